Context: an optimization exercise on an open-source flow, tuned for small area, a short achievable clock period and few clock cycles. The choices shown serve that exercise and are no tape-out recipe. RTL that was checked went through simulation tests only; none was proved equivalent to the original. Runs are listed by start time; runs that overlapped did not see each other's results, and the first one shown may already differ from the original design. Not every run is shown, and edits may drop behaviour that the tests do not exercise. Only the layout flow was run in runs 2, 3, 5, 7, 8, 10 to 12, 14, 17, 19 to 22, 34 and 35; the RTL was not checked for function there. No activity file was given, so power comes from the tool's default toggle rates.

## design.v

```verilog
module full_adder(
    input wire a,
    input wire b,
    input wire cin,
    output wire sum,
    output wire cout
);
    wire sum1, carry1, carry2;
    xor xor1(sum1, a, b);
    and and1(carry1, a, b);
    xor xor2(sum, sum1, cin);
    and and2(carry2, sum1, cin);
    or or1(cout, carry1, carry2);
endmodule
module adder_8bit(
    input wire [7:0] a,
    input wire [7:0] b,
    output wire [7:0] sum,
    output wire overflow
);
    wire [8:0] carry;   
    assign carry[0] = 1'b0;   
    genvar i;
    generate
        for (i = 0; i < 8; i = i + 1) begin : adder_gen
            full_adder fa(
                .a(a[i]),
                .b(b[i]),
                .cin(carry[i]),
                .sum(sum[i]),
                .cout(carry[i+1])
            );
        end
    endgenerate
    assign overflow = (a[7] == b[7]) && (sum[7] != a[7]);
endmodule
module subtractor_8bit(
    input wire [7:0] a,
    input wire [7:0] b,
    output wire [7:0] difference,
    output wire overflow
);
    wire [7:0] b_comp;
    wire [7:0] sum;
    wire [8:0] carry;
    assign b_comp = ~b;
    assign carry[0] = 1'b1;   
    genvar i;
    generate
        for (i = 0; i < 8; i = i + 1) begin : subtractor_gen
            full_adder fa(
                .a(a[i]),
                .b(b_comp[i]),
                .cin(carry[i]),
                .sum(difference[i]),
                .cout(carry[i+1])
            );
        end
    endgenerate
    assign overflow = (a[7] != b[7]) && (difference[7] != a[7]);
endmodule
module mux_4to1_16bit(
    input wire [15:0] a,
    input wire [15:0] b,
    input wire [15:0] c,
    input wire [15:0] d,
    input wire [3:0] sel,   
    output wire [15:0] out
);
    wire [15:0] out_a, out_b, out_c, out_d;
    genvar i;
    generate
        for (i = 0; i < 16; i = i + 1) begin : mux_16bit_gen
            and and_a(out_a[i], a[i], sel[0]);
            and and_b(out_b[i], b[i], sel[1]);
            and and_c(out_c[i], c[i], sel[2]);
            and and_d(out_d[i], d[i], sel[3]);
            or or_out(out[i], out_a[i], out_b[i], out_c[i], out_d[i]);
        end
    endgenerate
endmodule
module mux_4to1_1bit(
    input wire a,
    input wire b,
    input wire c,
    input wire d,
    input wire [3:0] sel,   
    output wire out
);
    wire out_a, out_b, out_c, out_d;
    and and_a(out_a, a, sel[0]);
    and and_b(out_b, b, sel[1]);
    and and_c(out_c, c, sel[2]);
    and and_d(out_d, d, sel[3]);
    or or_out(out, out_a, out_b, out_c, out_d);
endmodule
module mux_2to1_8bit(
    input wire [7:0] a,
    input wire [7:0] b,
    input wire sel,   
    output wire [7:0] out
);
    wire [7:0] out_a, out_b;
    wire not_sel;
    not not_gate(not_sel, sel);
    genvar i;
    generate
        for (i = 0; i < 8; i = i + 1) begin : mux_8bit_gen
            and and_a(out_a[i], a[i], not_sel);
            and and_b(out_b[i], b[i], sel);
            or or_out(out[i], out_a[i], out_b[i]);
        end
    endgenerate
endmodule
module booth_radix4_multiplier(
    input wire clk,
    input wire reset,
    input wire start,
    input wire [7:0] multiplicand,
    input wire [7:0] multiplier,
    output reg [15:0] product,
    output reg ready,
    output reg overflow
);
    localparam IDLE = 2'b00;
    localparam COMPUTE = 2'b01;
    localparam DONE = 2'b10;
    reg [1:0] state;
    reg [3:0] counter;           
    reg [9:0] acc;               
    reg [7:0] Q;                 
    reg Q_neg1;                  
    reg [8:0] M;                 
    wire [2:0] booth_sel;
    wire [9:0] booth_value;
    wire [9:0] acc_sum;
    assign booth_sel = {Q[1:0], Q_neg1};
    booth_value_generator booth_gen(
        .sel(booth_sel),
        .M(M),
        .booth_value(booth_value)
    );
    assign acc_sum = acc + booth_value;
    always @(posedge clk or posedge reset) begin
        if (reset) begin
            state <= IDLE;
            counter <= 4'b0000;
            acc <= 10'b0;
            Q <= 8'b0;
            Q_neg1 <= 1'b0;
            M <= 9'b0;
            product <= 16'b0;
            ready <= 1'b0;
            overflow <= 1'b0;
        end
        else begin
            case (state)
                IDLE: begin
                    if (start) begin
                        acc <= 10'b0;
                        Q <= multiplier;
                        Q_neg1 <= 1'b0;
                        M <= {multiplicand[7], multiplicand};  
                        counter <= 4'd4;    
                        state <= COMPUTE;
                        ready <= 1'b0;
                    end
                end
                COMPUTE: begin
                    acc <= {{2{acc_sum[9]}}, acc_sum[9:2]};
                    Q <= {acc_sum[1:0], Q[7:2]};
                    Q_neg1 <= Q[1];
                    counter <= counter - 1;
                    if (counter == 4'd1) begin
                        state <= DONE;
                    end
                end
                DONE: begin
                    product <= {acc[7:0], Q};
                    overflow <= (acc[9:8] != {2{acc[7]}});
                    ready <= 1'b1;
                    state <= IDLE;
                end
                default: state <= IDLE;
            endcase
        end
    end
endmodule
module booth_value_generator(
    input wire [2:0] sel,         
    input wire [8:0] M,           
    output reg [9:0] booth_value  
);
    always @(*) begin
        case (sel)
            3'b000, 3'b111: booth_value = 10'b0;               
            3'b001, 3'b010: booth_value = {M[8], M};            
            3'b011:         booth_value = {M, 1'b0};            
            3'b100:         booth_value = ~{M, 1'b0} + 1'b1;    
            3'b101, 3'b110: booth_value = ~{M[8], M} + 1'b1;    
            default:        booth_value = 10'b0;
        endcase
    end
endmodule
module nonrestoring_divider(
    input wire clk,
    input wire reset,
    input wire start,
    input wire [7:0] dividend,     
    input wire [7:0] divisor,      
    output reg [7:0] quotient,     
    output reg [7:0] remainder,    
    output reg ready,              
    output reg overflow            
);
    localparam IDLE = 2'b00;
    localparam COMPUTE = 2'b01;
    localparam FINAL_RESTORE = 2'b10;
    localparam DONE = 2'b11;
    reg [1:0] state;
    reg [3:0] counter;           
    reg [8:0] partial_remainder;  
    reg [7:0] A;                 
    reg [7:0] Q;                 
    reg [7:0] M;                 
    wire [8:0] extended_divisor;
    assign extended_divisor = {1'b0, M};
    wire [8:0] shifted_remainder;
    wire [8:0] add_operand;
    wire [8:0] add_result, sub_result;
    assign shifted_remainder = {partial_remainder[7:0], Q[7]};
    assign add_operand = (state == FINAL_RESTORE) ? partial_remainder : shifted_remainder;
    assign add_result = add_operand + extended_divisor;
    assign sub_result = add_operand - extended_divisor;
    always @(posedge clk or posedge reset) begin
        if (reset) begin
            state <= IDLE;
            counter <= 4'b0;
            partial_remainder <= 9'b0;
            A <= 8'b0;
            Q <= 8'b0;
            M <= 8'b0;
            quotient <= 8'b0;
            remainder <= 8'b0;
            ready <= 1'b0;
            overflow <= 1'b0;
        end
        else begin
            case (state)
                IDLE: begin
                    if (start) begin
                        if (divisor == 8'b0) begin
                            quotient <= 8'hFF;
                            remainder <= dividend;
                            overflow <= 1'b1;
                            ready <= 1'b1;
                            state <= IDLE;
                        end
                        else begin
                            partial_remainder <= 9'b0;
                            A <= 8'b0;
                            Q <= dividend;
                            M <= divisor;
                            counter <= 4'd8;   
                            overflow <= 1'b0;
                            ready <= 1'b0;
                            state <= COMPUTE;
                        end
                    end
                end
                COMPUTE: begin
                    if (partial_remainder[8] == 1'b0) begin
                        partial_remainder <= sub_result;
                        Q <= {Q[6:0], ~sub_result[8]};
                    end
                    else begin
                        partial_remainder <= add_result;
                        Q <= {Q[6:0], ~add_result[8]};
                    end
                    counter <= counter - 1;
                    if (counter == 4'd1) begin
                        state <= FINAL_RESTORE;
                    end
                end
                FINAL_RESTORE: begin
                    if (partial_remainder[8] == 1'b1) begin
                        partial_remainder <= add_result;
                    end
                    state <= DONE;
                end
                DONE: begin
                    quotient <= Q;
                    remainder <= partial_remainder[7:0];
                    ready <= 1'b1;
                    state <= IDLE;
                end
                default: state <= IDLE;
            endcase
        end
    end
endmodule
module control_unit(
    input wire clk,
    input wire reset,
    input wire [1:0] operation,     
    input wire start,               
    input wire mul_ready,           
    input wire div_ready,           
    output reg select_add,          
    output reg select_sub,          
    output reg select_mul,          
    output reg select_div,          
    output reg start_mul,           
    output reg start_div,           
    output reg ready                
);
    localparam IDLE = 2'b00;
    localparam COMPUTING = 2'b01;
    localparam DONE = 2'b10;
    localparam ADD = 2'b00;
    localparam SUB = 2'b01;
    localparam MUL = 2'b10;
    localparam DIV = 2'b11;
    reg [1:0] current_state, next_state;
    reg [1:0] current_op;
    always @(posedge clk or posedge reset) begin
        if (reset) begin
            current_state <= IDLE;
            current_op <= ADD;
        end
        else begin
            current_state <= next_state;
            if (current_state == IDLE && start)
                current_op <= operation;
        end
    end
    always @(*) begin
        case (current_state)
            IDLE: begin
                if (start) begin
                    if (operation == ADD || operation == SUB)
                        next_state = IDLE;     
                    else
                        next_state = COMPUTING;   
                end
                else
                    next_state = IDLE;
            end
            COMPUTING: begin
                if ((current_op == MUL && mul_ready) || 
                    (current_op == DIV && div_ready))
                    next_state = IDLE;
                else
                    next_state = COMPUTING;
            end
            DONE: begin
                next_state = IDLE;
            end
            default: next_state = IDLE;
        endcase
    end
    always @(*) begin
        select_add = 1'b0;
        select_sub = 1'b0;
        select_mul = 1'b0;
        select_div = 1'b0;
        start_mul = 1'b0;
        start_div = 1'b0;
        ready = 1'b0;
        case (current_state)
            IDLE: begin
                case (operation)
                    ADD: select_add = 1'b1;
                    SUB: select_sub = 1'b1;
                    MUL: select_mul = 1'b1;
                    DIV: select_div = 1'b1;
                endcase
                if (operation == ADD || operation == SUB)
                    ready = start;
                start_mul = (operation == MUL) && start;
                start_div = (operation == DIV) && start;
            end
            COMPUTING: begin
                case (current_op)
                    MUL: begin
                        select_mul = 1'b1;
                        ready = mul_ready;
                    end
                    DIV: begin
                        select_div = 1'b1;
                        ready = div_ready;
                    end
                endcase
            end
            DONE: begin
                case (current_op)
                    ADD: select_add = 1'b1;
                    SUB: select_sub = 1'b1;
                    MUL: select_mul = 1'b1;
                    DIV: select_div = 1'b1;
                endcase
                ready = 1'b1;
            end
        endcase
    end
endmodule
module alu_top(
    input wire clk,               
    input wire reset,              
    input wire [7:0] operand_a,    
    input wire [7:0] operand_b,    
    input wire [1:0] operation,    
    input wire start,              
    output wire [15:0] result,     
    output wire ready,             
    output wire overflow,         
    output wire zero              
);
    wire [15:0] add_result;
    wire [15:0] sub_result;
    wire [15:0] mul_result;
    wire [15:0] div_result;
    wire add_overflow, sub_overflow, mul_overflow, div_overflow;
    wire add_zero, sub_zero, mul_zero, div_zero;
    wire mul_ready, div_ready;
    wire select_add, select_sub, select_mul, select_div;
    wire start_mul, start_div;
    control_unit ctrl_unit (
        .clk(clk),
        .reset(reset),
        .operation(operation),
        .start(start),
        .mul_ready(mul_ready),
        .div_ready(div_ready),
        .select_add(select_add),
        .select_sub(select_sub),
        .select_mul(select_mul),
        .select_div(select_div),
        .start_mul(start_mul),
        .start_div(start_div),
        .ready(ready)
    );
    adder_8bit adder (
        .a(operand_a),
        .b(operand_b),
        .sum(add_result[7:0]),
        .overflow(add_overflow)
    );
    assign add_result[15:8] = {8{add_result[7]}};  
    assign add_zero = (add_result[7:0] == 8'd0);
    subtractor_8bit subtractor (
        .a(operand_a),
        .b(operand_b),
        .difference(sub_result[7:0]),
        .overflow(sub_overflow)
    );
    assign sub_result[15:8] = {8{sub_result[7]}}; 
    assign sub_zero = (sub_result[7:0] == 8'd0);
    booth_radix4_multiplier multiplier (
        .clk(clk),
        .reset(reset),
        .start(start_mul),
        .multiplicand(operand_a),
        .multiplier(operand_b),
        .product(mul_result),
        .ready(mul_ready),
        .overflow(mul_overflow)
    );
    assign mul_zero = (mul_result == 16'd0);
    nonrestoring_divider divider (
        .clk(clk),
        .reset(reset),
        .start(start_div),
        .dividend(operand_a),
        .divisor(operand_b),
        .quotient(div_result[7:0]),
        .remainder(div_result[15:8]),
        .ready(div_ready),
        .overflow(div_overflow)
    );
    assign div_zero = (div_result[7:0] == 8'd0);
    mux_4to1_16bit result_mux (
        .a(add_result),
        .b(sub_result),
        .c(mul_result),
        .d(div_result),
        .sel({select_div, select_mul, select_sub, select_add}),
        .out(result)
    );
    mux_4to1_1bit overflow_mux (
        .a(add_overflow),
        .b(sub_overflow),
        .c(mul_overflow),
        .d(div_overflow),
        .sel({select_div, select_mul, select_sub, select_add}),
        .out(overflow)
    );
    mux_4to1_1bit zero_mux (
        .a(add_zero),
        .b(sub_zero),
        .c(mul_zero),
        .d(div_zero),
        .sel({select_div, select_mul, select_sub, select_add}),
        .out(zero)
    );
endmodule
```

## run.sh

```bash
#!/bin/bash
# synth_recipe.tcl (not shown) runs the flow's synth.tcl, then flattens the netlist and writes it again
# the make line also repeats each setting of config.mk as NAME=value (left out here)
make -C /OpenROAD-flow-scripts/flow DESIGN_CONFIG=/design/flow/config.mk WORK_HOME=/design/flow/orfs CLKGATE_MAP_FILE= SYNTH_SCRIPT=/design/flow/synth_recipe.tcl finish
```

## config.mk

```make
export PLATFORM = sky130hd
export DESIGN_NAME = alu_top
export DESIGN_NICKNAME = alu_top
export VERILOG_FILES = /design/flow/design.v
export SDC_FILE = /design/flow/constraint.sdc
export NUM_CORES = 4
export LEC_CHECK = 0
export CAP_MARGIN = 20
export CORE_MARGIN = 2
export CORE_UTILIZATION = 40
export SETUP_SLACK_MARGIN = 0.2
export SLEW_MARGIN = 20
```

## constraint.sdc

```tcl
create_clock -name core_clock -period 7.0 [get_ports {clk}]
set_input_delay 1.4000 -clock core_clock [delete_from_list [all_inputs] [get_ports {clk}]]
set_output_delay 1.4000 -clock core_clock [all_outputs]
set_load 0.01 [all_outputs]
```

==> flow_metrics.env, run 1 <==
export IMPL_status="timing/DRC/antenna clean"
export IMPL_fin_cells=1024
export IMPL_crit_slowest_cell="clkdlybuf4s50_1"
export IMPL_postCtsHoldBufs=0
export IMPL_antenna_found_initial=0
export IMPL_synth_cell_types=63
export IMPL_maxSlewViolCount=0
export IMPL_ys_seq_area_frac=0.3630
export IMPL_clock_path_buffers=2
export IMPL_antenna_cells=0
export IMPL_core_area_sq_um=17060
export IMPL_hp_class="reg2reg"
export IMPL_die_h_um=135.3
export IMPL_gr_total_overflow=0
export IMPL_cts_tree="done"
export IMPL_final_cell_mix="dfrtp_1, nand2_1, nor2_1"
export IMPL_wirelength_um=19150
export IMPL_netlist_area_sq_um=6894
export IMPL_clock_tree_root_cell="clkbuf_16"
export IMPL_endpoint_kind="output pin"
export IMPL_max_slew_margin_rel=0.3739
export IMPL_yosysTopAreaCell="dfrtp_1"
export IMPL_setup_violations=0
export IMPL_final_net_count=871
export IMPL_rr_worst_depth=15
export IMPL_period_needed_ns=6.708
export IMPL_place_congestion=0.8903
export IMPL_first_iter_violations=457
export IMPL_worstHoldEndpoint="multiplier.counter[3]$_DFFE_PP0P_"
export IMPL_cp_data_arrival_time_ns=5.31
export IMPL_die_area_sq_um=18300
export IMPL_dp_cells=1008
export IMPL_routedWlPerCell_um=18.70
export IMPL_gr_usage_all_layers=0.2194
export IMPL_clk_pin_slew_ns=0.07
export IMPL_io_pins=40
export IMPL_drive_gt1_frac=0.1001
export IMPL_worstHoldStart="multiplier.counter[3]$_DFFE_PP0P_"
export IMPL_holdPathStages=1
export IMPL_finalCritPeriodShare=0.9583
export IMPL_cts_sinks=100
export IMPL_final_util=0.4580
export IMPL_worstPathCellList="clkdlybuf4s50_1 -> inv_2 -> fa_1 -> fa_1 -> fa_2 -> fa_1 -> inv_1 -> fa_1 -> fa_1 -> mux2i_2 -> xnor2_2 -> nor3_2 -> a221o_1 -> clkdlybuf4s50_1"
export IMPL_async_flop_share=1.000
export IMPL_htreeDepth=3
export IMPL_die_w_um=135.3
export IMPL_io_buffers=39
export IMPL_rows=48
export IMPL_r2r_slack_ns=3.01
export IMPL_crit_buf_inv=4
export IMPL_drtPass1Iterations=7
export IMPL_drc_errors=0
export IMPL_multiInputGateArea_sq_um=4026
export IMPL_grt_pass1_vias=5503
export IMPL_layout_commonest_cell="dfrtp_1"
export IMPL_yosysTopAreaCellShare=0.3630
export IMPL_worst_pin_slew_ns=0.9369
export IMPL_ant_nets=0
export IMPL_numCtsBuffers=9
export IMPL_slowest_delay_ns=0.52
export IMPL_r2r_start="divider.state[0]$_DFFE_PP0P_"
export IMPL_cp_top_family="adder cells"
export IMPL_vias=5738
export IMPL_avgSynthCellArea_sq_um=8.919
export IMPL_synth_seq_cells=100
export IMPL_avgViaCountPerCell=5.604
export IMPL_grt_max_degree=53
export IMPL_cp_max_fo=4
export IMPL_maxCapViolCount=0
export IMPL_rsz0062_at_grt="true"
export IMPL_finalSetupTns_ns=0
export IMPL_yosysWarningCount=4
export IMPL_final_hold_viol_count=0
export IMPL_synth_cells=773
export IMPL_synth_edff_count=0
export IMPL_critPathRequiredTime_ns=5.60
export IMPL_fin_hold_ws_ns=0.5014
export IMPL_dp_hpwl_um=14600
export IMPL_n_fill_cell=1657
export IMPL_syn_num_nets=848
export IMPL_grt_pass1_wl_um=30930
export IMPL_ys_top_cells_by_area="dfrtp_1, ha_1, nand2_1"
export IMPL_crit_top_cell="fa_1"
export IMPL_max_freq_mhz=149.1
export IMPL_start_kind="primary input"
export IMPL_r2r_end="divider.Q[0]$_DFFE_PP0P_"
export IMPL_cp_depth=14
export IMPL_skew_ns=0.01136
export IMPL_synthToLayoutAreaGrowth_pct=13.32
export IMPL_worstSkewPairLatency_ns=0.36
export IMPL_regArea_sq_um=2502
export IMPL_critPathKind="in2out"
export IMPL_synth_top_flop_cell="dfrtp_1"
export IMPL_start_util=0.4042
synthesized netlist by cell type, types with 19 or more instances:
cell type	number
a21oi_1	35
clkbuf_1	32
dfrtp_1	100
ha_1	39
inv_1	62
mux2_2	27
mux2i_1	20
nand2_1	92
nand3_1	20
nor2_1	65
o21ai_0	51
xnor2_1	19
worst max path at each step:
stage | from | to
global route | operand_a[0] | result[12]
CTS | operand_b[0] | result[8]
global placement | operand_a[0] | zero
floorplan | operand_a[0] | zero
detailed placement | operand_a[0] | zero
finish | operand_b[1] | result[11]
repair_timing:
| action | CTS | global route |
|---|---|---|
| pin swaps | 7 | 7 |
| buffers inserted | 1 | 0 |
| gates cloned | 1 | 0 |
| endpoints found under the setup margin | 12 | 12 |
| resized for setup | 15 | 8 |
routing by layer:
layer,vias up,wire length (um),part of all wire,global-route usage
met1,2793,9322,0.49,0.3245
met4,0,380,0.020,0.07060
met3,24,957,0.050,0.03853
met5,-,0,0,0
li1,2755,-,-,-
met2,166,8487,0.44,0.3260
area by class of cell:
cell class / instances / share of cell area
multi-input combinational: 569 / 0.5154
tap: 225 / 0.03603
timing repair buffer: 54 / 0.06422
sequential: 100 / 0.3203
clock buffer: 10 / 0.03059
inverter: 62 / 0.03011
clock inverter: 4 / 0.003363
cells by family after synthesis:
family | Yosys count | synth area share
simple gates | 245 | 0.1639
xor+xnor | 31 | 0.03938
mux | 47 | 0.07314
compound gates | 191 | 0.1857
fa+ha+maj | 54 | 0.1143
flops | 100 | 0.3630
buf+inv | 105 | 0.06062
sequential cells by signal, summed over array words and instances (netlist names), 4 cells and up:
name,flops
multiplier.counter,4
multiplier.acc,8
multiplier.M,8
divider.counter,4
divider.Q,8
divider.remainder,8
divider.M,8
multiplier.product,16
divider.partial_remainder,9
divider.quotient,8
multiplier.Q,8
stage by stage:
step / worst slack [ns] / cell area (sq um)
floorplan: 1.057 / 6894
global placement: -0.1845 / 7488
global route: 0.1501 / 7812
CTS: 0.08510 / 7800
detailed placement: -0.3410 / 7488
finish: 0.2919 / 7812
Testbench counts, summed over its fixed seeds: cycles 16,960.
Power of run 1 is not shown: the default activity estimate is doubtful for this run.
==> run 2, diff against run 1 <==
==> design.v (replaced) <==
module alu_top(
    input wire clk,
    input wire reset,
    input wire [7:0] operand_a,
    input wire [7:0] operand_b,
    input wire [1:0] operation,
    input wire start,
    output reg [15:0] result,
    output wire ready,
    output reg overflow,
    output reg zero
);
    wire [7:0] a = operand_a;
    wire [7:0] b = operand_b;
    reg busy;           
    reg is_div;         
    reg [1:0] cnt;      
    reg flag;           
    reg [7:0] M;        
    reg [16:0] W;       
    wire [7:0] bx = b ^ {8{operation[0]}};
    wire [8:0] sum = {1'b0, a} + {1'b0, bx} + {8'b0, operation[0]};
    wire [7:0] s = sum[7:0];
    wire as_ov = (a[7] == bx[7]) && (s[7] != a[7]);
    wire lt = ~sum[8];                           
    wire lt2 = {1'b0, a} < {b, 1'b0};           
    wire div_fast = lt2;
    wire signed [13:0] p_lo = $signed(b) * $signed(a[5:0]);
    wire q7 = ({7'b0, a[7]} >= b);
    wire r1 = q7 ? 1'b0 : a[7];                
    wire r1b = (b == 8'd0) ? a[7] : r1;
    wire [1:0] x2 = {r1b, a[6]};
    wire q6 = ({6'b0, x2} >= b);
    wire [1:0] r2 = q6 ? (x2 - b[1:0]) : x2;
    wire [7:0] R = W[15:8];
    wire [7:0] QL = W[7:0];
    wire [8:0] X1 = {R, QL[7]};
    wire [9:0] D1 = {1'b0, X1} - {2'b0, M};
    wire qa = ~D1[9];
    wire [7:0] Ra = qa ? D1[7:0] : X1[7:0];
    wire [8:0] X2 = {Ra, QL[6]};
    wire [9:0] D2 = {1'b0, X2} - {2'b0, M};
    wire qb = ~D2[9];
    wire [7:0] Rb = qb ? D2[7:0] : X2[7:0];
    wire [15:0] div_next = {Rb, QL[5:0], qa, qb};
    wire [2:0] a_hi = W[16:14];
    wire signed [13:0] P = W[13:0];
    reg signed [9:0] bd;
    always @(*) begin
        case (a_hi)
            3'b001, 3'b010: bd = {{2{M[7]}}, M};
            3'b011:         bd = {M[7], M, 1'b0};
            3'b100:         bd = -{M[7], M, 1'b0};
            3'b101, 3'b110: bd = -{{2{M[7]}}, M};
            default:        bd = 10'd0;
        endcase
    end
    wire [9:0] mul_hi = {{2{P[13]}}, P[13:6]} + bd;    
    wire [15:0] mul_res = {mul_hi, P[5:0]};
    wire fast = ~operation[1] | (operation[0] & div_fast);
    wire last = busy & (~is_div | cnt[1]);
    assign ready = (start & fast) | last;
    always @(posedge clk or posedge reset) begin
        if (reset) busy <= 1'b0;
        else busy <= busy ? ~last : (start & ~fast);
    end
    always @(posedge clk) begin
        if (!busy) begin
            M <= b;
            is_div <= operation[0];
            cnt <= 2'd0;
            flag <= operation[0] ? (b == 8'd0) : ((a == 8'd0) | (b == 8'd0));
            W <= operation[0] ? {1'b0, 6'b0, r2, a[5:0], q7, q6} : {a[7:5], p_lo};
        end else begin
            cnt <= cnt + 2'd1;
            W <= {1'b0, div_next};
        end
    end
    always @(*) begin
        if (busy) begin
            if (is_div) begin
                result = div_next;
                overflow = flag;
                zero = 1'b0;
            end else begin
                result = mul_res;
                overflow = 1'b0;
                zero = flag;
            end
        end else if (operation[1]) begin
            result = lt ? {a, 8'h00} : {s, 8'h01};
            overflow = 1'b0;
            zero = lt;
        end else begin
            result = {{8{s[7]}}, s};
            overflow = as_ov;
            zero = (s == 8'd0);
        end
    end
endmodule
==> flow_metrics.env, run 2 <==
export IMPL_clock_tree_root_cell="clkbuf_16"
export IMPL_wirelength_um=17170
export IMPL_place_congestion=0.9606
export IMPL_final_cell_mix="ha_1, inv_1, nand2_1"
export IMPL_final_hold_viol_count=0
export IMPL_maxSlewViolCount=0
export IMPL_cts_resized=0
export IMPL_n_fill_cell=1411
export IMPL_final_net_count=868
export IMPL_gr_usage_all_layers=0.2376
export IMPL_core_area_sq_um=13990
export IMPL_io_pins=40
export IMPL_numCtsBuffers=5
export IMPL_rr_worst_depth=15
export IMPL_routedWlPerCell_um=18.68
export IMPL_ir_worst_vdd_mv=0.1817
export IMPL_yosysMostFrequentCell="ha_1"
export IMPL_ys_top_cells_by_area="ha_1, fa_1, dfxtp_1"
export IMPL_yosys_area_share_simple=0.1830
export IMPL_skew_ns=0.007429
export IMPL_r2r_start="M[6]$_DFFE_PN_"
export IMPL_cts_setup_buffers=0
export IMPL_regMostFlops="W"
export IMPL_finalCritPeriodShare=0.9313
export IMPL_antenna_found_initial=0
export IMPL_maxCapViolCount=0
export IMPL_hp_class="reg2reg"
export IMPL_die_area_sq_um=15350
export IMPL_clk_pin_slew_ns=0.05
export IMPL_cts_sinks=30
export IMPL_gr_usage_met1=0.3178
export IMPL_clock_path_buffers=2
export IMPL_largestRegisters="W x17, M x8, cnt x2"
export IMPL_synth_mux_area_frac=0.07093
export IMPL_synth_compound_area_frac=0.1952
export IMPL_worstHoldStart="cnt[0]$_SDFF_PN0_"
export IMPL_rows=43
export IMPL_holdPathStages=1
export IMPL_gr_usage_met3=0.01923
export IMPL_multiInputGateArea_sq_um=4677
export IMPL_grt_max_degree=38
export IMPL_async_flop_share=0.03333
export IMPL_final_util=0.4674
export IMPL_synthAdderAreaFrac=0.2881
export IMPL_r2r_slack_ns=2.61
export IMPL_endpoint_kind="output pin"
export IMPL_synth_commonest_cells="ha_1, inv_1, nand2_1"
export IMPL_htreeDepth=2
export IMPL_finalSetupTns_ns=0
export IMPL_drc_errors=0
export IMPL_rsz0062_at_grt="false"
export IMPL_yosysWarningCount=1
export IMPL_power_density_nw_per_um2=391.6
export IMPL_die_h_um=123.9
export IMPL_max_freq_mhz=153.4
export IMPL_first_iter_violations=286
export IMPL_period_needed_ns=6.519
export IMPL_dp_hpwl_um=13810
export IMPL_start_kind="register"
export IMPL_vias=5250
export IMPL_synth_top_family_by_area="adder cells"
export IMPL_postCtsHoldBufs=0
export IMPL_critPathRequiredTime_ns=5.60
export IMPL_synthToLayoutAreaGrowth_pct=13.71
export IMPL_synth_cells=702
export IMPL_avgViaCountPerCell=5.713
export IMPL_start_util=0.4111
export IMPL_antenna_cells=0
export IMPL_worstHoldEndpoint="cnt[0]$_SDFF_PN0_"
export IMPL_synth_cell_types=66
export IMPL_cp_max_fo=9
export IMPL_drtPass1Iterations=6
export IMPL_critPathKind="reg2out"
export IMPL_layout_commonest_cell="ha_1"
export IMPL_syn_num_nets=832
export IMPL_grt_pass1_wl_um=27910
export IMPL_synth_top_flop_cell="dfxtp_1"
export IMPL_status="timing/DRC/antenna clean"
export IMPL_synth_edff_count=10
export IMPL_worstSkewPairLatency_ns=0.28
export IMPL_io_buffers=39
export IMPL_die_w_um=123.9
export IMPL_drive_gt1_frac=0.07307
export IMPL_ant_nets=0
export IMPL_r2r_end="W[14]$_DFF_P_"
export IMPL_cp_data_arrival_time_ns=5.12
export IMPL_setup_violations=0
export IMPL_top_usage_layer="met2"
export IMPL_largest_reg_flops=17
export IMPL_gr_total_overflow=0
export IMPL_regArea_sq_um=706.9
export IMPL_yosysTopAreaCell="ha_1"
export IMPL_met2_usage=0.4045
export IMPL_yosysTopAreaCellShare=0.1523
export IMPL_worst_pin_slew_ns=0.8681
export IMPL_synth_seq_cells=30
export IMPL_synth_xor_area_frac=0.07615
export IMPL_grt_pass1_vias=5343
export IMPL_p_leak_nw=3.004
export IMPL_avgSynthCellArea_sq_um=8.192
export IMPL_cts_tree="done"
export IMPL_netlist_area_sq_um=5751
export IMPL_max_slew_margin_rel=0.4177
export IMPL_ys_seq_area_frac=0.1227
## run 2: cell count changes in the layout (fill, tap and decap cells not counted), moves of 14 or more
cell     change
dfrtp_1     -99
nand2_1     -36
ha_1        +31
fa_1        +28
and2_1      +26
nor2_1      -19
dfxtp_1     +18
a31oi_1     -15
mux2_2      -15
nand3_1     -15
a221o_1     -14
## run 2: metal layers
metal / share of wire / up-vias
li1: - / 2524
met1: 0.45 / 2515
met2: 0.48 / 173
met3: 0.040 / 38
met4: 0.031 / 0
met5: 0 / -
## run 2: logic make-up after synthesis
kind of cell / after synthesis
muxes: 38
buffers and inverters: 96
AOI/OAI and AO/OA: 173
DFF: 30
xor gates and xnor gates: 50
adders and majority gates: 109
and+or+nand+nor: 206
## run 2: worst max-delay path by stage
stage	start	depth (start not counted)	endpoint	slack (ns)
finish	M[6]$_DFFE_PN_	16	result[10]	0.48
global route	M[3]$_DFFE_PN_	17	result[10]	0.24
CTS	M[6]$_DFFE_PN_	16	result[10]	0.53
detailed placement	operation[0]	11	zero	0.61
global placement	operation[0]	11	zero	0.67
floorplan	operation[0]	12	result[8]	1.38
## run 2: worst max-delay path, cell delays in order (launching register included)
cell,delay (ns)
edfxtp_1,0.47
inv_1,0.10
ha_1,0.36
a211o_1,0.35
o311a_1,0.37
nor3_1,0.18
buf_4,0.17
mux2i_1,0.35
ha_1,0.30
nor2b_1,0.14
o211ai_1,0.26
a32oi_1,0.16
and2_1,0.25
nor2_8,0.21
mux2_4,0.33
a311o_1,0.37
clkdlybuf4s50_1,0.48
## run 2: metrics by stage
stage	instances	hold slack (ns)	setup slack, ns	area (sq um)	power [W]
floorplan	702	0.3973	1.381	5751	0.001798
global placement	911	0.4060	0.6656	6392	0.002295
detailed placement	911	0.4187	0.6096	6392	0.002317
CTS	919	0.4312	0.5302	6538	0.002544
global route	919	0.4617	0.2380	6539	0.002785
finish	919	0.4278	0.4807	6539	0.002561
## run 2: cell type report
type | count | area share
Tap cell | 180 | 0.03444
Clock inverter | 3 | 0.003062
Clock buffer | 5 | 0.01914
Sequential cell | 30 | 0.1081
Timing Repair Buffer | 58 | 0.08152
Multi-Input combinational cell | 576 | 0.7153
Inverter | 67 | 0.03846
## run 2: power breakdown
| group | switching [W] | internal (W) | total (W) |
|---|---|---|---|
| sequential | 0.0000860 | 0.000233 | 0.000319 |
| clock | 0.0000816 | 0.000132 | 0.000213 |
| combinational | 0.00111 | 0.000920 | 0.00203 |
| total | 0.00128 | 0.00128 | 0.00256 |
==> run 3, diff against run 2 <==
==> design.v (replaced) <==
module alu_top(
    input wire clk,
    input wire reset,
    input wire [7:0] operand_a,
    input wire [7:0] operand_b,
    input wire [1:0] operation,
    input wire start,
    output reg [15:0] result,
    output wire ready,
    output reg overflow,
    output reg zero
);
    wire [7:0] a = operand_a;
    wire [7:0] b = operand_b;
    wire is_mul_in = operation[1] & ~operation[0];
    function [9:0] brow(input [7:0] m, input one, input two, input neg, input ext);
        reg [9:0] m1, m2;
        begin
            m1 = {{2{ext & m[7]}}, m};
            m2 = {ext & m[7], m, 1'b0};
            brow = (({10{one}} & m1) | ({10{two}} & m2)) ^ {10{neg}};
        end
    endfunction
    function [2:0] benc(input [2:0] x);
        benc = {x[1] ^ x[0], (x[2] & ~x[1] & ~x[0]) | (~x[2] & x[1] & x[0]), x[2]};
    endfunction
    reg busy;           
    reg is_div;         
    reg [1:0] cnt;      
    reg flag;           
    reg [7:0] M;        
    reg [16:0] W;       
    wire [2:0] e0 = benc({a[1:0], 1'b0});
    wire u1_one = is_mul_in ? e0[2] : 1'b1;
    wire u1_two = is_mul_in & e0[1];
    wire u1_neg = is_mul_in ? e0[0] : operation[0];
    wire [9:0] A1 = is_mul_in ? 10'd0 : {2'b00, a};
    wire [9:0] B1 = brow(b, u1_one, u1_two, u1_neg, is_mul_in);
    wire [10:0] S1 = {1'b0, A1} + {1'b0, B1} + {10'd0, u1_neg};
    wire [7:0] s = S1[7:0];
    wire as_ov = (a[7] == (b[7] ^ operation[0])) && (s[7] != a[7]);
    wire lt = S1[9];                                 
    wire [2:0] e1 = benc(a[3:1]);
    wire u2_one = is_mul_in & e1[2];
    wire u2_two = is_mul_in ? e1[1] : 1'b1;
    wire u2_neg = is_mul_in ? e1[0] : 1'b1;
    wire [9:0] A2 = is_mul_in ? {{2{S1[9]}}, S1[9:2]} : {2'b00, a};
    wire [9:0] B2 = brow(b, u2_one, u2_two, u2_neg, is_mul_in);
    wire [10:0] S2 = {1'b0, A2} + {1'b0, B2} + {10'd0, u2_neg};
    wire lt2 = S2[9];                                
    wire [11:0] p01 = {S2[9:0], S1[1:0]};            
    wire bz = (b == 8'd0);
    wire q7 = ({7'b0, a[7]} >= b);
    wire r1 = (q7 & ~bz) ? 1'b0 : a[7];
    wire [1:0] x2 = {r1, a[6]};
    wire q6 = ({6'b0, x2} >= b);
    wire [1:0] r2 = q6 ? (x2 - b[1:0]) : x2;
    wire [7:0] R = W[15:8];
    wire [7:0] QL = W[7:0];
    wire [11:0] P = W[11:0];
    wire [4:0] ah = W[16:12];                        
    wire [2:0] e2 = benc(ah[2:0]);
    wire [2:0] e3 = benc(ah[4:2]);
    wire d1_one = is_div | e2[2];
    wire d1_two = ~is_div & e2[1];
    wire d1_neg = is_div | e2[0];
    wire [9:0] DA1 = is_div ? {1'b0, R, QL[7]} : {{2{P[11]}}, P[11:4]};
    wire [9:0] DB1 = brow(M, d1_one, d1_two, d1_neg, ~is_div);
    wire [10:0] T1 = {1'b0, DA1} + {1'b0, DB1} + {10'd0, d1_neg};
    wire qa = ~T1[9];
    wire [7:0] Ra = qa ? T1[7:0] : {R[6:0], QL[7]};
    wire d2_one = is_div | e3[2];
    wire d2_two = ~is_div & e3[1];
    wire d2_neg = is_div | e3[0];
    wire [9:0] DA2 = is_div ? {1'b0, Ra, QL[6]} : {{2{T1[9]}}, T1[9:2]};
    wire [9:0] DB2 = brow(M, d2_one, d2_two, d2_neg, ~is_div);
    wire [10:0] T2 = {1'b0, DA2} + {1'b0, DB2} + {10'd0, d2_neg};
    wire qb = ~T2[9];
    wire [7:0] Rb = qb ? T2[7:0] : {Ra[6:0], QL[6]};
    wire [15:0] div_res = {Rb, QL[5:0], qa, qb};
    wire [15:0] mul_res = {T2[9:0], T1[1:0], P[3:0]};
    wire fast = ~operation[1] | (operation[0] & lt2);
    wire last = busy & (~is_div | cnt[1]);
    assign ready = (start & fast) | last;
    always @(posedge clk or posedge reset) begin
        if (reset) busy <= 1'b0;
        else busy <= busy ? ~last : (start & ~fast);
    end
    always @(posedge clk) begin
        if (!busy) begin
            M <= b;
            is_div <= operation[0];
            cnt <= 2'd0;
            flag <= bz | (~operation[0] & (a == 8'd0));
            W <= operation[0] ? {1'b0, 6'b0, r2, a[5:0], q7, q6} : {a[7:3], p01};
        end else begin
            cnt <= cnt + 2'd1;
            W <= {1'b0, div_res};
        end
    end
    always @(*) begin
        if (busy) begin
            if (is_div) begin
                result = div_res;
                overflow = flag;
                zero = 1'b0;
            end else begin
                result = mul_res;
                overflow = 1'b0;
                zero = flag;
            end
        end else if (operation[1]) begin
            result = lt ? {a, 8'h00} : {s, 8'h01};
            overflow = 1'b0;
            zero = lt;
        end else begin
            result = {{8{s[7]}}, s};
            overflow = as_ov;
            zero = (s == 8'd0);
        end
    end
endmodule
==> flow_metrics.env, run 3 <==
export IMPL_status="timing/DRC/antenna clean"
export IMPL_die_area_sq_um=13340
export IMPL_layout_commonest_cell="buf_4"
export IMPL_avgSynthCellArea_sq_um=6.938
export IMPL_synth_seq_cells=30
export IMPL_final_cell_mix="buf_4, nand2_1, o21ai_0"
export IMPL_largestRegisters="W x17, M x8, cnt x2"
export IMPL_maxCapViolCount=0
export IMPL_layout_setup_ws_ns=0.1282
export IMPL_rows=40
export IMPL_final_net_count=956
export IMPL_setup_violations=0
export IMPL_gr_total_overflow=0
export IMPL_cts_tree="done"
export IMPL_synthToLayoutAreaGrowth_pct=48.82
export IMPL_postCtsHoldBufs=0
export IMPL_cts_sinks=30
export IMPL_routedWlPerCell_um=19.08
export IMPL_netlist_area_sq_um=4975
export IMPL_drive_gt1_frac=0.3300
export IMPL_antenna_cells=0
export IMPL_wirelength_um=20320
export IMPL_grt_pass1_vias=6067
export IMPL_yosysWarningCount=1
export IMPL_maxSlewViolCount=0
export IMPL_largest_reg_flops=17
export IMPL_yosysTopAreaCell="ha_1"
export IMPL_core_area_sq_um=12060
export IMPL_n_fill_cell=1050
export IMPL_clk_pin_slew_ns=0.05
export IMPL_ant_nets=0
export IMPL_regMostFlops="W"
export IMPL_drc_errors=0
export IMPL_critPathKind="reg2out"
export IMPL_syn_num_nets=777
export IMPL_worstSkewPairLatency_ns=0.27
export IMPL_rsz0062_at_grt="true"
export IMPL_place_congestion=0.9626
export IMPL_cp_max_fo=6
export IMPL_max_freq_mhz=145.5
export IMPL_ys_top_cells_by_area="ha_1, o21ai_0, dfxtp_1"
export IMPL_synth_edff_count=10
export IMPL_synth_cell_types=63
export IMPL_skew_ns=0.008086
export IMPL_dp_slack_ns=-0.6391
export IMPL_yosysTopAreaCellShare=0.08551
export IMPL_grt_max_degree=44
export IMPL_grt_pass1_wl_um=31070
export IMPL_yosysMostFrequentCell="nand2_1"
export IMPL_clock_tree_root_cell="clkbuf_16"
export IMPL_ys_seq_area_frac=0.1419
export IMPL_period_needed_ns=6.872
export IMPL_max_slew_margin_rel=0.3656
export IMPL_antenna_found_initial=0
export IMPL_finalCritPeriodShare=0.9817
export IMPL_first_iter_violations=661
export IMPL_synth_commonest_cells="nand2_1, o21ai_0, a21oi_1"
export IMPL_io_buffers=39
export IMPL_synth_top_flop_cell="dfxtp_1"
export IMPL_worst_pin_slew_ns=0.9449
export IMPL_vias=6394
export IMPL_dp_hpwl_um=15060
export IMPL_cp_data_arrival_time_ns=5.47
export IMPL_endpoint_kind="output pin"
export IMPL_io_pins=40
export IMPL_synth_cells=717
export IMPL_start_util=0.4124
export IMPL_hp_class="reg2reg"
export IMPL_clock_path_buffers=2
export IMPL_critPathRequiredTime_ns=5.60
export IMPL_gr_usage_all_layers=0.2955
export IMPL_htreeDepth=2
export IMPL_drtPass1Iterations=7
export IMPL_die_w_um=115.5
export IMPL_numCtsBuffers=5
export IMPL_r2r_slack_ns=1.69
export IMPL_async_flop_share=0.03333
export IMPL_final_hold_viol_count=0
export IMPL_avgViaCountPerCell=6.004
export IMPL_start_kind="register"
export IMPL_die_h_um=115.5
==> run 3: changes by cell type after synthesis, moves of 18 or more <==
cell      before  now
o21ai_0       39   82
inv_1         66   29
ha_1          70   34
fa_1          39    5
a21oi_1       43   74
nand2_1       56   83
clkbuf_1      24   46
and2_1        28    8
nand3_1        5   23
==> run 3: final timing paths <==
| check | from | to | cells past startpoint |
|---|---|---|---|
| worst max-delay path | W[13]$_DFF_P_ | result[11] | 25 |
| worst min-delay path | cnt[0]$_SDFF_PN0_ | cnt[0]$_SDFF_PN0_ | 1 |
| worst max register to register | W[13]$_DFF_P_ | W[13]$_DFF_P_ | 27 |
| worst min register to register | cnt[0]$_SDFF_PN0_ | cnt[0]$_SDFF_PN0_ | 1 |
| max in group asynchronous | reset | busy$_DFF_PP0_ | 2 |
| min in group asynchronous | reset | busy$_DFF_PP0_ | 2 |
==> run 3: per-layer routing <==
layer  GRT usage  wire, um
met1      0.3929      8518
met2      0.4979      9546
met3     0.04184      1555
met4     0.08835       701
met5           0         0
==> run 3: critical path: stages (launching register included) <==
cell	delay (ns)
dfxtp_4	0.39
and2_4	0.19
buf_4	0.14
a222oi_1	0.34
o22ai_1	0.13
ha_1	0.31
a21oi_1	0.18
nor2_1	0.08
a211oi_2	0.19
o31a_1	0.31
xnor2_4	0.22
buf_6	0.15
mux2_4	0.32
nand2_1	0.07
o21ai_1	0.06
ha_1	0.32
a21o_1	0.21
a21oi_2	0.12
nor2b_1	0.06
a311oi_2	0.29
buf_6	0.18
buf_4	0.12
buf_4	0.10
o21ai_0	0.14
o21ai_0	0.37
buf_2	0.20
==> run 3: final cells by class <==
cell class / instances / area [sq um] / share of cell area
tap: 168 / 210.2 / 0.02839
inverter: 31 / 116.4 / 0.01572
clock inverter: 2 / 8.758 / 0.001183
multi-input combinational: 602 / 4382 / 0.5919
clock buffer: 6 / 128.9 / 0.01741
timing repair buffer: 226 / 1844 / 0.2491
sequential: 30 / 713.2 / 0.09633
==> run 3: metrics by stage <==
step / utilization / std cells / area, sq um / hold slack, ns / TNS (ns)
3_5_place_dp: 0.5401 / 1021 / 6515 / 0.4275 / -1.042
6_report: 0.6138 / 1065 / 7403 / 0.4313 / 0
3_3_place_gp: 0.5401 / 1021 / 6515 / 0.4220 / -0.7529
4_1_cts: 0.5837 / 1050 / 7041 / 0.4341 / 0
2_1_floorplan: - / 717 / 4992 / 0.4127 / 0
5_1_grt: 0.6138 / 1065 / 7403 / 0.4433 / -0.02946
==> run 3: logic make-up (layout without fill, tap and decap cells) <==
| group | count (synthesis) | after routing | synth area share |
|---|---|---|---|
| AND/OR/NAND/NOR | 212 | 213 | 0.1944 |
| adder cells (fa/ha/maj) | 39 | 39 | 0.1056 |
| AO/OA/AOI/OAI | 276 | 276 | 0.3451 |
| multiplexers | 32 | 32 | 0.06791 |
| XOR/XNOR | 41 | 42 | 0.07822 |
| flip-flops | 30 | 30 | 0.1418 |
| buffers and inverters | 87 | 265 | 0.06690 |
==> run 3: timing repair <==
action                     CTS  global route
pin swaps                   22            73
setup endpoints to repair   10            10
gates resized for setup     79            85
setup buffers               20            13
cloned                       1             1
Power of run 3 is not shown: the default activity estimate is doubtful for this run.
==> run 4, diff against run 3 <==
--- a/design.v
+++ b/design.v
@@ -42,12 +42,9 @@
     wire lt = S1[9];                                 
     wire [2:0] e1 = benc(a[3:1]);
-    wire u2_one = is_mul_in & e1[2];
-    wire u2_two = is_mul_in ? e1[1] : 1'b1;
-    wire u2_neg = is_mul_in ? e1[0] : 1'b1;
-    wire [9:0] A2 = is_mul_in ? {{2{S1[9]}}, S1[9:2]} : {2'b00, a};
-    wire [9:0] B2 = brow(b, u2_one, u2_two, u2_neg, is_mul_in);
-    wire [10:0] S2 = {1'b0, A2} + {1'b0, B2} + {10'd0, u2_neg};
-    wire lt2 = S2[9];                                
+    wire [9:0] A2 = {{2{S1[9]}}, S1[9:2]};
+    wire [9:0] B2 = brow(b, e1[2], e1[1], e1[0], 1'b1);
+    wire [10:0] S2 = {1'b0, A2} + {1'b0, B2} + {10'd0, e1[0]};
     wire [11:0] p01 = {S2[9:0], S1[1:0]};            
+    wire lt2 = {1'b0, a} < {b, 1'b0};                
     wire bz = (b == 8'd0);
     wire q7 = ({7'b0, a[7]} >= b);
--- a/config.mk
+++ b/config.mk
@@ -6,4 +6,5 @@
 export NUM_CORES = 4
 export LEC_CHECK = 0
+export ABC_AREA = 1
 export CAP_MARGIN = 20
 export CORE_MARGIN = 2
==> flow_metrics.env, run 4 <==
export IMPL_antenna_found_initial=0
export IMPL_synthToLayoutAreaGrowth_pct=17.71
export IMPL_cts_tree="done"
export IMPL_status="timing/DRC/antenna clean"
export IMPL_gr_usage_all_layers=0.2625
export IMPL_max_freq_mhz=151.4
export IMPL_rows=39
export IMPL_place_congestion=0.9131
export IMPL_gr_total_overflow=0
export IMPL_synth_seq_cells=30
export IMPL_die_w_um=112.0
export IMPL_netlist_area_sq_um=4662
export IMPL_cp_max_fo=10
export IMPL_finalCritPeriodShare=0.9434
export IMPL_clock_path_buffers=2
export IMPL_setup_violations=0
export IMPL_maxCapViolCount=0
export IMPL_ys_seq_area_frac=0.1514
export IMPL_ant_nets=0
export IMPL_avgViaCountPerCell=5.638
export IMPL_endpoint_kind="output pin"
export IMPL_fin_cells=899
export IMPL_cts_sinks=30
export IMPL_drive_gt1_frac=0.1124
export IMPL_start_util=0.4083
export IMPL_final_cell_mix="nand2_1, inv_1, nand3_1"
export IMPL_max_slew_margin_rel=0.6345
export IMPL_synth_top_flop_cell="dfxtp_1"
export IMPL_postCtsHoldBufs=0
export IMPL_skew_ns=0.004429
export IMPL_synth_edff_count=10
export IMPL_n_fill_cell=1177
export IMPL_period_needed_ns=6.604
export IMPL_clock_tree_root_cell="clkbuf_16"
export IMPL_numCtsBuffers=5
export IMPL_avgSynthCellArea_sq_um=6.557
export IMPL_synth_commonest_cells="nand2_1, inv_1, nand3_1"
export IMPL_final_cell_area_sq_um=5488
export IMPL_die_area_sq_um=12530
export IMPL_io_buffers=39
export IMPL_synth_cells=711
export IMPL_core_area_sq_um=11420
export IMPL_clk_pin_slew_ns=0.05
export IMPL_yosysTopAreaCell="nand2_1"
export IMPL_slowest_delay_ns=0.57
export IMPL_fin_hold_ws_ns=0.4330
export IMPL_drc_errors=0
export IMPL_cp_data_arrival_time_ns=5.20
export IMPL_largestRegisters="W x17, M x8, cnt x2"
export IMPL_layout_commonest_cell="nand2_1"
export IMPL_wirelength_um=16400
export IMPL_async_flop_share=0.03333
export IMPL_drtPass1Iterations=5
export IMPL_regMostFlops="W"
export IMPL_final_net_count=821
export IMPL_vias=5069
export IMPL_ys_top_cells_by_area="nand2_1, ha_1, dfxtp_1"
export IMPL_first_iter_violations=451
export IMPL_die_h_um=112.0
export IMPL_antenna_cells=0
export IMPL_rsz0062_at_grt="true"
export IMPL_worst_pin_slew_ns=0.5474
export IMPL_start_kind="primary input"
export IMPL_grt_pass1_vias=4861
export IMPL_hp_class="reg2reg"
export IMPL_grt_max_degree=32
export IMPL_worstSkewPairLatency_ns=0.28
export IMPL_syn_num_nets=777
export IMPL_htreeDepth=2
export IMPL_final_hold_viol_count=0
export IMPL_yosysTopAreaCellShare=0.1159
export IMPL_worstPathCellList="clkdlybuf4s50_1 -> inv_4 -> nor2_8 -> nand2_2 -> clkinvlp_4 -> nand2_2 -> o22ai_1 -> xnor2_1 -> fa_1 -> xnor2_1 -> buf_4 -> inv_1 -> nor4_1 -> nand4_1 -> o21ai_1 -> nand2_1 -> o21ai_0 -> clkdlybuf4s50_1"
export IMPL_maxSlewViolCount=0
export IMPL_critPathKind="in2out"
export IMPL_largest_reg_flops=17
export IMPL_routedWlPerCell_um=18.24
export IMPL_io_pins=40
export IMPL_dp_cells=888
export IMPL_finalSetupTns_ns=0
export IMPL_placed_cell_area_sq_um=5226
export IMPL_critPathRequiredTime_ns=5.60
export IMPL_crit_slowest_cell="clkdlybuf4s50_1"
export IMPL_yosysWarningCount=1
export IMPL_dp_hpwl_um=13350
export IMPL_grt_pass1_wl_um=26080
export IMPL_yosysMostFrequentCell="nand2_1"
export IMPL_synth_cell_types=52
-- run 4: cell count changes in the layout (fill, tap and decap cells not counted), sizes merged, moves of 12 or more --
cell	before	now
a21o	20	1
a21oi	74	43
buf	194	14
clkdlybuf4s50	20	38
inv	30	101
mux2	14	0
mux2i	18	3
nand2	83	150
nand3	23	80
nor2b	12	0
nor3	14	2
o21ai	84	68
o22ai	20	32
xor2	15	39
-- run 4: logic make-up after synthesis --
family / after synthesis / share of synthesized area
xor gates and xnor gates: 56 / 0.1068
buffers and inverters: 118 / 0.1020
AOI/OAI and AO/OA: 172 / 0.2228
adders and majority gates: 45 / 0.1288
and+or+nand+nor: 287 / 0.2818
DFF: 30 / 0.1514
muxes: 3 / 0.006441
-- run 4: timing repair --
item | in CTS | in global routing
gates resized for setup | 2 | 29
endpoints found under the setup margin | 8 | 11
pin swaps | 0 | 3
setup buffers | 0 | 3
-- run 4: worst max-delay path: cells and delay by family --
kind,cells,cell delay (ns)
buffers and inverters,6,1.59
and+or+nand+nor,6,0.88
AOI/OAI and AO/OA,3,0.46
adders and majority gates,1,0.45
xor gates and xnor gates,2,0.40
-- run 4: worst paths after layout --
| path | cells past startpoint | startpoint | endpoint | slack [ns] |
|---|---|---|---|---|
| max in group asynchronous | 2 | reset | busy$_DFF_PP0_ | 5.65 |
| setup reg to reg | 27 | W[12]$_DFF_P_ | W[15]$_DFF_P_ | 2.51 |
| hold / removal | 1 | cnt[0]$_SDFF_PN0_ | cnt[0]$_SDFF_PN0_ | 0.43 |
| hold reg to reg | 1 | cnt[0]$_SDFF_PN0_ | cnt[0]$_SDFF_PN0_ | 0.43 |
| setup / recovery | 18 | operation[1] | zero | 0.40 |
| min in group asynchronous | 2 | reset | busy$_DFF_PP0_ | 1.26 |
-- run 4: final cells by class --
type / count / area [sq um] / share of cell area
multi-input cells: 563 / 3567 / 0.6500
flip-flops and latches: 30 / 708.2 / 0.1290
repair buffers: 53 / 498.0 / 0.09074
inverters: 102 / 394.1 / 0.07182
well taps: 143 / 178.9 / 0.03260
clock buffers: 5 / 125.1 / 0.02280
clock inverters: 3 / 16.27 / 0.002964
-- run 4: routing by layer --
metal	vias to the layer above	GRT usage	part of all wire
met5	-	0	0
met4	0	0.09024	0.034
met3	37	0.04518	0.056
met2	184	0.4610	0.50
met1	2346	0.3250	0.41
li1	2502	-	-
-- run 4: per-stage QoR --
step                setup WS (ns)  utilization
CTS                        0.2134       0.4701
global route               0.1246       0.4806
floorplan                   1.390            -
detailed placement         0.3361       0.4577
finish                     0.3964       0.4806
global placement           0.4267       0.4577
Testbench counts for the RTL of run 4, summed over its fixed seeds: cycles 4,589.
Power of run 4 is left out: the tool's default activity adds up to more than one toggle a clock period on the data nets, which glitch-free logic cannot reach.
==> run 5, diff against run 4 <==
==> design.v (replaced) <==
module alu_top(
    input wire clk,
    input wire reset,
    input wire [7:0] operand_a,
    input wire [7:0] operand_b,
    input wire [1:0] operation,
    input wire start,
    output reg [15:0] result,
    output wire ready,
    output reg overflow,
    output reg zero
);
    wire [7:0] a = operand_a;
    wire [7:0] b = operand_b;
    function [9:0] brow(input [7:0] m, input one, input two, input neg, input ext);
        reg [9:0] m1, m2;
        begin
            m1 = {{2{ext & m[7]}}, m};
            m2 = {ext & m[7], m, 1'b0};
            brow = (({10{one}} & m1) | ({10{two}} & m2)) ^ {10{neg}};
        end
    endfunction
    function [2:0] benc(input [2:0] x);
        benc = {x[1] ^ x[0], (x[2] & ~x[1] & ~x[0]) | (~x[2] & x[1] & x[0]), x[2]};
    endfunction
    reg busy;           
    reg is_div;         
    reg [2:0] cnt;      
    reg flag;           
    reg [7:0] M;        
    reg [18:0] W;       
    wire is_mul_in = operation[1] & ~operation[0];
    wire [2:0] e0 = benc({a[1:0], 1'b0});
    wire u1_one = is_mul_in ? e0[2] : 1'b1;
    wire u1_two = is_mul_in & e0[1];
    wire u1_neg = is_mul_in ? e0[0] : operation[0];
    wire [9:0] A1 = is_mul_in ? 10'd0 : {2'b00, a};
    wire [9:0] B1 = brow(b, u1_one, u1_two, u1_neg, is_mul_in);
    wire [10:0] S1 = {1'b0, A1} + {1'b0, B1} + {10'd0, u1_neg};
    wire [7:0] s = S1[7:0];
    wire as_ov = (a[7] == (b[7] ^ operation[0])) && (s[7] != a[7]);
    wire lt = S1[9];                                 
    wire lt2 = {1'b0, a} < {b, 1'b0};                
    wire bz = (b == 8'd0);
    wire q7 = ({7'b0, a[7]} >= b);
    wire r7 = q7 ? (a[7] - b[0]) : a[7];
    wire [1:0] x6 = {r7, a[6]};
    wire q6 = ({6'b0, x6} >= b);
    wire [1:0] r6 = q6 ? (x6 - b[1:0]) : x6;
    wire [2:0] x5 = {r6, a[5]};
    wire q5 = ({5'b0, x5} >= b);
    wire [2:0] r5 = q5 ? (x5 - b[2:0]) : x5;
    wire [9:0] acc = W[18:9];
    wire [7:0] Q = W[8:1];
    wire qm1 = W[0];
    wire [7:0] R = W[16:9];
    wire [7:0] QL = W[8:1];
    wire [2:0] e = benc({Q[1:0], qm1});
    wire d_one = is_div | e[2];
    wire d_two = ~is_div & e[1];
    wire d_neg = is_div | e[0];
    wire [9:0] DA = is_div ? {1'b0, R, QL[7]} : acc;
    wire [9:0] DB = brow(M, d_one, d_two, d_neg, ~is_div);
    wire [10:0] T = {1'b0, DA} + {1'b0, DB} + {10'd0, d_neg};
    wire qbit = ~T[9];
    wire [7:0] Rn = qbit ? T[7:0] : {R[6:0], QL[7]};
    wire [18:0] W_mul = {{2{T[9]}}, T[9:2], T[1:0], Q[7:2], Q[1]};
    wire [18:0] W_div = {2'b00, Rn, QL[6:0], qbit, 1'b0};
    wire fast = ~operation[1] | (operation[0] & lt2);
    wire last = busy & (cnt == 3'd0);
    assign ready = (start & fast) | last;
    always @(posedge clk or posedge reset) begin
        if (reset) busy <= 1'b0;
        else busy <= busy ? ~last : (start & ~fast);
    end
    always @(posedge clk) begin
        if (!busy) begin
            M <= b;
            is_div <= operation[0];
            cnt <= operation[0] ? 3'd4 : 3'd2;
            flag <= bz | (~operation[0] & (a == 8'd0));
            if (operation[0]) W <= {2'b00, 5'b0, r5, a[4:0], q7, q6, q5, 1'b0};
            else              W <= {{2{S1[9]}}, S1[9:2], S1[1:0], a[7:2], a[1]};
        end else begin
            cnt <= cnt - 3'd1;
            W <= is_div ? W_div : W_mul;
        end
    end
    always @(*) begin
        if (busy) begin
            if (is_div) begin
                result = {Rn, QL[6:0], qbit};
                overflow = flag;
                zero = 1'b0;
            end else begin
                result = {T[9:0], Q[7:2]};
                overflow = 1'b0;
                zero = flag;
            end
        end else if (operation[1]) begin
            result = lt ? {a, 8'h00} : {s, 8'h01};
            overflow = 1'b0;
            zero = lt;
        end else begin
            result = {{8{s[7]}}, s};
            overflow = as_ov;
            zero = (s == 8'd0);
        end
    end
endmodule
==> flow_metrics.env, run 5 <==
export IMPL_start_util=0.4093
export IMPL_rr_worst_depth=18
export IMPL_holdPathStages=1
export IMPL_vias=3950
export IMPL_die_area_sq_um=10200
export IMPL_drc_errors=0
export IMPL_ant_nets=0
export IMPL_grt_pass1_vias=3770
export IMPL_ys_top_cells_by_area="nand2_1, dfxtp_1, ha_1"
export IMPL_start_kind="primary input"
export IMPL_status="timing/DRC/antenna clean"
export IMPL_routedWlPerCell_um=16.28
export IMPL_antenna_cells=0
export IMPL_layout_commonest_cell="nand2_1"
export IMPL_maxSlewViolCount=0
export IMPL_place_congestion=1.015
export IMPL_rows=35
export IMPL_drtPass1Iterations=5
export IMPL_setup_violations=0
export IMPL_cts_sinks=32
export IMPL_finalSetupTns_ns=0
export IMPL_p_leak_nw=2.159
export IMPL_largestRegisters="W x18, M x8, cnt x3"
export IMPL_grt_max_degree=28
export IMPL_drive_gt1_frac=0.08333
export IMPL_endpoint_kind="output pin"
export IMPL_numCtsBuffers=5
export IMPL_r2r_end="W[1]$_DFF_P_"
export IMPL_rsz0062_at_grt="false"
export IMPL_placed_cell_area_sq_um=4244
export IMPL_power_density_nw_per_um2=494.2
export IMPL_clock_path_buffers=2
export IMPL_dp_hpwl_um=9634
export IMPL_yosysTopAreaCell="nand2_1"
export IMPL_gr_total_overflow=0
export IMPL_postCtsHoldBufs=0
export IMPL_yosysMostFrequentCell="nand2_1"
export IMPL_cts_resized=0
export IMPL_io_pins=40
export IMPL_critPathKind="in2out"
export IMPL_synth_edff_count=10
export IMPL_totalPowerFinal_w=0.002159
export IMPL_yosysWarningCount=1
export IMPL_critPathRequiredTime_ns=5.60
export IMPL_final_hold_viol_count=0
export IMPL_avgSynthCellArea_sq_um=6.568
export IMPL_max_freq_mhz=154.3
export IMPL_syn_num_nets=627
export IMPL_antenna_found_initial=0
export IMPL_fin_hold_ws_ns=0.4099
export IMPL_regMostFlops="W"
export IMPL_worst_pin_slew_ns=0.7501
export IMPL_final_cell_area_sq_um=4369
export IMPL_clk_pin_slew_ns=0.07
export IMPL_finalCritPeriodShare=0.9261
export IMPL_r2r_slack_ns=3.20
export IMPL_avgViaCountPerCell=5.463
export IMPL_first_iter_violations=228
export IMPL_synth_commonest_cells="nand2_1, inv_1, nand3_1"
export IMPL_gr_usage_all_layers=0.2409
export IMPL_synthToLayoutAreaGrowth_pct=16.09
export IMPL_htreeDepth=2
export IMPL_period_needed_ns=6.482
export IMPL_worstSkewPairLatency_ns=0.29
export IMPL_die_h_um=101
export IMPL_synth_seq_cells=32
export IMPL_max_slew_margin_rel=0.5000
export IMPL_ir_worst_vdd_mv=0.1571
export IMPL_synth_top_flop_cell="dfxtp_1"
export IMPL_final_net_count=665
export IMPL_hp_class="reg2reg"
export IMPL_worstHoldStart="cnt[0]$_SDFF_PN0_"
export IMPL_io_buffers=39
export IMPL_yosysTopAreaCellShare=0.1426
export IMPL_worstHoldEndpoint="cnt[0]$_SDFF_PN0_"
export IMPL_cts_setup_buffers=0
export IMPL_cts_tree="done"
export IMPL_async_flop_share=0.03125
export IMPL_core_area_sq_um=9196
export IMPL_cp_data_arrival_time_ns=5.08
export IMPL_ys_seq_area_frac=0.1981
export IMPL_clock_tree_root_cell="clkbuf_8"
export IMPL_synth_cells=573
export IMPL_largest_reg_flops=18
export IMPL_r2r_start="is_div$_DFFE_PN_"
export IMPL_grt_pass1_wl_um=19020
export IMPL_final_cell_mix="nand2_1, inv_1, nand3_1"
export IMPL_cp_max_fo=11
export IMPL_skew_ns=0.008306
export IMPL_die_w_um=101
export IMPL_netlist_area_sq_um=3764
export IMPL_synth_cell_types=44
export IMPL_wirelength_um=11770
export IMPL_maxCapViolCount=0
run 5: changes by cell type in the layout (fill, tap and decap cells not counted), moves of 6 or more:
cell and change:
xor2_1 -25, a21oi_1 -22, o21ai_0 -15, o22ai_1 -14, o21ai_1 -12, nand4_1 +11
buf_4 -10, ha_1 -10, inv_2 -10, o21ai_2 -9, inv_1 -8, clkbuf_8 +6
xnor2_1 -6
run 5: final cells by class:
class,count,area [sq um]
Tap cell,111,138.9
Fill cell,935,4827
Clock buffer,6,82.58
Clock inverter,2,33.78
Inverter,85,322.8
Multi-Input combinational cell,444,2623
Sequential cell,32,745.7
Timing Repair Buffer,43,422.9
run 5: worst max-delay path, cell delays in order:
cell and delay (ns):
clkdlybuf4s50_1 0.50, inv_2 0.11, nor2_8 0.16, nand2_2 0.11, clkinvlp_4 0.15, nand2_2 0.11, o22ai_1 0.18, xnor2_1 0.09
ha_1 0.38, nand2_1 0.10, nand2_1 0.05, inv_1 0.08, o21a_1 0.15, nand2_2 0.08, nand2_2 0.08, nand2_2 0.05
nand2_2 0.20, nand3_2 0.22, nand3_1 0.15, nand2_1 0.06, nand2_1 0.11, clkdlybuf4s50_1 0.55
run 5: logic make-up after synthesis:
group / after synthesis / share of synthesized area
AOI/OAI and AO/OA: 92 / 0.1516
buffers and inverters: 97 / 0.1057
DFF: 32 / 0.1981
and+or+nand+nor: 295 / 0.3710
adders and majority gates: 33 / 0.1177
xor gates and xnor gates: 24 / 0.05585
run 5: metrics by stage:
step | std cells | util | setup WS, ns
6_report | 723 | 0.4751 | 0.5175
5_1_grt | 723 | 0.4751 | 0.2134
4_1_cts | 723 | 0.4742 | 0.4119
3_5_place_dp | 715 | 0.4615 | 0.4347
3_3_place_gp | 715 | 0.4615 | 0.5370
2_1_floorplan | 573 | - | 1.839
run 5: how the worst max path moves through the flow:
stage,startpoint,endpoint
floorplan,operation[0],overflow
global placement,operation[0],result[9]
detailed placement,operation[0],result[8]
CTS,operation[0],result[8]
global route,operation[1],result[8]
finish,operation[1],result[8]
run 5: where the power goes:
part	total (W)	switching (W)	internal, W
clock	0.000188	0.0000735	0.000115
sequential	0.000344	0.0000669	0.000277
combinational	0.00163	0.000997	0.000630
total	0.00216	0.00114	0.00102
run 5: metal layers:
layer  up-vias  part of all wire  track usage
li1       1994                 -            -
met1      1818              0.44       0.2921
met2       100              0.48       0.4190
met3        38             0.027      0.02080
met4         0             0.054       0.1331
met5         -                 0            0
==> run 6, diff against run 5 <==
==> design.v: back to that of run 4 <==
--- a/config.mk
+++ b/config.mk
@@ -10,4 +10,4 @@
 export CORE_MARGIN = 2
 export CORE_UTILIZATION = 40
-export SETUP_SLACK_MARGIN = 0.2
+export SETUP_SLACK_MARGIN = 1.0
 export SLEW_MARGIN = 20
==> flow_metrics.env, run 6 <==
export IMPL_setup_violations=0
export IMPL_synth_mux_area_frac=0.006441
export IMPL_vias=5508
export IMPL_placed_cell_area_sq_um=5226
export IMPL_maxCapViolCount=0
export IMPL_worstSkewPairLatency_ns=0.28
export IMPL_start_util=0.4083
export IMPL_yosysWarningCount=1
export IMPL_netlist_area_sq_um=4662
export IMPL_largestRegisters="W x17, M x8, cnt x2"
export IMPL_wirelength_um=18240
export IMPL_dp_cells=888
export IMPL_skew_ns=0.005773
export IMPL_avgViaCountPerCell=5.792
export IMPL_yosysTopAreaCell="nand2_1"
export IMPL_final_net_count=873
export IMPL_core_area_sq_um=11420
export IMPL_io_pins=40
export IMPL_cts_sinks=30
export IMPL_final_hold_viol_count=0
export IMPL_finalCritPeriodShare=0.8488
export IMPL_grt_pass1_wl_um=27270
export IMPL_start_kind="register"
export IMPL_grt_pass1_vias=5118
export IMPL_synth_top_flop_cell="dfxtp_1"
export IMPL_synthAdderAreaFrac=0.1288
export IMPL_synth_xor_area_frac=0.1068
export IMPL_dp_slack_ns=0.3361
export IMPL_grt_max_degree=32
export IMPL_synth_edff_count=10
export IMPL_dp_hpwl_um=13350
export IMPL_synth_top_family_by_area="simple AND/OR/NAND/NOR gates"
export IMPL_die_w_um=112.0
export IMPL_critPathRequiredTime_ns=5.60
export IMPL_layout_commonest_cell="nand2_1"
export IMPL_drc_errors=0
export IMPL_avgSynthCellArea_sq_um=6.557
export IMPL_status="timing/DRC/antenna clean"
export IMPL_hp_class="reg2reg"
export IMPL_critPathKind="reg2out"
export IMPL_finalSetupTns_ns=0
export IMPL_maxSlewViolCount=0
export IMPL_die_area_sq_um=12530
export IMPL_slowest_delay_ns=0.39
export IMPL_rows=39
export IMPL_routedWlPerCell_um=19.18
export IMPL_drtPass1Iterations=7
export IMPL_crit_slowest_cell="dfxtp_4"
export IMPL_first_iter_violations=454
export IMPL_synth_cells=711
export IMPL_ys_seq_area_frac=0.1514
export IMPL_layout_setup_ws_ns=1.058
export IMPL_die_h_um=112.0
export IMPL_clk_pin_slew_ns=0.06
export IMPL_drive_gt1_frac=0.2797
export IMPL_yosysMostFrequentCell="nand2_1"
export IMPL_yosys_area_share_simple=0.2818
export IMPL_synth_commonest_cells="nand2_1, inv_1, nand3_1"
export IMPL_ys_top_cells_by_area="nand2_1, ha_1, dfxtp_1"
export IMPL_max_slew_margin_rel=0.6004
export IMPL_htreeDepth=2
export IMPL_worst_pin_slew_ns=0.5932
export IMPL_synth_compound_area_frac=0.2228
export IMPL_cp_max_fo=6
export IMPL_ant_nets=0
export IMPL_clock_path_buffers=2
export IMPL_n_fill_cell=1088
export IMPL_period_needed_ns=5.942
export IMPL_endpoint_kind="output pin"
export IMPL_clock_tree_root_cell="clkbuf_16"
export IMPL_largest_reg_flops=17
export IMPL_gr_usage_all_layers=0.2730
export IMPL_numCtsBuffers=5
export IMPL_antenna_cells=0
export IMPL_rsz0062_at_grt="true"
export IMPL_crit_top_cell="nand2_2"
export IMPL_synth_seq_cells=30
export IMPL_gr_total_overflow=0
export IMPL_async_flop_share=0.03333
export IMPL_cts_tree="done"
export IMPL_place_congestion=0.9131
export IMPL_fin_cells=951
export IMPL_final_cell_mix="nand2_1, inv_1, buf_4"
export IMPL_multiInputGateArea_sq_um=4060
export IMPL_regArea_sq_um=713.2
export IMPL_syn_num_nets=777
export IMPL_antenna_found_initial=0
export IMPL_yosysTopAreaCellShare=0.1159
export IMPL_io_buffers=39
export IMPL_final_cell_area_sq_um=6381
export IMPL_max_freq_mhz=168.3
export IMPL_cp_data_arrival_time_ns=4.54
export IMPL_synthToLayoutAreaGrowth_pct=36.88
export IMPL_regMostFlops="W"
export IMPL_synth_cell_types=52
==> run 6: kinds of logic after synthesis <==
group | count (synthesis)
DFF | 30
xor gates and xnor gates | 56
adders and majority gates | 45
muxes | 3
and+or+nand+nor | 287
buffers and inverters | 118
AOI/OAI and AO/OA | 172
==> run 6: final timing paths <==
path                                    from                end  slack (ns)  cells past startpoint
max                            W[13]$_DFF_P_         result[10]        1.06                     31
max in group asynchronous              reset     busy$_DFF_PP0_        5.65                      2
min reg2reg                cnt[0]$_SDFF_PN0_  cnt[0]$_SDFF_PN0_        0.43                      1
max reg2reg                    W[13]$_DFF_P_      W[15]$_DFF_P_        2.59                     31
min in group asynchronous              reset     busy$_DFF_PP0_        1.26                      2
min                        cnt[0]$_SDFF_PN0_  cnt[0]$_SDFF_PN0_        0.43                      1
==> run 6: final cells by class <==
class                   count  share of cell area
clock inverters             3            0.002549
multi-input cells         567              0.6363
repair buffers            100              0.1349
clock buffers               5             0.01961
well taps                 143             0.02804
flip-flops and latches     30              0.1118
repair inverters            1            0.001373
inverters                 102             0.06549
==> run 6: routing by layer <==
| metal | GRT usage | part of all wire | routed length (um) |
|---|---|---|---|
| met1 | 0.3371 | 0.41 | 7502 |
| met2 | 0.4881 | 0.50 | 9161 |
| met3 | 0.03321 | 0.045 | 828 |
| met4 | 0.09919 | 0.041 | 751 |
| met5 | 0 | 0 | 0 |
==> run 6: timing repair <==
action	in CTS	in global routing
buffers inserted	27	23
endpoints found under the setup margin	16	15
endpoints found under the hold margin	0	0
gates resized for setup	67	131
gates cloned	0	5
hold buffers	0	0
pin swaps	24	49
==> run 6: critical path: cells and delay by family (launching register included) <==
kind	cells	cell delay, ns
and+or+nand+nor	15	1.58
DFF	1	0.39
xor gates and xnor gates	1	0.25
AOI/OAI and AO/OA	5	0.53
buffers and inverters	8	0.85
adders and majority gates	2	0.65
==> run 6: stage by stage <==
step           hold slack, ns    util
2_1_floorplan          0.4134       -
3_3_place_gp           0.4214  0.4577
3_5_place_dp           0.4257  0.4577
4_1_cts                0.4329  0.5011
5_1_grt                0.4575  0.5588
6_report               0.4328  0.5588
Testbench counts for the RTL of run 6, summed over its fixed seeds: cycles 4,589.
Power of run 6 is not shown: default switching activity piles up to over one toggle a cycle in this logic, so the estimate is an artifact.
==> run 7, diff against run 6 <==
==> design.v (replaced) <==
module alu_top(
    input wire clk,
    input wire reset,
    input wire [7:0] operand_a,
    input wire [7:0] operand_b,
    input wire [1:0] operation,
    input wire start,
    output reg [15:0] result,
    output wire ready,
    output reg overflow,
    output reg zero
);
    wire [7:0] a = operand_a;
    wire [7:0] b = operand_b;
    function [9:0] brow(input [7:0] m, input one, input two, input neg, input ext);
        reg [9:0] m1, m2;
        begin
            m1 = {{2{ext & m[7]}}, m};
            m2 = {ext & m[7], m, 1'b0};
            brow = (({10{one}} & m1) | ({10{two}} & m2)) ^ {10{neg}};
        end
    endfunction
    function [2:0] benc(input [2:0] x);
        benc = {x[1] ^ x[0], (x[2] & ~x[1] & ~x[0]) | (~x[2] & x[1] & x[0]), x[2]};
    endfunction
    reg busy;           
    reg is_div;         
    reg [1:0] cnt;      
    reg flag;           
    reg [7:0] M;        
    reg [16:0] W;       
    wire [7:0] R = W[15:8];
    wire [7:0] QL = W[7:0];
    wire [11:0] P = W[11:0];
    wire [4:0] ah = W[16:12];
    wire is_mul_in = operation[1] & ~operation[0];
    wire [2:0] e0 = benc({a[1:0], 1'b0});
    wire u1_one = is_mul_in ? e0[2] : 1'b1;
    wire u1_two = is_mul_in & e0[1];
    wire u1_neg = is_mul_in ? e0[0] : operation[0];
    wire [9:0] A1 = is_mul_in ? 10'd0 : {2'b00, a};
    wire [9:0] B1 = brow(b, u1_one, u1_two, u1_neg, is_mul_in);
    wire [10:0] S1 = {1'b0, A1} + {1'b0, B1} + {10'd0, u1_neg};
    wire [7:0] s = S1[7:0];
    wire as_ov = (a[7] == (b[7] ^ operation[0])) && (s[7] != a[7]);
    wire lt = S1[9];                                 
    wire lt2 = {1'b0, a} < {b, 1'b0};                
    wire bz = (b == 8'd0);
    wire q7 = ({7'b0, a[7]} >= b);
    wire r7 = q7 ? (a[7] - b[0]) : a[7];
    wire [1:0] x6 = {r7, a[6]};
    wire q6 = ({6'b0, x6} >= b);
    wire [1:0] r6 = q6 ? (x6 - b[1:0]) : x6;
    wire [2:0] x5 = {r6, a[5]};
    wire q5 = ({5'b0, x5} >= b);
    wire [2:0] r5 = q5 ? (x5 - b[2:0]) : x5;
    wire [2:0] e2 = benc(ah[2:0]);
    wire [2:0] e3 = benc(ah[4:2]);
    wire [9:0] row2 = brow(M, e2[2], e2[1], e2[0], 1'b1);
    wire [9:0] row3 = brow(M, e3[2], e3[1], e3[0], 1'b1);
    wire [11:0] cx = {{4{P[11]}}, P[11:4]};
    wire [11:0] cy = {{2{row2[9]}}, row2};
    wire [11:0] cz = {row3, e3[0], e3[0]};
    wire [11:0] cs = cx ^ cy ^ cz;
    wire [11:0] cc = {(cx[10:0] & cy[10:0]) | (cx[10:0] & cz[10:0]) | (cy[10:0] & cz[10:0]), e3[0]};
    wire [11:0] DA = is_div ? {3'b000, R, QL[7]} : cs;
    wire [11:0] DB = is_div ? {4'b1111, ~M} : cc;
    wire d_ci = is_div | e2[0];
    wire [12:0] T = {1'b0, DA} + {1'b0, DB} + {12'd0, d_ci};
    wire qa = ~T[11];
    wire [7:0] Ra = qa ? T[7:0] : {R[6:0], QL[7]};
    wire [2:0] e1 = benc(a[3:1]);
    wire u2_one = busy | e1[2];
    wire u2_two = ~busy & e1[1];
    wire u2_neg = busy | e1[0];
    wire [9:0] A2 = busy ? {1'b0, Ra, QL[6]} : {{2{S1[9]}}, S1[9:2]};
    wire [9:0] B2 = brow(busy ? M : b, u2_one, u2_two, u2_neg, ~busy);
    wire [10:0] S2 = {1'b0, A2} + {1'b0, B2} + {10'd0, u2_neg};
    wire qb = ~S2[9];
    wire [7:0] Rb = qb ? S2[7:0] : {Ra[6:0], QL[6]};
    wire [11:0] p01 = {S2[9:0], S1[1:0]};            
    wire fast = ~operation[1] | (operation[0] & lt2);
    wire last = busy & (~is_div | cnt[1]);
    assign ready = (start & fast) | last;
    always @(posedge clk or posedge reset) begin
        if (reset) busy <= 1'b0;
        else busy <= busy ? ~last : (start & ~fast);
    end
    always @(posedge clk) begin
        if (!busy) begin
            M <= b;
            is_div <= operation[0];
            cnt <= 2'd0;
            flag <= bz | (~operation[0] & (a == 8'd0));
            W <= operation[0] ? {1'b0, 5'b0, r5, a[4:0], q7, q6, q5} : {a[7:3], p01};
        end else begin
            cnt <= cnt + 2'd1;
            W <= {1'b0, Rb, QL[5:0], qa, qb};
        end
    end
    always @(*) begin
        if (busy) begin
            if (is_div) begin
                result = {Ra, QL[6:0], qa};
                overflow = flag;
                zero = 1'b0;
            end else begin
                result = {T[11:0], P[3:0]};
                overflow = 1'b0;
                zero = flag;
            end
        end else if (operation[1]) begin
            result = lt ? {a, 8'h00} : {s, 8'h01};
            overflow = 1'b0;
            zero = lt;
        end else begin
            result = {{8{s[7]}}, s};
            overflow = as_ov;
            zero = (s == 8'd0);
        end
    end
endmodule
==> flow_metrics.env, run 7 <==
export IMPL_synth_seq_cells=30
export IMPL_htreeDepth=2
export IMPL_placed_cell_area_sq_um=5426
export IMPL_critPathKind="in2out"
export IMPL_grt_pass1_vias=5028
export IMPL_maxCapViolCount=0
export IMPL_layout_commonest_cell="nand2_1"
export IMPL_gr_total_overflow=0
export IMPL_dp_slack_ns=0.4005
export IMPL_die_h_um=114.3
export IMPL_synthToLayoutAreaGrowth_pct=21.58
export IMPL_drtPass1Iterations=5
export IMPL_io_buffers=39
export IMPL_period_needed_ns=5.835
export IMPL_skew_ns=0.004376
export IMPL_antenna_found_initial=0
export IMPL_rsz0062_at_grt="false"
export IMPL_syn_num_nets=824
export IMPL_clock_tree_root_cell="clkbuf_16"
export IMPL_numCtsBuffers=5
export IMPL_io_pins=40
export IMPL_drc_errors=0
export IMPL_finalCritPeriodShare=0.8336
export IMPL_grt_pass1_wl_um=26820
export IMPL_slowest_delay_ns=0.31
export IMPL_rows=40
export IMPL_gr_usage_all_layers=0.2639
export IMPL_synth_cell_types=55
export IMPL_clock_path_buffers=2
export IMPL_cts_tree="done"
export IMPL_yosysTopAreaCell="nand2_1"
export IMPL_first_iter_violations=513
export IMPL_core_area_sq_um=11960
export IMPL_synth_commonest_cells="nand2_1, inv_1, o21ai_0"
export IMPL_crit_slowest_cell="dlygate4sd2_1"
export IMPL_avgViaCountPerCell=5.659
export IMPL_drive_gt1_frac=0.1360
export IMPL_vias=5410
export IMPL_status="timing/DRC/antenna clean"
export IMPL_async_flop_share=0.03333
export IMPL_endpoint_kind="output pin"
export IMPL_yosysMostFrequentCell="nand2_1"
export IMPL_regMostFlops="W"
export IMPL_clk_pin_slew_ns=0.06
export IMPL_largestRegisters="W x17, M x8, cnt x2"
export IMPL_worst_pin_slew_ns=0.6190
export IMPL_finalSetupTns_ns=0
export IMPL_grt_max_degree=48
export IMPL_critPathRequiredTime_ns=5.60
export IMPL_routedWlPerCell_um=17.96
export IMPL_antenna_cells=0
export IMPL_maxSlewViolCount=0
export IMPL_yosysTopAreaCellShare=0.1457
export IMPL_setup_violations=0
export IMPL_start_util=0.4071
export IMPL_synth_top_flop_cell="dfxtp_1"
export IMPL_final_hold_viol_count=0
export IMPL_dp_hpwl_um=13750
export IMPL_max_freq_mhz=171.4
export IMPL_final_cell_mix="nand2_1, inv_1, o21ai_0"
export IMPL_die_w_um=114.3
export IMPL_worstSkewPairLatency_ns=0.28
export IMPL_cp_max_fo=7
export IMPL_r2r_end="W[9]$_DFF_P_"
export IMPL_yosysWarningCount=1
export IMPL_cts_sinks=30
export IMPL_r2r_start="W[14]$_DFF_P_"
export IMPL_final_cell_area_sq_um=5921
export IMPL_ys_top_cells_by_area="nand2_1, dfxtp_1, ha_1"
export IMPL_synth_cells=749
export IMPL_hp_class="reg2reg"
export IMPL_ant_nets=0
export IMPL_cp_top_family="simple AND/OR/NAND/NOR gates"
export IMPL_wirelength_um=17170
export IMPL_final_net_count=883
export IMPL_cp_data_arrival_time_ns=4.43
export IMPL_final_util=0.4950
export IMPL_worstHoldEndpoint="cnt[0]$_SDFF_PN0_"
export IMPL_crit_buf_inv=6
export IMPL_r2r_slack_ns=1.35
export IMPL_crit_top_cell="nand2_1"
export IMPL_worstPathCellList="dlygate4sd2_1 -> inv_2 -> nand3_2 -> inv_4 -> nand2_4 -> o22ai_4 -> xnor2_1 -> ha_1 -> nand2_1 -> nand2_1 -> a31oi_2 -> nand2_1 -> nand2_1 -> nand2_2 -> nand2_4 -> nand2_4 -> nor2_4 -> buf_4 -> inv_2 -> nor2_1 -> o21ai_1 -> nand3_1 -> dlygate4sd2_1"
export IMPL_synth_edff_count=2
export IMPL_rr_worst_depth=33
export IMPL_place_congestion=0.9709
export IMPL_largest_reg_flops=17
export IMPL_ys_seq_area_frac=0.1285
export IMPL_layout_setup_ws_ns=1.165
export IMPL_holdPathStages=1
export IMPL_worstHoldStart="cnt[0]$_SDFF_PN0_"
export IMPL_max_slew_margin_rel=0.5858
export IMPL_start_kind="primary input"
export IMPL_die_area_sq_um=13070
export IMPL_netlist_area_sq_um=4870
export IMPL_avgSynthCellArea_sq_um=6.502
==> run 7: cell families after synthesis <==
logic type,count (synthesis),share of synthesized area
AO/OA/AOI/OAI,168,0.2174
buffers and inverters,120,0.09609
XOR/XNOR,53,0.09532
adder cells (fa/ha/maj),54,0.1650
AND/OR/NAND/NOR,324,0.2978
flip-flops,30,0.1285
==> run 7: cell type report <==
| class | instances | area, sq um |
|---|---|---|
| Multi-Input combinational cell | 599 | 3929 |
| Sequential cell | 30 | 625.6 |
| Fill cell | 1205 | 6041 |
| Timing Repair Buffer | 72 | 646.9 |
| Clock buffer | 6 | 138.9 |
| Tap cell | 147 | 183.9 |
| Inverter | 100 | 385.4 |
| Clock inverter | 2 | 11.26 |
==> run 7: per-stage QoR <==
step | std cells | hold WS (ns)
floorplan | 749 | 0.4127
global placement | 925 | 0.4202
detailed placement | 925 | 0.4286
CTS | 944 | 0.4365
global route | 956 | 0.4460
finish | 956 | 0.4352
==> run 7: worst max path at each step <==
stage	cells past startpoint	slack, ns	from	to
after detailed placement	24	0.40	operand_a[0]	result[8]
after CTS	22	0.81	operation[0]	result[10]
after floorplan	23	1.68	operation[0]	result[8]
after global routing	20	1.00	W[14]$_DFF_P_	result[12]
after global placement	21	0.50	operand_a[0]	result[11]
final	23	1.17	operand_a[0]	result[12]
==> run 7: metal layers <==
metal,wire length [um],vias to the layer above,GRT usage
met2,7510,248,0.4079
met3,1468,29,0.03070
met4,442,0,0.08293
met5,0,-,0
li1,-,2628,-
met1,7751,2505,0.3831
==> run 7: timing repair <==
item	CTS	global route
endpoints found under the setup margin	23	26
pin swaps	6	11
hold endpoints to repair	0	0
gates resized for setup	36	40
setup buffers	11	12
hold buffers	0	0
Power of run 7 is left out for the same reason.
==> run 8, diff against run 7 <==
--- a/design.v
+++ b/design.v
@@ -39,5 +39,5 @@
     wire u1_two = is_mul_in & e0[1];
     wire u1_neg = is_mul_in ? e0[0] : operation[0];
-    wire [9:0] A1 = is_mul_in ? 10'd0 : {2'b00, a};
+    wire [9:0] A1 = is_mul_in ? {3'b000, a[7], 1'b0, a[5], 1'b0, a[3], 2'b00} : {2'b00, a};
     wire [9:0] B1 = brow(b, u1_one, u1_two, u1_neg, is_mul_in);
     wire [10:0] S1 = {1'b0, A1} + {1'b0, B1} + {10'd0, u1_neg};
@@ -61,10 +61,10 @@
     wire [11:0] cx = {{4{P[11]}}, P[11:4]};
     wire [11:0] cy = {{2{row2[9]}}, row2};
-    wire [11:0] cz = {row3, e3[0], e3[0]};
+    wire [11:0] cz = {row3, 2'b00};
     wire [11:0] cs = cx ^ cy ^ cz;
-    wire [11:0] cc = {(cx[10:0] & cy[10:0]) | (cx[10:0] & cz[10:0]) | (cy[10:0] & cz[10:0]), e3[0]};
+    wire [11:0] cc = {(cx[10:0] & cy[10:0]) | (cx[10:0] & cz[10:0]) | (cy[10:0] & cz[10:0]), 1'b0};
     wire [11:0] DA = is_div ? {3'b000, R, QL[7]} : cs;
     wire [11:0] DB = is_div ? {4'b1111, ~M} : cc;
-    wire d_ci = is_div | e2[0];
+    wire d_ci = is_div;
     wire [12:0] T = {1'b0, DA} + {1'b0, DB} + {12'd0, d_ci};
     wire qa = ~T[11];
@@ -74,7 +74,8 @@
     wire u2_two = ~busy & e1[1];
     wire u2_neg = busy | e1[0];
+    wire u2_ci = busy;
     wire [9:0] A2 = busy ? {1'b0, Ra, QL[6]} : {{2{S1[9]}}, S1[9:2]};
     wire [9:0] B2 = brow(busy ? M : b, u2_one, u2_two, u2_neg, ~busy);
-    wire [10:0] S2 = {1'b0, A2} + {1'b0, B2} + {10'd0, u2_neg};
+    wire [10:0] S2 = {1'b0, A2} + {1'b0, B2} + {10'd0, u2_ci};
     wire qb = ~S2[9];
     wire [7:0] Rb = qb ? S2[7:0] : {Ra[6:0], QL[6]};
==> flow/run.sh (new file) <==
#!/bin/bash
# Standard layout, with the port buffers made of sky130_fd_sc_hd__buf_2 cells
# (buffer_ports otherwise picks the slow clkdlybuf4s50_1). Every port is still buffered.
set -euo pipefail
export BUFFER_PORTS_ARGS="-buffer_cell sky130_fd_sc_hd__buf_2"
bash standard.sh > standard.log 2>&1
==> standard.sh (new file) <==
#!/bin/bash
# synth_recipe.tcl (not shown) runs the flow's synth.tcl, then flattens the netlist and writes it again
# the make line also repeats each setting of config.mk as NAME=value (left out here)
make -C /OpenROAD-flow-scripts/flow DESIGN_CONFIG=/design/flow/config.mk WORK_HOME=/design/flow/orfs CLKGATE_MAP_FILE= SYNTH_SCRIPT=/design/flow/synth_recipe.tcl "${@:-finish}"
--- a/config.mk
+++ b/config.mk
@@ -10,4 +10,4 @@
 export CORE_MARGIN = 2
 export CORE_UTILIZATION = 40
-export SETUP_SLACK_MARGIN = 1.0
+export SETUP_SLACK_MARGIN = 0.2
 export SLEW_MARGIN = 20
removed: run.sh
==> flow_metrics.env, run 8 <==
export IMPL_status="timing/DRC/antenna clean"
export IMPL_maxSlewViolCount=0
export IMPL_placed_cell_area_sq_um=5220
export IMPL_period_needed_ns=6.253
export IMPL_start_kind="register"
export IMPL_finalSetupTns_ns=0
export IMPL_ys_seq_area_frac=0.1278
export IMPL_n_fill_cell=1268
export IMPL_largest_reg_flops=17
export IMPL_ys_top_cells_by_area="nand2_1, dfxtp_1, ha_1"
export IMPL_final_net_count=842
export IMPL_async_flop_share=0.03333
export IMPL_synthAdderAreaFrac=0.1676
export IMPL_synth_cell_types=53
export IMPL_dp_cells=905
export IMPL_rows=40
export IMPL_numCtsBuffers=5
export IMPL_drc_errors=0
export IMPL_crit_top_cell="nand2_1"
export IMPL_drtPass1Iterations=5
export IMPL_first_iter_violations=462
export IMPL_synth_commonest_cells="nand2_1, inv_1, o21ai_0"
export IMPL_finalCritPeriodShare=0.8932
export IMPL_synth_compound_area_frac=0.2216
export IMPL_wirelength_um=17970
export IMPL_grt_max_degree=49
export IMPL_synth_edff_count=2
export IMPL_avgViaCountPerCell=5.720
export IMPL_skew_ns=0.005508
export IMPL_clock_path_buffers=2
export IMPL_drive_gt1_frac=0.1123
export IMPL_start_util=0.4093
export IMPL_cts_sinks=30
export IMPL_syn_num_nets=809
export IMPL_crit_slowest_cell="dfxtp_1"
export IMPL_synth_top_family_by_area="simple AND/OR/NAND/NOR gates"
export IMPL_die_w_um=114.6
export IMPL_die_area_sq_um=13140
export IMPL_final_util=0.4507
export IMPL_cp_data_arrival_time_ns=6.41
export IMPL_clk_pin_slew_ns=0.06
export IMPL_dp_hpwl_um=14880
export IMPL_setup_violations=0
export IMPL_vias=5222
export IMPL_io_pins=40
export IMPL_clock_tree_root_cell="clkbuf_16"
export IMPL_ant_nets=0
export IMPL_critPathKind="reg2reg"
export IMPL_synth_mux_area_frac=0
export IMPL_cts_tree="done"
export IMPL_antenna_cells=0
export IMPL_yosysMostFrequentCell="nand2_1"
export IMPL_netlist_area_sq_um=4896
export IMPL_cts_setup_buffers=0
export IMPL_layout_commonest_cell="nand2_1"
export IMPL_grt_pass1_vias=5140
export IMPL_worst_pin_slew_ns=0.8117
export IMPL_gr_usage_all_layers=0.2822
export IMPL_yosysWarningCount=1
export IMPL_avgSynthCellArea_sq_um=6.688
export IMPL_critPathRequiredTime_ns=7.16
export IMPL_maxCapViolCount=0
export IMPL_antenna_found_initial=0
export IMPL_gr_total_overflow=0
export IMPL_htreeDepth=2
export IMPL_synthToLayoutAreaGrowth_pct=10.12
export IMPL_yosysTopAreaCell="nand2_1"
export IMPL_place_congestion=0.9589
export IMPL_max_freq_mhz=159.9
export IMPL_slowest_delay_ns=0.51
export IMPL_fin_cells=913
export IMPL_synth_xor_area_frac=0.1022
export IMPL_rsz0062_at_grt="false"
export IMPL_max_slew_margin_rel=0.4531
export IMPL_die_h_um=114.6
export IMPL_yosys_area_share_simple=0.2867
export IMPL_synth_cells=732
export IMPL_synth_seq_cells=30
export IMPL_regArea_sq_um=625.6
export IMPL_core_area_sq_um=11960
export IMPL_worstSkewPairLatency_ns=0.28
export IMPL_synth_top_flop_cell="dfxtp_1"
export IMPL_final_hold_viol_count=0
export IMPL_multiInputGateArea_sq_um=3814
export IMPL_final_cell_mix="nand2_1, inv_1, o21ai_0"
export IMPL_hp_class="reg2reg"
export IMPL_endpoint_kind="register"
export IMPL_grt_pass1_wl_um=28210
export IMPL_io_buffers=39
export IMPL_routedWlPerCell_um=19.68
export IMPL_cp_max_fo=13
export IMPL_yosysTopAreaCellShare=0.1303
export IMPL_final_cell_area_sq_um=5391
export IMPL_regMostFlops="W"
export IMPL_largestRegisters="W x17, M x8, cnt x2"
-- run 8: layout make-up --
class / instances / share of cell area
well taps: 147 / 0.03411
flip-flops and latches: 30 / 0.1160
repair buffers: 44 / 0.04317
multi-input cells: 586 / 0.7074
inverters: 98 / 0.06823
clock buffers: 8 / 0.03110
-- run 8: critical path, delay by kind of cell (launching register included) --
family / cells / cell delay [ns]
simple gates: 13 / 1.77
flops: 1 / 0.51
fa+ha+maj: 3 / 1.09
xor+xnor: 1 / 0.24
compound gates: 9 / 1.93
buf+inv: 3 / 0.59
-- run 8: cells by family (layout without fill, tap and decap cells) --
family	Yosys count	after routing
buffers and inverters	116	150
DFF	30	30
AOI/OAI and AO/OA	176	176
adders and majority gates	56	56
xor gates and xnor gates	55	55
and+or+nand+nor	299	299
-- run 8: repair_timing --
item,CTS,global route
resized for setup,0,2
endpoints found under the setup margin,0,9
hold buffers,0,0
-- run 8: per-stage QoR --
stage,hold slack [ns],setup WS [ns]
after detailed placement,0.4271,0.5419
after CTS,0.4387,0.6087
final,0.4348,0.7473
after global routing,0.4599,0.2074
after global placement,0.4215,0.4695
after floorplan,0.4127,1.751
-- run 8: path summary, 6_finish.rpt --
path	start	endpoint	slack, ns	depth (start not counted)
worst max register to register	W[16]$_SDFF_PP0_	W[15]$_DFF_P_	0.75	29
worst min register to register	cnt[0]$_SDFF_PN0_	cnt[0]$_SDFF_PN0_	0.43	1
worst min-delay path	cnt[0]$_SDFF_PN0_	cnt[0]$_SDFF_PN0_	0.43	1
max in group asynchronous	reset	busy$_DFF_PP0_	5.97	2
worst max-delay path	W[16]$_SDFF_PP0_	W[15]$_DFF_P_	0.75	29
min in group asynchronous	reset	busy$_DFF_PP0_	0.94	2
-- run 8: metal layers --
metal | global-route usage | vias to the layer above | routed length [um]
met4 | 0.1073 | 0 | 612
met1 | 0.3563 | 2430 | 7456
met3 | 0.04553 | 40 | 1397
met2 | 0.4813 | 210 | 8499
met5 | 0 | - | 0
li1 | - | 2542 | -
Power of run 8 is left out for the same reason.
==> run 9, diff against run 8 <==
==> design.v: back to that of run 4 <==
==> flow_metrics.env, run 9 <==
export IMPL_status="timing/DRC/antenna clean"
export IMPL_synth_edff_count=10
export IMPL_cp_max_fo=10
export IMPL_worst_pin_slew_ns=0.6760
export IMPL_rows=39
export IMPL_grt_pass1_vias=4768
export IMPL_crit_buf_inv=4
export IMPL_synth_seq_cells=30
export IMPL_endpoint_kind="output pin"
export IMPL_worstSkewPairLatency_ns=0.28
export IMPL_clock_path_buffers=2
export IMPL_ant_nets=0
export IMPL_start_kind="register"
export IMPL_ys_top_cells_by_area="nand2_1, ha_1, dfxtp_1"
export IMPL_final_hold_viol_count=0
export IMPL_netlist_area_sq_um=4662
export IMPL_io_buffers=39
export IMPL_dp_hpwl_um=12650
export IMPL_critPathRequiredTime_ns=5.60
export IMPL_clk_pin_slew_ns=0.05
export IMPL_yosysTopAreaCellShare=0.1159
export IMPL_maxSlewViolCount=0
export IMPL_n_fill_cell=1249
export IMPL_routedWlPerCell_um=17.57
export IMPL_hp_class="reg2reg"
export IMPL_synth_commonest_cells="nand2_1, inv_1, nand3_1"
export IMPL_numCtsBuffers=5
export IMPL_die_h_um=112.0
export IMPL_io_pins=40
export IMPL_finalSetupTns_ns=0
export IMPL_cp_data_arrival_time_ns=4.91
export IMPL_fin_hold_ws_ns=0.4439
export IMPL_avgViaCountPerCell=5.568
export IMPL_synthToLayoutAreaGrowth_pct=10.55
export IMPL_clock_tree_root_cell="clkbuf_16"
export IMPL_antenna_cells=0
export IMPL_finalCritPeriodShare=0.9014
export IMPL_critPathKind="reg2out"
export IMPL_yosysTopAreaCell="nand2_1"
export IMPL_yosysMostFrequentCell="nand2_1"
export IMPL_layout_commonest_cell="nand2_1"
export IMPL_final_cell_mix="nand2_1, inv_1, nand3_1"
export IMPL_ys_seq_area_frac=0.1514
export IMPL_setup_violations=0
export IMPL_max_freq_mhz=158.5
export IMPL_first_iter_violations=539
export IMPL_drc_errors=0
export IMPL_grt_pass1_wl_um=24780
export IMPL_antenna_found_initial=0
export IMPL_postCtsHoldBufs=0
export IMPL_crit_top_cell="nand2_1"
export IMPL_cts_tree="done"
export IMPL_async_flop_share=0.03333
export IMPL_core_area_sq_um=11420
export IMPL_max_slew_margin_rel=0.5477
export IMPL_start_util=0.4083
export IMPL_cts_sinks=30
export IMPL_rsz0062_at_grt="false"
export IMPL_regMostFlops="W"
export IMPL_drive_gt1_frac=0.1364
export IMPL_period_needed_ns=6.310
export IMPL_slowest_delay_ns=0.45
export IMPL_syn_num_nets=777
export IMPL_yosysWarningCount=1
export IMPL_drtPass1Iterations=5
export IMPL_cp_top_family="compound AO/OA/AOI/OAI gates"
export IMPL_vias=4961
export IMPL_maxCapViolCount=0
export IMPL_final_net_count=813
export IMPL_synth_cells=711
export IMPL_die_area_sq_um=12530
export IMPL_grt_max_degree=32
export IMPL_wirelength_um=15650
export IMPL_skew_ns=0.004553
export IMPL_synth_cell_types=52
export IMPL_largest_reg_flops=17
export IMPL_gr_total_overflow=0
export IMPL_htreeDepth=2
export IMPL_die_w_um=112.0
export IMPL_crit_slowest_cell="dfxtp_1"
export IMPL_place_congestion=0.9921
export IMPL_gr_usage_all_layers=0.2464
export IMPL_synth_top_flop_cell="dfxtp_1"
export IMPL_avgSynthCellArea_sq_um=6.557
export IMPL_largestRegisters="W x17, M x8, cnt x2"
==> run 9: worst paths after layout <==
kind / slack [ns] / from / depth (start not counted) / to
worst min register to register: 0.44 / cnt[0]$_SDFF_PN0_ / 1 / cnt[0]$_SDFF_PN0_
worst min-delay path: 0.44 / cnt[0]$_SDFF_PN0_ / 1 / cnt[0]$_SDFF_PN0_
worst max register to register: 2.31 / W[13]$_DFF_P_ / 26 / W[11]$_DFF_P_
worst max-delay path: 0.69 / W[13]$_DFF_P_ / 27 / result[10]
min in group asynchronous: 0.95 / reset / 2 / busy$_DFF_PP0_
max in group asynchronous: 5.96 / reset / 2 / busy$_DFF_PP0_
==> run 9: through the flow <==
step	worst slack (ns)	instance area [sq um]	instances	util
2_1_floorplan	1.390	4662	711	-
3_3_place_gp	0.9227	4971	880	0.4354
3_5_place_dp	0.7560	4971	880	0.4354
4_1_cts	0.4700	5117	888	0.4482
5_1_grt	0.2130	5154	891	0.4513
6_report	0.6900	5154	891	0.4513
==> run 9: routing by layer <==
layer  up-vias  GRT usage  wire (um)
met5         -          0          0
met4         0    0.09431        505
met3        34    0.02667        899
met2       198     0.4137       7352
met1      2237     0.3263       6893
li1       2492          -          -
==> run 9: cell families after synthesis <==
group	Yosys count	synth area share
xor gates and xnor gates	56	0.1068
DFF	30	0.1514
adders and majority gates	45	0.1288
buffers and inverters	118	0.1020
muxes	3	0.006441
and+or+nand+nor	287	0.2818
AOI/OAI and AO/OA	172	0.2228
==> run 9: area by class of cell <==
type                            count  area, sq um  area share
Multi-Input combinational cell    563         3493      0.6778
Sequential cell                    30        706.9      0.1372
Inverter                          102        387.9     0.07526
Timing Repair Buffer               45        240.2     0.04661
Tap cell                          143        178.9     0.03472
Clock buffer                        8        146.4     0.02840
==> run 9: what timing repair did <==
item / 4_1_cts / 5_1_grt
endpoints found under the setup margin: 0 / 9
gates resized for setup: 0 / 7
buffers inserted: 0 / 3
endpoints found under the hold margin: 0 / 0
Testbench counts for the RTL of run 9, summed over its fixed seeds: cycles 4,589.
Power of run 9 is left out for the same reason.
==> run 10, diff against run 9 <==
==> design.v (replaced) <==
module alu_top(
    input wire clk,
    input wire reset,
    input wire [7:0] operand_a,
    input wire [7:0] operand_b,
    input wire [1:0] operation,
    input wire start,
    output reg [15:0] result,
    output wire ready,
    output reg overflow,
    output reg zero
);
    wire [7:0] a = operand_a;
    wire [7:0] b = operand_b;
    function [9:0] brow(input [7:0] m, input one, input two, input neg, input ext);
        reg [9:0] m1, m2;
        begin
            m1 = {{2{ext & m[7]}}, m};
            m2 = {ext & m[7], m, 1'b0};
            brow = (({10{one}} & m1) | ({10{two}} & m2)) ^ {10{neg}};
        end
    endfunction
    function [2:0] benc(input [2:0] x);
        benc = {x[1] ^ x[0], (x[2] & ~x[1] & ~x[0]) | (~x[2] & x[1] & x[0]), x[2]};
    endfunction
    reg busy;           
    reg is_div;         
    reg [1:0] cnt;      
    reg flag;           
    reg [7:0] M;        
    reg [17:0] W;       
    wire [7:0] R = W[15:8];
    wire [7:0] QL = W[7:0];
    wire [11:0] P = W[11:0];
    wire [2:0] e2 = W[14:12];
    wire [2:0] e3 = W[17:15];
    wire is_mul_in = operation[1] & ~operation[0];
    wire [2:0] e0 = benc({a[1:0], 1'b0});
    wire u1_one = is_mul_in ? e0[2] : 1'b1;
    wire u1_two = is_mul_in & e0[1];
    wire u1_neg = is_mul_in ? e0[0] : operation[0];
    wire [9:0] A1 = is_mul_in ? {3'b000, a[7], 1'b0, a[5], 1'b0, a[3], 2'b00} : {2'b00, a};
    wire [9:0] B1 = brow(b, u1_one, u1_two, u1_neg, is_mul_in);
    wire [10:0] S1 = {1'b0, A1} + {1'b0, B1} + {10'd0, u1_neg};
    wire [7:0] s = S1[7:0];
    wire as_ov = (a[7] == (b[7] ^ operation[0])) && (s[7] != a[7]);
    wire lt = S1[9];                                 
    wire lt2 = {1'b0, a} < {b, 1'b0};                
    wire [7:0] zx = a ^ b;
    wire s_zero = operation[0] ? (zx == 8'd0) : (zx == {a[6:0] | b[6:0], 1'b0});
    wire bz = (b == 8'd0);
    wire q7 = ({7'b0, a[7]} >= b);
    wire r7 = q7 ? (a[7] - b[0]) : a[7];
    wire [1:0] x6 = {r7, a[6]};
    wire q6 = ({6'b0, x6} >= b);
    wire [1:0] r6 = q6 ? (x6 - b[1:0]) : x6;
    wire [2:0] x5 = {r6, a[5]};
    wire q5 = ({5'b0, x5} >= b);
    wire [2:0] r5 = q5 ? (x5 - b[2:0]) : x5;
    wire [9:0] row2 = brow(M, e2[2], e2[1], e2[0], 1'b1);
    wire [9:0] row3 = brow(M, e3[2], e3[1], e3[0], 1'b1);
    wire [11:0] cx = {{4{P[11]}}, P[11:4]};
    wire [11:0] cy = {{2{row2[9]}}, row2};
    wire [11:0] cz = {row3, 2'b00};
    wire [11:0] cs = cx ^ cy ^ cz;
    wire [11:0] cc = {(cx[10:0] & cy[10:0]) | (cx[10:0] & cz[10:0]) | (cy[10:0] & cz[10:0]), 1'b0};
    wire [11:0] DA = is_div ? {3'b000, R, QL[7]} : cs;
    wire [11:0] DB = is_div ? {4'b1111, ~M} : cc;
    wire d_ci = is_div;
    wire [12:0] T = {1'b0, DA} + {1'b0, DB} + {12'd0, d_ci};
    wire qa = ~T[11];
    wire [7:0] Ra = qa ? T[7:0] : {R[6:0], QL[7]};
    wire [2:0] e1 = benc(a[3:1]);
    wire u2_one = busy | e1[2];
    wire u2_two = ~busy & e1[1];
    wire u2_neg = busy | e1[0];
    wire u2_ci = busy;
    wire [9:0] A2 = busy ? {1'b0, Ra, QL[6]} : {{2{S1[9]}}, S1[9:2]};
    wire [9:0] B2 = brow(busy ? M : b, u2_one, u2_two, u2_neg, ~busy);
    wire [10:0] S2 = {1'b0, A2} + {1'b0, B2} + {10'd0, u2_ci};
    wire qb = ~S2[9];
    wire [7:0] Rb = qb ? S2[7:0] : {Ra[6:0], QL[6]};
    wire [11:0] p01 = {S2[9:0], S1[1:0]};            
    wire fast = ~operation[1] | (operation[0] & lt2);
    wire last = busy & (~is_div | cnt[1]);
    assign ready = (start & fast) | last;
    always @(posedge clk or posedge reset) begin
        if (reset) busy <= 1'b0;
        else busy <= busy ? ~last : (start & ~fast);
    end
    always @(posedge clk) begin
        if (!busy) begin
            M <= b;
            is_div <= operation[0];
            cnt <= 2'd0;
            flag <= bz | (~operation[0] & (a == 8'd0));
            W <= operation[0] ? {2'b0, 5'b0, r5, a[4:0], q7, q6, q5} : {benc(a[7:5]), benc(a[5:3]), p01};
        end else begin
            cnt <= cnt + 2'd1;
            W <= {2'b0, Rb, QL[5:0], qa, qb};
        end
    end
    always @(*) begin
        if (busy) begin
            if (is_div) begin
                result = {Ra, QL[6:0], qa};
                overflow = flag;
                zero = 1'b0;
            end else begin
                result = {T[11:0], P[3:0]};
                overflow = 1'b0;
                zero = flag;
            end
        end else if (operation[1]) begin
            result = lt ? {a, 8'h00} : {s, 8'h01};
            overflow = 1'b0;
            zero = lt;
        end else begin
            result = {{8{s[7]}}, s};
            overflow = as_ov;
            zero = s_zero;
        end
    end
endmodule
==> flow_metrics.env, run 10 <==
export IMPL_status="timing/DRC/antenna clean"
export IMPL_cts_sinks=31
export IMPL_cp_data_arrival_time_ns=4.57
export IMPL_synth_commonest_cells="nand2_1, inv_1, o21ai_0"
export IMPL_worstSkewPairLatency_ns=0.28
export IMPL_critPathKind="reg2out"
export IMPL_start_util=0.4090
export IMPL_dp_hpwl_um=13900
export IMPL_gr_usage_all_layers=0.2409
export IMPL_avgViaCountPerCell=5.600
export IMPL_syn_num_nets=883
export IMPL_core_area_sq_um=12570
export IMPL_postCtsHoldBufs=0
export IMPL_vias=5589
export IMPL_endpoint_kind="output pin"
export IMPL_grt_pass1_wl_um=26450
export IMPL_worst_pin_slew_ns=0.9484
export IMPL_grt_pass1_vias=5011
export IMPL_critPathRequiredTime_ns=5.60
export IMPL_synth_cells=799
export IMPL_final_hold_viol_count=0
export IMPL_yosysMostFrequentCell="nand2_1"
export IMPL_avgSynthCellArea_sq_um=6.433
export IMPL_htreeDepth=2
export IMPL_io_buffers=39
export IMPL_layout_commonest_cell="nand2_1"
export IMPL_dp_cells=990
export IMPL_maxSlewViolCount=0
export IMPL_final_cell_area_sq_um=5610
export IMPL_final_cell_mix="nand2_1, inv_1, o21ai_0"
export IMPL_wirelength_um=17130
export IMPL_worstPathCellList="inv_1 -> o21ai_0 -> ha_1 -> a21oi_1 -> o21ai_0 -> nand2_1 -> nand3_1 -> nand2_2 -> nand2_1 -> o21ai_0 -> nor2_1 -> o21ai_1 -> buf_2"
export IMPL_io_pins=40
export IMPL_max_freq_mhz=167.4
export IMPL_netlist_area_sq_um=5140
export IMPL_first_iter_violations=603
export IMPL_final_net_count=909
export IMPL_cts_tree="done"
export IMPL_layout_setup_ws_ns=1.027
export IMPL_hp_class="reg2reg"
export IMPL_die_area_sq_um=13770
export IMPL_crit_slowest_cell="edfxtp_1"
export IMPL_maxCapViolCount=0
export IMPL_gr_total_overflow=0
export IMPL_die_w_um=117.4
export IMPL_finalCritPeriodShare=0.8532
export IMPL_clk_pin_slew_ns=0.06
export IMPL_largestRegisters="W x18, M x8, cnt x2"
export IMPL_fin_cells=998
export IMPL_synth_top_flop_cell="dfxtp_1"
export IMPL_cts_setup_buffers=0
export IMPL_ys_seq_area_frac=0.1256
export IMPL_cp_max_fo=30
export IMPL_finalSetupTns_ns=0
export IMPL_drive_gt1_frac=0.08959
export IMPL_max_slew_margin_rel=0.3514
export IMPL_yosysTopAreaCell="nand2_1"
export IMPL_skew_ns=0.005806
export IMPL_die_h_um=117.4
export IMPL_rsz0062_at_grt="false"
export IMPL_rows=41
export IMPL_clock_tree_root_cell="clkbuf_16"
export IMPL_synth_cell_types=52
export IMPL_slowest_delay_ns=0.85
export IMPL_synthToLayoutAreaGrowth_pct=9.153
export IMPL_yosysTopAreaCellShare=0.1358
export IMPL_antenna_found_initial=0
export IMPL_largest_reg_flops=18
export IMPL_start_kind="register"
export IMPL_dp_slack_ns=1.123
export IMPL_ys_top_cells_by_area="nand2_1, ha_1, dfxtp_1"
export IMPL_placed_cell_area_sq_um=5451
export IMPL_drc_errors=0
export IMPL_cts_resized=0
export IMPL_drtPass1Iterations=5
export IMPL_regMostFlops="W"
export IMPL_async_flop_share=0.03226
export IMPL_antenna_cells=0
export IMPL_yosysWarningCount=1
export IMPL_place_congestion=0.9677
export IMPL_setup_violations=0
export IMPL_period_needed_ns=5.973
export IMPL_clock_path_buffers=2
export IMPL_grt_max_degree=46
export IMPL_ant_nets=0
export IMPL_crit_top_cell="o21ai_0"
export IMPL_synth_edff_count=2
export IMPL_numCtsBuffers=5
export IMPL_synth_seq_cells=31
export IMPL_routedWlPerCell_um=17.16
[run 10: worst max-delay path, delay by kind of cell, from the launching register on]
kind                     cells  cell delay [ns]
AO/OA/AOI/OAI                5             1.47
flip-flops                   1             0.85
AND/OR/NAND/NOR              5             0.84
buffers and inverters        2             0.78
adder cells (fa/ha/maj)      1             0.34
[run 10: stage by stage]
stage          utilization  hold WS [ns]
4_1_cts             0.4464        0.4371
2_1_floorplan            -        0.4127
3_5_place_dp        0.4337        0.4290
6_report            0.4464        0.4356
3_3_place_gp        0.4337        0.4222
5_1_grt             0.4464        0.4608
[run 10: final timing paths]
kind,slack [ns],startpoint,cells past startpoint,endpoint
max in group asynchronous,5.97,reset,2,busy$_DFF_PP0_
setup / recovery,1.03,is_div$_DFFE_PN_,13,result[15]
hold reg to reg,0.44,cnt[0]$_SDFF_PN0_,1,cnt[0]$_SDFF_PN0_
hold / removal,0.44,cnt[0]$_SDFF_PN0_,1,cnt[0]$_SDFF_PN0_
setup reg to reg,1.26,is_div$_DFFE_PN_,25,W[9]$_DFF_P_
min in group asynchronous,0.95,reset,2,busy$_DFF_PP0_
[run 10: routing by layer]
metal / GRT usage / routed length, um / vias to the layer above
met5: 0 / 0 / -
met4: 0.07003 / 462 / 0
met3: 0.01654 / 1119 / 33
met2: 0.3958 / 7834 / 252
met1: 0.3395 / 7710 / 2573
li1: - / - / 2731
[run 10: cell families after synthesis]
kind of cell | synth area share
and+or+nand+nor | 0.3028
AOI/OAI and AO/OA | 0.1916
buffers and inverters | 0.09932
adders and majority gates | 0.1767
xor gates and xnor gates | 0.1039
DFF | 0.1256
[run 10: cell type report]
class / count / area, sq um
Fill cell: 1364 / 6958
Sequential cell: 31 / 645.6
Inverter: 107 / 404.1
Clock inverter: 1 / 6.256
Timing Repair Buffer: 40 / 202.7
Tap cell: 172 / 215.2
Multi-Input combinational cell: 640 / 3984
Clock buffer: 7 / 152.6
Power of run 10 is left out for the same reason.
==> run 11, diff against run 10 <==
==> design.v (replaced) <==
module alu_top(
    input wire clk,
    input wire reset,
    input wire [7:0] operand_a,
    input wire [7:0] operand_b,
    input wire [1:0] operation,
    input wire start,
    output reg [15:0] result,
    output wire ready,
    output reg overflow,
    output reg zero
);
    wire [7:0] a = operand_a;
    wire [7:0] b = operand_b;
    wire is_mul_in = operation[1] & ~operation[0];
    function [9:0] brow(input [7:0] m, input one, input two, input neg, input ext);
        reg [9:0] m1, m2;
        begin
            m1 = {{2{ext & m[7]}}, m};
            m2 = {ext & m[7], m, 1'b0};
            brow = (({10{one}} & m1) | ({10{two}} & m2)) ^ {10{neg}};
        end
    endfunction
    function [2:0] benc(input [2:0] x);
        benc = {x[1] ^ x[0], (x[2] & ~x[1] & ~x[0]) | (~x[2] & x[1] & x[0]), x[2]};
    endfunction
    reg busy;           
    reg is_div;         
    reg [1:0] cnt;      
    reg flag;           
    reg [7:0] M;        
    reg [16:0] W;       
    wire [2:0] e0 = benc({a[1:0], 1'b0});
    wire u1_one = is_mul_in ? e0[2] : 1'b1;
    wire u1_two = is_mul_in & e0[1];
    wire u1_neg = is_mul_in ? e0[0] : operation[0];
    wire [9:0] A1 = is_mul_in ? 10'd0 : {2'b00, a};
    wire [9:0] B1 = brow(b, u1_one, u1_two, u1_neg, is_mul_in);
    wire [10:0] S1 = {1'b0, A1} + {1'b0, B1} + {10'd0, u1_neg};
    wire [7:0] s = S1[7:0];
    wire as_ov = (a[7] == (b[7] ^ operation[0])) && (s[7] != a[7]);
    wire lt = S1[9];                                 
    wire lt2 = {1'b0, a} < {b, 1'b0};                
    wire [7:0] zx = a ^ b;
    wire s_zero = operation[0] ? (zx == 8'd0) : (zx == {a[6:0] | b[6:0], 1'b0});
    wire bz = (b == 8'd0);
    wire q7 = ({7'b0, a[7]} >= b);
    wire r7 = q7 ? (a[7] - b[0]) : a[7];
    wire [1:0] x6 = {r7, a[6]};
    wire q6 = ({6'b0, x6} >= b);
    wire [1:0] r6 = q6 ? (x6 - b[1:0]) : x6;
    wire [2:0] x5 = {r6, a[5]};
    wire q5 = ({5'b0, x5} >= b);
    wire [2:0] r5 = q5 ? (x5 - b[2:0]) : x5;
    wire [2:0] e1 = benc(a[3:1]);
    wire u2_one = is_mul_in ? e1[2] : 1'b1;
    wire u2_two = is_mul_in & e1[1];
    wire u2_neg = is_mul_in ? e1[0] : 1'b1;
    wire [9:0] A2 = is_mul_in ? {{2{S1[9]}}, S1[9:2]} : {6'b0, r5, a[4]};
    wire [9:0] B2 = brow(b, u2_one, u2_two, u2_neg, is_mul_in);
    wire [10:0] S2 = {1'b0, A2} + {1'b0, B2} + {10'd0, u2_neg};
    wire [11:0] p01 = {S2[9:0], S1[1:0]};            
    wire q4 = ~S2[9];
    wire [7:0] r4 = q4 ? S2[7:0] : {4'b0, r5, a[4]};
    wire [7:0] R = W[15:8];
    wire [7:0] QL = W[7:0];
    wire [11:0] P = W[11:0];
    wire [4:0] ah = W[16:12];                        
    wire [2:0] e2 = benc(ah[2:0]);
    wire [2:0] e3 = benc(ah[4:2]);
    wire d1_one = is_div | e2[2];
    wire d1_two = ~is_div & e2[1];
    wire d1_neg = is_div | e2[0];
    wire [9:0] DA1 = is_div ? {1'b0, R, QL[7]} : {{2{P[11]}}, P[11:4]};
    wire [9:0] DB1 = brow(M, d1_one, d1_two, d1_neg, ~is_div);
    wire [10:0] T1 = {1'b0, DA1} + {1'b0, DB1} + {10'd0, d1_neg};
    wire qa = ~T1[9];
    wire [7:0] Ra = qa ? T1[7:0] : {R[6:0], QL[7]};
    wire d2_one = is_div | e3[2];
    wire d2_two = ~is_div & e3[1];
    wire d2_neg = is_div | e3[0];
    wire [9:0] DA2 = is_div ? {1'b0, Ra, QL[6]} : {{2{T1[9]}}, T1[9:2]};
    wire [9:0] DB2 = brow(M, d2_one, d2_two, d2_neg, ~is_div);
    wire [10:0] T2 = {1'b0, DA2} + {1'b0, DB2} + {10'd0, d2_neg};
    wire qb = ~T2[9];
    wire [7:0] Rb = qb ? T2[7:0] : {Ra[6:0], QL[6]};
    wire [15:0] div_res = {Rb, QL[5:0], qa, qb};
    wire [15:0] mul_res = {T2[9:0], T1[1:0], P[3:0]};
    wire fast = ~operation[1] | (operation[0] & lt2);
    wire last = busy & (~is_div | cnt[0]);
    assign ready = (start & fast) | last;
    always @(posedge clk or posedge reset) begin
        if (reset) busy <= 1'b0;
        else busy <= busy ? ~last : (start & ~fast);
    end
    always @(posedge clk) begin
        if (!busy) begin
            M <= b;
            is_div <= operation[0];
            cnt <= 2'd0;
            flag <= bz | (~operation[0] & (a == 8'd0));
            W <= operation[0] ? {1'b0, r4, a[3:0], q7, q6, q5, q4} : {a[7:3], p01};
        end else begin
            cnt <= cnt + 2'd1;
            W <= {1'b0, div_res};
        end
    end
    always @(*) begin
        if (busy) begin
            if (is_div) begin
                result = div_res;
                overflow = flag;
                zero = 1'b0;
            end else begin
                result = mul_res;
                overflow = 1'b0;
                zero = flag;
            end
        end else if (operation[1]) begin
            result = lt ? {a, 8'h00} : {s, 8'h01};
            overflow = 1'b0;
            zero = lt;
        end else begin
            result = {{8{s[7]}}, s};
            overflow = as_ov;
            zero = s_zero;
        end
    end
endmodule
==> flow_metrics.env, run 11 <==
export IMPL_die_area_sq_um=13790
export IMPL_max_freq_mhz=155.2
export IMPL_cts_tree="done"
export IMPL_ys_top_cells_by_area="nand2_1, ha_1, inv_1"
export IMPL_r2r_start="is_div$_DFFE_PN_"
export IMPL_wirelength_um=18180
export IMPL_fin_hold_ws_ns=0.4295
export IMPL_maxSlewViolCount=0
export IMPL_r2r_slack_ns=2.37
export IMPL_synth_commonest_cells="nand2_1, inv_1, nand3_1"
export IMPL_finalCritPeriodShare=0.9203
export IMPL_period_needed_ns=6.442
export IMPL_yosysWarningCount=1
export IMPL_antenna_cells=0
export IMPL_fin_cells=1048
export IMPL_endpoint_kind="output pin"
export IMPL_n_fill_cell=1376
export IMPL_crit_top_cell="nand2_1"
export IMPL_dp_cells=1032
export IMPL_layout_commonest_cell="nand2_1"
export IMPL_yosysMostFrequentCell="nand2_1"
export IMPL_status="timing/DRC/antenna clean"
export IMPL_async_flop_share=0.03448
export IMPL_grt_max_degree=34
export IMPL_cts_sinks=29
export IMPL_ant_nets=0
export IMPL_rr_worst_depth=31
export IMPL_slowest_delay_ns=0.42
export IMPL_synth_cells=827
export IMPL_drc_errors=0
export IMPL_io_buffers=39
export IMPL_cp_max_fo=9
export IMPL_setup_violations=0
export IMPL_place_congestion=0.9442
export IMPL_io_pins=40
export IMPL_antenna_found_initial=0
export IMPL_vias=5697
export IMPL_worstSkewPairLatency_ns=0.28
export IMPL_synth_xor_area_frac=0.1072
export IMPL_crit_slowest_cell="edfxtp_1"
export IMPL_htreeDepth=2
export IMPL_final_hold_viol_count=0
export IMPL_r2r_end="W[11]$_DFF_P_"
export IMPL_maxCapViolCount=0
export IMPL_yosys_area_share_simple=0.3101
export IMPL_synthAdderAreaFrac=0.1449
export IMPL_synth_edff_count=10
export IMPL_synth_compound_area_frac=0.2028
export IMPL_die_h_um=117.4
export IMPL_dp_hpwl_um=14580
export IMPL_ys_seq_area_frac=0.1333
export IMPL_synthToLayoutAreaGrowth_pct=13.50
export IMPL_synth_top_family_by_area="simple AND/OR/NAND/NOR gates"
export IMPL_die_w_um=117.4
export IMPL_yosysTopAreaCellShare=0.1620
export IMPL_synth_cell_types=50
export IMPL_critPathRequiredTime_ns=5.60
export IMPL_drive_gt1_frac=0.1256
export IMPL_largestRegisters="W x17, M x8"
export IMPL_max_slew_margin_rel=0.4263
export IMPL_netlist_area_sq_um=5145
export IMPL_critPathKind="reg2out"
export IMPL_multiInputGateArea_sq_um=3999
export IMPL_rsz0062_at_grt="false"
export IMPL_final_net_count=952
export IMPL_largest_reg_flops=17
export IMPL_yosysTopAreaCell="nand2_1"
export IMPL_synth_mux_area_frac=0
export IMPL_regMostFlops="W"
export IMPL_routedWlPerCell_um=17.34
export IMPL_gr_usage_all_layers=0.2597
export IMPL_avgSynthCellArea_sq_um=6.221
export IMPL_grt_pass1_wl_um=28580
export IMPL_final_cell_mix="nand2_1, inv_1, nand3_1"
export IMPL_crit_start="is_div$_DFFE_PN_"
export IMPL_skew_ns=0.004658
export IMPL_synth_seq_cells=29
export IMPL_drtPass1Iterations=5
export IMPL_avgViaCountPerCell=5.436
export IMPL_first_iter_violations=543
export IMPL_core_area_sq_um=12570
export IMPL_regArea_sq_um=689.4
export IMPL_gr_total_overflow=0
export IMPL_rows=41
export IMPL_synth_top_flop_cell="dfxtp_1"
export IMPL_hp_class="reg2reg"
export IMPL_clk_pin_slew_ns=0.05
export IMPL_syn_num_nets=904
export IMPL_start_kind="register"
export IMPL_finalSetupTns_ns=0
export IMPL_crit_path_end="result[0]"
export IMPL_clock_path_buffers=2
export IMPL_worst_pin_slew_ns=0.8574
export IMPL_cp_data_arrival_time_ns=5.04
export IMPL_numCtsBuffers=5
export IMPL_grt_pass1_vias=5334
export IMPL_clock_tree_root_cell="clkbuf_16"
export IMPL_start_util=0.4094
## run 11: layer usage
layer / global-route usage / part of all wire / vias up
met2: 0.4221 / 0.45 / 247
met3: 0.02091 / 0.066 / 49
met5: 0 / 0 / -
met1: 0.3566 / 0.45 / 2525
met4: 0.1032 / 0.038 / 0
li1: - / - / 2876
## run 11: timing repair
| action | in CTS | in global routing |
|---|---|---|
| gates resized for setup | 0 | 28 |
| buffers inserted | 0 | 7 |
| hold buffers | 0 | 0 |
| setup endpoints to repair | 0 | 13 |
## run 11: cells by family (layout without fill, tap and decap cells)
family,after synthesis,count (layout)
AND/OR/NAND/NOR,371,372
buffers and inverters,132,180
XOR/XNOR,63,63
adder cells (fa/ha/maj),56,56
AO/OA/AOI/OAI,176,176
flip-flops,29,29
## run 11: worst min-delay path by stage
stage | cells past startpoint | slack (ns) | endpoint | start
2_1_floorplan | 1 | 0.39 | cnt[0]$_SDFF_PN0_ | cnt[0]$_SDFF_PN0_
3_3_place_gp | 1 | 0.41 | cnt[0]$_SDFF_PN0_ | cnt[0]$_SDFF_PN0_
3_5_place_dp | 1 | 0.41 | cnt[0]$_SDFF_PN0_ | cnt[0]$_SDFF_PN0_
4_1_cts | 1 | 0.43 | cnt[0]$_SDFF_PN0_ | cnt[0]$_SDFF_PN0_
5_1_grt | 1 | 0.47 | cnt[0]$_SDFF_PN0_ | cnt[0]$_SDFF_PN0_
6_report | 1 | 0.43 | cnt[0]$_SDFF_PN0_ | cnt[0]$_SDFF_PN0_
## run 11: layout make-up
type / count / area share
Clock inverter: 1 / 0.0008571
Inverter: 113 / 0.07349
Tap cell: 172 / 0.03685
Sequential cell: 29 / 0.1181
Multi-Input combinational cell: 667 / 0.6848
Clock buffer: 7 / 0.02614
Timing Repair Buffer: 59 / 0.05978
## run 11: critical path: cells and delay by family (launching register included)
kind / cells / cell delay (ns)
and+or+nand+nor: 14 / 1.37
AOI/OAI and AO/OA: 5 / 1.13
buffers and inverters: 7 / 1.02
adders and majority gates: 2 / 0.63
DFF: 1 / 0.42
xor gates and xnor gates: 1 / 0.18
## run 11: per-stage QoR
| step | setup WS (ns) | cell area [sq um] | utilization |
|---|---|---|---|
| 2_1_floorplan | 0.9618 | 5145 | - |
| 3_3_place_gp | 0.1204 | 5559 | 0.4423 |
| 3_5_place_dp | 0.2111 | 5559 | 0.4423 |
| 4_1_cts | 0.3340 | 5717 | 0.4549 |
| 5_1_grt | 0.1607 | 5839 | 0.4646 |
| 6_report | 0.5576 | 5839 | 0.4646 |
Power of run 11 is left out for the same reason.
==> run 12, diff against run 11 <==
--- a/design.v
+++ b/design.v
@@ -45,12 +45,79 @@
     wire s_zero = operation[0] ? (zx == 8'd0) : (zx == {a[6:0] | b[6:0], 1'b0});
     wire bz = (b == 8'd0);
-    wire q7 = ({7'b0, a[7]} >= b);
-    wire r7 = q7 ? (a[7] - b[0]) : a[7];
-    wire [1:0] x6 = {r7, a[6]};
-    wire q6 = ({6'b0, x6} >= b);
-    wire [1:0] r6 = q6 ? (x6 - b[1:0]) : x6;
-    wire [2:0] x5 = {r6, a[5]};
-    wire q5 = ({5'b0, x5} >= b);
-    wire [2:0] r5 = q5 ? (x5 - b[2:0]) : x5;
+    reg [5:0] t;
+    always @(*) begin
+        case ({a[7:5], b[2:0]})
+            6'b000000: t = 6'b111000;
+            6'b000001: t = 6'b000000;
+            6'b000010: t = 6'b000000;
+            6'b000011: t = 6'b000000;
+            6'b000100: t = 6'b000000;
+            6'b000101: t = 6'b000000;
+            6'b000110: t = 6'b000000;
+            6'b000111: t = 6'b000000;
+            6'b001000: t = 6'b111001;
+            6'b001001: t = 6'b001000;
+            6'b001010: t = 6'b000001;
+            6'b001011: t = 6'b000001;
+            6'b001100: t = 6'b000001;
+            6'b001101: t = 6'b000001;
+            6'b001110: t = 6'b000001;
+            6'b001111: t = 6'b000001;
+            6'b010000: t = 6'b111010;
+            6'b010001: t = 6'b010000;
+            6'b010010: t = 6'b001000;
+            6'b010011: t = 6'b000010;
+            6'b010100: t = 6'b000010;
+            6'b010101: t = 6'b000010;
+            6'b010110: t = 6'b000010;
+            6'b010111: t = 6'b000010;
+            6'b011000: t = 6'b111011;
+            6'b011001: t = 6'b011000;
+            6'b011010: t = 6'b001001;
+            6'b011011: t = 6'b001000;
+            6'b011100: t = 6'b000011;
+            6'b011101: t = 6'b000011;
+            6'b011110: t = 6'b000011;
+            6'b011111: t = 6'b000011;
+            6'b100000: t = 6'b111100;
+            6'b100001: t = 6'b100000;
+            6'b100010: t = 6'b010000;
+            6'b100011: t = 6'b001001;
+            6'b100100: t = 6'b001000;
+            6'b100101: t = 6'b000100;
+            6'b100110: t = 6'b000100;
+            6'b100111: t = 6'b000100;
+            6'b101000: t = 6'b111101;
+            6'b101001: t = 6'b101000;
+            6'b101010: t = 6'b010001;
+            6'b101011: t = 6'b001010;
+            6'b101100: t = 6'b001001;
+            6'b101101: t = 6'b001000;
+            6'b101110: t = 6'b000101;
+            6'b101111: t = 6'b000101;
+            6'b110000: t = 6'b111110;
+            6'b110001: t = 6'b110000;
+            6'b110010: t = 6'b011000;
+            6'b110011: t = 6'b010000;
+            6'b110100: t = 6'b001010;
+            6'b110101: t = 6'b001001;
+            6'b110110: t = 6'b001000;
+            6'b110111: t = 6'b000110;
+            6'b111000: t = 6'b111111;
+            6'b111001: t = 6'b111000;
+            6'b111010: t = 6'b011001;
+            6'b111011: t = 6'b010001;
+            6'b111100: t = 6'b001011;
+            6'b111101: t = 6'b001010;
+            6'b111110: t = 6'b001001;
+            6'b111111: t = 6'b001000;
+            default: t = 6'b000000;
+        endcase
+    end
+    wire bh = |b[7:3];
+    wire q7 = ~bh & t[5];
+    wire q6 = ~bh & t[4];
+    wire q5 = ~bh & t[3];
+    wire [2:0] r5 = bh ? a[7:5] : t[2:0];
     wire [2:0] e1 = benc(a[3:1]);
     wire u2_one = is_mul_in ? e1[2] : 1'b1;
==> flow_metrics.env, run 12 <==
export IMPL_status="timing/DRC/antenna clean"
export IMPL_dp_hpwl_um=14920
export IMPL_grt_max_degree=36
export IMPL_die_h_um=120.2
export IMPL_gr_total_overflow=0
export IMPL_start_util=0.4093
export IMPL_cp_data_arrival_time_ns=4.96
export IMPL_async_flop_share=0.03448
export IMPL_place_congestion=0.9362
export IMPL_synth_top_flop_cell="dfxtp_1"
export IMPL_worstSkewPairLatency_ns=0.27
export IMPL_final_hold_viol_count=0
export IMPL_yosysTopAreaCellShare=0.1592
export IMPL_synth_cells=870
export IMPL_grt_pass1_vias=5582
export IMPL_cts_tree="done"
export IMPL_crit_top_cell="nand2_1"
export IMPL_r2r_slack_ns=2.33
export IMPL_htreeDepth=2
export IMPL_rr_worst_depth=27
export IMPL_rsz0062_at_grt="false"
export IMPL_regMostFlops="W"
export IMPL_die_w_um=120.2
export IMPL_setup_violations=0
export IMPL_clock_tree_root_cell="clkbuf_16"
export IMPL_io_buffers=39
export IMPL_io_pins=40
export IMPL_wirelength_um=18310
export IMPL_finalSetupTns_ns=0
export IMPL_largestRegisters="W x17, M x8"
export IMPL_start_kind="register"
export IMPL_drc_errors=0
export IMPL_avgViaCountPerCell=5.501
export IMPL_finalCritPeriodShare=0.9082
export IMPL_syn_num_nets=945
export IMPL_grt_pass1_wl_um=28920
export IMPL_first_iter_violations=395
export IMPL_netlist_area_sq_um=5399
export IMPL_synth_cell_types=53
export IMPL_slowest_delay_ns=0.51
export IMPL_max_freq_mhz=157.3
export IMPL_period_needed_ns=6.357
export IMPL_final_cell_mix="nand2_1, inv_1, nand3_1"
export IMPL_final_net_count=974
export IMPL_yosysWarningCount=1
export IMPL_yosysMostFrequentCell="nand2_1"
export IMPL_cts_sinks=29
export IMPL_antenna_found_initial=0
export IMPL_synth_commonest_cells="nand2_1, inv_1, nand3_1"
export IMPL_cp_max_fo=17
export IMPL_synthToLayoutAreaGrowth_pct=10.71
export IMPL_critPathRequiredTime_ns=5.60
export IMPL_layout_commonest_cell="nand2_1"
export IMPL_ant_nets=0
export IMPL_maxSlewViolCount=0
export IMPL_maxCapViolCount=0
export IMPL_drtPass1Iterations=5
export IMPL_hp_class="reg2reg"
export IMPL_crit_slowest_cell="edfxtp_1"
export IMPL_numCtsBuffers=5
export IMPL_die_area_sq_um=14440
export IMPL_routedWlPerCell_um=17.01
export IMPL_core_area_sq_um=13190
export IMPL_synth_edff_count=10
export IMPL_r2r_end="W[15]$_DFF_P_"
export IMPL_worst_pin_slew_ns=0.6737
export IMPL_avgSynthCellArea_sq_um=6.206
export IMPL_largest_reg_flops=17
export IMPL_ys_seq_area_frac=0.1270
export IMPL_clk_pin_slew_ns=0.05
export IMPL_gr_usage_all_layers=0.2537
export IMPL_crit_path_end="result[14]"
export IMPL_max_slew_margin_rel=0.5489
export IMPL_postCtsHoldBufs=0
export IMPL_antenna_cells=0
export IMPL_skew_ns=0.005185
export IMPL_r2r_start="is_div$_DFFE_PN_"
export IMPL_vias=5919
export IMPL_critPathKind="reg2out"
export IMPL_clock_path_buffers=2
export IMPL_crit_start="is_div$_DFFE_PN_"
export IMPL_drive_gt1_frac=0.1222
export IMPL_endpoint_kind="output pin"
export IMPL_yosysTopAreaCell="nand2_1"
export IMPL_ys_top_cells_by_area="nand2_1, ha_1, inv_1"
export IMPL_rows=42
export IMPL_synth_seq_cells=29
-- run 12: cell types whose count changed in the layout (fill, tap and decap cells not counted), sizes merged, moves of 6 or more --
cell,change
xnor2,-6
o211ai,+7
a21oi,+6
a22oi,+10
nand2,+11
buf,-10
-- run 12: layer usage --
layer | GRT usage | vias up | share of wire
met5 | 0 | - | 0
met4 | 0.1059 | 0 | 0.039
met3 | 0.01934 | 44 | 0.042
met2 | 0.4368 | 194 | 0.48
met1 | 0.3269 | 2688 | 0.44
li1 | - | 2993 | -
-- run 12: cells by family after synthesis --
| kind of cell | count (synthesis) | synth area share |
|---|---|---|
| AND/OR/NAND/NOR | 385 | 0.3159 |
| AO/OA/AOI/OAI | 199 | 0.2250 |
| buffers and inverters | 145 | 0.1059 |
| XOR/XNOR | 58 | 0.09548 |
| adder cells (fa/ha/maj) | 54 | 0.1307 |
| flip-flops | 29 | 0.1270 |
-- run 12: worst min path at each step --
stage                                 start                end  slack (ns)  cells after the start
after CTS                 cnt[0]$_SDFF_PN0_  cnt[0]$_SDFF_PN0_        0.42                      1
final                     cnt[0]$_SDFF_PN0_  cnt[0]$_SDFF_PN0_        0.41                      1
after floorplan           cnt[0]$_SDFF_PN0_  cnt[0]$_SDFF_PN0_        0.39                      1
after detailed placement  cnt[0]$_SDFF_PN0_  cnt[0]$_SDFF_PN0_        0.41                      1
after global routing      cnt[0]$_SDFF_PN0_  cnt[0]$_SDFF_PN0_        0.45                      1
after global placement    cnt[0]$_SDFF_PN0_  cnt[0]$_SDFF_PN0_        0.39                      1
-- run 12: cell type report --
cell class / count / area [sq um]
fillers: 1450 / 7213
multi-input cells: 696 / 4185
flip-flops and latches: 29 / 689.4
inverters: 119 / 449.2
repair buffers: 48 / 266.5
well taps: 176 / 220.2
clock buffers: 5 / 125.1
clock inverters: 3 / 41.29
-- run 12: what timing repair did --
item,in CTS,in global routing
setup endpoints to repair,0,9
resized for setup,0,23
setup buffers,0,2
-- run 12: through the flow --
| step | util | worst slack, ns | instance area (sq um) | instances | hold slack (ns) |
|---|---|---|---|---|---|
| 6_report | 0.4531 | 0.6429 | 5977 | 1076 | 0.4134 |
| 5_1_grt | 0.4531 | 0.2101 | 5977 | 1076 | 0.4531 |
| 4_1_cts | 0.4479 | 0.4332 | 5908 | 1074 | 0.4197 |
| 3_5_place_dp | 0.4353 | 0.5915 | 5742 | 1066 | 0.4121 |
| 3_3_place_gp | 0.4353 | 0.6136 | 5742 | 1066 | 0.3929 |
| 2_1_floorplan | - | 1.455 | 5399 | 870 | 0.3871 |
-- run 12: critical path, delay by kind of cell, from the launching register on --
family / cells / cell delay [ns]
AND/OR/NAND/NOR: 11 / 1.05
adder cells (fa/ha/maj): 2 / 0.89
buffers and inverters: 5 / 0.57
AO/OA/AOI/OAI: 10 / 1.33
flip-flops: 1 / 0.51
XOR/XNOR: 2 / 0.34
Power of run 12 is left out for the same reason.
==> run 13, diff against run 12 <==
==> design.v: back to that of run 4 <==
--- a/config.mk
+++ b/config.mk
@@ -10,4 +10,5 @@
 export CORE_MARGIN = 2
 export CORE_UTILIZATION = 40
+export CTS_BUF_LIST = sky130_fd_sc_hd__clkbuf_4
 export SETUP_SLACK_MARGIN = 0.2
 export SLEW_MARGIN = 20
==> flow_metrics.env, run 13 <==
export IMPL_rows=39
export IMPL_io_pins=40
export IMPL_largest_reg_flops=17
export IMPL_ant_nets=0
export IMPL_wirelength_um=15600
export IMPL_status="timing/DRC/antenna clean"
export IMPL_grt_pass1_vias=4781
export IMPL_final_hold_viol_count=0
export IMPL_syn_num_nets=777
export IMPL_synth_commonest_cells="nand2_1, inv_1, nand3_1"
export IMPL_io_buffers=39
export IMPL_finalCritPeriodShare=0.9119
export IMPL_synth_top_flop_cell="dfxtp_1"
export IMPL_drive_gt1_frac=0.1390
export IMPL_yosysWarningCount=1
export IMPL_synth_cells=711
export IMPL_async_flop_share=0.03333
export IMPL_netlist_area_sq_um=4662
export IMPL_max_freq_mhz=156.7
export IMPL_rr_worst_depth=26
export IMPL_routedWlPerCell_um=17.51
export IMPL_largestRegisters="W x17, M x8, cnt x2"
export IMPL_ys_top_cells_by_area="nand2_1, ha_1, dfxtp_1"
export IMPL_cts_tree="done"
export IMPL_grt_pass1_wl_um=24750
export IMPL_avgSynthCellArea_sq_um=6.557
export IMPL_htreeDepth=2
export IMPL_critPathKind="reg2out"
export IMPL_cp_max_fo=10
export IMPL_start_kind="register"
export IMPL_synthToLayoutAreaGrowth_pct=8.642
export IMPL_gr_usage_all_layers=0.2464
export IMPL_final_util=0.4436
export IMPL_placed_cell_area_sq_um=4971
export IMPL_fin_hold_ws_ns=0.4460
export IMPL_clock_path_buffers=2
export IMPL_die_area_sq_um=12530
export IMPL_numCtsBuffers=5
export IMPL_r2r_slack_ns=2.30
export IMPL_hp_class="reg2reg"
export IMPL_final_cell_area_sq_um=5065
export IMPL_cp_data_arrival_time_ns=4.98
export IMPL_cts_sinks=30
export IMPL_first_iter_violations=571
export IMPL_skew_ns=0.01137
export IMPL_ys_seq_area_frac=0.1514
export IMPL_endpoint_kind="output pin"
export IMPL_r2r_start="W[12]$_DFF_P_"
export IMPL_rsz0062_at_grt="false"
export IMPL_synth_seq_cells=30
export IMPL_setup_violations=0
export IMPL_grt_max_degree=32
export IMPL_maxCapViolCount=0
export IMPL_maxSlewViolCount=0
export IMPL_dp_hpwl_um=12650
export IMPL_crit_path_end="result[8]"
export IMPL_n_fill_cell=1261
export IMPL_clock_tree_root_cell="clkbuf_4"
export IMPL_worstSkewPairLatency_ns=0.33
export IMPL_start_util=0.4083
export IMPL_finalSetupTns_ns=0
export IMPL_vias=4977
export IMPL_die_h_um=112.0
export IMPL_synth_cell_types=52
export IMPL_drtPass1Iterations=5
export IMPL_final_net_count=813
export IMPL_yosysMostFrequentCell="nand2_1"
export IMPL_die_w_um=112.0
export IMPL_postCtsHoldBufs=0
export IMPL_gr_total_overflow=0
export IMPL_r2r_end="W[11]$_DFF_P_"
export IMPL_synth_edff_count=10
export IMPL_max_slew_margin_rel=0.5603
export IMPL_place_congestion=0.9921
export IMPL_layout_commonest_cell="nand2_1"
export IMPL_yosysTopAreaCell="nand2_1"
export IMPL_crit_start="W[12]$_DFF_P_"
export IMPL_worst_pin_slew_ns=0.6571
export IMPL_regMostFlops="W"
export IMPL_period_needed_ns=6.383
export IMPL_antenna_cells=0
export IMPL_drc_errors=0
export IMPL_clk_pin_slew_ns=0.10
export IMPL_avgViaCountPerCell=5.586
export IMPL_antenna_found_initial=0
export IMPL_critPathRequiredTime_ns=5.60
export IMPL_yosysTopAreaCellShare=0.1159
export IMPL_final_cell_mix="nand2_1, inv_1, nand3_1"
export IMPL_core_area_sq_um=11420
## run 13: cell count changes after synthesis, sizes merged, moves of 8 or more
cell,change
nand2,-94
inv,-15
a22oi,-9
o211ai,-8
ha,-10
## run 13: what timing repair did
item	4_1_cts	5_1_grt
endpoints found under the setup margin	0	9
buffers inserted	0	3
gates resized for setup	0	9
## run 13: cell families (layout without fill, tap and decap cells)
group                      after synthesis  in the layout  synth area share
xor gates and xnor gates                56             56            0.1068
adders and majority gates               45             45            0.1288
DFF                                     30             30            0.1514
muxes                                    3              3          0.006441
AOI/OAI and AO/OA                      172            172            0.2228
and+or+nand+nor                        287            287            0.2818
buffers and inverters                  118            155            0.1020
## run 13: final cells by class
class / instances / area [sq um] / share of cell area
clock inverters: 1 / 3.754 / 0.0007411
clock buffers: 7 / 52.55 / 0.01038
repair buffers: 45 / 240.2 / 0.04743
inverters: 102 / 387.9 / 0.07658
well taps: 143 / 178.9 / 0.03533
flip-flops and latches: 30 / 708.2 / 0.1398
multi-input cells: 563 / 3493 / 0.6897
## run 13: critical path, stage by stage (launching register included)
cell and delay [ns]:
dfxtp_1 0.45, inv_2 0.07, nand2_1 0.12, nand3_1 0.15
inv_2 0.16, o22ai_1 0.10, xor2_1 0.18, fa_1 0.45
o21ai_1 0.22, a21oi_1 0.11, o21ai_0 0.27, nand2_1 0.09
nand2_1 0.07, a21oi_1 0.07, xnor2_1 0.14, nand2_1 0.05
o21ai_0 0.08, ha_1 0.37, a21oi_1 0.27, o21ai_0 0.16
a21oi_1 0.14, nand2_1 0.13, inv_2 0.09, nand3_2 0.20
nand3_1 0.16, nand3_1 0.11, nand3_1 0.09, buf_2 0.13
## run 13: worst min path at each step
stage	from	end	slack, ns	cells after the start
finish	cnt[0]$_SDFF_PN0_	cnt[0]$_SDFF_PN0_	0.45	1
global route	cnt[0]$_SDFF_PN0_	cnt[0]$_SDFF_PN0_	0.47	1
CTS	cnt[0]$_SDFF_PN0_	cnt[0]$_SDFF_PN0_	0.45	1
detailed placement	cnt[0]$_SDFF_PN0_	cnt[0]$_SDFF_PN0_	0.43	1
global placement	cnt[0]$_SDFF_PN0_	cnt[0]$_SDFF_PN0_	0.42	1
floorplan	cnt[0]$_SDFF_PN0_	cnt[0]$_SDFF_PN0_	0.41	1
## run 13: through the flow
step,setup slack [ns],cells
final,0.6166,891
after detailed placement,0.7560,880
after global placement,0.9227,880
after global routing,0.1944,891
after floorplan,1.390,711
after CTS,0.3972,888
## run 13: routing by layer
metal,up-vias,wire [um],GRT usage
li1,2498,-,-
met1,2247,6930,0.3246
met2,192,7251,0.4121
met3,40,851,0.02994
met4,0,563,0.09675
met5,-,0,0
Testbench counts for the RTL of run 13, summed over its fixed seeds: cycles 4,589.
Power of run 13 is left out for the same reason.
==> run 14, diff against run 13 <==
--- a/design.v
+++ b/design.v
@@ -30,5 +30,5 @@
     reg flag;           
     reg [7:0] M;        
-    reg [16:0] W;       
+    reg [17:0] W;       
     wire [2:0] e0 = benc({a[1:0], 1'b0});
     wire u1_one = is_mul_in ? e0[2] : 1'b1;
@@ -47,4 +47,6 @@
     wire [11:0] p01 = {S2[9:0], S1[1:0]};            
     wire lt2 = {1'b0, a} < {b, 1'b0};                
+    wire [7:0] zx = a ^ b;
+    wire s_zero = operation[0] ? (zx == 8'd0) : (zx == {a[6:0] | b[6:0], 1'b0});
     wire bz = (b == 8'd0);
     wire q7 = ({7'b0, a[7]} >= b);
@@ -56,7 +58,6 @@
     wire [7:0] QL = W[7:0];
     wire [11:0] P = W[11:0];
-    wire [4:0] ah = W[16:12];                        
-    wire [2:0] e2 = benc(ah[2:0]);
-    wire [2:0] e3 = benc(ah[4:2]);
+    wire [2:0] e2 = W[14:12];                        
+    wire [2:0] e3 = W[17:15];                        
     wire d1_one = is_div | e2[2];
     wire d1_two = ~is_div & e2[1];
@@ -90,8 +91,8 @@
             cnt <= 2'd0;
             flag <= bz | (~operation[0] & (a == 8'd0));
-            W <= operation[0] ? {1'b0, 6'b0, r2, a[5:0], q7, q6} : {a[7:3], p01};
+            W <= operation[0] ? {2'b0, 6'b0, r2, a[5:0], q7, q6} : {benc(a[7:5]), benc(a[5:3]), p01};
         end else begin
             cnt <= cnt + 2'd1;
-            W <= {1'b0, div_res};
+            W <= {2'b0, div_res};
         end
     end
@@ -114,5 +115,5 @@
             result = {{8{s[7]}}, s};
             overflow = as_ov;
-            zero = (s == 8'd0);
+            zero = s_zero;
         end
     end
--- a/config.mk
+++ b/config.mk
@@ -10,5 +10,4 @@
 export CORE_MARGIN = 2
 export CORE_UTILIZATION = 40
-export CTS_BUF_LIST = sky130_fd_sc_hd__clkbuf_4
 export SETUP_SLACK_MARGIN = 0.2
 export SLEW_MARGIN = 20
==> flow_metrics.env, run 14 <==
export IMPL_htreeDepth=2
export IMPL_die_w_um=116.7
export IMPL_grt_max_degree=29
export IMPL_antenna_cells=0
export IMPL_gr_total_overflow=0
export IMPL_drtPass1Iterations=5
export IMPL_cp_max_fo=12
export IMPL_numCtsBuffers=5
export IMPL_avgSynthCellArea_sq_um=6.483
export IMPL_core_area_sq_um=12520
export IMPL_gr_usage_met1=0.3349
export IMPL_regMostFlops="W"
export IMPL_critPathRequiredTime_ns=5.60
export IMPL_met2_usage=0.4337
export IMPL_largest_reg_flops=18
export IMPL_ys_top_cells_by_area="nand2_1, ha_1, nand3_1"
export IMPL_finalSetupTns_ns=0
export IMPL_syn_num_nets=856
export IMPL_layout_setup_ws_ns=0.7469
export IMPL_cts_sinks=31
export IMPL_synth_cells=783
export IMPL_gr_usage_met3=0.02595
export IMPL_worstSkewPairLatency_ns=0.28
export IMPL_drive_gt1_frac=0.1311
export IMPL_start_kind="register"
export IMPL_io_pins=40
export IMPL_final_cell_mix="nand2_1, inv_1, nand3_1"
export IMPL_crit_buf_inv=4
export IMPL_layout_commonest_cell="nand2_1"
export IMPL_rows=41
export IMPL_dp_slack_ns=0.9681
export IMPL_maxSlewViolCount=0
export IMPL_cp_top_family="simple AND/OR/NAND/NOR gates"
export IMPL_first_iter_violations=466
export IMPL_synthToLayoutAreaGrowth_pct=9.662
export IMPL_final_hold_viol_count=0
export IMPL_gr_usage_all_layers=0.2546
export IMPL_finalCritPeriodShare=0.8933
export IMPL_synth_commonest_cells="nand2_1, inv_1, nand3_1"
export IMPL_avgViaCountPerCell=5.399
export IMPL_crit_top_cell="nand2_1"
export IMPL_io_buffers=39
export IMPL_final_net_count=888
export IMPL_max_freq_mhz=159.9
export IMPL_clk_pin_slew_ns=0.05
export IMPL_endpoint_kind="output pin"
export IMPL_antenna_found_initial=0
export IMPL_critPathKind="reg2out"
export IMPL_die_h_um=116.7
export IMPL_yosysTopAreaCellShare=0.1383
export IMPL_max_slew_margin_rel=0.5492
export IMPL_slowest_delay_ns=0.57
export IMPL_yosysWarningCount=1
export IMPL_rsz0062_at_grt="false"
export IMPL_yosysTopAreaCell="nand2_1"
export IMPL_period_needed_ns=6.253
export IMPL_die_area_sq_um=13610
export IMPL_skew_ns=0.005561
export IMPL_grt_pass1_vias=5081
export IMPL_crit_slowest_cell="o21ai_0"
export IMPL_status="timing/DRC/antenna clean"
export IMPL_maxCapViolCount=0
export IMPL_synth_top_flop_cell="dfxtp_1"
export IMPL_ys_seq_area_frac=0.1430
export IMPL_drc_errors=0
export IMPL_clock_path_buffers=2
export IMPL_dp_hpwl_um=13540
export IMPL_start_util=0.4055
export IMPL_setup_violations=0
export IMPL_vias=5334
export IMPL_top_usage_layer="met2"
export IMPL_synth_seq_cells=31
export IMPL_wirelength_um=16660
export IMPL_routedWlPerCell_um=16.86
export IMPL_yosysMostFrequentCell="nand2_1"
export IMPL_place_congestion=0.9381
export IMPL_async_flop_share=0.03226
export IMPL_synth_cell_types=52
export IMPL_worst_pin_slew_ns=0.6691
export IMPL_ant_nets=0
export IMPL_netlist_area_sq_um=5076
export IMPL_clock_tree_root_cell="clkbuf_16"
export IMPL_cts_tree="done"
export IMPL_largestRegisters="W x18, M x8, cnt x2"
export IMPL_hp_class="reg2reg"
export IMPL_cp_data_arrival_time_ns=4.85
export IMPL_synth_edff_count=10
export IMPL_grt_pass1_wl_um=26620
==> run 14: layout make-up <==
cell class	count	area, sq um
clock inverter	3	38.79
tap	172	215.2
inverter	101	386.6
fill	1397	6950
clock buffer	5	125.1
sequential	31	725.7
timing repair buffer	45	240.2
multi-input combinational	631	3835
==> run 14: worst reg2reg max path, delay by kind of cell (launching register included) <==
family | cells | cell delay, ns
AOI/OAI and AO/OA | 6 | 1.15
and+or+nand+nor | 13 | 1.41
buffers and inverters | 3 | 0.55
muxes | 1 | 0.12
DFF | 1 | 0.46
adders and majority gates | 2 | 0.75
==> run 14: kinds of logic (layout without fill, tap and decap cells) <==
| family | count (synthesis) | count (layout) | synth area share |
|---|---|---|---|
| buf+inv | 121 | 154 | 0.1020 |
| mux | 6 | 6 | 0.01183 |
| simple gates | 367 | 367 | 0.3352 |
| compound gates | 157 | 157 | 0.1878 |
| flops | 31 | 31 | 0.1430 |
| fa+ha+maj | 52 | 52 | 0.1356 |
| xor+xnor | 49 | 49 | 0.08454 |
==> run 14: layer usage <==
metal,routed length (um),part of all wire
met2,7921,0.48
met3,889,0.053
met5,0,0
met1,7285,0.44
met4,561,0.034
==> run 14: path summary, 6_finish.rpt <==
check                                  startpoint                 to  slack [ns]  cells after the start
worst max-delay path             is_div$_DFFE_PN_          result[9]        0.75                     26
worst min-delay path            cnt[0]$_SDFF_PN0_  cnt[0]$_SDFF_PN0_        0.43                      1
worst max register to register   is_div$_DFFE_PN_      W[10]$_DFF_P_        2.43                     25
worst min register to register  cnt[0]$_SDFF_PN0_  cnt[0]$_SDFF_PN0_        0.43                      1
max in group asynchronous                   reset     busy$_DFF_PP0_        5.96                      2
min in group asynchronous                   reset     busy$_DFF_PP0_        0.95                      2
==> run 14: repair_timing <==
item / CTS / global route
endpoints found under the hold margin: 0 / 0
hold buffers: 0 / 0
endpoints found under the setup margin: 0 / 8
buffers inserted: 0 / 1
resized for setup: 0 / 1
==> run 14: per-stage QoR <==
stage | instance area, sq um | std cells | util | hold WS [ns]
4_1_cts | 5557 | 987 | 0.4439 | 0.4357
5_1_grt | 5567 | 988 | 0.4447 | 0.4817
3_5_place_dp | 5393 | 979 | 0.4308 | 0.4291
2_1_floorplan | 5076 | 783 | - | 0.4127
6_report | 5567 | 988 | 0.4447 | 0.4338
3_3_place_gp | 5393 | 979 | 0.4308 | 0.4203
Power of run 14 is left out for the same reason.
==> run 15, diff against run 14 <==
--- a/design.v
+++ b/design.v
@@ -30,5 +30,5 @@
     reg flag;           
     reg [7:0] M;        
-    reg [17:0] W;       
+    reg [16:0] W;       
     wire [2:0] e0 = benc({a[1:0], 1'b0});
     wire u1_one = is_mul_in ? e0[2] : 1'b1;
@@ -47,6 +47,4 @@
     wire [11:0] p01 = {S2[9:0], S1[1:0]};            
     wire lt2 = {1'b0, a} < {b, 1'b0};                
-    wire [7:0] zx = a ^ b;
-    wire s_zero = operation[0] ? (zx == 8'd0) : (zx == {a[6:0] | b[6:0], 1'b0});
     wire bz = (b == 8'd0);
     wire q7 = ({7'b0, a[7]} >= b);
@@ -58,6 +56,7 @@
     wire [7:0] QL = W[7:0];
     wire [11:0] P = W[11:0];
-    wire [2:0] e2 = W[14:12];                        
-    wire [2:0] e3 = W[17:15];                        
+    wire [4:0] ah = W[16:12];                        
+    wire [2:0] e2 = benc(ah[2:0]);
+    wire [2:0] e3 = benc(ah[4:2]);
     wire d1_one = is_div | e2[2];
     wire d1_two = ~is_div & e2[1];
@@ -91,8 +90,8 @@
             cnt <= 2'd0;
             flag <= bz | (~operation[0] & (a == 8'd0));
-            W <= operation[0] ? {2'b0, 6'b0, r2, a[5:0], q7, q6} : {benc(a[7:5]), benc(a[5:3]), p01};
+            W <= operation[0] ? {1'b0, 6'b0, r2, a[5:0], q7, q6} : {a[7:3], p01};
         end else begin
             cnt <= cnt + 2'd1;
-            W <= {2'b0, div_res};
+            W <= {1'b0, div_res};
         end
     end
@@ -115,5 +114,5 @@
             result = {{8{s[7]}}, s};
             overflow = as_ov;
-            zero = s_zero;
+            zero = (s == 8'd0);
         end
     end
--- a/config.mk
+++ b/config.mk
@@ -10,4 +10,7 @@
 export CORE_MARGIN = 2
 export CORE_UTILIZATION = 40
+export CTS_BUF_LIST = sky130_fd_sc_hd__clkbuf_16
+export CTS_CLUSTER_DIAMETER = 500
+export CTS_CLUSTER_SIZE = 50
 export SETUP_SLACK_MARGIN = 0.2
 export SLEW_MARGIN = 20
==> flow_metrics.env, run 15 <==
export IMPL_max_slew_margin_rel=0.5611
export IMPL_clk_pin_slew_ns=0.05
export IMPL_grt_pass1_vias=4768
export IMPL_final_hold_viol_count=0
export IMPL_place_congestion=0.9921
export IMPL_yosysTopAreaCell="nand2_1"
export IMPL_grt_max_degree=32
export IMPL_finalCritPeriodShare=0.9051
export IMPL_cts_tree="done"
export IMPL_die_h_um=112.0
export IMPL_die_area_sq_um=12530
export IMPL_layout_setup_ws_ns=0.6643
export IMPL_maxCapViolCount=0
export IMPL_largestRegisters="W x17, M x8, cnt x2"
export IMPL_cp_data_arrival_time_ns=4.94
export IMPL_ant_nets=0
export IMPL_yosysWarningCount=1
export IMPL_synthToLayoutAreaGrowth_pct=10.33
export IMPL_hp_class="reg2reg"
export IMPL_first_iter_violations=546
export IMPL_top_usage_layer="met2"
export IMPL_syn_num_nets=777
export IMPL_gr_usage_met3=0.02667
export IMPL_max_freq_mhz=157.8
export IMPL_cts_sinks=30
export IMPL_gr_total_overflow=0
export IMPL_dp_hpwl_um=12650
export IMPL_clock_path_buffers=2
export IMPL_die_w_um=112.0
export IMPL_endpoint_kind="output pin"
export IMPL_yosysTopAreaCellShare=0.1159
export IMPL_layout_commonest_cell="nand2_1"
export IMPL_drive_gt1_frac=0.1350
export IMPL_synth_edff_count=10
export IMPL_synth_cell_types=52
export IMPL_drtPass1Iterations=6
export IMPL_final_net_count=813
export IMPL_core_area_sq_um=11420
export IMPL_period_needed_ns=6.336
export IMPL_critPathKind="reg2out"
export IMPL_drc_errors=0
export IMPL_grt_pass1_wl_um=24780
export IMPL_cp_max_fo=10
export IMPL_io_pins=40
export IMPL_synth_cells=711
export IMPL_numCtsBuffers=5
export IMPL_dp_slack_ns=0.7560
export IMPL_met2_usage=0.4137
export IMPL_worst_pin_slew_ns=0.6559
export IMPL_netlist_area_sq_um=4662
export IMPL_avgViaCountPerCell=5.587
export IMPL_gr_usage_all_layers=0.2464
export IMPL_skew_ns=0.003800
export IMPL_rsz0062_at_grt="false"
export IMPL_finalSetupTns_ns=0
export IMPL_maxSlewViolCount=0
export IMPL_largest_reg_flops=17
export IMPL_yosysMostFrequentCell="nand2_1"
export IMPL_ys_top_cells_by_area="nand2_1, ha_1, dfxtp_1"
export IMPL_ys_seq_area_frac=0.1514
export IMPL_clock_tree_root_cell="clkbuf_16"
export IMPL_async_flop_share=0.03333
export IMPL_gr_usage_met1=0.3263
export IMPL_antenna_cells=0
export IMPL_synth_top_flop_cell="dfxtp_1"
export IMPL_status="timing/DRC/antenna clean"
export IMPL_antenna_found_initial=0
export IMPL_worstSkewPairLatency_ns=0.28
export IMPL_start_util=0.4083
export IMPL_rows=39
export IMPL_critPathRequiredTime_ns=5.60
export IMPL_postCtsHoldBufs=0
export IMPL_htreeDepth=2
export IMPL_wirelength_um=15690
export IMPL_start_kind="register"
export IMPL_n_fill_cell=1250
export IMPL_setup_violations=0
export IMPL_vias=4978
export IMPL_routedWlPerCell_um=17.61
export IMPL_regMostFlops="W"
export IMPL_avgSynthCellArea_sq_um=6.557
export IMPL_synth_commonest_cells="nand2_1, inv_1, nand3_1"
export IMPL_synth_seq_cells=30
export IMPL_final_cell_mix="nand2_1, inv_1, nand3_1"
export IMPL_io_buffers=39
run 15: timing repair:
item / CTS / global route
buffers inserted: 0 / 3
resized for setup: 0 / 7
endpoints found under the setup margin: 0 / 9
run 15: area by class of cell:
cell class / instances / area [sq um] / share of cell area
Clock buffer: 5 / 125.1 / 0.02432
Multi-Input combinational cell: 563 / 3493 / 0.6792
Inverter: 102 / 387.9 / 0.07541
Timing Repair Buffer: 45 / 240.2 / 0.04670
Clock inverter: 3 / 11.26 / 0.002189
Tap cell: 143 / 178.9 / 0.03478
Sequential cell: 30 / 706.9 / 0.1374
run 15: cells by family (layout without fill, tap and decap cells):
kind of cell	Yosys count	in the layout	share of synthesized area
xor+xnor	56	56	0.1068
simple gates	287	287	0.2818
flops	30	30	0.1514
fa+ha+maj	45	45	0.1288
mux	3	3	0.006441
compound gates	172	172	0.2228
buf+inv	118	155	0.1020
run 15: final timing paths:
check | startpoint | to | slack [ns] | cells after the start
max in group asynchronous | reset | busy$_DFF_PP0_ | 5.96 | 2
worst max register to register | W[13]$_DFF_P_ | W[11]$_DFF_P_ | 2.30 | 26
worst min register to register | cnt[0]$_SDFF_PN0_ | cnt[0]$_SDFF_PN0_ | 0.44 | 1
worst min-delay path | cnt[0]$_SDFF_PN0_ | cnt[0]$_SDFF_PN0_ | 0.44 | 1
min in group asynchronous | reset | busy$_DFF_PP0_ | 0.95 | 2
worst max-delay path | W[13]$_DFF_P_ | result[8] | 0.66 | 27
run 15: routing by layer:
metal	vias up	wire, um
met5	-	0
met4	0	545
met2	190	7354
met3	36	892
li1	2492	-
met1	2260	6899
run 15: critical path, stage by stage (launching register included):
cell     delay, ns
dfxtp_1       0.45
inv_1         0.12
nand2_1       0.08
nand3_1       0.14
inv_2         0.16
o22ai_1       0.11
xor2_1        0.18
fa_1          0.44
o21ai_1       0.22
a21oi_1       0.11
o21ai_0       0.27
nand2_1       0.09
nand2_1       0.07
a21oi_1       0.07
xnor2_1       0.14
nand2_1       0.05
o21ai_0       0.08
ha_1          0.37
a21oi_1       0.26
o21ai_0       0.15
a21oi_1       0.14
nand2_1       0.14
inv_2         0.10
nand3_2       0.20
nand3_1       0.17
nand3_1       0.12
nand3_1       0.09
buf_2         0.13
run 15: metrics by stage:
step | cell area (sq um) | instances | util | hold WS, ns
detailed placement | 4971 | 880 | 0.4354 | 0.4274
finish | 5144 | 891 | 0.4505 | 0.4440
CTS | 5107 | 888 | 0.4473 | 0.4415
global placement | 4971 | 880 | 0.4354 | 0.4228
global route | 5144 | 891 | 0.4505 | 0.4647
floorplan | 4662 | 711 | - | 0.4134
Testbench counts for the RTL of run 15, summed over its fixed seeds: cycles 4,589.
Power of run 15 is left out for the same reason.
==> run 16, diff against run 15 <==
--- a/config.mk
+++ b/config.mk
@@ -10,5 +10,5 @@
 export CORE_MARGIN = 2
 export CORE_UTILIZATION = 40
-export CTS_BUF_LIST = sky130_fd_sc_hd__clkbuf_16
+export CTS_BUF_LIST = sky130_fd_sc_hd__clkbuf_8
 export CTS_CLUSTER_DIAMETER = 500
 export CTS_CLUSTER_SIZE = 50
==> flow_metrics.env, run 16 <==
export IMPL_ys_top_cells_by_area="nand2_1, ha_1, dfxtp_1"
export IMPL_synth_seq_cells=30
export IMPL_postCtsHoldBufs=0
export IMPL_synth_top_flop_cell="dfxtp_1"
export IMPL_core_area_sq_um=11420
export IMPL_max_slew_margin_rel=0.5394
export IMPL_rows=39
export IMPL_ys_seq_area_frac=0.1514
export IMPL_critPathKind="reg2out"
export IMPL_gr_total_overflow=0
export IMPL_first_iter_violations=579
export IMPL_final_hold_viol_count=0
export IMPL_final_cell_mix="nand2_1, inv_1, nand3_1"
export IMPL_maxSlewViolCount=0
export IMPL_ant_nets=0
export IMPL_n_fill_cell=1260
export IMPL_worst_pin_slew_ns=0.6884
export IMPL_io_buffers=39
export IMPL_vias=4958
export IMPL_htreeDepth=2
export IMPL_hp_class="reg2reg"
export IMPL_drive_gt1_frac=0.1364
export IMPL_yosysTopAreaCellShare=0.1159
export IMPL_largestRegisters="W x17, M x8, cnt x2"
export IMPL_synthToLayoutAreaGrowth_pct=9.340
export IMPL_die_h_um=112.0
export IMPL_synth_cell_types=52
export IMPL_setup_violations=0
export IMPL_avgSynthCellArea_sq_um=6.557
export IMPL_layout_commonest_cell="nand2_1"
export IMPL_worstSkewPairLatency_ns=0.28
export IMPL_cp_data_arrival_time_ns=4.93
export IMPL_netlist_area_sq_um=4662
export IMPL_multiInputGateArea_sq_um=3493
export IMPL_antenna_found_initial=0
export IMPL_largest_reg_flops=17
export IMPL_finalSetupTns_ns=0
export IMPL_wirelength_um=15530
export IMPL_grt_pass1_wl_um=24780
export IMPL_clk_pin_slew_ns=0.07
export IMPL_grt_pass1_vias=4767
export IMPL_gr_usage_all_layers=0.2464
export IMPL_max_freq_mhz=158.0
export IMPL_clock_path_buffers=2
export IMPL_routedWlPerCell_um=17.43
export IMPL_dp_hpwl_um=12650
export IMPL_fin_hold_ws_ns=0.4459
export IMPL_io_pins=40
export IMPL_numCtsBuffers=5
export IMPL_synth_commonest_cells="nand2_1, inv_1, nand3_1"
export IMPL_endpoint_kind="output pin"
export IMPL_start_kind="register"
export IMPL_status="timing/DRC/antenna clean"
export IMPL_cts_tree="done"
export IMPL_antenna_cells=0
export IMPL_cts_sinks=30
export IMPL_regArea_sq_um=706.9
export IMPL_yosysWarningCount=1
export IMPL_rsz0062_at_grt="false"
export IMPL_yosysTopAreaCell="nand2_1"
export IMPL_die_area_sq_um=12530
export IMPL_clock_tree_root_cell="clkbuf_8"
export IMPL_skew_ns=0.005023
export IMPL_drc_errors=0
export IMPL_period_needed_ns=6.330
export IMPL_die_w_um=112.0
export IMPL_drtPass1Iterations=5
export IMPL_synth_cells=711
export IMPL_place_congestion=0.9921
export IMPL_critPathRequiredTime_ns=5.60
export IMPL_cp_max_fo=10
export IMPL_maxCapViolCount=0
export IMPL_start_util=0.4083
export IMPL_synth_edff_count=10
export IMPL_grt_max_degree=32
export IMPL_regMostFlops="W"
export IMPL_yosysMostFrequentCell="nand2_1"
export IMPL_async_flop_share=0.03333
export IMPL_finalCritPeriodShare=0.9044
export IMPL_syn_num_nets=777
export IMPL_final_net_count=813
export IMPL_avgViaCountPerCell=5.565
==> run 16: cell families after synthesis <==
kind of cell,Yosys count,synth area share
and+or+nand+nor,287,0.2818
xor gates and xnor gates,56,0.1068
DFF,30,0.1514
muxes,3,0.006441
adders and majority gates,45,0.1288
AOI/OAI and AO/OA,172,0.2228
buffers and inverters,118,0.1020
==> run 16: path summary, 6_finish.rpt <==
path / from / end / slack (ns) / cells past startpoint
max in group asynchronous: reset / busy$_DFF_PP0_ / 5.97 / 2
min in group asynchronous: reset / busy$_DFF_PP0_ / 0.94 / 2
hold / removal: cnt[0]$_SDFF_PN0_ / cnt[0]$_SDFF_PN0_ / 0.45 / 1
hold reg to reg: cnt[0]$_SDFF_PN0_ / cnt[0]$_SDFF_PN0_ / 0.45 / 1
setup / recovery: W[13]$_DFF_P_ / result[8] / 0.67 / 27
setup reg to reg: W[13]$_DFF_P_ / W[11]$_DFF_P_ / 2.30 / 26
==> run 16: area by class of cell <==
cell class              instances  share of cell area
repair buffers                 45             0.04713
flip-flops and latches         30              0.1387
clock inverters                 2            0.001473
inverters                     102             0.07609
well taps                     143             0.03510
multi-input cells             563              0.6853
clock buffers                   6             0.01620
==> run 16: through the flow <==
stage / worst slack (ns) / instance area [sq um] / utilization / cells
after floorplan: 1.390 / 4662 / - / 711
after global placement: 0.9227 / 4971 / 0.4354 / 880
after detailed placement: 0.7560 / 4971 / 0.4354 / 880
after CTS: 0.4568 / 5061 / 0.4432 / 888
after global routing: 0.1977 / 5097 / 0.4464 / 891
final: 0.6695 / 5097 / 0.4464 / 891
==> run 16: repair_timing <==
action                     in CTS  in global routing
setup endpoints to repair       0                  9
buffers inserted                0                  3
gates resized for setup         0                  7
==> run 16: worst max-delay path: stages (launching register included) <==
cell	delay (ns)
dfxtp_1	0.45
inv_1	0.12
nand2_1	0.08
nand3_1	0.14
inv_2	0.16
o22ai_1	0.11
xor2_1	0.19
fa_1	0.45
o21ai_1	0.22
a21oi_1	0.11
o21ai_0	0.27
nand2_1	0.09
nand2_1	0.07
a21oi_1	0.07
xnor2_1	0.14
nand2_1	0.05
o21ai_0	0.08
ha_1	0.37
a21oi_1	0.27
o21ai_0	0.16
a21oi_1	0.14
nand2_1	0.14
inv_2	0.10
nand3_2	0.19
nand3_1	0.16
nand3_1	0.11
nand3_1	0.09
buf_2	0.13
==> run 16: layer usage <==
layer / track usage / wire length (um)
met1: 0.3263 / 6789
met2: 0.4137 / 7310
met3: 0.02667 / 887
met4: 0.09431 / 547
met5: 0 / 0
Power of run 16 is left out for the same reason.
==> run 17, diff against run 16 <==
--- a/design.v
+++ b/design.v
@@ -31,14 +31,34 @@
     reg [7:0] M;        
     reg [16:0] W;       
-    wire [2:0] e0 = benc({a[1:0], 1'b0});
-    wire u1_one = is_mul_in ? e0[2] : 1'b1;
-    wire u1_two = is_mul_in & e0[1];
-    wire u1_neg = is_mul_in ? e0[0] : operation[0];
-    wire [9:0] A1 = is_mul_in ? 10'd0 : {2'b00, a};
-    wire [9:0] B1 = brow(b, u1_one, u1_two, u1_neg, is_mul_in);
+    wire [7:0] R = W[15:8];
+    wire [7:0] QL = W[7:0];
+    wire [11:0] P = W[11:0];
+    wire [4:0] ah = W[16:12];                        
+    wire [2:0] e2 = benc(ah[2:0]);
+    wire d1_one = is_div | e2[2];
+    wire d1_two = ~is_div & e2[1];
+    wire d1_neg = is_div | e2[0];
+    wire [9:0] DA1 = is_div ? {1'b0, R, QL[7]} : {{2{P[11]}}, P[11:4]};
+    wire [9:0] DB1 = brow(M, d1_one, d1_two, d1_neg, ~is_div);
+    wire [10:0] T1 = {1'b0, DA1} + {1'b0, DB1} + {10'd0, d1_neg};
+    wire qa = ~T1[9];
+    wire [7:0] Ra = qa ? T1[7:0] : {R[6:0], QL[7]};
+    wire [2:0] e0 = benc(busy ? ah[4:2] : {a[1:0], 1'b0});
+    wire mulmode = busy ? ~is_div : is_mul_in;
+    wire u1_one = mulmode ? e0[2] : 1'b1;
+    wire u1_two = mulmode & e0[1];
+    wire u1_neg = mulmode ? e0[0] : (busy | operation[0]);
+    reg [9:0] A1;
+    always @(*) begin
+        if (busy) A1 = is_div ? {1'b0, Ra, QL[6]} : {{2{T1[9]}}, T1[9:2]};
+        else      A1 = is_mul_in ? 10'd0 : {2'b00, a};
+    end
+    wire [9:0] B1 = brow(busy ? M : b, u1_one, u1_two, u1_neg, mulmode);
     wire [10:0] S1 = {1'b0, A1} + {1'b0, B1} + {10'd0, u1_neg};
     wire [7:0] s = S1[7:0];
     wire as_ov = (a[7] == (b[7] ^ operation[0])) && (s[7] != a[7]);
     wire lt = S1[9];                                 
+    wire qb = ~S1[9];
+    wire [7:0] Rb = qb ? S1[7:0] : {Ra[6:0], QL[6]};
     wire [2:0] e1 = benc(a[3:1]);
     wire [9:0] A2 = {{2{S1[9]}}, S1[9:2]};
@@ -53,28 +73,6 @@
     wire q6 = ({6'b0, x2} >= b);
     wire [1:0] r2 = q6 ? (x2 - b[1:0]) : x2;
-    wire [7:0] R = W[15:8];
-    wire [7:0] QL = W[7:0];
-    wire [11:0] P = W[11:0];
-    wire [4:0] ah = W[16:12];                        
-    wire [2:0] e2 = benc(ah[2:0]);
-    wire [2:0] e3 = benc(ah[4:2]);
-    wire d1_one = is_div | e2[2];
-    wire d1_two = ~is_div & e2[1];
-    wire d1_neg = is_div | e2[0];
-    wire [9:0] DA1 = is_div ? {1'b0, R, QL[7]} : {{2{P[11]}}, P[11:4]};
-    wire [9:0] DB1 = brow(M, d1_one, d1_two, d1_neg, ~is_div);
-    wire [10:0] T1 = {1'b0, DA1} + {1'b0, DB1} + {10'd0, d1_neg};
-    wire qa = ~T1[9];
-    wire [7:0] Ra = qa ? T1[7:0] : {R[6:0], QL[7]};
-    wire d2_one = is_div | e3[2];
-    wire d2_two = ~is_div & e3[1];
-    wire d2_neg = is_div | e3[0];
-    wire [9:0] DA2 = is_div ? {1'b0, Ra, QL[6]} : {{2{T1[9]}}, T1[9:2]};
-    wire [9:0] DB2 = brow(M, d2_one, d2_two, d2_neg, ~is_div);
-    wire [10:0] T2 = {1'b0, DA2} + {1'b0, DB2} + {10'd0, d2_neg};
-    wire qb = ~T2[9];
-    wire [7:0] Rb = qb ? T2[7:0] : {Ra[6:0], QL[6]};
     wire [15:0] div_res = {Rb, QL[5:0], qa, qb};
-    wire [15:0] mul_res = {T2[9:0], T1[1:0], P[3:0]};
+    wire [15:0] mul_res = {S1[9:0], T1[1:0], P[3:0]};
     wire fast = ~operation[1] | (operation[0] & lt2);
     wire last = busy & (~is_div | cnt[1]);
--- a/config.mk
+++ b/config.mk
@@ -10,7 +10,5 @@
 export CORE_MARGIN = 2
 export CORE_UTILIZATION = 40
-export CTS_BUF_LIST = sky130_fd_sc_hd__clkbuf_8
-export CTS_CLUSTER_DIAMETER = 500
-export CTS_CLUSTER_SIZE = 50
+export CTS_BUF_LIST = sky130_fd_sc_hd__clkbuf_4
 export SETUP_SLACK_MARGIN = 0.2
 export SLEW_MARGIN = 20
==> flow_metrics.env, run 17 <==
export IMPL_avgViaCountPerCell=5.777
export IMPL_cp_data_arrival_time_ns=5.18
export IMPL_final_cell_mix="nand2_1, inv_1, nand3_1, o21ai_0, buf_2"
export IMPL_gr_total_overflow=0
export IMPL_drtPass1Iterations=5
export IMPL_n_fill_cell=1075
export IMPL_maxSlewViolCount=0
export IMPL_finalSetupTns_ns=0
export IMPL_cts_sinks=30
export IMPL_dp_hpwl_um=12900
export IMPL_die_area_sq_um=11660
export IMPL_ys_top_cells_by_area="nand2_1, dfxtp_1, ha_1"
export IMPL_gr_usage_all_layers=0.2737
export IMPL_final_hold_viol_count=0
export IMPL_layout_commonest_cell="nand2_1"
export IMPL_cp_max_fo=7
export IMPL_core_area_sq_um=10420
export IMPL_regArea_sq_um=629.4
export IMPL_antenna_cells=0
export IMPL_yosysMostFrequentCell="nand2_1"
export IMPL_dp_cells=860
export IMPL_final_net_count=807
export IMPL_synth_edff_count=2
export IMPL_cts_tree="done"
export IMPL_clock_path_buffers=2
export IMPL_htreeDepth=2
export IMPL_start_util=0.4154
export IMPL_grt_pass1_vias=4486
export IMPL_synth_top_flop_cell="dfxtp_1"
export IMPL_crit_buf_inv=4
export IMPL_finalCritPeriodShare=0.9402
export IMPL_ys_seq_area_frac=0.1446
export IMPL_multiInputGateArea_sq_um=3501
export IMPL_die_h_um=108
export IMPL_worst_pin_slew_ns=0.8978
export IMPL_async_flop_share=0.03333
export IMPL_critPathKind="reg2out"
export IMPL_first_iter_violations=535
export IMPL_synth_commonest_cells="nand2_1, inv_1, o21ai_0"
export IMPL_synthToLayoutAreaGrowth_pct=18.59
export IMPL_start_kind="register"
export IMPL_max_freq_mhz=151.9
export IMPL_setup_violations=0
export IMPL_yosysWarningCount=1
export IMPL_clk_pin_slew_ns=0.12
export IMPL_crit_slowest_cell="edfxtp_1"
export IMPL_grt_max_degree=29
export IMPL_largestRegisters="W x17, M x8, cnt x2"
export IMPL_yosysTopAreaCell="nand2_1"
export IMPL_drive_gt1_frac=0.2077
export IMPL_postCtsHoldBufs=0
export IMPL_netlist_area_sq_um=4327
export IMPL_io_buffers=39
export IMPL_wirelength_um=16610
export IMPL_synth_cell_types=52
export IMPL_drc_errors=0
export IMPL_routedWlPerCell_um=18.72
export IMPL_slowest_delay_ns=0.52
export IMPL_final_cell_area_sq_um=5131
export IMPL_largest_reg_flops=17
export IMPL_synth_seq_cells=30
export IMPL_crit_top_cell="nand2_1"
export IMPL_die_w_um=108
export IMPL_ant_nets=0
export IMPL_synth_cells=695
export IMPL_placed_cell_area_sq_um=4643
export IMPL_numCtsBuffers=5
export IMPL_rsz0062_at_grt="false"
export IMPL_fin_cells=887
export IMPL_skew_ns=0.007878
export IMPL_max_slew_margin_rel=0.3860
export IMPL_rows=37
export IMPL_clock_tree_root_cell="clkbuf_4"
export IMPL_avgSynthCellArea_sq_um=6.225
export IMPL_syn_num_nets=752
export IMPL_endpoint_kind="output pin"
export IMPL_cp_top_family="compound AO/OA/AOI/OAI gates"
export IMPL_grt_pass1_wl_um=24340
export IMPL_regMostFlops="W"
export IMPL_vias=5124
export IMPL_worstSkewPairLatency_ns=0.35
export IMPL_period_needed_ns=6.581
export IMPL_critPathRequiredTime_ns=5.60
export IMPL_yosysTopAreaCellShare=0.1544
export IMPL_hp_class="reg2reg"
export IMPL_io_pins=40
export IMPL_antenna_found_initial=0
export IMPL_status="timing/DRC/antenna clean"
export IMPL_maxCapViolCount=0
export IMPL_place_congestion=1.018
-- run 17: changes by cell type after synthesis, sizes merged, moves of 10 or more --
cell | before | now
xnor2 | 17 | 7
o22ai | 32 | 17
nand2 | 150 | 195
nand3 | 80 | 48
-- run 17: kinds of logic (layout without fill, tap and decap cells) --
kind of cell    after synthesis  count (layout)  share of synthesized area
simple gates                300             302                     0.3146
mux                           1               1                   0.002314
buf+inv                     120             174                     0.1154
flops                        30              30                     0.1446
compound gates              169             169                     0.2331
xor+xnor                     39              39                    0.07895
fa+ha+maj                    36              36                     0.1110
-- run 17: cell type report --
cell class                      instances  share of cell area
Clock buffer                            5            0.007315
Timing Repair Buffer                   64             0.07462
Sequential cell                        30              0.1227
Inverter                              102             0.07705
Clock inverter                          3            0.002926
Tap cell                              136             0.03316
Multi-Input combinational cell        547              0.6823
-- run 17: timing repair --
item | CTS | global route
buffers inserted | 1 | 16
setup endpoints to repair | 10 | 15
gates cloned | 0 | 2
pin swaps | 0 | 19
gates resized for setup | 3 | 67
-- run 17: per-layer routing --
metal | share of wire | track usage | vias to the layer above
li1 | - | - | 2439
met1 | 0.42 | 0.3834 | 2346
met2 | 0.44 | 0.4371 | 292
met3 | 0.10 | 0.03255 | 47
met4 | 0.034 | 0.08883 | 0
met5 | 0 | 0 | -
-- run 17: worst register-to-register path, delay by kind of cell, from the launching register on --
family / cells / cell delay, ns
AND/OR/NAND/NOR: 13 / 1.36
adder cells (fa/ha/maj): 3 / 1.09
XOR/XNOR: 2 / 0.28
AO/OA/AOI/OAI: 11 / 1.77
flip-flops: 1 / 0.52
buffers and inverters: 5 / 0.51
-- run 17: path summary, 6_finish.rpt --
check                                   from                 to  slack (ns)  cells after the start
setup / recovery            is_div$_DFFE_PN_         result[10]        0.42                     30
hold / removal             cnt[0]$_SDFF_PN0_  cnt[0]$_SDFF_PN0_        0.45                      1
setup reg to reg            is_div$_DFFE_PN_       W[9]$_DFF_P_        1.42                     34
hold reg to reg            cnt[0]$_SDFF_PN0_  cnt[0]$_SDFF_PN0_        0.45                      1
max in group asynchronous              reset     busy$_DFF_PP0_        6.06                      2
min in group asynchronous              reset     busy$_DFF_PP0_        0.85                      2
-- run 17: stage by stage --
step                      utilization  hold WS [ns]  setup slack [ns]
final                          0.4926        0.4531            0.4188
after global routing           0.4926        0.4884           0.09115
after CTS                      0.4525        0.4561            0.2614
after detailed placement       0.4458        0.4371            0.3148
after global placement         0.4458        0.4215            0.3907
after floorplan                     -        0.4127             1.099
Power of run 17 is left out for the same reason.
==> run 18, diff against run 17 <==
==> design.v: back to that of run 4 <==
--- a/config.mk
+++ b/config.mk
@@ -11,4 +11,4 @@
 export CORE_UTILIZATION = 40
 export CTS_BUF_LIST = sky130_fd_sc_hd__clkbuf_4
-export SETUP_SLACK_MARGIN = 0.2
+export SETUP_SLACK_MARGIN = 0.7
 export SLEW_MARGIN = 20
==> flow_metrics.env, run 18 <==
export IMPL_die_w_um=112.0
export IMPL_cts_sinks=30
export IMPL_vias=5170
export IMPL_rsz0062_at_grt="true"
export IMPL_io_buffers=39
export IMPL_die_h_um=112.0
export IMPL_grt_pass1_vias=4813
export IMPL_core_area_sq_um=11420
export IMPL_maxCapViolCount=0
export IMPL_synth_cells=711
export IMPL_place_congestion=0.9921
export IMPL_clock_tree_root_cell="clkbuf_4"
export IMPL_clk_pin_slew_ns=0.09
export IMPL_synth_top_flop_cell="dfxtp_1"
export IMPL_worst_pin_slew_ns=0.6693
export IMPL_postCtsHoldBufs=0
export IMPL_period_needed_ns=6.060
export IMPL_gr_usage_all_layers=0.2471
export IMPL_synth_seq_cells=30
export IMPL_max_freq_mhz=165.0
export IMPL_netlist_area_sq_um=4662
export IMPL_cts_tree="done"
export IMPL_critPathKind="in2out"
export IMPL_dp_slack_ns=0.7560
export IMPL_final_util=0.4699
export IMPL_async_flop_share=0.03333
export IMPL_dp_hpwl_um=12650
export IMPL_finalSetupTns_ns=0
export IMPL_drive_gt1_frac=0.1924
export IMPL_final_net_count=829
export IMPL_htreeDepth=2
export IMPL_finalCritPeriodShare=0.8658
export IMPL_route_met2_wl_um=7665
export IMPL_cp_data_arrival_time_ns=4.66
export IMPL_maxSlewViolCount=0
export IMPL_ys_top_cells_by_area="nand2_1, ha_1, dfxtp_1"
export IMPL_wl_met1_um=6851
export IMPL_die_area_sq_um=12530
export IMPL_yosysWarningCount=1
export IMPL_antenna_cells=0
export IMPL_worstHoldStart="cnt[0]$_SDFF_PN0_"
export IMPL_grt_max_degree=32
export IMPL_final_hold_viol_count=0
export IMPL_start_kind="primary input"
export IMPL_synthToLayoutAreaGrowth_pct=15.08
export IMPL_setup_violations=0
export IMPL_antenna_found_initial=0
export IMPL_numCtsBuffers=5
export IMPL_gr_total_overflow=0
export IMPL_drc_errors=0
export IMPL_final_cell_area_sq_um=5365
export IMPL_yosysTopAreaCellShare=0.1159
export IMPL_crit_start="operation[1]"
export IMPL_synth_cell_types=52
export IMPL_layout_commonest_cell="nand2_1"
export IMPL_rr_worst_depth=24
export IMPL_regMostFlops="W"
export IMPL_critPathRequiredTime_ns=5.60
export IMPL_crit_path_end="result[13]"
export IMPL_largestRegisters="W x17, M x8, cnt x2"
export IMPL_ys_seq_area_frac=0.1514
export IMPL_io_pins=40
export IMPL_r2r_end="W[10]$_DFF_P_"
export IMPL_rows=39
export IMPL_syn_num_nets=777
export IMPL_layout_setup_ws_ns=0.9396
export IMPL_wirelength_um=16000
export IMPL_ant_nets=0
export IMPL_endpoint_kind="output pin"
export IMPL_placed_cell_area_sq_um=4971
export IMPL_r2r_start="W[12]$_DFF_P_"
export IMPL_grt_pass1_wl_um=24810
export IMPL_hp_class="reg2reg"
export IMPL_clock_path_buffers=2
export IMPL_synth_commonest_cells="nand2_1, inv_1, nand3_1"
export IMPL_start_util=0.4083
export IMPL_wl_met3_um=878
export IMPL_r2r_slack_ns=2.64
export IMPL_first_iter_violations=510
export IMPL_routedWlPerCell_um=17.64
export IMPL_worstSkewPairLatency_ns=0.33
export IMPL_yosysTopAreaCell="nand2_1"
export IMPL_final_cell_mix="nand2_1, inv_1, nand3_1"
export IMPL_yosysMostFrequentCell="nand2_1"
export IMPL_avgSynthCellArea_sq_um=6.557
export IMPL_largest_reg_flops=17
export IMPL_status="timing/DRC/antenna clean"
export IMPL_avgViaCountPerCell=5.700
export IMPL_top_layer="met4"
export IMPL_skew_ns=0.01202
export IMPL_max_slew_margin_rel=0.5522
export IMPL_synth_edff_count=10
export IMPL_cp_max_fo=10
export IMPL_drtPass1Iterations=7
## run 18: changes by cell type in the layout (fill, tap and decap cells not counted), moves of 7 or more
cell | before | now
nand2_1 | 175 | 143
nand3_1 | 39 | 69
o21ai_1 | 31 | 18
o22ai_1 | 11 | 23
ha_1 | 27 | 38
xnor2_1 | 6 | 17
dfxtp_1 | 24 | 16
edfxtp_1 | 2 | 10
nand2_2 | 14 | 6
nand4_1 | 12 | 4
a22o_1 | 7 | 0
## run 18: area by class of cell
class / instances / area, sq um
Timing Repair Buffer: 61 / 362.8
Multi-Input combinational cell: 563 / 3645
Tap cell: 143 / 178.9
Sequential cell: 30 / 716.9
Fill cell: 1223 / 6053
Clock inverter: 1 / 3.754
Clock buffer: 7 / 52.55
Inverter: 102 / 405.4
## run 18: how the worst min path moves through the flow
stage	end	slack (ns)	cells after the start
2_1_floorplan	cnt[0]$_SDFF_PN0_	0.41	1
3_3_place_gp	cnt[0]$_SDFF_PN0_	0.42	1
3_5_place_dp	cnt[0]$_SDFF_PN0_	0.43	1
4_1_cts	cnt[0]$_SDFF_PN0_	0.45	1
5_1_grt	cnt[0]$_SDFF_PN0_	0.47	1
6_report	cnt[0]$_SDFF_PN0_	0.44	1
## run 18: worst max-delay path, cell delays in order
cell and delay [ns]:
clkbuf_4 0.23, inv_4 0.09, nor2_8 0.17, nand2_2 0.09, inv_1 0.20, nand2_1 0.21, o22ai_1 0.20, xnor2_1 0.15
ha_1 0.29, inv_1 0.11, o21bai_1 0.08, a31oi_1 0.22, nor2_1 0.08, nor2_1 0.13, nand3_2 0.14, nand2_1 0.26
nor2_1 0.07, o21ai_1 0.28, nand3_1 0.11, buf_2 0.15
## run 18: what timing repair did
action | 4_1_cts | 5_1_grt
gates resized for setup | 7 | 48
pin swaps | 2 | 15
gates cloned | 0 | 0
endpoints found under the setup margin | 9 | 10
buffers inserted | 4 | 15
## run 18: kinds of logic after synthesis
group           Yosys count  synth area share
flops                    30            0.1514
xor+xnor                 56            0.1068
mux                       3          0.006441
fa+ha+maj                45            0.1288
compound gates          172            0.2228
simple gates            287            0.2818
buf+inv                 118            0.1020
## run 18: metal layers
metal	vias to the layer above	global-route usage
li1	2530	-
met1	2397	0.3250
met2	202	0.4121
met3	41	0.02994
met4	0	0.1008
met5	-	0
## run 18: through the flow
| step | cells | hold WS (ns) |
|---|---|---|
| 2_1_floorplan | 711 | 0.4134 |
| 3_3_place_gp | 880 | 0.4228 |
| 3_5_place_dp | 880 | 0.4274 |
| 4_1_cts | 892 | 0.4480 |
| 5_1_grt | 907 | 0.4745 |
| 6_report | 907 | 0.4443 |
Testbench counts for the RTL of run 18, summed over its fixed seeds: cycles 4,589.
Power of run 18 is left out for the same reason.
==> run 19, diff against run 18 <==
--- a/design.v
+++ b/design.v
@@ -30,5 +30,5 @@
     reg flag;           
     reg [7:0] M;        
-    reg [16:0] W;       
+    reg [19:0] W;       
     wire [2:0] e0 = benc({a[1:0], 1'b0});
     wire u1_one = is_mul_in ? e0[2] : 1'b1;
@@ -56,12 +56,12 @@
     wire [7:0] QL = W[7:0];
     wire [11:0] P = W[11:0];
-    wire [4:0] ah = W[16:12];                        
-    wire [2:0] e2 = benc(ah[2:0]);
-    wire [2:0] e3 = benc(ah[4:2]);
-    wire d1_one = is_div | e2[2];
-    wire d1_two = ~is_div & e2[1];
-    wire d1_neg = is_div | e2[0];
+    wire [2:0] ah = W[14:12];                        
+    wire [2:0] e3 = benc(ah);
+    wire [3:0] dc = W[19:16];                        
+    wire d1_one = dc[3];
+    wire d1_two = dc[2];
+    wire d1_neg = dc[1];
     wire [9:0] DA1 = is_div ? {1'b0, R, QL[7]} : {{2{P[11]}}, P[11:4]};
-    wire [9:0] DB1 = brow(M, d1_one, d1_two, d1_neg, ~is_div);
+    wire [9:0] DB1 = brow(M, d1_one, d1_two, d1_neg, dc[0]);
     wire [10:0] T1 = {1'b0, DA1} + {1'b0, DB1} + {10'd0, d1_neg};
     wire qa = ~T1[9];
@@ -90,8 +90,8 @@
             cnt <= 2'd0;
             flag <= bz | (~operation[0] & (a == 8'd0));
-            W <= operation[0] ? {1'b0, 6'b0, r2, a[5:0], q7, q6} : {a[7:3], p01};
+            W <= operation[0] ? {4'b1010, 6'b0, r2, a[5:0], q7, q6} : {benc(a[5:3]), 1'b1, 1'b0, a[7:5], p01};
         end else begin
             cnt <= cnt + 2'd1;
-            W <= {1'b0, div_res};
+            W <= {4'b1010, div_res};
         end
     end
--- a/config.mk
+++ b/config.mk
@@ -10,5 +10,5 @@
 export CORE_MARGIN = 2
 export CORE_UTILIZATION = 40
-export CTS_BUF_LIST = sky130_fd_sc_hd__clkbuf_4
-export SETUP_SLACK_MARGIN = 0.7
+export CTS_BUF_LIST = sky130_fd_sc_hd__clkbuf_8
+export SETUP_SLACK_MARGIN = 0.2
 export SLEW_MARGIN = 20
==> flow_metrics.env, run 19 <==
export IMPL_clk_pin_slew_ns=0.07
export IMPL_cts_resized=0
export IMPL_drtPass1Iterations=5
export IMPL_cts_tree="done"
export IMPL_start_util=0.4058
export IMPL_antenna_cells=0
export IMPL_final_util=0.4422
export IMPL_grt_max_degree=37
export IMPL_worstSkewPairLatency_ns=0.30
export IMPL_vias=5193
export IMPL_die_h_um=113.9
export IMPL_drive_gt1_frac=0.1111
export IMPL_syn_num_nets=825
export IMPL_synth_edff_count=10
export IMPL_finalSetupTns_ns=0
export IMPL_synth_mux_area_frac=0.006213
export IMPL_regMostFlops="W"
export IMPL_slowest_delay_ns=0.52
export IMPL_synth_top_flop_cell="dfxtp_1"
export IMPL_holdPathStages=1
export IMPL_max_freq_mhz=158.4
export IMPL_synthToLayoutAreaGrowth_pct=8.983
export IMPL_synth_cells=759
export IMPL_largestRegisters="W x20, M x8, cnt x2"
export IMPL_clock_tree_root_cell="clkbuf_8"
export IMPL_netlist_area_sq_um=4833
export IMPL_maxSlewViolCount=0
export IMPL_cp_max_fo=14
export IMPL_drc_errors=0
export IMPL_gr_usage_all_layers=0.2444
export IMPL_r2r_slack_ns=2.46
export IMPL_maxCapViolCount=0
export IMPL_routedWlPerCell_um=16.86
export IMPL_yosysMostFrequentCell="nand2_1"
export IMPL_yosysWarningCount=1
export IMPL_final_cell_mix="nand2_1, inv_1, nand3_1"
export IMPL_crit_buf_inv=3
export IMPL_yosysTopAreaCell="nand2_1"
export IMPL_synth_xor_area_frac=0.09423
export IMPL_cp_depth=26
export IMPL_grt_pass1_wl_um=25060
export IMPL_clock_path_buffers=2
export IMPL_io_buffers=39
export IMPL_placed_cell_area_sq_um=5130
export IMPL_fin_hold_ws_ns=0.4434
export IMPL_final_net_count=857
export IMPL_rows=40
export IMPL_synth_seq_cells=33
export IMPL_core_area_sq_um=11910
export IMPL_htreeDepth=2
export IMPL_async_flop_share=0.03030
export IMPL_dp_hpwl_um=13010
export IMPL_die_w_um=113.9
export IMPL_crit_slowest_cell="edfxtp_1"
export IMPL_n_fill_cell=1302
export IMPL_setup_violations=0
export IMPL_postCtsHoldBufs=0
export IMPL_ys_top_cells_by_area="nand2_1, ha_1, dfxtp_1"
export IMPL_synth_commonest_cells="nand2_1, inv_1, nand3_1"
export IMPL_yosys_area_share_simple=0.3228
export IMPL_worst_pin_slew_ns=0.7741
export IMPL_avgViaCountPerCell=5.530
export IMPL_finalCritPeriodShare=0.9022
export IMPL_cts_sinks=33
export IMPL_rr_worst_depth=26
export IMPL_crit_top_cell="nand2_1"
export IMPL_critPathRequiredTime_ns=5.60
export IMPL_final_cell_area_sq_um=5268
export IMPL_cp_top_family="compound AO/OA/AOI/OAI gates"
export IMPL_io_pins=40
export IMPL_grt_pass1_vias=4944
export IMPL_first_iter_violations=462
export IMPL_cts_setup_buffers=0
export IMPL_start_kind="register"
export IMPL_status="timing/DRC/antenna clean"
export IMPL_endpoint_kind="output pin"
export IMPL_ant_nets=0
export IMPL_hp_class="reg2reg"
export IMPL_synth_cell_types=53
export IMPL_numCtsBuffers=5
export IMPL_yosysTopAreaCellShare=0.1545
export IMPL_gr_total_overflow=0
export IMPL_period_needed_ns=6.315
export IMPL_place_congestion=0.9369
export IMPL_wirelength_um=15840
export IMPL_ys_seq_area_frac=0.1584
export IMPL_layout_commonest_cell="nand2_1"
export IMPL_synthAdderAreaFrac=0.1243
export IMPL_rsz0062_at_grt="false"
export IMPL_critPathKind="reg2out"
export IMPL_final_hold_viol_count=0
export IMPL_synth_top_family_by_area="simple AND/OR/NAND/NOR gates"
export IMPL_avgSynthCellArea_sq_um=6.368
export IMPL_largest_reg_flops=20
export IMPL_skew_ns=0.005694
export IMPL_die_area_sq_um=12980
export IMPL_cp_data_arrival_time_ns=4.92
export IMPL_antenna_found_initial=0
export IMPL_synth_compound_area_frac=0.1931
export IMPL_max_slew_margin_rel=0.4820
-- run 19: cells by family after synthesis --
logic type,count (synthesis)
muxes,3
adders and majority gates,45
and+or+nand+nor,349
xor gates and xnor gates,52
AOI/OAI and AO/OA,157
buffers and inverters,120
DFF,33
-- run 19: cell type report --
type	instances	area, sq um	share of cell area
repair buffers	45	240.2	0.04561
flip-flops and latches	33	765.7	0.1454
inverters	100	382.9	0.07268
clock inverters	3	46.29	0.008789
multi-input cells	606	3580	0.6796
well taps	147	183.9	0.03492
clock buffers	5	68.82	0.01306
-- run 19: final timing paths --
path                                           to         startpoint
max in group asynchronous          busy$_DFF_PP0_              reset
worst max-delay path                   result[14]   is_div$_DFFE_PN_
min in group asynchronous          busy$_DFF_PP0_              reset
worst min register to register  cnt[0]$_SDFF_PN0_  cnt[0]$_SDFF_PN0_
worst min-delay path            cnt[0]$_SDFF_PN0_  cnt[0]$_SDFF_PN0_
worst max register to register      W[10]$_DFF_P_   is_div$_DFFE_PN_
-- run 19: through the flow --
stage               cells  worst slack, ns
finish                939           0.6849
global route          939           0.3527
CTS                   936           0.6203
detailed placement    928           0.8950
global placement      928           0.9725
floorplan             759            1.535
-- run 19: worst reg2reg max path, stage by stage (launching register included) --
cell      delay (ns)
edfxtp_1        0.52
inv_2           0.37
o21ai_0         0.18
ha_1            0.39
nand2_1         0.07
nor2_1          0.15
and2_1          0.20
nand2_4         0.07
nand3_2         0.07
nand2_2         0.06
nand2_4         0.11
inv_2           0.12
o21ai_0         0.27
o21ai_0         0.16
ha_1            0.38
inv_1           0.05
o21ai_0         0.22
nand3_1         0.10
nand2_1         0.09
a21oi_1         0.05
nand2_2         0.12
inv_2           0.05
nand3_4         0.13
nand2_4         0.13
nand2_1         0.10
and2_1          0.19
o21ai_1         0.07
-- run 19: metal layers --
layer  share of wire  global-route usage  wire length (um)
met1            0.43              0.3129              6862
met3           0.057             0.02657               900
met2            0.48              0.4258              7555
met4           0.033             0.08618               517
met5               0                   0                 0
Power of run 19 is left out for the same reason.
==> run 20, diff against run 19 <==
--- a/design.v
+++ b/design.v
@@ -48,9 +48,30 @@
     wire lt2 = {1'b0, a} < {b, 1'b0};                
     wire bz = (b == 8'd0);
-    wire q7 = ({7'b0, a[7]} >= b);
-    wire r1 = (q7 & ~bz) ? 1'b0 : a[7];
-    wire [1:0] x2 = {r1, a[6]};
-    wire q6 = ({6'b0, x2} >= b);
-    wire [1:0] r2 = q6 ? (x2 - b[1:0]) : x2;
+    reg [3:0] t;
+    always @(*) begin
+        case ({a[7:6], b[1:0]})
+            4'b0000: t = 4'b1100;
+            4'b0001: t = 4'b0000;
+            4'b0010: t = 4'b0000;
+            4'b0011: t = 4'b0000;
+            4'b0100: t = 4'b1101;
+            4'b0101: t = 4'b0100;
+            4'b0110: t = 4'b0001;
+            4'b0111: t = 4'b0001;
+            4'b1000: t = 4'b1110;
+            4'b1001: t = 4'b1000;
+            4'b1010: t = 4'b0100;
+            4'b1011: t = 4'b0010;
+            4'b1100: t = 4'b1111;
+            4'b1101: t = 4'b1100;
+            4'b1110: t = 4'b0101;
+            4'b1111: t = 4'b0100;
+            default: t = 4'b0000;
+        endcase
+    end
+    wire bh = |b[7:2];
+    wire q7 = ~bh & t[3];
+    wire q6 = ~bh & t[2];
+    wire [1:0] r2 = bh ? a[7:6] : t[1:0];
     wire [7:0] R = W[15:8];
     wire [7:0] QL = W[7:0];
==> flow_metrics.env, run 20 <==
export IMPL_clk_pin_slew_ns=0.08
export IMPL_cp_data_arrival_time_ns=4.90
export IMPL_grt_pass1_vias=4950
export IMPL_routedWlPerCell_um=18.03
export IMPL_io_buffers=39
export IMPL_avgViaCountPerCell=5.688
export IMPL_yosysTopAreaCellShare=0.1405
export IMPL_start_kind="register"
export IMPL_clock_tree_root_cell="clkbuf_8"
export IMPL_final_hold_viol_count=0
export IMPL_rows=39
export IMPL_final_cell_mix="nand2_1, inv_1, nand3_1"
export IMPL_synth_cells=739
export IMPL_maxSlewViolCount=0
export IMPL_worstHoldStart="cnt[0]$_SDFF_PN0_"
export IMPL_max_freq_mhz=158.6
export IMPL_r2r_start="is_div$_DFFE_PN_"
export IMPL_cts_sinks=33
export IMPL_largestRegisters="W x20, M x8, cnt x2"
export IMPL_regArea_sq_um=767.0
export IMPL_ant_nets=0
export IMPL_vias=5222
export IMPL_place_congestion=0.9489
export IMPL_dp_hpwl_um=13620
export IMPL_regMostFlops="W"
export IMPL_grt_max_degree=36
export IMPL_syn_num_nets=803
export IMPL_synth_cell_types=50
export IMPL_status="timing/DRC/antenna clean"
export IMPL_antenna_found_initial=0
export IMPL_r2r_end="W[13]$_DFF_P_"
export IMPL_largest_reg_flops=20
export IMPL_placed_cell_area_sq_um=5065
export IMPL_ys_top_cells_by_area="nand2_1, ha_1, dfxtp_1"
export IMPL_numCtsBuffers=5
export IMPL_fin_cells=918
export IMPL_synth_edff_count=10
export IMPL_dp_cells=909
export IMPL_gr_usage_all_layers=0.2602
export IMPL_worst_pin_slew_ns=0.7707
export IMPL_synthToLayoutAreaGrowth_pct=8.421
export IMPL_wirelength_um=16550
export IMPL_endpoint_kind="output pin"
export IMPL_yosysTopAreaCell="nand2_1"
export IMPL_clock_path_buffers=2
export IMPL_critPathRequiredTime_ns=5.60
export IMPL_max_slew_margin_rel=0.4808
export IMPL_drive_gt1_frac=0.1059
export IMPL_die_area_sq_um=12770
export IMPL_ys_seq_area_frac=0.1611
export IMPL_holdPathStages=1
export IMPL_multiInputGateArea_sq_um=3532
export IMPL_start_util=0.4129
export IMPL_layout_commonest_cell="nand2_1"
export IMPL_maxCapViolCount=0
export IMPL_core_area_sq_um=11520
export IMPL_yosysWarningCount=1
export IMPL_synth_top_flop_cell="dfxtp_1"
export IMPL_yosysMostFrequentCell="nand2_1"
export IMPL_netlist_area_sq_um=4755
export IMPL_finalCritPeriodShare=0.9007
export IMPL_die_h_um=113.0
export IMPL_setup_violations=0
export IMPL_avgSynthCellArea_sq_um=6.434
export IMPL_finalSetupTns_ns=0
export IMPL_rsz0062_at_grt="false"
export IMPL_final_net_count=837
export IMPL_drtPass1Iterations=6
export IMPL_drc_errors=0
export IMPL_n_fill_cell=1241
export IMPL_postCtsHoldBufs=0
export IMPL_die_w_um=113.0
export IMPL_skew_ns=0.01093
export IMPL_first_iter_violations=522
export IMPL_htreeDepth=2
export IMPL_synth_commonest_cells="nand2_1, inv_1, nand3_1"
export IMPL_synth_seq_cells=33
export IMPL_gr_total_overflow=0
export IMPL_rr_worst_depth=24
export IMPL_worstSkewPairLatency_ns=0.29
export IMPL_cp_max_fo=21
export IMPL_hp_class="reg2reg"
export IMPL_period_needed_ns=6.305
export IMPL_io_pins=40
export IMPL_r2r_slack_ns=2.40
export IMPL_async_flop_share=0.03030
export IMPL_final_cell_area_sq_um=5155
export IMPL_cts_tree="done"
export IMPL_worstHoldEndpoint="cnt[0]$_SDFF_PN0_"
export IMPL_grt_pass1_wl_um=26190
export IMPL_critPathKind="reg2out"
## run 20: per-stage QoR
step | utilization | hold WS [ns] | setup WS [ns]
detailed placement | 0.4398 | 0.4313 | 1.045
global route | 0.4474 | 0.4708 | 0.2499
global placement | 0.4398 | 0.4229 | 1.056
CTS | 0.4473 | 0.4451 | 0.7236
finish | 0.4476 | 0.4486 | 0.6950
floorplan | - | 0.4134 | 1.671
## run 20: cell type report
class / instances / share of cell area
antenna: 1 / 0.0004854
sequential: 33 / 0.1488
multi-input combinational: 594 / 0.6852
inverter: 96 / 0.07039
clock inverter: 3 / 0.003398
tap: 143 / 0.03471
clock buffer: 5 / 0.01335
timing repair buffer: 43 / 0.04369
## run 20: timing repair
item                       4_1_cts  5_1_grt
resized for setup                0        1
buffers inserted                 0        0
setup endpoints to repair        0        2
## run 20: worst max path at each step
| stage | start | endpoint | depth (start not counted) |
|---|---|---|---|
| final | is_div$_DFFE_PN_ | result[12] | 26 |
| after global routing | is_div$_DFFE_PN_ | result[12] | 26 |
| after CTS | W[17]$_SDFF_PP1_ | result[12] | 30 |
| after detailed placement | operation[1] | result[14] | 21 |
| after global placement | W[17]$_SDFF_PP1_ | result[12] | 25 |
| after floorplan | is_div$_DFFE_PN_ | result[12] | 27 |
## run 20: worst max-delay path, cell delays in order, from the launching register on
cell	delay, ns
edfxtp_1	0.40
buf_4	0.24
o21ai_0	0.38
ha_1	0.37
nand2_1	0.09
nand2_1	0.07
nand2_1	0.08
nand2_1	0.08
a21oi_1	0.18
nand3_1	0.11
nand2_2	0.17
inv_2	0.15
o21ai_0	0.28
mux2i_1	0.13
ha_1	0.39
a21oi_1	0.21
o21ai_0	0.13
a21oi_1	0.15
nand2_1	0.12
inv_1	0.11
nand3_4	0.15
nand2_4	0.16
nand2_1	0.09
nand3_1	0.08
nand3_1	0.08
nand2_1	0.08
buf_2	0.12
## run 20: layer usage
layer	vias up	GRT usage	routed length (um)
met2	196	0.4647	8224
li1	2577	-	-
met1	2412	0.3319	6880
met3	37	0.01607	912
met5	-	0	0
met4	0	0.09106	534
## run 20: kinds of logic (layout without fill, tap and decap cells)
family	after synthesis	count (layout)	share of synthesized area
compound gates	166	166	0.2066
flops	33	33	0.1611
mux	3	3	0.006316
buf+inv	112	147	0.09605
xor+xnor	50	50	0.09211
simple gates	332	332	0.3184
other cells	0	1	0
fa+ha+maj	43	43	0.1195
Power of run 20 is left out for the same reason.
==> run 21, diff against run 20 <==
--- a/design.v
+++ b/design.v
@@ -27,4 +27,5 @@
     reg busy;           
     reg is_div;         
+    reg is_mul;         
     reg [1:0] cnt;      
     reg flag;           
@@ -83,5 +84,5 @@
     wire d1_two = dc[2];
     wire d1_neg = dc[1];
-    wire [9:0] DA1 = is_div ? {1'b0, R, QL[7]} : {{2{P[11]}}, P[11:4]};
+    wire [9:0] DA1 = is_mul ? {{2{P[11]}}, P[11:4]} : {1'b0, R, QL[7]};
     wire [9:0] DB1 = brow(M, d1_one, d1_two, d1_neg, dc[0]);
     wire [10:0] T1 = {1'b0, DA1} + {1'b0, DB1} + {10'd0, d1_neg};
@@ -91,5 +92,5 @@
     wire d2_two = ~is_div & e3[1];
     wire d2_neg = is_div | e3[0];
-    wire [9:0] DA2 = is_div ? {1'b0, Ra, QL[6]} : {{2{T1[9]}}, T1[9:2]};
+    wire [9:0] DA2 = is_mul ? {{2{T1[9]}}, T1[9:2]} : {1'b0, Ra, QL[6]};
     wire [9:0] DB2 = brow(M, d2_one, d2_two, d2_neg, ~is_div);
     wire [10:0] T2 = {1'b0, DA2} + {1'b0, DB2} + {10'd0, d2_neg};
@@ -109,4 +110,5 @@
             M <= b;
             is_div <= operation[0];
+            is_mul <= ~operation[0];
             cnt <= 2'd0;
             flag <= bz | (~operation[0] & (a == 8'd0));
==> flow_metrics.env, run 21 <==
export IMPL_setup_violations=0
export IMPL_maxSlewViolCount=0
export IMPL_crit_top_cell="nand2_1"
export IMPL_avgSynthCellArea_sq_um=6.238
export IMPL_route_met2_wl_um=8241
export IMPL_syn_num_nets=841
export IMPL_crit_slowest_cell="fa_1"
export IMPL_layout_setup_ws_ns=0.7280
export IMPL_slowest_delay_ns=0.50
export IMPL_wl_met3_um=687
export IMPL_yosysWarningCount=1
export IMPL_cp_data_arrival_time_ns=4.87
export IMPL_yosysMostFrequentCell="nand2_1"
export IMPL_netlist_area_sq_um=4847
export IMPL_skew_ns=0.003205
export IMPL_largest_reg_flops=20
export IMPL_vias=5421
export IMPL_routedWlPerCell_um=17.31
export IMPL_r2r_slack_ns=2.41
export IMPL_synthToLayoutAreaGrowth_pct=8.441
export IMPL_synth_edff_count=11
export IMPL_yosysTopAreaCellShare=0.1572
export IMPL_ant_nets=0
export IMPL_place_congestion=0.9445
export IMPL_die_h_um=114.1
export IMPL_clock_path_buffers=2
export IMPL_grt_max_degree=31
export IMPL_rr_worst_depth=24
export IMPL_gr_total_overflow=0
export IMPL_final_net_count=875
export IMPL_maxCapViolCount=0
export IMPL_first_iter_violations=470
export IMPL_synth_top_flop_cell="dfxtp_1"
export IMPL_worstHoldEndpoint="cnt[0]$_SDFF_PN0_"
export IMPL_start_util=0.4069
export IMPL_ys_seq_area_frac=0.1642
export IMPL_synth_cells=777
export IMPL_endpoint_kind="output pin"
export IMPL_drc_errors=0
export IMPL_regMostFlops="W"
export IMPL_wl_met1_um=6895
export IMPL_dp_hpwl_um=13710
export IMPL_wirelength_um=16590
export IMPL_die_w_um=114.1
export IMPL_die_area_sq_um=13010
export IMPL_max_slew_margin_rel=0.3279
export IMPL_gr_usage_all_layers=0.2571
export IMPL_r2r_end="W[13]$_DFF_P_"
export IMPL_async_flop_share=0.02941
export IMPL_cts_sinks=34
export IMPL_final_util=0.4413
export IMPL_critPathKind="reg2out"
export IMPL_ys_top_cells_by_area="nand2_1, ha_1, nand3_1"
export IMPL_r2r_start="M[7]$_DFFE_PN_"
export IMPL_drive_gt1_frac=0.09248
export IMPL_layout_commonest_cell="nand2_1"
export IMPL_antenna_found_initial=0
export IMPL_grt_pass1_wl_um=26190
export IMPL_critPathRequiredTime_ns=5.60
export IMPL_synth_commonest_cells="nand2_1, inv_1, nand3_1"
export IMPL_holdPathStages=1
export IMPL_drtPass1Iterations=5
export IMPL_dp_slack_ns=0.3753
export IMPL_clk_pin_slew_ns=0.07
export IMPL_htreeDepth=2
export IMPL_worstSkewPairLatency_ns=0.29
export IMPL_largestRegisters="W x20, M x8, cnt x2"
export IMPL_avgViaCountPerCell=5.659
export IMPL_rows=40
export IMPL_synth_seq_cells=34
export IMPL_core_area_sq_um=11910
export IMPL_start_kind="register"
export IMPL_worstHoldStart="cnt[0]$_SDFF_PN0_"
export IMPL_period_needed_ns=6.272
export IMPL_synth_cell_types=48
export IMPL_cp_max_fo=20
export IMPL_clock_tree_root_cell="clkbuf_8"
export IMPL_io_pins=40
export IMPL_grt_pass1_vias=5028
export IMPL_final_cell_mix="nand2_1, inv_1, nand3_1"
export IMPL_rsz0062_at_grt="false"
export IMPL_top_layer="met4"
export IMPL_status="timing/DRC/antenna clean"
export IMPL_hp_class="reg2reg"
export IMPL_worst_pin_slew_ns=1.004
export IMPL_postCtsHoldBufs=0
export IMPL_io_buffers=39
export IMPL_finalCritPeriodShare=0.8960
export IMPL_numCtsBuffers=5
export IMPL_final_hold_viol_count=0
export IMPL_yosysTopAreaCell="nand2_1"
export IMPL_finalSetupTns_ns=0
export IMPL_max_freq_mhz=159.4
export IMPL_cts_tree="done"
export IMPL_antenna_cells=0
-- run 21: changes by cell type in the layout (fill, tap and decap cells not counted), moves of 3 or more --
cell	before	now
o21bai_1	5	1
nand4_1	6	10
inv_1	89	104
nand3_1	80	89
or2_2	4	1
nand2_4	4	1
o21ai_0	48	52
a21oi_1	39	36
nand2_1	178	202
o221ai_1	6	3
-- run 21: worst max-delay path by stage --
stage                           from         end  slack (ns)  cells after the start
global route        W[19]$_SDFF_PP1_  result[14]        0.28                     26
floorplan           is_mul$_DFFE_PN_  result[14]        1.56                     27
global placement    is_mul$_DFFE_PN_  result[15]        0.49                     21
CTS                 W[17]$_SDFF_PP1_  result[14]        0.44                     26
detailed placement  is_mul$_DFFE_PN_  result[14]        0.38                     24
finish                M[7]$_DFFE_PN_  result[14]        0.73                     26
-- run 21: final cells by class --
type	count	area [sq um]
fill	1305	6655
multi-input combinational	617	3553
sequential	34	797.0
inverter	108	405.4
timing repair buffer	45	240.2
tap	147	183.9
clock buffer	5	68.82
clock inverter	2	7.507
-- run 21: through the flow --
step / area, sq um / std cells / hold slack (ns)
6_report: 5256 / 958 / 0.4408
5_1_grt: 5256 / 958 / 0.4624
4_1_cts: 5230 / 955 / 0.4425
3_5_place_dp: 5146 / 947 / 0.4313
3_3_place_gp: 5146 / 947 / 0.4232
2_1_floorplan: 4847 / 777 / 0.4134
-- run 21: critical path, delay by kind of cell (launching register included) --
family	cells	cell delay [ns]
AND/OR/NAND/NOR	16	1.85
AO/OA/AOI/OAI	6	1.08
adder cells (fa/ha/maj)	2	0.86
flip-flops	1	0.47
XOR/XNOR	1	0.18
buffers and inverters	1	0.13
-- run 21: repair_timing --
item / 4_1_cts / 5_1_grt
resized for setup: 0 / 2
setup buffers: 1 / 3
endpoints found under the setup margin: 7 / 9
pin swaps: 0 / 0
-- run 21: metal layers --
metal  GRT usage  up-vias
li1            -     2676
met4      0.1236        0
met2      0.4607      177
met5           0        -
met3     0.02329       38
met1      0.3090     2530
-- run 21: cells by family (layout without fill, tap and decap cells) --
logic type | count (synthesis) | after routing | share of synthesized area
DFF | 34 | 34 | 0.1642
buffers and inverters | 126 | 160 | 0.1033
AOI/OAI and AO/OA | 156 | 156 | 0.1866
adders and majority gates | 43 | 43 | 0.1172
muxes | 2 | 2 | 0.004130
xor gates and xnor gates | 49 | 49 | 0.08854
and+or+nand+nor | 367 | 367 | 0.3361
Power of run 21 is left out for the same reason.
==> run 22, diff against run 21 <==
==> design.v (replaced) <==
module alu_top(
    input wire clk,
    input wire reset,
    input wire [7:0] operand_a,
    input wire [7:0] operand_b,
    input wire [1:0] operation,
    input wire start,
    output reg [15:0] result,
    output wire ready,
    output reg overflow,
    output reg zero
);
    wire [7:0] a = operand_a;
    wire [7:0] b = operand_b;
    function [9:0] brow(input [7:0] m, input one, input two, input neg, input ext);
        reg [9:0] m1, m2;
        begin
            m1 = {{2{ext & m[7]}}, m};
            m2 = {ext & m[7], m, 1'b0};
            brow = (({10{one}} & m1) | ({10{two}} & m2)) ^ {10{neg}};
        end
    endfunction
    function [2:0] benc(input [2:0] x);
        benc = {x[1] ^ x[0], (x[2] & ~x[1] & ~x[0]) | (~x[2] & x[1] & x[0]), x[2]};
    endfunction
    reg busy;           
    reg is_div;         
    reg [1:0] cnt;      
    reg flag;           
    reg [7:0] M;        
    reg [16:0] W;       
    wire [7:0] R = W[15:8];
    wire [7:0] QL = W[7:0];
    wire [13:0] P = W[13:0];                         
    wire [2:0] e3 = W[16:14];
    wire is_mul_in = operation[1] & ~operation[0];
    wire [2:0] e0 = benc({a[1:0], 1'b0});
    wire u1_one = is_mul_in ? e0[2] : 1'b1;
    wire u1_two = is_mul_in & e0[1];
    wire u1_neg = is_mul_in ? e0[0] : operation[0];
    wire [9:0] A1 = is_mul_in ? {3'b000, a[7], 1'b0, a[5], 1'b0, a[3], 2'b00} : {2'b00, a};
    wire [9:0] B1 = brow(b, u1_one, u1_two, u1_neg, is_mul_in);
    wire [10:0] S1 = {1'b0, A1} + {1'b0, B1} + {10'd0, u1_neg};
    wire [7:0] s = S1[7:0];
    wire as_ov = (a[7] == (b[7] ^ operation[0])) && (s[7] != a[7]);
    wire lt = S1[9];                                 
    wire lt2 = {1'b0, a} < {b, 1'b0};                
    wire [7:0] zx = a ^ b;
    wire s_zero = operation[0] ? (zx == 8'd0) : (zx == {a[6:0] | b[6:0], 1'b0});
    wire [2:0] e1 = benc(a[3:1]);
    wire [2:0] e2 = benc(a[5:3]);
    wire [9:0] row1 = brow(b, e1[2], e1[1], e1[0], 1'b1);
    wire [9:0] row2 = brow(b, e2[2], e2[1], e2[0], 1'b1);
    wire [11:0] cx = {{4{S1[9]}}, S1[9:2]};
    wire [11:0] cy = {{2{row1[9]}}, row1};
    wire [11:0] cz = {row2, 2'b00};
    wire [11:0] cs = cx ^ cy ^ cz;
    wire [11:0] cc = {(cx[10:0] & cy[10:0]) | (cx[10:0] & cz[10:0]) | (cy[10:0] & cz[10:0]), 1'b0};
    wire bz = (b == 8'd0);
    wire q7 = ({7'b0, a[7]} >= b);
    wire r7 = q7 ? (a[7] - b[0]) : a[7];
    wire [1:0] x6 = {r7, a[6]};
    wire q6 = ({6'b0, x6} >= b);
    wire [1:0] r6 = q6 ? (x6 - b[1:0]) : x6;
    wire [2:0] x5 = {r6, a[5]};
    wire q5 = ({5'b0, x5} >= b);
    wire [2:0] r5 = q5 ? (x5 - b[2:0]) : x5;
    wire d_one = is_div | e3[2];
    wire d_two = ~is_div & e3[1];
    wire d_neg = is_div | e3[0];
    wire [9:0] DA = is_div ? {1'b0, R, QL[7]} : {{2{P[13]}}, P[13:6]};
    wire [9:0] DB = brow(M, d_one, d_two, d_neg, ~is_div);
    wire [10:0] T = {1'b0, DA} + {1'b0, DB} + {10'd0, is_div};
    wire qa = ~T[9];
    wire [7:0] Ra = qa ? T[7:0] : {R[6:0], QL[7]};
    wire [11:0] A2 = busy ? {3'b000, Ra, QL[6]} : cs;
    wire [11:0] B2 = busy ? {4'b1111, ~M} : cc;
    wire [12:0] S2 = {1'b0, A2} + {1'b0, B2} + {12'd0, busy};
    wire qb = ~S2[11];
    wire [7:0] Rb = qb ? S2[7:0] : {Ra[6:0], QL[6]};
    wire [13:0] p012 = {S2[11:0], S1[1:0]};
    wire fast = ~operation[1] | (operation[0] & lt2);
    wire last = busy & (~is_div | cnt[1]);
    assign ready = (start & fast) | last;
    always @(posedge clk or posedge reset) begin
        if (reset) busy <= 1'b0;
        else busy <= busy ? ~last : (start & ~fast);
    end
    always @(posedge clk) begin
        if (!busy) begin
            M <= b;
            is_div <= operation[0];
            cnt <= 2'd0;
            flag <= bz | (~operation[0] & (a == 8'd0));
            W <= operation[0] ? {1'b0, 5'b0, r5, a[4:0], q7, q6, q5} : {benc(a[7:5]), p012};
        end else begin
            cnt <= cnt + 2'd1;
            W <= {1'b0, Rb, QL[5:0], qa, qb};
        end
    end
    always @(*) begin
        if (busy) begin
            if (is_div) begin
                result = {Ra, QL[6:0], qa};
                overflow = flag;
                zero = 1'b0;
            end else begin
                result = {T[9:0], P[5:0]};
                overflow = 1'b0;
                zero = flag;
            end
        end else if (operation[1]) begin
            result = lt ? {a, 8'h00} : {s, 8'h01};
            overflow = 1'b0;
            zero = lt;
        end else begin
            result = {{8{s[7]}}, s};
            overflow = as_ov;
            zero = s_zero;
        end
    end
endmodule
==> flow_metrics.env, run 22 <==
export IMPL_core_area_sq_um=12010
export IMPL_final_cell_mix="nand2_1, inv_1, o21ai_0"
export IMPL_met2_usage=0.4976
export IMPL_crit_path_end="W[10]$_DFF_P_"
export IMPL_cts_tree="done"
export IMPL_grt_pass1_vias=5253
export IMPL_synthToLayoutAreaGrowth_pct=10.54
export IMPL_maxCapViolCount=0
export IMPL_endpoint_kind="register"
export IMPL_finalCritPeriodShare=0.8943
export IMPL_io_pins=40
export IMPL_worst_pin_slew_ns=0.8307
export IMPL_io_buffers=39
export IMPL_grt_max_degree=45
export IMPL_rr_worst_depth=29
export IMPL_critPathRequiredTime_ns=7.19
export IMPL_gr_usage_met1=0.3742
export IMPL_synth_commonest_cells="nand2_1, inv_1, o21ai_0"
export IMPL_synth_seq_cells=30
export IMPL_clk_pin_slew_ns=0.07
export IMPL_regMostFlops="W"
export IMPL_finalSetupTns_ns=0
export IMPL_crit_top_cell="nand2_1"
export IMPL_ant_nets=0
export IMPL_crit_buf_inv=4
export IMPL_setup_violations=0
export IMPL_yosysWarningCount=1
export IMPL_period_needed_ns=6.260
export IMPL_status="timing/DRC/antenna clean"
export IMPL_numCtsBuffers=5
export IMPL_cts_sinks=30
export IMPL_avgSynthCellArea_sq_um=6.602
export IMPL_critPathKind="in2reg"
export IMPL_vias=5404
export IMPL_die_area_sq_um=13250
export IMPL_max_slew_margin_rel=0.4404
export IMPL_clock_tree_root_cell="clkbuf_8"
export IMPL_start_kind="primary input"
export IMPL_final_hold_viol_count=0
export IMPL_rows=40
export IMPL_maxSlewViolCount=0
export IMPL_die_h_um=115.1
export IMPL_yosysTopAreaCell="nand2_1"
export IMPL_synth_edff_count=10
export IMPL_synth_cells=748
export IMPL_crit_slowest_cell="xor2_1"
export IMPL_dp_hpwl_um=15090
export IMPL_r2r_start="is_div$_DFFE_PN_"
export IMPL_final_net_count=868
export IMPL_slowest_delay_ns=0.48
export IMPL_antenna_cells=0
export IMPL_syn_num_nets=828
export IMPL_gr_usage_all_layers=0.2879
export IMPL_ys_seq_area_frac=0.1429
export IMPL_yosysTopAreaCellShare=0.1475
export IMPL_htreeDepth=2
export IMPL_crit_start="operation[0]"
export IMPL_first_iter_violations=543
export IMPL_cp_max_fo=9
export IMPL_clock_path_buffers=2
export IMPL_layout_commonest_cell="nand2_1"
export IMPL_yosysMostFrequentCell="nand2_1"
export IMPL_place_congestion=1.038
export IMPL_gr_total_overflow=0
export IMPL_largest_reg_flops=17
export IMPL_antenna_found_initial=0
export IMPL_start_util=0.4111
export IMPL_largestRegisters="W x17, M x8, cnt x2"
export IMPL_cp_depth=30
export IMPL_max_freq_mhz=159.7
export IMPL_avgViaCountPerCell=5.774
export IMPL_drive_gt1_frac=0.1166
export IMPL_rsz0062_at_grt="false"
export IMPL_grt_pass1_wl_um=29150
export IMPL_routedWlPerCell_um=19.54
export IMPL_top_usage_layer="met2"
export IMPL_drc_errors=0
export IMPL_skew_ns=0.01788
export IMPL_synth_cell_types=49
export IMPL_drtPass1Iterations=5
export IMPL_cp_top_family="simple AND/OR/NAND/NOR gates"
export IMPL_cp_data_arrival_time_ns=6.45
export IMPL_async_flop_share=0.03333
export IMPL_wirelength_um=18290
export IMPL_worstSkewPairLatency_ns=0.30
export IMPL_netlist_area_sq_um=4938
export IMPL_die_w_um=115.1
export IMPL_r2r_end="W[14]$_DFF_P_"
export IMPL_ys_top_cells_by_area="nand2_1, ha_1, dfxtp_1"
export IMPL_synth_top_flop_cell="dfxtp_1"
export IMPL_hp_class="reg2reg"
export IMPL_r2r_slack_ns=1.16
export IMPL_gr_usage_met3=0.03479
-- run 22: timing repair --
action,4_1_cts,5_1_grt
setup endpoints to repair,0,9
gates resized for setup,0,3
hold buffers,0,0
setup buffers,0,1
-- run 22: cell families after synthesis --
kind of cell               count (synthesis)  share of synthesized area
AOI/OAI and AO/OA                        165                     0.2040
xor gates and xnor gates                  64                     0.1165
adders and majority gates                 59                     0.1677
buffers and inverters                    116                    0.09197
DFF                                       30                     0.1429
and+or+nand+nor                          314                     0.2769
-- run 22: how the worst min path moves through the flow --
stage / startpoint / end / slack, ns / depth (start not counted)
after global routing: cnt[0]$_SDFF_PN0_ / cnt[0]$_SDFF_PN0_ / 0.49 / 1
final: cnt[0]$_SDFF_PN0_ / cnt[0]$_SDFF_PN0_ / 0.44 / 1
after CTS: cnt[0]$_SDFF_PN0_ / cnt[0]$_SDFF_PN0_ / 0.44 / 1
after floorplan: cnt[0]$_SDFF_PN0_ / cnt[0]$_SDFF_PN0_ / 0.41 / 1
after detailed placement: cnt[0]$_SDFF_PN0_ / cnt[0]$_SDFF_PN0_ / 0.43 / 1
after global placement: cnt[0]$_SDFF_PN0_ / cnt[0]$_SDFF_PN0_ / 0.42 / 1
-- run 22: routing by layer --
layer | share of wire | vias to the layer above
li1 | - | 2605
met3 | 0.075 | 38
met5 | 0 | -
met4 | 0.032 | 0
met1 | 0.42 | 2502
met2 | 0.48 | 259
-- run 22: through the flow --
stage / setup WS (ns) / hold WS, ns / area, sq um / util / cells
CTS: 0.6946 / 0.4398 / 5445 / 0.4533 / 935
floorplan: 1.108 / 0.4127 / 4938 / - / 748
global placement: 0.5664 / 0.4220 / 5303 / 0.4415 / 927
detailed placement: 0.3884 / 0.4285 / 5303 / 0.4415 / 927
finish: 0.7398 / 0.4359 / 5459 / 0.4545 / 936
global route: 0.2189 / 0.4875 / 5459 / 0.4545 / 936
-- run 22: layout make-up --
type	instances	area [sq um]
fillers	1283	6553
multi-input cells	602	3785
flip-flops and latches	30	705.7
inverters	102	386.6
repair buffers	47	255.2
well taps	147	183.9
clock buffers	6	82.58
clock inverters	2	60.06
-- run 22: worst register-to-register path, delay by kind of cell, from the launching register on --
kind,cells,cell delay (ns)
AO/OA/AOI/OAI,8,2.09
AND/OR/NAND/NOR,14,1.59
buffers and inverters,4,0.93
adder cells (fa/ha/maj),2,0.68
flip-flops,1,0.37
XOR/XNOR,1,0.10
Power of run 22 is not shown: the default activity estimate is doubtful for this run.
==> run 23, diff against run 22 <==
==> design.v (replaced) <==
module alu_top(
    input wire clk,
    input wire reset,
    input wire [7:0] operand_a,
    input wire [7:0] operand_b,
    input wire [1:0] operation,
    input wire start,
    output reg [15:0] result,
    output wire ready,
    output reg overflow,
    output reg zero
);
    wire [7:0] a = operand_a;
    wire [7:0] b = operand_b;
    wire is_mul_in = operation[1] & ~operation[0];
    function [9:0] brow(input [7:0] m, input one, input two, input neg, input ext);
        reg [9:0] m1, m2;
        begin
            m1 = {{2{ext & m[7]}}, m};
            m2 = {ext & m[7], m, 1'b0};
            brow = (({10{one}} & m1) | ({10{two}} & m2)) ^ {10{neg}};
        end
    endfunction
    function [2:0] benc(input [2:0] x);
        benc = {x[1] ^ x[0], (x[2] & ~x[1] & ~x[0]) | (~x[2] & x[1] & x[0]), x[2]};
    endfunction
    reg busy;           
    reg is_div;         
    reg [1:0] cnt;      
    reg flag;           
    reg [7:0] M;        
    reg [16:0] W;       
    wire [2:0] e0 = benc({a[1:0], 1'b0});
    wire u1_one = is_mul_in ? e0[2] : 1'b1;
    wire u1_two = is_mul_in & e0[1];
    wire u1_neg = is_mul_in ? e0[0] : operation[0];
    wire [9:0] A1 = is_mul_in ? 10'd0 : {2'b00, a};
    wire [9:0] B1 = brow(b, u1_one, u1_two, u1_neg, is_mul_in);
    wire [10:0] S1 = {1'b0, A1} + {1'b0, B1} + {10'd0, u1_neg};
    wire [7:0] s = S1[7:0];
    wire as_ov = (a[7] == (b[7] ^ operation[0])) && (s[7] != a[7]);
    wire lt = S1[9];                                 
    wire [2:0] e1 = benc(a[3:1]);
    wire [9:0] A2 = {{2{S1[9]}}, S1[9:2]};
    wire [9:0] B2 = brow(b, e1[2], e1[1], e1[0], 1'b1);
    wire [10:0] S2 = {1'b0, A2} + {1'b0, B2} + {10'd0, e1[0]};
    wire [11:0] p01 = {S2[9:0], S1[1:0]};            
    wire lt2 = {1'b0, a} < {b, 1'b0};                
    wire bz = (b == 8'd0);
    reg [3:0] t;
    always @(*) begin
        case ({a[7:6], b[1:0]})
            4'b0000: t = 4'b1100;
            4'b0001: t = 4'b0000;
            4'b0010: t = 4'b0000;
            4'b0011: t = 4'b0000;
            4'b0100: t = 4'b1101;
            4'b0101: t = 4'b0100;
            4'b0110: t = 4'b0001;
            4'b0111: t = 4'b0001;
            4'b1000: t = 4'b1110;
            4'b1001: t = 4'b1000;
            4'b1010: t = 4'b0100;
            4'b1011: t = 4'b0010;
            4'b1100: t = 4'b1111;
            4'b1101: t = 4'b1100;
            4'b1110: t = 4'b0101;
            4'b1111: t = 4'b0100;
            default: t = 4'b0000;
        endcase
    end
    wire bh = |b[7:2];
    wire q7 = ~bh & t[3];
    wire q6 = ~bh & t[2];
    wire [1:0] r2 = bh ? a[7:6] : t[1:0];
    wire [7:0] R = W[15:8];
    wire [7:0] QL = W[7:0];
    wire [11:0] P = W[11:0];
    wire [4:0] ah = W[16:12];                        
    wire [2:0] e2 = benc(ah[2:0]);
    wire [2:0] e3 = benc(ah[4:2]);
    wire d1_one = is_div | e2[2];
    wire d1_two = ~is_div & e2[1];
    wire d1_neg = is_div | e2[0];
    wire [9:0] DA1 = is_div ? {1'b0, R, QL[7]} : {{2{P[11]}}, P[11:4]};
    wire [9:0] DB1 = brow(M, d1_one, d1_two, d1_neg, ~is_div);
    wire [10:0] T1 = {1'b0, DA1} + {1'b0, DB1} + {10'd0, d1_neg};
    wire qa = ~T1[9];
    wire [7:0] Ra = qa ? T1[7:0] : {R[6:0], QL[7]};
    wire d2_one = is_div | e3[2];
    wire d2_two = ~is_div & e3[1];
    wire d2_neg = is_div | e3[0];
    wire [9:0] DA2 = is_div ? {1'b0, Ra, QL[6]} : {{2{T1[9]}}, T1[9:2]};
    wire [9:0] DB2 = brow(M, d2_one, d2_two, d2_neg, ~is_div);
    wire [10:0] T2 = {1'b0, DA2} + {1'b0, DB2} + {10'd0, d2_neg};
    wire qb = ~T2[9];
    wire [7:0] Rb = qb ? T2[7:0] : {Ra[6:0], QL[6]};
    wire [15:0] div_res = {Rb, QL[5:0], qa, qb};
    wire [15:0] mul_res = {T2[9:0], T1[1:0], P[3:0]};
    wire fast = ~operation[1] | (operation[0] & lt2);
    wire last = busy & (~is_div | cnt[1]);
    assign ready = (start & fast) | last;
    always @(posedge clk or posedge reset) begin
        if (reset) busy <= 1'b0;
        else busy <= busy ? ~last : (start & ~fast);
    end
    always @(posedge clk) begin
        if (!busy) begin
            M <= b;
            is_div <= operation[0];
            cnt <= 2'd0;
            flag <= bz | (~operation[0] & (a == 8'd0));
            W <= operation[0] ? {1'b0, 6'b0, r2, a[5:0], q7, q6} : {a[7:3], p01};
        end else begin
            cnt <= cnt + 2'd1;
            W <= {1'b0, div_res};
        end
    end
    always @(*) begin
        if (busy) begin
            if (is_div) begin
                result = div_res;
                overflow = flag;
                zero = 1'b0;
            end else begin
                result = mul_res;
                overflow = 1'b0;
                zero = flag;
            end
        end else if (operation[1]) begin
            result = lt ? {a, 8'h00} : {s, 8'h01};
            overflow = 1'b0;
            zero = lt;
        end else begin
            result = {{8{s[7]}}, s};
            overflow = as_ov;
            zero = (s == 8'd0);
        end
    end
endmodule
==> flow_metrics.env, run 23 <==
export IMPL_status="timing/DRC/antenna clean"
export IMPL_async_flop_share=0.03333
export IMPL_final_cell_area_sq_um=5066
export IMPL_start_util=0.4074
export IMPL_antenna_cells=0
export IMPL_yosys_area_share_simple=0.2854
export IMPL_layout_commonest_cell="nand2_1"
export IMPL_htreeDepth=2
export IMPL_regMostFlops="W"
export IMPL_ant_nets=0
export IMPL_vias=5005
export IMPL_crit_slowest_cell="edfxtp_1"
export IMPL_synth_seq_cells=30
export IMPL_ys_seq_area_frac=0.1530
export IMPL_clock_tree_root_cell="clkbuf_8"
export IMPL_gr_usage_all_layers=0.2447
export IMPL_final_util=0.4475
export IMPL_endpoint_kind="output pin"
export IMPL_synth_xor_area_frac=0.1080
export IMPL_dp_hpwl_um=12560
export IMPL_synthAdderAreaFrac=0.1232
export IMPL_rsz0062_at_grt="false"
export IMPL_largestRegisters="W x17, M x8, cnt x2"
export IMPL_io_pins=40
export IMPL_yosysMostFrequentCell="nand2_1"
export IMPL_synthToLayoutAreaGrowth_pct=9.848
export IMPL_synth_compound_area_frac=0.2279
export IMPL_finalSetupTns_ns=0
export IMPL_crit_top_cell="nand2_1"
export IMPL_start_kind="register"
export IMPL_grt_max_degree=31
export IMPL_die_h_um=111.4
export IMPL_cp_max_fo=26
export IMPL_final_net_count=789
export IMPL_synth_commonest_cells="nand2_1, inv_1, nand3_1"
export IMPL_clock_path_buffers=2
export IMPL_drc_errors=0
export IMPL_critPathKind="reg2out"
export IMPL_first_iter_violations=396
export IMPL_worst_pin_slew_ns=0.6625
export IMPL_drtPass1Iterations=8
export IMPL_yosysTopAreaCellShare=0.1058
export IMPL_die_w_um=111.4
export IMPL_max_freq_mhz=157.5
export IMPL_cp_data_arrival_time_ns=4.95
export IMPL_synth_edff_count=10
export IMPL_finalCritPeriodShare=0.9072
export IMPL_synth_top_flop_cell="dfxtp_1"
export IMPL_crit_start="is_div$_DFFE_PN_"
export IMPL_worstHoldStart="cnt[0]$_SDFF_PN0_"
export IMPL_maxSlewViolCount=0
export IMPL_io_buffers=39
export IMPL_avgViaCountPerCell=5.759
export IMPL_syn_num_nets=753
export IMPL_final_cell_mix="nand2_1, inv_1, nand3_1"
export IMPL_synth_cells=689
export IMPL_avgSynthCellArea_sq_um=6.694
export IMPL_worstSkewPairLatency_ns=0.28
export IMPL_r2r_start="is_div$_DFFE_PN_"
export IMPL_grt_pass1_wl_um=24570
export IMPL_synth_cell_types=52
export IMPL_critPathRequiredTime_ns=5.60
export IMPL_core_area_sq_um=11320
export IMPL_cts_tree="done"
export IMPL_yosysTopAreaCell="ha_1"
export IMPL_synth_mux_area_frac=0.004341
export IMPL_final_hold_viol_count=0
export IMPL_hp_class="reg2reg"
export IMPL_yosysWarningCount=1
export IMPL_routedWlPerCell_um=18.08
export IMPL_numCtsBuffers=5
export IMPL_grt_pass1_vias=4720
export IMPL_postCtsHoldBufs=0
export IMPL_netlist_area_sq_um=4612
export IMPL_fin_hold_ws_ns=0.4385
export IMPL_place_congestion=0.9395
export IMPL_synth_top_family_by_area="simple AND/OR/NAND/NOR gates"
export IMPL_clk_pin_slew_ns=0.07
export IMPL_cts_sinks=30
export IMPL_wirelength_um=15710
export IMPL_skew_ns=0.007895
export IMPL_setup_violations=0
export IMPL_max_slew_margin_rel=0.5567
export IMPL_placed_cell_area_sq_um=4910
export IMPL_drive_gt1_frac=0.1529
export IMPL_die_area_sq_um=12400
export IMPL_maxCapViolCount=0
export IMPL_rows=39
export IMPL_slowest_delay_ns=0.46
export IMPL_largest_reg_flops=17
export IMPL_ys_top_cells_by_area="ha_1, nand2_1, dfxtp_1"
export IMPL_period_needed_ns=6.350
export IMPL_gr_total_overflow=0
export IMPL_antenna_found_initial=0
run 23: cell count changes in the layout (fill, tap and decap cells not counted), moves of 11 or more:
cell,before,now
a21oi_1,29,40
nand2_1,194,125
nand3_1,42,68
o21ai_0,53,42
o221ai_1,16,4
run 23: stage by stage:
step | std cells | setup WS [ns]
floorplan | 689 | 1.438
global placement | 857 | 0.7278
detailed placement | 857 | 0.6469
CTS | 865 | 0.3237
global route | 869 | 0.2323
finish | 869 | 0.6498
run 23: area by class of cell:
| class | instances | area [sq um] |
|---|---|---|
| Inverter | 93 | 362.8 |
| Fill cell | 1223 | 6255 |
| Tap cell | 143 | 178.9 |
| Timing Repair Buffer | 44 | 236.5 |
| Clock inverter | 3 | 16.27 |
| Timing Repair inverter | 1 | 5.005 |
| Multi-Input combinational cell | 550 | 3487 |
| Sequential cell | 30 | 710.7 |
| Clock buffer | 5 | 68.82 |
run 23: worst paths after layout:
check                               endpoint  slack (ns)  cells past startpoint
setup / recovery                   result[0]        0.65                     27
hold / removal             cnt[0]$_SDFF_PN0_        0.44                      1
setup reg to reg               W[12]$_DFF_P_        2.37                     27
hold reg to reg            cnt[0]$_SDFF_PN0_        0.44                      1
max in group asynchronous     busy$_DFF_PP0_        5.95                      2
min in group asynchronous     busy$_DFF_PP0_        0.95                      2
run 23: repair_timing:
item | CTS | global route
buffers inserted | 0 | 2
endpoints found under the setup margin | 0 | 9
resized for setup | 0 | 18
run 23: worst max-delay path, delay by kind of cell, from the launching register on:
kind | cells | cell delay [ns]
flip-flops | 1 | 0.46
adder cells (fa/ha/maj) | 2 | 0.73
XOR/XNOR | 1 | 0.18
multiplexers | 1 | 0.11
buffers and inverters | 7 | 0.99
AO/OA/AOI/OAI | 3 | 0.53
AND/OR/NAND/NOR | 13 | 1.66
run 23: kinds of logic after synthesis:
group	Yosys count
buffers and inverters	110
muxes	2
adders and majority gates	43
DFF	30
xor gates and xnor gates	56
AOI/OAI and AO/OA	175
and+or+nand+nor	273
run 23: per-layer routing:
| metal | routed length, um | GRT usage |
|---|---|---|
| met5 | 0 | 0 |
| met4 | 518 | 0.08724 |
| met1 | 6856 | 0.3289 |
| met3 | 863 | 0.01633 |
| met2 | 7469 | 0.4167 |
Testbench counts for the RTL of run 23, summed over its fixed seeds: cycles 4,589.
Power of run 23 is not shown: default switching activity piles up to over one toggle a cycle in this logic, so the estimate is an artifact.
==> run 24, diff against run 23 <==
--- a/config.mk
+++ b/config.mk
@@ -11,4 +11,4 @@
 export CORE_UTILIZATION = 40
 export CTS_BUF_LIST = sky130_fd_sc_hd__clkbuf_8
-export SETUP_SLACK_MARGIN = 0.2
+export SETUP_SLACK_MARGIN = 0.7
 export SLEW_MARGIN = 20
==> flow_metrics.env, run 24 <==
export IMPL_async_flop_share=0.03333
export IMPL_yosysTopAreaCell="ha_1"
export IMPL_io_pins=40
export IMPL_clock_path_buffers=2
export IMPL_grt_pass1_vias=4834
export IMPL_synthToLayoutAreaGrowth_pct=25.80
export IMPL_avgSynthCellArea_sq_um=6.694
export IMPL_endpoint_kind="output pin"
export IMPL_n_fill_cell=1152
export IMPL_finalSetupTns_ns=0
export IMPL_htreeDepth=2
export IMPL_die_h_um=111.4
export IMPL_final_net_count=824
export IMPL_max_freq_mhz=159.5
export IMPL_critPathRequiredTime_ns=5.60
export IMPL_gr_total_overflow=0
export IMPL_avgViaCountPerCell=5.843
export IMPL_yosysTopAreaCellShare=0.1058
export IMPL_io_buffers=39
export IMPL_regArea_sq_um=714.4
export IMPL_max_slew_margin_rel=0.5449
export IMPL_final_hold_viol_count=0
export IMPL_worstSkewPairLatency_ns=0.28
export IMPL_antenna_found_initial=0
export IMPL_antenna_cells=0
export IMPL_first_iter_violations=393
export IMPL_synth_cell_types=52
export IMPL_setup_violations=0
export IMPL_slowest_delay_ns=0.49
export IMPL_core_area_sq_um=11320
export IMPL_netlist_area_sq_um=4612
export IMPL_drtPass1Iterations=5
export IMPL_critPathKind="reg2out"
export IMPL_synth_edff_count=10
export IMPL_clk_pin_slew_ns=0.07
export IMPL_gr_usage_all_layers=0.2492
export IMPL_multiInputGateArea_sq_um=3940
export IMPL_ys_seq_area_frac=0.1530
export IMPL_maxSlewViolCount=0
export IMPL_period_needed_ns=6.270
export IMPL_grt_max_degree=31
export IMPL_yosysMostFrequentCell="nand2_1"
export IMPL_numCtsBuffers=5
export IMPL_largestRegisters="W x17, M x8, cnt x2"
export IMPL_maxCapViolCount=0
export IMPL_yosysWarningCount=1
export IMPL_dp_hpwl_um=12560
export IMPL_synth_top_flop_cell="dfxtp_1"
export IMPL_hp_class="reg2reg"
export IMPL_skew_ns=0.008018
export IMPL_drc_errors=0
export IMPL_place_congestion=0.9395
export IMPL_cp_data_arrival_time_ns=4.87
export IMPL_ys_top_cells_by_area="ha_1, nand2_1, dfxtp_1"
export IMPL_start_util=0.4074
export IMPL_die_w_um=111.4
export IMPL_cp_max_fo=26
export IMPL_vias=5282
export IMPL_largest_reg_flops=17
export IMPL_ant_nets=0
export IMPL_die_area_sq_um=12400
export IMPL_cts_sinks=30
export IMPL_cts_tree="done"
export IMPL_final_util=0.5125
export IMPL_status="timing/DRC/antenna clean"
export IMPL_start_kind="register"
export IMPL_synth_seq_cells=30
export IMPL_crit_slowest_cell="edfxtp_1"
export IMPL_regMostFlops="W"
export IMPL_rsz0062_at_grt="true"
export IMPL_final_cell_mix="nand2_1, inv_1, nand3_1"
export IMPL_worst_pin_slew_ns=0.6801
export IMPL_syn_num_nets=753
export IMPL_synth_commonest_cells="nand2_1, inv_1, nand3_1"
export IMPL_routedWlPerCell_um=18.55
export IMPL_drive_gt1_frac=0.2760
export IMPL_grt_pass1_wl_um=25020
export IMPL_rows=39
export IMPL_finalCritPeriodShare=0.8957
export IMPL_clock_tree_root_cell="clkbuf_8"
export IMPL_wirelength_um=16770
export IMPL_r2r_slack_ns=2.40
export IMPL_layout_commonest_cell="nand2_1"
export IMPL_synth_cells=689
==> run 24: cell count changes in the layout (fill, tap and decap cells not counted), moves of 5 or more <==
cell,change
inv_1,-6
nand3_4,+11
o22ai_1,-5
nand3_2,+13
nand2_2,+6
o22ai_2,+5
o21ai_0,-5
buf_4,+29
nand2_1,-11
nand3_1,-20
==> run 24: timing repair <==
| action | 4_1_cts | 5_1_grt |
|---|---|---|
| gates resized for setup | 10 | 111 |
| buffers inserted | 5 | 28 |
| endpoints found under the hold margin | 0 | 0 |
| pin swaps | 2 | 42 |
| endpoints found under the setup margin | 9 | 11 |
| hold buffers | 0 | 0 |
| cloned | 1 | 5 |
==> run 24: logic make-up (layout without fill, tap and decap cells) <==
group	count (synthesis)	after routing	share of synthesized area
AOI/OAI and AO/OA	175	175	0.2279
xor gates and xnor gates	56	56	0.1080
adders and majority gates	43	43	0.1232
buffers and inverters	110	177	0.09821
DFF	30	30	0.1530
muxes	2	2	0.004341
and+or+nand+nor	273	278	0.2854
==> run 24: final timing paths <==
check | startpoint | to | cells past startpoint
max reg2reg | is_div$_DFFE_PN_ | W[8]$_DFF_P_ | 29
max in group asynchronous | reset | busy$_DFF_PP0_ | 2
min | cnt[0]$_SDFF_PN0_ | cnt[0]$_SDFF_PN0_ | 1
min reg2reg | cnt[0]$_SDFF_PN0_ | cnt[0]$_SDFF_PN0_ | 1
min in group asynchronous | reset | busy$_DFF_PP0_ | 2
max | is_div$_DFFE_PN_ | result[0] | 28
==> run 24: layer usage <==
layer,vias to the layer above,global-route usage,part of all wire
met1,2495,0.3309,0.42
met2,225,0.4305,0.49
met3,45,0.01960,0.055
li1,2517,-,-
met4,0,0.08148,0.034
met5,-,0,0
==> run 24: stage by stage <==
step | hold WS (ns) | setup WS, ns | area [sq um] | instances
global placement | 0.4236 | 0.7278 | 4910 | 857
floorplan | 0.4134 | 1.438 | 4612 | 689
CTS | 0.4466 | 0.7013 | 5067 | 871
finish | 0.4385 | 0.7299 | 5802 | 904
global route | 0.4556 | 0.4686 | 5802 | 904
detailed placement | 0.4349 | 0.6469 | 4910 | 857
==> run 24: cell type report <==
type / count / area share
Timing Repair inverter: 1 / 0.0006470
Clock buffer: 5 / 0.01186
Inverter: 93 / 0.06491
Timing Repair Buffer: 75 / 0.08669
Sequential cell: 30 / 0.1231
Tap cell: 143 / 0.03084
Clock inverter: 3 / 0.002804
Multi-Input combinational cell: 554 / 0.6791
==> run 24: worst max-delay path, delay by kind of cell, from the launching register on <==
family          cells  cell delay [ns]
simple gates       15             1.84
buf+inv             7             1.06
fa+ha+maj           2             0.56
flops               1             0.49
compound gates      3             0.47
xor+xnor            1             0.17
Power of run 24 is left out for the same reason.
==> run 25, diff against run 24 <==
--- a/config.mk
+++ b/config.mk
@@ -9,6 +9,6 @@
 export CAP_MARGIN = 20
 export CORE_MARGIN = 2
-export CORE_UTILIZATION = 40
+export CORE_UTILIZATION = 55
 export CTS_BUF_LIST = sky130_fd_sc_hd__clkbuf_8
-export SETUP_SLACK_MARGIN = 0.7
+export SETUP_SLACK_MARGIN = 0.2
 export SLEW_MARGIN = 20
==> flow_metrics.env, run 25 <==
export IMPL_status="timing/DRC/antenna clean"
export IMPL_grt_pass1_vias=4854
export IMPL_cp_max_fo=13
export IMPL_gr_usage_met3=0.03162
export IMPL_yosysTopAreaCell="ha_1"
export IMPL_max_freq_mhz=152.3
export IMPL_netlist_area_sq_um=4612
export IMPL_htreeDepth=2
export IMPL_rr_worst_depth=28
export IMPL_avgViaCountPerCell=6.154
export IMPL_syn_num_nets=753
export IMPL_synth_seq_cells=30
export IMPL_start_util=0.5641
export IMPL_routedWlPerCell_um=18.51
export IMPL_holdPathStages=1
export IMPL_r2r_end="W[12]$_DFF_P_"
export IMPL_synth_commonest_cells="nand2_1, inv_1, nand3_1"
export IMPL_gr_total_overflow=0
export IMPL_grt_max_degree=31
export IMPL_clk_pin_slew_ns=0.07
export IMPL_worstHoldStart="cnt[0]$_SDFF_PN0_"
export IMPL_worst_pin_slew_ns=0.6299
export IMPL_avgSynthCellArea_sq_um=6.694
export IMPL_io_buffers=39
export IMPL_worstHoldEndpoint="cnt[0]$_SDFF_PN0_"
export IMPL_clock_tree_root_cell="clkbuf_8"
export IMPL_largestRegisters="W x17, M x8, cnt x2"
export IMPL_max_slew_margin_rel=0.5747
export IMPL_cp_top_family="simple AND/OR/NAND/NOR gates"
export IMPL_maxCapViolCount=0
export IMPL_die_area_sq_um=9134
export IMPL_ys_seq_area_frac=0.1530
export IMPL_gr_usage_all_layers=0.3435
export IMPL_synth_top_flop_cell="dfxtp_1"
export IMPL_numCtsBuffers=5
export IMPL_crit_buf_inv=6
export IMPL_crit_top_cell="nand3_1"
export IMPL_synth_cells=689
export IMPL_top_usage_layer="met2"
export IMPL_ant_nets=0
export IMPL_finalCritPeriodShare=0.9382
export IMPL_cp_data_arrival_time_ns=5.17
export IMPL_finalSetupTns_ns=0
export IMPL_wirelength_um=15380
export IMPL_postCtsHoldBufs=0
export IMPL_place_congestion=0.9812
export IMPL_cts_sinks=30
export IMPL_setup_violations=0
export IMPL_antenna_found_initial=0
export IMPL_yosysMostFrequentCell="nand2_1"
export IMPL_met2_usage=0.5839
export IMPL_synth_edff_count=10
export IMPL_regMostFlops="W"
export IMPL_hp_class="reg2reg"
export IMPL_period_needed_ns=6.568
export IMPL_drive_gt1_frac=0.1474
export IMPL_cts_tree="done"
export IMPL_placed_cell_area_sq_um=4877
export IMPL_critPathRequiredTime_ns=5.60
export IMPL_vias=5114
export IMPL_yosysTopAreaCellShare=0.1058
export IMPL_gr_usage_met1=0.4152
export IMPL_yosysWarningCount=1
export IMPL_grt_pass1_wl_um=23910
export IMPL_largest_reg_flops=17
export IMPL_worstSkewPairLatency_ns=0.28
export IMPL_r2r_start="W[13]$_DFF_P_"
export IMPL_endpoint_kind="output pin"
export IMPL_slowest_delay_ns=0.43
export IMPL_final_hold_viol_count=0
export IMPL_core_area_sq_um=8175
export IMPL_dp_slack_ns=0.8904
export IMPL_drc_errors=0
export IMPL_first_iter_violations=393
export IMPL_final_cell_area_sq_um=5005
export IMPL_layout_commonest_cell="nand2_1"
export IMPL_drtPass1Iterations=5
export IMPL_die_h_um=95.57
export IMPL_start_kind="register"
export IMPL_rows=33
export IMPL_synthToLayoutAreaGrowth_pct=8.519
export IMPL_crit_slowest_cell="dfxtp_1"
export IMPL_clock_path_buffers=2
export IMPL_die_w_um=95.57
export IMPL_final_net_count=789
export IMPL_final_cell_mix="nand2_1, inv_1, nand3_1"
export IMPL_dp_hpwl_um=12260
export IMPL_critPathKind="reg2out"
export IMPL_ys_top_cells_by_area="ha_1, nand2_1, dfxtp_1"
export IMPL_skew_ns=0.005445
export IMPL_io_pins=40
export IMPL_layout_setup_ws_ns=0.4324
export IMPL_synth_cell_types=52
export IMPL_async_flop_share=0.03333
export IMPL_rsz0062_at_grt="false"
export IMPL_maxSlewViolCount=0
export IMPL_antenna_cells=0
export IMPL_r2r_slack_ns=2.09
[run 25: changes by cell type in the layout (fill, tap and decap cells not counted), sizes merged]
cell,previous run,this run
clkinvlp,3,1
inv,90,92
nand3,83,79
clkbuf,7,6
clkinv,4,2
buf,73,46
nand2,140,139
[run 25: kinds of logic after synthesis]
logic type,synth area share
fa+ha+maj,0.1232
compound gates,0.2279
buf+inv,0.09821
flops,0.1530
simple gates,0.2854
mux,0.004341
xor+xnor,0.1080
[run 25: how the worst max path moves through the flow]
stage	start	to	slack [ns]	depth (start not counted)
floorplan	is_div$_DFFE_PN_	result[14]	1.44	28
detailed placement	W[14]$_DFF_P_	result[9]	0.89	27
global route	W[13]$_DFF_P_	result[15]	0.17	30
CTS	W[14]$_DFF_P_	result[14]	0.56	27
global placement	operation[1]	zero	0.94	20
finish	W[13]$_DFF_P_	result[15]	0.43	29
[run 25: what timing repair did]
item | 4_1_cts | 5_1_grt
endpoints found under the setup margin | 0 | 9
gates resized for setup | 0 | 5
setup buffers | 0 | 2
[run 25: final cells by class]
type | instances | area (sq um)
clock buffer | 6 | 82.58
clock inverter | 2 | 12.51
fill | 849 | 3171
inverter | 93 | 354.1
multi-input combinational | 549 | 3470
sequential | 30 | 706.9
tap | 105 | 131.4
timing repair buffer | 46 | 247.7
[run 25: through the flow]
step / hold WS, ns / utilization / instances
global placement: 0.4224 / 0.5966 / 821
finish: 0.4391 / 0.6122 / 831
floorplan: 0.4134 / - / 689
global route: 0.4537 / 0.6122 / 831
detailed placement: 0.4301 / 0.5966 / 821
CTS: 0.4371 / 0.6082 / 829
[run 25: metal layers]
metal	up-vias	share of wire
met1	2336	0.40
met4	0	0.063
met2	264	0.48
li1	2442	-
met5	-	0
met3	72	0.059
[run 25: worst register-to-register path: cells and delay by family, from the launching register on]
family          cells  cell delay, ns
compound gates      4            0.78
xor+xnor            1            0.13
fa+ha+maj           2            0.71
buf+inv             5            0.60
flops               1            0.43
simple gates       16            2.09
Power of run 25 is left out for the same reason.
==> run 26, diff against run 25 <==
--- a/config.mk
+++ b/config.mk
@@ -7,8 +7,8 @@
 export LEC_CHECK = 0
 export ABC_AREA = 1
-export CAP_MARGIN = 20
+export CAP_MARGIN = 0
 export CORE_MARGIN = 2
-export CORE_UTILIZATION = 55
+export CORE_UTILIZATION = 70
 export CTS_BUF_LIST = sky130_fd_sc_hd__clkbuf_8
 export SETUP_SLACK_MARGIN = 0.2
-export SLEW_MARGIN = 20
+export SLEW_MARGIN = 0
==> flow_metrics.env, run 26 <==
export IMPL_antenna_cells=0
export IMPL_n_fill_cell=521
export IMPL_grt_pass1_vias=4966
export IMPL_regMostFlops="W"
export IMPL_start_util=0.7263
export IMPL_fin_cells=799
export IMPL_start_kind="register"
export IMPL_maxCapViolCount=0
export IMPL_vias=5155
export IMPL_grt_pass1_wl_um=23020
export IMPL_yosysTopAreaCellShare=0.1058
export IMPL_maxSlewViolCount=0
export IMPL_avgViaCountPerCell=6.452
export IMPL_clock_path_buffers=2
export IMPL_synth_edff_count=10
export IMPL_drive_gt1_frac=0.1413
export IMPL_placed_cell_area_sq_um=4820
export IMPL_cp_max_fo=26
export IMPL_drtPass1Iterations=10
export IMPL_finalSetupTns_ns=0
export IMPL_die_area_sq_um=7254
export IMPL_clk_pin_slew_ns=0.06
export IMPL_cp_data_arrival_time_ns=4.92
export IMPL_yosysMostFrequentCell="nand2_1"
export IMPL_critPathKind="reg2out"
export IMPL_gr_total_overflow=0
export IMPL_synth_top_flop_cell="dfxtp_1"
export IMPL_final_util=0.7775
export IMPL_final_hold_viol_count=0
export IMPL_rsz0062_at_grt="false"
export IMPL_drc_errors=0
export IMPL_dp_hpwl_um=11350
export IMPL_r2r_end="W[11]$_DFF_P_"
export IMPL_endpoint_kind="output pin"
export IMPL_synth_compound_area_frac=0.2279
export IMPL_worst_pin_slew_ns=0.9560
export IMPL_yosysWarningCount=1
export IMPL_final_net_count=785
export IMPL_ant_nets=0
export IMPL_numCtsBuffers=5
export IMPL_syn_num_nets=753
export IMPL_hp_class="reg2reg"
export IMPL_gr_usage_all_layers=0.3952
export IMPL_worstSkewPairLatency_ns=0.28
export IMPL_layout_commonest_cell="nand2_1"
export IMPL_die_h_um=85.17
export IMPL_final_cell_mix="nand2_1, inv_1, nand3_1"
export IMPL_setup_violations=0
export IMPL_synthAdderAreaFrac=0.1232
export IMPL_ys_seq_area_frac=0.1530
export IMPL_clock_tree_root_cell="clkbuf_8"
export IMPL_ys_top_cells_by_area="ha_1, nand2_1, dfxtp_1"
export IMPL_crit_path_end="result[14]"
export IMPL_r2r_slack_ns=2.36
export IMPL_rows=29
export IMPL_finalCritPeriodShare=0.9029
export IMPL_max_freq_mhz=158.2
export IMPL_critPathRequiredTime_ns=5.60
export IMPL_largestRegisters="W x17, M x8, cnt x2"
export IMPL_crit_start="is_div$_DFFE_PN_"
export IMPL_synth_commonest_cells="nand2_1, inv_1, nand3_1"
export IMPL_async_flop_share=0.03333
export IMPL_netlist_area_sq_um=4612
export IMPL_routedWlPerCell_um=17.84
export IMPL_first_iter_violations=594
export IMPL_final_cell_area_sq_um=4937
export IMPL_cts_tree="done"
export IMPL_synth_xor_area_frac=0.1080
export IMPL_grt_max_degree=31
export IMPL_core_area_sq_um=6350
export IMPL_r2r_start="is_div$_DFFE_PN_"
export IMPL_synth_cells=689
export IMPL_io_buffers=39
export IMPL_yosys_area_share_simple=0.2854
export IMPL_cts_sinks=30
export IMPL_wirelength_um=14260
export IMPL_skew_ns=0.006820
export IMPL_max_slew_margin_rel=0.3620
export IMPL_synth_mux_area_frac=0.004341
export IMPL_synth_top_family_by_area="simple AND/OR/NAND/NOR gates"
export IMPL_place_congestion=0.9497
export IMPL_synthToLayoutAreaGrowth_pct=7.054
export IMPL_yosysTopAreaCell="ha_1"
export IMPL_largest_reg_flops=17
export IMPL_period_needed_ns=6.320
export IMPL_rr_worst_depth=28
export IMPL_dp_cells=790
export IMPL_avgSynthCellArea_sq_um=6.694
export IMPL_io_pins=40
export IMPL_status="timing/DRC/antenna clean"
export IMPL_antenna_found_initial=0
export IMPL_htreeDepth=2
export IMPL_synth_seq_cells=30
export IMPL_die_w_um=85.17
export IMPL_synth_cell_types=52
==> run 26: cell count changes in the layout (fill, tap and decap cells not counted), sizes merged <==
cell,before,now
clkinvlp,1,0
buf,46,42
inv,92,93
==> run 26: kinds of logic (layout without fill, tap and decap cells) <==
logic type | Yosys count | after routing
AO/OA/AOI/OAI | 175 | 175
XOR/XNOR | 56 | 56
adder cells (fa/ha/maj) | 43 | 43
buffers and inverters | 110 | 143
flip-flops | 30 | 30
multiplexers | 2 | 2
AND/OR/NAND/NOR | 273 | 273
==> run 26: stage by stage <==
stage | setup WS, ns | hold slack, ns
after global placement | 0.6956 | 0.4233
after detailed placement | 0.6502 | 0.4347
final | 0.6798 | 0.4486
after floorplan | 1.438 | 0.4134
after CTS | 0.3257 | 0.4450
after global routing | 0.2661 | 0.4690
==> run 26: routing by layer <==
metal	part of all wire	global-route usage	wire length (um)	vias to the layer above
li1	-	-	-	2431
met5	0	0	0	-
met3	0.096	0.03599	1370	84
met1	0.37	0.4677	5209	2289
met2	0.48	0.6925	6820	351
met4	0.060	0.2323	857	0
==> run 26: how the worst min path moves through the flow <==
stage,start,endpoint,cells after the start
4_1_cts,cnt[0]$_SDFF_PN0_,cnt[0]$_SDFF_PN0_,1
3_5_place_dp,cnt[0]$_SDFF_PN0_,cnt[0]$_SDFF_PN0_,1
3_3_place_gp,cnt[0]$_SDFF_PN0_,cnt[0]$_SDFF_PN0_,1
5_1_grt,cnt[0]$_SDFF_PN0_,cnt[0]$_SDFF_PN0_,1
6_report,cnt[0]$_SDFF_PN0_,cnt[0]$_SDFF_PN0_,1
2_1_floorplan,cnt[0]$_SDFF_PN0_,cnt[0]$_SDFF_PN0_,1
==> run 26: critical path, stage by stage, from the launching register on <==
cell and delay (ns):
edfxtp_1 0.45, buf_4 0.26, nor2_4 0.19, inv_2 0.12, xor2_1 0.18, ha_1 0.37
nand2_1 0.07, inv_1 0.08, nand3_1 0.09, nor2_1 0.12, nand3_1 0.08, nand2_1 0.11
inv_1 0.06, nand3_1 0.11, nand2_4 0.13, o21ai_1 0.28, o21ai_0 0.22, fa_1 0.50
nand3_1 0.09, nand2_1 0.09, a21oi_1 0.15, o21bai_1 0.11, a21o_1 0.17, a21oi_1 0.15
xnor2_1 0.13, nand2_1 0.06, nand3_1 0.10, buf_2 0.13
==> run 26: cell type report <==
| class | instances | area (sq um) | share of cell area |
|---|---|---|---|
| Clock buffer | 6 | 82.58 | 0.01673 |
| Clock inverter | 2 | 8.758 | 0.001774 |
| Inverter | 93 | 361.6 | 0.07324 |
| Tap cell | 77 | 96.34 | 0.01951 |
| Multi-Input combinational cell | 549 | 3463 | 0.7015 |
| Sequential cell | 30 | 706.9 | 0.1432 |
| Timing Repair Buffer | 42 | 217.7 | 0.04410 |
==> run 26: what timing repair did <==
item                       CTS  global route
setup buffers                0             1
setup endpoints to repair    0             9
resized for setup            0            11
hold buffers                 0             0
Power of run 26 is left out for the same reason.
==> run 27, diff against run 26 <==
--- a/config.mk
+++ b/config.mk
@@ -7,8 +7,8 @@
 export LEC_CHECK = 0
 export ABC_AREA = 1
-export CAP_MARGIN = 0
+export CAP_MARGIN = 20
 export CORE_MARGIN = 2
 export CORE_UTILIZATION = 70
 export CTS_BUF_LIST = sky130_fd_sc_hd__clkbuf_8
 export SETUP_SLACK_MARGIN = 0.2
-export SLEW_MARGIN = 0
+export SLEW_MARGIN = 20
==> flow_metrics.env, run 27 <==
export IMPL_start_kind="register"
export IMPL_core_area_sq_um=6350
export IMPL_final_hold_viol_count=0
export IMPL_synth_edff_count=10
export IMPL_final_net_count=785
export IMPL_slowest_delay_ns=0.50
export IMPL_grt_pass1_wl_um=23020
export IMPL_dp_hpwl_um=11350
export IMPL_ant_nets=0
export IMPL_synth_top_flop_cell="dfxtp_1"
export IMPL_hp_class="reg2reg"
export IMPL_drc_errors=0
export IMPL_rsz0062_at_grt="false"
export IMPL_ys_top_cells_by_area="ha_1, nand2_1, dfxtp_1"
export IMPL_wirelength_um=14260
export IMPL_fin_cells=799
export IMPL_syn_num_nets=753
export IMPL_period_needed_ns=6.320
export IMPL_endpoint_kind="output pin"
export IMPL_clock_path_buffers=2
export IMPL_die_w_um=85.17
export IMPL_drive_gt1_frac=0.1413
export IMPL_crit_top_cell="nand3_1"
export IMPL_largestRegisters="W x17, M x8, cnt x2"
export IMPL_setup_violations=0
export IMPL_maxCapViolCount=0
export IMPL_layout_commonest_cell="nand2_1"
export IMPL_grt_pass1_vias=4966
export IMPL_start_util=0.7263
export IMPL_critPathKind="reg2out"
export IMPL_dp_slack_ns=0.6502
export IMPL_synthToLayoutAreaGrowth_pct=7.054
export IMPL_skew_ns=0.006820
export IMPL_drtPass1Iterations=10
export IMPL_critPathRequiredTime_ns=5.60
export IMPL_synth_cells=689
export IMPL_synth_cell_types=52
export IMPL_gr_total_overflow=0
export IMPL_max_freq_mhz=158.2
export IMPL_cp_max_fo=26
export IMPL_yosysWarningCount=1
export IMPL_io_pins=40
export IMPL_die_h_um=85.17
export IMPL_numCtsBuffers=5
export IMPL_worst_pin_slew_ns=0.9560
export IMPL_max_slew_margin_rel=0.3620
export IMPL_cp_data_arrival_time_ns=4.92
export IMPL_avgSynthCellArea_sq_um=6.694
export IMPL_clock_tree_root_cell="clkbuf_8"
export IMPL_yosysTopAreaCellShare=0.1058
export IMPL_maxSlewViolCount=0
export IMPL_yosysTopAreaCell="ha_1"
export IMPL_routedWlPerCell_um=17.84
export IMPL_worstSkewPairLatency_ns=0.28
export IMPL_clk_pin_slew_ns=0.06
export IMPL_dp_cells=790
export IMPL_yosysMostFrequentCell="nand2_1"
export IMPL_vias=5155
export IMPL_synth_seq_cells=30
export IMPL_first_iter_violations=594
export IMPL_grt_max_degree=31
export IMPL_gr_usage_all_layers=0.3952
export IMPL_cts_sinks=30
export IMPL_die_area_sq_um=7254
export IMPL_avgViaCountPerCell=6.452
export IMPL_antenna_cells=0
export IMPL_antenna_found_initial=0
export IMPL_largest_reg_flops=17
export IMPL_htreeDepth=2
export IMPL_netlist_area_sq_um=4612
export IMPL_rows=29
export IMPL_status="timing/DRC/antenna clean"
export IMPL_ys_seq_area_frac=0.1530
export IMPL_async_flop_share=0.03333
export IMPL_finalCritPeriodShare=0.9029
export IMPL_final_cell_mix="nand2_1, inv_1, nand3_1"
export IMPL_regMostFlops="W"
export IMPL_place_congestion=0.9497
export IMPL_synth_commonest_cells="nand2_1, inv_1, nand3_1"
export IMPL_cts_tree="done"
export IMPL_layout_setup_ws_ns=0.6798
export IMPL_postCtsHoldBufs=0
export IMPL_crit_slowest_cell="fa_1"
export IMPL_placed_cell_area_sq_um=4820
export IMPL_finalSetupTns_ns=0
export IMPL_io_buffers=39
export IMPL_final_cell_area_sq_um=4937
==> run 27: cell counts after synthesis <==
Identical to the previous run, type by type.
==> run 27: critical path: cells and delay by family (launching register included) <==
kind | cells | cell delay, ns
compound gates | 6 | 1.08
buf+inv | 5 | 0.65
simple gates | 12 | 1.24
fa+ha+maj | 2 | 0.87
flops | 1 | 0.45
xor+xnor | 2 | 0.31
==> run 27: final cells by class <==
type | count | area (sq um)
Sequential cell | 30 | 706.9
Fill cell | 521 | 1413
Inverter | 93 | 361.6
Timing Repair Buffer | 42 | 217.7
Clock inverter | 2 | 8.758
Clock buffer | 6 | 82.58
Tap cell | 77 | 96.34
Multi-Input combinational cell | 549 | 3463
==> run 27: per-stage QoR <==
| stage | util | hold WS [ns] |
|---|---|---|
| floorplan | - | 0.4134 |
| global placement | 0.7590 | 0.4233 |
| detailed placement | 0.7590 | 0.4347 |
| CTS | 0.7734 | 0.4450 |
| global route | 0.7775 | 0.4690 |
| finish | 0.7775 | 0.4486 |
==> run 27: worst paths after layout <==
kind | from | slack [ns] | end | depth (start not counted)
setup reg to reg | is_div$_DFFE_PN_ | 2.36 | W[11]$_DFF_P_ | 28
hold / removal | cnt[0]$_SDFF_PN0_ | 0.45 | cnt[0]$_SDFF_PN0_ | 1
min in group asynchronous | reset | 0.93 | busy$_DFF_PP0_ | 2
max in group asynchronous | reset | 5.98 | busy$_DFF_PP0_ | 2
hold reg to reg | cnt[0]$_SDFF_PN0_ | 0.45 | cnt[0]$_SDFF_PN0_ | 1
setup / recovery | is_div$_DFFE_PN_ | 0.68 | result[14] | 27
==> run 27: repair_timing <==
| action | 4_1_cts | 5_1_grt |
|---|---|---|
| hold endpoints to repair | 0 | 0 |
| setup buffers | 0 | 1 |
| endpoints found under the setup margin | 0 | 9 |
| gates resized for setup | 0 | 11 |
==> run 27: per-layer routing <==
layer	vias up	wire [um]	part of all wire	GRT usage
met5	-	0	0	0
met4	0	857	0.060	0.2323
met3	84	1370	0.096	0.03599
met2	351	6820	0.48	0.6925
met1	2289	5209	0.37	0.4677
li1	2431	-	-	-
==> run 27: cells by family (layout without fill, tap and decap cells) <==
| group | Yosys count | count (layout) | share of synthesized area |
|---|---|---|---|
| and+or+nand+nor | 273 | 273 | 0.2854 |
| AOI/OAI and AO/OA | 175 | 175 | 0.2279 |
| buffers and inverters | 110 | 143 | 0.09821 |
| xor gates and xnor gates | 56 | 56 | 0.1080 |
| adders and majority gates | 43 | 43 | 0.1232 |
| DFF | 30 | 30 | 0.1530 |
| muxes | 2 | 2 | 0.004341 |
Power of run 27 is left out for the same reason.
==> run 28, diff against run 27 <==
==> design.v (replaced) <==
module alu_top(
    input wire clk,
    input wire reset,
    input wire [7:0] operand_a,
    input wire [7:0] operand_b,
    input wire [1:0] operation,
    input wire start,
    output reg [15:0] result,
    output wire ready,
    output reg overflow,
    output reg zero
);
    wire [7:0] a = operand_a;
    wire [7:0] b = operand_b;
    function [9:0] brow(input [7:0] m, input one, input two, input neg, input ext);
        reg [9:0] m1, m2;
        begin
            m1 = {{2{ext & m[7]}}, m};
            m2 = {ext & m[7], m, 1'b0};
            brow = (({10{one}} & m1) | ({10{two}} & m2)) ^ {10{neg}};
        end
    endfunction
    function [2:0] benc(input [2:0] x);
        benc = {x[1] ^ x[0], (x[2] & ~x[1] & ~x[0]) | (~x[2] & x[1] & x[0]), x[2]};
    endfunction
    reg busy;           
    reg is_div;         
    reg [1:0] cnt;      
    reg flag;           
    reg [7:0] M;        
    reg [16:0] W;       
    wire [7:0] R = W[15:8];
    wire [7:0] QL = W[7:0];
    wire [13:0] P = W[13:0];                         
    wire [2:0] e3 = W[16:14];
    wire [9:0] B1 = {2'b00, b} ^ {10{operation[0]}};
    wire [10:0] S1 = {3'b000, a} + {1'b0, B1} + {10'd0, operation[0]};
    wire [7:0] s = S1[7:0];
    wire as_ov = (a[7] == (b[7] ^ operation[0])) && (s[7] != a[7]);
    wire lt = S1[9];                                 
    wire lt2 = {1'b0, a} < {b, 1'b0};                
    wire [2:0] e0 = benc({a[1:0], 1'b0});
    wire [2:0] e1 = benc(a[3:1]);
    wire [2:0] e2 = benc(a[5:3]);
    wire [9:0] r0 = brow(b, e0[2], e0[1], e0[0], 1'b1);
    wire [9:0] r1 = brow(b, e1[2], e1[1], e1[0], 1'b1);
    wire [9:0] r2 = brow(b, e2[2], e2[1], e2[0], 1'b1);
    wire [13:0] mx = {{4{r0[9]}}, r0};
    wire [13:0] my = {{2{r1[9]}}, r1, 1'b0, e0[0]};
    wire [13:0] mz = {r2, 1'b0, e1[0], 2'b00};
    wire [13:0] mv = {7'b0, a[7], 1'b0, e2[0], 4'b0};
    wire [13:0] s1 = mx ^ my ^ mz;
    wire [13:0] k1 = {(mx[12:0] & my[12:0]) | (mx[12:0] & mz[12:0]) | (my[12:0] & mz[12:0]), 1'b0};
    wire [13:0] s2 = s1 ^ k1 ^ mv;
    wire [13:0] k2 = {(s1[12:0] & k1[12:0]) | (s1[12:0] & mv[12:0]) | (k1[12:0] & mv[12:0]), 1'b0};
    wire bz = (b == 8'd0);
    wire q7 = ({7'b0, a[7]} >= b);
    wire r7 = q7 ? (a[7] - b[0]) : a[7];
    wire [1:0] x6 = {r7, a[6]};
    wire q6 = ({6'b0, x6} >= b);
    wire [1:0] r6 = q6 ? (x6 - b[1:0]) : x6;
    wire [2:0] x5 = {r6, a[5]};
    wire q5 = ({5'b0, x5} >= b);
    wire [2:0] r5 = q5 ? (x5 - b[2:0]) : x5;
    wire d_one = is_div | e3[2];
    wire d_two = ~is_div & e3[1];
    wire d_neg = is_div | e3[0];
    wire [9:0] DA = is_div ? {1'b0, R, QL[7]} : {{2{P[13]}}, P[13:6]};
    wire [9:0] DB = brow(M, d_one, d_two, d_neg, ~is_div);
    wire [10:0] T = {1'b0, DA} + {1'b0, DB} + {10'd0, is_div};
    wire qa = ~T[9];
    wire [7:0] Ra = qa ? T[7:0] : {R[6:0], QL[7]};
    wire [11:0] A2 = busy ? {3'b000, Ra, QL[6]} : s2[13:2];
    wire [11:0] B2 = busy ? {4'b1111, ~M} : k2[13:2];
    wire [12:0] S2 = {1'b0, A2} + {1'b0, B2} + {12'd0, busy};
    wire qb = ~S2[11];
    wire [7:0] Rb = qb ? S2[7:0] : {Ra[6:0], QL[6]};
    wire [13:0] p012 = {S2[11:0], s2[1:0]};
    wire fast = ~operation[1] | (operation[0] & lt2);
    wire last = busy & (~is_div | cnt[1]);
    assign ready = (start & fast) | last;
    always @(posedge clk or posedge reset) begin
        if (reset) busy <= 1'b0;
        else busy <= busy ? ~last : (start & ~fast);
    end
    always @(posedge clk) begin
        if (!busy) begin
            M <= b;
            is_div <= operation[0];
            cnt <= 2'd0;
            flag <= bz | (~operation[0] & (a == 8'd0));
            W <= operation[0] ? {1'b0, 5'b0, r5, a[4:0], q7, q6, q5} : {benc(a[7:5]), p012};
        end else begin
            cnt <= cnt + 2'd1;
            W <= {1'b0, Rb, QL[5:0], qa, qb};
        end
    end
    always @(*) begin
        if (busy) begin
            if (is_div) begin
                result = {Ra, QL[6:0], qa};
                overflow = flag;
                zero = 1'b0;
            end else begin
                result = {T[9:0], P[5:0]};
                overflow = 1'b0;
                zero = flag;
            end
        end else if (operation[1]) begin
            result = lt ? {a, 8'h00} : {s, 8'h01};
            overflow = 1'b0;
            zero = lt;
        end else begin
            result = {{8{s[7]}}, s};
            overflow = as_ov;
            zero = (s == 8'd0);
        end
    end
endmodule
==> flow_metrics.env, run 28 <==
export IMPL_status="timing/DRC/antenna clean"
export IMPL_die_w_um=89.66
export IMPL_cp_max_fo=25
export IMPL_place_congestion=0.9821
export IMPL_dp_hpwl_um=12830
export IMPL_route_met2_wl_um=7438
export IMPL_synth_commonest_cells="nand2_1, inv_1, nand3_1"
export IMPL_yosysTopAreaCellShare=0.1593
export IMPL_start_util=0.7158
export IMPL_top_layer="met4"
export IMPL_wirelength_um=16090
export IMPL_postCtsHoldBufs=0
export IMPL_wl_met1_um=6336
export IMPL_skew_ns=0.01423
export IMPL_finalSetupTns_ns=0
export IMPL_period_needed_ns=5.635
export IMPL_ant_nets=0
export IMPL_clock_tree_root_cell="clkbuf_8"
export IMPL_cp_top_family="simple AND/OR/NAND/NOR gates"
export IMPL_hp_class="reg2reg"
export IMPL_final_cell_mix="nand2_1, inv_1, nand3_1"
export IMPL_cp_data_arrival_time_ns=4.24
export IMPL_crit_buf_inv=3
export IMPL_finalCritPeriodShare=0.8051
export IMPL_gr_total_overflow=0
export IMPL_htreeDepth=2
export IMPL_synth_edff_count=10
export IMPL_io_pins=40
export IMPL_endpoint_kind="output pin"
export IMPL_cts_resized=0
export IMPL_vias=5715
export IMPL_antenna_cells=0
export IMPL_clk_pin_slew_ns=0.07
export IMPL_final_net_count=914
export IMPL_io_buffers=39
export IMPL_ir_worst_vdd_mv=0.1587
export IMPL_start_kind="register"
export IMPL_critPathKind="reg2out"
export IMPL_grt_pass1_vias=5117
export IMPL_final_util=0.7613
export IMPL_cts_sinks=30
export IMPL_first_iter_violations=606
export IMPL_fin_cells=927
export IMPL_setup_violations=0
export IMPL_drive_gt1_frac=0.09662
export IMPL_numCtsBuffers=5
export IMPL_largestRegisters="W x17, M x8, cnt x2"
export IMPL_yosysMostFrequentCell="nand2_1"
export IMPL_grt_max_degree=52
export IMPL_r2r_slack_ns=1.37
export IMPL_cts_tree="done"
export IMPL_synthToLayoutAreaGrowth_pct=6.358
export IMPL_rows=31
export IMPL_syn_num_nets=886
export IMPL_synth_seq_cells=30
export IMPL_slowest_delay_ns=0.88
export IMPL_die_area_sq_um=8039
export IMPL_async_flop_share=0.03333
export IMPL_crit_slowest_cell="edfxtp_1"
export IMPL_worstPathCellList="inv_1 -> nand2_1 -> o21ai_0 -> xor2_1 -> ha_1 -> nand2_1 -> nor2_1 -> nand3_1 -> nand3_2 -> nand3_2 -> nand2_2 -> inv_1 -> nand2_1 -> nand3_1 -> nand3_1 -> buf_2"
export IMPL_antenna_found_initial=0
export IMPL_max_freq_mhz=177.5
export IMPL_yosysWarningCount=1
export IMPL_p_leak_nw=2.907
export IMPL_cts_setup_buffers=0
export IMPL_layout_commonest_cell="nand2_1"
export IMPL_n_fill_cell=600
export IMPL_clock_path_buffers=2
export IMPL_core_area_sq_um=7176
export IMPL_max_slew_margin_rel=0.4515
export IMPL_synth_cell_types=45
export IMPL_wl_met3_um=1716
export IMPL_worstSkewPairLatency_ns=0.29
export IMPL_maxSlewViolCount=0
export IMPL_dp_cells=919
export IMPL_largest_reg_flops=17
export IMPL_synth_top_flop_cell="dfxtp_1"
export IMPL_maxCapViolCount=0
export IMPL_routedWlPerCell_um=17.35
export IMPL_worst_pin_slew_ns=0.8141
export IMPL_synth_cells=799
export IMPL_ys_top_cells_by_area="nand2_1, ha_1, inv_1"
export IMPL_netlist_area_sq_um=5136
export IMPL_yosysTopAreaCell="nand2_1"
export IMPL_power_density_nw_per_um2=388.2
export IMPL_drtPass1Iterations=6
export IMPL_gr_usage_all_layers=0.4064
export IMPL_avgViaCountPerCell=6.165
export IMPL_rsz0062_at_grt="false"
export IMPL_final_hold_viol_count=0
export IMPL_avgSynthCellArea_sq_um=6.428
export IMPL_critPathRequiredTime_ns=5.60
export IMPL_drc_errors=0
export IMPL_ys_seq_area_frac=0.1374
export IMPL_totalPowerFinal_w=0.002121
export IMPL_grt_pass1_wl_um=25120
export IMPL_regMostFlops="W"
export IMPL_die_h_um=89.66
==> run 28: changes by cell type after synthesis, moves of 9 or more <==
cell     previous run  this run
ha_1               39        48
a21oi_1            41        31
fa_1                4        18
inv_1              81       110
nand2_1           125       218
==> run 28: logic make-up (layout without fill, tap and decap cells) <==
logic type,after synthesis,after routing,synth area share
fa+ha+maj,66,66,0.1871
xor+xnor,57,57,0.09720
flops,30,30,0.1374
simple gates,365,365,0.3106
compound gates,142,142,0.1632
buf+inv,139,168,0.1045
==> run 28: layout make-up <==
| type | instances | area (sq um) | area share |
|---|---|---|---|
| multi-input cells | 630 | 3894 | 0.7128 |
| flip-flops and latches | 30 | 705.7 | 0.1292 |
| inverters | 119 | 446.7 | 0.08177 |
| repair buffers | 41 | 210.2 | 0.03848 |
| well taps | 99 | 123.9 | 0.02268 |
| clock buffers | 5 | 68.82 | 0.01260 |
| clock inverters | 3 | 13.76 | 0.002519 |
==> run 28: through the flow <==
stage	hold slack, ns	setup slack (ns)	instance area, sq um
floorplan	0.4127	2.098	5136
global placement	0.4205	1.622	5380
detailed placement	0.4654	1.452	5380
CTS	0.4753	1.466	5463
global route	0.4819	0.8820	5463
finish	0.4895	1.365	5463
==> run 28: where the power goes <==
| group | switching [W] | internal (W) | leakage [nW] |
|---|---|---|---|
| clock | 0.0000733 | 0.0000675 | 0.0491 |
| combinational | 0.00113 | 0.000572 | 2.58 |
| sequential | 0.0000416 | 0.000236 | 0.276 |
| total | 0.00125 | 0.000875 | 2.91 |
==> run 28: worst reg2reg max path, stage by stage, from the launching register on <==
cell and delay (ns):
edfxtp_1 0.88, inv_1 0.48, nand2_1 0.30, o22ai_1 0.11, xor2_1 0.24, ha_1 0.33
a21oi_1 0.20, nand2_1 0.09, nand2_1 0.07, nand3_2 0.14, nand3_2 0.17, nand2_2 0.19
inv_1 0.26, nand2_1 0.10, nand2_1 0.16, o21ai_1 0.09, ha_1 0.43, nand2_1 0.11
nor2_1 0.11, nand2_1 0.07, nand2_1 0.13, nand2_1 0.11, nand2_1 0.14, nand2_1 0.15
nand2_1 0.21, nand3_1 0.10, nand2_1 0.08, o21ai_1 0.06
==> run 28: final timing paths <==
kind | startpoint | endpoint | depth (start not counted)
setup / recovery | is_div$_DFFE_PN_ | result[15] | 16
min in group asynchronous | reset | busy$_DFF_PP0_ | 2
max in group asynchronous | reset | busy$_DFF_PP0_ | 2
setup reg to reg | is_div$_DFFE_PN_ | W[15]$_DFF_P_ | 27
hold / removal | cnt[0]$_SDFF_PN0_ | cnt[0]$_SDFF_PN0_ | 1
hold reg to reg | cnt[0]$_SDFF_PN0_ | cnt[0]$_SDFF_PN0_ | 1
==> run 28: routing by layer <==
metal | up-vias | track usage
met5 | - | 0
li1 | 2691 | -
met1 | 2577 | 0.5306
met2 | 393 | 0.6638
met3 | 54 | 0.08958
met4 | 0 | 0.1425
Testbench counts for the RTL of run 28, summed over its fixed seeds: cycles 4,589.
==> run 29, diff against run 28 <==
--- a/config.mk
+++ b/config.mk
@@ -11,4 +11,4 @@
 export CORE_UTILIZATION = 70
 export CTS_BUF_LIST = sky130_fd_sc_hd__clkbuf_8
-export SETUP_SLACK_MARGIN = 0.2
+export SETUP_SLACK_MARGIN = 1.3
 export SLEW_MARGIN = 20
==> flow_metrics.env, run 29 <==
export IMPL_synth_cells=799
export IMPL_cp_data_arrival_time_ns=5.51
export IMPL_syn_num_nets=886
export IMPL_cp_max_fo=15
export IMPL_finalSetupTns_ns=0
export IMPL_numCtsBuffers=5
export IMPL_cts_sinks=30
export IMPL_drc_errors=0
export IMPL_avgViaCountPerCell=6.261
export IMPL_status="timing/DRC/antenna clean"
export IMPL_netlist_area_sq_um=5136
export IMPL_htreeDepth=2
export IMPL_synth_cell_types=45
export IMPL_dp_hpwl_um=12830
export IMPL_synth_edff_count=10
export IMPL_ys_seq_area_frac=0.1374
export IMPL_max_freq_mhz=187.1
export IMPL_maxCapViolCount=0
export IMPL_rr_worst_depth=27
export IMPL_worst_pin_slew_ns=0.8065
export IMPL_p_leak_nw=2.916
export IMPL_synth_xor_area_frac=0.09720
export IMPL_cts_tree="done"
export IMPL_synth_seq_cells=30
export IMPL_grt_max_degree=52
export IMPL_synthAdderAreaFrac=0.1871
export IMPL_period_needed_ns=5.344
export IMPL_io_buffers=39
export IMPL_worstSkewPairLatency_ns=0.29
export IMPL_final_net_count=917
export IMPL_ir_worst_vdd_mv=0.1610
export IMPL_yosysTopAreaCellShare=0.1593
export IMPL_die_area_sq_um=8039
export IMPL_yosysWarningCount=1
export IMPL_final_cell_mix="nand2_1, inv_1, nand3_1"
export IMPL_grt_pass1_vias=5117
export IMPL_drtPass1Iterations=6
export IMPL_gr_usage_all_layers=0.4064
export IMPL_fin_hold_ws_ns=0.4817
export IMPL_avgSynthCellArea_sq_um=6.428
export IMPL_yosysMostFrequentCell="nand2_1"
export IMPL_clock_path_buffers=2
export IMPL_worstPathCellList="buf_2 -> inv_1 -> nand2_1 -> o21ai_1 -> o22ai_1 -> xor2_1 -> fa_1 -> inv_1 -> fa_1 -> nand2_1 -> o21ai_1 -> ha_1 -> a21oi_1 -> o21a_1 -> nand2_1 -> nand2_1 -> nand2_1 -> nand2_1 -> nand2_1 -> nand3_1 -> nand2_1 -> o21ai_1"
export IMPL_ant_nets=0
export IMPL_largestRegisters="W x17, M x8, cnt x2"
export IMPL_yosysTopAreaCell="nand2_1"
export IMPL_grt_pass1_wl_um=25120
export IMPL_routedWlPerCell_um=17.42
export IMPL_synth_top_flop_cell="dfxtp_1"
export IMPL_slowest_delay_ns=0.51
export IMPL_worstHoldStart="cnt[0]$_SDFF_PN0_"
export IMPL_critPathRequiredTime_ns=7.17
export IMPL_synth_top_family_by_area="simple AND/OR/NAND/NOR gates"
export IMPL_synth_mux_area_frac=0
export IMPL_wirelength_um=16210
export IMPL_clock_tree_root_cell="clkbuf_8"
export IMPL_critPathKind="in2reg"
export IMPL_holdPathStages=1
export IMPL_cp_top_family="adder cells"
export IMPL_dp_slack_ns=1.452
export IMPL_clk_pin_slew_ns=0.07
export IMPL_synth_commonest_cells="nand2_1, inv_1, nand3_1"
export IMPL_layout_setup_ws_ns=1.656
export IMPL_rsz0062_at_grt="false"
export IMPL_synth_compound_area_frac=0.1632
export IMPL_async_flop_share=0.03333
export IMPL_endpoint_kind="register"
export IMPL_antenna_found_initial=0
export IMPL_totalPowerFinal_w=0.002130
export IMPL_skew_ns=0.01512
export IMPL_io_pins=40
export IMPL_largest_reg_flops=17
export IMPL_drive_gt1_frac=0.1011
export IMPL_crit_top_cell="nand2_1"
export IMPL_start_util=0.7158
export IMPL_start_kind="primary input"
export IMPL_antenna_cells=0
export IMPL_final_hold_viol_count=0
export IMPL_r2r_slack_ns=1.77
export IMPL_hp_class="reg2reg"
export IMPL_maxSlewViolCount=0
export IMPL_finalCritPeriodShare=0.7634
export IMPL_yosys_area_share_simple=0.3106
export IMPL_r2r_end="W[15]$_DFF_P_"
export IMPL_power_density_nw_per_um2=388.1
export IMPL_core_area_sq_um=7176
export IMPL_crit_buf_inv=3
export IMPL_first_iter_violations=529
export IMPL_gr_total_overflow=0
export IMPL_setup_violations=0
export IMPL_regMostFlops="W"
export IMPL_worstHoldEndpoint="cnt[0]$_SDFF_PN0_"
export IMPL_ys_top_cells_by_area="nand2_1, ha_1, inv_1"
export IMPL_r2r_start="is_div$_DFFE_PN_"
export IMPL_crit_slowest_cell="fa_1"
export IMPL_place_congestion=0.9821
export IMPL_rows=31
export IMPL_max_slew_margin_rel=0.4566
export IMPL_postCtsHoldBufs=0
export IMPL_synthToLayoutAreaGrowth_pct=6.870
export IMPL_die_w_um=89.66
export IMPL_die_h_um=89.66
export IMPL_layout_commonest_cell="nand2_1"
export IMPL_vias=5823
-- run 29: timing repair --
action,in CTS,in global routing
gates resized for setup,0,1
buffers inserted,0,3
endpoints found under the setup margin,0,16
-- run 29: worst max-delay path by stage --
stage,cells past startpoint,endpoint,from
floorplan,16,W[15]$_DFF_P_,operand_a[1]
global placement,16,W[15]$_DFF_P_,operand_a[1]
detailed placement,17,W[15]$_DFF_P_,operand_a[1]
CTS,16,result[15],is_div$_DFFE_PN_
global route,23,W[15]$_DFF_P_,operand_a[5]
finish,22,W[15]$_DFF_P_,operand_a[5]
-- run 29: worst register-to-register path, stage by stage (launching register included) --
cell	delay, ns
edfxtp_1	0.57
clkinvlp_4	0.38
nand2_1	0.27
o22ai_1	0.11
xor2_1	0.23
ha_1	0.33
a21oi_1	0.20
nand2_1	0.09
nand2_1	0.07
nand3_2	0.14
nand3_2	0.16
nand2_2	0.19
inv_1	0.27
nand2_1	0.10
nand2_1	0.19
o21ai_1	0.10
ha_1	0.44
nand2_1	0.11
nor2_1	0.11
nand2_1	0.07
nand2_1	0.14
nand2_1	0.11
nand2_1	0.14
nand2_1	0.15
nand2_1	0.20
nand3_1	0.10
nand2_1	0.08
o21ai_1	0.06
-- run 29: cell type report --
cell class,count,area (sq um)
inverter,119,450.4
clock buffer,5,68.82
fill,595,1687
multi-input combinational,630,3894
sequential,30,705.7
clock inverter,3,13.76
timing repair buffer,44,232.7
tap,99,123.9
-- run 29: cell families (layout without fill, tap and decap cells) --
group,count (synthesis),after routing
AOI/OAI and AO/OA,142,142
xor gates and xnor gates,57,57
adders and majority gates,66,66
buffers and inverters,139,171
DFF,30,30
and+or+nand+nor,365,365
-- run 29: stage by stage --
stage | cell area (sq um) | util | cells
after floorplan | 5136 | - | 799
after global routing | 5489 | 0.7650 | 930
final | 5489 | 0.7650 | 930
after detailed placement | 5380 | 0.7498 | 919
after CTS | 5463 | 0.7613 | 927
after global placement | 5380 | 0.7498 | 919
-- run 29: per-layer routing --
metal  up-vias  part of all wire  GRT usage
li1       2694                 -          -
met1      2623              0.39     0.5306
met2       440              0.46     0.6638
met3        66              0.12    0.08958
met4         0             0.039     0.1425
met5         -                 0          0
-- run 29: where the power goes --
group          switching [W]  internal [W]  leakage (nW)
clock network      0.0000732     0.0000675        0.0491
logic                0.00114      0.000575          2.59
registers          0.0000389      0.000236         0.276
==> run 30, diff against run 29 <==
--- a/config.mk
+++ b/config.mk
@@ -11,4 +11,4 @@
 export CORE_UTILIZATION = 70
 export CTS_BUF_LIST = sky130_fd_sc_hd__clkbuf_8
-export SETUP_SLACK_MARGIN = 1.3
+export SETUP_SLACK_MARGIN = 1.6
 export SLEW_MARGIN = 20
==> flow_metrics.env, run 30 <==
export IMPL_status="timing/DRC/antenna clean"
export IMPL_rr_worst_depth=29
export IMPL_io_pins=40
export IMPL_max_slew_margin_rel=0.4812
export IMPL_cp_depth=13
export IMPL_routedWlPerCell_um=17.55
export IMPL_top_layer="met4"
export IMPL_worstPathCellList="buf_2 -> xor2_1 -> ha_1 -> a21oi_1 -> o21ai_0 -> nand2_1 -> nand4_2 -> nor2_4 -> nand2_1 -> nand3_1 -> nand2_1 -> nand3_1 -> buf_2"
export IMPL_yosysTopAreaCell="nand2_1"
export IMPL_async_flop_share=0.03333
export IMPL_critPathKind="in2out"
export IMPL_synth_cell_types=45
export IMPL_cp_data_arrival_time_ns=3.81
export IMPL_avgViaCountPerCell=6.168
export IMPL_maxCapViolCount=0
export IMPL_yosysMostFrequentCell="nand2_1"
export IMPL_crit_buf_inv=2
export IMPL_largestRegisters="W x17, M x8, cnt x2"
export IMPL_endpoint_kind="output pin"
export IMPL_placed_cell_area_sq_um=5380
export IMPL_drive_gt1_frac=0.1147
export IMPL_start_kind="primary input"
export IMPL_final_cell_area_sq_um=5555
export IMPL_ys_top_cells_by_area="nand2_1, ha_1, inv_1"
export IMPL_crit_slowest_cell="ha_1"
export IMPL_period_needed_ns=5.205
export IMPL_clock_path_buffers=2
export IMPL_synth_top_flop_cell="dfxtp_1"
export IMPL_antenna_cells=0
export IMPL_ir_worst_vdd_mv=0.1601
export IMPL_die_h_um=89.66
export IMPL_clock_tree_root_cell="clkbuf_8"
export IMPL_synth_cells=799
export IMPL_dp_slack_ns=1.452
export IMPL_start_util=0.7158
export IMPL_synth_edff_count=10
export IMPL_wl_met1_um=6421
export IMPL_rows=31
export IMPL_clk_pin_slew_ns=0.07
export IMPL_ant_nets=0
export IMPL_hp_class="reg2reg"
export IMPL_syn_num_nets=886
export IMPL_rsz0062_at_grt="false"
export IMPL_p_leak_nw=2.943
export IMPL_gr_total_overflow=0
export IMPL_netlist_area_sq_um=5136
export IMPL_io_buffers=39
export IMPL_holdPathStages=1
export IMPL_core_area_sq_um=7176
export IMPL_vias=5773
export IMPL_grt_pass1_wl_um=25250
export IMPL_skew_ns=0.01560
export IMPL_cts_tree="done"
export IMPL_numCtsBuffers=5
export IMPL_cts_sinks=30
export IMPL_largest_reg_flops=17
export IMPL_crit_top_cell="nand2_1"
export IMPL_critPathRequiredTime_ns=5.60
export IMPL_place_congestion=0.9821
export IMPL_route_met2_wl_um=7536
export IMPL_dp_hpwl_um=12830
export IMPL_synth_seq_cells=30
export IMPL_wl_met3_um=1889
export IMPL_avgSynthCellArea_sq_um=6.428
export IMPL_cp_top_family="simple AND/OR/NAND/NOR gates"
export IMPL_final_hold_viol_count=0
export IMPL_cp_max_fo=15
export IMPL_worst_pin_slew_ns=0.7754
export IMPL_drtPass1Iterations=5
export IMPL_drc_errors=0
export IMPL_yosysWarningCount=1
export IMPL_ys_seq_area_frac=0.1374
export IMPL_grt_max_degree=52
export IMPL_yosysTopAreaCellShare=0.1593
export IMPL_first_iter_violations=555
export IMPL_max_freq_mhz=192.1
export IMPL_synthToLayoutAreaGrowth_pct=8.161
export IMPL_layout_setup_ws_ns=1.795
export IMPL_maxSlewViolCount=0
export IMPL_finalSetupTns_ns=0
export IMPL_slowest_delay_ns=0.33
export IMPL_gr_usage_all_layers=0.4085
export IMPL_htreeDepth=2
export IMPL_layout_commonest_cell="nand2_1"
export IMPL_die_w_um=89.66
export IMPL_grt_pass1_vias=5148
export IMPL_final_net_count=923
export IMPL_worstSkewPairLatency_ns=0.29
export IMPL_finalCritPeriodShare=0.7436
export IMPL_antenna_found_initial=0
export IMPL_power_density_nw_per_um2=385.3
export IMPL_die_area_sq_um=8039
export IMPL_regMostFlops="W"
export IMPL_final_cell_mix="nand2_1, inv_1, nand3_1"
export IMPL_setup_violations=0
export IMPL_n_fill_cell=583
export IMPL_wirelength_um=16430
export IMPL_synth_commonest_cells="nand2_1, inv_1, nand3_1"
==> run 30: cell count changes in the layout (fill, tap and decap cells not counted), sizes merged <==
cell | before | now
clkinvlp | 1 | 2
inv | 114 | 113
clkbuf | 5 | 6
buf | 44 | 49
==> run 30: final timing paths <==
| kind | start | endpoint | slack, ns |
|---|---|---|---|
| min | cnt[0]$_SDFF_PN0_ | cnt[0]$_SDFF_PN0_ | 0.49 |
| max in group asynchronous | reset | busy$_DFF_PP0_ | 5.98 |
| min in group asynchronous | reset | busy$_DFF_PP0_ | 0.93 |
| max | operation[0] | result[14] | 1.79 |
| max reg2reg | is_div$_DFFE_PN_ | W[15]$_DFF_P_ | 2.00 |
| min reg2reg | cnt[0]$_SDFF_PN0_ | cnt[0]$_SDFF_PN0_ | 0.49 |
==> run 30: logic make-up (layout without fill, tap and decap cells) <==
group                      count (synthesis)  in the layout  synth area share
AOI/OAI and AO/OA                        142            142            0.1632
DFF                                       30             30            0.1374
buffers and inverters                    139            177            0.1045
and+or+nand+nor                          365            365            0.3106
xor gates and xnor gates                  57             57           0.09720
adders and majority gates                 66             66            0.1871
==> run 30: per-layer routing <==
metal / global-route usage / up-vias
li1: - / 2707
met1: 0.5306 / 2587
met2: 0.6678 / 419
met3: 0.09324 / 60
met4: 0.1438 / 0
met5: 0 / -
==> run 30: worst reg2reg max path, delay by kind of cell, from the launching register on <==
kind	cells	cell delay [ns]
adder cells (fa/ha/maj)	2	0.72
AND/OR/NAND/NOR	19	2.41
flip-flops	1	0.52
XOR/XNOR	1	0.30
AO/OA/AOI/OAI	3	0.30
buffers and inverters	4	0.65
==> run 30: where the power goes <==
part	total, W	internal (W)	switching (W)
Sequential	0.000275	0.000236	0.0000390
Clock	0.000138	0.0000675	0.0000709
Combinational	0.00173	0.000580	0.00115
==> run 30: layout make-up <==
cell class                      count  area (sq um)  share of cell area
Clock buffer                        5         68.82             0.01239
Clock inverter                      3         13.76            0.002477
Inverter                          119         454.2             0.08176
Multi-Input combinational cell    630          3909              0.7036
Timing Repair Buffer               50         280.3             0.05045
Sequential cell                    30         705.7              0.1270
Tap cell                           99         123.9             0.02230
==> run 30: stage by stage <==
step	power (W)	instances	hold slack, ns	utilization
final	0.002140	936	0.4855	0.7742
after global routing	0.002314	936	0.4819	0.7742
after CTS	0.002068	928	0.4753	0.7623
after detailed placement	0.001920	919	0.4654	0.7498
after global placement	0.001889	919	0.4205	0.7498
after floorplan	0.001507	799	0.4127	-
==> run 30: timing repair <==
item / CTS / global route
hold buffers: 0 / 0
gates resized for setup: 0 / 9
buffers inserted: 1 / 8
setup endpoints to repair: 7 / 18
==> run 31, diff against run 30 <==
--- a/config.mk
+++ b/config.mk
@@ -11,4 +11,4 @@
 export CORE_UTILIZATION = 70
 export CTS_BUF_LIST = sky130_fd_sc_hd__clkbuf_8
-export SETUP_SLACK_MARGIN = 1.6
+export SETUP_SLACK_MARGIN = 2.0
 export SLEW_MARGIN = 20
==> flow_metrics.env, run 31 <==
export IMPL_status="timing/DRC/antenna clean"
export IMPL_critPathKind="in2out"
export IMPL_die_area_sq_um=8039
export IMPL_io_pins=40
export IMPL_drtPass1Iterations=9
export IMPL_crit_path_end="result[12]"
export IMPL_ys_seq_area_frac=0.1374
export IMPL_cp_depth=13
export IMPL_worstSkewPairLatency_ns=0.29
export IMPL_ant_nets=0
export IMPL_io_buffers=39
export IMPL_worst_pin_slew_ns=0.7757
export IMPL_hp_class="reg2reg"
export IMPL_rsz0062_at_grt="false"
export IMPL_gr_usage_all_layers=0.4138
export IMPL_antenna_cells=0
export IMPL_gr_total_overflow=0
export IMPL_cts_sinks=30
export IMPL_avgSynthCellArea_sq_um=6.428
export IMPL_crit_buf_inv=3
export IMPL_wirelength_um=16990
export IMPL_max_slew_margin_rel=0.4810
export IMPL_rows=31
export IMPL_first_iter_violations=648
export IMPL_totalPowerFinal_w=0.002233
export IMPL_layout_commonest_cell="nand2_1"
export IMPL_power_density_nw_per_um2=386.5
export IMPL_regMostFlops="W"
export IMPL_synth_commonest_cells="nand2_1, inv_1, nand3_1"
export IMPL_synth_top_flop_cell="dfxtp_1"
export IMPL_clock_path_buffers=2
export IMPL_crit_slowest_cell="ha_1"
export IMPL_grt_pass1_vias=5186
export IMPL_start_kind="primary input"
export IMPL_power_frac_seq=0.122
export IMPL_clock_tree_root_cell="clkbuf_8"
export IMPL_skew_ns=0.01175
export IMPL_synthToLayoutAreaGrowth_pct=12.50
export IMPL_rr_worst_depth=26
export IMPL_period_needed_ns=4.870
export IMPL_drc_errors=0
export IMPL_synth_cell_types=45
export IMPL_die_w_um=89.66
export IMPL_largestRegisters="W x17, M x8, cnt x2"
export IMPL_drive_gt1_frac=0.1545
export IMPL_dp_hpwl_um=12830
export IMPL_synth_edff_count=10
export IMPL_n_fill_cell=529
export IMPL_yosysTopAreaCellShare=0.1593
export IMPL_cp_max_fo=15
export IMPL_synth_seq_cells=30
export IMPL_swShare=0.5800
export IMPL_combinationalPowerShare=0.814
export IMPL_place_congestion=0.9821
export IMPL_worstHoldStart="cnt[0]$_SDFF_PN0_"
export IMPL_critPathRequiredTime_ns=5.60
export IMPL_layout_setup_ws_ns=2.130
export IMPL_start_util=0.7158
export IMPL_p_int_w=0.0009379
export IMPL_endpoint_kind="output pin"
export IMPL_maxCapViolCount=0
export IMPL_crit_top_cell="nand2_1"
export IMPL_grt_max_degree=52
export IMPL_htreeDepth=2
export IMPL_worstPathCellList="buf_6 -> xor2_1 -> ha_1 -> nand2_1 -> o21ai_0 -> nand2_1 -> nand4_4 -> buf_4 -> nand3b_1 -> nand3_1 -> nand2_1 -> nand3_1 -> buf_2"
export IMPL_cp_top_family="simple AND/OR/NAND/NOR gates"
export IMPL_dp_slack_ns=1.452
export IMPL_largest_reg_flops=17
export IMPL_r2r_slack_ns=2.35
export IMPL_switchingPower_w=0.001295
export IMPL_cts_tree="done"
export IMPL_ys_top_cells_by_area="nand2_1, ha_1, inv_1"
export IMPL_final_cell_mix="nand2_1, inv_1, nand3_1"
export IMPL_final_util=0.8052
export IMPL_cp_data_arrival_time_ns=3.47
export IMPL_async_flop_share=0.03333
export IMPL_p_leak_nw=3.026
export IMPL_clkPwrFrac=0.063
export IMPL_holdPathStages=1
export IMPL_netlist_area_sq_um=5136
export IMPL_crit_start="operation[0]"
export IMPL_max_freq_mhz=205.3
export IMPL_ir_worst_vdd_mv=0.1644
export IMPL_r2r_start="is_div$_DFFE_PN_"
export IMPL_postCtsHoldBufs=0
export IMPL_syn_num_nets=886
export IMPL_numCtsBuffers=5
export IMPL_yosysMostFrequentCell="nand2_1"
export IMPL_core_area_sq_um=7176
export IMPL_clk_pin_slew_ns=0.08
export IMPL_antenna_found_initial=0
export IMPL_synth_cells=799
export IMPL_yosysWarningCount=1
export IMPL_finalSetupTns_ns=0
export IMPL_final_hold_viol_count=0
export IMPL_grt_pass1_wl_um=25590
export IMPL_avgViaCountPerCell=6.319
export IMPL_final_net_count=934
export IMPL_vias=5984
export IMPL_setup_violations=0
export IMPL_maxSlewViolCount=0
export IMPL_slowest_delay_ns=0.40
export IMPL_die_h_um=89.66
export IMPL_yosysTopAreaCell="nand2_1"
export IMPL_finalCritPeriodShare=0.6957
export IMPL_routedWlPerCell_um=17.94
export IMPL_r2r_end="W[13]$_DFF_P_"
[run 31: cell counts after synthesis]
Identical to the previous run, type by type.
[run 31: power by group through the flow]
stage	logic, W	clock network [W]	registers [W]
5_1_grt	0.00198	0.000147	0.000277
2_1_floorplan	0.00125	0	0.000260
3_5_place_dp	0.00164	0	0.000280
4_1_cts	0.00167	0.000137	0.000273
6_report	0.00182	0.000142	0.000273
3_3_place_gp	0.00161	0	0.000278
[run 31: cell type report]
type	count	area, sq um	share of cell area
sequential	30	705.7	0.1221
tap	99	123.9	0.02144
inverter	119	462.9	0.08012
clock buffer	5	68.82	0.01191
timing repair buffer	61	374.1	0.06475
multi-input combinational	630	4029	0.6973
clock inverter	3	13.76	0.002382
[run 31: per-layer routing]
layer	up-vias	routed length [um]	track usage
met3	93	2087	0.09963
met2	469	7750	0.6738
met1	2680	6371	0.5355
met5	-	0	0
li1	2742	-	-
met4	0	782	0.1479
[run 31: logic make-up after synthesis]
family / synth area share
simple gates: 0.3106
compound gates: 0.1632
buf+inv: 0.1045
fa+ha+maj: 0.1871
xor+xnor: 0.09720
flops: 0.1374
[run 31: worst min-delay path by stage]
stage | endpoint | slack (ns)
floorplan | cnt[0]$_SDFF_PN0_ | 0.41
global placement | cnt[0]$_SDFF_PN0_ | 0.42
detailed placement | cnt[0]$_SDFF_PN0_ | 0.47
CTS | cnt[0]$_SDFF_PN0_ | 0.48
global route | cnt[0]$_SDFF_PN0_ | 0.48
finish | cnt[0]$_SDFF_PN0_ | 0.48
[run 31: what timing repair did]
| item | CTS | global route |
|---|---|---|
| pin swaps | 2 | 9 |
| endpoints found under the setup margin | 18 | 19 |
| cloned | 0 | 0 |
| gates resized for setup | 11 | 36 |
| buffers inserted | 5 | 15 |
[run 31: worst reg2reg max path, cell delays in order (launching register included)]
cell and delay, ns:
edfxtp_1 0.40, buf_4 0.17, clkinvlp_4 0.12, nand2_1 0.14
o21ai_0 0.28, xor2_1 0.21, ha_1 0.30, nand2_1 0.11
inv_1 0.04, a21oi_1 0.16, nand3_2 0.18, nand3_2 0.18
nand2_4 0.14, inv_2 0.16, nand2_1 0.08, nand2_1 0.17
o21ai_1 0.10, ha_1 0.44, nand2_1 0.11, nor2_1 0.11
nand2_1 0.08, nand2_1 0.15, nand2_2 0.10, nand2_2 0.13
nand2_1 0.14, or2_2 0.32, nand2_1 0.06
[run 31: through the flow]
step                      hold WS, ns  instance area, sq um  cells
final                          0.4765                  5778    947
after floorplan                0.4127                  5136    799
after detailed placement       0.4654                  5380    919
after global routing           0.4818                  5778    947
after CTS                      0.4753                  5539    932
after global placement         0.4205                  5380    919
==> run 32, diff against run 31 <==
--- a/config.mk
+++ b/config.mk
@@ -11,4 +11,4 @@
 export CORE_UTILIZATION = 70
 export CTS_BUF_LIST = sky130_fd_sc_hd__clkbuf_8
-export SETUP_SLACK_MARGIN = 2.0
+export SETUP_SLACK_MARGIN = 2.4
 export SLEW_MARGIN = 20
==> flow_metrics.env, run 32 <==
export IMPL_status="aborted with a tool error"
export IMPL_failing_step="global routing (5_1_grt)"
export IMPL_error="[ERROR GRT-0232] Routing congestion too high. Check the congestion heatmap in the GUI."
export IMPL_crit_endpoint="result[12]"
export IMPL_yosysTopAreaCell="nand2_1"
export IMPL_dp_hpwl_um=12550
export IMPL_synth_mux_area_frac=0
export IMPL_htreeDepth=2
export IMPL_numCtsBuffers=5
export IMPL_yosysMostFrequentCell="nand2_1"
export IMPL_worstEpCategory="top-level output"
export IMPL_rows=31
export IMPL_grt_max_degree=52
export IMPL_async_flop_share=0.03333
export IMPL_synth_compound_area_frac=0.1632
export IMPL_clock_tree_root_cell="clkbuf_8"
export IMPL_postCtsHoldBufs=0
export IMPL_cts_sinks=30
export IMPL_synthAdderAreaFrac=0.1871
export IMPL_start_util=0.7158
export IMPL_synth_cell_types=45
export IMPL_io_buffers=39
export IMPL_ys_top_cells_by_area="nand2_1, ha_1, inv_1"
export IMPL_synth_commonest_cells="nand2_1, inv_1, nand3_1"
export IMPL_synth_xor_area_frac=0.09720
export IMPL_netlist_area_sq_um=5136
export IMPL_synth_edff_count=10
export IMPL_synth_seq_cells=30
export IMPL_yosysWarningCount=1
export IMPL_io_pins=40
export IMPL_synth_top_family_by_area="simple AND/OR/NAND/NOR gates"
export IMPL_yosys_area_share_simple=0.3106
export IMPL_clock_path_buffers=2
export IMPL_synth_cells=799
export IMPL_gr_total_overflow=43
export IMPL_die_h_um=89.66
export IMPL_die_w_um=89.66
export IMPL_avgSynthCellArea_sq_um=6.428
export IMPL_ys_seq_area_frac=0.1374
export IMPL_yosysTopAreaCellShare=0.1593
export IMPL_syn_num_nets=886
export IMPL_place_congestion=0.9731
export IMPL_gr_usage_all_layers=0.7665
export IMPL_synth_top_flop_cell="dfxtp_1"
-- run 32: repair_timing --
item	in CTS
endpoints found under the setup margin	30
endpoints found under the hold margin	0
setup buffers	23
gates cloned	1
gates resized for setup	55
pin swaps	22
-- run 32: stage by stage --
step	cell area (sq um)	utilization	instances	setup slack (ns)	hold slack (ns)
2_1_floorplan	5196	-	799	2.399	0.4127
3_3_place_gp	5435	0.7575	919	1.817	0.4208
3_5_place_dp	5435	0.7575	919	1.669	0.4267
4_1_cts	5949	0.8291	951	2.282	0.4374
-- run 32: how the worst min path moves through the flow --
stage                      start                 to  slack (ns)  cells past startpoint
2_1_floorplan  cnt[0]$_SDFF_PN0_  cnt[0]$_SDFF_PN0_        0.41                      1
3_3_place_gp   cnt[0]$_SDFF_PN0_  cnt[0]$_SDFF_PN0_        0.42                      1
3_5_place_dp   cnt[0]$_SDFF_PN0_  cnt[0]$_SDFF_PN0_        0.43                      1
4_1_cts        cnt[0]$_SDFF_PN0_  cnt[0]$_SDFF_PN0_        0.44                      1
-- run 32: logic make-up after synthesis --
kind of cell,Yosys count
adders and majority gates,66
buffers and inverters,139
AOI/OAI and AO/OA,142
xor gates and xnor gates,57
and+or+nand+nor,365
DFF,30
-- run 32: per-layer routing --
layer	overflow	global-route usage
met1	0	0.7849
met2	22	0.9291
met4	21	0.8073
met3	0	0.5686
met5	0	0.1883
==> run 33, diff against run 32 <==
--- a/config.mk
+++ b/config.mk
@@ -9,6 +9,6 @@
 export CAP_MARGIN = 20
 export CORE_MARGIN = 2
-export CORE_UTILIZATION = 70
+export CORE_UTILIZATION = 50
 export CTS_BUF_LIST = sky130_fd_sc_hd__clkbuf_8
-export SETUP_SLACK_MARGIN = 2.4
+export SETUP_SLACK_MARGIN = 2.2
 export SLEW_MARGIN = 20
==> flow_metrics.env, run 33 <==
export IMPL_status="timing/DRC/antenna clean"
export IMPL_critPathKind="in2out"
export IMPL_slowest_delay_ns=0.33
export IMPL_maxCapViolCount=0
export IMPL_die_area_sq_um=11100
export IMPL_first_iter_violations=327
export IMPL_postCtsHoldBufs=0
export IMPL_avgSynthCellArea_sq_um=6.428
export IMPL_endpoint_kind="output pin"
export IMPL_vias=5590
export IMPL_cts_tree="done"
export IMPL_drive_gt1_frac=0.2007
export IMPL_place_congestion=0.9372
export IMPL_synth_commonest_cells="nand2_1, inv_1, nand3_1"
export IMPL_ir_worst_vdd_mv=0.1940
export IMPL_largestRegisters="W x17, M x8, cnt x2"
export IMPL_max_slew_margin_rel=0.4675
export IMPL_synth_top_family_by_area="simple AND/OR/NAND/NOR gates"
export IMPL_grt_pass1_wl_um=26040
export IMPL_synth_cell_types=45
export IMPL_core_area_sq_um=9864
export IMPL_netlist_area_sq_um=5136
export IMPL_avgViaCountPerCell=5.618
export IMPL_yosysTopAreaCellShare=0.1593
export IMPL_wl_met3_um=1163
export IMPL_power_density_nw_per_um2=391.9
export IMPL_cts_sinks=30
export IMPL_start_util=0.5207
export IMPL_skew_ns=0.007231
export IMPL_layout_commonest_cell="nand2_1"
export IMPL_clkPwrFrac=0.074
export IMPL_switchingPower_w=0.001331
export IMPL_final_util=0.6229
export IMPL_totalPowerFinal_w=0.002408
export IMPL_antenna_found_initial=0
export IMPL_numCtsBuffers=5
export IMPL_regMostFlops="W"
export IMPL_largest_reg_flops=17
export IMPL_ys_top_cells_by_area="nand2_1, ha_1, inv_1"
export IMPL_yosys_area_share_simple=0.3106
export IMPL_rows=36
export IMPL_cp_max_fo=15
export IMPL_dp_hpwl_um=13360
export IMPL_yosysWarningCount=1
export IMPL_die_h_um=105.4
export IMPL_wl_met1_um=7588
export IMPL_synth_seq_cells=30
export IMPL_synth_edff_count=10
export IMPL_io_pins=40
export IMPL_gr_total_overflow=0
export IMPL_grt_max_degree=52
export IMPL_route_met2_wl_um=8013
export IMPL_power_frac_seq=0.114
export IMPL_clock_path_buffers=2
export IMPL_final_net_count=948
export IMPL_syn_num_nets=886
export IMPL_die_w_um=105.4
export IMPL_p_leak_nw=3.158
export IMPL_synth_cells=799
export IMPL_yosysTopAreaCell="nand2_1"
export IMPL_synth_xor_area_frac=0.09720
export IMPL_async_flop_share=0.03333
export IMPL_wirelength_um=17300
export IMPL_synth_mux_area_frac=0
export IMPL_io_buffers=39
export IMPL_synth_top_flop_cell="dfxtp_1"
export IMPL_finalCritPeriodShare=0.6897
export IMPL_critPathRequiredTime_ns=5.60
export IMPL_synth_compound_area_frac=0.1632
export IMPL_gr_usage_all_layers=0.2973
export IMPL_worst_pin_slew_ns=0.7959
export IMPL_clk_pin_slew_ns=0.07
export IMPL_maxSlewViolCount=0
export IMPL_fin_cells=995
export IMPL_antenna_cells=0
export IMPL_swShare=0.5528
export IMPL_htreeDepth=2
export IMPL_p_int_w=0.001077
export IMPL_drtPass1Iterations=5
export IMPL_max_freq_mhz=207.1
export IMPL_drc_errors=0
export IMPL_period_needed_ns=4.828
export IMPL_start_kind="primary input"
export IMPL_setup_violations=0
export IMPL_final_cell_mix="nand2_1, inv_1, nand3_1"
export IMPL_finalSetupTns_ns=0
export IMPL_ant_nets=0
export IMPL_clock_tree_root_cell="clkbuf_8"
export IMPL_top_layer="met4"
export IMPL_rsz0062_at_grt="true"
export IMPL_dp_cells=953
export IMPL_worstPathCellList="buf_8 -> xor2_1 -> ha_1 -> a21oi_2 -> o21ai_2 -> nand2_2 -> nand4_4 -> nor2_4 -> nand2_1 -> nand3_1 -> nand2_1 -> nand3_1 -> buf_2"
export IMPL_grt_pass1_vias=5055
export IMPL_synthToLayoutAreaGrowth_pct=19.63
export IMPL_synthAdderAreaFrac=0.1871
export IMPL_ys_seq_area_frac=0.1374
export IMPL_worstSkewPairLatency_ns=0.29
export IMPL_cp_data_arrival_time_ns=3.43
export IMPL_yosysMostFrequentCell="nand2_1"
export IMPL_crit_slowest_cell="ha_1"
export IMPL_routedWlPerCell_um=17.38
export IMPL_hp_class="reg2reg"
export IMPL_combinationalPowerShare=0.812
export IMPL_final_hold_viol_count=0
run 33: cell type report:
cell class | instances | area (sq um)
Timing Repair Buffer | 75 | 503.0
Tap cell | 133 | 166.4
Clock buffer | 5 | 68.82
Multi-Input combinational cell | 630 | 4185
Inverter | 119 | 475.5
Sequential cell | 30 | 705.7
Clock inverter | 3 | 40.04
Fill cell | 937 | 3720
run 33: layer usage:
layer	vias to the layer above	track usage
li1	2751	-
met5	-	0
met1	2577	0.4175
met4	0	0.1038
met3	37	0.03587
met2	225	0.4691
run 33: cell families (layout without fill, tap and decap cells):
family / count (synthesis) / count (layout)
AO/OA/AOI/OAI: 142 / 142
adder cells (fa/ha/maj): 66 / 66
buffers and inverters: 139 / 202
XOR/XNOR: 57 / 57
AND/OR/NAND/NOR: 365 / 365
flip-flops: 30 / 30
run 33: through the flow:
stage	worst slack, ns	cell area, sq um	hold WS [ns]
floorplan	2.226	5142	0.4127
global placement	1.515	5429	0.4209
global route	2.070	6145	0.4523
detailed placement	1.441	5429	0.4358
CTS	2.181	5702	0.4448
finish	2.172	6145	0.4381
run 33: repair_timing:
action                     CTS  global route
gates resized for setup     25            75
setup endpoints to repair   23            20
setup buffers                9            25
pin swaps                    6            28
run 33: power groups by stage:
| stage | clock, W | combinational [W] | sequential, W |
|---|---|---|---|
| 2_1_floorplan | 0 | 0.00125 | 0.000260 |
| 3_3_place_gp | 0 | 0.00166 | 0.000281 |
| 3_5_place_dp | 0 | 0.00165 | 0.000281 |
| 4_1_cts | 0.000179 | 0.00172 | 0.000274 |
| 5_1_grt | 0.000185 | 0.00214 | 0.000279 |
| 6_report | 0.000178 | 0.00196 | 0.000275 |
run 33: worst paths after layout:
check                                       start                 to  slack, ns  cells past startpoint
worst max-delay path                 operation[0]          result[9]       2.17                     13
worst min-delay path            cnt[0]$_SDFF_PN0_  cnt[0]$_SDFF_PN0_       0.44                      1
worst max register to register   is_div$_DFFE_PN_      W[13]$_DFF_P_       2.62                     24
worst min register to register  cnt[0]$_SDFF_PN0_  cnt[0]$_SDFF_PN0_       0.44                      1
max in group asynchronous                   reset     busy$_DFF_PP0_       5.98                      2
min in group asynchronous                   reset     busy$_DFF_PP0_       0.93                      2
run 33: critical path: cells and delay by family:
family                     cells  cell delay (ns)
xor gates and xnor gates       1             0.23
buffers and inverters          2             0.30
AOI/OAI and AO/OA              2             0.31
and+or+nand+nor                7             0.84
adders and majority gates      1             0.33
==> run 34, diff against run 33 <==
--- a/design.v
+++ b/design.v
@@ -26,12 +26,13 @@
     reg busy;           
     reg is_div;         
+    reg is_mul;         
     reg [1:0] cnt;      
     reg flag;           
     reg [7:0] M;        
-    reg [16:0] W;       
+    reg [19:0] W;       
     wire [7:0] R = W[15:8];
     wire [7:0] QL = W[7:0];
     wire [13:0] P = W[13:0];                         
-    wire [2:0] e3 = W[16:14];
+    wire [3:0] dc = W[19:16];                        
     wire [9:0] B1 = {2'b00, b} ^ {10{operation[0]}};
     wire [10:0] S1 = {3'b000, a} + {1'b0, B1} + {10'd0, operation[0]};
@@ -63,10 +64,7 @@
     wire q5 = ({5'b0, x5} >= b);
     wire [2:0] r5 = q5 ? (x5 - b[2:0]) : x5;
-    wire d_one = is_div | e3[2];
-    wire d_two = ~is_div & e3[1];
-    wire d_neg = is_div | e3[0];
-    wire [9:0] DA = is_div ? {1'b0, R, QL[7]} : {{2{P[13]}}, P[13:6]};
-    wire [9:0] DB = brow(M, d_one, d_two, d_neg, ~is_div);
-    wire [10:0] T = {1'b0, DA} + {1'b0, DB} + {10'd0, is_div};
+    wire [9:0] DA = is_mul ? {{2{P[13]}}, P[13:6]} : {1'b0, R, QL[7]};
+    wire [9:0] DB = brow(M, dc[3], dc[2], dc[1], dc[0]);
+    wire [10:0] T = {1'b0, DA} + {1'b0, DB} + {10'd0, ~dc[0]};
     wire qa = ~T[9];
     wire [7:0] Ra = qa ? T[7:0] : {R[6:0], QL[7]};
@@ -88,10 +86,11 @@
             M <= b;
             is_div <= operation[0];
+            is_mul <= ~operation[0];
             cnt <= 2'd0;
             flag <= bz | (~operation[0] & (a == 8'd0));
-            W <= operation[0] ? {1'b0, 5'b0, r5, a[4:0], q7, q6, q5} : {benc(a[7:5]), p012};
+            W <= operation[0] ? {4'b1010, 5'b0, r5, a[4:0], q7, q6, q5} : {benc(a[7:5]), 1'b1, 2'b00, p012};
         end else begin
             cnt <= cnt + 2'd1;
-            W <= {1'b0, Rb, QL[5:0], qa, qb};
+            W <= {4'b1010, Rb, QL[5:0], qa, qb};
         end
     end
--- a/config.mk
+++ b/config.mk
@@ -9,6 +9,6 @@
 export CAP_MARGIN = 20
 export CORE_MARGIN = 2
-export CORE_UTILIZATION = 50
+export CORE_UTILIZATION = 70
 export CTS_BUF_LIST = sky130_fd_sc_hd__clkbuf_8
-export SETUP_SLACK_MARGIN = 2.2
+export SETUP_SLACK_MARGIN = 2.0
 export SLEW_MARGIN = 20
==> flow_metrics.env, run 34 <==
export IMPL_status="timing/DRC/antenna clean"
export IMPL_yosysTopAreaCellShare=0.1635
export IMPL_crit_top_cell="nand2_1"
export IMPL_ant_nets=0
export IMPL_antenna_cells=0
export IMPL_fin_hold_ws_ns=0.4357
export IMPL_grt_pass1_vias=5251
export IMPL_p_leak_nw=3.092
export IMPL_period_needed_ns=4.871
export IMPL_ys_top_cells_by_area="nand2_1, ha_1, dfxtp_1"
export IMPL_synth_cell_types=49
export IMPL_synth_seq_cells=34
export IMPL_avgViaCountPerCell=6.083
export IMPL_die_h_um=90.84
export IMPL_dp_hpwl_um=12830
export IMPL_cp_data_arrival_time_ns=3.47
export IMPL_grt_max_degree=55
export IMPL_regMostFlops="W"
export IMPL_die_area_sq_um=8252
export IMPL_synth_cells=811
export IMPL_placed_cell_area_sq_um=5504
export IMPL_final_hold_viol_count=0
export IMPL_r2r_start="is_mul$_DFFE_PN_"
export IMPL_clock_tree_root_cell="clkbuf_8"
export IMPL_r2r_slack_ns=2.55
export IMPL_io_buffers=39
export IMPL_drtPass1Iterations=5
export IMPL_synth_edff_count=11
export IMPL_gr_usage_all_layers=0.3863
export IMPL_core_area_sq_um=7292
export IMPL_slowest_delay_ns=0.43
export IMPL_final_net_count=934
export IMPL_first_iter_violations=581
export IMPL_start_util=0.7239
export IMPL_p_int_w=0.0008756
export IMPL_swShare=0.5610
export IMPL_final_cell_mix="nand2_1, inv_1, nand3_1"
export IMPL_critPathKind="in2out"
export IMPL_critPathRequiredTime_ns=5.60
export IMPL_power_density_nw_per_um2=341.1
export IMPL_wirelength_um=16390
export IMPL_yosysTopAreaCell="nand2_1"
export IMPL_switchingPower_w=0.001119
export IMPL_skew_ns=0.008989
export IMPL_crit_path_end="zero"
export IMPL_place_congestion=1.039
export IMPL_die_w_um=90.84
export IMPL_r2r_end="W[11]$_DFF_P_"
export IMPL_worstPathCellList="clkbuf_4 -> inv_4 -> nand2_1 -> nand2_2 -> inv_1 -> fa_1 -> inv_1 -> nand3_1 -> nand2_1 -> nand2_1 -> nand2_2 -> nand3b_1 -> nor2_1 -> nand3_1 -> nand2_1 -> nand3_1 -> nand2_1 -> buf_2"
export IMPL_worst_pin_slew_ns=0.9431
export IMPL_maxSlewViolCount=0
export IMPL_clkPwrFrac=0.079
export IMPL_worstSkewPairLatency_ns=0.30
export IMPL_grt_pass1_wl_um=25500
export IMPL_final_cell_area_sq_um=5847
export IMPL_largest_reg_flops=20
export IMPL_ir_worst_vdd_mv=0.1401
export IMPL_maxCapViolCount=0
export IMPL_async_flop_share=0.02941
export IMPL_htreeDepth=2
export IMPL_finalCritPeriodShare=0.6959
export IMPL_max_freq_mhz=205.3
export IMPL_gr_total_overflow=0
export IMPL_crit_slowest_cell="fa_1"
export IMPL_fin_cells=947
export IMPL_totalPowerFinal_w=0.001995
export IMPL_rsz0062_at_grt="true"
export IMPL_dp_cells=930
export IMPL_clk_pin_slew_ns=0.08
export IMPL_start_kind="primary input"
export IMPL_syn_num_nets=898
export IMPL_setup_violations=0
export IMPL_drive_gt1_frac=0.1427
export IMPL_finalSetupTns_ns=0
export IMPL_largestRegisters="W x20, M x8, cnt x2"
export IMPL_cp_max_fo=8
export IMPL_numCtsBuffers=5
export IMPL_rows=31
export IMPL_io_pins=40
export IMPL_synthToLayoutAreaGrowth_pct=10.76
export IMPL_synth_commonest_cells="nand2_1, inv_1, nand3_1"
export IMPL_antenna_found_initial=0
export IMPL_hp_class="reg2reg"
export IMPL_power_frac_seq=0.155
export IMPL_crit_start="operand_b[0]"
export IMPL_yosysMostFrequentCell="nand2_1"
export IMPL_netlist_area_sq_um=5279
export IMPL_vias=5761
export IMPL_yosysWarningCount=1
export IMPL_endpoint_kind="output pin"
export IMPL_drc_errors=0
export IMPL_max_slew_margin_rel=0.3703
export IMPL_routedWlPerCell_um=17.30
export IMPL_ys_seq_area_frac=0.1507
export IMPL_layout_commonest_cell="nand2_1"
export IMPL_combinationalPowerShare=0.766
export IMPL_cts_tree="done"
export IMPL_n_fill_cell=555
export IMPL_clock_path_buffers=2
export IMPL_rr_worst_depth=23
export IMPL_avgSynthCellArea_sq_um=6.509
export IMPL_cts_sinks=34
export IMPL_synth_top_flop_cell="dfxtp_1"
run 34: changes by cell type in the layout (fill, tap and decap cells not counted), sizes merged, moves of 7 or more:
| cell | previous run | this run |
|---|---|---|
| o21ai | 51 | 43 |
| nand2 | 228 | 241 |
| buf | 72 | 44 |
| nand3 | 67 | 74 |
run 34: logic make-up after synthesis:
| group | Yosys count | synth area share |
|---|---|---|
| AOI/OAI and AO/OA | 124 | 0.1382 |
| and+or+nand+nor | 390 | 0.3318 |
| xor gates and xnor gates | 54 | 0.08959 |
| buffers and inverters | 143 | 0.1076 |
| adders and majority gates | 66 | 0.1820 |
| DFF | 34 | 0.1507 |
run 34: critical path: cells and delay by family:
kind | cells | cell delay (ns)
adder cells (fa/ha/maj) | 1 | 0.43
buffers and inverters | 5 | 0.60
AND/OR/NAND/NOR | 12 | 1.04
run 34: layout make-up:
type | instances | area, sq um | share of cell area
Multi-Input combinational cell | 634 | 4031 | 0.6895
Sequential cell | 34 | 797.0 | 0.1363
Inverter | 124 | 499.2 | 0.08538
Timing Repair Buffer | 48 | 304.0 | 0.05200
Tap cell | 99 | 123.9 | 0.02119
Clock buffer | 6 | 82.58 | 0.01412
Clock inverter | 2 | 8.758 | 0.001498
run 34: repair_timing:
| action | in CTS | in global routing |
|---|---|---|
| buffers inserted | 1 | 8 |
| gates resized for setup | 8 | 42 |
| pin swaps | 0 | 10 |
| hold buffers | 0 | 0 |
| endpoints found under the setup margin | 10 | 16 |
run 34: how the worst min path moves through the flow:
stage	cells after the start	slack, ns	from	end
after CTS	1	0.44	cnt[0]$_SDFF_PN0_	cnt[0]$_SDFF_PN0_
after detailed placement	1	0.43	cnt[0]$_SDFF_PN0_	cnt[0]$_SDFF_PN0_
final	1	0.44	cnt[0]$_SDFF_PN0_	cnt[0]$_SDFF_PN0_
after global placement	1	0.42	cnt[0]$_SDFF_PN0_	cnt[0]$_SDFF_PN0_
after global routing	1	0.46	cnt[0]$_SDFF_PN0_	cnt[0]$_SDFF_PN0_
after floorplan	1	0.41	cnt[0]$_SDFF_PN0_	cnt[0]$_SDFF_PN0_
run 34: power groups by stage:
| stage | Combinational (W) | Clock, W | Sequential, W |
|---|---|---|---|
| 2_1_floorplan | 0.00108 | 0 | 0.000284 |
| 3_3_place_gp | 0.00138 | 0 | 0.000311 |
| 3_5_place_dp | 0.00143 | 0 | 0.000311 |
| 4_1_cts | 0.00144 | 0.000152 | 0.000308 |
| 5_1_grt | 0.00167 | 0.000162 | 0.000314 |
| 6_report | 0.00153 | 0.000157 | 0.000310 |
run 34: routing by layer:
metal	GRT usage	routed length (um)	vias up
met2	0.6281	7497	354
li1	-	-	2733
met5	0	0	-
met1	0.5157	6444	2608
met4	0.1477	801	0
met3	0.06344	1641	66
run 34: metrics by stage:
step / setup slack (ns) / utilization
6_report: 2.129 / 0.8018
5_1_grt: 1.954 / 0.8018
4_1_cts: 1.996 / 0.7720
3_5_place_dp: 1.385 / 0.7548
3_3_place_gp: 1.662 / 0.7548
2_1_floorplan: 2.137 / -
==> run 35, diff against run 34 <==
==> design.v: back to that of run 22 <==
--- a/config.mk
+++ b/config.mk
@@ -11,4 +11,4 @@
 export CORE_UTILIZATION = 70
 export CTS_BUF_LIST = sky130_fd_sc_hd__clkbuf_8
-export SETUP_SLACK_MARGIN = 2.0
+export SETUP_SLACK_MARGIN = 1.8
 export SLEW_MARGIN = 20
==> flow_metrics.env, run 35 <==
export IMPL_crit_endpoint="W[14]$_DFF_P_/D"
export IMPL_dp_hpwl_um=13190
export IMPL_yosysMostFrequentCell="nand2_1"
export IMPL_netlist_area_sq_um=4938
export IMPL_synth_commonest_cells="nand2_1, inv_1, o21ai_0"
export IMPL_synth_cells=748
export IMPL_ys_seq_area_frac=0.1429
export IMPL_synth_seq_cells=30
export IMPL_worstEpCategory="sequential cell input"
export IMPL_io_buffers=39
export IMPL_yosysWarningCount=1
export IMPL_ys_top_cells_by_area="nand2_1, ha_1, dfxtp_1"
export IMPL_avgSynthCellArea_sq_um=6.602
export IMPL_gr_total_overflow=124
export IMPL_synth_edff_count=10
export IMPL_yosysTopAreaCell="nand2_1"
export IMPL_die_w_um=88.00
export IMPL_error="[ERROR GRT-0232] Routing congestion too high. Check the congestion heatmap in the GUI."
export IMPL_grt_max_degree=45
export IMPL_syn_num_nets=828
export IMPL_cts_sinks=30
export IMPL_htreeDepth=2
export IMPL_clock_tree_root_cell="clkbuf_8"
export IMPL_die_h_um=88.00
export IMPL_gr_usage_all_layers=0.8009
export IMPL_status="aborted with a tool error"
export IMPL_yosysTopAreaCellShare=0.1475
export IMPL_async_flop_share=0.03333
export IMPL_numCtsBuffers=5
export IMPL_synth_cell_types=49
export IMPL_start_util=0.7269
export IMPL_place_congestion=1.104
export IMPL_postCtsHoldBufs=0
export IMPL_failing_step="global routing (5_1_grt)"
export IMPL_io_pins=40
export IMPL_synth_top_flop_cell="dfxtp_1"
export IMPL_rows=30
export IMPL_clock_path_buffers=2
run 35: how the worst max path moves through the flow:
stage | cells past startpoint | from | to
CTS | 19 | operation[0] | result[12]
detailed placement | 30 | operation[0] | W[15]$_DFF_P_
global placement | 30 | operation[0] | W[12]$_DFF_P_
floorplan | 28 | operation[0] | W[14]$_DFF_P_
run 35: timing repair:
action	in CTS
resized for setup	64
buffers inserted	33
pin swaps	26
setup endpoints to repair	25
run 35: cells by family after synthesis:
logic type	Yosys count	share of synthesized area
AOI/OAI and AO/OA	165	0.2040
DFF	30	0.1429
and+or+nand+nor	314	0.2769
adders and majority gates	59	0.1677
buffers and inverters	116	0.09197
xor gates and xnor gates	64	0.1165
run 35: through the flow:
step	instances	util	cell area [sq um]	setup WS, ns
2_1_floorplan	748	-	5032	1.704
3_3_place_gp	874	0.7808	5305	1.122
3_5_place_dp	874	0.7808	5305	0.9773
4_1_cts	915	0.8683	5899	1.710
run 35: layer usage:
metal / overflow / GRT usage
met1: 2 / 0.7683
met2: 75 / 1.000
met3: 0 / 0.6041
met4: 47 / 0.9133
met5: 0 / 0.1234
==> run 36, diff against run 35 <==
==> design.v: back to that of run 28 <==
==> flow_metrics.env, run 36 <==
export IMPL_power_density_nw_per_um2=384.2
export IMPL_ys_top_cells_by_area="nand2_1, ha_1, inv_1"
export IMPL_dp_slack_ns=1.452
export IMPL_n_fill_cell=565
export IMPL_core_area_sq_um=7176
export IMPL_endpoint_kind="output pin"
export IMPL_final_cell_mix="nand2_1, inv_1, nand3_1"
export IMPL_crit_top_cell="nand2_1"
export IMPL_critPathKind="in2out"
export IMPL_fin_hold_ws_ns=0.4908
export IMPL_grt_pass1_vias=5149
export IMPL_gr_total_overflow=0
export IMPL_yosys_area_share_simple=0.3106
export IMPL_synth_cell_types=45
export IMPL_synthToLayoutAreaGrowth_pct=9.281
export IMPL_antenna_found_initial=0
export IMPL_final_hold_viol_count=0
export IMPL_place_congestion=0.9821
export IMPL_worstHoldEndpoint="cnt[0]$_SDFF_PN0_"
export IMPL_drive_gt1_frac=0.1263
export IMPL_synthAdderAreaFrac=0.1871
export IMPL_clkPwrFrac=0.065
export IMPL_layout_commonest_cell="nand2_1"
export IMPL_r2r_start="is_div$_DFFE_PN_"
export IMPL_yosysTopAreaCell="nand2_1"
export IMPL_r2r_end="W[15]$_DFF_P_"
export IMPL_rr_worst_depth=27
export IMPL_status="timing/DRC/antenna clean"
export IMPL_regMostFlops="W"
export IMPL_clock_tree_root_cell="clkbuf_8"
export IMPL_drc_errors=0
export IMPL_avgViaCountPerCell=6.180
export IMPL_combinationalPowerShare=0.808
export IMPL_worstHoldStart="cnt[0]$_SDFF_PN0_"
export IMPL_vias=5797
export IMPL_syn_num_nets=886
export IMPL_start_kind="primary input"
export IMPL_crit_buf_inv=2
export IMPL_grt_max_degree=52
export IMPL_ir_worst_vdd_mv=0.1635
export IMPL_gr_usage_all_layers=0.4101
export IMPL_yosysTopAreaCellShare=0.1593
export IMPL_async_flop_share=0.03333
export IMPL_rows=31
export IMPL_wirelength_um=16340
export IMPL_critPathRequiredTime_ns=5.60
export IMPL_dp_hpwl_um=12830
export IMPL_largestRegisters="W x17, M x8, cnt x2"
export IMPL_finalCritPeriodShare=0.7209
export IMPL_period_needed_ns=5.046
export IMPL_antenna_cells=0
export IMPL_yosysMostFrequentCell="nand2_1"
export IMPL_yosysWarningCount=1
export IMPL_p_int_w=0.0008971
export IMPL_synth_cells=799
export IMPL_final_net_count=925
export IMPL_cp_data_arrival_time_ns=3.65
export IMPL_cp_top_family="simple AND/OR/NAND/NOR gates"
export IMPL_ant_nets=0
export IMPL_max_freq_mhz=198.2
export IMPL_worstSkewPairLatency_ns=0.29
export IMPL_numCtsBuffers=5
export IMPL_cts_tree="done"
export IMPL_layout_setup_ws_ns=1.954
export IMPL_crit_slowest_cell="ha_1"
export IMPL_synth_edff_count=10
export IMPL_worst_pin_slew_ns=0.7435
export IMPL_worstPathCellList="clkbuf_4 -> xor2_1 -> ha_1 -> a21oi_2 -> o21ai_0 -> nand2_1 -> nand4_4 -> nor2_4 -> nand2_1 -> nand3_1 -> nand2_1 -> nand3_1 -> buf_2"
export IMPL_io_pins=40
export IMPL_finalSetupTns_ns=0
export IMPL_synth_mux_area_frac=0
export IMPL_postCtsHoldBufs=0
export IMPL_p_leak_nw=2.965
export IMPL_skew_ns=0.01726
export IMPL_ys_seq_area_frac=0.1374
export IMPL_holdPathStages=1
export IMPL_cts_sinks=30
export IMPL_routedWlPerCell_um=17.42
export IMPL_synth_top_flop_cell="dfxtp_1"
export IMPL_cp_max_fo=15
export IMPL_synth_top_family_by_area="simple AND/OR/NAND/NOR gates"
export IMPL_setup_violations=0
export IMPL_slowest_delay_ns=0.39
export IMPL_clock_path_buffers=2
export IMPL_maxCapViolCount=0
export IMPL_rsz0062_at_grt="false"
export IMPL_htreeDepth=2
export IMPL_netlist_area_sq_um=5136
export IMPL_clk_pin_slew_ns=0.07
export IMPL_synth_compound_area_frac=0.1632
export IMPL_synth_commonest_cells="nand2_1, inv_1, nand3_1"
export IMPL_largest_reg_flops=17
export IMPL_max_slew_margin_rel=0.5025
export IMPL_hp_class="reg2reg"
export IMPL_die_h_um=89.66
export IMPL_r2r_slack_ns=2.11
export IMPL_die_w_um=89.66
export IMPL_swShare=0.5840
export IMPL_grt_pass1_wl_um=25350
export IMPL_synth_seq_cells=30
export IMPL_maxSlewViolCount=0
export IMPL_io_buffers=39
export IMPL_die_area_sq_um=8039
export IMPL_first_iter_violations=646
export IMPL_avgSynthCellArea_sq_um=6.428
export IMPL_start_util=0.7158
export IMPL_switchingPower_w=0.001260
export IMPL_drtPass1Iterations=8
export IMPL_power_frac_seq=0.127
export IMPL_synth_xor_area_frac=0.09720
run 36: cell count changes after synthesis, sizes merged, moves of 4 or more:
cell	delta
xor2	+5
buf	+5
nor4	-4
inv	+20
o221ai	-8
o21ai	-12
nand2	+25
nand3	+21
or2	+4
o211ai	-4
xnor2	-12
fa	+6
run 36: cell type report:
type	count	area [sq um]	share of cell area
Multi-Input combinational cell	630	3946	0.7031
Sequential cell	30	705.7	0.1257
Inverter	119	454.2	0.08092
Timing Repair Buffer	52	300.3	0.05350
Tap cell	99	123.9	0.02207
Clock buffer	5	68.82	0.01226
Clock inverter	3	13.76	0.002452
run 36: timing repair:
item / CTS / global route
endpoints found under the hold margin: 0 / 0
buffers inserted: 2 / 9
endpoints found under the setup margin: 15 / 17
resized for setup: 4 / 18
gates cloned: 0 / 0
pin swaps: 0 / 4
run 36: metal layers:
metal	up-vias	GRT usage	wire length (um)
li1	2718	-	-
met1	2600	0.5352	6266
met2	410	0.6731	7535
met3	69	0.08958	1927
met4	0	0.1384	614
met5	-	0	0
run 36: worst max-delay path by stage:
| stage | slack [ns] | endpoint | startpoint | depth (start not counted) |
|---|---|---|---|---|
| floorplan | 2.10 | W[15]$_DFF_P_ | operand_a[1] | 16 |
| global placement | 1.62 | W[15]$_DFF_P_ | operand_a[1] | 16 |
| detailed placement | 1.45 | W[15]$_DFF_P_ | operand_a[1] | 17 |
| CTS | 1.84 | W[15]$_DFF_P_ | operand_a[5] | 21 |
| global route | 1.79 | W[12]$_DFF_P_ | operand_a[1] | 24 |
| finish | 1.95 | result[14] | operation[0] | 13 |
run 36: per-stage QoR:
stage	utilization	instance area (sq um)	instances	power [W]
after global placement	0.7498	5380	919	0.001889
final	0.7822	5613	938	0.002157
after CTS	0.7650	5489	929	0.002071
after floorplan	-	5136	799	0.001507
after global routing	0.7822	5613	938	0.002338
after detailed placement	0.7498	5380	919	0.001920
run 36: power groups by stage:
| stage | Sequential (W) | Combinational (W) | Clock (W) |
|---|---|---|---|
| final | 0.000274 | 0.00174 | 0.000140 |
| after global routing | 0.000278 | 0.00191 | 0.000145 |
| after CTS | 0.000273 | 0.00166 | 0.000137 |
| after detailed placement | 0.000280 | 0.00164 | 0 |
| after global placement | 0.000278 | 0.00161 | 0 |
| after floorplan | 0.000260 | 0.00125 | 0 |
run 36: worst register-to-register path: stages (launching register included):
cell and delay, ns:
edfxtp_1 0.49, buf_4 0.25, nor2_2 0.24, o22ai_1 0.12
xor2_1 0.24, ha_1 0.33, a21oi_1 0.20, nand2_1 0.09
nand2_1 0.07, nand3_2 0.14, nand3_2 0.16, nand2_2 0.19
inv_1 0.27, nand2_1 0.11, nand2_1 0.18, o21ai_1 0.10
ha_1 0.44, nand2_1 0.10, nor2_1 0.11, nand2_1 0.07
nand2_1 0.14, nand2_1 0.11, nand2_1 0.15, nand2_2 0.12
nand2_2 0.13, nand3_1 0.08, nand2_1 0.07, o21ai_1 0.06
run 36: kinds of logic after synthesis:
group / count (synthesis)
AOI/OAI and AO/OA: 142
xor gates and xnor gates: 57
adders and majority gates: 66
buffers and inverters: 139
DFF: 30
and+or+nand+nor: 365
Testbench counts for the RTL of run 36, summed over its fixed seeds: cycles 4,589.
==> run 37, diff against run 36 <==
--- a/config.mk
+++ b/config.mk
@@ -10,5 +10,5 @@
 export CORE_MARGIN = 2
 export CORE_UTILIZATION = 70
-export CTS_BUF_LIST = sky130_fd_sc_hd__clkbuf_8
-export SETUP_SLACK_MARGIN = 1.8
+export CTS_BUF_LIST = sky130_fd_sc_hd__clkbuf_4
+export SETUP_SLACK_MARGIN = 1.9
 export SLEW_MARGIN = 20
==> flow_metrics.env, run 37 <==
export IMPL_status="timing/DRC/antenna clean"
export IMPL_clock_path_buffers=2
export IMPL_ys_top_cells_by_area="nand2_1, ha_1, inv_1"
export IMPL_start_kind="primary input"
export IMPL_yosysTopAreaCellShare=0.1593
export IMPL_setup_violations=0
export IMPL_syn_num_nets=886
export IMPL_cp_max_fo=13
export IMPL_final_util=0.7867
export IMPL_routedWlPerCell_um=17.59
export IMPL_period_needed_ns=4.934
export IMPL_drtPass1Iterations=5
export IMPL_rows=31
export IMPL_largest_reg_flops=17
export IMPL_skew_ns=0.01741
export IMPL_start_util=0.7158
export IMPL_synth_top_flop_cell="dfxtp_1"
export IMPL_gr_usage_all_layers=0.4083
export IMPL_fin_hold_ws_ns=0.4815
export IMPL_clock_tree_root_cell="clkbuf_4"
export IMPL_clk_pin_slew_ns=0.10
export IMPL_grt_max_degree=52
export IMPL_yosysWarningCount=1
export IMPL_netlist_area_sq_um=5136
export IMPL_drive_gt1_frac=0.1376
export IMPL_yosysMostFrequentCell="nand2_1"
export IMPL_max_freq_mhz=202.7
export IMPL_place_congestion=0.9821
export IMPL_synth_edff_count=10
export IMPL_rsz0062_at_grt="false"
export IMPL_drc_errors=0
export IMPL_cts_tree="done"
export IMPL_grt_pass1_vias=5102
export IMPL_worst_pin_slew_ns=0.7539
export IMPL_grt_pass1_wl_um=25230
export IMPL_dp_hpwl_um=12830
export IMPL_die_w_um=89.66
export IMPL_endpoint_kind="output pin"
export IMPL_cp_data_arrival_time_ns=3.53
export IMPL_async_flop_share=0.03333
export IMPL_first_iter_violations=689
export IMPL_maxSlewViolCount=0
export IMPL_regMostFlops="W"
export IMPL_worstSkewPairLatency_ns=0.34
export IMPL_finalCritPeriodShare=0.7049
export IMPL_critPathKind="in2out"
export IMPL_synth_cell_types=45
export IMPL_final_net_count=929
export IMPL_synth_commonest_cells="nand2_1, inv_1, nand3_1"
export IMPL_htreeDepth=2
export IMPL_io_pins=40
export IMPL_ys_seq_area_frac=0.1374
export IMPL_yosysTopAreaCell="nand2_1"
export IMPL_p_leak_nw=2.970
export IMPL_numCtsBuffers=5
export IMPL_synth_seq_cells=30
export IMPL_die_area_sq_um=8039
export IMPL_die_h_um=89.66
export IMPL_ir_worst_vdd_mv=0.2031
export IMPL_dp_slack_ns=1.452
export IMPL_synthToLayoutAreaGrowth_pct=9.915
export IMPL_antenna_cells=0
export IMPL_final_cell_mix="nand2_1, inv_1, nand3_1"
export IMPL_gr_total_overflow=0
export IMPL_io_buffers=39
export IMPL_max_slew_margin_rel=0.4955
export IMPL_core_area_sq_um=7176
export IMPL_vias=5830
export IMPL_hp_class="reg2reg"
export IMPL_largestRegisters="W x17, M x8, cnt x2"
export IMPL_avgViaCountPerCell=6.189
export IMPL_avgSynthCellArea_sq_um=6.428
export IMPL_wirelength_um=16570
export IMPL_cts_sinks=30
export IMPL_antenna_found_initial=0
export IMPL_final_hold_viol_count=0
export IMPL_ant_nets=0
export IMPL_layout_setup_ws_ns=2.066
export IMPL_critPathRequiredTime_ns=5.60
export IMPL_maxCapViolCount=0
export IMPL_layout_commonest_cell="nand2_1"
export IMPL_power_density_nw_per_um2=386.4
export IMPL_finalSetupTns_ns=0
export IMPL_synth_cells=799
-- run 37: stage by stage --
step	cell area, sq um	total power (W)	instances
2_1_floorplan	5136	0.001507	799
3_3_place_gp	5380	0.001889	919
3_5_place_dp	5380	0.001920	919
4_1_cts	5464	0.002040	929
5_1_grt	5645	0.002353	942
6_report	5645	0.002182	942
-- run 37: final timing paths --
path | from | endpoint | slack (ns) | depth (start not counted)
setup / recovery | operand_a[1] | result[14] | 2.07 | 13
hold / removal | cnt[0]$_SDFF_PN0_ | cnt[0]$_SDFF_PN0_ | 0.48 | 1
setup reg to reg | is_div$_DFFE_PN_ | W[15]$_DFF_P_ | 2.32 | 26
hold reg to reg | cnt[0]$_SDFF_PN0_ | cnt[0]$_SDFF_PN0_ | 0.48 | 1
max in group asynchronous | reset | busy$_DFF_PP0_ | 6.04 | 2
min in group asynchronous | reset | busy$_DFF_PP0_ | 0.87 | 2
-- run 37: final cells by class --
| class | count | area, sq um |
|---|---|---|
| inverter | 119 | 461.7 |
| clock inverter | 2 | 10.01 |
| multi-input combinational | 630 | 3965 |
| sequential | 30 | 705.7 |
| clock buffer | 6 | 45.04 |
| tap | 99 | 123.9 |
| timing repair buffer | 56 | 334.1 |
| fill | 566 | 1530 |
-- run 37: repair_timing --
item                                    4_1_cts  5_1_grt
endpoints found under the setup margin       17       17
gates resized for setup                       5       25
pin swaps                                     0        7
buffers inserted                              2       13
hold buffers                                  0        0
-- run 37: critical path, cell delays in order --
cell and delay (ns):
clkbuf_4 0.24, clkinvlp_4 0.27, fa_1 0.52, inv_1 0.10, nand4_1 0.15, nand3_1 0.13
nand2_1 0.07, nand2_1 0.09, nand3_1 0.09, nand3_1 0.11, nand2_1 0.12, nand3_1 0.12
buf_2 0.13
-- run 37: logic make-up after synthesis --
logic type	Yosys count	synth area share
AOI/OAI and AO/OA	142	0.1632
buffers and inverters	139	0.1045
DFF	30	0.1374
xor gates and xnor gates	57	0.09720
and+or+nand+nor	365	0.3106
adders and majority gates	66	0.1871
-- run 37: layer usage --
layer | part of all wire | vias to the layer above | global-route usage
met5 | 0 | - | 0
met4 | 0.038 | 0 | 0.1289
met3 | 0.11 | 72 | 0.07861
met2 | 0.46 | 421 | 0.6718
met1 | 0.39 | 2611 | 0.5417
li1 | - | 2726 | -
-- run 37: where the power goes --
group          internal (W)  leakage [nW]  switching [W]
clock             0.0000421        0.0354      0.0000673
combinational      0.000626          2.66        0.00117
sequential         0.000235         0.276      0.0000387
total              0.000903          2.97        0.00128
==> run 38, diff against run 37 <==
--- a/config.mk
+++ b/config.mk
@@ -6,9 +6,9 @@
 export NUM_CORES = 4
 export LEC_CHECK = 0
-export ABC_AREA = 1
+export ABC_AREA = 0
 export CAP_MARGIN = 20
 export CORE_MARGIN = 2
 export CORE_UTILIZATION = 70
-export CTS_BUF_LIST = sky130_fd_sc_hd__clkbuf_4
-export SETUP_SLACK_MARGIN = 1.9
+export CTS_BUF_LIST = sky130_fd_sc_hd__clkbuf_8
+export SETUP_SLACK_MARGIN = 1.8
 export SLEW_MARGIN = 20
==> flow_metrics.env, run 38 <==
export IMPL_status="timing/DRC/antenna clean"
export IMPL_drive_gt1_frac=0.1719
export IMPL_fin_hold_ws_ns=0.4915
export IMPL_grt_pass1_vias=5288
export IMPL_yosysTopAreaCell="ha_1"
export IMPL_numCtsBuffers=5
export IMPL_ys_seq_area_frac=0.1231
export IMPL_yosysWarningCount=1
export IMPL_synthToLayoutAreaGrowth_pct=10.92
export IMPL_cts_tree="done"
export IMPL_synthAdderAreaFrac=0.1904
export IMPL_crit_start="is_div$_DFFE_PN_"
export IMPL_grt_pass1_wl_um=27660
export IMPL_die_w_um=94.48
export IMPL_drc_errors=0
export IMPL_rr_worst_depth=19
export IMPL_maxCapViolCount=0
export IMPL_io_pins=40
export IMPL_cp_data_arrival_time_ns=5.29
export IMPL_async_flop_share=0.03333
export IMPL_dp_slack_ns=0.8768
export IMPL_finalCritPeriodShare=0.7357
export IMPL_layout_commonest_cell="nand2_1"
export IMPL_synth_compound_area_frac=0.2889
export IMPL_layout_setup_ws_ns=1.850
export IMPL_synth_xor_area_frac=0.07424
export IMPL_final_net_count=883
export IMPL_yosysMostFrequentCell="nand2_1"
export IMPL_synth_cell_types=76
export IMPL_first_iter_violations=577
export IMPL_ant_nets=0
export IMPL_final_cell_mix="nand2_1, a21oi_1, o21ai_0"
export IMPL_gr_total_overflow=0
export IMPL_dp_hpwl_um=12960
export IMPL_synth_mux_area_frac=0.07183
export IMPL_synth_commonest_cells="nand2_1, a21oi_1, o21ai_0"
export IMPL_slowest_delay_ns=0.49
export IMPL_max_slew_margin_rel=0.5874
export IMPL_antenna_cells=0
export IMPL_n_fill_cell=598
export IMPL_critPathKind="reg2reg"
export IMPL_crit_slowest_cell="a2111o_1"
export IMPL_yosys_area_share_simple=0.1764
export IMPL_maxSlewViolCount=0
export IMPL_clock_path_buffers=2
export IMPL_cp_max_fo=9
export IMPL_synth_cells=782
export IMPL_critPathRequiredTime_ns=7.14
export IMPL_largestRegisters="W x17, M x8, cnt x2"
export IMPL_synth_top_family_by_area="compound AO/OA/AOI/OAI gates"
export IMPL_worstHoldStart="cnt[0]$_SDFF_PN0_"
export IMPL_r2r_start="is_div$_DFFE_PN_"
export IMPL_power_density_nw_per_um2=362.5
export IMPL_routedWlPerCell_um=20.05
export IMPL_max_freq_mhz=194.2
export IMPL_avgSynthCellArea_sq_um=7.328
export IMPL_worstSkewPairLatency_ns=0.29
export IMPL_avgViaCountPerCell=6.678
export IMPL_cts_sinks=30
export IMPL_start_kind="register"
export IMPL_vias=6024
export IMPL_core_area_sq_um=8093
export IMPL_final_hold_viol_count=0
export IMPL_start_util=0.7081
export IMPL_largest_reg_flops=17
export IMPL_worst_pin_slew_ns=0.6189
export IMPL_clock_tree_root_cell="clkbuf_8"
export IMPL_holdPathStages=1
export IMPL_endpoint_kind="register"
export IMPL_die_h_um=94.48
export IMPL_cp_depth=19
export IMPL_wirelength_um=18090
export IMPL_period_needed_ns=5.150
export IMPL_finalSetupTns_ns=0
export IMPL_setup_violations=0
export IMPL_netlist_area_sq_um=5730
export IMPL_ir_worst_vdd_mv=0.1771
export IMPL_syn_num_nets=869
export IMPL_ys_top_cells_by_area="ha_1, dfxtp_1, a21oi_1"
export IMPL_skew_ns=0.005444
export IMPL_p_leak_nw=2.712
export IMPL_rsz0062_at_grt="true"
export IMPL_grt_max_degree=62
export IMPL_synth_seq_cells=30
export IMPL_cp_top_family="compound AO/OA/AOI/OAI gates"
export IMPL_crit_buf_inv=2
export IMPL_synth_edff_count=10
export IMPL_worstPathCellList="or2_2 -> a221oi_4 -> a221oi_4 -> ha_2 -> a2111o_1 -> o21ai_4 -> a21oi_2 -> nand2b_4 -> buf_4 -> buf_4 -> a21oi_1 -> a21oi_1 -> ha_1 -> a21o_1 -> a21o_1 -> or3_1 -> o21a_2 -> xnor2_1 -> o221ai_1"
export IMPL_place_congestion=0.9967
export IMPL_antenna_found_initial=0
export IMPL_io_buffers=39
export IMPL_htreeDepth=2
export IMPL_clk_pin_slew_ns=0.07
export IMPL_yosysTopAreaCellShare=0.1048
export IMPL_hp_class="reg2reg"
export IMPL_rows=33
export IMPL_regMostFlops="W"
export IMPL_synth_top_flop_cell="dfxtp_1"
export IMPL_gr_usage_all_layers=0.3997
export IMPL_die_area_sq_um=8926
export IMPL_totalPowerFinal_w=0.002304
export IMPL_drtPass1Iterations=7
[run 38: report_power, final]
part           switching, W  internal (W)  total (W)  leakage, nW
Clock             0.0000761     0.0000780   0.000154       0.0524
Combinational       0.00108      0.000752    0.00183         2.38
Sequential        0.0000794      0.000237   0.000317        0.276
Total               0.00124       0.00107    0.00230         2.71
[run 38: routing by layer]
layer  vias up  global-route usage  wire length [um]
met5         -                   0                 0
met4         0              0.1679               685
met3        60             0.07023              1889
met2       354              0.6375              8368
met1      2771              0.5344              7143
li1       2839                   -                 -
[run 38: cells by family after synthesis]
| logic type | count (synthesis) |
|---|---|
| AOI/OAI and AO/OA | 256 |
| xor gates and xnor gates | 47 |
| adders and majority gates | 79 |
| buffers and inverters | 108 |
| DFF | 30 |
| muxes | 39 |
| and+or+nand+nor | 223 |
[run 38: final cells by class]
class                   instances  area [sq um]  share of cell area
clock buffers                   6         82.58             0.01299
clock inverters                 2         8.758            0.001378
inverters                      48         197.7             0.03110
multi-input cells             644          4755              0.7480
flip-flops and latches         30         713.2              0.1122
well taps                     105         131.4             0.02067
repair buffers                 67         467.9             0.07362
[run 38: final timing paths]
path / end / slack (ns)
setup / recovery: W[13]$_DFF_P_ / 1.85
hold / removal: cnt[0]$_SDFF_PN0_ / 0.49
setup reg to reg: W[13]$_DFF_P_ / 1.85
hold reg to reg: cnt[0]$_SDFF_PN0_ / 0.49
max in group asynchronous: busy$_DFF_PP0_ / 5.96
min in group asynchronous: busy$_DFF_PP0_ / 0.93
[run 38: per-stage QoR]
stage          cells  cell area, sq um  utilization
2_1_floorplan    782              5731            -
3_3_place_gp     869              5831       0.7205
3_5_place_dp     869              5831       0.7205
4_1_cts          887              6075       0.7506
5_1_grt          902              6356       0.7854
6_report         902              6356       0.7854
[run 38: repair_timing]
action,4_1_cts,5_1_grt
gates resized for setup,25,38
pin swaps,0,4
buffers inserted,10,15
hold buffers,0,0
setup endpoints to repair,23,20
hold endpoints to repair,0,0
==> run 39, diff against run 38 <==
--- a/config.mk
+++ b/config.mk
@@ -6,9 +6,8 @@
 export NUM_CORES = 4
 export LEC_CHECK = 0
-export ABC_AREA = 0
+export ABC_AREA = 1
 export CAP_MARGIN = 20
 export CORE_MARGIN = 2
 export CORE_UTILIZATION = 70
-export CTS_BUF_LIST = sky130_fd_sc_hd__clkbuf_8
 export SETUP_SLACK_MARGIN = 1.8
 export SLEW_MARGIN = 20
==> flow_metrics.env, run 39 <==
export IMPL_swShare=0.5839
export IMPL_combinationalPowerShare=0.808
export IMPL_place_congestion=0.9821
export IMPL_skew_ns=0.01443
export IMPL_ys_seq_area_frac=0.1374
export IMPL_synth_seq_cells=30
export IMPL_io_pins=40
export IMPL_period_needed_ns=5.072
export IMPL_routedWlPerCell_um=17.44
export IMPL_maxCapViolCount=0
export IMPL_power_frac_seq=0.127
export IMPL_max_freq_mhz=197.2
export IMPL_start_util=0.7158
export IMPL_crit_top_cell="nand2_1"
export IMPL_grt_max_degree=52
export IMPL_final_net_count=925
export IMPL_gr_usage_all_layers=0.4101
export IMPL_postCtsHoldBufs=0
export IMPL_switchingPower_w=0.001261
export IMPL_first_iter_violations=645
export IMPL_die_h_um=89.66
export IMPL_rr_worst_depth=27
export IMPL_rows=31
export IMPL_htreeDepth=2
export IMPL_crit_start="operation[0]"
export IMPL_critPathRequiredTime_ns=5.60
export IMPL_synth_top_flop_cell="dfxtp_1"
export IMPL_grt_pass1_vias=5149
export IMPL_drtPass1Iterations=7
export IMPL_layout_commonest_cell="nand2_1"
export IMPL_fin_hold_ws_ns=0.4878
export IMPL_slowest_delay_ns=0.34
export IMPL_clock_tree_root_cell="clkbuf_8"
export IMPL_drc_errors=0
export IMPL_yosysWarningCount=1
export IMPL_cp_max_fo=15
export IMPL_final_cell_mix="nand2_1, inv_1, nand3_1"
export IMPL_worstPathCellList="clkbuf_4 -> xor2_1 -> ha_1 -> a21oi_1 -> o21ai_0 -> nand2_1 -> nand4_4 -> nor2_4 -> nand2_1 -> nand3_1 -> nand2_1 -> nand3_1 -> buf_2"
export IMPL_endpoint_kind="output pin"
export IMPL_wirelength_um=16360
export IMPL_r2r_slack_ns=2.10
export IMPL_dp_hpwl_um=12830
export IMPL_start_kind="primary input"
export IMPL_core_area_sq_um=7176
export IMPL_finalSetupTns_ns=0
export IMPL_power_density_nw_per_um2=384.8
export IMPL_avgSynthCellArea_sq_um=6.428
export IMPL_crit_slowest_cell="ha_1"
export IMPL_r2r_start="is_div$_DFFE_PN_"
export IMPL_worstHoldStart="cnt[0]$_SDFF_PN0_"
export IMPL_synth_edff_count=10
export IMPL_grt_pass1_wl_um=25350
export IMPL_ys_top_cells_by_area="nand2_1, ha_1, inv_1"
export IMPL_setup_violations=0
export IMPL_largestRegisters="W x17, M x8, cnt x2"
export IMPL_io_buffers=39
export IMPL_worstSkewPairLatency_ns=0.29
export IMPL_critPathKind="in2out"
export IMPL_clkPwrFrac=0.065
export IMPL_clock_path_buffers=2
export IMPL_async_flop_share=0.03333
export IMPL_synth_commonest_cells="nand2_1, inv_1, nand3_1"
export IMPL_r2r_end="W[15]$_DFF_P_"
export IMPL_gr_total_overflow=0
export IMPL_yosysTopAreaCell="nand2_1"
export IMPL_die_area_sq_um=8039
export IMPL_final_hold_viol_count=0
export IMPL_ant_nets=0
export IMPL_ir_worst_vdd_mv=0.1628
export IMPL_max_slew_margin_rel=0.5114
export IMPL_clk_pin_slew_ns=0.07
export IMPL_rsz0062_at_grt="false"
export IMPL_yosysTopAreaCellShare=0.1593
export IMPL_status="timing/DRC/antenna clean"
export IMPL_maxSlewViolCount=0
export IMPL_yosysMostFrequentCell="nand2_1"
export IMPL_avgViaCountPerCell=6.149
export IMPL_placed_cell_area_sq_um=5380
export IMPL_n_fill_cell=565
export IMPL_numCtsBuffers=5
export IMPL_synth_cell_types=45
export IMPL_regMostFlops="W"
export IMPL_finalCritPeriodShare=0.7246
export IMPL_crit_path_end="result[14]"
export IMPL_netlist_area_sq_um=5136
export IMPL_hp_class="reg2reg"
export IMPL_vias=5768
export IMPL_die_w_um=89.66
export IMPL_synthToLayoutAreaGrowth_pct=9.281
export IMPL_antenna_cells=0
export IMPL_cts_tree="done"
export IMPL_antenna_found_initial=0
export IMPL_dp_cells=919
export IMPL_syn_num_nets=886
export IMPL_final_cell_area_sq_um=5613
export IMPL_p_int_w=0.0008987
export IMPL_p_leak_nw=2.961
export IMPL_largest_reg_flops=17
export IMPL_worst_pin_slew_ns=0.7302
export IMPL_cp_data_arrival_time_ns=3.67
export IMPL_drive_gt1_frac=0.1263
export IMPL_fin_cells=938
export IMPL_cts_sinks=30
export IMPL_synth_cells=799
==> run 39: power groups by stage <==
stage               combinational (W)  sequential, W  clock (W)
floorplan                     0.00125       0.000260          0
global placement              0.00161       0.000278          0
detailed placement            0.00164       0.000280          0
CTS                           0.00166       0.000273   0.000139
global route                  0.00191       0.000278   0.000147
finish                        0.00174       0.000274   0.000141
==> run 39: cell families (layout without fill, tap and decap cells) <==
kind of cell	after synthesis	in the layout	synth area share
DFF	30	30	0.1374
xor gates and xnor gates	57	57	0.09720
and+or+nand+nor	365	365	0.3106
buffers and inverters	139	179	0.1045
adders and majority gates	66	66	0.1871
AOI/OAI and AO/OA	142	142	0.1632
==> run 39: layer usage <==
| metal | vias to the layer above | GRT usage | part of all wire |
|---|---|---|---|
| met1 | 2563 | 0.5352 | 0.38 |
| li1 | 2717 | - | - |
| met4 | 0 | 0.1384 | 0.038 |
| met3 | 69 | 0.08958 | 0.12 |
| met5 | - | 0 | 0 |
| met2 | 419 | 0.6731 | 0.46 |
==> run 39: worst min-delay path by stage <==
stage,end,slack (ns),cells after the start
6_report,cnt[0]$_SDFF_PN0_,0.49,1
5_1_grt,cnt[0]$_SDFF_PN0_,0.48,1
4_1_cts,cnt[0]$_SDFF_PN0_,0.48,1
3_5_place_dp,cnt[0]$_SDFF_PN0_,0.47,1
3_3_place_gp,cnt[0]$_SDFF_PN0_,0.42,1
2_1_floorplan,cnt[0]$_SDFF_PN0_,0.41,1
==> run 39: per-stage QoR <==
stage                     worst slack, ns    util  total power (W)
after global placement              1.622  0.7498         0.001889
after floorplan                     2.098       -         0.001507
after global routing                1.789  0.7822         0.002339
after CTS                           1.841  0.7650         0.002072
final                               1.928  0.7822         0.002160
after detailed placement            1.452  0.7498         0.001920
==> run 39: critical path: cells and delay by family <==
| family | cells | cell delay, ns |
|---|---|---|
| compound gates | 2 | 0.37 |
| simple gates | 7 | 0.98 |
| xor+xnor | 1 | 0.21 |
| buf+inv | 2 | 0.36 |
| fa+ha+maj | 1 | 0.34 |
==> run 39: what timing repair did <==
action | CTS | global route
endpoints found under the setup margin | 15 | 17
buffers inserted | 2 | 9
cloned | 0 | 0
gates resized for setup | 4 | 18
pin swaps | 0 | 4
==> run 39: final cells by class <==
type	count	area [sq um]	share of cell area
timing repair buffer	52	300.3	0.05350
inverter	119	454.2	0.08092
multi-input combinational	630	3946	0.7031
clock inverter	2	10.01	0.001783
tap	99	123.9	0.02207
sequential	30	705.7	0.1257
clock buffer	6	72.57	0.01293
==> run 40, diff against run 39 <==
--- a/config.mk
+++ b/config.mk
@@ -10,4 +10,5 @@
 export CORE_MARGIN = 2
 export CORE_UTILIZATION = 70
-export SETUP_SLACK_MARGIN = 1.8
+export CTS_BUF_LIST = sky130_fd_sc_hd__clkbuf_8
+export SETUP_SLACK_MARGIN = 1.9
 export SLEW_MARGIN = 20
==> flow_metrics.env, run 40 <==
export IMPL_rsz0062_at_grt="true"
export IMPL_syn_num_nets=886
export IMPL_dp_cells=919
export IMPL_synth_commonest_cells="nand2_1, inv_1, nand3_1"
export IMPL_first_iter_violations=570
export IMPL_power_density_nw_per_um2=385.5
export IMPL_p_int_w=0.0009139
export IMPL_period_needed_ns=4.959
export IMPL_setup_violations=0
export IMPL_start_kind="primary input"
export IMPL_clk_pin_slew_ns=0.07
export IMPL_n_fill_cell=549
export IMPL_synth_cells=799
export IMPL_gr_usage_all_layers=0.4103
export IMPL_worstSkewPairLatency_ns=0.29
export IMPL_clkPwrFrac=0.064
export IMPL_final_net_count=927
export IMPL_synth_xor_area_frac=0.09720
export IMPL_crit_top_cell="nand3_1"
export IMPL_die_w_um=89.66
export IMPL_avgSynthCellArea_sq_um=6.428
export IMPL_yosysTopAreaCell="nand2_1"
export IMPL_grt_pass1_wl_um=25370
export IMPL_combinationalPowerShare=0.810
export IMPL_cp_max_fo=13
export IMPL_largest_reg_flops=17
export IMPL_finalSetupTns_ns=0
export IMPL_largestRegisters="W x17, M x8, cnt x2"
export IMPL_p_leak_nw=2.980
export IMPL_htreeDepth=2
export IMPL_gr_total_overflow=0
export IMPL_clock_path_buffers=2
export IMPL_async_flop_share=0.03333
export IMPL_netlist_area_sq_um=5136
export IMPL_core_area_sq_um=7176
export IMPL_ant_nets=0
export IMPL_hp_class="reg2reg"
export IMPL_dp_hpwl_um=12830
export IMPL_switchingPower_w=0.001271
export IMPL_cts_tree="done"
export IMPL_fin_cells=940
export IMPL_maxCapViolCount=0
export IMPL_worstPathCellList="clkbuf_4 -> clkinvlp_4 -> fa_1 -> inv_1 -> nand4_1 -> nand3_1 -> nand2_1 -> nand2_1 -> nand3_1 -> nand3_1 -> nand2_1 -> nand3_1 -> buf_2"
export IMPL_finalCritPeriodShare=0.7084
export IMPL_place_congestion=0.9821
export IMPL_swShare=0.5817
export IMPL_synth_compound_area_frac=0.1632
export IMPL_max_slew_margin_rel=0.4891
export IMPL_synth_seq_cells=30
export IMPL_slowest_delay_ns=0.50
export IMPL_status="timing/DRC/antenna clean"
export IMPL_yosysTopAreaCellShare=0.1593
export IMPL_maxSlewViolCount=0
export IMPL_ir_worst_vdd_mv=0.1663
export IMPL_crit_slowest_cell="fa_1"
export IMPL_ys_seq_area_frac=0.1374
export IMPL_synth_mux_area_frac=0
export IMPL_yosysMostFrequentCell="nand2_1"
export IMPL_antenna_cells=0
export IMPL_power_frac_seq=0.126
export IMPL_routedWlPerCell_um=17.52
export IMPL_cp_depth=13
export IMPL_synthToLayoutAreaGrowth_pct=10.35
export IMPL_yosys_area_share_simple=0.3106
export IMPL_die_area_sq_um=8039
export IMPL_io_pins=40
export IMPL_synth_top_family_by_area="simple AND/OR/NAND/NOR gates"
export IMPL_cp_data_arrival_time_ns=3.56
export IMPL_drc_errors=0
export IMPL_drtPass1Iterations=7
export IMPL_antenna_found_initial=0
export IMPL_drive_gt1_frac=0.1367
export IMPL_max_freq_mhz=201.7
export IMPL_synthAdderAreaFrac=0.1871
export IMPL_synth_cell_types=45
export IMPL_avgViaCountPerCell=6.228
export IMPL_wirelength_um=16470
export IMPL_rr_worst_depth=27
export IMPL_numCtsBuffers=5
export IMPL_grt_pass1_vias=5160
export IMPL_rows=31
export IMPL_holdPathStages=1
export IMPL_clock_tree_root_cell="clkbuf_8"
export IMPL_synth_top_flop_cell="dfxtp_1"
export IMPL_io_buffers=39
export IMPL_crit_buf_inv=4
export IMPL_cp_top_family="simple AND/OR/NAND/NOR gates"
export IMPL_cts_sinks=30
export IMPL_endpoint_kind="output pin"
export IMPL_layout_commonest_cell="nand2_1"
export IMPL_final_cell_mix="nand2_1, inv_1, nand3_1"
export IMPL_totalPowerFinal_w=0.002185
export IMPL_vias=5854
export IMPL_worst_pin_slew_ns=0.7635
export IMPL_final_hold_viol_count=0
export IMPL_synth_edff_count=10
export IMPL_critPathRequiredTime_ns=5.60
export IMPL_ys_top_cells_by_area="nand2_1, ha_1, inv_1"
export IMPL_regMostFlops="W"
export IMPL_critPathKind="in2out"
export IMPL_start_util=0.7158
export IMPL_skew_ns=0.01446
export IMPL_yosysWarningCount=1
export IMPL_die_h_um=89.66
export IMPL_grt_max_degree=52
run 40: cell counts after synthesis:
No cell type changed its count.
run 40: worst register-to-register path, stage by stage, from the launching register on:
cell,delay [ns]
edfxtp_1,0.48
buf_4,0.25
nor2_1,0.19
inv_2,0.14
xor2_1,0.27
ha_1,0.33
a21oi_1,0.20
nand2_1,0.09
nand2_1,0.07
nand3_2,0.14
nand3_2,0.16
nand2_2,0.20
inv_2,0.19
nand2_1,0.09
nand2_1,0.18
o21ai_1,0.10
ha_1,0.44
nand2_1,0.11
nor2_1,0.11
nand2_1,0.07
nand2_1,0.14
nand2_1,0.12
nand2_2,0.12
nand2_2,0.11
nand2_2,0.13
nand3_1,0.08
nand2_1,0.07
o21ai_1,0.06
run 40: timing repair:
item,CTS,global route
setup endpoints to repair,17,18
pin swaps,0,7
hold buffers,0,0
buffers inserted,4,9
resized for setup,6,27
run 40: logic make-up after synthesis:
kind of cell             Yosys count
AO/OA/AOI/OAI                    142
XOR/XNOR                          57
adder cells (fa/ha/maj)           66
buffers and inverters            139
flip-flops                        30
AND/OR/NAND/NOR                  365
run 40: power by group through the flow:
stage / Combinational (W) / Sequential, W / Clock, W
2_1_floorplan: 0.00125 / 0.000260 / 0
3_3_place_gp: 0.00161 / 0.000278 / 0
3_5_place_dp: 0.00164 / 0.000280 / 0
4_1_cts: 0.00166 / 0.000273 / 0.000137
5_1_grt: 0.00194 / 0.000278 / 0.000145
6_report: 0.00177 / 0.000274 / 0.000140
run 40: worst paths after layout:
check / from / end / slack (ns)
worst max-delay path: operand_a[1] / result[14] / 2.04
worst min-delay path: cnt[0]$_SDFF_PN0_ / cnt[0]$_SDFF_PN0_ / 0.48
worst max register to register: is_div$_DFFE_PN_ / W[15]$_DFF_P_ / 2.26
worst min register to register: cnt[0]$_SDFF_PN0_ / cnt[0]$_SDFF_PN0_ / 0.48
max in group asynchronous: reset / busy$_DFF_PP0_ / 5.98
min in group asynchronous: reset / busy$_DFF_PP0_ / 0.93
run 40: area by class of cell:
class / instances / area [sq um] / area share
clock buffers: 5 / 68.82 / 0.01214
repair buffers: 54 / 319.1 / 0.05629
clock inverters: 3 / 13.76 / 0.002428
inverters: 119 / 460.4 / 0.08124
flip-flops and latches: 30 / 705.7 / 0.1245
multi-input cells: 630 / 3976 / 0.7015
well taps: 99 / 123.9 / 0.02185
run 40: metal layers:
layer / part of all wire / up-vias / GRT usage / wire length, um
li1: - / 2719 / - / -
met1: 0.38 / 2614 / 0.5352 / 6306
met2: 0.45 / 436 / 0.6765 / 7484
met3: 0.12 / 85 / 0.08867 / 1986
met4: 0.042 / 0 / 0.1343 / 693
met5: 0 / - / 0 / 0
run 40: per-stage QoR:
step	setup WS [ns]	util	hold WS, ns	cell area, sq um
2_1_floorplan	2.098	-	0.4127	5136
3_3_place_gp	1.622	0.7498	0.4205	5380
3_5_place_dp	1.452	0.7498	0.4654	5380
4_1_cts	1.933	0.7679	0.4753	5510
5_1_grt	1.864	0.7899	0.4819	5668
6_report	2.041	0.7899	0.4850	5668
==> run 41, diff against run 40 <==
--- a/config.mk
+++ b/config.mk
@@ -9,6 +9,6 @@
 export CAP_MARGIN = 20
 export CORE_MARGIN = 2
-export CORE_UTILIZATION = 70
+export CORE_UTILIZATION = 65
 export CTS_BUF_LIST = sky130_fd_sc_hd__clkbuf_8
-export SETUP_SLACK_MARGIN = 1.9
+export SETUP_SLACK_MARGIN = 1.8
 export SLEW_MARGIN = 20
==> flow_metrics.env, run 41 <==
export IMPL_max_slew_margin_rel=0.4618
export IMPL_avgSynthCellArea_sq_um=6.428
export IMPL_max_freq_mhz=198.8
export IMPL_async_flop_share=0.03333
export IMPL_first_iter_violations=508
export IMPL_r2r_start="is_div$_DFFE_PN_"
export IMPL_r2r_slack_ns=2.19
export IMPL_drc_errors=0
export IMPL_setup_violations=0
export IMPL_antenna_found_initial=0
export IMPL_synth_edff_count=10
export IMPL_power_density_nw_per_um2=386.8
export IMPL_layout_setup_ws_ns=1.971
export IMPL_critPathKind="in2reg"
export IMPL_multiInputGateArea_sq_um=3959
export IMPL_rr_worst_depth=27
export IMPL_synthToLayoutAreaGrowth_pct=9.549
export IMPL_synth_cell_types=45
export IMPL_gr_usage_all_layers=0.3734
export IMPL_r2r_end="W[15]$_DFF_P_"
export IMPL_worstSkewPairLatency_ns=0.29
export IMPL_wl_met1_um=6516
export IMPL_io_buffers=39
export IMPL_ant_nets=0
export IMPL_die_h_um=92.89
export IMPL_cp_data_arrival_time_ns=5.19
export IMPL_clk_pin_slew_ns=0.07
export IMPL_finalCritPeriodShare=0.7185
export IMPL_synth_top_flop_cell="dfxtp_1"
export IMPL_die_area_sq_um=8629
export IMPL_rows=32
export IMPL_largestRegisters="W x17, M x8, cnt x2"
export IMPL_grt_max_degree=52
export IMPL_clock_tree_root_cell="clkbuf_8"
export IMPL_p_leak_nw=2.962
export IMPL_avgViaCountPerCell=6.043
export IMPL_syn_num_nets=886
export IMPL_drive_gt1_frac=0.1240
export IMPL_regMostFlops="W"
export IMPL_crit_path_end="W[15]$_DFF_P_"
export IMPL_die_w_um=92.89
export IMPL_synth_commonest_cells="nand2_1, inv_1, nand3_1"
export IMPL_start_util=0.6681
export IMPL_final_net_count=925
export IMPL_top_layer="met4"
export IMPL_route_met2_wl_um=7335
export IMPL_maxCapViolCount=0
export IMPL_layout_commonest_cell="nand2_1"
export IMPL_grt_pass1_vias=5141
export IMPL_yosysWarningCount=1
export IMPL_endpoint_kind="register"
export IMPL_io_pins=40
export IMPL_dp_hpwl_um=12830
export IMPL_maxSlewViolCount=0
export IMPL_htreeDepth=2
export IMPL_ir_worst_vdd_mv=0.1669
export IMPL_totalPowerFinal_w=0.002176
export IMPL_fin_hold_ws_ns=0.4555
export IMPL_n_fill_cell=665
export IMPL_crit_start="operand_a[3]"
export IMPL_gr_total_overflow=0
export IMPL_synth_seq_cells=30
export IMPL_skew_ns=0.007896
export IMPL_yosysMostFrequentCell="nand2_1"
export IMPL_grt_pass1_wl_um=25430
export IMPL_cts_sinks=30
export IMPL_critPathRequiredTime_ns=7.16
export IMPL_final_hold_viol_count=0
export IMPL_finalSetupTns_ns=0
export IMPL_largest_reg_flops=17
export IMPL_place_congestion=1.010
export IMPL_vias=5686
export IMPL_ys_seq_area_frac=0.1374
export IMPL_start_kind="primary input"
export IMPL_cp_max_fo=10
export IMPL_clock_path_buffers=2
export IMPL_worst_pin_slew_ns=0.8043
export IMPL_dp_slack_ns=1.344
export IMPL_drtPass1Iterations=6
export IMPL_netlist_area_sq_um=5136
export IMPL_hp_class="reg2reg"
export IMPL_core_area_sq_um=7687
export IMPL_routedWlPerCell_um=17.43
export IMPL_yosysTopAreaCellShare=0.1593
export IMPL_ys_top_cells_by_area="nand2_1, ha_1, inv_1"
export IMPL_wl_met3_um=1749
export IMPL_wirelength_um=16400
export IMPL_yosysTopAreaCell="nand2_1"
export IMPL_regArea_sq_um=705.7
export IMPL_status="timing/DRC/antenna clean"
export IMPL_synth_cells=799
export IMPL_period_needed_ns=5.029
export IMPL_rsz0062_at_grt="false"
export IMPL_antenna_cells=0
export IMPL_numCtsBuffers=5
export IMPL_cts_tree="done"
export IMPL_final_cell_mix="nand2_1, inv_1, nand3_1"
==> run 41: where the power goes <==
part	internal [W]	switching [W]	total (W)	leakage (nW)
Combinational	0.000612	0.00116	0.00177	2.65
Clock	0.0000663	0.0000677	0.000134	0.0407
Sequential	0.000236	0.0000358	0.000272	0.276
==> run 41: critical path, stage by stage <==
cell,delay (ns)
clkbuf_4,0.19
nand2_1,0.10
inv_1,0.07
nor2_1,0.23
inv_1,0.17
o22ai_1,0.24
xor2_1,0.22
fa_1,0.44
inv_1,0.08
fa_1,0.41
nand2_1,0.07
o21ai_1,0.07
ha_1,0.39
a21oi_2,0.09
o21a_1,0.18
nand2_1,0.11
nand2_1,0.12
nand2_1,0.16
nand2_2,0.12
nand2_2,0.13
nand3_1,0.08
nand2_1,0.06
o21ai_1,0.06
==> run 41: how the worst min path moves through the flow <==
stage                             end         startpoint  depth (start not counted)
detailed placement  cnt[0]$_SDFF_PN0_  cnt[0]$_SDFF_PN0_                          1
global placement    cnt[0]$_SDFF_PN0_  cnt[0]$_SDFF_PN0_                          1
floorplan           cnt[0]$_SDFF_PN0_  cnt[0]$_SDFF_PN0_                          1
finish              cnt[0]$_SDFF_PN0_  cnt[0]$_SDFF_PN0_                          1
global route        cnt[0]$_SDFF_PN0_  cnt[0]$_SDFF_PN0_                          1
CTS                 cnt[0]$_SDFF_PN0_  cnt[0]$_SDFF_PN0_                          1
==> run 41: what timing repair did <==
| action | in CTS | in global routing |
|---|---|---|
| pin swaps | 0 | 5 |
| endpoints found under the setup margin | 16 | 17 |
| hold buffers | 0 | 0 |
| buffers inserted | 2 | 9 |
| resized for setup | 4 | 19 |
==> run 41: cells by family (layout without fill, tap and decap cells) <==
| family | Yosys count | count (layout) | share of synthesized area |
|---|---|---|---|
| and+or+nand+nor | 365 | 365 | 0.3106 |
| AOI/OAI and AO/OA | 142 | 142 | 0.1632 |
| buffers and inverters | 139 | 179 | 0.1045 |
| adders and majority gates | 66 | 66 | 0.1871 |
| xor gates and xnor gates | 57 | 57 | 0.09720 |
| DFF | 30 | 30 | 0.1374 |
==> run 41: metrics by stage <==
stage,cells,utilization,area (sq um)
CTS,932,0.7142,5490
global placement,922,0.7004,5384
floorplan,799,-,5136
detailed placement,922,0.7004,5384
global route,941,0.7319,5627
finish,941,0.7319,5627
==> run 41: routing by layer <==
layer,vias up,track usage
li1,2712,-
met1,2551,0.4995
met2,356,0.5996
met3,67,0.05858
met4,0,0.1556
met5,-,0
==> run 41: cell type report <==
class,instances,share of cell area
clock buffer,5,0.01223
clock inverter,3,0.002001
inverter,119,0.08072
multi-input combinational,630,0.7036
sequential,30,0.1254
tap,102,0.02268
timing repair buffer,52,0.05337

-- afterwards: timing with drivers on the ports --
In the flow no input, the clock included, has a driving cell. The finished layouts below were timed again as built, in two steps. Step 1: set_driving_cell puts a clkbuf_16 on clk and a buf_2 on each other input, an assumption about the parent block. Step 2 also shifts input and output timing later by t, the mid clock arrival at the registers, as if the neighbouring blocks saw the same clock. a / b / c = no drivers / after step 1 / after step 2; a / b = the first two.
| run | t (ns) | setup WS [ns] | worst data-port slew with drivers (ns) | pins driven straight from the clock port |
|---|---|---|---|---|
| run 1 | 0.395 | 0.292 / 0.257 / 0.257 | 0.04 | 1 |
| run 2 | 0.311 | 0.481 / 0.444 / 0.615 | 0.04 | 1 |
| run 3 | 0.311 | 0.128 / 0.086 / 0.320 | 0.05 | 1 |
| run 4 | 0.314 | 0.396 / 0.373 / 0.373 | 0.04 | 1 |
| run 5 | 0.312 | 0.518 / 0.487 / 0.487 | 0.04 | 1 |
| run 6 | 0.319 | 1.058 / 1.015 / 1.100 | 0.05 | 1 |
| run 7 | 0.312 | 1.165 / 1.146 / 1.048 | 0.03 | 1 |
| run 8 | 0.316 | 0.747 / 0.747 / 0.576 | 0.03 | 1 |
| run 9 | 0.313 | 0.690 / 0.652 / 0.818 | 0.03 | 1 |
| run 10 | 0.312 | 1.027 / 0.991 / 0.995 | 0.03 | 1 |
| run 11 | 0.310 | 0.558 / 0.520 / 0.354 | 0.04 | 1 |
| run 12 | 0.304 | 0.643 / 0.609 / 0.659 | 0.03 | 1 |
| run 13 | 0.358 | 0.617 / 0.585 / 0.841 | 0.03 | 1 |
| run 14 | 0.312 | 0.747 / 0.711 / 0.955 | 0.04 | 1 |
| run 15 | 0.313 | 0.664 / 0.626 / 0.819 | 0.03 | 1 |
| run 16 | 0.313 | 0.670 / 0.636 / 0.842 | 0.03 | 1 |
| run 17 | 0.378 | 0.419 / 0.388 / 0.766 | 0.03 | 1 |
| run 18 | 0.357 | 0.940 / 0.916 / 0.916 | 0.03 | 1 |
| run 19 | 0.326 | 0.685 / 0.655 / 0.833 | 0.03 | 1 |
| run 20 | 0.324 | 0.695 / 0.661 / 0.963 | 0.06 | 1 |
| run 21 | 0.310 | 0.728 / 0.701 / 0.801 | 0.03 | 1 |
| run 22 | 0.330 | 0.740 / 0.756 / 0.426 | 0.05 | 1 |
| run 23 | 0.306 | 0.650 / 0.617 / 0.764 | 0.03 | 1 |
| run 24 | 0.309 | 0.730 / 0.697 / 1.006 | 0.03 | 1 |
| run 25 | 0.311 | 0.432 / 0.403 / 0.714 | 0.03 | 1 |
| run 26 | 0.305 | 0.680 / 0.653 / 0.843 | 0.03 | 1 |
| run 27 | 0.305 | 0.680 / 0.653 / 0.843 | 0.03 | 1 |
| run 28 | 0.309 | 1.365 / 1.337 / 1.363 | 0.03 | 1 |
| run 29 | 0.308 | 1.656 / 1.665 / 1.357 | 0.03 | 1 |
| run 30 | 0.305 | 1.795 / 1.774 / 1.573 | 0.03 | 1 |
| run 31 | 0.310 | 2.130 / 2.094 / 1.856 | 0.04 | 1 |
| run 33 | 0.316 | 2.172 / 2.118 / 2.015 | 0.05 | 1 |
| run 34 | 0.323 | 2.129 / 2.099 / 1.856 | 0.04 | 1 |
| run 36 | 0.308 | 1.954 / 1.934 / 1.765 | 0.03 | 1 |
| run 37 | 0.358 | 2.066 / 2.040 / 1.736 | 0.04 | 1 |
| run 38 | 0.322 | 1.850 / 1.833 / 1.601 | 0.06 | 1 |
| run 39 | 0.310 | 1.928 / 1.908 / 1.759 | 0.03 | 1 |
| run 40 | 0.309 | 2.041 / 2.018 / 1.798 | 0.04 | 1 |
| run 41 | 0.315 | 1.971 / 1.959 / 1.664 | 0.03 | 1 |
After both steps setup and hold are still met in every run listed. The setup slack of run 37, which loses most, moves by -0.026 ns with the drivers and by -0.330 ns with both steps.
